Background: an optimization exercise with open tools, aiming at small area and a short achievable clock period. Do not read the settings as production practice. RTL that was checked went through simulation tests only; none was proved equivalent to the original. The runs stand in the order in which they began. Some may have run side by side, so a run need not build on the results above it, and the first need not be the original design. Some runs may be left out. An edit can pass the tests and still lose a function that they never use. Function not checked in runs 1 to 5, 8, 10, 11, 13, 34 to 40, 45, 46, 51 and 52: the RTL went through the layout flow alone. Power and IR drop assume default switching activity.

==> flow/design.v <==
module part2 (
    clear,
    clock,
    digit,
    digit_valid,
    end_of_line,
    total,
    line_result
);
    input clear;
    input clock;
    input [3:0] digit;
    input digit_valid;
    input end_of_line;
    output [63:0] total;
    output [47:0] line_result;
    wire [63:0] _205;
    wire [47:0] _38;
    wire [43:0] _196;
    wire [47:0] _197;
    wire [47:0] _193;
    wire [47:0] _186;
    wire [47:0] _172;
    wire [47:0] _158;
    wire [47:0] _144;
    wire [47:0] _130;
    wire [47:0] _116;
    wire [47:0] _102;
    wire [47:0] _88;
    wire [47:0] _74;
    wire [47:0] _60;
    wire vdd;
    wire _3;
    wire _5;
    wire [47:0] _49;
    wire [3:0] _7;
    wire [47:0] _45;
    wire _46;
    wire _47;
    wire [47:0] _50;
    wire [47:0] _52;
    wire [47:0] _8;
    reg [47:0] _43;
    wire [47:0] _9;
    wire [95:0] _57;
    wire [47:0] _58;
    wire [47:0] _61;
    wire _62;
    wire _63;
    wire [47:0] _64;
    wire [47:0] _66;
    wire [47:0] _10;
    reg [47:0] _55;
    wire [47:0] _11;
    wire [95:0] _71;
    wire [47:0] _72;
    wire [47:0] _75;
    wire _76;
    wire _77;
    wire [47:0] _78;
    wire [47:0] _80;
    wire [47:0] _12;
    reg [47:0] _69;
    wire [47:0] _13;
    wire [95:0] _85;
    wire [47:0] _86;
    wire [47:0] _89;
    wire _90;
    wire _91;
    wire [47:0] _92;
    wire [47:0] _94;
    wire [47:0] _14;
    reg [47:0] _83;
    wire [47:0] _15;
    wire [95:0] _99;
    wire [47:0] _100;
    wire [47:0] _103;
    wire _104;
    wire _105;
    wire [47:0] _106;
    wire [47:0] _108;
    wire [47:0] _16;
    reg [47:0] _97;
    wire [47:0] _17;
    wire [95:0] _113;
    wire [47:0] _114;
    wire [47:0] _117;
    wire _118;
    wire _119;
    wire [47:0] _120;
    wire [47:0] _122;
    wire [47:0] _18;
    reg [47:0] _111;
    wire [47:0] _19;
    wire [95:0] _127;
    wire [47:0] _128;
    wire [47:0] _131;
    wire _132;
    wire _133;
    wire [47:0] _134;
    wire [47:0] _136;
    wire [47:0] _20;
    reg [47:0] _125;
    wire [47:0] _21;
    wire [95:0] _141;
    wire [47:0] _142;
    wire [47:0] _145;
    wire _146;
    wire _147;
    wire [47:0] _148;
    wire [47:0] _150;
    wire [47:0] _22;
    reg [47:0] _139;
    wire [47:0] _23;
    wire [95:0] _155;
    wire [47:0] _156;
    wire [47:0] _159;
    wire _160;
    wire _161;
    wire [47:0] _162;
    wire [47:0] _164;
    wire [47:0] _24;
    reg [47:0] _153;
    wire [47:0] _25;
    wire [95:0] _169;
    wire [47:0] _170;
    wire [47:0] _173;
    wire _174;
    wire _175;
    wire [47:0] _176;
    wire [47:0] _178;
    wire [47:0] _26;
    reg [47:0] _167;
    wire [47:0] _27;
    wire [95:0] _183;
    wire [47:0] _184;
    wire [47:0] _187;
    wire _188;
    wire _189;
    wire [47:0] _190;
    wire [47:0] _192;
    wire [47:0] _28;
    reg [47:0] _181;
    wire [47:0] _29;
    wire [95:0] _194;
    wire [47:0] _195;
    wire [47:0] _198;
    wire _199;
    wire _31;
    wire _200;
    wire [47:0] _201;
    wire _33;
    wire [47:0] _203;
    wire [47:0] _34;
    reg [47:0] _40;
    wire [15:0] _207;
    wire [63:0] _208;
    wire [63:0] _209;
    wire [63:0] _35;
    reg [63:0] _206;
    assign _205 = 64'b0000000000000000000000000000000000000000000000000000000000000000;
    assign _38 = 48'b000000000000000000000000000000000000000000000000;
    assign _196 = 44'b00000000000000000000000000000000000000000000;
    assign _197 = { _196,
                    _7 };
    assign _193 = 48'b000000000000000000000000000000000000000000001010;
    assign _186 = { _196,
                    _7 };
    assign _172 = { _196,
                    _7 };
    assign _158 = { _196,
                    _7 };
    assign _144 = { _196,
                    _7 };
    assign _130 = { _196,
                    _7 };
    assign _116 = { _196,
                    _7 };
    assign _102 = { _196,
                    _7 };
    assign _88 = { _196,
                   _7 };
    assign _74 = { _196,
                   _7 };
    assign _60 = { _196,
                   _7 };
    assign vdd = 1'b1;
    assign _3 = clear;
    assign _5 = clock;
    assign _49 = { _196,
                   _7 };
    assign _7 = digit;
    assign _45 = { _196,
                   _7 };
    assign _46 = _43 < _45;
    assign _47 = _31 & _46;
    assign _50 = _47 ? _49 : _43;
    assign _52 = _33 ? _38 : _50;
    assign _8 = _52;
    always @(posedge _5) begin
        if (_3)
            _43 <= _38;
        else
            _43 <= _8;
    end
    assign _9 = _43;
    assign _57 = _9 * _193;
    assign _58 = _57[47:0];
    assign _61 = _58 + _60;
    assign _62 = _55 < _61;
    assign _63 = _31 & _62;
    assign _64 = _63 ? _61 : _55;
    assign _66 = _33 ? _38 : _64;
    assign _10 = _66;
    always @(posedge _5) begin
        if (_3)
            _55 <= _38;
        else
            _55 <= _10;
    end
    assign _11 = _55;
    assign _71 = _11 * _193;
    assign _72 = _71[47:0];
    assign _75 = _72 + _74;
    assign _76 = _69 < _75;
    assign _77 = _31 & _76;
    assign _78 = _77 ? _75 : _69;
    assign _80 = _33 ? _38 : _78;
    assign _12 = _80;
    always @(posedge _5) begin
        if (_3)
            _69 <= _38;
        else
            _69 <= _12;
    end
    assign _13 = _69;
    assign _85 = _13 * _193;
    assign _86 = _85[47:0];
    assign _89 = _86 + _88;
    assign _90 = _83 < _89;
    assign _91 = _31 & _90;
    assign _92 = _91 ? _89 : _83;
    assign _94 = _33 ? _38 : _92;
    assign _14 = _94;
    always @(posedge _5) begin
        if (_3)
            _83 <= _38;
        else
            _83 <= _14;
    end
    assign _15 = _83;
    assign _99 = _15 * _193;
    assign _100 = _99[47:0];
    assign _103 = _100 + _102;
    assign _104 = _97 < _103;
    assign _105 = _31 & _104;
    assign _106 = _105 ? _103 : _97;
    assign _108 = _33 ? _38 : _106;
    assign _16 = _108;
    always @(posedge _5) begin
        if (_3)
            _97 <= _38;
        else
            _97 <= _16;
    end
    assign _17 = _97;
    assign _113 = _17 * _193;
    assign _114 = _113[47:0];
    assign _117 = _114 + _116;
    assign _118 = _111 < _117;
    assign _119 = _31 & _118;
    assign _120 = _119 ? _117 : _111;
    assign _122 = _33 ? _38 : _120;
    assign _18 = _122;
    always @(posedge _5) begin
        if (_3)
            _111 <= _38;
        else
            _111 <= _18;
    end
    assign _19 = _111;
    assign _127 = _19 * _193;
    assign _128 = _127[47:0];
    assign _131 = _128 + _130;
    assign _132 = _125 < _131;
    assign _133 = _31 & _132;
    assign _134 = _133 ? _131 : _125;
    assign _136 = _33 ? _38 : _134;
    assign _20 = _136;
    always @(posedge _5) begin
        if (_3)
            _125 <= _38;
        else
            _125 <= _20;
    end
    assign _21 = _125;
    assign _141 = _21 * _193;
    assign _142 = _141[47:0];
    assign _145 = _142 + _144;
    assign _146 = _139 < _145;
    assign _147 = _31 & _146;
    assign _148 = _147 ? _145 : _139;
    assign _150 = _33 ? _38 : _148;
    assign _22 = _150;
    always @(posedge _5) begin
        if (_3)
            _139 <= _38;
        else
            _139 <= _22;
    end
    assign _23 = _139;
    assign _155 = _23 * _193;
    assign _156 = _155[47:0];
    assign _159 = _156 + _158;
    assign _160 = _153 < _159;
    assign _161 = _31 & _160;
    assign _162 = _161 ? _159 : _153;
    assign _164 = _33 ? _38 : _162;
    assign _24 = _164;
    always @(posedge _5) begin
        if (_3)
            _153 <= _38;
        else
            _153 <= _24;
    end
    assign _25 = _153;
    assign _169 = _25 * _193;
    assign _170 = _169[47:0];
    assign _173 = _170 + _172;
    assign _174 = _167 < _173;
    assign _175 = _31 & _174;
    assign _176 = _175 ? _173 : _167;
    assign _178 = _33 ? _38 : _176;
    assign _26 = _178;
    always @(posedge _5) begin
        if (_3)
            _167 <= _38;
        else
            _167 <= _26;
    end
    assign _27 = _167;
    assign _183 = _27 * _193;
    assign _184 = _183[47:0];
    assign _187 = _184 + _186;
    assign _188 = _181 < _187;
    assign _189 = _31 & _188;
    assign _190 = _189 ? _187 : _181;
    assign _192 = _33 ? _38 : _190;
    assign _28 = _192;
    always @(posedge _5) begin
        if (_3)
            _181 <= _38;
        else
            _181 <= _28;
    end
    assign _29 = _181;
    assign _194 = _29 * _193;
    assign _195 = _194[47:0];
    assign _198 = _195 + _197;
    assign _199 = _40 < _198;
    assign _31 = digit_valid;
    assign _200 = _31 & _199;
    assign _201 = _200 ? _198 : _40;
    assign _33 = end_of_line;
    assign _203 = _33 ? _38 : _201;
    assign _34 = _203;
    always @(posedge _5) begin
        if (_3)
            _40 <= _38;
        else
            _40 <= _34;
    end
    assign _207 = 16'b0000000000000000;
    assign _208 = { _207,
                    _40 };
    assign _209 = _206 + _208;
    assign _35 = _209;
    always @(posedge _5) begin
        if (_3)
            _206 <= _205;
        else
            if (_33)
                _206 <= _35;
    end
    assign total = _206;
    assign line_result = _40;
endmodule
==> flow/run.sh <==
#!/bin/bash
# synth_recipe.tcl (not shown) runs the flow's synth.tcl, then flattens the netlist and writes it again
# the make line also repeats each setting of config.mk as NAME=value (left out here)
make -C /OpenROAD-flow-scripts/flow DESIGN_CONFIG=/design/flow/config.mk WORK_HOME=/design/flow/orfs CLKGATE_MAP_FILE= SYNTH_SCRIPT=/design/flow/synth_recipe.tcl finish
==> flow/config.mk <==
export PLATFORM = sky130hd
export DESIGN_NAME = part2
export DESIGN_NICKNAME = part2
export VERILOG_FILES = /design/flow/design.v
export SDC_FILE = /design/flow/constraint.sdc
export NUM_CORES = 4
export LEC_CHECK = 0
export CAP_MARGIN = 20
export CORE_MARGIN = 2
export CORE_UTILIZATION = 40
export SLEW_MARGIN = 20
==> flow/constraint.sdc <==
create_clock -name core_clock -period 6.5 [get_ports {clock}]
set_input_delay 1.3000 -clock core_clock [delete_from_list [all_inputs] [get_ports {clock}]]
set_output_delay 1.3000 -clock core_clock [all_outputs]
set_load 0.01 [all_outputs]
==> impl_metrics.csv, run 1 <==
group,metric,value,unit
outcome,status,"complete, no violations",
floorplanning,floorplan.die_area,134000,µm²
timing,final.period_utilization,96.9,%
timing,maxSlewViolCount,0,
grt,grt_pass1_vias,47300,
timing,clock_skew,42.0,ps
synth,yosysWarnings,1,
floorplanning,row_count,132,
synth,netlist_instances,6594,
grt,grt_util_all_layers,20.8,%
power,power.net_switching,7.10,mW
power,clkPwrFrac,20.1,%
clock_tree,clock-sinks,424,
floorplanning,dieHeight,366,µm
route,remaining_drc_errors,0,
power,leakagePower,28.1,nW
worst_setup_path,cpPeakStageDelay,540,ps
power,power.total,16.5,mW
synth,synth-seq-cells,424,
placed_design,dp_hpwl,117000,µm
route,post_drt_wl_per_cell,17.0,µm
synth,synth.avg_cell_area,7.95,µm²
floorplanning,coreArea,130000,µm²
timing,setup_violations,0,
cells_and_area,drive_gt1_share,11.6,%
clock_tree,clockBufferDepth,3,
job,max_cap_viol_count,0,
floorplanning,io_pins,120,
cells_and_area,num_antenna_cells,0,
worst_setup_path,end_kind,"flip-flop",
route,routed_wl,148000,µm
synth,yosys.area.top_type,"ha_1",
synth,yosysSeqAreaShare,16.2,%
placed_design,dp_cells,8585,
power,seqPwrFrac,21.6,%
power,power.internal,9.38,mW
synth,synthFlopType,"dfxtp_1",
synth,synthTopCellsByArea,"ha_1, dfxtp_1, xnor2_1",
synth,yosysMostFrequentCell,"ha_1",
cells_and_area,stdcell_count,8730,
timing,tightest_slew,1000,ps
clock_tree,cts_buffers,56,
synth,yosys-top-cells-count,"ha_1, nor2_1, a21oi_1, nand2_1, dfxtp_1",
synth,synth-edff-count,0,
clock_tree,clkTransAtPathRegs,60,ps
timing,fmax,159,MHz
cells_and_area,fillerInstances,12800,
worst_setup_path,crit_fanout,8,
grt,grt_max_degree,94,
worst_setup_path,cpMostUsedCell,"a21o_1",
synth,ys_types,115,
timing,fin_crit,6300,ps
power,comb_power_share,58.3,%
route,viasPerCell,5.68,
clock_tree,clk_latency,660,ps
cells_and_area,nets,7973,
worst_setup_path,cp-start-kind,"flip-flop",
floorplanning,die_x,366,µm
route,vias,49600,
grt,grt_overflow,0,
min_path,min_path_type,"reg -> reg",
cells_and_area,final_core_util,47.4,%
route,drtIter0Drc,2556,
synth,syn_area,52400,µm²
placed_design,portBuffers,119,
timing,slew_headroom,33.1,%
clock_tree,cts_max_level,2,
worst_setup_path,crit_type,"reg -> reg",
grt,antenna_found_initial,3,
synth,synth-async-reset-ratio,0,%
floorplanning,start_util,40.4,%
grt,grt_pass1_wl,240000,µm
power,switching_share,43.1,%
power,power_density,268,nW/µm²
timing,timing.final.hold_violations,0,
worst_setup_path,cp.required,7030,ps
clock_tree,ctsHoldBuffers,0,
timing,tns,0,ps
placed_design,gp_congestion,0.896,
worst_setup_path,slowest_stage,"or4b_4",
synth,yosysTopAreaCellShare,23.8,%
route,dr.pass1.iters,6,
cells_and_area,syn2layout_area_growth,17.3,%
route,drt.antenna.violating_nets,0,
clock_tree,cts_tree,"yes",
clock_tree,root_buffer,"clkbuf_16",
worst_setup_path,arrival,6830,ps
power,peakVddDrop,0.000377,V
## metal layers
metal | GRT usage, % | up-vias | wire [µm]
li1 | - | 25300 | -
met1 | 26.9 | 23300 | 68500
met2 | 37.5 | 819 | 72300
met3 | 1.81 | 183 | 4410
met4 | 4.47 | 4 | 2830
met5 | 0 | - | 28
## power groups by stage
stage                     sequential [mW]  clock, mW  combinational, mW
after global routing                 3.62       3.49               10.7
after detailed placement             3.62          0               8.69
after global placement               3.62          0               8.57
after CTS                            3.57       3.40               8.77
after floorplan                      3.44          0               5.74
final                                3.56       3.31               9.61
## path summary, 6_finish.rpt
kind	from	end	slack, ps	cells after the start
setup / recovery	_181[3]	_40[15]	200	29
hold / removal	_181[47]	_181[47]	470	2
setup reg to reg	_181[3]	_40[15]	200	29
hold reg to reg	_181[47]	_181[47]	470	2
## cells in the final DEF, fill, tap and decap left out, types with 192 or more instances in the layout
cell / count
inv_1: 192
nand2_1: 448
xor2_1: 232
ha_1: 981
dfxtp_1: 411
buf_4: 388
o21ai_0: 314
a21o_1: 259
a21oi_1: 496
a211oi_1: 234
nor2_1: 596
xnor2_1: 296
## final cells by class
type | count | area, µm² | area share [%]
clock buffer | 74 | 1580 | 2.57
clock inverter | 29 | 359 | 0.584
inverter | 194 | 728 | 1.18
multi-input combinational | 5724 | 43300 | 70.5
sequential | 424 | 8510 | 13.8
tap | 1742 | 2180 | 3.55
timing repair buffer | 543 | 4780 | 7.78
## through the flow
step                cell area (µm²)  setup WS, ps  hold slack (ps)
floorplan                     52500          8.92              433
global placement              58000          -570              450
finish                        61500           200              465
global route                  61500         -57.3              499
CTS                           60100         -9.78              464
detailed placement            58000          -692              456
## flip-flops by register name, summed over array words and instances, names as in the netlist, 29 cells and up
name  count
_206     64
_167     48
_181     48
_40      48
_153     44
_139     39
_125     34
_111     29
## what timing repair did
item | CTS | global route
pin swaps | 8 | 42
cloned | 0 | 8
buffers inserted | 5 | 29
gates resized for setup | 23 | 208
endpoints found under the setup margin | 86 | 257
## cell families (layout without fill, tap and decap cells)
group,after synthesis,in the layout,synth area share (%)
buffers and inverters,452,840,3.32
adder cells (fa/ha/maj),1022,1022,24.7
AO/OA/AOI/OAI,1927,1927,24.3
XOR/XNOR,542,542,9.05
flip-flops,424,424,16.2
AND/OR/NAND/NOR,2126,2126,20.5
other,1,7,0.00715
multiplexers,100,100,1.92
## worst max-delay path: cells and delay by family, from the launching register on
kind	cells	cell delay (ps)
XOR/XNOR	2	420
AO/OA/AOI/OAI	12	2400
AND/OR/NAND/NOR	4	1030
buffers and inverters	7	860
adder cells (fa/ha/maj)	4	1070
flip-flops	1	360
==> run 2, diff against run 1 <==
==> flow/design.v (replaced) <==
module part2 (
    clear,
    clock,
    digit,
    digit_valid,
    end_of_line,
    total,
    line_result
);
    input clear;
    input clock;
    input [3:0] digit;
    input digit_valid;
    input end_of_line;
    output [63:0] total;
    output [47:0] line_result;
    reg [47:0] x;        
    reg [39:0] lr;       
    reg [63:0] tot;
    function [3:0] dig;
        input [47:0] v;
        input integer i;
        dig = v[48 - 4 * i +: 4];
    endfunction
    wire [51:0] ext = {x, digit};    
    reg  [12:1] asc;
    reg  [12:1] sh;
    reg  [47:0] y;
    integer i;
    always @(*) begin
        for (i = 1; i <= 12; i = i + 1)
            asc[i] = ext[52 - 4 * i +: 4] < ext[48 - 4 * i +: 4];
        sh[1] = asc[1];
        for (i = 2; i <= 12; i = i + 1)
            sh[i] = sh[i - 1] | asc[i];
        for (i = 1; i <= 12; i = i + 1)
            y[48 - 4 * i +: 4] = sh[i] ? ext[48 - 4 * i +: 4] : ext[52 - 4 * i +: 4];
    end
    wire [39:0] yv =
          y[47:44] * 40'd100000000000 + y[43:40] * 40'd10000000000
        + y[39:36] * 40'd1000000000   + y[35:32] * 40'd100000000
        + y[31:28] * 40'd10000000     + y[27:24] * 40'd1000000
        + y[23:20] * 40'd100000       + y[19:16] * 40'd10000
        + y[15:12] * 40'd1000         + y[11:8]  * 40'd100
        + y[7:4]   * 40'd10           + y[3:0];
    always @(posedge clock) begin
        if (clear | end_of_line) begin
            x  <= 48'd0;
            lr <= 40'd0;
        end else if (digit_valid) begin
            x  <= y;
            lr <= yv;
        end
        if (clear)
            tot <= 64'd0;
        else if (end_of_line)
            tot <= tot + {24'd0, lr};
    end
    assign total = tot;
    assign line_result = {8'd0, lr};
endmodule
==> impl_metrics.csv, run 2 <==
group,metric,value,unit
cells_and_area,clockBufferCount,18,
power,leakagePower,15.4,nW
worst_setup_path,crit_type,"reg -> reg",
clock_tree,postCtsSetupRepairBufs,35,
worst_setup_path,cp-start-kind,"flip-flop",
route,routed_wl,65900,µm
outcome,violations,"negative setup slack",
route,viasPerCell,5.16,
timing,final.period_utilization,133,%
worst_setup_path,crit_fanout,6,
cells_and_area,multi_input_area_share,61.1,%
cells_and_area,stdcell_count,3849,
placed_design,pre_cts_ws,-2400,ps
grt,grt_util_all_layers,23.5,%
cells_and_area,final_core_util,56.6,%
route,drt.antenna.violating_nets,0,
power,power_density,247,nW/µm²
timing,fmax,116,MHz
timing,slew_headroom,29.9,%
floorplanning,die_x,235,µm
clock_tree,cts-resized-gates,107,
clock_tree,root_buffer,"clkbuf_16",
timing,clock_skew,20.6,ps
route,post_drt_wl_per_cell,17.1,µm
timing,whs,487,ps
route,dr.pass1.iters,6,
worst_setup_path,crit_family,"adder cells",
route,drtIter0Drc,1081,
synth,synth-seq-cells,151,
placed_design,placed_area,27800,µm²
job,max_cap_viol_count,0,
timing,fin_crit,8640,ps
grt,grt_overflow,0,
cells_and_area,largest_register,"tot",
route,vias,19900,
synth,yosys.area.top_type,"ha_1",
cells_and_area,seq_area_share,10.2,%
grt,grt_pass1_wl,105000,µm
cells_and_area,nFlopsAndLatches,151,
timing,rsz0062_at_grt,"true",
synth,yosys-top-cells-count,"ha_1, inv_1, nor2_1, fa_1, a21oi_1",
cells_and_area,syn2layout_area_growth,39.6,%
cells_and_area,inverters,338,
outcome,status,"failed layout checks",
clock_tree,ctsHoldBuffers,0,
synth,synth.avg_cell_area,8.69,µm²
cells_and_area,comb.multi_input.count,1912,
timing,maxSlewViolCount,0,
cells_and_area,largest_reg_flops,64,
floorplanning,nWellTaps,688,
grt,grt_max_degree,72,
synth,synthTopCellsByArea,"ha_1, fa_1, dfxtp_1",
synth,synthFlopType,"dfxtp_1",
floorplanning,row_count,84,
worst_setup_path,cp.required,6830,ps
floorplanning,start_util,40.5,%
cells_and_area,largestRegisters,"tot x64, x x48, lr x39",
placed_design,dp_cells,3763,
synth,syn_area,21400,µm²
timing,tns,-53390,ps
clock_tree,clkTransAtPathRegs,80,ps
clock_tree,clk_latency,470,ps
worst_setup_path,cp_num_buf_inv,9,
power,power.total,7.35,mW
cells_and_area,nets,3716,
min_path,min_path_type,"reg -> reg",
worst_setup_path,cpMostUsedCell,"inv_2",
cells_and_area,drive_gt1_share,29.0,%
cells_and_area,clkCellAreaFrac,1.86,%
placed_design,portBuffers,111,
clock_tree,cts_tree,"yes",
placed_design,dp_hpwl,54400,µm
cells_and_area,num_antenna_cells,0,
synth,synth-edff-count,0,
floorplanning,io_pins,120,
grt,grt_pass1_vias,20300,
synth,ys_types,80,
floorplanning,dieHeight,235,µm
synth,yosysWarnings,1,
timing,setup_violations,32,
cells_and_area,bufAreaShareNonClock,19.7,%
route,remaining_drc_errors,0,
cells_and_area,biggestCellCategory,"multi-input combinational cells",
synth,synth-async-reset-ratio,0,%
timing,timing.final.hold_violations,0,
synth,netlist_instances,2457,
cells_and_area,regArea,3040,µm²
timing,timing.final.ws_setup,-2140,ps
worst_setup_path,cpPeakStageDelay,570,ps
cells_and_area,n_all_buffers,728,
clock_tree,cts_buffers,17,
cells_and_area,final_common_cell,"buf_4",
clock_tree,clockBufferDepth,2,
timing,tightest_slew,1050,ps
floorplanning,floorplan.die_area,55200,µm²
worst_setup_path,end_kind,"flip-flop",
cells_and_area,multi_input_area,18200,µm²
worst_setup_path,arrival,8960,ps
power,peakVddDrop,0.000345,V
floorplanning,coreArea,52700,µm²
synth,yosysTopAreaCellShare,22.5,%
synth,yosysSeqAreaShare,14.2,%
run 2: cell count changes after synthesis, sizes merged, moves of 144 or more:
cell / before / now
clkbuf: 225 / 43
xnor2: 305 / 134
ha: 999 / 384
nor2: 605 / 227
inv: 193 / 337
a21oi: 517 / 167
a21o: 260 / 97
o21ai: 348 / 98
xor2: 237 / 62
a211oi: 260 / 45
fa: 23 / 176
nand2: 448 / 106
dfxtp: 424 / 151
run 2: logic make-up after synthesis:
group | count (synthesis) | share of synthesized area (%)
AOI/OAI and AO/OA | 546 | 16.7
xor gates and xnor gates | 196 | 8.04
adders and majority gates | 560 | 39.0
buffers and inverters | 401 | 7.26
DFF | 151 | 14.2
muxes | 67 | 3.15
other | 1 | 0.0176
and+or+nand+nor | 535 | 11.7
run 2: worst paths after layout:
path | start | endpoint | slack [ps] | cells after the start
worst max-delay path | x[37] | lr[39] | -2140 | 42
worst min-delay path | tot[24] | tot[24] | 490 | 2
worst max register to register | x[37] | lr[39] | -2140 | 42
worst min register to register | tot[24] | tot[24] | 490 | 2
run 2: power by group:
part | internal, mW | switching (mW) | total [mW]
combinational | 2.69 | 2.59 | 5.27
clock | 0.507 | 0.478 | 0.985
sequential | 1.01 | 0.0847 | 1.09
total | 4.20 | 3.15 | 7.35
run 2: routing by layer:
layer  vias to the layer above  part of all wire, %  wire length (µm)  track usage [%]
met5                         -                    0                 0                0
met4                         0                  2.4              1560             6.23
met3                        95                  3.4              2250             2.51
met2                       376                   49             32000             39.8
met1                      9642                   46             30100             31.9
li1                       9763                    -                 -                -
run 2: worst register-to-register path, delay by kind of cell (launching register included):
kind | cells | cell delay [ps]
DFF | 1 | 390
AOI/OAI and AO/OA | 15 | 2300
buffers and inverters | 9 | 670
adders and majority gates | 9 | 3810
xor gates and xnor gates | 2 | 260
and+or+nand+nor | 7 | 1040
--- run 3: outline of the changes from run 2 ---
flow/design.v: 61 -> 1046 lines; modules unchanged: 0
  part2: edited, 61 -> 1046 lines, shown in part
==> module part2, changes in run 3, first 39 of 1050 lines <==
@@ -17,32 +17,1017 @@
     reg [47:0] x;        
     reg [39:0] lr;       
     reg [63:0] tot;
-    function [3:0] dig;
-        input [47:0] v;
-        input integer i;
-        dig = v[48 - 4 * i +: 4];
-    endfunction
     wire [51:0] ext = {x, digit};    
-    reg  [12:1] asc;
-    reg  [12:1] sh;
-    reg  [47:0] y;
-    integer i;
+    reg  [11:0] asc;     
+    reg  [11:0] sh;      
+    reg  [47:0] y;       
+    integer k;
     always @(*) begin
-        for (i = 1; i <= 12; i = i + 1)
-            asc[i] = ext[52 - 4 * i +: 4] < ext[48 - 4 * i +: 4];
-        sh[1] = asc[1];
-        for (i = 2; i <= 12; i = i + 1)
-            sh[i] = sh[i - 1] | asc[i];
-        for (i = 1; i <= 12; i = i + 1)
-            y[48 - 4 * i +: 4] = sh[i] ? ext[48 - 4 * i +: 4] : ext[52 - 4 * i +: 4];
+        for (k = 0; k < 12; k = k + 1)
+            asc[k] = ext[4 * k + 4 +: 4] < ext[4 * k +: 4];
+        sh[11] = asc[11];
+        for (k = 10; k >= 0; k = k - 1)
+            sh[k] = sh[k + 1] | asc[k];
+        for (k = 0; k < 12; k = k + 1)
+            y[4 * k +: 4] = sh[k] ? ext[4 * k +: 4] : ext[4 * k + 4 +: 4];
     end
-    wire [39:0] yv =
-          y[47:44] * 40'd100000000000 + y[43:40] * 40'd10000000000
-        + y[39:36] * 40'd1000000000   + y[35:32] * 40'd100000000
-        + y[31:28] * 40'd10000000     + y[27:24] * 40'd1000000
-        + y[23:20] * 40'd100000       + y[19:16] * 40'd10000
==> impl_metrics.csv, run 3 <==
group,metric,value,unit
synth,synth.avg_cell_area,8.55,µm²
timing,timing.final.hold_violations,0,
worst_setup_path,cp.required,6870,ps
cells_and_area,n_all_buffers,464,
route,remaining_drc_errors,0,
floorplanning,start_util,40.4,%
cells_and_area,biggestCellCategory,"multi-input combinational cells",
worst_setup_path,rr_worst_depth,32,
worst_setup_path,cp-start-kind,"flip-flop",
route,post_drt_wl_per_cell,16.0,µm
cells_and_area,regArea,3050,µm²
synth,yosys-top-cells-count,"inv_1, ha_1, nor2_1, dfxtp_1, fa_1",
cells_and_area,largestRegisters,"tot x64, x x47, lr x40",
timing,clock_skew,11.5,ps
floorplanning,floorplan.die_area,40500,µm²
power,power_density,274,nW/µm²
timing,timing.final.ws_setup,-370,ps
timing,setup_violations,22,
worst_setup_path,arrival,7240,ps
synth,ys_types,76,
timing,final.period_utilization,106,%
power,leakagePower,10.2,nW
cells_and_area,largest_reg_flops,64,
floorplanning,io_pins,120,
synth,synth-seq-cells,151,
synth,yosysSeqAreaShare,19.4,%
clock_tree,clk_latency,450,ps
cells_and_area,seq_area_share,14.2,%
grt,grt_max_degree,67,
cells_and_area,clkCellAreaFrac,2.74,%
route,routed_wl,44500,µm
placed_design,gp_congestion,0.944,
cells_and_area,inverters,267,
floorplanning,coreArea,38600,µm²
route,viasPerCell,5.03,
clock_tree,clockBufferDepth,2,
route,drt.antenna.violating_nets,0,
clock_tree,root_buffer,"clkbuf_16",
cells_and_area,num_antenna_cells,0,
cells_and_area,final_common_cell,"buf_4",
timing,maxSlewViolCount,0,
clock_tree,clkTransAtPathRegs,70,ps
cells_and_area,final_cell_mix,"buf_4, inv_1, nor2_1, ha_1, dfxtp_1",
min_path,hold_path_depth,2,
placed_design,dp_cells,2704,
cells_and_area,design_area,21500,µm²
grt,grt_overflow,0,
clock_tree,cts_tree,"yes",
worst_setup_path,end_kind,"flip-flop",
synth,synth-edff-count,0,
cells_and_area,nFlopsAndLatches,151,
route,drtIter0Drc,698,
min_path,min_path_type,"reg -> reg",
power,power.total,5.89,mW
cells_and_area,largest_register,"tot",
synth,synth-async-reset-ratio,0,%
cells_and_area,clockBufferCount,21,
cells_and_area,drive_gt1_share,26.2,%
synth,netlist_instances,1821,
grt,grt_pass1_vias,13900,
clock_tree,cts_buffers,17,
synth,yosysMostFrequentCell,"inv_1",
clock_tree,cts_max_level,4,
outcome,violations,"negative setup slack",
timing,rsz0062_at_grt,"true",
cells_and_area,final_core_util,55.7,%
grt,grt_pass1_wl,71700,µm
cells_and_area,stdcell_count,2781,
placed_design,portBuffers,111,
job,max_cap_viol_count,0,
synth,yosys.area.top_type,"dfxtp_1",
synth,synthTopCellsByArea,"dfxtp_1, fa_1, ha_1",
timing,fin_crit,6870,ps
cells_and_area,multi_input_area,12300,µm²
worst_setup_path,crit_fanout,7,
worst_setup_path,cpPeakStageDelay,540,ps
synth,yosysWarnings,1,
cells_and_area,comb.multi_input.count,1349,
grt,antenna_found_initial,0,
floorplanning,row_count,72,
placed_design,pre_cts_ws,-554,ps
floorplanning,dieHeight,201,µm
power,peakVddDrop,0.000249,V
timing,fmax,146,MHz
synth,yosysTopAreaCellShare,19.4,%
floorplanning,nWellTaps,518,
worst_setup_path,crit_type,"reg -> reg",
synth,syn_area,15600,µm²
cells_and_area,syn2layout_area_growth,37.9,%
timing,tns,-4990,ps
route,dr.pass1.iters,5,
cells_and_area,multi_input_area_share,57.5,%
cells_and_area,nets,2571,
route,vias,14000,
synth,synthFlopType,"dfxtp_1",
clock_tree,ctsHoldBuffers,0,
grt,grt_util_all_layers,21.8,%
placed_design,dp_hpwl,35700,µm
clock_tree,clock-sinks,151,
timing,whs,482,ps
worst_setup_path,cpMostUsedCell,"inv_2",
outcome,status,"failed layout checks",
cells_and_area,bufAreaShareNonClock,17.9,%
floorplanning,die_x,201,µm
placed_design,placed_area,19900,µm²
worst_setup_path,slowest_stage,"fa_1",
timing,slew_headroom,32.9,%
cells_and_area,fillerInstances,3511,
timing,tightest_slew,1000,ps
run 3: cell types whose count changed after synthesis, sizes merged, moves of 16 or more:
cell and change:
a21oi -64, inv -71, xor2 -16, nor2 -43, mux2i +22, ha -197, xnor2 -104, a21o -51
o21ai -19, o21bai -17, fa -50
run 3: layer usage:
metal / vias up / share of wire [%] / track usage (%)
met4: 0 / 1.9 / 5.96
met3: 42 / 3.4 / 2.98
li1: 7018 / - / -
met1: 6658 / 48 / 29.5
met5: - / 0 / 0
met2: 284 / 47 / 36.6
run 3: repair_timing:
| action | 4_1_cts | 5_1_grt |
|---|---|---|
| pin swaps | 55 | 58 |
| resized for setup | 67 | 79 |
| setup buffers | 24 | 21 |
| setup endpoints to repair | 27 | 30 |
run 3: logic make-up (layout without fill, tap and decap cells):
| family | Yosys count | after routing | share of synthesized area (%) |
|---|---|---|---|
| and+or+nand+nor | 468 | 468 | 14.1 |
| AOI/OAI and AO/OA | 394 | 394 | 16.8 |
| buffers and inverters | 328 | 763 | 8.19 |
| adders and majority gates | 313 | 313 | 31.2 |
| DFF | 151 | 151 | 19.4 |
| muxes | 90 | 90 | 6.00 |
| xor gates and xnor gates | 76 | 76 | 4.27 |
| other | 1 | 8 | 0.0241 |
run 3: critical path, delay by kind of cell (launching register included):
family          cells  cell delay [ps]
flops               1              330
buf+inv             9              710
compound gates      7             1310
mux                 1              320
simple gates        7              940
fa+ha+maj           8             3150
run 3: final timing paths:
check                               end  slack, ps    start
worst max-delay path             lr[33]       -370    x[43]
worst min-delay path            tot[25]        480  tot[25]
worst max register to register   lr[33]       -370    x[43]
worst min register to register  tot[25]        480  tot[25]
run 3: power by group:
part	leakage, nW	total, mW	internal (mW)	switching, mW
registers	1.23	1.12	1.02	0.101
clock network	0.283	1.03	0.575	0.451
logic	8.68	3.74	1.92	1.82
total	10.2	5.89	3.51	2.38
==> run 4, diff against run 3 <==
--- a/flow/design.v
+++ b/flow/design.v
@@ -15,22 +15,23 @@
     output [63:0] total;
     output [47:0] line_result;
     reg [47:0] x;        
-    reg [39:0] lr;       
+    reg [39:0] la;       
+    reg [37:1] lb;
     reg [63:0] tot;
-    wire [51:0] ext = {x, digit};    
-    reg  [11:0] asc;     
-    reg  [11:0] sh;      
-    reg  [47:0] y;       
     integer k;
+    wire [51:0] ext = {x, digit};    
+    reg  [11:1] shr;     
+    wire [11:0] sh = {shr, shr[1] | (x[3:0] < digit)};
+    reg  [11:1] ysh;
     always @(*) begin
-        for (k = 0; k < 12; k = k + 1)
-            asc[k] = ext[4 * k + 4 +: 4] < ext[4 * k +: 4];
-        sh[11] = asc[11];
-        for (k = 10; k >= 0; k = k - 1)
-            sh[k] = sh[k + 1] | asc[k];
+        ysh[11] = y[47:44] < y[43:40];
+        for (k = 10; k >= 1; k = k - 1)
+            ysh[k] = ysh[k + 1] | (y[4 * k +: 4] < y[4 * k - 4 +: 4]);
+    end
+    reg  [47:0] y;       
+    always @(*)
         for (k = 0; k < 12; k = k + 1)
             y[4 * k +: 4] = sh[k] ? ext[4 * k +: 4] : ext[4 * k + 4 +: 4];
-    end
     reg [3:0] r0;    
     always @(*) case (y[3:0]) 4'd0: r0 = 4'd0; 4'd1: r0 = 4'd1; 4'd2: r0 = 4'd2; 4'd3: r0 = 4'd3; 4'd4: r0 = 4'd4; 4'd5: r0 = 4'd5; 4'd6: r0 = 4'd6; 4'd7: r0 = 4'd7; 4'd8: r0 = 4'd8; 4'd9: r0 = 4'd9; 4'd10: r0 = 4'd8; 4'd11: r0 = 4'd9; 4'd12: r0 = 4'd8; 4'd13: r0 = 4'd9; 4'd14: r0 = 4'd8; 4'd15: r0 = 4'd9; endcase
     reg [5:0] r1;    
@@ -213,8 +214,8 @@
     wire c156 = r8[20] & r9[19];
     wire s157 = r8[21] ^ r9[20];
     wire c158 = r8[21] & r9[20];
-    wire s159 = r0[3] ^ r1[2];
-    wire c160 = r0[3] & r1[2];
+    wire s159 = r1[2] ^ r2[1];
+    wire c160 = r1[2] & r2[1];
     wire s161 = r1[3] ^ r2[2] ^ r3[1];
     wire c162 = (r1[3] & r2[2]) | (r1[3] & r3[1]) | (r2[2] & r3[1]);
     wire s163 = s67 ^ r3[2] ^ r4[1];
@@ -275,10 +276,10 @@
     wire c218 = r9[23] & r10[22];
     wire s219 = r9[24] ^ r10[23];
     wire c220 = r9[24] & r10[23];
-    wire s221 = r0[2] ^ r1[1];
-    wire c222 = r0[2] & r1[1];
-    wire s223 = s159 ^ r2[1] ^ r3[0];
-    wire c224 = (s159 & r2[1]) | (s159 & r3[0]) | (r2[1] & r3[0]);
+    wire s221 = r1[1] ^ r2[0];
+    wire c222 = r1[1] & r2[0];
+    wire s223 = s159 ^ r3[0] ^ r0[3];
+    wire c224 = (s159 & r3[0]) | (s159 & r0[3]) | (r3[0] & r0[3]);
     wire s225 = c160 ^ s161 ^ r4[0];
     wire c226 = (c160 & s161) | (c160 & r4[0]) | (s161 & r4[0]);
     wire s227 = c162 ^ s163 ^ r5[0];
@@ -345,84 +346,86 @@
     wire c288 = r10[25] & r11[24];
     wire s289 = r10[26] ^ r11[25];
     wire c290 = r10[26] & r11[25];
-    wire ag291 = r0[1] & r1[0];
-    wire ap292 = r0[1] ^ r1[0];
-    wire ag293 = s221 & r2[0];
-    wire ap294 = s221 ^ r2[0];
-    wire ag295 = c222 & s223;
-    wire ap296 = c222 ^ s223;
-    wire ag297 = c224 & s225;
-    wire ap298 = c224 ^ s225;
-    wire ag299 = c226 & s227;
-    wire ap300 = c226 ^ s227;
-    wire ag301 = c228 & s229;
-    wire ap302 = c228 ^ s229;
-    wire ag303 = c230 & s231;
-    wire ap304 = c230 ^ s231;
-    wire ag305 = c232 & s233;
-    wire ap306 = c232 ^ s233;
-    wire ag307 = c234 & s235;
-    wire ap308 = c234 ^ s235;
-    wire ag309 = c236 & s237;
-    wire ap310 = c236 ^ s237;
-    wire ag311 = c238 & s239;
-    wire ap312 = c238 ^ s239;
-    wire ag313 = c240 & s241;
-    wire ap314 = c240 ^ s241;
-    wire ag315 = c242 & s243;
-    wire ap316 = c242 ^ s243;
-    wire ag317 = c244 & s245;
-    wire ap318 = c244 ^ s245;
-    wire ag319 = c246 & s247;
-    wire ap320 = c246 ^ s247;
-    wire ag321 = c248 & s249;
-    wire ap322 = c248 ^ s249;
-    wire ag323 = c250 & s251;
-    wire ap324 = c250 ^ s251;
-    wire ag325 = c252 & s253;
-    wire ap326 = c252 ^ s253;
-    wire ag327 = c254 & s255;
-    wire ap328 = c254 ^ s255;
-    wire ag329 = c256 & s257;
-    wire ap330 = c256 ^ s257;
-    wire ag331 = c258 & s259;
-    wire ap332 = c258 ^ s259;
-    wire ag333 = c260 & s261;
-    wire ap334 = c260 ^ s261;
-    wire ag335 = c262 & s263;
-    wire ap336 = c262 ^ s263;
-    wire ag337 = c264 & s265;
-    wire ap338 = c264 ^ s265;
-    wire ag339 = c266 & s267;
-    wire ap340 = c266 ^ s267;
-    wire ag341 = c268 & s269;
-    wire ap342 = c268 ^ s269;
-    wire ag343 = c270 & s271;
-    wire ap344 = c270 ^ s271;
-    wire ag345 = c272 & s273;
-    wire ap346 = c272 ^ s273;
-    wire ag347 = c274 & s275;
-    wire ap348 = c274 ^ s275;
-    wire ag349 = c276 & s277;
-    wire ap350 = c276 ^ s277;
-    wire ag351 = c278 & s279;
-    wire ap352 = c278 ^ s279;
-    wire ag353 = c280 & s281;
-    wire ap354 = c280 ^ s281;
-    wire ag355 = c282 & s283;
-    wire ap356 = c282 ^ s283;
-    wire ag357 = c284 & s285;
-    wire ap358 = c284 ^ s285;
-    wire ag359 = c286 & s287;
-    wire ap360 = c286 ^ s287;
-    wire ag361 = c288 & s289;
-    wire ap362 = c288 ^ s289;
-    wire ag363 = c290 & r11[26];
-    wire ap364 = c290 ^ r11[26];
-    wire ag365 = r11[27] & 1'b0;
-    wire ap366 = r11[27] ^ 1'b0;
-    wire ag367 = r11[28] & 1'b0;
-    wire ap368 = r11[28] ^ 1'b0;
+    wire [39:0] ya = {r11[28], r11[27], c290, c288, c286, c284, c282, c280, c278, c276, c274, c272, c270, c268, c266, c264, c262, c260, c258, c256, c254, c252, c250, c248, c246, c244, c242, c240, c238, c236, c234, c232, c230, c228, c226, c224, c222, s221, r1[0], r0[0]};
+    wire [39:0] yb = {1'b0, 1'b0, r11[26], s289, s287, s285, s283, s281, s279, s277, s275, s273, s271, s269, s267, s265, s263, s261, s259, s257, s255, s253, s251, s249, s247, s245, s243, s241, s239, s237, s235, s233, s231, s229, s227, s225, s223, r0[2], r0[1], 1'b0};
+    wire ag291 = la[1] & lb[1];
+    wire ap292 = la[1] ^ lb[1];
+    wire ag293 = la[2] & lb[2];
+    wire ap294 = la[2] ^ lb[2];
+    wire ag295 = la[3] & lb[3];
+    wire ap296 = la[3] ^ lb[3];
+    wire ag297 = la[4] & lb[4];
+    wire ap298 = la[4] ^ lb[4];
+    wire ag299 = la[5] & lb[5];
+    wire ap300 = la[5] ^ lb[5];
+    wire ag301 = la[6] & lb[6];
+    wire ap302 = la[6] ^ lb[6];
+    wire ag303 = la[7] & lb[7];
+    wire ap304 = la[7] ^ lb[7];
+    wire ag305 = la[8] & lb[8];
+    wire ap306 = la[8] ^ lb[8];
+    wire ag307 = la[9] & lb[9];
+    wire ap308 = la[9] ^ lb[9];
+    wire ag309 = la[10] & lb[10];
+    wire ap310 = la[10] ^ lb[10];
+    wire ag311 = la[11] & lb[11];
+    wire ap312 = la[11] ^ lb[11];
+    wire ag313 = la[12] & lb[12];
+    wire ap314 = la[12] ^ lb[12];
+    wire ag315 = la[13] & lb[13];
+    wire ap316 = la[13] ^ lb[13];
+    wire ag317 = la[14] & lb[14];
+    wire ap318 = la[14] ^ lb[14];
+    wire ag319 = la[15] & lb[15];
+    wire ap320 = la[15] ^ lb[15];
+    wire ag321 = la[16] & lb[16];
+    wire ap322 = la[16] ^ lb[16];
+    wire ag323 = la[17] & lb[17];
+    wire ap324 = la[17] ^ lb[17];
+    wire ag325 = la[18] & lb[18];
+    wire ap326 = la[18] ^ lb[18];
+    wire ag327 = la[19] & lb[19];
+    wire ap328 = la[19] ^ lb[19];
+    wire ag329 = la[20] & lb[20];
+    wire ap330 = la[20] ^ lb[20];
+    wire ag331 = la[21] & lb[21];
+    wire ap332 = la[21] ^ lb[21];
+    wire ag333 = la[22] & lb[22];
+    wire ap334 = la[22] ^ lb[22];
+    wire ag335 = la[23] & lb[23];
+    wire ap336 = la[23] ^ lb[23];
+    wire ag337 = la[24] & lb[24];
+    wire ap338 = la[24] ^ lb[24];
+    wire ag339 = la[25] & lb[25];
+    wire ap340 = la[25] ^ lb[25];
+    wire ag341 = la[26] & lb[26];
+    wire ap342 = la[26] ^ lb[26];
+    wire ag343 = la[27] & lb[27];
+    wire ap344 = la[27] ^ lb[27];
+    wire ag345 = la[28] & lb[28];
+    wire ap346 = la[28] ^ lb[28];
+    wire ag347 = la[29] & lb[29];
+    wire ap348 = la[29] ^ lb[29];
+    wire ag349 = la[30] & lb[30];
+    wire ap350 = la[30] ^ lb[30];
+    wire ag351 = la[31] & lb[31];
+    wire ap352 = la[31] ^ lb[31];
+    wire ag353 = la[32] & lb[32];
+    wire ap354 = la[32] ^ lb[32];
+    wire ag355 = la[33] & lb[33];
+    wire ap356 = la[33] ^ lb[33];
+    wire ag357 = la[34] & lb[34];
+    wire ap358 = la[34] ^ lb[34];
+    wire ag359 = la[35] & lb[35];
+    wire ap360 = la[35] ^ lb[35];
+    wire ag361 = la[36] & lb[36];
+    wire ap362 = la[36] ^ lb[36];
+    wire ag363 = la[37] & lb[37];
+    wire ap364 = la[37] ^ lb[37];
+    wire ag365 = la[38] & 1'b0;
+    wire ap366 = la[38] ^ 1'b0;
+    wire ag367 = la[39] & 1'b0;
+    wire ap368 = la[39] ^ 1'b0;
     wire aG369 = ag293 | (ap294 & ag291);
     wire aP370 = ap294 & ap292;
     wire aG371 = ag297 | (ap298 & ag295);
@@ -615,426 +618,428 @@
     wire aP558 = aP480 & aP546;
     wire aG559 = aG481 | (aP482 & aG545);
     wire aP560 = aP482 & aP546;
-    wire as561 = ap292 ^ 1'b0;
-    wire as562 = ap294 ^ ag291;
-    wire as563 = ap296 ^ aG369;
-    wire as564 = ap298 ^ aG407;
-    wire as565 = ap300 ^ aG409;
-    wire as566 = ap302 ^ aG445;
-    wire as567 = ap304 ^ aG447;
-    wire as568 = ap306 ^ aG449;
-    wire as569 = ap308 ^ aG451;
-    wire as570 = ap310 ^ aG483;
-    wire as571 = ap312 ^ aG485;
-    wire as572 = ap314 ^ aG487;
-    wire as573 = ap316 ^ aG489;
-    wire as574 = ap318 ^ aG491;
-    wire as575 = ap320 ^ aG493;
-    wire as576 = ap322 ^ aG495;
-    wire as577 = ap324 ^ aG497;
-    wire as578 = ap326 ^ aG515;
-    wire as579 = ap328 ^ aG517;
-    wire as580 = ap330 ^ aG519;
-    wire as581 = ap332 ^ aG521;
-    wire as582 = ap334 ^ aG523;
-    wire as583 = ap336 ^ aG525;
-    wire as584 = ap338 ^ aG527;
-    wire as585 = ap340 ^ aG529;
-    wire as586 = ap342 ^ aG531;
-    wire as587 = ap344 ^ aG533;
-    wire as588 = ap346 ^ aG535;
-    wire as589 = ap348 ^ aG537;
-    wire as590 = ap350 ^ aG539;
-    wire as591 = ap352 ^ aG541;
-    wire as592 = ap354 ^ aG543;
-    wire as593 = ap356 ^ aG545;
-    wire as594 = ap358 ^ aG547;
-    wire as595 = ap360 ^ aG549;
-    wire as596 = ap362 ^ aG551;
-    wire as597 = ap364 ^ aG553;
-    wire as598 = ap366 ^ aG555;
-    wire as599 = ap368 ^ aG557;
-    wire [39:0] yv = {as599, as598, as597, as596, as595, as594, as593, as592, as591, as590, as589, as588, as587, as586, as585, as584, as583, as582, as581, as580, as579, as578, as577, as576, as575, as574, as573, as572, as571, as570, as569, as568, as567, as566, as565, as564, as563, as562, as561, r0[0]};
-    wire tg600 = tot[0] & lr[0];
-    wire tp601 = tot[0] ^ lr[0];
-    wire tg602 = tot[1] & lr[1];
-    wire tp603 = tot[1] ^ lr[1];
-    wire tg604 = tot[2] & lr[2];
-    wire tp605 = tot[2] ^ lr[2];
-    wire tg606 = tot[3] & lr[3];
-    wire tp607 = tot[3] ^ lr[3];
-    wire tg608 = tot[4] & lr[4];
-    wire tp609 = tot[4] ^ lr[4];
-    wire tg610 = tot[5] & lr[5];
-    wire tp611 = tot[5] ^ lr[5];
-    wire tg612 = tot[6] & lr[6];
-    wire tp613 = tot[6] ^ lr[6];
-    wire tg614 = tot[7] & lr[7];
-    wire tp615 = tot[7] ^ lr[7];
-    wire tg616 = tot[8] & lr[8];
-    wire tp617 = tot[8] ^ lr[8];
-    wire tg618 = tot[9] & lr[9];
-    wire tp619 = tot[9] ^ lr[9];
-    wire tg620 = tot[10] & lr[10];
-    wire tp621 = tot[10] ^ lr[10];
-    wire tg622 = tot[11] & lr[11];
-    wire tp623 = tot[11] ^ lr[11];
-    wire tg624 = tot[12] & lr[12];
-    wire tp625 = tot[12] ^ lr[12];
-    wire tg626 = tot[13] & lr[13];
-    wire tp627 = tot[13] ^ lr[13];
-    wire tg628 = tot[14] & lr[14];
-    wire tp629 = tot[14] ^ lr[14];
-    wire tg630 = tot[15] & lr[15];
-    wire tp631 = tot[15] ^ lr[15];
-    wire tg632 = tot[16] & lr[16];
-    wire tp633 = tot[16] ^ lr[16];
-    wire tg634 = tot[17] & lr[17];
-    wire tp635 = tot[17] ^ lr[17];
-    wire tg636 = tot[18] & lr[18];
-    wire tp637 = tot[18] ^ lr[18];
-    wire tg638 = tot[19] & lr[19];
-    wire tp639 = tot[19] ^ lr[19];
-    wire tg640 = tot[20] & lr[20];
-    wire tp641 = tot[20] ^ lr[20];
-    wire tg642 = tot[21] & lr[21];
-    wire tp643 = tot[21] ^ lr[21];
-    wire tg644 = tot[22] & lr[22];
-    wire tp645 = tot[22] ^ lr[22];
-    wire tg646 = tot[23] & lr[23];
-    wire tp647 = tot[23] ^ lr[23];
-    wire tg648 = tot[24] & lr[24];
-    wire tp649 = tot[24] ^ lr[24];
-    wire tg650 = tot[25] & lr[25];
-    wire tp651 = tot[25] ^ lr[25];
-    wire tg652 = tot[26] & lr[26];
-    wire tp653 = tot[26] ^ lr[26];
-    wire tg654 = tot[27] & lr[27];
-    wire tp655 = tot[27] ^ lr[27];
-    wire tg656 = tot[28] & lr[28];
-    wire tp657 = tot[28] ^ lr[28];
-    wire tg658 = tot[29] & lr[29];
-    wire tp659 = tot[29] ^ lr[29];
-    wire tg660 = tot[30] & lr[30];
-    wire tp661 = tot[30] ^ lr[30];
-    wire tg662 = tot[31] & lr[31];
-    wire tp663 = tot[31] ^ lr[31];
-    wire tg664 = tot[32] & lr[32];
-    wire tp665 = tot[32] ^ lr[32];
-    wire tg666 = tot[33] & lr[33];
-    wire tp667 = tot[33] ^ lr[33];
-    wire tg668 = tot[34] & lr[34];
-    wire tp669 = tot[34] ^ lr[34];
-    wire tg670 = tot[35] & lr[35];
-    wire tp671 = tot[35] ^ lr[35];
-    wire tg672 = tot[36] & lr[36];
-    wire tp673 = tot[36] ^ lr[36];
-    wire tg674 = tot[37] & lr[37];
-    wire tp675 = tot[37] ^ lr[37];
-    wire tg676 = tot[38] & lr[38];
-    wire tp677 = tot[38] ^ lr[38];
-    wire tg678 = tot[39] & lr[39];
-    wire tp679 = tot[39] ^ lr[39];
-    wire tG680 = tg602 | (tp603 & tg600);
-    wire tP681 = tp603 & tp601;
-    wire tG682 = tg606 | (tp607 & tg604);
-    wire tP683 = tp607 & tp605;
-    wire tG684 = tg610 | (tp611 & tg608);
-    wire tP685 = tp611 & tp609;
-    wire tG686 = tg614 | (tp615 & tg612);
-    wire tP687 = tp615 & tp613;
-    wire tG688 = tg618 | (tp619 & tg616);
-    wire tP689 = tp619 & tp617;
-    wire tG690 = tg622 | (tp623 & tg620);
-    wire tP691 = tp623 & tp621;
-    wire tG692 = tg626 | (tp627 & tg624);
-    wire tP693 = tp627 & tp625;
-    wire tG694 = tg630 | (tp631 & tg628);
-    wire tP695 = tp631 & tp629;
-    wire tG696 = tg634 | (tp635 & tg632);
-    wire tP697 = tp635 & tp633;
-    wire tG698 = tg638 | (tp639 & tg636);
-    wire tP699 = tp639 & tp637;
-    wire tG700 = tg642 | (tp643 & tg640);
-    wire tP701 = tp643 & tp641;
-    wire tG702 = tg646 | (tp647 & tg644);
-    wire tP703 = tp647 & tp645;
-    wire tG704 = tg650 | (tp651 & tg648);
-    wire tP705 = tp651 & tp649;
-    wire tG706 = tg654 | (tp655 & tg652);
-    wire tP707 = tp655 & tp653;
-    wire tG708 = tg658 | (tp659 & tg656);
-    wire tP709 = tp659 & tp657;
-    wire tG710 = tg662 | (tp663 & tg660);
-    wire tP711 = tp663 & tp661;
-    wire tG712 = tg666 | (tp667 & tg664);
-    wire tP713 = tp667 & tp665;
-    wire tG714 = tg670 | (tp671 & tg668);
-    wire tP715 = tp671 & tp669;
-    wire tG716 = tg674 | (tp675 & tg672);
-    wire tP717 = tp675 & tp673;
-    wire tG718 = tg678 | (tp679 & tg676);
-    wire tP719 = tp679 & tp677;
-    wire tG720 = tg604 | (tp605 & tG680);
-    wire tP721 = tp605 & tP681;
-    wire tG722 = tG682 | (tP683 & tG680);
-    wire tP723 = tP683 & tP681;
-    wire tG724 = tg612 | (tp613 & tG684);
-    wire tP725 = tp613 & tP685;
-    wire tG726 = tG686 | (tP687 & tG684);
-    wire tP727 = tP687 & tP685;
-    wire tG728 = tg620 | (tp621 & tG688);
-    wire tP729 = tp621 & tP689;
-    wire tG730 = tG690 | (tP691 & tG688);
-    wire tP731 = tP691 & tP689;
-    wire tG732 = tg628 | (tp629 & tG692);
-    wire tP733 = tp629 & tP693;
-    wire tG734 = tG694 | (tP695 & tG692);
-    wire tP735 = tP695 & tP693;
-    wire tG736 = tg636 | (tp637 & tG696);
-    wire tP737 = tp637 & tP697;
-    wire tG738 = tG698 | (tP699 & tG696);
-    wire tP739 = tP699 & tP697;
-    wire tG740 = tg644 | (tp645 & tG700);
-    wire tP741 = tp645 & tP701;
-    wire tG742 = tG702 | (tP703 & tG700);
-    wire tP743 = tP703 & tP701;
-    wire tG744 = tg652 | (tp653 & tG704);
-    wire tP745 = tp653 & tP705;
-    wire tG746 = tG706 | (tP707 & tG704);
-    wire tP747 = tP707 & tP705;
-    wire tG748 = tg660 | (tp661 & tG708);
-    wire tP749 = tp661 & tP709;
-    wire tG750 = tG710 | (tP711 & tG708);
-    wire tP751 = tP711 & tP709;
-    wire tG752 = tg668 | (tp669 & tG712);
-    wire tP753 = tp669 & tP713;
-    wire tG754 = tG714 | (tP715 & tG712);
-    wire tP755 = tP715 & tP713;
-    wire tG756 = tg676 | (tp677 & tG716);
-    wire tP757 = tp677 & tP717;
-    wire tG758 = tG718 | (tP719 & tG716);
-    wire tP759 = tP719 & tP717;
-    wire tG760 = tg608 | (tp609 & tG722);
-    wire tP761 = tp609 & tP723;
-    wire tG762 = tG684 | (tP685 & tG722);
-    wire tP763 = tP685 & tP723;
-    wire tG764 = tG724 | (tP725 & tG722);
-    wire tP765 = tP725 & tP723;
-    wire tG766 = tG726 | (tP727 & tG722);
-    wire tP767 = tP727 & tP723;
-    wire tG768 = tg624 | (tp625 & tG730);
-    wire tP769 = tp625 & tP731;
-    wire tG770 = tG692 | (tP693 & tG730);
-    wire tP771 = tP693 & tP731;
-    wire tG772 = tG732 | (tP733 & tG730);
-    wire tP773 = tP733 & tP731;
-    wire tG774 = tG734 | (tP735 & tG730);
-    wire tP775 = tP735 & tP731;
-    wire tG776 = tg640 | (tp641 & tG738);
-    wire tP777 = tp641 & tP739;
-    wire tG778 = tG700 | (tP701 & tG738);
-    wire tP779 = tP701 & tP739;
-    wire tG780 = tG740 | (tP741 & tG738);
-    wire tP781 = tP741 & tP739;
-    wire tG782 = tG742 | (tP743 & tG738);
-    wire tP783 = tP743 & tP739;
-    wire tG784 = tg656 | (tp657 & tG746);
-    wire tP785 = tp657 & tP747;
-    wire tG786 = tG708 | (tP709 & tG746);
-    wire tP787 = tP709 & tP747;
-    wire tG788 = tG748 | (tP749 & tG746);
-    wire tP789 = tP749 & tP747;
-    wire tG790 = tG750 | (tP751 & tG746);
-    wire tP791 = tP751 & tP747;
-    wire tG792 = tg672 | (tp673 & tG754);
-    wire tP793 = tp673 & tP755;
-    wire tG794 = tG716 | (tP717 & tG754);
-    wire tP795 = tP717 & tP755;
-    wire tG796 = tG756 | (tP757 & tG754);
-    wire tP797 = tP757 & tP755;
-    wire tG798 = tG758 | (tP759 & tG754);
-    wire tP799 = tP759 & tP755;
-    wire tG800 = tg616 | (tp617 & tG766);
-    wire tP801 = tp617 & tP767;
-    wire tG802 = tG688 | (tP689 & tG766);
-    wire tP803 = tP689 & tP767;
-    wire tG804 = tG728 | (tP729 & tG766);
-    wire tP805 = tP729 & tP767;
-    wire tG806 = tG730 | (tP731 & tG766);
-    wire tP807 = tP731 & tP767;
-    wire tG808 = tG768 | (tP769 & tG766);
-    wire tP809 = tP769 & tP767;
-    wire tG810 = tG770 | (tP771 & tG766);
-    wire tP811 = tP771 & tP767;
-    wire tG812 = tG772 | (tP773 & tG766);
-    wire tP813 = tP773 & tP767;
-    wire tG814 = tG774 | (tP775 & tG766);
-    wire tP815 = tP775 & tP767;
-    wire tG816 = tg648 | (tp649 & tG782);
-    wire tP817 = tp649 & tP783;
-    wire tG818 = tG704 | (tP705 & tG782);
-    wire tP819 = tP705 & tP783;
-    wire tG820 = tG744 | (tP745 & tG782);
-    wire tP821 = tP745 & tP783;
-    wire tG822 = tG746 | (tP747 & tG782);
-    wire tP823 = tP747 & tP783;
-    wire tG824 = tG784 | (tP785 & tG782);
-    wire tP825 = tP785 & tP783;
-    wire tG826 = tG786 | (tP787 & tG782);
-    wire tP827 = tP787 & tP783;
-    wire tG828 = tG788 | (tP789 & tG782);
-    wire tP829 = tP789 & tP783;
-    wire tG830 = tG790 | (tP791 & tG782);
-    wire tP831 = tP791 & tP783;
-    wire tG832 = tg632 | (tp633 & tG814);
-    wire tP833 = tp633 & tP815;
-    wire tG834 = tG696 | (tP697 & tG814);
-    wire tP835 = tP697 & tP815;
-    wire tG836 = tG736 | (tP737 & tG814);
-    wire tP837 = tP737 & tP815;
-    wire tG838 = tG738 | (tP739 & tG814);
-    wire tP839 = tP739 & tP815;
-    wire tG840 = tG776 | (tP777 & tG814);
-    wire tP841 = tP777 & tP815;
-    wire tG842 = tG778 | (tP779 & tG814);
-    wire tP843 = tP779 & tP815;
-    wire tG844 = tG780 | (tP781 & tG814);
-    wire tP845 = tP781 & tP815;
-    wire tG846 = tG782 | (tP783 & tG814);
-    wire tP847 = tP783 & tP815;
-    wire tG848 = tG816 | (tP817 & tG814);
-    wire tP849 = tP817 & tP815;
-    wire tG850 = tG818 | (tP819 & tG814);
-    wire tP851 = tP819 & tP815;
-    wire tG852 = tG820 | (tP821 & tG814);
-    wire tP853 = tP821 & tP815;
-    wire tG854 = tG822 | (tP823 & tG814);
-    wire tP855 = tP823 & tP815;
-    wire tG856 = tG824 | (tP825 & tG814);
-    wire tP857 = tP825 & tP815;
-    wire tG858 = tG826 | (tP827 & tG814);
-    wire tP859 = tP827 & tP815;
-    wire tG860 = tG828 | (tP829 & tG814);
-    wire tP861 = tP829 & tP815;
-    wire tG862 = tG830 | (tP831 & tG814);
-    wire tP863 = tP831 & tP815;
-    wire tG864 = tg664 | (tp665 & tG862);
-    wire tP865 = tp665 & tP863;
-    wire tG866 = tG712 | (tP713 & tG862);
-    wire tP867 = tP713 & tP863;
-    wire tG868 = tG752 | (tP753 & tG862);
-    wire tP869 = tP753 & tP863;
-    wire tG870 = tG754 | (tP755 & tG862);
-    wire tP871 = tP755 & tP863;
-    wire tG872 = tG792 | (tP793 & tG862);
-    wire tP873 = tP793 & tP863;
-    wire tG874 = tG794 | (tP795 & tG862);
-    wire tP875 = tP795 & tP863;
-    wire tG876 = tG796 | (tP797 & tG862);
-    wire tP877 = tP797 & tP863;
-    wire tG878 = tG798 | (tP799 & tG862);
-    wire tP879 = tP799 & tP863;
-    wire ts880 = tp601 ^ 1'b0;
-    wire ts881 = tp603 ^ tg600;
-    wire ts882 = tp605 ^ tG680;
-    wire ts883 = tp607 ^ tG720;
-    wire ts884 = tp609 ^ tG722;
-    wire ts885 = tp611 ^ tG760;
-    wire ts886 = tp613 ^ tG762;
-    wire ts887 = tp615 ^ tG764;
-    wire ts888 = tp617 ^ tG766;
-    wire ts889 = tp619 ^ tG800;
-    wire ts890 = tp621 ^ tG802;
-    wire ts891 = tp623 ^ tG804;
-    wire ts892 = tp625 ^ tG806;
-    wire ts893 = tp627 ^ tG808;
-    wire ts894 = tp629 ^ tG810;
-    wire ts895 = tp631 ^ tG812;
-    wire ts896 = tp633 ^ tG814;
-    wire ts897 = tp635 ^ tG832;
-    wire ts898 = tp637 ^ tG834;
-    wire ts899 = tp639 ^ tG836;
-    wire ts900 = tp641 ^ tG838;
-    wire ts901 = tp643 ^ tG840;
-    wire ts902 = tp645 ^ tG842;
-    wire ts903 = tp647 ^ tG844;
-    wire ts904 = tp649 ^ tG846;
-    wire ts905 = tp651 ^ tG848;
-    wire ts906 = tp653 ^ tG850;
-    wire ts907 = tp655 ^ tG852;
-    wire ts908 = tp657 ^ tG854;
-    wire ts909 = tp659 ^ tG856;
-    wire ts910 = tp661 ^ tG858;
-    wire ts911 = tp663 ^ tG860;
-    wire ts912 = tp665 ^ tG862;
-    wire ts913 = tp667 ^ tG864;
-    wire ts914 = tp669 ^ tG866;
-    wire ts915 = tp671 ^ tG868;
-    wire ts916 = tp673 ^ tG870;
-    wire ts917 = tp675 ^ tG872;
-    wire ts918 = tp677 ^ tG874;
-    wire ts919 = tp679 ^ tG876;
-    wire tP920 = tot[41] & tot[40];
-    wire tP921 = tot[43] & tot[42];
-    wire tP922 = tot[45] & tot[44];
-    wire tP923 = tot[47] & tot[46];
-    wire tP924 = tot[49] & tot[48];
-    wire tP925 = tot[51] & tot[50];
-    wire tP926 = tot[53] & tot[52];
-    wire tP927 = tot[55] & tot[54];
-    wire tP928 = tot[57] & tot[56];
-    wire tP929 = tot[59] & tot[58];
-    wire tP930 = tot[61] & tot[60];
-    wire tP931 = tot[63] & tot[62];
-    wire tP932 = tot[42] & tP920;
+    wire as561 = ap294 ^ ag291;
+    wire as562 = ap296 ^ aG369;
+    wire as563 = ap298 ^ aG407;
+    wire as564 = ap300 ^ aG409;
+    wire as565 = ap302 ^ aG445;
+    wire as566 = ap304 ^ aG447;
+    wire as567 = ap306 ^ aG449;
+    wire as568 = ap308 ^ aG451;
+    wire as569 = ap310 ^ aG483;
+    wire as570 = ap312 ^ aG485;
+    wire as571 = ap314 ^ aG487;
+    wire as572 = ap316 ^ aG489;
+    wire as573 = ap318 ^ aG491;
+    wire as574 = ap320 ^ aG493;
+    wire as575 = ap322 ^ aG495;
+    wire as576 = ap324 ^ aG497;
+    wire as577 = ap326 ^ aG515;
+    wire as578 = ap328 ^ aG517;
+    wire as579 = ap330 ^ aG519;
+    wire as580 = ap332 ^ aG521;
+    wire as581 = ap334 ^ aG523;
+    wire as582 = ap336 ^ aG525;
+    wire as583 = ap338 ^ aG527;
+    wire as584 = ap340 ^ aG529;
+    wire as585 = ap342 ^ aG531;
+    wire as586 = ap344 ^ aG533;
+    wire as587 = ap346 ^ aG535;
+    wire as588 = ap348 ^ aG537;
+    wire as589 = ap350 ^ aG539;
+    wire as590 = ap352 ^ aG541;
+    wire as591 = ap354 ^ aG543;
+    wire as592 = ap356 ^ aG545;
+    wire as593 = ap358 ^ aG547;
+    wire as594 = ap360 ^ aG549;
+    wire as595 = ap362 ^ aG551;
+    wire as596 = ap364 ^ aG553;
+    wire as597 = ap366 ^ aG555;
+    wire as598 = ap368 ^ aG557;
+    wire [39:0] lr = {as598, as597, as596, as595, as594, as593, as592, as591, as590, as589, as588, as587, as586, as585, as584, as583, as582, as581, as580, as579, as578, as577, as576, as575, as574, as573, as572, as571, as570, as569, as568, as567, as566, as565, as564, as563, as562, as561, ap292, la[0]};
+    wire tg599 = tot[0] & lr[0];
+    wire tp600 = tot[0] ^ lr[0];
+    wire tg601 = tot[1] & lr[1];
+    wire tp602 = tot[1] ^ lr[1];
+    wire tg603 = tot[2] & lr[2];
+    wire tp604 = tot[2] ^ lr[2];
+    wire tg605 = tot[3] & lr[3];
+    wire tp606 = tot[3] ^ lr[3];
+    wire tg607 = tot[4] & lr[4];
+    wire tp608 = tot[4] ^ lr[4];
+    wire tg609 = tot[5] & lr[5];
+    wire tp610 = tot[5] ^ lr[5];
+    wire tg611 = tot[6] & lr[6];
+    wire tp612 = tot[6] ^ lr[6];
+    wire tg613 = tot[7] & lr[7];
+    wire tp614 = tot[7] ^ lr[7];
+    wire tg615 = tot[8] & lr[8];
+    wire tp616 = tot[8] ^ lr[8];
+    wire tg617 = tot[9] & lr[9];
+    wire tp618 = tot[9] ^ lr[9];
+    wire tg619 = tot[10] & lr[10];
+    wire tp620 = tot[10] ^ lr[10];
+    wire tg621 = tot[11] & lr[11];
+    wire tp622 = tot[11] ^ lr[11];
+    wire tg623 = tot[12] & lr[12];
+    wire tp624 = tot[12] ^ lr[12];
+    wire tg625 = tot[13] & lr[13];
+    wire tp626 = tot[13] ^ lr[13];
+    wire tg627 = tot[14] & lr[14];
+    wire tp628 = tot[14] ^ lr[14];
+    wire tg629 = tot[15] & lr[15];
+    wire tp630 = tot[15] ^ lr[15];
+    wire tg631 = tot[16] & lr[16];
+    wire tp632 = tot[16] ^ lr[16];
+    wire tg633 = tot[17] & lr[17];
+    wire tp634 = tot[17] ^ lr[17];
+    wire tg635 = tot[18] & lr[18];
+    wire tp636 = tot[18] ^ lr[18];
+    wire tg637 = tot[19] & lr[19];
+    wire tp638 = tot[19] ^ lr[19];
+    wire tg639 = tot[20] & lr[20];
+    wire tp640 = tot[20] ^ lr[20];
+    wire tg641 = tot[21] & lr[21];
+    wire tp642 = tot[21] ^ lr[21];
+    wire tg643 = tot[22] & lr[22];
+    wire tp644 = tot[22] ^ lr[22];
+    wire tg645 = tot[23] & lr[23];
+    wire tp646 = tot[23] ^ lr[23];
+    wire tg647 = tot[24] & lr[24];
+    wire tp648 = tot[24] ^ lr[24];
+    wire tg649 = tot[25] & lr[25];
+    wire tp650 = tot[25] ^ lr[25];
+    wire tg651 = tot[26] & lr[26];
+    wire tp652 = tot[26] ^ lr[26];
+    wire tg653 = tot[27] & lr[27];
+    wire tp654 = tot[27] ^ lr[27];
+    wire tg655 = tot[28] & lr[28];
+    wire tp656 = tot[28] ^ lr[28];
+    wire tg657 = tot[29] & lr[29];
+    wire tp658 = tot[29] ^ lr[29];
+    wire tg659 = tot[30] & lr[30];
+    wire tp660 = tot[30] ^ lr[30];
+    wire tg661 = tot[31] & lr[31];
+    wire tp662 = tot[31] ^ lr[31];
+    wire tg663 = tot[32] & lr[32];
+    wire tp664 = tot[32] ^ lr[32];
+    wire tg665 = tot[33] & lr[33];
+    wire tp666 = tot[33] ^ lr[33];
+    wire tg667 = tot[34] & lr[34];
+    wire tp668 = tot[34] ^ lr[34];
+    wire tg669 = tot[35] & lr[35];
+    wire tp670 = tot[35] ^ lr[35];
+    wire tg671 = tot[36] & lr[36];
+    wire tp672 = tot[36] ^ lr[36];
+    wire tg673 = tot[37] & lr[37];
+    wire tp674 = tot[37] ^ lr[37];
+    wire tg675 = tot[38] & lr[38];
+    wire tp676 = tot[38] ^ lr[38];
+    wire tg677 = tot[39] & lr[39];
+    wire tp678 = tot[39] ^ lr[39];
+    wire tG679 = tg601 | (tp602 & tg599);
+    wire tP680 = tp602 & tp600;
+    wire tG681 = tg605 | (tp606 & tg603);
+    wire tP682 = tp606 & tp604;
+    wire tG683 = tg609 | (tp610 & tg607);
+    wire tP684 = tp610 & tp608;
+    wire tG685 = tg613 | (tp614 & tg611);
+    wire tP686 = tp614 & tp612;
+    wire tG687 = tg617 | (tp618 & tg615);
+    wire tP688 = tp618 & tp616;
+    wire tG689 = tg621 | (tp622 & tg619);
+    wire tP690 = tp622 & tp620;
+    wire tG691 = tg625 | (tp626 & tg623);
+    wire tP692 = tp626 & tp624;
+    wire tG693 = tg629 | (tp630 & tg627);
+    wire tP694 = tp630 & tp628;
+    wire tG695 = tg633 | (tp634 & tg631);
+    wire tP696 = tp634 & tp632;
+    wire tG697 = tg637 | (tp638 & tg635);
+    wire tP698 = tp638 & tp636;
+    wire tG699 = tg641 | (tp642 & tg639);
+    wire tP700 = tp642 & tp640;
+    wire tG701 = tg645 | (tp646 & tg643);
+    wire tP702 = tp646 & tp644;
+    wire tG703 = tg649 | (tp650 & tg647);
+    wire tP704 = tp650 & tp648;
+    wire tG705 = tg653 | (tp654 & tg651);
+    wire tP706 = tp654 & tp652;
+    wire tG707 = tg657 | (tp658 & tg655);
+    wire tP708 = tp658 & tp656;
+    wire tG709 = tg661 | (tp662 & tg659);
+    wire tP710 = tp662 & tp660;
+    wire tG711 = tg665 | (tp666 & tg663);
+    wire tP712 = tp666 & tp664;
+    wire tG713 = tg669 | (tp670 & tg667);
+    wire tP714 = tp670 & tp668;
+    wire tG715 = tg673 | (tp674 & tg671);
+    wire tP716 = tp674 & tp672;
+    wire tG717 = tg677 | (tp678 & tg675);
+    wire tP718 = tp678 & tp676;
+    wire tG719 = tg603 | (tp604 & tG679);
+    wire tP720 = tp604 & tP680;
+    wire tG721 = tG681 | (tP682 & tG679);
+    wire tP722 = tP682 & tP680;
+    wire tG723 = tg611 | (tp612 & tG683);
+    wire tP724 = tp612 & tP684;
+    wire tG725 = tG685 | (tP686 & tG683);
+    wire tP726 = tP686 & tP684;
+    wire tG727 = tg619 | (tp620 & tG687);
+    wire tP728 = tp620 & tP688;
+    wire tG729 = tG689 | (tP690 & tG687);
+    wire tP730 = tP690 & tP688;
+    wire tG731 = tg627 | (tp628 & tG691);
+    wire tP732 = tp628 & tP692;
+    wire tG733 = tG693 | (tP694 & tG691);
+    wire tP734 = tP694 & tP692;
+    wire tG735 = tg635 | (tp636 & tG695);
+    wire tP736 = tp636 & tP696;
+    wire tG737 = tG697 | (tP698 & tG695);
+    wire tP738 = tP698 & tP696;
+    wire tG739 = tg643 | (tp644 & tG699);
+    wire tP740 = tp644 & tP700;
+    wire tG741 = tG701 | (tP702 & tG699);
+    wire tP742 = tP702 & tP700;
+    wire tG743 = tg651 | (tp652 & tG703);
+    wire tP744 = tp652 & tP704;
+    wire tG745 = tG705 | (tP706 & tG703);
+    wire tP746 = tP706 & tP704;
+    wire tG747 = tg659 | (tp660 & tG707);
+    wire tP748 = tp660 & tP708;
+    wire tG749 = tG709 | (tP710 & tG707);
+    wire tP750 = tP710 & tP708;
+    wire tG751 = tg667 | (tp668 & tG711);
+    wire tP752 = tp668 & tP712;
+    wire tG753 = tG713 | (tP714 & tG711);
+    wire tP754 = tP714 & tP712;
+    wire tG755 = tg675 | (tp676 & tG715);
+    wire tP756 = tp676 & tP716;
+    wire tG757 = tG717 | (tP718 & tG715);
+    wire tP758 = tP718 & tP716;
+    wire tG759 = tg607 | (tp608 & tG721);
+    wire tP760 = tp608 & tP722;
+    wire tG761 = tG683 | (tP684 & tG721);
+    wire tP762 = tP684 & tP722;
+    wire tG763 = tG723 | (tP724 & tG721);
+    wire tP764 = tP724 & tP722;
+    wire tG765 = tG725 | (tP726 & tG721);
+    wire tP766 = tP726 & tP722;
+    wire tG767 = tg623 | (tp624 & tG729);
+    wire tP768 = tp624 & tP730;
+    wire tG769 = tG691 | (tP692 & tG729);
+    wire tP770 = tP692 & tP730;
+    wire tG771 = tG731 | (tP732 & tG729);
+    wire tP772 = tP732 & tP730;
+    wire tG773 = tG733 | (tP734 & tG729);
+    wire tP774 = tP734 & tP730;
+    wire tG775 = tg639 | (tp640 & tG737);
+    wire tP776 = tp640 & tP738;
+    wire tG777 = tG699 | (tP700 & tG737);
+    wire tP778 = tP700 & tP738;
+    wire tG779 = tG739 | (tP740 & tG737);
+    wire tP780 = tP740 & tP738;
+    wire tG781 = tG741 | (tP742 & tG737);
+    wire tP782 = tP742 & tP738;
+    wire tG783 = tg655 | (tp656 & tG745);
+    wire tP784 = tp656 & tP746;
+    wire tG785 = tG707 | (tP708 & tG745);
+    wire tP786 = tP708 & tP746;
+    wire tG787 = tG747 | (tP748 & tG745);
+    wire tP788 = tP748 & tP746;
+    wire tG789 = tG749 | (tP750 & tG745);
+    wire tP790 = tP750 & tP746;
+    wire tG791 = tg671 | (tp672 & tG753);
+    wire tP792 = tp672 & tP754;
+    wire tG793 = tG715 | (tP716 & tG753);
+    wire tP794 = tP716 & tP754;
+    wire tG795 = tG755 | (tP756 & tG753);
+    wire tP796 = tP756 & tP754;
+    wire tG797 = tG757 | (tP758 & tG753);
+    wire tP798 = tP758 & tP754;
+    wire tG799 = tg615 | (tp616 & tG765);
+    wire tP800 = tp616 & tP766;
+    wire tG801 = tG687 | (tP688 & tG765);
+    wire tP802 = tP688 & tP766;
+    wire tG803 = tG727 | (tP728 & tG765);
+    wire tP804 = tP728 & tP766;
+    wire tG805 = tG729 | (tP730 & tG765);
+    wire tP806 = tP730 & tP766;
+    wire tG807 = tG767 | (tP768 & tG765);
+    wire tP808 = tP768 & tP766;
+    wire tG809 = tG769 | (tP770 & tG765);
+    wire tP810 = tP770 & tP766;
+    wire tG811 = tG771 | (tP772 & tG765);
+    wire tP812 = tP772 & tP766;
+    wire tG813 = tG773 | (tP774 & tG765);
+    wire tP814 = tP774 & tP766;
+    wire tG815 = tg647 | (tp648 & tG781);
+    wire tP816 = tp648 & tP782;
+    wire tG817 = tG703 | (tP704 & tG781);
+    wire tP818 = tP704 & tP782;
+    wire tG819 = tG743 | (tP744 & tG781);
+    wire tP820 = tP744 & tP782;
+    wire tG821 = tG745 | (tP746 & tG781);
+    wire tP822 = tP746 & tP782;
+    wire tG823 = tG783 | (tP784 & tG781);
+    wire tP824 = tP784 & tP782;
+    wire tG825 = tG785 | (tP786 & tG781);
+    wire tP826 = tP786 & tP782;
+    wire tG827 = tG787 | (tP788 & tG781);
+    wire tP828 = tP788 & tP782;
+    wire tG829 = tG789 | (tP790 & tG781);
+    wire tP830 = tP790 & tP782;
+    wire tG831 = tg631 | (tp632 & tG813);
+    wire tP832 = tp632 & tP814;
+    wire tG833 = tG695 | (tP696 & tG813);
+    wire tP834 = tP696 & tP814;
+    wire tG835 = tG735 | (tP736 & tG813);
+    wire tP836 = tP736 & tP814;
+    wire tG837 = tG737 | (tP738 & tG813);
+    wire tP838 = tP738 & tP814;
+    wire tG839 = tG775 | (tP776 & tG813);
+    wire tP840 = tP776 & tP814;
+    wire tG841 = tG777 | (tP778 & tG813);
+    wire tP842 = tP778 & tP814;
+    wire tG843 = tG779 | (tP780 & tG813);
+    wire tP844 = tP780 & tP814;
+    wire tG845 = tG781 | (tP782 & tG813);
+    wire tP846 = tP782 & tP814;
+    wire tG847 = tG815 | (tP816 & tG813);
+    wire tP848 = tP816 & tP814;
+    wire tG849 = tG817 | (tP818 & tG813);
+    wire tP850 = tP818 & tP814;
+    wire tG851 = tG819 | (tP820 & tG813);
+    wire tP852 = tP820 & tP814;
+    wire tG853 = tG821 | (tP822 & tG813);
+    wire tP854 = tP822 & tP814;
+    wire tG855 = tG823 | (tP824 & tG813);
+    wire tP856 = tP824 & tP814;
+    wire tG857 = tG825 | (tP826 & tG813);
+    wire tP858 = tP826 & tP814;
+    wire tG859 = tG827 | (tP828 & tG813);
+    wire tP860 = tP828 & tP814;
+    wire tG861 = tG829 | (tP830 & tG813);
+    wire tP862 = tP830 & tP814;
+    wire tG863 = tg663 | (tp664 & tG861);
+    wire tP864 = tp664 & tP862;
+    wire tG865 = tG711 | (tP712 & tG861);
+    wire tP866 = tP712 & tP862;
+    wire tG867 = tG751 | (tP752 & tG861);
+    wire tP868 = tP752 & tP862;
+    wire tG869 = tG753 | (tP754 & tG861);
+    wire tP870 = tP754 & tP862;
+    wire tG871 = tG791 | (tP792 & tG861);
+    wire tP872 = tP792 & tP862;
+    wire tG873 = tG793 | (tP794 & tG861);
+    wire tP874 = tP794 & tP862;
+    wire tG875 = tG795 | (tP796 & tG861);
+    wire tP876 = tP796 & tP862;
+    wire tG877 = tG797 | (tP798 & tG861);
+    wire tP878 = tP798 & tP862;
+    wire ts879 = tp602 ^ tg599;
+    wire ts880 = tp604 ^ tG679;
+    wire ts881 = tp606 ^ tG719;
+    wire ts882 = tp608 ^ tG721;
+    wire ts883 = tp610 ^ tG759;
+    wire ts884 = tp612 ^ tG761;
+    wire ts885 = tp614 ^ tG763;
+    wire ts886 = tp616 ^ tG765;
+    wire ts887 = tp618 ^ tG799;
+    wire ts888 = tp620 ^ tG801;
+    wire ts889 = tp622 ^ tG803;
+    wire ts890 = tp624 ^ tG805;
+    wire ts891 = tp626 ^ tG807;
+    wire ts892 = tp628 ^ tG809;
+    wire ts893 = tp630 ^ tG811;
+    wire ts894 = tp632 ^ tG813;
+    wire ts895 = tp634 ^ tG831;
+    wire ts896 = tp636 ^ tG833;
+    wire ts897 = tp638 ^ tG835;
+    wire ts898 = tp640 ^ tG837;
+    wire ts899 = tp642 ^ tG839;
+    wire ts900 = tp644 ^ tG841;
+    wire ts901 = tp646 ^ tG843;
+    wire ts902 = tp648 ^ tG845;
+    wire ts903 = tp650 ^ tG847;
+    wire ts904 = tp652 ^ tG849;
+    wire ts905 = tp654 ^ tG851;
+    wire ts906 = tp656 ^ tG853;
+    wire ts907 = tp658 ^ tG855;
+    wire ts908 = tp660 ^ tG857;
+    wire ts909 = tp662 ^ tG859;
+    wire ts910 = tp664 ^ tG861;
+    wire ts911 = tp666 ^ tG863;
+    wire ts912 = tp668 ^ tG865;
+    wire ts913 = tp670 ^ tG867;
+    wire ts914 = tp672 ^ tG869;
+    wire ts915 = tp674 ^ tG871;
+    wire ts916 = tp676 ^ tG873;
+    wire ts917 = tp678 ^ tG875;
+    wire tP918 = tot[41] & tot[40];
+    wire tP919 = tot[43] & tot[42];
+    wire tP920 = tot[45] & tot[44];
+    wire tP921 = tot[47] & tot[46];
+    wire tP922 = tot[49] & tot[48];
+    wire tP923 = tot[51] & tot[50];
+    wire tP924 = tot[53] & tot[52];
+    wire tP925 = tot[55] & tot[54];
+    wire tP926 = tot[57] & tot[56];
+    wire tP927 = tot[59] & tot[58];
+    wire tP928 = tot[61] & tot[60];
+    wire tP929 = tot[63] & tot[62];
+    wire tP930 = tot[42] & tP918;
+    wire tP931 = tP919 & tP918;
+    wire tP932 = tot[46] & tP920;
     wire tP933 = tP921 & tP920;
-    wire tP934 = tot[46] & tP922;
+    wire tP934 = tot[50] & tP922;
     wire tP935 = tP923 & tP922;
-    wire tP936 = tot[50] & tP924;
+    wire tP936 = tot[54] & tP924;
     wire tP937 = tP925 & tP924;
-    wire tP938 = tot[54] & tP926;
+    wire tP938 = tot[58] & tP926;
     wire tP939 = tP927 & tP926;
-    wire tP940 = tot[58] & tP928;
+    wire tP940 = tot[62] & tP928;
     wire tP941 = tP929 & tP928;
-    wire tP942 = tot[62] & tP930;
-    wire tP943 = tP931 & tP930;
-    wire tP944 = tot[44] & tP933;
-    wire tP945 = tP922 & tP933;
-    wire tP946 = tP934 & tP933;
-    wire tP947 = tP935 & tP933;
-    wire tP948 = tot[52] & tP937;
-    wire tP949 = tP926 & tP937;
-    wire tP950 = tP938 & tP937;
-    wire tP951 = tP939 & tP937;
-    wire tP952 = tot[60] & tP941;
-    wire tP953 = tP930 & tP941;
-    wire tP954 = tP942 & tP941;
-    wire tP955 = tP943 & tP941;
-    wire tP956 = tot[48] & tP947;
-    wire tP957 = tP924 & tP947;
-    wire tP958 = tP936 & tP947;
-    wire tP959 = tP937 & tP947;
-    wire tP960 = tP948 & tP947;
-    wire tP961 = tP949 & tP947;
-    wire tP962 = tP950 & tP947;
-    wire tP963 = tP951 & tP947;
-    wire tP964 = tot[56] & tP963;
-    wire tP965 = tP928 & tP963;
-    wire tP966 = tP940 & tP963;
-    wire tP967 = tP941 & tP963;
-    wire tP968 = tP952 & tP963;
-    wire tP969 = tP953 & tP963;
-    wire tP970 = tP954 & tP963;
-    wire tP971 = tP955 & tP963;
-    wire [63:0] tsum = {(tot[63] ^ (tG878 & tP970)), (tot[62] ^ (tG878 & tP969)), (tot[61] ^ (tG878 & tP968)), (tot[60] ^ (tG878 & tP967)), (tot[59] ^ (tG878 & tP966)), (tot[58] ^ (tG878 & tP965)), (tot[57] ^ (tG878 & tP964)), (tot[56] ^ (tG878 & tP963)), (tot[55] ^ (tG878 & tP962)), (tot[54] ^ (tG878 & tP961)), (tot[53] ^ (tG878 & tP960)), (tot[52] ^ (tG878 & tP959)), (tot[51] ^ (tG878 & tP958)), (tot[50] ^ (tG878 & tP957)), (tot[49] ^ (tG878 & tP956)), (tot[48] ^ (tG878 & tP947)), (tot[47] ^ (tG878 & tP946)), (tot[46] ^ (tG878 & tP945)), (tot[45] ^ (tG878 & tP944)), (tot[44] ^ (tG878 & tP933)), (tot[43] ^ (tG878 & tP932)), (tot[42] ^ (tG878 & tP920)), (tot[41] ^ (tG878 & tot[40])), (tot[40] ^ tG878), ts919, ts918, ts917, ts916, ts915, ts914, ts913, ts912, ts911, ts910, ts909, ts908, ts907, ts906, ts905, ts904, ts903, ts902, ts901, ts900, ts899, ts898, ts897, ts896, ts895, ts894, ts893, ts892, ts891, ts890, ts889, ts888, ts887, ts886, ts885, ts884, ts883, ts882, ts881, ts880};
+    wire tP942 = tot[44] & tP931;
+    wire tP943 = tP920 & tP931;
+    wire tP944 = tP932 & tP931;
+    wire tP945 = tP933 & tP931;
+    wire tP946 = tot[52] & tP935;
+    wire tP947 = tP924 & tP935;
+    wire tP948 = tP936 & tP935;
+    wire tP949 = tP937 & tP935;
+    wire tP950 = tot[60] & tP939;
+    wire tP951 = tP928 & tP939;
+    wire tP952 = tP940 & tP939;
+    wire tP953 = tP941 & tP939;
+    wire tP954 = tot[48] & tP945;
+    wire tP955 = tP922 & tP945;
+    wire tP956 = tP934 & tP945;
+    wire tP957 = tP935 & tP945;
+    wire tP958 = tP946 & tP945;
+    wire tP959 = tP947 & tP945;
+    wire tP960 = tP948 & tP945;
+    wire tP961 = tP949 & tP945;
+    wire tP962 = tot[56] & tP961;
+    wire tP963 = tP926 & tP961;
+    wire tP964 = tP938 & tP961;
+    wire tP965 = tP939 & tP961;
+    wire tP966 = tP950 & tP961;
+    wire tP967 = tP951 & tP961;
+    wire tP968 = tP952 & tP961;
+    wire tP969 = tP953 & tP961;
+    wire [63:0] tsum = {(tot[63] ^ (tG877 & tP968)), (tot[62] ^ (tG877 & tP967)), (tot[61] ^ (tG877 & tP966)), (tot[60] ^ (tG877 & tP965)), (tot[59] ^ (tG877 & tP964)), (tot[58] ^ (tG877 & tP963)), (tot[57] ^ (tG877 & tP962)), (tot[56] ^ (tG877 & tP961)), (tot[55] ^ (tG877 & tP960)), (tot[54] ^ (tG877 & tP959)), (tot[53] ^ (tG877 & tP958)), (tot[52] ^ (tG877 & tP957)), (tot[51] ^ (tG877 & tP956)), (tot[50] ^ (tG877 & tP955)), (tot[49] ^ (tG877 & tP954)), (tot[48] ^ (tG877 & tP945)), (tot[47] ^ (tG877 & tP944)), (tot[46] ^ (tG877 & tP943)), (tot[45] ^ (tG877 & tP942)), (tot[44] ^ (tG877 & tP931)), (tot[43] ^ (tG877 & tP930)), (tot[42] ^ (tG877 & tP918)), (tot[41] ^ (tG877 & tot[40])), (tot[40] ^ tG877), ts917, ts916, ts915, ts914, ts913, ts912, ts911, ts910, ts909, ts908, ts907, ts906, ts905, ts904, ts903, ts902, ts901, ts900, ts899, ts898, ts897, ts896, ts895, ts894, ts893, ts892, ts891, ts890, ts889, ts888, ts887, ts886, ts885, ts884, ts883, ts882, ts881, ts880, ts879, tp600};
     always @(posedge clock) begin
         if (clear | end_of_line) begin
             x  <= 48'd0;
-            lr <= 40'd0;
+            shr <= 11'd0;
+            la <= 40'd0;
+            lb <= 0;
         end else if (digit_valid) begin
             x  <= y;
-            lr <= yv;
+            shr <= ysh;
+            la <= ya;
+            lb <= yb[37:1];
         end
         if (clear)
             tot <= 64'd0;
==> impl_metrics.csv, run 4 <==
group,metric,value,unit
worst_setup_path,cp-start-kind,"flip-flop",
cells_and_area,stdcell_count,2520,
timing,timing.final.hold_violations,0,
job,max_cap_viol_count,0,
synth,yosysMostFrequentCell,"nor2_1",
synth,synth-seq-cells,198,
worst_setup_path,slowest_stage,"a2111oi_4",
clock_tree,cts_buffers,17,
placed_design,placed_area,18200,µm²
floorplanning,floorplan.die_area,43800,µm²
worst_setup_path,cpPeakStageDelay,590,ps
cells_and_area,design_area,18700,µm²
placed_design,dp_hpwl,33800,µm
synth,yosys.area.top_type,"dfxtp_1",
clock_tree,clkTransAtPathRegs,70,ps
power,seqPwrFrac,36.6,%
power,power.internal,2.37,mW
grt,grt_pass1_vias,12600,
timing,maxSlewViolCount,0,
route,routed_wl,42000,µm
route,remaining_drc_errors,0,
route,post_drt_wl_per_cell,16.7,µm
timing,setup_violations,0,
synth,netlist_instances,1931,
synth,yosysWarnings,1,
cells_and_area,num_antenna_cells,0,
timing,slew_headroom,30.8,%
route,drt.antenna.violating_nets,0,
route,drtIter0Drc,1016,
timing,tns,0,ps
power,clkPwrFrac,28.6,%
synth,synthTopCellsByArea,"dfxtp_1, fa_1, ha_1",
grt,antenna_found_initial,0,
route,dr.pass1.iters,7,
placed_design,pre_cts_ws,640,ps
cells_and_area,syn2layout_area_growth,11.1,%
power,switching_share,35.8,%
cells_and_area,final_common_cell,"nor2_1",
synth,yosysSeqAreaShare,23.5,%
cells_and_area,largest_register,"tot",
timing,fmax,169,MHz
placed_design,dp_cells,2488,
route,viasPerCell,5.16,
power,comb_power_share,34.8,%
floorplanning,die_x,209,µm
synth,synth-async-reset-ratio,0,%
power,peakVddDrop,0.000227,V
synth,yosys-top-cells-count,"nor2_1, inv_1, dfxtp_1, ha_1, fa_1",
cells_and_area,nets,2286,
clock_tree,root_buffer,"clkbuf_16",
clock_tree,clock-sinks,198,
cells_and_area,fillerInstances,4032,
synth,synthFlopType,"dfxtp_1",
grt,grt_util_all_layers,19.3,%
cells_and_area,multi_input_area,11400,µm²
cells_and_area,drive_gt1_share,3.28,%
synth,yosysTopAreaCellShare,23.5,%
floorplanning,row_count,75,
power,power_leader,"sequential cells",
cells_and_area,regArea,3960,µm²
timing,whs,472,ps
clock_tree,cts-resized-gates,0,
worst_setup_path,cp.required,6900,ps
clock_tree,postCtsSetupRepairBufs,0,
power,p_comb,1.28,mW
timing,rsz0062_at_grt,"false",
power,power.total,3.69,mW
grt,grt_max_degree,95,
placed_design,portBuffers,111,
cells_and_area,final_core_util,44.9,%
clock_tree,clk_latency,470,ps
cells_and_area,largestRegisters,"tot x64, x x46, la x40",
grt,grt_pass1_wl,67600,µm
power,power.net_switching,1.32,mW
synth,ys_types,64,
worst_setup_path,crit_family,"compound AO/OA/AOI/OAI gates",
timing,fin_crit,5910,ps
power,leakagePower,8.90,nW
timing,final.period_utilization,90.9,%
worst_setup_path,path_cells,"ha_1 > inv_1 > fa_1 > nor2b_1 > o31a_1 > o31ai_1 > a211oi_1 > buf_4 > o2111ai_1 > o21ai_0 > a21o_1 > fa_1 > xor2_1 > ha_1 > nand4_1 > nor3_1 > nand2_1 > nor2_1 > a221oi_2 > a2111oi_4 > nand3_4 > or4_1 > a21oi_1",
timing,clock_skew,14.1,ps
route,vias,13000,
floorplanning,dieHeight,209,µm
clock_tree,cts_max_level,4,
worst_setup_path,crit_type,"reg -> reg",
power,power_density,197,nW/µm²
worst_setup_path,cp_num_buf_inv,2,
grt,grt_overflow,0,
placed_design,gp_congestion,0.934,
outcome,status,"complete, no violations",
cells_and_area,largest_reg_flops,64,
cells_and_area,final_cell_mix,"nor2_1, inv_1, dfxtp_1, ha_1, fa_1",
power,pg_seq,1.35,mW
clock_tree,ctsHoldBuffers,0,
min_path,min_path_type,"reg -> reg",
timing,tightest_slew,1010,ps
worst_setup_path,crit_fanout,9,
floorplanning,coreArea,41800,µm²
clock_tree,cts_tree,"yes",
power,clk-power,1.05,mW
worst_setup_path,end_kind,"flip-flop",
worst_setup_path,arrival,6310,ps
==> run 4: cell count changes after synthesis, sizes merged, moves of 24 or more <==
| cell | before | now |
|---|---|---|
| buf | 24 | 59 |
| o21ai | 79 | 103 |
| nor2 | 184 | 249 |
| mux2i | 87 | 123 |
| inv | 266 | 222 |
| dfxtp | 151 | 198 |
==> run 4: final cells by class <==
| class | instances | area share, % |
|---|---|---|
| sequential | 198 | 21.1 |
| tap | 539 | 3.60 |
| clock inverter | 13 | 0.661 |
| timing repair buffer | 129 | 6.65 |
| inverter | 228 | 4.57 |
| clock buffer | 19 | 2.31 |
| multi-input combinational | 1394 | 61.1 |
==> run 4: cells by family (layout without fill, tap and decap cells) <==
logic type | after synthesis | in the layout | share of synthesized area [%]
adder cells (fa/ha/maj) | 310 | 310 | 28.6
XOR/XNOR | 87 | 87 | 4.52
AO/OA/AOI/OAI | 381 | 381 | 14.4
buffers and inverters | 346 | 389 | 8.81
other | 1 | 8 | 0.0222
multiplexers | 127 | 127 | 7.57
AND/OR/NAND/NOR | 481 | 481 | 12.5
flip-flops | 198 | 198 | 23.5
==> run 4: worst min-delay path: cells and delay by family (launching register included) <==
kind,cells,cell delay (ps)
simple gates,1,60
flops,1,320
compound gates,1,50
==> run 4: final timing paths <==
check / slack, ps / to / from / depth (start not counted)
worst min register to register: 470 / lb[2] / lb[2] / 2
worst min-delay path: 470 / lb[2] / lb[2] / 2
worst max register to register: 590 / tot[61] / la[1] / 23
worst max-delay path: 590 / tot[61] / la[1] / 23
==> run 4: routing by layer <==
layer | share of wire, % | routed length, µm | track usage, % | up-vias
met2 | 45 | 18800 | 30.8 | 216
met1 | 50 | 21100 | 27.2 | 6206
li1 | - | - | - | 6525
met5 | 0 | 0 | 0 | -
met4 | 2.0 | 825 | 5.79 | 0
met3 | 3.0 | 1260 | 2.71 | 49
==> run 5, diff against run 4 <==
--- a/flow/config.mk
+++ b/flow/config.mk
@@ -5,6 +5,7 @@
 export SDC_FILE = /design/flow/constraint.sdc
 export NUM_CORES = 4
 export LEC_CHECK = 0
+export ABC_AREA = 1
 export CAP_MARGIN = 20
 export CORE_MARGIN = 2
 export CORE_UTILIZATION = 40
==> impl_metrics.csv, run 5 <==
group,metric,value,unit
synth,synth-seq-cells,198,
synth,yosysWarnings,1,
worst_setup_path,cpMostUsedCell,"nand2_1",
timing,tightest_slew,929,ps
min_path,hold_path_startpoint,"tot[45]",
clock_tree,postCtsSetupRepairBufs,0,
synth,synthTopCellsByArea,"dfxtp_1, fa_1, ha_1",
grt,grt_overflow,0,
placed_design,dp_hpwl,37200,µm
cells_and_area,final_core_util,44.6,%
floorplanning,coreArea,43900,µm²
worst_setup_path,ff2ff_setup_slack,1690,ps
clock_tree,clockBufferDepth,2,
floorplanning,start_util,40.2,%
clock_tree,cts-resized-gates,0,
clock_tree,cts_tree,"yes",
worst_setup_path,slowest_stage,"clkdlybuf4s50_1",
cells_and_area,largestRegisters,"tot x64, x x46, la x40",
outcome,status,"complete, no violations",
synth,yosysSeqAreaShare,22.4,%
timing,rsz0062_at_grt,"false",
worst_setup_path,rr_worst_depth,21,
floorplanning,row_count,77,
route,post_drt_wl_per_cell,15.2,µm
power,power.total,4.00,mW
clock_tree,cts_max_level,4,
timing,tns,0,ps
timing,final.period_utilization,79.7,%
worst_setup_path,crit_type,"reg -> out",
cells_and_area,syn2layout_area_growth,10.9,%
min_path,hold_path_depth,2,
clock_tree,cts_buffers,17,
min_path,hold_path_end,"tot[45]",
floorplanning,floorplan.die_area,45900,µm²
cells_and_area,design_area,19600,µm²
placed_design,portBuffers,111,
route,routed_wl,47000,µm
min_path,min_path_type,"reg -> reg",
synth,yosysMostFrequentCell,"nand2_1",
job,max_cap_viol_count,0,
grt,grt_util_met1,29.4,%
timing,maxSlewViolCount,0,
timing,clock_skew,15.3,ps
worst_setup_path,cp-start-kind,"flip-flop",
worst_setup_path,end_kind,"output port",
synth,synthFlopType,"dfxtp_1",
cells_and_area,num_antenna_cells,0,
synth,yosys-top-cells-count,"nand2_1, inv_1, a21oi_1, dfxtp_1, ha_1",
synth,synth-edff-count,0,
grt,grt_pass1_wl,76500,µm
cells_and_area,largest_reg_flops,64,
cells_and_area,final_cell_mix,"nand2_1, inv_1, a21oi_1, dfxtp_1, ha_1",
route,viasPerCell,4.94,
timing,slew_headroom,37.4,%
clock_tree,clk_latency,480,ps
timing,fmax,193,MHz
floorplanning,io_pins,120,
worst_setup_path,cp.required,5200,ps
clock_tree,ctsHoldBuffers,0,
floorplanning,dieHeight,214,µm
cells_and_area,nets,2811,
synth,netlist_instances,2460,
synth,yosysTopAreaCellShare,22.4,%
clock_tree,root_buffer,"clkbuf_16",
synth,synth-async-reset-ratio,0,%
timing,whs,462,ps
worst_setup_path,crit_start,"la[1]",
grt,grt_max_degree,98,
timing,setup_violations,0,
worst_setup_path,regToRegEndpoint,"tot[40]",
worst_setup_path,timing.rr.start,"la[1]",
route,drt.antenna.violating_nets,0,
cells_and_area,largest_register,"tot",
grt,antenna_found_initial,0,
placed_design,placed_area,19000,µm²
worst_setup_path,path_cells,"ha_1 > inv_1 > fa_1 > o21ai_1 > nand2_1 > nand2_1 > nand3_1 > nand2_2 > nand2_1 > nand2_2 > nand2_1 > nand2_1 > fa_1 > xor2_1 > clkdlybuf4s50_1",
grt,grt_util_all_layers,20.8,%
power,power_density,204,nW/µm²
synth,syn_area,17700,µm²
timing,fin_crit,5180,ps
power,leakagePower,9.86,nW
placed_design,gp_congestion,0.937,
grt,met3_usage,2.72,%
clock_tree,clkTransAtPathRegs,80,ps
power,peakVddDrop,0.000216,V
cells_and_area,final_common_cell,"nand2_1",
floorplanning,die_x,214,µm
cells_and_area,drive_gt1_share,3.83,%
worst_setup_path,crit_fanout,12,
synth,synth.avg_cell_area,7.19,µm²
grt,grtUsageMet2,32.8,%
grt,grt_pass1_vias,14600,
worst_setup_path,arrival,3880,ps
timing,timing.final.hold_violations,0,
route,remaining_drc_errors,0,
grt,grt_busiest_layer,"met2",
worst_setup_path,cpPeakStageDelay,600,ps
route,dr.pass1.iters,8,
synth,ys_types,54,
clock_tree,clock-sinks,198,
synth,yosys.area.top_type,"dfxtp_1",
route,drtIter0Drc,1134,
route,vias,15300,
-- run 5: power by group --
part | switching, mW | leakage [nW] | internal [mW]
logic | 0.920 | 7.96 | 0.599
clock network | 0.559 | 0.289 | 0.565
registers | 0.0660 | 1.61 | 1.29
total | 1.55 | 9.86 | 2.45
-- run 5: layout make-up --
| cell class | instances | area, µm² |
|---|---|---|
| fillers | 4518 | 24300 |
| well taps | 592 | 741 |
| inverters | 474 | 1790 |
| clock inverters | 12 | 134 |
| flip-flops and latches | 198 | 3960 |
| repair buffers | 124 | 1210 |
| clock buffers | 20 | 457 |
| multi-input cells | 1678 | 11300 |
-- run 5: per-stage QoR --
stage,std cells,setup slack [ps]
after detailed placement,3065,1740
final,3098,1320
after global routing,3098,1050
after global placement,3065,1880
after floorplan,2467,2260
after CTS,3097,1300
-- run 5: cells by family after synthesis --
family	Yosys count	synth area share, %
buf+inv	591	13.8
simple gates	836	19.5
flops	198	22.4
fa+ha+maj	310	27.3
other cells	1	0.0212
xor+xnor	30	1.49
compound gates	494	15.5
-- run 5: layer usage --
layer | vias to the layer above | share of wire [%]
met1 | 7117 | 49
met3 | 53 | 4.3
met5 | - | 0
met2 | 351 | 44
li1 | 7778 | -
met4 | 0 | 2.1
-- run 5: worst max path at each step --
stage,endpoint,slack [ps],cells past startpoint
detailed placement,tot[40],1740,21
CTS,line_result[34],1300,15
finish,line_result[34],1320,15
global placement,tot[40],1880,21
global route,line_result[34],1050,15
floorplan,tot[33],2260,23
-- run 5: critical path: cells and delay by family (launching register included) --
| kind | cells | cell delay, ps |
|---|---|---|
| compound gates | 1 | 230 |
| buf+inv | 2 | 650 |
| simple gates | 8 | 1080 |
| xor+xnor | 1 | 270 |
| flops | 1 | 370 |
| fa+ha+maj | 3 | 810 |
## Run 6: large edit since run 5, in outline
flow/design.v: 1051 -> 995 lines; modules unchanged: 0
  part2: edited, 1051 -> 995 lines, shown in part
==> module part2 as of run 6, first 38 of 995 lines <==
module part2 (
    clear,
    clock,
    digit,
    digit_valid,
    end_of_line,
    total,
    line_result
);
    input clear;
    input clock;
    input [3:0] digit;
    input digit_valid;
    input end_of_line;
    output [63:0] total;
    output [47:0] line_result;
    reg [47:0] x;        
    reg [39:0] ls;       
    reg [3:0] lg;        
    reg [4:1] lp;        
    reg [63:0] tot;
    integer k;
    wire [51:0] ext = {x, digit};    
    reg  [11:1] shr;     
    wire [11:0] sh = {shr, shr[1] | (x[3:0] < digit)};
    reg  [11:1] ysh;
    always @(*) begin
        ysh[11] = y[47:44] < y[43:40];
        for (k = 10; k >= 1; k = k - 1)
            ysh[k] = ysh[k + 1] | (y[4 * k +: 4] < y[4 * k - 4 +: 4]);
    end
    reg  [47:0] y;       
    always @(*)
        for (k = 0; k < 12; k = k + 1)
            y[4 * k +: 4] = sh[k] ? ext[4 * k +: 4] : ext[4 * k + 4 +: 4];
    reg [3:0] r0;    
    always @(*) case (y[3:0]) 4'd0: r0 = 4'd0; 4'd1: r0 = 4'd1; 4'd2: r0 = 4'd2; 4'd3: r0 = 4'd3; 4'd4: r0 = 4'd4; 4'd5: r0 = 4'd5; 4'd6: r0 = 4'd6; 4'd7: r0 = 4'd7; 4'd8: r0 = 4'd8; 4'd9: r0 = 4'd9; 4'd10: r0 = 4'd8; 4'd11: r0 = 4'd9; 4'd12: r0 = 4'd8; 4'd13: r0 = 4'd9; 4'd14: r0 = 4'd8; 4'd15: r0 = 4'd9; endcase
    reg [5:0] r1;    
--- a/flow/config.mk
+++ b/flow/config.mk
@@ -9,4 +9,5 @@
 export CAP_MARGIN = 20
 export CORE_MARGIN = 2
 export CORE_UTILIZATION = 40
+export SETUP_SLACK_MARGIN = 3.0
 export SLEW_MARGIN = 20
==> impl_metrics.csv, run 6 <==
group,metric,value,unit
outcome,status,"complete, no violations",
floorplanning,die_x,209,µm
floorplanning,row_count,75,
floorplanning,io_pins,120,
placed_design,pre_cts_ws,1460,ps
clock_tree,ctsHoldBuffers,0,
worst_setup_path,path_cells,"inv_2 > o21ai_4 > inv_4 > ha_4 > o21ai_4 > a21oi_4 > fa_2 > inv_2 > fa_1 > inv_1 > fa_1 > inv_2 > fa_1 > inv_2 > ha_4 > fa_2 > nand2_2 > nand2_2 > fa_2 > nand2_1 > a21oi_2",
route,wl_met2,23300,µm
route,top_layer,"met4",
synth,synthTopCellsByArea,"dfxtp_1, fa_1, ha_1",
grt,met3_usage,2.95,%
cells_and_area,design_area,23000,µm²
placed_design,gp_congestion,0.957,
synth,yosys.area.top_type,"dfxtp_1",
timing,tightest_slew,1180,ps
route,drt.antenna.violating_nets,0,
route,routed_wl,48500,µm
floorplanning,dieHeight,209,µm
grt,grt_overflow,0,
timing,timing.final.hold_violations,0,
cells_and_area,final_cell_mix,"inv_1, nand2_1, nor2_1, dfxtp_1, ha_1",
synth,yosysMostFrequentCell,"inv_1",
timing,whs,468,ps
floorplanning,start_util,40.3,%
grt,grt_util_all_layers,22.3,%
power,leakagePower,11.2,nW
worst_setup_path,rr_worst_depth,21,
route,vias,15200,
placed_design,dp_hpwl,35000,µm
timing,slew_headroom,21.0,%
cells_and_area,nets,2879,
timing,clock_skew,17.6,ps
worst_setup_path,end_kind,"flip-flop",
job,max_cap_viol_count,0,
cells_and_area,largest_reg_flops,64,
cells_and_area,num_antenna_cells,0,
placed_design,placed_area,19400,µm²
grt,grt_pass1_wl,78600,µm
route,wl_met3,1620,µm
route,remaining_drc_errors,0,
power,peakVddDrop,0.000258,V
min_path,hold_path_startpoint,"lp[0]",
synth,netlist_instances,2279,
timing,fin_crit,4630,ps
timing,timing.final.ws_setup,1870,ps
route,wl_met1,22600,µm
synth,ys_types,56,
grt,grtUsageMet2,38.0,%
synth,synth.avg_cell_area,7.37,µm²
synth,yosysTopAreaCellShare,20.1,%
worst_setup_path,crit_fanout,5,
clock_tree,clk_latency,480,ps
floorplanning,floorplan.die_area,43600,µm²
placed_design,portBuffers,111,
cells_and_area,final_common_cell,"inv_1",
clock_tree,clock-sinks,169,
worst_setup_path,cpPeakStageDelay,520,ps
grt,grt_busiest_layer,"met2",
clock_tree,cts_tree,"yes",
clock_tree,root_buffer,"clkbuf_16",
synth,syn_area,16800,µm²
min_path,hold_path_end,"lp[0]",
clock_tree,clockBufferDepth,2,
timing,rsz0062_at_grt,"true",
timing,tns,0,ps
clock_tree,cts_max_level,4,
synth,yosysSeqAreaShare,20.1,%
min_path,min_path_type,"reg -> reg",
timing,setup_violations,0,
timing,maxSlewViolCount,0,
cells_and_area,largestRegisters,"tot x64, x x47, ls x40",
==> run 6: changes by cell type in the layout (fill, tap and decap cells not counted), moves of 53 or more <==
cell / before / now
a21oi_1: 228 / 133
buf_4: 13 / 137
buf_6: 0 / 55
ha_4: 0 / 65
inv_1: 461 / 408
inv_2: 7 / 61
nand2_1: 541 / 317
o21ai_0: 155 / 97
==> run 6: cell type report <==
cell class	instances	area, µm²
Fill cell	3799	18700
Multi-Input combinational cell	1546	13600
Sequential cell	169	3440
Timing Repair Buffer	290	2670
Inverter	497	1960
Tap cell	539	674
Clock buffer	18	439
Clock inverter	14	169
==> run 6: how the worst max path moves through the flow <==
| stage | start | slack (ps) | depth (start not counted) | endpoint |
|---|---|---|---|---|
| 2_1_floorplan | shr[5] | 1980 | 21 | ls[12] |
| 3_3_place_gp | shr[5] | 1510 | 19 | ls[21] |
| 3_5_place_dp | shr[8] | 1460 | 22 | ls[21] |
| 4_1_cts | shr[7] | 1860 | 17 | ls[12] |
| 5_1_grt | shr[9] | 1640 | 21 | ls[20] |
| 6_report | x[37] | 1870 | 21 | ls[20] |
==> run 6: report_power, final <==
part	internal (mW)	switching [mW]	leakage, nW
sequential	1.12	0.0934	1.39
clock	0.562	0.513	0.300
combinational	1.35	1.63	9.55
total	3.03	2.23	11.2
==> run 6: what timing repair did <==
action                                 CTS  global route
pin swaps                              107           102
setup endpoints to repair              105           111
buffers inserted                       120            50
endpoints found under the hold margin    0             0
cloned                                   3             0
resized for setup                      346           256
==> run 6: cell families after synthesis <==
group / Yosys count / share of synthesized area [%]
compound gates: 459 / 15.4
xor+xnor: 30 / 1.56
fa+ha+maj: 350 / 32.1
buf+inv: 574 / 13.5
flops: 169 / 20.1
other cells: 1 / 0.0223
simple gates: 696 / 17.3
==> run 6: through the flow <==
step	power, mW	instances
global placement	3.64	2868
global route	5.71	3073
detailed placement	3.70	2868
CTS	5.05	3023
floorplan	3.06	2286
finish	5.26	3073
==> run 7, diff against run 6 <==
--- a/flow/config.mk
+++ b/flow/config.mk
@@ -9,5 +9,5 @@
 export CAP_MARGIN = 20
 export CORE_MARGIN = 2
 export CORE_UTILIZATION = 40
-export SETUP_SLACK_MARGIN = 3.0
+export SETUP_SLACK_MARGIN = 2.0
 export SLEW_MARGIN = 20
==> impl_metrics.csv, run 7 <==
group,metric,value,unit
placed_design,dp_cells,2868,
synth,synthTopCellsByArea,"dfxtp_1, fa_1, ha_1",
power,comb_power_share,56.7,%
power,power_leader,"combinational logic",
power,clk-power,1.03,mW
placed_design,portBuffers,111,
power,power_density,241,nW/µm²
synth,yosysWarnings,1,
synth,synth-seq-cells,169,
power,p_comb,2.91,mW
clock_tree,clkTransAtPathRegs,80,ps
clock_tree,clk_latency,470,ps
timing,final.period_utilization,72.1,%
worst_setup_path,cp-start-kind,"flip-flop",
power,power.internal,2.93,mW
power,pg_seq,1.19,mW
min_path,min_path_type,"reg -> reg",
route,drtIter0Drc,962,
worst_setup_path,cpPeakStageDelay,490,ps
cells_and_area,largestRegisters,"tot x64, x x47, ls x40",
grt,grt_max_degree,62,
floorplanning,dieHeight,209,µm
timing,tightest_slew,959,ps
cells_and_area,syn2layout_area_growth,26.8,%
cells_and_area,fillerInstances,3970,
placed_design,dp_hpwl,35100,µm
timing,fmax,213,MHz
synth,synthFlopType,"dfxtp_1",
grt,grt_util_all_layers,21.4,%
floorplanning,row_count,75,
worst_setup_path,cp.required,6830,ps
clock_tree,root_buffer,"clkbuf_16",
synth,yosysSeqAreaShare,20.1,%
outcome,status,"complete, no violations",
timing,tns,0,ps
worst_setup_path,end_kind,"flip-flop",
worst_setup_path,crit_fanout,8,
cells_and_area,design_area,21300,µm²
floorplanning,floorplan.die_area,43600,µm²
cells_and_area,nets,2842,
job,max_cap_viol_count,0,
synth,yosysTopAreaCellShare,20.1,%
cells_and_area,stdcell_count,3036,
clock_tree,clockBufferDepth,2,
synth,yosys.area.top_type,"dfxtp_1",
synth,ys_types,56,
worst_setup_path,cpMostUsedCell,"fa_1",
route,vias,15100,
power,power.total,5.13,mW
power,peakVddDrop,0.000251,V
cells_and_area,drive_gt1_share,20.2,%
timing,rsz0062_at_grt,"true",
clock_tree,cts-resized-gates,168,
cells_and_area,largest_reg_flops,64,
synth,yosysMostFrequentCell,"inv_1",
floorplanning,start_util,40.3,%
route,dr.pass1.iters,5,
placed_design,gp_congestion,0.943,
worst_setup_path,path_cells,"buf_6 > o21ai_4 > clkinv_4 > ha_4 > nand2_2 > nand2_2 > nor2_2 > nor2_1 > fa_1 > fa_1 > inv_1 > fa_1 > inv_1 > fa_1 > inv_2 > ha_4 > nand2_4 > o21ai_4 > fa_2 > nand2_1 > a21oi_1",
clock_tree,cts_max_level,4,
timing,timing.final.hold_violations,0,
clock_tree,clock-sinks,169,
synth,synth-compound-area-share,15.4,%
timing,slew_headroom,36.0,%
synth,netlist_instances,2279,
synth,yosys-top-cells-count,"inv_1, nand2_1, ha_1, nor2_1, a21oi_1",
route,drt.antenna.violating_nets,0,
cells_and_area,num_antenna_cells,0,
synth,synth.avg_cell_area,7.37,µm²
cells_and_area,final_common_cell,"inv_1",
synth,synthAdderAreaFrac,32.1,%
placed_design,placed_area,18600,µm²
synth,synthMuxAreaShare,0,%
timing,timing.final.ws_setup,1810,ps
grt,grt_pass1_vias,14600,
timing,setup_violations,0,
power,power.net_switching,2.20,mW
worst_setup_path,crit_type,"reg -> reg",
route,remaining_drc_errors,0,
route,post_drt_wl_per_cell,15.5,µm
route,routed_wl,46900,µm
floorplanning,die_x,209,µm
power,leakagePower,10.8,nW
clock_tree,cts_buffers,17,
timing,maxSlewViolCount,0,
power,switching_share,42.9,%
floorplanning,coreArea,41700,µm²
grt,antenna_found_initial,0,
clock_tree,ctsHoldBuffers,0,
cells_and_area,final_cell_mix,"inv_1, nand2_1, ha_1, nor2_1, a21oi_1",
synth,synthXorXnorAreaFrac,1.56,%
clock_tree,cts_tree,"yes",
grt,grt_overflow,0,
power,seqPwrFrac,23.3,%
worst_setup_path,slowest_stage,"fa_1",
grt,grt_pass1_wl,74500,µm
synth,synth-edff-count,0,
cells_and_area,final_core_util,51.1,%
synth,synth-async-reset-ratio,0,%
synth,synth_top_family_by_area,"adder cells",
synth,syn_area,16800,µm²
route,viasPerCell,4.96,
==> run 7: changes by cell type in the layout (fill, tap and decap cells not counted), moves of 19 or more <==
cell / previous run / this run
nand2_2: 60 / 34
a21oi_2: 42 / 23
buf_6: 55 / 30
ha_4: 65 / 22
inv_1: 408 / 428
a21oi_1: 133 / 154
clkdlybuf4s50_1: 77 / 105
buf_4: 137 / 111
nand2_1: 317 / 353
ha_1: 142 / 186
o21ai_0: 97 / 117
==> run 7: critical path: cells and delay by family (launching register included) <==
kind	cells	cell delay, ps
flip-flops	1	370
adder cells (fa/ha/maj)	7	2930
AND/OR/NAND/NOR	6	420
AO/OA/AOI/OAI	3	450
buffers and inverters	5	380
==> run 7: layout make-up <==
| type | instances | area [µm²] | area share (%) |
|---|---|---|---|
| clock buffers | 18 | 439 | 2.06 |
| clock inverters | 14 | 131 | 0.617 |
| inverters | 497 | 1920 | 9.00 |
| multi-input cells | 1544 | 12400 | 58.1 |
| flip-flops and latches | 169 | 3430 | 16.1 |
| well taps | 539 | 674 | 3.17 |
| repair buffers | 255 | 2320 | 10.9 |
==> run 7: final timing paths <==
check	from	to	slack (ps)	cells past startpoint
setup / recovery	shr[5]	ls[12]	1810	21
hold / removal	tot[60]	tot[60]	470	2
setup reg to reg	shr[5]	ls[12]	1810	21
hold reg to reg	tot[60]	tot[60]	470	2
==> run 7: metal layers <==
metal,wire length [µm],share of wire [%],up-vias,GRT usage (%)
li1,-,-,7571,-
met1,22100,47,7118,28.8
met2,21900,47,303,35.3
met3,1930,4.1,60,3.68
met4,1030,2.2,0,6.03
met5,0,0,-,0
==> run 7: cells by family after synthesis <==
kind of cell	count (synthesis)
AO/OA/AOI/OAI	459
XOR/XNOR	30
adder cells (fa/ha/maj)	350
buffers and inverters	574
flip-flops	169
other	1
AND/OR/NAND/NOR	696
==> run 8, diff against run 7 <==
==> flow/design.v: back to that of run 4 <==
==> flow/flow/run.sh (new file) <==
#!/bin/bash
# The standard layout, except that synthesis maps adders to plain gates
# (no full/half adder cells), so ABC can restructure the arithmetic.
set -euo pipefail
bash standard.sh ADDER_MAP_FILE= finish > standard_flow.log 2>&1
==> flow/standard.sh (new file) <==
#!/bin/bash
# synth_recipe.tcl (not shown) runs the flow's synth.tcl, then flattens the netlist and writes it again
# the make line also repeats each setting of config.mk as NAME=value (left out here)
make -C /OpenROAD-flow-scripts/flow DESIGN_CONFIG=/design/flow/config.mk WORK_HOME=/design/flow/orfs CLKGATE_MAP_FILE= SYNTH_SCRIPT=/design/flow/synth_recipe.tcl "${@:-finish}"
--- a/flow/config.mk
+++ b/flow/config.mk
@@ -9,5 +9,4 @@
 export CAP_MARGIN = 20
 export CORE_MARGIN = 2
 export CORE_UTILIZATION = 40
-export SETUP_SLACK_MARGIN = 2.0
 export SLEW_MARGIN = 20
removed: flow/run.sh
==> impl_metrics.csv, run 8 <==
group,metric,value,unit
outcome,status,"complete, no violations",
route,remaining_drc_errors,0,
cells_and_area,largest_reg_flops,64,
grt,met3_usage,3.44,%
synth,synthXorXnorAreaFrac,5.71,%
clock_tree,cts_buffers,17,
cells_and_area,largest_register,"tot",
synth,netlist_instances,3433,
synth,synthTopCellsByArea,"nand2_1, dfxtp_1, inv_1",
clock_tree,cts_max_level,4,
timing,tightest_slew,986,ps
clock_tree,clockBufferDepth,2,
min_path,hold_path_startpoint,"tot[44]",
grt,grt_pass1_vias,17100,
power,leakagePower,11.0,nW
synth,yosysTopAreaCellShare,21.7,%
synth,synth_simple_gate_area_share,40.1,%
route,vias,19300,
worst_setup_path,arrival,3050,ps
route,drt.antenna.violating_nets,0,
worst_setup_path,cp.required,5200,ps
grt,grtUsageMet2,32.3,%
timing,tns,0,ps
grt,grt_util_met1,31.0,%
cells_and_area,final_cell_mix,"nand2_1, inv_1, nor2_1, a21oi_1, nand3_1",
route,wl_met1,27200,µm
floorplanning,row_count,79,
placed_design,portBuffers,111,
timing,rsz0062_at_grt,"false",
cells_and_area,num_antenna_cells,0,
cells_and_area,final_core_util,44.5,%
timing,timing.final.hold_violations,0,
route,viasPerCell,4.74,
timing,final.period_utilization,66.9,%
worst_setup_path,ff2ff_setup_slack,2820,ps
synth,yosysMostFrequentCell,"nand2_1",
floorplanning,coreArea,46500,µm²
power,power_density,178,nW/µm²
grt,grt_pass1_wl,86100,µm
synth,yosysSeqAreaShare,21.1,%
clock_tree,clk_latency,500,ps
route,wl_met3,2070,µm
synth,synthMuxAreaShare,0,%
cells_and_area,final_common_cell,"nand2_1",
synth,synth-async-reset-ratio,0,%
floorplanning,start_util,40.5,%
timing,fmax,230,MHz
clock_tree,clock-sinks,198,
grt,grt_max_degree,86,
grt,grt_overflow,0,
synth,synth-compound-area-share,17.0,%
synth,synthFlopType,"dfxtp_1",
worst_setup_path,crit_fanout,6,
min_path,hold_path_depth,2,
clock_tree,clkTransAtPathRegs,80,ps
min_path,min_path_type,"reg -> reg",
route,wl_met2,21400,µm
route,post_drt_wl_per_cell,12.6,µm
worst_setup_path,timing.rr.start,"la[1]",
synth,synth-seq-cells,198,
worst_setup_path,crit_type,"reg -> out",
floorplanning,dieHeight,221,µm
floorplanning,die_x,221,µm
worst_setup_path,regToRegEndpoint,"tot[54]",
grt,grt_util_all_layers,21.2,%
clock_tree,cts-resized-gates,0,
synth,yosys.area.top_type,"nand2_1",
grt,antenna_found_initial,0,
timing,maxSlewViolCount,0,
synth,yosysWarnings,1,
synth,syn_area,18800,µm²
route,routed_wl,51500,µm
timing,slew_headroom,34.2,%
cells_and_area,drive_gt1_share,4.87,%
clock_tree,cts_tree,"yes",
power,peakVddDrop,0.000219,V
cells_and_area,regArea,3960,µm²
clock_tree,postCtsSetupRepairBufs,0,
cells_and_area,nets,3462,
synth,synth.avg_cell_area,5.48,µm²
synth,ys_types,59,
placed_design,dp_hpwl,40700,µm
route,dr.pass1.iters,6,
clock_tree,root_buffer,"clkbuf_16",
grt,grt_busiest_layer,"met2",
min_path,hold_path_end,"tot[44]",
route,drtIter0Drc,1344,
job,max_cap_viol_count,0,
cells_and_area,largestRegisters,"tot x64, x x46, la x40",
worst_setup_path,end_kind,"output port",
floorplanning,floorplan.die_area,48800,µm²
synth,synthAdderAreaFrac,0.266,%
cells_and_area,syn2layout_area_growth,9.77,%
route,top_layer,"met4",
cells_and_area,fillerInstances,5128,
timing,fin_crit,4350,ps
worst_setup_path,rr_worst_depth,23,
synth,yosys-top-cells-count,"nand2_1, inv_1, nor2_1, a21oi_1, nand3_1",
worst_setup_path,cp-start-kind,"flip-flop",
placed_design,gp_congestion,0.922,
clock_tree,ctsHoldBuffers,0,
synth,synth_top_family_by_area,"simple AND/OR/NAND/NOR gates",
## run 8: cell count changes after synthesis, sizes merged, moves of 46 or more
cell / before / now
fa: 135 / 0
a21oi: 180 / 226
inv: 492 / 597
xor2: 25 / 93
ha: 215 / 0
nand3: 53 / 226
nor2: 199 / 363
nand2: 405 / 1113
## run 8: area by class of cell
type | instances | area share (%)
Clock buffer | 18 | 2.08
Multi-Input combinational cell | 2510 | 57.6
Clock inverter | 14 | 0.630
Timing Repair Buffer | 126 | 5.89
Tap cell | 607 | 3.68
Sequential cell | 198 | 19.2
Inverter | 601 | 10.9
## run 8: kinds of logic after synthesis
group | after synthesis
adder cells (fa/ha/maj) | 5
XOR/XNOR | 121
other | 1
buffers and inverters | 732
AND/OR/NAND/NOR | 1804
flip-flops | 198
AO/OA/AOI/OAI | 572
## run 8: worst max path at each step
stage,depth (start not counted),startpoint,end
4_1_cts,15,la[1],line_result[39]
2_1_floorplan,14,digit[0],shr[1]
3_5_place_dp,9,clear,la[39]
3_3_place_gp,9,clear,la[39]
5_1_grt,15,la[27],line_result[36]
6_report,16,la[26],line_result[38]
## run 8: where the power goes
group,switching [mW],total (mW),leakage (nW),internal (mW)
sequential,0.0511,1.32,1.61,1.27
clock,0.561,1.07,0.282,0.509
combinational,0.827,1.29,9.14,0.465
total,1.44,3.68,11.0,2.24
## run 8: through the flow
stage,std cells,worst slack [ps],hold slack [ps],power (mW),cell area [µm²]
floorplan,3440,3310,450,2.33,18900
global placement,4042,2460,451,2.62,20100
detailed placement,4042,2450,461,2.63,20100
CTS,4074,2120,473,3.72,20700
global route,4074,1830,499,3.96,20700
finish,4074,2150,466,3.68,20700
## run 8: critical path, cell delays in order (launching register included)
cell	delay [ps]
dfxtp_1	330
nand2_1	90
inv_1	40
nor2_1	130
inv_1	80
nor2_2	140
nand2_1	140
nor2_1	150
inv_1	70
nor2_1	200
a21oi_1	190
nand2_4	140
nand3_2	90
nand2_1	120
nand2_1	70
inv_1	50
clkdlybuf4s50_1	520
==> run 9, diff against run 8 <==
==> flow/design.v: back to that of run 6 <==
==> impl_metrics.csv, run 9 <==
group,metric,value,unit
outcome,status,"complete, no violations",
worst_setup_path,rr_worst_depth,25,
timing,rsz0062_at_grt,"false",
clock_tree,clk_latency,480,ps
synth,ys_types,64,
route,drt.antenna.violating_nets,0,
clock_tree,ctsHoldBuffers,0,
worst_setup_path,cp-start-kind,"flip-flop",
floorplanning,coreArea,47500,µm²
worst_setup_path,cp.required,5200,ps
synth,synthFlopType,"dfxtp_1",
cells_and_area,final_cell_mix,"nand2_1, inv_1, nand3_1, nor2_1, a21oi_1",
cells_and_area,fillerInstances,5167,
clock_tree,cts_max_level,4,
cells_and_area,drive_gt1_share,9.98,%
placed_design,pre_cts_ws,2310,ps
synth,yosysTopAreaCellShare,24.2,%
min_path,min_path_type,"reg -> reg",
floorplanning,start_util,40.3,%
min_path,hold_path_depth,2,
clock_tree,postCtsSetupRepairBufs,0,
timing,fmax,231,MHz
synth,netlist_instances,3477,
route,drtIter0Drc,1343,
worst_setup_path,slowest_stage,"clkdlybuf4s50_1",
floorplanning,floorplan.die_area,49600,µm²
cells_and_area,multi_input_area,13000,µm²
synth,synth-seq-cells,169,
route,routed_wl,54700,µm
grt,grt_overflow,0,
route,viasPerCell,4.87,
cells_and_area,regArea,3380,µm²
placed_design,portBuffers,111,
route,post_drt_wl_per_cell,13.1,µm
clock_tree,clkTransAtPathRegs,70,ps
synth,synth.avg_cell_area,5.51,µm²
clock_tree,root_buffer,"clkbuf_16",
grt,grt_max_degree,89,
cells_and_area,nets,3542,
worst_setup_path,path_cells,"a21o_2 > nand2_2 > nand2_2 > nand2_1 > nand2_1 > nand4_2 > nor2_1 > nand2_1 > inv_2 > nand3_1 > xor2_1 > clkdlybuf4s50_1",
synth,synth-edff-count,0,
synth,yosys.area.top_type,"nand2_1",
synth,synth-async-reset-ratio,0,%
floorplanning,row_count,80,
power,peakVddDrop,0.000208,V
route,vias,20300,
cells_and_area,syn2layout_area_growth,10.7,%
floorplanning,io_pins,120,
placed_design,gp_congestion,0.967,
timing,timing.final.hold_violations,0,
clock_tree,clock-sinks,169,
synth,yosysMostFrequentCell,"nand2_1",
route,remaining_drc_errors,0,
worst_setup_path,arrival,3030,ps
placed_design,dp_hpwl,43900,µm
timing,tightest_slew,918,ps
cells_and_area,num_antenna_cells,0,
cells_and_area,largestRegisters,"tot x64, x x47, ls x40",
synth,yosys-top-cells-count,"nand2_1, inv_1, nand3_1, nor2_1, a21oi_1",
floorplanning,dieHeight,223,µm
timing,tns,0,ps
job,max_cap_viol_count,0,
grt,grt_util_all_layers,22.2,%
clock_tree,cts_tree,"yes",
cells_and_area,largest_reg_flops,64,
timing,slew_headroom,38.8,%
route,dr.pass1.iters,5,
timing,timing.final.ws_setup,2170,ps
worst_setup_path,cpPeakStageDelay,650,ps
floorplanning,die_x,223,µm
timing,clock_skew,21.8,ps
synth,synthTopCellsByArea,"nand2_1, dfxtp_1, inv_1",
worst_setup_path,crit_type,"reg -> out",
cells_and_area,largest_register,"tot",
timing,fin_crit,4330,ps
grt,grt_pass1_wl,90400,µm
timing,setup_violations,0,
synth,syn_area,19100,µm²
clock_tree,cts-resized-gates,0,
power,power_density,229,nW/µm²
cells_and_area,final_common_cell,"nand2_1",
worst_setup_path,cpMostUsedCell,"nand2_1",
grt,antenna_found_initial,0,
timing,maxSlewViolCount,0,
clock_tree,clockBufferDepth,2,
timing,final.period_utilization,66.6,%
worst_setup_path,end_kind,"output port",
clock_tree,cts_buffers,17,
synth,yosysWarnings,1,
worst_setup_path,crit_fanout,5,
power,leakagePower,11.6,nW
grt,grt_pass1_vias,18000,
synth,yosysSeqAreaShare,17.7,%
run 9: cell count changes in the layout (fill, tap and decap cells not counted), moves of 31 or more:
cell / change
nand2_2: +56
a21oi_1: -49
nand2_1: +147
nor2_1: -131
inv_2: +55
nand3_1: +113
inv_1: -72
o21ai_0: -31
run 9: cell type report:
class	count	area share (%)
clock inverter	14	0.785
timing repair buffer	119	5.57
tap	615	3.63
sequential	169	16.0
clock buffer	18	2.07
inverter	587	10.5
multi-input combinational	2640	61.5
run 9: metrics by stage:
step	hold WS, ps	cell area (µm²)	power, mW	instances	utilization (%)
after global routing	485	21200	5.29	4162	44.6
after global placement	457	20600	3.75	4129	43.3
after detailed placement	458	20600	3.76	4129	43.3
after CTS	470	21200	4.88	4161	44.5
after floorplan	445	19200	3.21	3484	-
final	465	21200	4.85	4162	44.6
run 9: cell families after synthesis:
group / share of synthesized area, %
simple gates: 46.5
buf+inv: 14.4
compound gates: 15.8
flops: 17.7
xor+xnor: 5.47
fa+ha+maj: 0.157
other cells: 0.0196
run 9: final timing paths:
check,start,end,slack [ps]
worst max-delay path,lg[0],line_result[39],2170
worst min-delay path,tot[46],tot[46],470
worst max register to register,shr[8],ls[21],2560
worst min register to register,tot[46],tot[46],470
run 9: per-layer routing:
metal / vias up / wire length [µm] / track usage (%)
met5: - / 0 / 0
met4: 0 / 1420 / 6.75
met3: 59 / 2170 / 2.35
met2: 408 / 23200 / 35.6
met1: 8761 / 27900 / 31.3
li1: 11000 / - / -
run 9: critical path: cells and delay by family (launching register included):
| family | cells | cell delay [ps] |
|---|---|---|
| xor gates and xnor gates | 1 | 310 |
| buffers and inverters | 2 | 730 |
| and+or+nand+nor | 8 | 900 |
| AOI/OAI and AO/OA | 1 | 240 |
| DFF | 1 | 390 |
run 9: power breakdown:
part	internal [mW]	switching, mW	total, mW
Clock	0.587	0.513	1.10
Combinational	0.894	1.70	2.59
Sequential	1.10	0.0611	1.16
Total	2.58	2.28	4.85
==> run 10, diff against run 9 <==
==> flow/design.v: back to that of run 4 <==
--- a/flow/config.mk
+++ b/flow/config.mk
@@ -9,4 +9,5 @@
 export CAP_MARGIN = 20
 export CORE_MARGIN = 2
 export CORE_UTILIZATION = 40
+export SETUP_SLACK_MARGIN = 2.5
 export SLEW_MARGIN = 20
==> impl_metrics.csv, run 10 <==
group,metric,value,unit
worst_setup_path,path_cells,"nand2_2 > inv_1 > nor2_2 > inv_1 > nor2_4 > nand2_4 > nor2_4 > inv_1 > nor2_4 > nand3_4 > nand2_4 > buf_4 > nand2_1 > nand2_1 > nand3_2 > inv_1 > clkdlybuf4s15_1",
timing,fmax,256,MHz
worst_setup_path,endpoint,"line_result[37]",
route,remaining_drc_errors,0,
floorplanning,start_util,40.5,%
cells_and_area,final_common_cell,"nand2_1",
job,max_cap_viol_count,0,
timing,clock_skew,15.6,ps
timing,maxSlewViolCount,0,
route,drt.antenna.violating_nets,0,
timing,tightest_slew,987,ps
power,leakagePower,11.4,nW
worst_setup_path,cp-start-kind,"flip-flop",
timing,slew_headroom,34.1,%
synth,yosysMostFrequentCell,"nand2_1",
clock_tree,ctsHoldBuffers,0,
clock_tree,clkTransAtPathRegs,80,ps
grt,grt_overflow,0,
floorplanning,floorplan.die_area,48800,µm²
floorplanning,die_x,221,µm
placed_design,gp_congestion,0.922,
synth,syn_area,18800,µm²
synth,yosysWarnings,1,
worst_setup_path,crit_family,"simple AND/OR/NAND/NOR gates",
clock_tree,clk_latency,500,ps
power,peakVddDrop,0.000219,V
worst_setup_path,slowest_stage,"dfxtp_2",
clock_tree,cts_tree,"yes",
worst_setup_path,end_kind,"output port",
worst_setup_path,cp.depth,17,
floorplanning,io_pins,120,
placed_design,placed_area,20100,µm²
synth,synth-seq-cells,198,
timing,final.period_utilization,60.0,%
synth,synthFlopType,"dfxtp_1",
cells_and_area,final_cell_mix,"nand2_1, inv_1, nor2_1, a21oi_1, nand3_1",
cells_and_area,largest_register,"tot",
clock_tree,cts_buffers,17,
min_path,hold_path_startpoint,"tot[44]",
worst_setup_path,cp.required,5200,ps
route,post_drt_wl_per_cell,12.8,µm
grt,grt_pass1_wl,86400,µm
power,power_density,175,nW/µm²
worst_setup_path,crit_type,"reg -> out",
route,routed_wl,52200,µm
cells_and_area,drive_gt1_share,8.05,%
outcome,status,"complete, no violations",
synth,yosysTopAreaCellShare,21.7,%
grt,grt_pass1_vias,17200,
cells_and_area,nets,3484,
worst_setup_path,crit_start,"la[26]",
route,vias,19600,
cells_and_area,largestRegisters,"tot x64, x x46, la x40",
synth,yosysSeqAreaShare,21.1,%
cells_and_area,design_area,21200,µm²
cells_and_area,num_antenna_cells,0,
timing,timing.final.hold_violations,0,
timing,setup_violations,0,
synth,synthTopCellsByArea,"nand2_1, dfxtp_1, inv_1",
min_path,hold_path_depth,2,
route,dr.pass1.iters,8,
timing,fin_crit,3900,ps
route,viasPerCell,4.79,
worst_setup_path,ff2ff_setup_slack,2870,ps
synth,synth-edff-count,0,
clock_tree,cts_max_level,4,
clock_tree,clock-sinks,198,
floorplanning,row_count,79,
synth,yosys.area.top_type,"nand2_1",
cells_and_area,largest_reg_flops,64,
cells_and_area,syn2layout_area_growth,12.6,%
worst_setup_path,crit_fanout,5,
min_path,min_path_type,"reg -> reg",
clock_tree,root_buffer,"clkbuf_16",
floorplanning,dieHeight,221,µm
synth,synth.avg_cell_area,5.48,µm²
synth,yosys-top-cells-count,"nand2_1, inv_1, nor2_1, a21oi_1, nand3_1",
worst_setup_path,cpMostUsedCell,"inv_1",
placed_design,dp_hpwl,40700,µm
clock_tree,clockBufferDepth,2,
worst_setup_path,arrival,2600,ps
route,drtIter0Drc,1270,
synth,ys_types,59,
floorplanning,coreArea,46500,µm²
min_path,hold_path_end,"tot[44]",
timing,rsz0062_at_grt,"true",
worst_setup_path,timing.rr.start,"shr[11]",
grt,grt_util_all_layers,21.3,%
worst_setup_path,cpPeakStageDelay,340,ps
timing,tns,0,ps
synth,netlist_instances,3433,
synth,synth-async-reset-ratio,0,%
placed_design,portBuffers,111,
worst_setup_path,cp_num_buf_inv,6,
grt,grt_max_degree,86,
grt,antenna_found_initial,0,
worst_setup_path,rr_worst_depth,17,
worst_setup_path,regToRegEndpoint,"lb[14]",
==> run 10: cell types whose count changed after synthesis, sizes merged, moves of 14 or more <==
cell    before   now
xor2        75    93
clkbuf      40    62
inv        583   597
dfxtp      169   198
or2         19    47
a21oi      179   226
nor2       255   363
nand4       42    18
nand3      354   226
nand2     1323  1113
buf         48    69
==> run 10: timing repair <==
action	4_1_cts	5_1_grt
gates cloned	0	1
buffers inserted	5	16
pin swaps	5	16
endpoints found under the hold margin	0	0
endpoints found under the setup margin	22	36
resized for setup	50	102
==> run 10: kinds of logic (layout without fill, tap and decap cells) <==
family                     Yosys count  count (layout)  synth area share [%]
xor gates and xnor gates           121             121                  5.71
other                                1               8                0.0199
adders and majority gates            5               5                 0.266
buffers and inverters              732             780                  15.9
DFF                                198             198                  21.1
and+or+nand+nor                   1804            1805                  40.1
AOI/OAI and AO/OA                  572             572                  17.0
==> run 10: through the flow <==
stage	hold slack [ps]	util [%]	setup slack (ps)	instances	power [mW]
6_report	466	45.6	2600	4096	3.70
2_1_floorplan	450	-	3310	3440	2.33
5_1_grt	493	45.6	2450	4096	3.97
3_3_place_gp	451	43.3	2460	4042	2.62
4_1_cts	473	44.8	2330	4079	3.72
3_5_place_dp	461	43.3	2450	4042	2.63
==> run 10: layer usage <==
metal  global-route usage, %  part of all wire [%]
met1                    31.0                    52
met2                    32.6                    42
met3                    3.44                   3.8
met4                    5.50                   1.6
met5                       0                     0
==> run 10: final cells by class <==
class	instances	area, µm²
Fill cell	5112	25300
Multi-Input combinational cell	2511	12300
Sequential cell	198	3990
Inverter	601	2260
Timing Repair Buffer	147	1380
Tap cell	607	759
Clock buffer	18	429
Clock inverter	14	130
==> run 10: where the power goes <==
group	internal [mW]	switching, mW
Sequential	1.27	0.0540
Clock	0.509	0.562
Combinational	0.468	0.838
==> run 11, diff against run 10 <==
--- a/flow/design.v
+++ b/flow/design.v
@@ -15,8 +15,7 @@
     output [63:0] total;
     output [47:0] line_result;
     reg [47:0] x;        
-    reg [39:0] la;       
-    reg [37:1] lb;
+    reg [39:0] lr;       
     reg [63:0] tot;
     integer k;
     wire [51:0] ext = {x, digit};    
@@ -348,84 +347,84 @@
     wire c290 = r10[26] & r11[25];
     wire [39:0] ya = {r11[28], r11[27], c290, c288, c286, c284, c282, c280, c278, c276, c274, c272, c270, c268, c266, c264, c262, c260, c258, c256, c254, c252, c250, c248, c246, c244, c242, c240, c238, c236, c234, c232, c230, c228, c226, c224, c222, s221, r1[0], r0[0]};
     wire [39:0] yb = {1'b0, 1'b0, r11[26], s289, s287, s285, s283, s281, s279, s277, s275, s273, s271, s269, s267, s265, s263, s261, s259, s257, s255, s253, s251, s249, s247, s245, s243, s241, s239, s237, s235, s233, s231, s229, s227, s225, s223, r0[2], r0[1], 1'b0};
-    wire ag291 = la[1] & lb[1];
-    wire ap292 = la[1] ^ lb[1];
-    wire ag293 = la[2] & lb[2];
-    wire ap294 = la[2] ^ lb[2];
-    wire ag295 = la[3] & lb[3];
-    wire ap296 = la[3] ^ lb[3];
-    wire ag297 = la[4] & lb[4];
-    wire ap298 = la[4] ^ lb[4];
-    wire ag299 = la[5] & lb[5];
-    wire ap300 = la[5] ^ lb[5];
-    wire ag301 = la[6] & lb[6];
-    wire ap302 = la[6] ^ lb[6];
-    wire ag303 = la[7] & lb[7];
-    wire ap304 = la[7] ^ lb[7];
-    wire ag305 = la[8] & lb[8];
-    wire ap306 = la[8] ^ lb[8];
-    wire ag307 = la[9] & lb[9];
-    wire ap308 = la[9] ^ lb[9];
-    wire ag309 = la[10] & lb[10];
-    wire ap310 = la[10] ^ lb[10];
-    wire ag311 = la[11] & lb[11];
-    wire ap312 = la[11] ^ lb[11];
-    wire ag313 = la[12] & lb[12];
-    wire ap314 = la[12] ^ lb[12];
-    wire ag315 = la[13] & lb[13];
-    wire ap316 = la[13] ^ lb[13];
-    wire ag317 = la[14] & lb[14];
-    wire ap318 = la[14] ^ lb[14];
-    wire ag319 = la[15] & lb[15];
-    wire ap320 = la[15] ^ lb[15];
-    wire ag321 = la[16] & lb[16];
-    wire ap322 = la[16] ^ lb[16];
-    wire ag323 = la[17] & lb[17];
-    wire ap324 = la[17] ^ lb[17];
-    wire ag325 = la[18] & lb[18];
-    wire ap326 = la[18] ^ lb[18];
-    wire ag327 = la[19] & lb[19];
-    wire ap328 = la[19] ^ lb[19];
-    wire ag329 = la[20] & lb[20];
-    wire ap330 = la[20] ^ lb[20];
-    wire ag331 = la[21] & lb[21];
-    wire ap332 = la[21] ^ lb[21];
-    wire ag333 = la[22] & lb[22];
-    wire ap334 = la[22] ^ lb[22];
-    wire ag335 = la[23] & lb[23];
-    wire ap336 = la[23] ^ lb[23];
-    wire ag337 = la[24] & lb[24];
-    wire ap338 = la[24] ^ lb[24];
-    wire ag339 = la[25] & lb[25];
-    wire ap340 = la[25] ^ lb[25];
-    wire ag341 = la[26] & lb[26];
-    wire ap342 = la[26] ^ lb[26];
-    wire ag343 = la[27] & lb[27];
-    wire ap344 = la[27] ^ lb[27];
-    wire ag345 = la[28] & lb[28];
-    wire ap346 = la[28] ^ lb[28];
-    wire ag347 = la[29] & lb[29];
-    wire ap348 = la[29] ^ lb[29];
-    wire ag349 = la[30] & lb[30];
-    wire ap350 = la[30] ^ lb[30];
-    wire ag351 = la[31] & lb[31];
-    wire ap352 = la[31] ^ lb[31];
-    wire ag353 = la[32] & lb[32];
-    wire ap354 = la[32] ^ lb[32];
-    wire ag355 = la[33] & lb[33];
-    wire ap356 = la[33] ^ lb[33];
-    wire ag357 = la[34] & lb[34];
-    wire ap358 = la[34] ^ lb[34];
-    wire ag359 = la[35] & lb[35];
-    wire ap360 = la[35] ^ lb[35];
-    wire ag361 = la[36] & lb[36];
-    wire ap362 = la[36] ^ lb[36];
-    wire ag363 = la[37] & lb[37];
-    wire ap364 = la[37] ^ lb[37];
-    wire ag365 = la[38] & 1'b0;
-    wire ap366 = la[38] ^ 1'b0;
-    wire ag367 = la[39] & 1'b0;
-    wire ap368 = la[39] ^ 1'b0;
+    wire ag291 = r1[0] & r0[1];
+    wire ap292 = r1[0] ^ r0[1];
+    wire ag293 = s221 & r0[2];
+    wire ap294 = s221 ^ r0[2];
+    wire ag295 = c222 & s223;
+    wire ap296 = c222 ^ s223;
+    wire ag297 = c224 & s225;
+    wire ap298 = c224 ^ s225;
+    wire ag299 = c226 & s227;
+    wire ap300 = c226 ^ s227;
+    wire ag301 = c228 & s229;
+    wire ap302 = c228 ^ s229;
+    wire ag303 = c230 & s231;
+    wire ap304 = c230 ^ s231;
+    wire ag305 = c232 & s233;
+    wire ap306 = c232 ^ s233;
+    wire ag307 = c234 & s235;
+    wire ap308 = c234 ^ s235;
+    wire ag309 = c236 & s237;
+    wire ap310 = c236 ^ s237;
+    wire ag311 = c238 & s239;
+    wire ap312 = c238 ^ s239;
+    wire ag313 = c240 & s241;
+    wire ap314 = c240 ^ s241;
+    wire ag315 = c242 & s243;
+    wire ap316 = c242 ^ s243;
+    wire ag317 = c244 & s245;
+    wire ap318 = c244 ^ s245;
+    wire ag319 = c246 & s247;
+    wire ap320 = c246 ^ s247;
+    wire ag321 = c248 & s249;
+    wire ap322 = c248 ^ s249;
+    wire ag323 = c250 & s251;
+    wire ap324 = c250 ^ s251;
+    wire ag325 = c252 & s253;
+    wire ap326 = c252 ^ s253;
+    wire ag327 = c254 & s255;
+    wire ap328 = c254 ^ s255;
+    wire ag329 = c256 & s257;
+    wire ap330 = c256 ^ s257;
+    wire ag331 = c258 & s259;
+    wire ap332 = c258 ^ s259;
+    wire ag333 = c260 & s261;
+    wire ap334 = c260 ^ s261;
+    wire ag335 = c262 & s263;
+    wire ap336 = c262 ^ s263;
+    wire ag337 = c264 & s265;
+    wire ap338 = c264 ^ s265;
+    wire ag339 = c266 & s267;
+    wire ap340 = c266 ^ s267;
+    wire ag341 = c268 & s269;
+    wire ap342 = c268 ^ s269;
+    wire ag343 = c270 & s271;
+    wire ap344 = c270 ^ s271;
+    wire ag345 = c272 & s273;
+    wire ap346 = c272 ^ s273;
+    wire ag347 = c274 & s275;
+    wire ap348 = c274 ^ s275;
+    wire ag349 = c276 & s277;
+    wire ap350 = c276 ^ s277;
+    wire ag351 = c278 & s279;
+    wire ap352 = c278 ^ s279;
+    wire ag353 = c280 & s281;
+    wire ap354 = c280 ^ s281;
+    wire ag355 = c282 & s283;
+    wire ap356 = c282 ^ s283;
+    wire ag357 = c284 & s285;
+    wire ap358 = c284 ^ s285;
+    wire ag359 = c286 & s287;
+    wire ap360 = c286 ^ s287;
+    wire ag361 = c288 & s289;
+    wire ap362 = c288 ^ s289;
+    wire ag363 = c290 & r11[26];
+    wire ap364 = c290 ^ r11[26];
+    wire ag365 = r11[27] & 1'b0;
+    wire ap366 = r11[27] ^ 1'b0;
+    wire ag367 = r11[28] & 1'b0;
+    wire ap368 = r11[28] ^ 1'b0;
     wire aG369 = ag293 | (ap294 & ag291);
     wire aP370 = ap294 & ap292;
     wire aG371 = ag297 | (ap298 & ag295);
@@ -656,7 +655,7 @@
     wire as596 = ap364 ^ aG553;
     wire as597 = ap366 ^ aG555;
     wire as598 = ap368 ^ aG557;
-    wire [39:0] lr = {as598, as597, as596, as595, as594, as593, as592, as591, as590, as589, as588, as587, as586, as585, as584, as583, as582, as581, as580, as579, as578, as577, as576, as575, as574, as573, as572, as571, as570, as569, as568, as567, as566, as565, as564, as563, as562, as561, ap292, la[0]};
+    wire [39:0] yv = {as598, as597, as596, as595, as594, as593, as592, as591, as590, as589, as588, as587, as586, as585, as584, as583, as582, as581, as580, as579, as578, as577, as576, as575, as574, as573, as572, as571, as570, as569, as568, as567, as566, as565, as564, as563, as562, as561, ap292, r0[0]};
     wire tg599 = tot[0] & lr[0];
     wire tp600 = tot[0] ^ lr[0];
     wire tg601 = tot[1] & lr[1];
@@ -1033,13 +1032,11 @@
         if (clear | end_of_line) begin
             x  <= 48'd0;
             shr <= 11'd0;
-            la <= 40'd0;
-            lb <= 0;
+            lr <= 40'd0;
         end else if (digit_valid) begin
             x  <= y;
             shr <= ysh;
-            la <= ya;
-            lb <= yb[37:1];
+            lr <= yv;
         end
         if (clear)
             tot <= 64'd0;
==> impl_metrics.csv, run 11 <==
group,metric,value,unit
grt,grt_util_all_layers,23.6,%
cells_and_area,num_antenna_cells,0,
timing,clock_skew,13.0,ps
min_path,min_path_type,"reg -> reg",
worst_setup_path,cp.required,6890,ps
clock_tree,postCtsSetupRepairBufs,9,
min_path,hold_path_startpoint,"tot[41]",
synth,syn_area,18600,µm²
worst_setup_path,crit_start,"digit[3]",
synth,synthFlopType,"dfxtp_1",
cells_and_area,largestRegisters,"tot x64, x x47, lr x40",
worst_setup_path,slowest_stage,"clkdlybuf4s50_1",
route,remaining_drc_errors,0,
worst_setup_path,path_cells,"clkdlybuf4s50_1 > o21ai_1 > o21ai_2 > nand2_1 > o21ai_2 > nand2_2 > xor2_2 > nand2_2 > o21ai_2 > nand3_1 > nand2_1 > nand3_2 > nand2_2 > nand3_2 > nand3_4 > nand3_4 > nand3_4 > nand2_4 > nand2_4 > buf_4 > xor2_1 > o21ai_1 > inv_1",
route,viasPerCell,5.04,
floorplanning,floorplan.die_area,48300,µm²
worst_setup_path,arrival,4180,ps
synth,synth-seq-cells,162,
timing,tns,0,ps
power,seqPwrFrac,21.4,%
clock_tree,cts_tree,"yes",
clock_tree,cts-resized-gates,48,
worst_setup_path,end_kind,"flip-flop",
timing,maxSlewViolCount,0,
timing,fin_crit,3790,ps
timing,whs,484,ps
synth,yosysMostFrequentCell,"nand2_1",
cells_and_area,final_common_cell,"nand2_1",
grt,grt_max_degree,89,
synth,yosysTopAreaCellShare,27.8,%
clock_tree,root_buffer,"clkbuf_16",
floorplanning,coreArea,46300,µm²
synth,ys_types,60,
clock_tree,clock-sinks,162,
placed_design,dp_hpwl,44100,µm
clock_tree,cts_buffers,17,
route,routed_wl,59400,µm
clock_tree,clockBufferDepth,2,
grt,antenna_found_initial,0,
power,power_density,224,nW/µm²
job,max_cap_viol_count,0,
power,power.net_switching,2.53,mW
placed_design,dp_cells,4217,
route,drt.antenna.violating_nets,0,
worst_setup_path,crit_type,"in -> reg",
worst_setup_path,cpPeakStageDelay,510,ps
clock_tree,clk_latency,500,ps
cells_and_area,final_core_util,50.8,%
timing,timing.final.ws_setup,2710,ps
worst_setup_path,crit_family,"simple AND/OR/NAND/NOR gates",
timing,final.period_utilization,58.4,%
placed_design,pre_cts_ws,1640,ps
cells_and_area,design_area,23500,µm²
timing,fmax,264,MHz
route,dr.pass1.iters,8,
timing,setup_violations,0,
floorplanning,row_count,79,
cells_and_area,final_cell_mix,"nand2_1, inv_1, nand3_1, nor2_1, a21oi_1",
synth,netlist_instances,3572,
placed_design,gp_congestion,0.929,
synth,yosysSeqAreaShare,17.4,%
placed_design,placed_area,20100,µm²
worst_setup_path,crit_fanout,7,
grt,grt_pass1_wl,91600,µm
worst_setup_path,timing.rr.start,"shr[8]",
power,clkPwrFrac,20.2,%
grt,grt_overflow,0,
synth,yosys.area.top_type,"nand2_1",
cells_and_area,drive_gt1_share,17.3,%
route,post_drt_wl_per_cell,13.5,µm
timing,tightest_slew,1020,ps
timing,rsz0062_at_grt,"true",
floorplanning,die_x,220,µm
clock_tree,cts_max_level,4,
route,drtIter0Drc,1720,
power,power.internal,2.74,mW
worst_setup_path,cp_num_buf_inv,3,
power,leakagePower,12.8,nW
cells_and_area,nets,3786,
timing,slew_headroom,31.4,%
clock_tree,clkTransAtPathRegs,70,ps
route,vias,22100,
synth,synth.avg_cell_area,5.22,µm²
grt,grt_pass1_vias,18300,
synth,synth-edff-count,0,
cells_and_area,syn2layout_area_growth,26.2,%
floorplanning,io_pins,120,
synth,synth-async-reset-ratio,0,%
clock_tree,ctsHoldBuffers,0,
power,peakVddDrop,0.000240,V
cells_and_area,fillerInstances,4892,
synth,yosysWarnings,1,
power,comb_power_share,58.4,%
outcome,status,"complete, no violations",
power,power.total,5.27,mW
floorplanning,start_util,40.3,%
placed_design,portBuffers,111,
synth,synthTopCellsByArea,"nand2_1, dfxtp_1, inv_1",
timing,timing.final.hold_violations,0,
cells_and_area,largest_register,"tot",
cells_and_area,largest_reg_flops,64,
cells_and_area,stdcell_count,4398,
[run 11: cell type report]
| class | instances | area (µm²) | share of cell area [%] |
|---|---|---|---|
| Timing Repair Buffer | 266 | 2340 | 9.95 |
| Clock buffer | 19 | 443 | 1.88 |
| Clock inverter | 13 | 149 | 0.633 |
| Tap cell | 607 | 759 | 3.23 |
| Multi-Input combinational cell | 2798 | 14500 | 61.7 |
| Inverter | 533 | 2030 | 8.62 |
| Sequential cell | 162 | 3300 | 14.0 |
[run 11: metal layers]
layer	vias to the layer above	GRT usage, %	part of all wire, %
met1	9828	32.3	48
met2	517	37.3	43
met3	102	3.92	4.9
li1	11700	-	-
met4	0	8.03	3.2
met5	-	0	0
[run 11: worst paths after layout]
path / slack [ps] / cells after the start / to
setup reg to reg: 2720 / 32 / lr[37]
setup / recovery: 2710 / 23 / lr[25]
hold reg to reg: 480 / 2 / tot[41]
hold / removal: 480 / 2 / tot[41]
[run 11: cells by family (layout without fill, tap and decap cells)]
logic type / Yosys count / after routing / synth area share [%]
AOI/OAI and AO/OA: 502 / 504 / 15.7
xor gates and xnor gates: 78 / 78 / 3.83
adders and majority gates: 4 / 4 / 0.215
buffers and inverters: 623 / 831 / 13.3
DFF: 162 / 162 / 17.4
other: 1 / 8 / 0.0201
and+or+nand+nor: 2202 / 2204 / 49.5
[run 11: power by group through the flow]
stage | clock network (mW) | registers [mW] | logic (mW)
2_1_floorplan | 0 | 1.15 | 2.07
4_1_cts | 1.10 | 1.13 | 2.67
5_1_grt | 1.13 | 1.14 | 3.50
6_report | 1.07 | 1.13 | 3.08
3_3_place_gp | 0 | 1.15 | 2.62
3_5_place_dp | 0 | 1.16 | 2.64
[run 11: tightest hold or removal path: stages, from the launching register on]
cell and delay (ps):
dfxtp_1 340, inv_1 60, a21oi_1 50
==> run 12, diff against run 11 <==
==> flow/design.v: back to that of run 6 <==
==> impl_metrics.csv, run 12 <==
group,metric,value,unit
grt,grt_pass1_vias,18000,
synth,yosysTopAreaCellShare,24.2,%
synth,synthFlopType,"dfxtp_1",
clock_tree,root_buffer,"clkbuf_16",
synth,synthTopCellsByArea,"nand2_1, dfxtp_1, inv_1",
min_path,hold_path_depth,2,
cells_and_area,stdcell_count,4166,
cells_and_area,final_cell_mix,"nand2_1, inv_1, nand3_1, nor2_1, a21oi_1",
cells_and_area,largest_reg_flops,64,
route,drtIter0Drc,1225,
floorplanning,dieHeight,223,µm
grt,grt_overflow,0,
placed_design,pre_cts_ws,2310,ps
route,drt.antenna.violating_nets,0,
floorplanning,start_util,40.3,%
cells_and_area,largestRegisters,"tot x64, x x47, ls x40",
floorplanning,floorplan.die_area,49600,µm²
synth,netlist_instances,3477,
clock_tree,cts_max_level,4,
worst_setup_path,cp-start-kind,"flip-flop",
outcome,status,"complete, no violations",
worst_setup_path,arrival,2530,ps
synth,yosys-top-cells-count,"nand2_1, inv_1, nand3_1, nor2_1, a21oi_1",
min_path,min_path_type,"reg -> reg",
timing,maxSlewViolCount,0,
floorplanning,coreArea,47500,µm²
cells_and_area,drive_gt1_share,10.6,%
worst_setup_path,rr_worst_depth,22,
worst_setup_path,end_kind,"output port",
timing,final.period_utilization,58.9,%
clock_tree,clockBufferDepth,2,
worst_setup_path,slowest_stage,"clkdlybuf4s50_1",
timing,fmax,261,MHz
min_path,hold_path_end,"tot[46]",
route,routed_wl,55100,µm
clock_tree,clock-sinks,169,
floorplanning,row_count,80,
worst_setup_path,cpMostUsedCell,"nand2_2",
route,viasPerCell,4.88,
timing,tns,0,ps
clock_tree,cts_tree,"yes",
cells_and_area,syn2layout_area_growth,11.4,%
cells_and_area,fillerInstances,5149,
route,dr.pass1.iters,5,
clock_tree,clkTransAtPathRegs,70,ps
route,remaining_drc_errors,0,
cells_and_area,largest_register,"tot",
worst_setup_path,ff2ff_setup_slack,2870,ps
cells_and_area,design_area,21300,µm²
placed_design,placed_area,20600,µm²
worst_setup_path,cp.required,5200,ps
power,peakVddDrop,0.000208,V
synth,ys_types,64,
power,power.total,4.86,mW
timing,rsz0062_at_grt,"true",
placed_design,dp_cells,4129,
timing,timing.final.ws_setup,2670,ps
synth,syn_area,19100,µm²
placed_design,gp_congestion,0.967,
cells_and_area,final_common_cell,"nand2_1",
worst_setup_path,crit_fanout,5,
timing,whs,466,ps
job,max_cap_viol_count,0,
grt,grt_pass1_wl,90500,µm
timing,slew_headroom,38.5,%
clock_tree,clk_latency,480,ps
synth,yosysSeqAreaShare,17.7,%
floorplanning,die_x,223,µm
worst_setup_path,crit_type,"reg -> out",
timing,clock_skew,21.7,ps
grt,antenna_found_initial,0,
## run 12: cell types whose count changed after synthesis, moves of 13 or more
cell,delta
xnor2_1,+14
nor2_2,+15
nand3_2,+17
inv_1,+19
inv_2,+30
nand3_1,-26
nand2_2,+37
nand2_1,-148
xor2_1,+13
nand3b_1,-14
nor2_1,-82
## run 12: area by class of cell
type / instances / share of cell area, %
Tap cell: 615 / 3.61
Clock inverter: 14 / 0.780
Sequential cell: 169 / 15.9
Inverter: 587 / 10.4
Multi-Input combinational cell: 2641 / 61.5
Timing Repair Buffer: 122 / 5.71
Clock buffer: 18 / 2.06
## run 12: where the power goes
part	internal, mW	switching, mW	leakage, nW
sequential	1.10	0.0617	1.38
combinational	0.897	1.70	10.0
clock	0.587	0.515	0.292
total	2.58	2.28	11.7
## run 12: layer usage
| layer | part of all wire (%) | track usage [%] | wire, µm |
|---|---|---|---|
| met3 | 4.0 | 2.35 | 2180 |
| met2 | 43 | 35.7 | 23500 |
| met4 | 2.4 | 6.75 | 1330 |
| met5 | 0 | 0 | 0 |
| met1 | 51 | 31.3 | 28000 |
## run 12: logic make-up after synthesis
group / Yosys count / share of synthesized area (%)
fa+ha+maj: 3 / 0.157
flops: 169 / 17.7
simple gates: 2023 / 46.5
other cells: 1 / 0.0196
compound gates: 495 / 15.8
xor+xnor: 111 / 5.47
buf+inv: 675 / 14.4
## run 12: what timing repair did
action,CTS,global route
cloned,0,1
setup buffers,0,3
resized for setup,6,23
pin swaps,0,3
setup endpoints to repair,5,48
hold buffers,0,0
## run 12: critical path: cells and delay by family (launching register included)
kind	cells	cell delay, ps
XOR/XNOR	1	190
buffers and inverters	3	690
AO/OA/AOI/OAI	1	160
flip-flops	1	370
AND/OR/NAND/NOR	6	640
## run 12: worst max path at each step
stage,from,to,cells after the start
after floorplan,digit[1],lg[0],20
after global placement,digit[1],ls[7],22
after detailed placement,digit[1],ls[7],22
after CTS,lg[0],line_result[38],14
after global routing,shr[6],ls[21],29
final,lg[0],line_result[31],11
## Run 13: large edit since run 12, in outline
flow/design.v: 995 -> 1201 lines; modules unchanged: 0
  part2: edited, 995 -> 1201 lines, shown in part
==> module part2 as of run 13, first 35 of 1201 lines <==
module part2 (
    clear,
    clock,
    digit,
    digit_valid,
    end_of_line,
    total,
    line_result
);
    input clear;
    input clock;
    input [3:0] digit;
    input digit_valid;
    input end_of_line;
    output [63:0] total;
    output [47:0] line_result;
    reg [47:0] x;        
    reg [39:0] la;       
    reg [37:1] lb;
    reg [63:0] tot;
    integer k;
    wire [51:0] ext = {x, digit};    
    reg  [11:1] shr;     
    wire [11:0] sh = {shr, shr[1] | (x[3:0] < digit)};
    reg  [11:1] ysh;
    always @(*) begin
        ysh[11] = y[47:44] < y[43:40];
        for (k = 10; k >= 1; k = k - 1)
            ysh[k] = ysh[k + 1] | (y[4 * k +: 4] < y[4 * k - 4 +: 4]);
    end
    reg  [47:0] y;       
    always @(*)
        for (k = 0; k < 12; k = k + 1)
            y[4 * k +: 4] = sh[k] ? ext[4 * k +: 4] : ext[4 * k + 4 +: 4];
    reg [3:0] r0;    
removed: flow/flow/run.sh
removed: flow/standard.sh
==> flow/run.sh (new file) <==
#!/bin/bash
# synth_recipe.tcl (not shown) runs the flow's synth.tcl, then flattens the netlist and writes it again
# the make line also repeats each setting of config.mk as NAME=value (left out here)
make -C /OpenROAD-flow-scripts/flow DESIGN_CONFIG=/design/flow/config.mk WORK_HOME=/design/flow/orfs CLKGATE_MAP_FILE= SYNTH_SCRIPT=/design/flow/synth_recipe.tcl finish
==> impl_metrics.csv, run 13 <==
group,metric,value,unit
synth,ys_types,52,
timing,rsz0062_at_grt,"true",
synth,netlist_instances,2595,
placed_design,dp_hpwl,40400,µm
synth,synth-async-reset-ratio,0,%
placed_design,dp_cells,3202,
floorplanning,row_count,78,
clock_tree,clock-sinks,198,
worst_setup_path,crit_type,"reg -> out",
synth,synthFlopType,"dfxtp_1",
power,leakagePower,10.5,nW
synth,synth-edff-count,0,
min_path,min_path_type,"reg -> reg",
worst_setup_path,cpPeakStageDelay,340,ps
clock_tree,clk_latency,500,ps
cells_and_area,regArea,4020,µm²
cells_and_area,stdcell_count,3304,
synth,yosys-top-cells-count,"nand2_1, inv_1, a21oi_1, nor2_1, dfxtp_1",
timing,whs,463,ps
route,post_drt_wl_per_cell,16.1,µm
worst_setup_path,cp.required,5200,ps
timing,tns,0,ps
synth,synth.avg_cell_area,7.01,µm²
clock_tree,cts_max_level,4,
clock_tree,ctsHoldBuffers,0,
grt,grt_pass1_vias,16100,
power,clkPwrFrac,26.3,%
power,seqPwrFrac,33.5,%
timing,fin_crit,4000,ps
power,switching_share,38.8,%
worst_setup_path,crit_fanout,5,
synth,syn_area,18200,µm²
synth,synth-seq-cells,198,
route,vias,16800,
route,dr.pass1.iters,5,
worst_setup_path,cp-start-kind,"flip-flop",
synth,yosysWarnings,1,
cells_and_area,drive_gt1_share,16.5,%
floorplanning,start_util,40.4,%
worst_setup_path,cp_num_buf_inv,1,
route,viasPerCell,5.08,
route,drtIter0Drc,1082,
cells_and_area,num_antenna_cells,0,
cells_and_area,largest_register,"tot",
floorplanning,io_pins,120,
clock_tree,cts_tree,"yes",
clock_tree,cts_buffers,17,
timing,fmax,250,MHz
clock_tree,clockBufferDepth,2,
worst_setup_path,path_cells,"ha_4 > nand2_1 > nor2_1 > nand4_1 > nor3_2 > a21oi_2 > o21ai_1 > xor2_1 > clkdlybuf4s15_2",
worst_setup_path,slowest_stage,"dfxtp_2",
timing,slew_headroom,30.7,%
placed_design,portBuffers,111,
power,comb_power_share,40.2,%
cells_and_area,final_core_util,49.3,%
route,drt.antenna.violating_nets,0,
cells_and_area,multi_input_area,13500,µm²
power,power.internal,2.52,mW
power,peakVddDrop,0.000237,V
clock_tree,root_buffer,"clkbuf_16",
synth,yosysTopAreaCellShare,21.8,%
job,max_cap_viol_count,0,
grt,grt_util_all_layers,22.3,%
timing,timing.final.ws_setup,2500,ps
cells_and_area,largest_reg_flops,64,
placed_design,pre_cts_ws,1790,ps
floorplanning,die_x,217,µm
grt,grt_max_degree,82,
worst_setup_path,end_kind,"output port",
grt,antenna_found_initial,1,
outcome,status,"complete, no violations",
timing,clock_skew,11.5,ps
timing,tightest_slew,1040,ps
grt,grt_overflow,0,
floorplanning,coreArea,45100,µm²
timing,final.period_utilization,61.5,%
timing,setup_violations,0,
clock_tree,clkTransAtPathRegs,80,ps
route,remaining_drc_errors,0,
worst_setup_path,arrival,2700,ps
cells_and_area,final_cell_mix,"nand2_1, inv_1, a21oi_1, nor2_1, dfxtp_1",
worst_setup_path,crit_family,"simple AND/OR/NAND/NOR gates",
grt,grt_pass1_wl,83200,µm
cells_and_area,final_common_cell,"nand2_1",
floorplanning,floorplan.die_area,47200,µm²
synth,yosysSeqAreaShare,21.8,%
cells_and_area,largestRegisters,"tot x64, x x46, la x40",
timing,timing.final.hold_violations,0,
synth,yosysMostFrequentCell,"nand2_1",
synth,synthTopCellsByArea,"dfxtp_1, fa_1, ha_1",
cells_and_area,syn2layout_area_growth,22.3,%
placed_design,gp_congestion,0.927,
cells_and_area,fillerInstances,4425,
cells_and_area,nets,3005,
timing,maxSlewViolCount,0,
route,routed_wl,53100,µm
synth,yosys.area.top_type,"dfxtp_1",
power,power_density,185,nW/µm²
floorplanning,dieHeight,217,µm
power,power.net_switching,1.60,mW
-- run 13: cell count changes in the layout (fill, tap and decap cells not counted), sizes merged, moves of 72 or more --
cell   before  now
buf        13   88
fa          0  122
inv       587  468
ha          0  184
nand2    1323  578
a21oi     179  251
nand3     354   82
-- run 13: metrics by stage --
step / instance area, µm² / power [mW]
finish: 22200 / 4.12
global route: 22200 / 4.44
CTS: 21200 / 4.07
detailed placement: 19500 / 2.89
global placement: 19500 / 2.86
floorplan: 18200 / 2.46
-- run 13: worst paths after layout --
kind                            slack, ps               to  cells past startpoint     from
worst max-delay path                 2500  line_result[23]                      9    lb[7]
worst min register to register        460          tot[49]                      2  tot[49]
worst min-delay path                  460          tot[49]                      2  tot[49]
worst max register to register       2530          tot[33]                     18    lb[7]
-- run 13: power by group through the flow --
stage,logic [mW],clock network [mW],registers (mW)
after floorplan,1.08,0,1.37
after global placement,1.48,0,1.38
after detailed placement,1.51,0,1.38
after CTS,1.58,1.12,1.37
after global routing,1.89,1.16,1.39
final,1.66,1.08,1.38
-- run 13: repair_timing --
item,CTS,global route
pin swaps,44,72
buffers inserted,29,40
cloned,1,0
setup endpoints to repair,97,91
gates resized for setup,281,197
-- run 13: kinds of logic after synthesis --
group	share of synthesized area [%]
simple gates	20.4
xor+xnor	1.97
flops	21.8
compound gates	16.4
mux	0.0619
buf+inv	13.3
other cells	0.0206
fa+ha+maj	26.1
-- run 13: layout make-up --
cell class                 count  area share [%]
clock inverter                12           0.517
inverter                     469            8.02
timing repair buffer         189            7.49
multi-input combinational   1816            60.5
tap                          600            3.37
sequential                   198            18.1
clock buffer                  20            2.01
-- run 13: metal layers --
metal | track usage, % | wire (µm)
met2 | 37.6 | 25200
met5 | 0 | 13
met1 | 28.7 | 24200
met3 | 3.91 | 2180
met4 | 8.01 | 1520
==> run 14, diff against run 13 <==
==> flow/design.v: back to that of run 6 <==
==> flow/flow/run.sh (new file) <==
#!/bin/bash
# The standard layout, except that synthesis maps adders to plain gates
# (no full/half adder cells), so ABC can restructure the arithmetic.
set -euo pipefail
bash standard.sh ADDER_MAP_FILE= finish > standard_flow.log 2>&1
==> flow/standard.sh (new file) <==
#!/bin/bash
# synth_recipe.tcl (not shown) runs the flow's synth.tcl, then flattens the netlist and writes it again
# the make line also repeats each setting of config.mk as NAME=value (left out here)
make -C /OpenROAD-flow-scripts/flow DESIGN_CONFIG=/design/flow/config.mk WORK_HOME=/design/flow/orfs CLKGATE_MAP_FILE= SYNTH_SCRIPT=/design/flow/synth_recipe.tcl "${@:-finish}"
--- a/flow/config.mk
+++ b/flow/config.mk
@@ -9,5 +9,5 @@
 export CAP_MARGIN = 20
 export CORE_MARGIN = 2
 export CORE_UTILIZATION = 40
-export SETUP_SLACK_MARGIN = 2.5
+export SETUP_SLACK_MARGIN = 3.5
 export SLEW_MARGIN = 20
removed: flow/run.sh
==> impl_metrics.csv, run 14 <==
group,metric,value,unit
outcome,status,"complete, no violations",
route,dr.pass1.iters,6,
timing,maxSlewViolCount,0,
grt,grt_util_all_layers,25.3,%
synth,yosysWarnings,1,
timing,timing.final.ws_setup,3020,ps
worst_setup_path,cp.required,6850,ps
worst_setup_path,slowest_stage,"dfxtp_4",
placed_design,dp_cells,4130,
synth,netlist_instances,3477,
worst_setup_path,arrival,3840,ps
min_path,hold_path_depth,2,
cells_and_area,design_area,30600,µm²
synth,yosysMostFrequentCell,"nand2_1",
power,leakagePower,15.5,nW
floorplanning,coreArea,47500,µm²
cells_and_area,final_cell_mix,"nand2_1, inv_1, nand2_2, buf_4, nand2_4",
timing,fin_crit,3480,ps
worst_setup_path,cpMostUsedCell,"nand2_2",
grt,grt_overflow,0,
route,routed_wl,75700,µm
cells_and_area,largestRegisters,"tot x64, x x47, ls x40",
worst_setup_path,crit_type,"reg -> reg",
route,drt.antenna.violating_nets,0,
clock_tree,clkTransAtPathRegs,80,ps
timing,slew_headroom,57.2,%
placed_design,gp_congestion,0.937,
worst_setup_path,cp_num_buf_inv,4,
synth,synth.avg_cell_area,5.51,µm²
clock_tree,cts_tree,"yes",
grt,antenna_found_initial,0,
route,vias,24500,
grt,grt_pass1_vias,20900,
min_path,min_path_type,"reg -> reg",
cells_and_area,nets,3969,
placed_design,portBuffers,111,
synth,yosys-top-cells-count,"nand2_1, inv_1, nand3_1, nor2_1, a21oi_1",
floorplanning,io_pins,120,
clock_tree,cts_buffers,17,
route,post_drt_wl_per_cell,16.5,µm
placed_design,dp_hpwl,44300,µm
cells_and_area,drive_gt1_share,44.4,%
cells_and_area,stdcell_count,4589,
clock_tree,root_buffer,"clkbuf_16",
worst_setup_path,cp-start-kind,"flip-flop",
synth,synth-async-reset-ratio,0,%
worst_setup_path,crit_fanout,8,
cells_and_area,largest_register,"tot",
worst_setup_path,end_kind,"flip-flop",
worst_setup_path,rr_worst_depth,26,
synth,synthTopCellsByArea,"nand2_1, dfxtp_1, inv_1",
floorplanning,floorplan.die_area,49600,µm²
cells_and_area,num_antenna_cells,0,
timing,fmax,287,MHz
clock_tree,cts_max_level,4,
timing,whs,463,ps
timing,clock_skew,16.5,ps
timing,rsz0062_at_grt,"true",
floorplanning,die_x,223,µm
cells_and_area,syn2layout_area_growth,59.9,%
power,power.total,6.84,mW
route,remaining_drc_errors,0,
placed_design,placed_area,20600,µm²
worst_setup_path,crit_family,"simple AND/OR/NAND/NOR gates",
grt,grt_max_degree,66,
synth,ys_types,64,
synth,yosys.area.top_type,"nand2_1",
synth,yosysSeqAreaShare,17.7,%
synth,synth-seq-cells,169,
synth,yosysTopAreaCellShare,24.2,%
synth,synthFlopType,"dfxtp_1",
placed_design,pre_cts_ws,2400,ps
job,max_cap_viol_count,0,
floorplanning,dieHeight,223,µm
cells_and_area,largest_reg_flops,64,
cells_and_area,final_core_util,64.4,%
floorplanning,start_util,40.3,%
timing,final.period_utilization,53.6,%
clock_tree,clockBufferDepth,2,
clock_tree,ctsHoldBuffers,0,
clock_tree,clock-sinks,169,
synth,synth-edff-count,0,
power,peakVddDrop,0.000231,V
route,drtIter0Drc,2394,
route,viasPerCell,5.35,
clock_tree,clk_latency,470,ps
floorplanning,row_count,80,
grt,grt_pass1_wl,103000,µm
synth,syn_area,19100,µm²
timing,setup_violations,0,
power,power_density,223,nW/µm²
timing,tightest_slew,642,ps
cells_and_area,final_common_cell,"nand2_1",
timing,timing.final.hold_violations,0,
worst_setup_path,cpPeakStageDelay,400,ps
worst_setup_path,cp.depth,26,
timing,tns,0,ps
[run 14: cell count changes after synthesis, moves of 39 or more]
| cell | delta |
|---|---|
| nand2_1 | +664 |
| inv_2 | +61 |
| xor2_1 | +39 |
| nand2_2 | +72 |
| a21oi_1 | -79 |
| ha_1 | -184 |
| fa_1 | -122 |
| nand3_1 | +246 |
| inv_1 | +51 |
[run 14: power breakdown]
group	total (mW)	switching, mW	internal (mW)
Sequential	1.17	0.0730	1.10
Clock	1.19	0.494	0.691
Combinational	4.49	2.71	1.78
[run 14: layer usage]
layer  part of all wire [%]  GRT usage, %
met5                      0             0
met4                    5.0          9.57
met3                    7.1          3.25
met2                     47          42.6
met1                     41          32.9
[run 14: logic make-up (layout without fill, tap and decap cells)]
group,after synthesis,in the layout,share of synthesized area [%]
and+or+nand+nor,2023,2025,46.5
buffers and inverters,675,1160,14.4
AOI/OAI and AO/OA,495,498,15.8
DFF,169,169,17.7
xor gates and xnor gates,111,111,5.47
adders and majority gates,3,3,0.157
other,1,8,0.0196
[run 14: final cells by class]
cell class | instances | area (µm²)
clock buffers | 21 | 480
inverters | 587 | 2310
fillers | 3872 | 16900
flip-flops and latches | 169 | 3440
clock inverters | 11 | 181
repair inverters | 1 | 5.00
repair buffers | 540 | 4910
well taps | 615 | 769
multi-input cells | 2645 | 18500
[run 14: worst register-to-register path: cells and delay by family (launching register included)]
family                 cells  cell delay, ps
buffers and inverters      4             610
AO/OA/AOI/OAI              2             460
AND/OR/NAND/NOR           20            1880
flip-flops                 1             400
[run 14: worst paths after layout]
kind                  end  slack, ps  startpoint
setup reg to reg   ls[23]       3020      shr[9]
hold reg to reg   tot[43]        460     tot[43]
hold / removal    tot[43]        460     tot[43]
setup / recovery   ls[23]       3020      shr[9]
[run 14: repair_timing]
action | CTS | global route
setup buffers | 248 | 172
cloned | 4 | 3
endpoints found under the setup margin | 152 | 120
pin swaps | 248 | 443
resized for setup | 825 | 894
==> run 15, diff against run 14 <==
==> flow/flow/run.sh (replaced) <==
#!/bin/bash
set -euo pipefail
here=$(pwd)
rm -rf "$here/synth_scripts"
cp -r "$FLOW_HOME/scripts" "$here/synth_scripts"
cp "$here/flow/abc_area.script" "$here/synth_scripts/abc_area.script"
bash standard.sh ADDER_MAP_FILE= SCRIPTS_DIR="$here/synth_scripts" synth > synth.log 2>&1
bash standard.sh ADDER_MAP_FILE= finish > layout.log 2>&1
==> flow/flow/abc_area.script (new file) <==
strash
dch
map -D 3000
topo
stime -c
buffer -c
upsize -c -D 3000
dnsize -c -D 3000
--- a/flow/config.mk
+++ b/flow/config.mk
@@ -9,5 +9,5 @@
 export CAP_MARGIN = 20
 export CORE_MARGIN = 2
 export CORE_UTILIZATION = 40
-export SETUP_SLACK_MARGIN = 3.5
+export SETUP_SLACK_MARGIN = 3.0
 export SLEW_MARGIN = 20
==> impl_metrics.csv, run 15 <==
group,metric,value,unit
route,vias,18400,
cells_and_area,fillerInstances,3597,
floorplanning,floorplan.die_area,42300,µm²
worst_setup_path,crit_type,"reg -> reg",
power,leakagePower,10.7,nW
clock_tree,clk_latency,470,ps
synth,synth-seq-cells,169,
grt,grtUsageMet2,40.6,%
placed_design,placed_area,17700,µm²
route,drt.antenna.violating_nets,0,
synth,synth.avg_cell_area,5.88,µm²
cells_and_area,design_area,23500,µm²
timing,fin_crit,3880,ps
clock_tree,cts_tree,"yes",
timing,setup_violations,0,
floorplanning,start_util,40.8,%
clock_tree,root_buffer,"clkbuf_16",
cells_and_area,stdcell_count,3660,
cells_and_area,final_common_cell,"nand2_1",
timing,timing.final.ws_setup,2620,ps
timing,rsz0062_at_grt,"true",
placed_design,dp_hpwl,36800,µm
cells_and_area,drive_gt1_share,31.9,%
synth,synth-async-reset-ratio,0,%
cells_and_area,final_cell_mix,"nand2_1, nor2_1, inv_1, buf_4, a21oi_1",
outcome,status,"complete, no violations",
power,power.total,6.65,mW
timing,whs,468,ps
cells_and_area,largest_reg_flops,64,
synth,yosys.area.top_type,"dfxtp_1",
cells_and_area,multi_input_area,13700,µm²
timing,final.period_utilization,59.7,%
route,remaining_drc_errors,0,
floorplanning,io_pins,120,
timing,slew_headroom,25.7,%
clock_tree,cts_max_level,4,
synth,yosysWarnings,1,
cells_and_area,regArea,3440,µm²
worst_setup_path,cp.required,6860,ps
synth,syn_area,16300,µm²
cells_and_area,largest_register,"tot",
clock_tree,clock-sinks,169,
synth,yosysMostFrequentCell,"nand2_1",
grt,grt_max_degree,104,
synth,ys_types,78,
placed_design,pre_cts_ws,1940,ps
floorplanning,coreArea,39900,µm²
grt,grt_pass1_wl,83600,µm
cells_and_area,final_core_util,58.9,%
grt,grt_util_all_layers,24.3,%
worst_setup_path,slowest_stage,"dfxtp_4",
route,dr.pass1.iters,5,
synth,yosysSeqAreaShare,20.8,%
floorplanning,die_x,206,µm
floorplanning,row_count,73,
route,drtIter0Drc,1089,
clock_tree,clockBufferDepth,2,
grt,grt_busiest_layer,"met2",
timing,tightest_slew,1110,ps
synth,yosysTopAreaCellShare,20.8,%
timing,timing.final.hold_violations,0,
timing,tns,0,ps
cells_and_area,num_antenna_cells,0,
worst_setup_path,end_kind,"flip-flop",
power,peakVddDrop,0.000255,V
synth,synthFlopType,"dfxtp_1",
grt,met3_usage,3.63,%
grt,grt_util_met1,32.0,%
worst_setup_path,cpPeakStageDelay,370,ps
placed_design,gp_congestion,0.962,
clock_tree,clkTransAtPathRegs,70,ps
synth,yosys-top-cells-count,"nand2_1, nor2_1, inv_1, a21oi_1, o21ai_0",
worst_setup_path,crit_fanout,5,
route,post_drt_wl_per_cell,14.7,µm
timing,clock_skew,9.77,ps
worst_setup_path,cp-start-kind,"flip-flop",
job,max_cap_viol_count,0,
worst_setup_path,ff2ff_setup_slack,2620,ps
timing,fmax,258,MHz
synth,synth-edff-count,0,
route,viasPerCell,5.04,
cells_and_area,largestRegisters,"tot x64, x x47, ls x40",
power,power_density,283,nW/µm²
timing,maxSlewViolCount,0,
grt,antenna_found_initial,0,
min_path,min_path_type,"reg -> reg",
clock_tree,cts_buffers,17,
worst_setup_path,arrival,4240,ps
clock_tree,ctsHoldBuffers,0,
grt,grt_pass1_vias,17100,
floorplanning,dieHeight,206,µm
cells_and_area,nets,3130,
cells_and_area,syn2layout_area_growth,44.3,%
placed_design,portBuffers,111,
synth,synthTopCellsByArea,"dfxtp_1, nand2_1, nor2_1",
route,routed_wl,53700,µm
placed_design,dp_cells,3342,
synth,netlist_instances,2770,
grt,grt_overflow,0,
run 15: cell count changes after synthesis, moves of 39 or more:
cell	delta
a21oi_1	+62
inv_1	-150
nand2_1	-629
nand2_2	-62
nand3_1	-271
nor2_1	+242
o21ai_0	+39
xor2_1	+68
run 15: per-layer routing:
| layer | up-vias | part of all wire [%] |
|---|---|---|
| li1 | 9499 | - |
| met1 | 8417 | 46 |
| met2 | 433 | 47 |
| met3 | 81 | 4.3 |
| met4 | 0 | 2.1 |
| met5 | - | 0 |
run 15: cells by family (layout without fill, tap and decap cells):
group           count (synthesis)  after routing  share of synthesized area [%]
fa+ha+maj                       5              5                          0.307
flops                         169            169                           20.8
simple gates                 1275           1275                           32.4
xor+xnor                      192            192                           10.7
buf+inv                       479            836                           11.9
compound gates                649            650                           23.9
other cells                     1              8                         0.0230
run 15: power breakdown:
| part | switching [mW] | leakage [nW] | internal [mW] | total [mW] |
|---|---|---|---|---|
| logic | 2.49 | 8.98 | 1.88 | 4.37 |
| clock network | 0.466 | 0.286 | 0.608 | 1.07 |
| registers | 0.0918 | 1.39 | 1.12 | 1.21 |
run 15: final timing paths:
kind | to | start | depth (start not counted)
hold reg to reg | tot[62] | tot[62] | 2
hold / removal | tot[62] | tot[62] | 2
setup reg to reg | ls[15] | shr[7] | 25
setup / recovery | ls[15] | shr[7] | 25
run 15: cell type report:
type | count | share of cell area (%)
tap | 525 | 2.80
sequential | 169 | 14.6
timing repair buffer | 403 | 15.0
multi-input combinational | 2130 | 58.2
clock buffer | 23 | 2.08
inverter | 401 | 6.72
clock inverter | 9 | 0.485
run 15: critical path, delay by kind of cell (launching register included):
family                    cells  cell delay, ps
AOI/OAI and AO/OA             8            1260
xor gates and xnor gates      3             500
and+or+nand+nor              10            1100
DFF                           1             370
buffers and inverters         4             510
run 15: repair_timing:
action / in CTS / in global routing
buffers inserted: 200 / 85
pin swaps: 168 / 166
gates cloned: 1 / 0
setup endpoints to repair: 101 / 102
resized for setup: 559 / 317
==> run 16, diff against run 15 <==
==> flow/flow/abc_area.script (replaced) <==
strash
dch
map -D 2500
topo
stime -c
buffer -c
upsize -c -D 2500
dnsize -c -D 2500
--- a/flow/config.mk
+++ b/flow/config.mk
@@ -9,5 +9,5 @@
 export CAP_MARGIN = 20
 export CORE_MARGIN = 2
 export CORE_UTILIZATION = 40
-export SETUP_SLACK_MARGIN = 3.0
+export SETUP_SLACK_MARGIN = 2.5
 export SLEW_MARGIN = 20
==> impl_metrics.csv, run 16 <==
group,metric,value,unit
cells_and_area,num_antenna_cells,0,
power,power.total,5.37,mW
worst_setup_path,rr_worst_depth,19,
clock_tree,cts_buffers,17,
clock_tree,root_buffer,"clkbuf_16",
synth,synth.avg_cell_area,6.06,µm²
cells_and_area,largest_register,"tot",
synth,synthXorXnorAreaFrac,10.2,%
worst_setup_path,cp-start-kind,"flip-flop",
timing,tightest_slew,849,ps
min_path,hold_path_depth,2,
outcome,status,"complete, no violations",
synth,synthMuxAreaShare,0,%
floorplanning,dieHeight,210,µm
worst_setup_path,cp.required,5200,ps
worst_setup_path,end_kind,"output port",
clock_tree,clock-sinks,169,
power,comb_power_share,59.6,%
placed_design,gp_congestion,0.961,
clock_tree,clkTransAtPathRegs,70,ps
job,max_cap_viol_count,0,
worst_setup_path,path_cells,"a21o_1 > a21o_1 > buf_4 > a21oi_2 > nor2_2 > nand2_1 > nor2_2 > nor2_1 > clkdlybuf4s50_1",
worst_setup_path,regToRegEndpoint,"ls[29]",
worst_setup_path,timing.rr.start,"shr[7]",
cells_and_area,drive_gt1_share,15.1,%
cells_and_area,nets,2952,
route,vias,17800,
power,power.net_switching,2.55,mW
clock_tree,cts_tree,"yes",
timing,rsz0062_at_grt,"true",
placed_design,placed_area,18300,µm²
synth,yosysTopAreaCellShare,20.0,%
floorplanning,coreArea,41900,µm²
timing,timing.final.ws_setup,2650,ps
clock_tree,cts-resized-gates,37,
worst_setup_path,crit_start,"lg[0]",
worst_setup_path,ff2ff_setup_slack,2730,ps
synth,synth-seq-cells,169,
synth,netlist_instances,2795,
cells_and_area,fillerInstances,4310,
worst_setup_path,crit_type,"reg -> out",
grt,grt_pass1_wl,81300,µm
route,drtIter0Drc,1371,
synth,synth-async-reset-ratio,0,%
worst_setup_path,slowest_stage,"clkdlybuf4s50_1",
synth,yosysWarnings,1,
synth,yosys-top-cells-count,"nand2_1, nor2_1, inv_1, o21ai_0, a21oi_1",
placed_design,portBuffers,111,
clock_tree,clockBufferDepth,2,
synth,yosys.area.top_type,"dfxtp_1",
timing,whs,475,ps
cells_and_area,stdcell_count,3496,
synth,synth-edff-count,0,
route,post_drt_wl_per_cell,14.6,µm
cells_and_area,largestRegisters,"tot x64, x x47, ls x40",
grt,grt_overflow,0,
worst_setup_path,crit_family,"buffers and inverters",
clock_tree,cts_max_level,4,
placed_design,pre_cts_ws,1820,ps
timing,clock_skew,10.0,ps
route,routed_wl,51100,µm
floorplanning,start_util,40.5,%
synth,syn_area,16900,µm²
timing,setup_violations,0,
worst_setup_path,crit_fanout,4,
route,remaining_drc_errors,0,
cells_and_area,final_common_cell,"nand2_1",
timing,final.period_utilization,59.3,%
grt,grt_util_all_layers,22.7,%
worst_setup_path,endpoint,"line_result[34]",
placed_design,dp_cells,3377,
synth,yosysSeqAreaShare,20.0,%
grt,grt_pass1_vias,16000,
worst_setup_path,cp.depth,9,
synth,synthFlopType,"dfxtp_1",
timing,fmax,260,MHz
synth,yosysMostFrequentCell,"nand2_1",
timing,slew_headroom,43.3,%
power,clkPwrFrac,18.2,%
timing,fin_crit,3850,ps
route,drt.antenna.violating_nets,0,
cells_and_area,design_area,20400,µm²
timing,maxSlewViolCount,0,
synth,synthTopCellsByArea,"dfxtp_1, nand2_1, nor2_1",
synth,synth_top_family_by_area,"simple AND/OR/NAND/NOR gates",
cells_and_area,largest_reg_flops,64,
clock_tree,ctsHoldBuffers,0,
floorplanning,row_count,75,
power,power_density,264,nW/µm²
power,leakagePower,9.21,nW
grt,grt_max_degree,88,
worst_setup_path,cpPeakStageDelay,590,ps
synth,ys_types,86,
floorplanning,floorplan.die_area,44000,µm²
floorplanning,io_pins,120,
synth,synthAdderAreaFrac,0.185,%
power,peakVddDrop,0.000258,V
synth,synth_simple_gate_area_share,34.2,%
route,viasPerCell,5.09,
placed_design,dp_hpwl,39800,µm
worst_setup_path,cp_num_buf_inv,2,
timing,timing.final.hold_violations,0,
run 16: changes by cell type in the layout (fill, tap and decap cells not counted), moves of 49 or more:
cell,previous run,this run
nand2_1,520,704
buf_4,239,91
buf_6,62,0
nand2_2,88,32
nor2_4,72,18
nand3_1,43,92
run 16: layout make-up:
class                      instances  area (µm²)  share of cell area [%]
timing repair buffer             202        1790                    8.78
multi-input combinational       2243       12700                    62.6
clock inverter                    11        90.1                   0.443
clock buffer                      21         450                    2.21
inverter                         311        1190                    5.84
tap                              539         674                    3.31
sequential                       169        3420                    16.8
run 16: power by group through the flow:
| stage | clock network, mW | logic (mW) | registers, mW |
|---|---|---|---|
| floorplan | 0 | 2.39 | 1.19 |
| global placement | 0 | 2.96 | 1.21 |
| detailed placement | 0 | 3.01 | 1.21 |
| CTS | 1.01 | 3.03 | 1.19 |
| global route | 1.05 | 3.61 | 1.21 |
| finish | 0.978 | 3.20 | 1.19 |
run 16: worst min path at each step:
stage                  from       to  slack, ps
floorplan             lp[2]    lp[2]        440
global placement    tot[63]  tot[63]        450
detailed placement    lp[0]    lp[0]        460
CTS                   lp[2]    lp[2]        470
global route          lp[1]    lp[1]        500
finish                lp[0]    lp[0]        470
run 16: routing by layer:
layer	GRT usage [%]	part of all wire [%]	vias to the layer above
li1	-	-	9434
met1	31.6	50	7932
met2	36.5	44	360
met3	3.59	4.1	53
met4	6.16	1.7	0
met5	0	0	-
run 16: cells by family after synthesis:
group	after synthesis
AOI/OAI and AO/OA	693
xor gates and xnor gates	188
adders and majority gates	3
buffers and inverters	393
DFF	169
other	1
and+or+nand+nor	1348
run 16: worst min-delay path: cells and delay by family (launching register included):
kind / cells / cell delay [ps]
flip-flops: 1 / 320
AND/OR/NAND/NOR: 1 / 60
AO/OA/AOI/OAI: 1 / 50
==> run 17, diff against run 16 <==
==> flow/flow/abc_area.script (replaced) <==
strash
dch
map -D 3000
topo
stime -c
buffer -c
upsize -c -D 3000
dnsize -c -D 3000
--- a/flow/config.mk
+++ b/flow/config.mk
@@ -8,6 +8,6 @@
 export ABC_AREA = 1
 export CAP_MARGIN = 20
 export CORE_MARGIN = 2
-export CORE_UTILIZATION = 40
-export SETUP_SLACK_MARGIN = 2.5
+export CORE_UTILIZATION = 65
+export SETUP_SLACK_MARGIN = 2.2
 export SLEW_MARGIN = 20
==> impl_metrics.csv, run 17 <==
group,metric,value,unit
worst_setup_path,cpPeakStageDelay,500,ps
clock_tree,clk_latency,450,ps
cells_and_area,final_common_cell,"nand2_1",
timing,fin_crit,4150,ps
cells_and_area,largest_reg_flops,64,
route,remaining_drc_errors,0,
placed_design,gp_congestion,0.985,
grt,grt_pass1_wl,73700,µm
worst_setup_path,timing.rr.start,"lg[0]",
placed_design,portBuffers,111,
clock_tree,cts_tree,"yes",
floorplanning,row_count,57,
cells_and_area,syn2layout_area_growth,14.9,%
cells_and_area,regArea,3410,µm²
cells_and_area,largestRegisters,"tot x64, x x47, ls x40",
placed_design,placed_area,17500,µm²
synth,yosysWarnings,1,
grt,grt_max_degree,104,
placed_design,dp_hpwl,34700,µm
clock_tree,root_buffer,"clkbuf_16",
synth,ys_types,78,
clock_tree,cts_buffers,17,
worst_setup_path,regToRegEndpoint,"tot[59]",
clock_tree,cts_max_level,4,
power,power_density,294,nW/µm²
floorplanning,io_pins,120,
timing,setup_violations,0,
cells_and_area,fillerInstances,1987,
synth,synth-async-reset-ratio,0,%
worst_setup_path,crit_fanout,6,
cells_and_area,num_antenna_cells,0,
cells_and_area,largest_register,"tot",
timing,final.period_utilization,63.9,%
power,peakVddDrop,0.000167,V
synth,netlist_instances,2770,
worst_setup_path,cp-start-kind,"input port",
grt,grt_pass1_vias,15900,
power,power.total,5.50,mW
min_path,hold_path_end,"tot[62]",
synth,yosys.area.top_type,"dfxtp_1",
floorplanning,floorplan.die_area,26300,µm²
outcome,status,"complete, no violations",
worst_setup_path,crit_type,"in -> reg",
min_path,hold_path_depth,2,
grt,grt_util_all_layers,33.7,%
synth,synthTopCellsByArea,"dfxtp_1, nand2_1, nor2_1",
cells_and_area,final_cell_mix,"nand2_1, nor2_1, inv_1, a21oi_1, o21ai_0",
timing,slew_headroom,41.3,%
timing,clock_skew,20.2,ps
route,vias,17900,
route,drtIter0Drc,1728,
cells_and_area,stdcell_count,3201,
route,dr.pass1.iters,6,
timing,timing.final.hold_violations,0,
route,viasPerCell,5.59,
worst_setup_path,slowest_stage,"clkdlybuf4s50_1",
worst_setup_path,end_kind,"flip-flop",
cells_and_area,nets,2872,
synth,synth-seq-cells,169,
floorplanning,dieHeight,162,µm
cells_and_area,design_area,18700,µm²
synth,yosysMostFrequentCell,"nand2_1",
synth,yosysTopAreaCellShare,20.8,%
timing,tns,0,ps
grt,grt_overflow,0,
synth,synthFlopType,"dfxtp_1",
floorplanning,start_util,66.6,%
synth,synth.avg_cell_area,5.88,µm²
grt,grtUsageMet2,58.7,%
route,routed_wl,46300,µm
grt,grt_util_met1,44.4,%
[run 17: worst max-delay path by stage]
stage / slack, ps / start / cells after the start / end
global placement: 1970 / digit[3] / 21 / ls[7]
floorplan: 2690 / digit[2] / 20 / ls[7]
finish: 2350 / digit[3] / 23 / ls[7]
detailed placement: 1830 / digit[3] / 21 / ls[7]
CTS: 2220 / shr[9] / 23 / ls[22]
global route: 2120 / ls[8] / 27 / tot[55]
[run 17: cell families after synthesis]
kind of cell    Yosys count  synth area share (%)
compound gates          649                  23.9
flops                   169                  20.8
xor+xnor                192                  10.7
buf+inv                 479                  11.9
simple gates           1275                  32.4
fa+ha+maj                 5                 0.307
other cells               1                0.0230
[run 17: layer usage]
layer,part of all wire (%),wire (µm)
met1,44,20300
met2,46,21500
met3,7.3,3380
met4,2.4,1110
met5,0,0
[run 17: power by group]
part	switching, mW	leakage, nW	internal, mW
logic	2.00	7.03	1.21
clock network	0.526	0.294	0.565
registers	0.0829	1.39	1.12
total	2.61	8.71	2.89
[run 17: cell type report]
class / count / share of cell area (%)
clock inverters: 14 / 0.903
multi-input cells: 2129 / 60.7
flip-flops and latches: 169 / 18.2
well taps: 324 / 2.17
clock buffers: 18 / 2.35
repair buffers: 146 / 7.54
inverters: 401 / 8.14
[run 17: through the flow]
step | setup WS (ps) | hold slack, ps
floorplan | 2690 | 444
global placement | 1970 | 447
detailed placement | 1830 | 458
CTS | 2220 | 468
global route | 2120 | 493
finish | 2350 | 468
[run 17: critical path, delay by kind of cell]
kind	cells	cell delay [ps]
fa+ha+maj	1	380
simple gates	6	410
compound gates	11	1510
buf+inv	5	900
[run 17: repair_timing]
| item | in CTS | in global routing |
|---|---|---|
| resized for setup | 4 | 101 |
| setup buffers | 0 | 27 |
| setup endpoints to repair | 5 | 59 |
| pin swaps | 1 | 14 |
| cloned | 0 | 0 |
==> run 18, diff against run 17 <==
==> flow/flow/abc_area.script (replaced) <==
strash
dch
map -D 2500
topo
stime -c
buffer -c
upsize -c -D 2500
dnsize -c -D 2500
--- a/flow/config.mk
+++ b/flow/config.mk
@@ -9,5 +9,5 @@
 export CAP_MARGIN = 20
 export CORE_MARGIN = 2
 export CORE_UTILIZATION = 65
-export SETUP_SLACK_MARGIN = 2.2
+export SETUP_SLACK_MARGIN = 2.5
 export SLEW_MARGIN = 20
==> impl_metrics.csv, run 18 <==
group,metric,value,unit
synth,synth-seq-cells,169,
synth,syn_area,16900,µm²
floorplanning,die_x,165,µm
clock_tree,clk_latency,460,ps
timing,clock_skew,21.1,ps
worst_setup_path,cp.depth,22,
min_path,hold_path_depth,2,
route,drtIter0Drc,1848,
floorplanning,row_count,59,
placed_design,gp_congestion,1.00,
grt,grt_pass1_wl,78800,µm
synth,netlist_instances,2795,
grt,grt_busiest_layer,"met2",
timing,slew_headroom,34.4,%
power,peakVddDrop,0.000210,V
route,wl_met1,22200,µm
worst_setup_path,crit_type,"reg -> reg",
clock_tree,cts_max_level,4,
synth,yosysMostFrequentCell,"nand2_1",
timing,final.period_utilization,63.0,%
clock_tree,cts_tree,"yes",
timing,timing.final.hold_violations,0,
route,top_layer,"met4",
cells_and_area,syn2layout_area_growth,18.9,%
route,vias,19300,
synth,synth-edff-count,0,
route,wl_met3,4100,µm
cells_and_area,nets,2942,
grt,antenna_found_initial,0,
synth,yosys-top-cells-count,"nand2_1, nor2_1, inv_1, o21ai_0, a21oi_1",
timing,maxSlewViolCount,0,
cells_and_area,drive_gt1_share,15.1,%
worst_setup_path,rr_worst_depth,22,
worst_setup_path,cp-start-kind,"flip-flop",
grt,grt_pass1_vias,16500,
placed_design,portBuffers,111,
clock_tree,root_buffer,"clkbuf_16",
cells_and_area,final_cell_mix,"nand2_1, nor2_1, inv_1, o21ai_0, a21oi_1",
clock_tree,clkTransAtPathRegs,90,ps
clock_tree,clockBufferDepth,2,
grt,grt_util_all_layers,35.4,%
cells_and_area,largest_register,"tot",
grt,grtUsageMet2,59.4,%
worst_setup_path,arrival,4460,ps
floorplanning,floorplan.die_area,27400,µm²
timing,rsz0062_at_grt,"true",
floorplanning,io_pins,120,
cells_and_area,largest_reg_flops,64,
placed_design,pre_cts_ws,1760,ps
synth,yosys.area.top_type,"dfxtp_1",
route,remaining_drc_errors,0,
route,drt.antenna.violating_nets,0,
worst_setup_path,crit_fanout,5,
grt,grt_util_met1,47.0,%
synth,yosysTopAreaCellShare,20.0,%
min_path,min_path_type,"reg -> reg",
clock_tree,ctsHoldBuffers,0,
timing,timing.final.ws_setup,2410,ps
cells_and_area,fillerInstances,1944,
grt,grt_overflow,0,
cells_and_area,design_area,20100,µm²
clock_tree,clock-sinks,169,
timing,tightest_slew,984,ps
cells_and_area,num_antenna_cells,0,
outcome,status,"complete, no violations",
timing,fmax,244,MHz
grt,grt_max_degree,107,
worst_setup_path,end_kind,"flip-flop",
worst_setup_path,crit_family,"simple AND/OR/NAND/NOR gates",
placed_design,placed_area,18100,µm²
grt,met3_usage,4.10,%
==> run 18: cell count changes after synthesis, sizes merged, moves of 18 or more <==
| cell | previous run | this run |
|---|---|---|
| nor2 | 482 | 358 |
| nand2 | 621 | 739 |
| inv | 399 | 307 |
| nand3 | 56 | 101 |
| a21oi | 242 | 221 |
| xor2 | 142 | 124 |
==> run 18: path summary, 6_finish.rpt <==
kind,slack (ps),from,endpoint
hold / removal,470,lp[0],lp[0]
hold reg to reg,470,lp[0],lp[0]
setup / recovery,2410,lg[0],tot[52]
setup reg to reg,2410,lg[0],tot[52]
==> run 18: power breakdown <==
part           internal, mW  leakage, nW  switching (mW)
clock                 0.566        0.309           0.567
combinational          1.23         7.50            2.11
sequential             1.11         1.39          0.0849
total                  2.91         9.20            2.76
==> run 18: layout make-up <==
class,count,area [µm²],share of cell area [%]
clock buffers,17,425,2.11
clock inverters,15,215,1.07
multi-input cells,2241,12700,63.2
repair buffers,194,1760,8.71
well taps,335,419,2.08
flip-flops and latches,169,3420,17.0
inverters,311,1170,5.83
==> run 18: cell families (layout without fill, tap and decap cells) <==
logic type               count (synthesis)  in the layout  share of synthesized area [%]
buffers and inverters                  393            537                           9.76
other                                    1              8                         0.0221
flip-flops                             169            169                           20.0
AND/OR/NAND/NOR                       1348           1349                           34.2
AO/OA/AOI/OAI                          693            693                           25.7
adder cells (fa/ha/maj)                  3              3                          0.185
XOR/XNOR                               188            188                           10.2
==> run 18: what timing repair did <==
action	4_1_cts	5_1_grt
pin swaps	8	47
gates resized for setup	24	198
hold endpoints to repair	0	0
buffers inserted	13	64
setup endpoints to repair	27	72
cloned	1	0
==> run 18: stage by stage <==
step / power [mW] / utilization (%) / hold slack [ps] / instances
after floorplan: 3.58 / - / 445 / 2802
after global placement: 4.09 / 69.9 / 448 / 3172
after detailed placement: 4.21 / 69.9 / 459 / 3172
after CTS: 5.35 / 73.0 / 470 / 3218
after global routing: 6.07 / 78.0 / 503 / 3282
final: 5.67 / 78.0 / 472 / 3282
==> run 19, diff against run 18 <==
==> flow/flow/abc_area.script (replaced) <==
strash
dch
amap
topo
stime -c
buffer -c
upsize -c
dnsize -c
--- a/flow/config.mk
+++ b/flow/config.mk
@@ -8,6 +8,6 @@
 export ABC_AREA = 1
 export CAP_MARGIN = 20
 export CORE_MARGIN = 2
-export CORE_UTILIZATION = 65
-export SETUP_SLACK_MARGIN = 2.5
+export CORE_UTILIZATION = 40
+export SETUP_SLACK_MARGIN = 2.0
 export SLEW_MARGIN = 20
==> impl_metrics.csv, run 19 <==
group,metric,value,unit
clock_tree,cts_max_level,4,
route,drtIter0Drc,1292,
placed_design,dp_cells,2878,
timing,clock_skew,13.3,ps
worst_setup_path,ff2ff_setup_slack,1740,ps
clock_tree,cts_buffers,17,
worst_setup_path,cp-start-kind,"flip-flop",
outcome,status,"complete, no violations",
cells_and_area,largestRegisters,"tot x64, x x47, ls x40",
route,wl_met1,23900,µm
cells_and_area,clkCellAreaFrac,2.84,%
clock_tree,clkTransAtPathRegs,70,ps
floorplanning,io_pins,120,
route,remaining_drc_errors,0,
synth,synthTopCellsByArea,"dfxtp_1, nor2_1, o21ai_0",
worst_setup_path,arrival,5120,ps
floorplanning,row_count,70,
synth,syn_area,14600,µm²
floorplanning,die_x,195,µm
floorplanning,coreArea,36300,µm²
cells_and_area,num_antenna_cells,0,
worst_setup_path,endpoint,"tot[33]",
worst_setup_path,cpMostUsedCell,"buf_4",
route,vias,17500,
grt,grt_max_degree,74,
floorplanning,start_util,40.2,%
cells_and_area,n_all_buffers,322,
cells_and_area,drive_gt1_share,30.7,%
cells_and_area,design_area,20500,µm²
power,peakVddDrop,0.000243,V
cells_and_area,bufAreaShareNonClock,13.6,%
worst_setup_path,regToRegEndpoint,"tot[33]",
grt,grt_util_all_layers,24.6,%
placed_design,dp_hpwl,35200,µm
clock_tree,clock-sinks,169,
timing,timing.final.hold_violations,0,
synth,yosysSeqAreaShare,23.1,%
worst_setup_path,end_kind,"flip-flop",
cells_and_area,multi_input_area_share,59.6,%
cells_and_area,multi_input_area,12200,µm²
worst_setup_path,cp.required,6860,ps
timing,tightest_slew,1130,ps
cells_and_area,largest_register,"tot",
cells_and_area,nets,2631,
clock_tree,cts_tree,"yes",
timing,setup_violations,0,
route,wl_met2,23500,µm
clock_tree,root_buffer,"clkbuf_16",
power,leakagePower,7.83,nW
cells_and_area,largest_reg_flops,64,
cells_and_area,final_common_cell,"nor2_1",
min_path,min_path_type,"reg -> reg",
timing,slew_headroom,24.8,%
synth,yosys-top-cells-count,"nor2_1, nand2_1, o21ai_0, a21oi_1, dfxtp_1",
cells_and_area,nFlopsAndLatches,169,
cells_and_area,comb.multi_input.count,1895,
worst_setup_path,crit_start,"lp[0]",
job,max_cap_viol_count,0,
timing,tns,0,ps
worst_setup_path,rr_worst_depth,31,
cells_and_area,fillerInstances,3432,
cells_and_area,regArea,3430,µm²
timing,whs,465,ps
synth,synth-async-reset-ratio,0,%
worst_setup_path,crit_fanout,4,
synth,yosys.area.top_type,"dfxtp_1",
cells_and_area,clockBufferCount,19,
worst_setup_path,slowest_stage,"nor4_4",
floorplanning,dieHeight,195,µm
cells_and_area,syn2layout_area_growth,39.9,%
timing,rsz0062_at_grt,"true",
synth,yosysTopAreaCellShare,23.1,%
placed_design,gp_congestion,0.925,
grt,grt_overflow,0,
placed_design,placed_area,16100,µm²
timing,final.period_utilization,73.2,%
min_path,hold_path_startpoint,"tot[63]",
route,post_drt_wl_per_cell,16.3,µm
grt,grt_pass1_vias,15000,
grt,grt_pass1_wl,76700,µm
route,routed_wl,50700,µm
cells_and_area,biggestCellCategory,"multi-input combinational cells",
synth,synthFlopType,"dfxtp_1",
synth,synth-seq-cells,169,
synth,yosysMostFrequentCell,"nor2_1",
timing,maxSlewViolCount,0,
synth,synth-edff-count,0,
timing,timing.final.ws_setup,1740,ps
clock_tree,clk_latency,470,ps
clock_tree,clockBufferDepth,2,
floorplanning,floorplan.die_area,38100,µm²
placed_design,pre_cts_ws,1350,ps
worst_setup_path,cpPeakStageDelay,340,ps
cells_and_area,final_cell_mix,"nor2_1, nand2_1, buf_4, o21ai_0, a21oi_1",
synth,ys_types,68,
route,wl_met3,2100,µm
route,viasPerCell,5.63,
power,power.total,4.99,mW
synth,yosysWarnings,1,
floorplanning,nWellTaps,468,
synth,netlist_instances,2351,
route,dr.pass1.iters,9,
## run 19: cell types whose count changed after synthesis, sizes merged, moves of 36 or more
| cell | change |
|---|---|
| xnor2 | -62 |
| xor2 | -119 |
| o22ai | +85 |
| nand3 | -94 |
| o221a | +59 |
| nor2 | +171 |
| nand2 | -475 |
| inv | -93 |
| a21oi | +36 |
| or2 | -53 |
| o21ai | +53 |
## run 19: per-layer routing
| metal | vias to the layer above | global-route usage, % |
|---|---|---|
| li1 | 8920 | - |
| met1 | 8049 | 33.4 |
| met2 | 439 | 40.4 |
| met3 | 83 | 2.75 |
| met4 | 0 | 8.59 |
| met5 | - | 0 |
## run 19: power breakdown
| part | total, mW | internal [mW] | switching (mW) |
|---|---|---|---|
| combinational | 2.78 | 1.10 | 1.69 |
| sequential | 1.17 | 1.10 | 0.0700 |
| clock | 1.04 | 0.549 | 0.492 |
| total | 4.99 | 2.75 | 2.25 |
## run 19: what timing repair did
item | CTS | global route
pin swaps | 51 | 118
setup endpoints to repair | 51 | 62
resized for setup | 199 | 421
setup buffers | 57 | 136
cloned | 1 | 0
## run 19: worst min-delay path by stage
stage	end	slack, ps	depth (start not counted)
6_report	tot[63]	470	1
4_1_cts	tot[63]	470	1
3_3_place_gp	tot[63]	450	1
5_1_grt	tot[63]	490	1
3_5_place_dp	tot[63]	460	1
2_1_floorplan	lp[1]	440	2
## run 19: cells by family (layout without fill, tap and decap cells)
kind of cell / Yosys count / after routing / share of synthesized area, %
buffers and inverters: 294 / 572 / 8.12
XOR/XNOR: 7 / 7 / 0.419
other: 1 / 8 / 0.0256
AND/OR/NAND/NOR: 955 / 955 / 27.7
AO/OA/AOI/OAI: 925 / 925 / 40.6
flip-flops: 169 / 169 / 23.1
## run 19: critical path, delay by kind of cell (launching register included)
kind	cells	cell delay, ps
and+or+nand+nor	12	1700
DFF	1	320
AOI/OAI and AO/OA	5	900
buffers and inverters	14	1720
==> run 20, diff against run 19 <==
==> flow/flow/abc_area.script (replaced) <==
strash
dch
map -D 3000
topo
stime -c
buffer -c
upsize -c -D 3000
dnsize -c -D 3000
--- a/flow/config.mk
+++ b/flow/config.mk
@@ -9,5 +9,5 @@
 export CAP_MARGIN = 20
 export CORE_MARGIN = 2
 export CORE_UTILIZATION = 40
-export SETUP_SLACK_MARGIN = 2.0
+export SETUP_SLACK_MARGIN = 2.2
 export SLEW_MARGIN = 20
==> impl_metrics.csv, run 20 <==
group,metric,value,unit
timing,maxSlewViolCount,0,
job,max_cap_viol_count,0,
clock_tree,cts_tree,"yes",
timing,tns,0,ps
floorplanning,start_util,40.8,%
route,remaining_drc_errors,0,
cells_and_area,syn2layout_area_growth,16.5,%
cells_and_area,nets,2870,
power,comb_power_share,58.7,%
min_path,hold_path_startpoint,"tot[62]",
cells_and_area,largest_register,"tot",
synth,synth.avg_cell_area,5.88,µm²
power,p_comb,3.15,mW
clock_tree,clkTransAtPathRegs,70,ps
placed_design,portBuffers,111,
synth,netlist_instances,2770,
grt,grt_pass1_vias,15100,
grt,grt_overflow,0,
placed_design,gp_congestion,0.926,
synth,synth-compound-area-share,23.9,%
route,routed_wl,46100,µm
cells_and_area,largestRegisters,"tot x64, x x47, ls x40",
worst_setup_path,cpPeakStageDelay,480,ps
synth,yosysSeqAreaShare,20.8,%
power,switching_share,46.5,%
worst_setup_path,crit_start,"digit[2]",
clock_tree,cts_max_level,4,
synth,synthXorXnorAreaFrac,10.7,%
power,seqPwrFrac,22.3,%
floorplanning,dieHeight,206,µm
worst_setup_path,cp_num_buf_inv,4,
worst_setup_path,timing.rr.start,"shr[6]",
grt,grt_pass1_wl,74500,µm
clock_tree,root_buffer,"clkbuf_16",
placed_design,dp_cells,3342,
floorplanning,floorplan.die_area,42300,µm²
grt,grt_max_degree,98,
worst_setup_path,cp.required,6880,ps
clock_tree,clk_latency,470,ps
grt,grt_util_all_layers,21.7,%
timing,timing.final.hold_violations,0,
route,vias,16800,
cells_and_area,drive_gt1_share,10.6,%
power,power_density,283,nW/µm²
route,dr.pass1.iters,5,
synth,yosys-top-cells-count,"nand2_1, nor2_1, inv_1, a21oi_1, o21ai_0",
clock_tree,clockBufferDepth,2,
synth,synth-seq-cells,169,
min_path,min_path_type,"reg -> reg",
synth,synthAdderAreaFrac,0.307,%
timing,fmax,246,MHz
timing,rsz0062_at_grt,"false",
worst_setup_path,ff2ff_setup_slack,2560,ps
timing,fin_crit,4060,ps
worst_setup_path,arrival,4450,ps
route,viasPerCell,4.95,
power,leakagePower,8.72,nW
cells_and_area,final_common_cell,"nand2_1",
power,peakVddDrop,0.000227,V
floorplanning,die_x,206,µm
clock_tree,clock-sinks,169,
outcome,status,"complete, no violations",
floorplanning,row_count,73,
route,post_drt_wl_per_cell,13.6,µm
synth,synth_top_family_by_area,"simple AND/OR/NAND/NOR gates",
route,drt.antenna.violating_nets,0,
synth,synth_simple_gate_area_share,32.4,%
cells_and_area,largest_reg_flops,64,
power,clkPwrFrac,19.0,%
cells_and_area,final_cell_mix,"nand2_1, nor2_1, inv_1, a21oi_1, o21ai_0",
synth,ys_types,78,
worst_setup_path,cpMostUsedCell,"nand2_1",
timing,final.period_utilization,62.5,%
cells_and_area,num_antenna_cells,0,
synth,synthTopCellsByArea,"dfxtp_1, nand2_1, nor2_1",
synth,yosysTopAreaCellShare,20.8,%
worst_setup_path,crit_family,"compound AO/OA/AOI/OAI gates",
worst_setup_path,end_kind,"flip-flop",
timing,setup_violations,0,
power,pg_seq,1.20,mW
timing,tightest_slew,867,ps
power,power_leader,"combinational logic",
worst_setup_path,cp-start-kind,"input port",
floorplanning,io_pins,120,
grt,antenna_found_initial,0,
power,power.internal,2.87,mW
worst_setup_path,slowest_stage,"clkdlybuf4s50_1",
synth,synthFlopType,"dfxtp_1",
worst_setup_path,crit_type,"in -> reg",
timing,clock_skew,11.9,ps
power,clk-power,1.02,mW
synth,synth-async-reset-ratio,0,%
route,drtIter0Drc,1087,
synth,yosys.area.top_type,"dfxtp_1",
placed_design,dp_hpwl,36600,µm
power,power.net_switching,2.49,mW
floorplanning,coreArea,39900,µm²
synth,synth-edff-count,0,
synth,syn_area,16300,µm²
synth,yosysMostFrequentCell,"nand2_1",
synth,yosysWarnings,1,
worst_setup_path,crit_fanout,5,
-- run 20: cell types whose count changed in the layout (fill, tap and decap cells not counted), moves of 34 or more --
cell / before / now
nor2_4: 51 / 9
or2_1: 1 / 35
nand2_1: 240 / 602
o221a_2: 54 / 0
inv_1: 145 / 362
xor2_1: 5 / 131
buf_4: 194 / 31
o22ai_4: 37 / 1
nand3_1: 6 / 54
a21oi_2: 73 / 15
xnor2_1: 2 / 46
a21oi_1: 177 / 224
-- run 20: final timing paths --
check,end,cells after the start
min,tot[62],2
max reg2reg,ls[31],28
max,ls[7],22
min reg2reg,tot[62],2
-- run 20: layout make-up --
| type | count | area, µm² |
|---|---|---|
| sequential | 169 | 3410 |
| clock buffer | 20 | 457 |
| multi-input combinational | 2130 | 11500 |
| tap | 525 | 657 |
| fill | 4170 | 20900 |
| inverter | 401 | 1520 |
| clock inverter | 11 | 113 |
| timing repair buffer | 143 | 1370 |
-- run 20: timing repair --
action | in CTS | in global routing
setup buffers | 0 | 25
pin swaps | 0 | 13
cloned | 0 | 1
gates resized for setup | 11 | 114
endpoints found under the setup margin | 12 | 68
hold buffers | 0 | 0
-- run 20: through the flow --
stage	utilization (%)	hold WS [ps]	worst slack (ps)	area (µm²)	total power, mW
6_report	47.5	475	2440	19000	5.36
5_1_grt	47.5	496	2170	19000	5.87
4_1_cts	45.9	469	2210	18300	5.33
3_5_place_dp	44.4	457	1870	17700	4.30
3_3_place_gp	44.4	450	1960	17700	4.25
2_1_floorplan	-	444	2690	16300	3.67
-- run 20: kinds of logic after synthesis --
logic type	count (synthesis)
AOI/OAI and AO/OA	649
buffers and inverters	479
adders and majority gates	5
and+or+nand+nor	1275
xor gates and xnor gates	192
other	1
DFF	169
-- run 20: layer usage --
layer	track usage [%]	wire (µm)	share of wire, %
met3	3.31	1970	4.3
met2	35.1	20300	44
met5	0	0	0
met4	5.66	827	1.8
met1	29.9	23000	50
==> run 21, diff against run 20 <==
==> flow/flow/run.sh (replaced) <==
#!/bin/bash
# The standard layout (standard.sh), with these changes:
#  - synthesis leaves adders to ABC as plain gates (ADDER_MAP_FILE empty: no
#    full or half adder cells), so ABC can restructure the arithmetic;
#  - ABC's area script maps for a delay target (flow/abc_area.script) instead
#    of the unreachable default, so it can recover area off the critical paths;
set -euo pipefail
here=$(pwd)
rm -rf "$here/synth_scripts"
cp -r "$FLOW_HOME/scripts" "$here/synth_scripts"
cp "$here/flow/abc_area.script" "$here/synth_scripts/abc_area.script"
bash standard.sh ADDER_MAP_FILE= SCRIPTS_DIR="$here/synth_scripts" synth > synth.log 2>&1
export BUFFER_PORTS_ARGS="-buffer_cell sky130_fd_sc_hd__buf_2"
bash standard.sh ADDER_MAP_FILE= "BUFFER_PORTS_ARGS=$BUFFER_PORTS_ARGS" finish > layout.log 2>&1
==> impl_metrics.csv, run 21 <==
group,metric,value,unit
timing,maxSlewViolCount,0,
timing,final.period_utilization,61.0,%
clock_tree,clkTransAtPathRegs,70,ps
min_path,min_path_type,"reg -> reg",
synth,ys_types,78,
grt,grt_overflow,0,
cells_and_area,final_common_cell,"nand2_1",
synth,yosysTopAreaCellShare,20.8,%
grt,grt_max_degree,104,
timing,rsz0062_at_grt,"true",
timing,slew_headroom,34.8,%
synth,synth-async-reset-ratio,0,%
grt,antenna_found_initial,0,
cells_and_area,syn2layout_area_growth,11.6,%
worst_setup_path,crit_fanout,4,
floorplanning,die_x,206,µm
timing,timing.final.hold_violations,0,
route,remaining_drc_errors,0,
synth,netlist_instances,2770,
grt,grt_pass1_vias,14800,
synth,yosysWarnings,1,
worst_setup_path,crit_start,"lg[0]",
route,drt.antenna.violating_nets,0,
worst_setup_path,timing.rr.start,"shr[7]",
floorplanning,start_util,40.8,%
placed_design,portBuffers,111,
worst_setup_path,end_kind,"output port",
synth,synthFlopType,"dfxtp_1",
timing,tns,0,ps
min_path,hold_path_startpoint,"tot[63]",
clock_tree,cts_max_level,4,
cells_and_area,largestRegisters,"tot x64, x x47, ls x40",
synth,syn_area,16300,µm²
cells_and_area,largest_register,"tot",
clock_tree,cts_tree,"yes",
placed_design,dp_hpwl,36100,µm
synth,yosys.area.top_type,"dfxtp_1",
floorplanning,row_count,73,
timing,fin_crit,3960,ps
route,vias,16600,
floorplanning,coreArea,39900,µm²
route,drtIter0Drc,1191,
cells_and_area,largest_reg_flops,64,
cells_and_area,fillerInstances,4198,
timing,clock_skew,10.6,ps
cells_and_area,nets,2855,
job,max_cap_viol_count,0,
floorplanning,io_pins,120,
grt,grt_util_all_layers,21.6,%
synth,synth-seq-cells,169,
power,power_density,292,nW/µm²
synth,yosysMostFrequentCell,"nand2_1",
cells_and_area,drive_gt1_share,13.3,%
clock_tree,root_buffer,"clkbuf_16",
worst_setup_path,crit_type,"reg -> out",
route,dr.pass1.iters,5,
route,post_drt_wl_per_cell,13.5,µm
worst_setup_path,cp-start-kind,"flip-flop",
cells_and_area,regArea,3400,µm²
clock_tree,clock-sinks,169,
clock_tree,clockBufferDepth,2,
placed_design,pre_cts_ws,1910,ps
worst_setup_path,arrival,2660,ps
synth,synth.avg_cell_area,5.88,µm²
synth,synthTopCellsByArea,"dfxtp_1, nand2_1, nor2_1",
synth,yosys-top-cells-count,"nand2_1, nor2_1, inv_1, a21oi_1, o21ai_0",
floorplanning,dieHeight,206,µm
clock_tree,cts_buffers,17,
timing,whs,468,ps
synth,yosysSeqAreaShare,20.8,%
cells_and_area,design_area,18200,µm²
timing,timing.final.ws_setup,2540,ps
timing,tightest_slew,977,ps
power,peakVddDrop,0.000224,V
cells_and_area,final_core_util,45.5,%
route,viasPerCell,4.91,
worst_setup_path,cp.required,5200,ps
synth,synth-edff-count,0,
floorplanning,floorplan.die_area,42300,µm²
placed_design,placed_area,17100,µm²
clock_tree,clk_latency,470,ps
cells_and_area,num_antenna_cells,0,
cells_and_area,final_cell_mix,"nand2_1, nor2_1, inv_1, a21oi_1, o21ai_0",
power,leakagePower,8.78,nW
grt,grt_pass1_wl,74000,µm
cells_and_area,multi_input_area,11300,µm²
placed_design,gp_congestion,0.960,
timing,setup_violations,0,
outcome,status,"complete, no violations",
timing,fmax,252,MHz
route,routed_wl,45900,µm
==> run 21: path summary, 6_finish.rpt <==
kind | cells after the start | end | slack [ps]
worst max-delay path | 14 | line_result[39] | 2540
worst min-delay path | 2 | tot[63] | 470
worst max register to register | 23 | ls[15] | 2540
worst min register to register | 2 | tot[63] | 470
==> run 21: through the flow <==
stage | std cells | power (mW)
floorplan | 2777 | 3.67
global placement | 3339 | 4.18
detailed placement | 3339 | 4.22
CTS | 3371 | 5.30
global route | 3385 | 5.82
finish | 3385 | 5.32
==> run 21: repair_timing <==
item / in CTS / in global routing
hold endpoints to repair: 0 / 0
endpoints found under the setup margin: 11 / 54
cloned: 0 / 1
resized for setup: 4 / 80
hold buffers: 0 / 0
pin swaps: 0 / 7
buffers inserted: 0 / 13
==> run 21: logic make-up after synthesis <==
logic type / share of synthesized area, %
AOI/OAI and AO/OA: 23.9
DFF: 20.8
adders and majority gates: 0.307
buffers and inverters: 11.9
xor gates and xnor gates: 10.7
and+or+nand+nor: 32.4
other: 0.0230
==> run 21: where the power goes <==
group	total, mW	switching (mW)	internal (mW)
Combinational	3.07	1.94	1.13
Sequential	1.19	0.0769	1.12
Clock	1.06	0.497	0.559
Total	5.32	2.51	2.81
==> run 21: layout make-up <==
type	count	share of cell area, %
multi-input combinational	2130	62.2
clock buffer	19	2.49
sequential	169	18.7
tap	525	3.61
timing repair buffer	128	3.91
inverter	401	8.38
clock inverter	13	0.730
==> run 21: per-layer routing <==
metal	GRT usage, %	wire length, µm
met3	3.71	2260
met4	5.64	927
met2	34.3	19700
met1	30.2	23000
met5	0	0
==> run 21: worst max-delay path, stage by stage (launching register included) <==
cell and delay (ps):
dfxtp_2 360, a21oi_1 100, inv_1 110, a21oi_1 100
inv_1 100, a21oi_1 90, nor2_1 130, inv_1 90
nor3_2 170, nand2_1 100, nor2_1 170, nand2_1 110
nor2_2 160, xor2_2 220, buf_2 170
==> run 22, diff against run 21 <==
==> flow/flow/abc_area.script (replaced) <==
strash
dch
map -D 3500
topo
stime -c
buffer -c
upsize -c -D 3500
dnsize -c -D 3500
==> impl_metrics.csv, run 22 <==
group,metric,value,unit
outcome,status,"complete, no violations",
timing,rsz0062_at_grt,"true",
min_path,hold_path_startpoint,"tot[63]",
cells_and_area,final_cell_mix,"nor2_1, nand2_1, inv_1, a21oi_1, o21ai_0",
min_path,min_path_type,"reg -> reg",
worst_setup_path,end_kind,"flip-flop",
timing,clock_skew,20.9,ps
cells_and_area,largestRegisters,"tot x64, x x47, ls x40",
synth,syn_area,16000,µm²
floorplanning,row_count,73,
placed_design,dp_hpwl,36100,µm
power,power.internal,3.14,mW
synth,yosysWarnings,1,
grt,grt_pass1_vias,15100,
placed_design,portBuffers,111,
timing,timing.final.hold_violations,0,
power,p_comb,3.63,mW
grt,grt_max_degree,103,
synth,netlist_instances,2770,
worst_setup_path,endpoint,"ls[31]",
clock_tree,clk_latency,470,ps
timing,final.period_utilization,63.7,%
worst_setup_path,ff2ff_setup_slack,2360,ps
clock_tree,cts_buffers,17,
synth,synth.avg_cell_area,5.79,µm²
worst_setup_path,timing.rr.start,"shr[7]",
cells_and_area,final_common_cell,"nor2_1",
floorplanning,io_pins,120,
worst_setup_path,slowest_stage,"dfxtp_4",
worst_setup_path,cpPeakStageDelay,420,ps
synth,ys_types,66,
synth,yosys.area.top_type,"dfxtp_1",
timing,fin_crit,4140,ps
route,drtIter0Drc,1254,
cells_and_area,largest_reg_flops,64,
cells_and_area,syn2layout_area_growth,23.3,%
min_path,hold_path_end,"tot[63]",
grt,antenna_found_initial,0,
synth,yosysTopAreaCellShare,21.1,%
worst_setup_path,rr_worst_depth,28,
cells_and_area,drive_gt1_share,21.3,%
timing,tightest_slew,992,ps
worst_setup_path,crit_start,"shr[7]",
synth,synth-async-reset-ratio,0,%
synth,synthTopCellsByArea,"dfxtp_1, nor2_1, nand2_1",
power,leakagePower,9.40,nW
timing,maxSlewViolCount,0,
cells_and_area,fillerInstances,4039,
grt,grt_overflow,0,
cells_and_area,final_core_util,49.9,%
clock_tree,clockBufferDepth,2,
synth,synth-edff-count,0,
power,power_density,297,nW/µm²
clock_tree,clock-sinks,169,
job,max_cap_viol_count,0,
power,clk-power,1.05,mW
synth,yosysSeqAreaShare,21.1,%
worst_setup_path,crit_fanout,8,
route,post_drt_wl_per_cell,13.7,µm
route,vias,17400,
timing,fmax,241,MHz
synth,yosysMostFrequentCell,"nor2_1",
synth,yosys-top-cells-count,"nor2_1, nand2_1, inv_1, a21oi_1, o21ai_0",
synth,synthFlopType,"dfxtp_1",
worst_setup_path,cp.required,6830,ps
worst_setup_path,cpMostUsedCell,"nand2_2",
clock_tree,root_buffer,"clkbuf_16",
power,power.net_switching,2.74,mW
grt,grt_pass1_wl,74500,µm
synth,synth-seq-cells,169,
timing,slew_headroom,33.8,%
power,peakVddDrop,0.000218,V
clock_tree,cts_tree,"yes",
worst_setup_path,cp-start-kind,"flip-flop",
floorplanning,start_util,40.5,%
clock_tree,clkTransAtPathRegs,70,ps
cells_and_area,stdcell_count,3503,
floorplanning,coreArea,39600,µm²
min_path,hold_path_depth,2,
route,remaining_drc_errors,0,
power,switching_share,46.6,%
worst_setup_path,regToRegEndpoint,"ls[31]",
power,clkPwrFrac,17.9,%
route,routed_wl,47800,µm
placed_design,dp_cells,3342,
worst_setup_path,arrival,4470,ps
cells_and_area,largest_register,"tot",
placed_design,gp_congestion,0.947,
power,seqPwrFrac,20.4,%
route,drt.antenna.violating_nets,0,
floorplanning,die_x,204,µm
grt,grt_util_all_layers,21.9,%
worst_setup_path,crit_type,"reg -> reg",
cells_and_area,num_antenna_cells,0,
cells_and_area,nets,2973,
power,comb_power_share,61.7,%
floorplanning,floorplan.die_area,41700,µm²
clock_tree,cts_max_level,4,
power,power_leader,"combinational logic",
route,dr.pass1.iters,8,
timing,tns,0,ps
route,viasPerCell,4.96,
power,pg_seq,1.20,mW
floorplanning,dieHeight,204,µm
timing,setup_violations,0,
-- run 22: changes by cell type after synthesis, sizes merged, moves of 5 or more --
cell    delta
nor2      +79
inv       +45
and2      +10
o211ai     -6
nand2    -115
xor2       -7
nand3b     -5
o21a       -7
a21oi     +28
or2        +5
nand3     -18
a21boi     -8
nor3       +7
-- run 22: layout make-up --
class                      instances  area (µm²)  area share (%)
clock buffer                      17         425            2.15
clock inverter                    15         173           0.873
inverter                         449        1710            8.65
multi-input combinational       2081       11700            59.4
sequential                       169        3420            17.3
tap                              525         657            3.32
timing repair buffer             247        1640            8.29
-- run 22: per-stage QoR --
stage	total power, mW	hold slack, ps	worst slack [ps]	cell area, µm²
6_report	5.88	468	2360	19800
5_1_grt	6.40	481	2060	19800
4_1_cts	5.43	464	2160	17800
3_5_place_dp	4.34	453	1720	17000
3_3_place_gp	4.29	448	1830	17000
2_1_floorplan	3.74	445	2700	16100
-- run 22: worst max-delay path: cells and delay by family (launching register included) --
kind | cells | cell delay (ps)
DFF | 1 | 420
xor gates and xnor gates | 5 | 1030
AOI/OAI and AO/OA | 6 | 780
and+or+nand+nor | 15 | 1620
buffers and inverters | 2 | 120
-- run 22: per-layer routing --
metal	share of wire (%)	vias up	global-route usage, %
met1	48	7768	30.4
met2	45	410	35.3
met4	2.0	0	5.95
met5	0	-	0
met3	4.9	50	3.22
li1	-	9138	-
-- run 22: logic make-up after synthesis --
kind of cell / after synthesis / synth area share (%)
XOR/XNOR: 187 / 10.7
flip-flops: 169 / 21.1
buffers and inverters: 528 / 13.0
AND/OR/NAND/NOR: 1233 / 31.5
adder cells (fa/ha/maj): 5 / 0.320
AO/OA/AOI/OAI: 647 / 23.4
other: 1 / 0.0234
-- run 22: repair_timing --
action	CTS	global route
setup buffers	6	122
resized for setup	43	269
hold buffers	0	0
endpoints found under the setup margin	38	65
cloned	0	1
endpoints found under the hold margin	0	0
pin swaps	4	80
==> run 23, diff against run 22 <==
==> flow/flow/abc_area.script (replaced) <==
strash
dch
map -D 3000
topo
stime -c
buffer -c
upsize -c -D 3000
dnsize -c -D 3000
--- a/flow/config.mk
+++ b/flow/config.mk
@@ -9,5 +9,6 @@
 export CAP_MARGIN = 20
 export CORE_MARGIN = 2
 export CORE_UTILIZATION = 40
+export CTS_BUF_LIST = sky130_fd_sc_hd__clkbuf_4 sky130_fd_sc_hd__clkbuf_8
 export SETUP_SLACK_MARGIN = 2.2
 export SLEW_MARGIN = 20
==> impl_metrics.csv, run 23 <==
group,metric,value,unit
timing,setup_violations,0,
worst_setup_path,crit_fanout,4,
synth,syn_area,16300,µm²
timing,final.period_utilization,61.6,%
cells_and_area,fillerInstances,4223,
clock_tree,ctsHoldBuffers,0,
grt,grt_pass1_vias,14800,
worst_setup_path,cp.required,5200,ps
clock_tree,cts_tree,"yes",
cells_and_area,drive_gt1_share,13.5,%
worst_setup_path,end_kind,"output port",
synth,synth-edff-count,0,
worst_setup_path,timing.rr.start,"shr[7]",
worst_setup_path,rr_worst_depth,23,
placed_design,portBuffers,111,
worst_setup_path,cp-start-kind,"flip-flop",
worst_setup_path,crit_type,"reg -> out",
outcome,status,"complete, no violations",
timing,whs,472,ps
worst_setup_path,ff2ff_setup_slack,2510,ps
grt,grt_util_met1,30.0,%
timing,fmax,250,MHz
clock_tree,clock-sinks,169,
route,routed_wl,45900,µm
timing,rsz0062_at_grt,"true",
timing,fin_crit,4010,ps
synth,ys_types,78,
timing,slew_headroom,35.0,%
clock_tree,root_buffer,"clkbuf_8",
cells_and_area,final_cell_mix,"nand2_1, nor2_1, inv_1, a21oi_1, o21ai_0",
grt,grt_overflow,0,
synth,synthTopCellsByArea,"dfxtp_1, nand2_1, nor2_1",
grt,grt_busiest_layer,"met2",
cells_and_area,regArea,3400,µm²
route,dr.pass1.iters,5,
route,post_drt_wl_per_cell,13.5,µm
grt,grt_pass1_wl,73600,µm
timing,maxSlewViolCount,0,
route,wl_met1,22900,µm
worst_setup_path,regToRegEndpoint,"ls[15]",
floorplanning,coreArea,39900,µm²
floorplanning,dieHeight,206,µm
synth,yosys.area.top_type,"dfxtp_1",
cells_and_area,largest_reg_flops,64,
power,power.total,5.06,mW
floorplanning,die_x,206,µm
cells_and_area,syn2layout_area_growth,10.8,%
floorplanning,floorplan.die_area,42300,µm²
timing,tns,0,ps
worst_setup_path,arrival,2710,ps
floorplanning,start_util,40.8,%
cells_and_area,stdcell_count,3390,
floorplanning,row_count,73,
grt,grtUsageMet2,34.0,%
clock_tree,clkTransAtPathRegs,100,ps
cells_and_area,multi_input_area,11300,µm²
cells_and_area,nets,2860,
cells_and_area,final_core_util,45.2,%
grt,antenna_found_initial,0,
power,peakVddDrop,0.000124,V
cells_and_area,final_common_cell,"nand2_1",
timing,timing.final.ws_setup,2490,ps
clock_tree,cts_max_level,4,
placed_design,gp_congestion,0.960,
placed_design,placed_area,17100,µm²
clock_tree,clockBufferDepth,2,
placed_design,dp_cells,3339,
cells_and_area,num_antenna_cells,0,
power,leakagePower,8.74,nW
clock_tree,clk_latency,540,ps
timing,timing.final.hold_violations,0,
job,max_cap_viol_count,0,
grt,grt_max_degree,104,
synth,yosysMostFrequentCell,"nand2_1",
grt,grt_util_all_layers,21.5,%
route,vias,16600,
synth,synthFlopType,"dfxtp_1",
synth,synth-seq-cells,169,
synth,synth.avg_cell_area,5.88,µm²
timing,tightest_slew,975,ps
floorplanning,io_pins,120,
grt,met3_usage,3.58,%
route,wl_met2,19700,µm
placed_design,dp_hpwl,36100,µm
synth,yosysTopAreaCellShare,20.8,%
route,viasPerCell,4.90,
route,wl_met3,2220,µm
worst_setup_path,endpoint,"line_result[39]",
cells_and_area,design_area,18000,µm²
synth,netlist_instances,2770,
min_path,min_path_type,"reg -> reg",
placed_design,pre_cts_ws,1910,ps
cells_and_area,largest_register,"tot",
route,drtIter0Drc,1225,
route,drt.antenna.violating_nets,0,
synth,synth-async-reset-ratio,0,%
worst_setup_path,crit_start,"lg[0]",
power,power_density,281,nW/µm²
route,top_layer,"met4",
synth,yosys-top-cells-count,"nand2_1, nor2_1, inv_1, a21oi_1, o21ai_0",
synth,yosysWarnings,1,
synth,yosysSeqAreaShare,20.8,%
timing,clock_skew,17.4,ps
clock_tree,cts_buffers,17,
route,remaining_drc_errors,0,
cells_and_area,largestRegisters,"tot x64, x x47, ls x40",
-- run 23: cells by family (layout without fill, tap and decap cells) --
family,Yosys count,after routing,share of synthesized area [%]
and+or+nand+nor,1275,1276,32.4
AOI/OAI and AO/OA,649,649,23.9
buffers and inverters,479,566,11.9
xor gates and xnor gates,192,192,10.7
DFF,169,169,20.8
adders and majority gates,5,5,0.307
other,1,8,0.0230
-- run 23: how the worst min path moves through the flow --
stage	start	end	slack, ps	depth (start not counted)
after global routing	tot[63]	tot[63]	480	2
final	tot[63]	tot[63]	470	2
after floorplan	lp[0]	lp[0]	440	2
after detailed placement	tot[63]	tot[63]	450	2
after CTS	tot[63]	tot[63]	470	2
after global placement	tot[63]	tot[63]	450	2
-- run 23: final cells by class --
cell class | count | area share [%]
Sequential cell | 169 | 18.9
Inverter | 401 | 8.42
Clock inverter | 13 | 0.735
Tap cell | 525 | 3.64
Clock buffer | 19 | 1.45
Timing Repair Buffer | 133 | 4.15
Multi-Input combinational cell | 2130 | 62.8
-- run 23: critical path: stages (launching register included) --
cell,delay [ps]
dfxtp_2,370
a21oi_1,100
inv_1,110
a21oi_1,100
inv_1,100
a21oi_1,90
nor2_1,130
inv_1,110
nor3_4,150
nand2_1,100
nor2_2,120
nand2_1,80
nor2_1,170
xor2_1,260
buf_2,180
-- run 23: what timing repair did --
| action | in CTS | in global routing |
|---|---|---|
| gates resized for setup | 4 | 85 |
| endpoints found under the setup margin | 12 | 54 |
| hold endpoints to repair | 0 | 0 |
| gates cloned | 0 | 1 |
| buffers inserted | 1 | 17 |
| pin swaps | 1 | 10 |
-- run 23: where the power goes --
| group | internal, mW | leakage, nW | switching, mW |
|---|---|---|---|
| registers | 1.12 | 1.39 | 0.0767 |
| clock network | 0.334 | 0.206 | 0.460 |
| logic | 1.13 | 7.15 | 1.94 |
| total | 2.58 | 8.74 | 2.48 |
==> run 24, diff against run 23 <==
==> flow/flow/abc_area.script (replaced) <==
strash
dch -f
map -D 3000
topo
stime -c
buffer -c
upsize -c -D 3000
dnsize -c -D 3000
--- a/flow/config.mk
+++ b/flow/config.mk
@@ -9,6 +9,5 @@
 export CAP_MARGIN = 20
 export CORE_MARGIN = 2
 export CORE_UTILIZATION = 40
-export CTS_BUF_LIST = sky130_fd_sc_hd__clkbuf_4 sky130_fd_sc_hd__clkbuf_8
 export SETUP_SLACK_MARGIN = 2.2
 export SLEW_MARGIN = 20
==> impl_metrics.csv, run 24 <==
group,metric,value,unit
clock_tree,root_buffer,"clkbuf_16",
route,wl_met3,1940,µm
route,post_drt_wl_per_cell,13.5,µm
timing,slew_headroom,42.8,%
floorplanning,die_x,204,µm
min_path,min_path_type,"reg -> reg",
power,power.net_switching,1.72,mW
route,dr.pass1.iters,8,
grt,grt_util_all_layers,21.6,%
power,seqPwrFrac,28.9,%
power,clkPwrFrac,23.7,%
power,pg_seq,1.16,mW
grt,antenna_found_initial,0,
power,leakagePower,8.49,nW
worst_setup_path,ff2ff_setup_slack,2500,ps
synth,synth-async-reset-ratio,0,%
route,remaining_drc_errors,0,
worst_setup_path,crit_type,"reg -> out",
route,drt.antenna.violating_nets,0,
placed_design,dp_hpwl,36100,µm
cells_and_area,largestRegisters,"tot x64, x x47, ls x40",
cells_and_area,syn2layout_area_growth,11.1,%
power,clk-power,951,µW
clock_tree,clk_latency,470,ps
outcome,status,"complete, no violations",
worst_setup_path,arrival,2740,ps
floorplanning,coreArea,39700,µm²
synth,yosysTopAreaCellShare,21.1,%
route,top_layer,"met4",
timing,fmax,247,MHz
timing,final.period_utilization,62.2,%
timing,tightest_slew,853,ps
synth,yosys-top-cells-count,"nand2_1, nor2_1, inv_1, a21oi_1, o21ai_0",
floorplanning,dieHeight,204,µm
grt,grt_pass1_wl,73700,µm
route,wl_met2,19900,µm
cells_and_area,final_cell_mix,"nand2_1, nor2_1, inv_1, a21oi_1, o21ai_0",
timing,timing.final.hold_violations,0,
timing,rsz0062_at_grt,"true",
power,power.total,4.02,mW
synth,netlist_instances,2755,
cells_and_area,final_core_util,44.9,%
worst_setup_path,cp.required,5200,ps
power,p_comb,1.91,mW
synth,yosys.area.top_type,"dfxtp_1",
placed_design,dp_cells,3332,
floorplanning,floorplan.die_area,41800,µm²
synth,synth-seq-cells,169,
synth,yosysWarnings,1,
floorplanning,io_pins,120,
cells_and_area,stdcell_count,3378,
power,power_density,225,nW/µm²
timing,tns,0,ps
job,max_cap_viol_count,0,
route,vias,16700,
placed_design,portBuffers,111,
synth,yosysMostFrequentCell,"nand2_1",
clock_tree,clockBufferDepth,2,
power,peakVddDrop,0.000126,V
synth,synthTopCellsByArea,"dfxtp_1, nand2_1, nor2_1",
cells_and_area,drive_gt1_share,12.4,%
route,viasPerCell,4.96,
clock_tree,cts_tree,"yes",
cells_and_area,num_antenna_cells,0,
floorplanning,start_util,40.4,%
route,routed_wl,45500,µm
floorplanning,row_count,73,
worst_setup_path,slowest_stage,"dfxtp_2",
worst_setup_path,path_cells,"a21oi_2 > inv_2 > a21oi_2 > inv_1 > a21oi_1 > nor2_1 > inv_1 > nor2_2 > and2_1 > nand2_1 > nor2_1 > nand2_1 > nor2_1 > xnor2_1 > inv_1 > buf_2",
clock_tree,clock-sinks,169,
synth,synth.avg_cell_area,5.83,µm²
cells_and_area,final_common_cell,"nand2_1",
synth,synthFlopType,"dfxtp_1",
synth,syn_area,16100,µm²
synth,ys_types,79,
worst_setup_path,cp-start-kind,"flip-flop",
timing,clock_skew,11.6,ps
cells_and_area,nets,2850,
power,switching_share,42.9,%
power,comb_power_share,47.5,%
clock_tree,cts_max_level,4,
cells_and_area,largest_reg_flops,64,
grt,grt_max_degree,79,
grt,grt_overflow,0,
power,power_leader,"combinational logic",
timing,maxSlewViolCount,0,
cells_and_area,largest_register,"tot",
timing,setup_violations,0,
worst_setup_path,cpPeakStageDelay,350,ps
worst_setup_path,crit_fanout,4,
clock_tree,clkTransAtPathRegs,70,ps
power,power.internal,2.29,mW
worst_setup_path,end_kind,"output port",
route,drtIter0Drc,1080,
grt,grt_pass1_vias,15000,
synth,synth-edff-count,0,
synth,yosysSeqAreaShare,21.1,%
route,wl_met1,22800,µm
clock_tree,cts_buffers,17,
cells_and_area,fillerInstances,4182,
placed_design,gp_congestion,0.972,
timing,fin_crit,4040,ps
timing,whs,471,ps
clock_tree,ctsHoldBuffers,0,
-- run 24: cell type report --
class / instances / area [µm²] / area share, %
Clock buffer: 20 / 447 / 2.50
Tap cell: 525 / 657 / 3.68
Timing Repair Buffer: 135 / 738 / 4.14
Inverter: 363 / 1390 / 7.77
Sequential cell: 169 / 3400 / 19.0
Multi-Input combinational cell: 2156 / 11200 / 62.5
Clock inverter: 10 / 72.6 / 0.407
-- run 24: per-stage QoR --
stage          setup WS (ps)  instance area [µm²]
6_report                2460                17800
5_1_grt                 2130                17800
4_1_cts                 2240                17500
3_5_place_dp            1960                17000
3_3_place_gp            2080                17000
2_1_floorplan           2430                16100
-- run 24: cells by family after synthesis --
kind of cell               synth area share [%]
other                                    0.0233
and+or+nand+nor                            34.5
DFF                                        21.1
xor gates and xnor gates                   11.3
buffers and inverters                      11.1
AOI/OAI and AO/OA                          21.7
adders and majority gates                 0.311
-- run 24: routing by layer --
layer | track usage [%] | vias to the layer above
li1 | - | 8941
met4 | 7.22 | 0
met3 | 2.77 | 39
met2 | 34.3 | 326
met1 | 30.1 | 7442
met5 | 0 | -
-- run 24: worst max-delay path, delay by kind of cell (launching register included) --
| family | cells | cell delay, ps |
|---|---|---|
| AOI/OAI and AO/OA | 3 | 640 |
| xor gates and xnor gates | 1 | 220 |
| buffers and inverters | 5 | 490 |
| DFF | 1 | 350 |
| and+or+nand+nor | 7 | 560 |
-- run 24: worst paths after layout --
kind,endpoint,cells after the start,start
worst max-delay path,line_result[39],16,lg[0]
worst min-delay path,lp[2],2,lp[2]
worst max register to register,ls[31],23,shr[7]
worst min register to register,lp[2],2,lp[2]
-- run 24: timing repair --
action / CTS / global route
endpoints found under the setup margin: 6 / 55
resized for setup: 2 / 66
setup buffers: 0 / 16
pin swaps: 0 / 7
==> run 25, diff against run 24 <==
==> flow/flow/abc_area.script (replaced) <==
strash
dch -f
map -D 3000 -A 0.9
topo
stime -c
buffer -c
upsize -c -D 3000
dnsize -c -D 3000
==> impl_metrics.csv, run 25 <==
group,metric,value,unit
outcome,status,"complete, no violations",
clock_tree,ctsHoldBuffers,0,
clock_tree,clkTransAtPathRegs,70,ps
worst_setup_path,cpMostUsedCell,"inv_1",
floorplanning,coreArea,40600,µm²
timing,timing.final.hold_violations,0,
placed_design,dp_cells,3574,
timing,clock_skew,11.2,ps
cells_and_area,largest_register,"tot",
grt,grt_pass1_wl,75100,µm
placed_design,placed_area,17400,µm²
power,power.total,4.20,mW
timing,tightest_slew,973,ps
clock_tree,cts_max_level,4,
clock_tree,clockBufferDepth,2,
floorplanning,floorplan.die_area,42700,µm²
route,viasPerCell,4.73,
floorplanning,die_x,207,µm
route,drt.antenna.violating_nets,0,
route,remaining_drc_errors,0,
route,dr.pass1.iters,7,
route,vias,17100,
cells_and_area,final_common_cell,"nand2_1",
cells_and_area,nets,3070,
cells_and_area,drive_gt1_share,10.9,%
placed_design,pre_cts_ws,2210,ps
worst_setup_path,rr_worst_depth,25,
synth,yosysSeqAreaShare,20.6,%
timing,slew_headroom,35.1,%
min_path,hold_path_startpoint,"tot[58]",
worst_setup_path,cp.required,5200,ps
synth,yosysMostFrequentCell,"nand2_1",
route,routed_wl,45800,µm
grt,grt_overflow,0,
cells_and_area,stdcell_count,3607,
floorplanning,io_pins,120,
min_path,hold_path_depth,2,
min_path,hold_path_end,"tot[58]",
timing,whs,464,ps
worst_setup_path,end_kind,"output port",
cells_and_area,final_core_util,44.8,%
timing,tns,0,ps
floorplanning,row_count,74,
worst_setup_path,slowest_stage,"dfxtp_1",
synth,synthFlopType,"dfxtp_1",
synth,synthTopCellsByArea,"nand2_1, dfxtp_1, nor2_1",
synth,yosys.area.top_type,"nand2_1",
worst_setup_path,arrival,2670,ps
timing,timing.final.ws_setup,2530,ps
worst_setup_path,cp-start-kind,"flip-flop",
power,peakVddDrop,0.000148,V
worst_setup_path,regToRegEndpoint,"ls[23]",
synth,ys_types,52,
clock_tree,cts_tree,"yes",
synth,synth.avg_cell_area,5.49,µm²
cells_and_area,largest_reg_flops,64,
cells_and_area,design_area,18200,µm²
worst_setup_path,crit_family,"simple AND/OR/NAND/NOR gates",
timing,final.period_utilization,61.1,%
placed_design,portBuffers,111,
worst_setup_path,timing.rr.start,"shr[10]",
synth,syn_area,16400,µm²
timing,maxSlewViolCount,0,
placed_design,dp_hpwl,36600,µm
synth,yosys-top-cells-count,"nand2_1, nor2_1, inv_1, a21oi_1, o21ai_0",
clock_tree,clock-sinks,169,
synth,netlist_instances,2988,
worst_setup_path,crit_fanout,4,
route,drtIter0Drc,948,
synth,synth-seq-cells,169,
timing,rsz0062_at_grt,"false",
==> run 25: cell types whose count changed in the layout (fill, tap and decap cells not counted), moves of 15 or more <==
cell,delta
o22ai_1,-15
xnor2_1,+25
nand3_1,-20
nor3_1,-17
buf_4,-19
nor2_1,+79
nand2_1,+239
a31oi_1,-17
nor2_2,+18
inv_1,+51
==> run 25: cells by family after synthesis <==
| family | count (synthesis) | share of synthesized area, % |
|---|---|---|
| compound gates | 480 | 15.5 |
| buf+inv | 489 | 11.8 |
| flops | 169 | 20.6 |
| other cells | 1 | 0.0228 |
| simple gates | 1629 | 40.0 |
| xor+xnor | 220 | 12.1 |
==> run 25: area by class of cell <==
cell class	instances	area, µm²
Inverter	420	1600
Timing Repair Buffer	117	616
Tap cell	532	666
Clock inverter	14	185
Multi-Input combinational cell	2337	11300
Fill cell	4407	22400
Sequential cell	169	3390
Clock buffer	18	439
==> run 25: report_power, final <==
part	switching [mW]	leakage (nW)	total [mW]	internal (mW)
sequential	0.0562	1.38	1.15	1.10
combinational	1.22	7.75	1.92	0.700
clock	0.496	0.307	1.12	0.626
==> run 25: how the worst max path moves through the flow <==
stage                        start               to  slack (ps)  depth (start not counted)
after floorplan           digit[1]            ls[7]        3010                         23
after global placement       lg[0]          tot[43]        2290                         27
after detailed placement     lg[0]          tot[44]        2210                         27
after CTS                    ls[1]          tot[42]        2310                         29
after global routing       shr[10]            lp[0]        2200                         24
final                        lg[0]  line_result[39]        2530                         18
==> run 25: layer usage <==
metal / wire (µm) / up-vias / track usage, %
met3: 1790 / 33 / 2.81
met5: 0 / - / 0
met2: 20200 / 289 / 35.2
met1: 23100 / 7493 / 30.4
met4: 674 / 0 / 5.46
li1: - / 9257 / -
==> run 25: repair_timing <==
item                                   4_1_cts  5_1_grt
endpoints found under the hold margin        0        0
setup buffers                                0        1
pin swaps                                    0        5
setup endpoints to repair                    2       42
gates resized for setup                      2       59
==> run 26, diff against run 25 <==
--- a/flow/config.mk
+++ b/flow/config.mk
@@ -9,5 +9,5 @@
 export CAP_MARGIN = 20
 export CORE_MARGIN = 2
 export CORE_UTILIZATION = 40
-export SETUP_SLACK_MARGIN = 2.2
+export SETUP_SLACK_MARGIN = 2.4
 export SLEW_MARGIN = 20
==> impl_metrics.csv, run 26 <==
group,metric,value,unit
clock_tree,cts_max_level,4,
route,dr.pass1.iters,5,
route,vias,17300,
worst_setup_path,cpPeakStageDelay,340,ps
grt,met3_usage,2.81,%
cells_and_area,final_cell_mix,"nand2_1, nor2_1, inv_1, a21oi_1, o21ai_0",
timing,clock_skew,13.0,ps
timing,slew_headroom,34.5,%
route,remaining_drc_errors,0,
worst_setup_path,cpMostUsedCell,"inv_1",
synth,yosysSeqAreaShare,20.6,%
synth,synth.avg_cell_area,5.49,µm²
route,drtIter0Drc,938,
cells_and_area,drive_gt1_share,14.0,%
synth,synthFlopType,"dfxtp_1",
synth,synth-async-reset-ratio,0,%
worst_setup_path,timing.rr.start,"shr[4]",
worst_setup_path,slowest_stage,"dfxtp_2",
outcome,status,"complete, no violations",
cells_and_area,largest_reg_flops,64,
grt,antenna_found_initial,0,
placed_design,placed_area,17400,µm²
grt,grt_max_degree,107,
route,post_drt_wl_per_cell,12.7,µm
clock_tree,clkTransAtPathRegs,70,ps
synth,yosys-top-cells-count,"nand2_1, nor2_1, inv_1, a21oi_1, o21ai_0",
clock_tree,clk_latency,470,ps
synth,netlist_instances,2988,
floorplanning,coreArea,40600,µm²
timing,rsz0062_at_grt,"true",
synth,yosysWarnings,1,
worst_setup_path,path_cells,"a21oi_2 > inv_1 > nand2_1 > inv_1 > nor2_2 > inv_1 > a21oi_1 > inv_1 > nand2_1 > nor2_2 > and2_1 > nand2_1 > nor2_2 > nand2_1 > nor2_4 > xnor2_2 > inv_1 > buf_2",
min_path,min_path_type,"reg -> reg",
synth,yosys.area.top_type,"nand2_1",
placed_design,dp_hpwl,36600,µm
timing,setup_violations,0,
synth,yosysTopAreaCellShare,20.8,%
placed_design,portBuffers,111,
route,routed_wl,46500,µm
timing,maxSlewViolCount,0,
grt,grt_overflow,0,
synth,synth-edff-count,0,
synth,synth-seq-cells,169,
worst_setup_path,arrival,2540,ps
grt,grt_pass1_wl,75100,µm
cells_and_area,design_area,18800,µm²
timing,fin_crit,3840,ps
timing,tns,0,ps
worst_setup_path,end_kind,"output port",
worst_setup_path,crit_type,"reg -> out",
floorplanning,die_x,207,µm
worst_setup_path,crit_start,"lg[0]",
job,max_cap_viol_count,0,
grt,grtUsageMet2,35.3,%
floorplanning,row_count,74,
clock_tree,root_buffer,"clkbuf_16",
synth,yosysMostFrequentCell,"nand2_1",
worst_setup_path,cp-start-kind,"flip-flop",
timing,whs,465,ps
grt,grt_pass1_vias,15200,
floorplanning,start_util,40.4,%
grt,grt_busiest_layer,"met2",
cells_and_area,syn2layout_area_growth,14.6,%
grt,grt_util_all_layers,21.7,%
timing,final.period_utilization,59.0,%
floorplanning,io_pins,120,
min_path,hold_path_startpoint,"lp[1]",
power,peakVddDrop,0.000150,V
timing,fmax,261,MHz
synth,synthTopCellsByArea,"nand2_1, dfxtp_1, nor2_1",
timing,tightest_slew,983,ps
route,drt.antenna.violating_nets,0,
synth,syn_area,16400,µm²
power,leakagePower,9.69,nW
clock_tree,ctsHoldBuffers,0,
synth,ys_types,52,
cells_and_area,nets,3107,
clock_tree,clock-sinks,169,
floorplanning,dieHeight,207,µm
cells_and_area,num_antenna_cells,0,
power,power_density,228,nW/µm²
cells_and_area,final_common_cell,"nand2_1",
cells_and_area,largestRegisters,"tot x64, x x47, ls x40",
floorplanning,floorplan.die_area,42700,µm²
grt,grt_util_met1,30.4,%
cells_and_area,largest_register,"tot",
clock_tree,cts_tree,"yes",
timing,timing.final.hold_violations,0,
clock_tree,clockBufferDepth,2,
clock_tree,cts_buffers,17,
route,viasPerCell,4.74,
worst_setup_path,cp.required,5200,ps
placed_design,gp_congestion,0.927,
worst_setup_path,crit_fanout,4,
run 26: area by class of cell:
| type | instances | area, µm² |
|---|---|---|
| multi-input cells | 2338 | 11600 |
| well taps | 532 | 666 |
| clock buffers | 18 | 439 |
| clock inverters | 14 | 185 |
| flip-flops and latches | 169 | 3400 |
| repair buffers | 153 | 886 |
| inverters | 420 | 1620 |
| fillers | 4350 | 21800 |
run 26: cell families after synthesis:
| logic type | synth area share, % |
|---|---|
| AOI/OAI and AO/OA | 15.5 |
| xor gates and xnor gates | 12.1 |
| buffers and inverters | 11.8 |
| DFF | 20.6 |
| other | 0.0228 |
| and+or+nand+nor | 40.0 |
run 26: critical path: cells and delay by family (launching register included):
kind	cells	cell delay, ps
and+or+nand+nor	9	820
DFF	1	340
xor gates and xnor gates	1	160
buffers and inverters	6	460
AOI/OAI and AO/OA	2	280
run 26: power by group:
group	leakage, nW	switching (mW)	internal, mW
Clock	0.307	0.498	0.626
Combinational	7.99	1.25	0.749
Sequential	1.38	0.0571	1.10
Total	9.69	1.81	2.47
run 26: through the flow:
stage	total power, mW	std cells	worst slack [ps]	utilization (%)
3_5_place_dp	3.08	3574	2210	42.7
6_report	4.28	3644	2660	46.3
3_3_place_gp	3.05	3574	2290	42.7
4_1_cts	4.21	3606	2410	44.3
2_1_floorplan	2.71	2995	3010	-
5_1_grt	4.65	3644	2370	46.3
run 26: worst paths after layout:
kind | to | cells past startpoint | slack (ps)
worst min-delay path | lp[1] | 2 | 470
worst max register to register | ls[23] | 24 | 2710
worst max-delay path | line_result[39] | 18 | 2660
worst min register to register | lp[1] | 2 | 470
run 26: routing by layer:
layer	share of wire, %	up-vias	routed length [µm]
met5	0	-	0
met4	1.9	0	860
met3	4.0	45	1870
met2	44	316	20600
met1	50	7571	23100
li1	-	9333	-
run 26: repair_timing:
action                                  in CTS  in global routing
buffers inserted                             0                 37
endpoints found under the setup margin      24                 61
gates cloned                                 0                  1
gates resized for setup                      5                151
pin swaps                                    0                 21
==> run 27, diff against run 26 <==
--- a/flow/config.mk
+++ b/flow/config.mk
@@ -9,5 +9,6 @@
 export CAP_MARGIN = 20
 export CORE_MARGIN = 2
 export CORE_UTILIZATION = 40
-export SETUP_SLACK_MARGIN = 2.4
+export GPL_TIMING_DRIVEN = 1
+export SETUP_SLACK_MARGIN = 2.2
 export SLEW_MARGIN = 20
==> impl_metrics.csv, run 27 <==
group,metric,value,unit
floorplanning,dieHeight,207,µm
worst_setup_path,cp-start-kind,"flip-flop",
cells_and_area,final_common_cell,"nand2_1",
cells_and_area,final_cell_mix,"nand2_1, nor2_1, inv_1, a21oi_1, o21ai_0",
route,routed_wl,45800,µm
power,seqPwrFrac,27.5,%
worst_setup_path,cpPeakStageDelay,370,ps
floorplanning,io_pins,120,
power,clk-power,1.12,mW
outcome,status,"complete, no violations",
clock_tree,cts_max_level,4,
grt,grt_pass1_wl,75100,µm
worst_setup_path,arrival,2670,ps
floorplanning,coreArea,40600,µm²
synth,yosys.area.top_type,"nand2_1",
worst_setup_path,crit_fanout,4,
clock_tree,clkTransAtPathRegs,70,ps
cells_and_area,nets,3070,
clock_tree,clk_latency,470,ps
worst_setup_path,endpoint,"line_result[39]",
power,power_leader,"combinational logic",
synth,yosysSeqAreaShare,20.6,%
route,post_drt_wl_per_cell,12.7,µm
cells_and_area,stdcell_count,3607,
cells_and_area,largest_reg_flops,64,
cells_and_area,fillerInstances,4407,
clock_tree,cts_buffers,17,
synth,syn_area,16400,µm²
power,power.net_switching,1.77,mW
timing,clock_skew,11.2,ps
synth,synth.avg_cell_area,5.49,µm²
worst_setup_path,cp_num_buf_inv,6,
grt,grt_util_all_layers,21.7,%
power,clkPwrFrac,26.7,%
cells_and_area,num_antenna_cells,0,
power,switching_share,42.3,%
grt,grt_pass1_vias,15300,
worst_setup_path,cp.required,5200,ps
timing,maxSlewViolCount,0,
power,p_comb,1.92,mW
floorplanning,die_x,207,µm
clock_tree,root_buffer,"clkbuf_16",
worst_setup_path,path_cells,"a21oi_1 > inv_1 > nand2_1 > inv_1 > nor2_1 > inv_1 > a21oi_1 > inv_1 > nand2_1 > nor2_1 > and2_1 > nand2_1 > nor2_1 > nand2_1 > nor2_2 > xnor2_2 > inv_1 > buf_2",
placed_design,dp_hpwl,36600,µm
cells_and_area,syn2layout_area_growth,11.0,%
placed_design,dp_cells,3574,
worst_setup_path,ff2ff_setup_slack,2610,ps
power,power.internal,2.42,mW
synth,yosysMostFrequentCell,"nand2_1",
power,peakVddDrop,0.000148,V
clock_tree,clock-sinks,169,
route,vias,17100,
worst_setup_path,crit_family,"simple AND/OR/NAND/NOR gates",
synth,synth-edff-count,0,
synth,synth-async-reset-ratio,0,%
synth,yosysTopAreaCellShare,20.8,%
synth,yosysWarnings,1,
power,comb_power_share,45.8,%
grt,grt_max_degree,107,
timing,fin_crit,3970,ps
cells_and_area,largest_register,"tot",
grt,grt_overflow,0,
timing,slew_headroom,35.1,%
cells_and_area,regArea,3390,µm²
cells_and_area,drive_gt1_share,10.9,%
min_path,min_path_type,"reg -> reg",
synth,synthFlopType,"dfxtp_1",
timing,final.period_utilization,61.1,%
route,drt.antenna.violating_nets,0,
cells_and_area,largestRegisters,"tot x64, x x47, ls x40",
worst_setup_path,cpMostUsedCell,"inv_1",
timing,tns,0,ps
grt,antenna_found_initial,0,
worst_setup_path,crit_type,"reg -> out",
worst_setup_path,timing.rr.start,"shr[10]",
floorplanning,row_count,74,
route,viasPerCell,4.73,
worst_setup_path,crit_start,"lg[0]",
timing,fmax,252,MHz
floorplanning,start_util,40.4,%
route,dr.pass1.iters,7,
placed_design,gp_congestion,0.927,
worst_setup_path,end_kind,"output port",
job,max_cap_viol_count,0,
route,remaining_drc_errors,0,
clock_tree,clockBufferDepth,2,
synth,netlist_instances,2988,
placed_design,portBuffers,111,
timing,tightest_slew,973,ps
power,leakagePower,9.43,nW
worst_setup_path,regToRegEndpoint,"ls[23]",
timing,rsz0062_at_grt,"false",
timing,setup_violations,0,
route,drtIter0Drc,948,
timing,timing.final.hold_violations,0,
power,power_density,230,nW/µm²
synth,yosys-top-cells-count,"nand2_1, nor2_1, inv_1, a21oi_1, o21ai_0",
cells_and_area,multi_input_area,11300,µm²
worst_setup_path,slowest_stage,"dfxtp_1",
worst_setup_path,rr_worst_depth,25,
synth,ys_types,52,
floorplanning,floorplan.die_area,42700,µm²
run 27: what timing repair did:
| action | 4_1_cts | 5_1_grt |
|---|---|---|
| gates resized for setup | 2 | 59 |
| buffers inserted | 0 | 1 |
| pin swaps | 0 | 5 |
| endpoints found under the setup margin | 2 | 42 |
| hold buffers | 0 | 0 |
run 27: kinds of logic (layout without fill, tap and decap cells):
kind of cell	after synthesis	count (layout)	synth area share, %
xor gates and xnor gates	220	220	12.1
DFF	169	169	20.6
AOI/OAI and AO/OA	480	480	15.5
buffers and inverters	489	569	11.8
and+or+nand+nor	1629	1629	40.0
other	1	8	0.0228
run 27: per-stage QoR:
step / util [%] / worst slack (ps) / cell area [µm²] / power (mW) / hold slack [ps]
final: 44.8 / 2530 / 18200 / 4.20 / 464
after detailed placement: 42.7 / 2210 / 17400 / 3.08 / 454
after global routing: 44.8 / 2200 / 18200 / 4.57 / 488
after floorplan: - / 3010 / 16400 / 2.71 / 445
after global placement: 42.7 / 2290 / 17400 / 3.05 / 448
after CTS: 44.3 / 2310 / 18000 / 4.21 / 466
run 27: final cells by class:
cell class	count	area share [%]
Multi-Input combinational cell	2337	62.2
Timing Repair Buffer	117	3.38
Inverter	420	8.76
Sequential cell	169	18.6
Tap cell	532	3.66
Clock buffer	18	2.41
Clock inverter	14	1.02
run 27: routing by layer:
metal  track usage [%]  wire length (µm)
met1              30.4             23100
met2              35.2             20200
met3              2.81              1790
met4              5.46               674
met5                 0                 0
run 27: how the worst min path moves through the flow:
stage                 start      end  cells past startpoint
finish              tot[58]  tot[58]                      2
global route          lp[1]    lp[1]                      2
global placement    tot[56]  tot[56]                      2
CTS                 tot[58]  tot[58]                      2
floorplan             lp[0]    lp[0]                      2
detailed placement  tot[58]  tot[58]                      2
run 27: tightest hold or removal path, cell delays in order (launching register included):
cell and delay, ps:
dfxtp_1 330, inv_1 50, a21oi_1 50
## Run 28: large edit since run 27, in outline
flow/design.v: 995 -> 1184 lines; modules unchanged: 0
  part2: edited, 995 -> 1184 lines, shown in part
==> module part2, changes in run 28, first 29 of 285 lines <==
@@ -14,49 +14,236 @@
     input end_of_line;
     output [63:0] total;
     output [47:0] line_result;
-    reg [47:0] x;        
+    reg [47:4] z;        
+    reg [3:0] x0;        
     reg [39:0] ls;       
     reg [3:0] lg;        
     reg [4:1] lp;        
     reg [63:0] tot;
     integer k;
-    wire [51:0] ext = {x, digit};    
     reg  [11:1] shr;     
-    wire [11:0] sh = {shr, shr[1] | (x[3:0] < digit)};
+    wire [3:0]  y0 = (shr[1] | (x0 < digit)) ? digit : x0;
+    wire [47:0] y = {z, y0};
     reg  [11:1] ysh;
     always @(*) begin
         ysh[11] = y[47:44] < y[43:40];
         for (k = 10; k >= 1; k = k - 1)
             ysh[k] = ysh[k + 1] | (y[4 * k +: 4] < y[4 * k - 4 +: 4]);
     end
-    reg  [47:0] y;       
+    reg  [47:4] zn;
     always @(*)
-        for (k = 0; k < 12; k = k + 1)
-            y[4 * k +: 4] = sh[k] ? ext[4 * k +: 4] : ext[4 * k + 4 +: 4];
-    reg [3:0] r0;    
--- a/flow/config.mk
+++ b/flow/config.mk
@@ -9,6 +9,5 @@
 export CAP_MARGIN = 20
 export CORE_MARGIN = 2
 export CORE_UTILIZATION = 40
-export GPL_TIMING_DRIVEN = 1
-export SETUP_SLACK_MARGIN = 2.2
+export SETUP_SLACK_MARGIN = 2.6
 export SLEW_MARGIN = 20
==> impl_metrics.csv, run 28 <==
group,metric,value,unit
cells_and_area,final_core_util,47.9,%
worst_setup_path,end_kind,"flip-flop",
route,drt.antenna.violating_nets,0,
clock_tree,root_buffer,"clkbuf_16",
synth,yosys-top-cells-count,"nand2_1, nor2_1, inv_1, a21oi_1, o21ai_0",
floorplanning,coreArea,37800,µm²
cells_and_area,biggestCellCategory,"multi-input combinational cells",
cells_and_area,clkCellAreaFrac,3.07,%
synth,synthTopCellsByArea,"dfxtp_1, nand2_1, nor2_1",
cells_and_area,multi_input_area_share,60.8,%
synth,ys_types,48,
grt,grt_max_degree,98,
timing,slew_headroom,29.0,%
clock_tree,clkTransAtPathRegs,70,ps
cells_and_area,largest_reg_flops,64,
placed_design,portBuffers,111,
floorplanning,start_util,40.8,%
worst_setup_path,crit_family,"simple AND/OR/NAND/NOR gates",
cells_and_area,final_common_cell,"nand2_1",
synth,synth.avg_cell_area,5.51,µm²
min_path,hold_path_depth,2,
grt,grt_util_all_layers,20.9,%
cells_and_area,final_cell_mix,"nand2_1, nor2_1, inv_1, a21oi_1, o21ai_0",
timing,timing.final.ws_setup,2790,ps
worst_setup_path,slowest_stage,"dfxtp_4",
cells_and_area,drive_gt1_share,16.2,%
worst_setup_path,cp.depth,23,
timing,tightest_slew,1060,ps
clock_tree,clk_latency,450,ps
min_path,min_path_type,"reg -> reg",
worst_setup_path,ff2ff_setup_slack,2790,ps
cells_and_area,clockBufferCount,21,
cells_and_area,fillerInstances,4017,
cells_and_area,regArea,3300,µm²
route,dr.pass1.iters,6,
clock_tree,ctsHoldBuffers,0,
worst_setup_path,crit_type,"reg -> reg",
cells_and_area,seq_area_share,18.2,%
timing,rsz0062_at_grt,"true",
worst_setup_path,cp.required,6880,ps
min_path,hold_path_end,"tot[57]",
worst_setup_path,timing.rr.start,"lg[0]",
cells_and_area,n_all_buffers,168,
outcome,status,"complete, no violations",
synth,netlist_instances,2800,
route,remaining_drc_errors,0,
floorplanning,dieHeight,200,µm
route,post_drt_wl_per_cell,12.6,µm
timing,setup_violations,0,
timing,clock_skew,11.2,ps
worst_setup_path,cpPeakStageDelay,370,ps
cells_and_area,syn2layout_area_growth,17.4,%
worst_setup_path,crit_fanout,5,
route,vias,16000,
grt,grt_pass1_vias,14000,
clock_tree,clock-sinks,160,
timing,timing.final.hold_violations,0,
cells_and_area,multi_input_area,11000,µm²
synth,synth-seq-cells,160,
synth,syn_area,15400,µm²
cells_and_area,comb.multi_input.count,2159,
timing,final.period_utilization,57.1,%
grt,grt_overflow,0,
route,routed_wl,43500,µm
synth,yosysWarnings,1,
floorplanning,nWellTaps,511,
worst_setup_path,arrival,4090,ps
worst_setup_path,cp-start-kind,"flip-flop",
floorplanning,floorplan.die_area,40200,µm²
min_path,hold_path_startpoint,"tot[57]",
synth,synth-edff-count,0,
-- run 28: cell count changes after synthesis, moves of 13 or more --
cell,delta
inv_2,-21
xor2_1,+18
nand2_1,-148
nand2_2,-14
nor2_1,+13
inv_1,+16
a21oi_1,-16
-- run 28: metrics by stage --
stage / cell area, µm² / hold slack [ps] / instances
final: 18100 / 472 / 3444
after detailed placement: 16300 / 458 / 3360
after floorplan: 15500 / 445 / 2807
after global placement: 16300 / 449 / 3360
after CTS: 17000 / 469 / 3397
after global routing: 18100 / 487 / 3444
-- run 28: logic make-up (layout without fill, tap and decap cells) --
kind of cell | after synthesis | in the layout | synth area share (%)
flip-flops | 160 | 160 | 20.7
XOR/XNOR | 229 | 229 | 13.3
AND/OR/NAND/NOR | 1483 | 1483 | 38.7
adder cells (fa/ha/maj) | 3 | 3 | 0.195
other | 1 | 8 | 0.0243
AO/OA/AOI/OAI | 436 | 436 | 14.5
buffers and inverters | 488 | 614 | 12.6
-- run 28: worst max path at each step --
stage | startpoint | to
after floorplan | digit[0] | ls[7]
final | lg[0] | tot[59]
after CTS | z[39] | ls[31]
after global routing | z[31] | ls[31]
after detailed placement | digit[0] | ls[7]
after global placement | digit[0] | ls[7]
-- run 28: what timing repair did --
item | in CTS | in global routing
setup buffers | 5 | 46
pin swaps | 3 | 52
gates resized for setup | 27 | 229
endpoints found under the setup margin | 46 | 66
endpoints found under the hold margin | 0 | 0
cloned | 0 | 1
-- run 28: tightest hold or removal path, stage by stage, from the launching register on --
cell     delay [ps]
dfxtp_1         320
inv_1            50
a21oi_1          50
-- run 28: per-layer routing --
metal / vias to the layer above / routed length [µm] / track usage [%]
met1: 6950 / 21400 / 29.2
met2: 333 / 19300 / 33.9
li1: 8715 / - / -
met4: 0 / 603 / 4.74
met5: - / 0 / 0
met3: 34 / 2080 / 3.28
Power of run 28 is not shown: the default activity estimate is doubtful for this run.
==> run 29, diff against run 28 <==
--- a/flow/config.mk
+++ b/flow/config.mk
@@ -9,5 +9,5 @@
 export CAP_MARGIN = 20
 export CORE_MARGIN = 2
 export CORE_UTILIZATION = 40
-export SETUP_SLACK_MARGIN = 2.6
+export SETUP_SLACK_MARGIN = 2.2
 export SLEW_MARGIN = 20
==> impl_metrics.csv, run 29 <==
group,metric,value,unit
grt,antenna_found_initial,0,
worst_setup_path,arrival,2640,ps
cells_and_area,largest_register,"tot",
placed_design,placed_area,16300,µm²
timing,timing.final.hold_violations,0,
timing,final.period_utilization,60.6,%
floorplanning,row_count,71,
synth,netlist_instances,2800,
worst_setup_path,crit_fanout,4,
clock_tree,cts_max_level,4,
floorplanning,io_pins,120,
route,post_drt_wl_per_cell,12.4,µm
clock_tree,clockBufferDepth,2,
route,routed_wl,42000,µm
worst_setup_path,rr_worst_depth,20,
cells_and_area,nets,2881,
cells_and_area,drive_gt1_share,9.36,%
clock_tree,root_buffer,"clkbuf_16",
timing,setup_violations,0,
timing,slew_headroom,28.8,%
synth,synth-edff-count,0,
min_path,hold_path_startpoint,"lp[1]",
synth,synth-seq-cells,160,
route,remaining_drc_errors,0,
min_path,hold_path_depth,2,
synth,yosys.area.top_type,"dfxtp_1",
timing,rsz0062_at_grt,"true",
floorplanning,coreArea,37800,µm²
worst_setup_path,timing.rr.start,"z[43]",
cells_and_area,largest_reg_flops,64,
outcome,status,"complete, no violations",
synth,synthFlopType,"dfxtp_1",
placed_design,gp_congestion,0.901,
synth,yosysWarnings,1,
clock_tree,cts_tree,"yes",
cells_and_area,final_common_cell,"nand2_1",
synth,syn_area,15400,µm²
grt,grt_overflow,0,
cells_and_area,num_antenna_cells,0,
floorplanning,die_x,200,µm
grt,grt_pass1_wl,69400,µm
floorplanning,dieHeight,200,µm
synth,yosysMostFrequentCell,"nand2_1",
synth,yosysSeqAreaShare,20.7,%
synth,yosys-top-cells-count,"nand2_1, nor2_1, inv_1, a21oi_1, o21ai_0",
synth,synth-async-reset-ratio,0,%
route,vias,15700,
min_path,min_path_type,"reg -> reg",
grt,grt_pass1_vias,14000,
route,viasPerCell,4.62,
placed_design,dp_hpwl,33300,µm
clock_tree,clock-sinks,160,
grt,grt_max_degree,98,
worst_setup_path,cp.required,5200,ps
cells_and_area,final_cell_mix,"nand2_1, nor2_1, inv_1, a21oi_1, o21ai_0",
worst_setup_path,end_kind,"output port",
route,drtIter0Drc,989,
timing,fin_crit,3940,ps
worst_setup_path,crit_start,"lg[0]",
timing,maxSlewViolCount,0,
floorplanning,start_util,40.8,%
clock_tree,clk_latency,450,ps
synth,yosysTopAreaCellShare,20.7,%
worst_setup_path,ff2ff_setup_slack,2560,ps
route,dr.pass1.iters,6,
route,drt.antenna.violating_nets,0,
grt,grt_util_all_layers,20.9,%
min_path,hold_path_end,"lp[1]",
synth,ys_types,48,
cells_and_area,design_area,17000,µm²
synth,synth.avg_cell_area,5.51,µm²
placed_design,portBuffers,111,
clock_tree,clkTransAtPathRegs,70,ps
timing,fmax,254,MHz
timing,tightest_slew,1070,ps
cells_and_area,largestRegisters,"tot x64, z x44, ls x40",
cells_and_area,syn2layout_area_growth,10.2,%
job,max_cap_viol_count,0,
worst_setup_path,crit_type,"reg -> out",
worst_setup_path,regToRegEndpoint,"ls[23]",
timing,clock_skew,11.6,ps
synth,synthTopCellsByArea,"dfxtp_1, nand2_1, nor2_1",
worst_setup_path,cp-start-kind,"flip-flop",
timing,tns,0,ps
clock_tree,cts_buffers,17,
floorplanning,floorplan.die_area,40200,µm²
-- run 29: cell counts after synthesis --
Identical to the previous run, type by type.
-- run 29: kinds of logic after synthesis --
group / synth area share [%]
AO/OA/AOI/OAI: 14.5
XOR/XNOR: 13.3
adder cells (fa/ha/maj): 0.195
buffers and inverters: 12.6
flip-flops: 20.7
other: 0.0243
AND/OR/NAND/NOR: 38.7
-- run 29: layout make-up --
class	count	area, µm²
clock buffer	21	450
clock inverter	11	106
fill	4112	20800
inverter	414	1570
multi-input combinational	2159	10400
sequential	160	3220
tap	511	639
timing repair buffer	121	631
-- run 29: what timing repair did --
item	4_1_cts	5_1_grt
hold buffers	0	0
resized for setup	0	36
setup buffers	0	5
setup endpoints to repair	0	47
-- run 29: critical path, stage by stage (launching register included) --
cell	delay (ps)
dfxtp_2	360
a21oi_2	90
nor2_1	140
nor2_1	70
inv_1	100
a21oi_1	120
nor2_1	140
nand2_1	60
inv_1	80
nand2_1	50
inv_1	80
nand2_1	80
nor2_2	120
nand2_1	80
nor2_1	150
xor2_1	280
buf_2	190
-- run 29: metal layers --
layer / vias up / wire, µm / track usage, %
met1: 6685 / 21200 / 29.1
met2: 344 / 18300 / 33.8
met5: - / 0 / 0
li1: 8643 / - / -
met4: 0 / 479 / 4.74
met3: 27 / 2070 / 3.28
-- run 29: worst max-delay path by stage --
stage	end	slack [ps]	depth (start not counted)
finish	line_result[39]	2560	16
global route	ls[31]	2130	26
CTS	ls[31]	2310	22
detailed placement	ls[7]	2220	23
global placement	ls[7]	2360	23
floorplan	ls[7]	2690	22
-- run 29: per-stage QoR --
stage / setup WS [ps] / util, % / hold WS, ps / std cells
2_1_floorplan: 2690 / - / 445 / 2807
3_3_place_gp: 2360 / 43.1 / 449 / 3360
3_5_place_dp: 2220 / 43.1 / 458 / 3360
4_1_cts: 2310 / 44.6 / 469 / 3392
5_1_grt: 2130 / 45.0 / 488 / 3397
6_report: 2560 / 45.0 / 470 / 3397
Power of run 29 is not shown: the default activity estimate is doubtful for this run.
==> run 30, diff against run 29 <==
==> flow/flow/abc_area.script (replaced) <==
strash
dch -f
map -D 3500 -A 0.9
topo
stime -c
buffer -c
upsize -c -D 3500
dnsize -c -D 3500
==> impl_metrics.csv, run 30 <==
group,metric,value,unit
job,max_cap_viol_count,0,
synth,yosysWarnings,1,
clock_tree,cts_tree,"yes",
worst_setup_path,crit_fanout,5,
clock_tree,cts_buffers,17,
grt,met3_usage,3.71,%
grt,grt_busiest_layer,"met2",
synth,yosys-top-cells-count,"nand2_1, nor2_1, inv_1, a21oi_1, o21ai_0",
worst_setup_path,cp.required,6840,ps
route,routed_wl,42700,µm
floorplanning,die_x,200,µm
timing,tns,0,ps
synth,yosysTopAreaCellShare,20.9,%
floorplanning,row_count,71,
route,wl_met1,21600,µm
cells_and_area,largestRegisters,"tot x64, z x44, ls x40",
synth,synth-async-reset-ratio,0,%
route,post_drt_wl_per_cell,12.3,µm
route,wl_met2,18200,µm
worst_setup_path,slowest_stage,"dfxtp_4",
worst_setup_path,arrival,4490,ps
timing,maxSlewViolCount,0,
grt,grt_overflow,0,
grt,grt_util_all_layers,21.6,%
placed_design,placed_area,16300,µm²
synth,yosys.area.top_type,"dfxtp_1",
floorplanning,dieHeight,200,µm
cells_and_area,largest_register,"tot",
synth,synthTopCellsByArea,"dfxtp_1, nand2_1, nor2_1",
timing,fmax,241,MHz
worst_setup_path,end_kind,"flip-flop",
placed_design,portBuffers,111,
synth,ys_types,32,
placed_design,gp_congestion,0.897,
synth,yosysMostFrequentCell,"nand2_1",
timing,fin_crit,4150,ps
synth,netlist_instances,2871,
timing,final.period_utilization,63.8,%
route,drtIter0Drc,901,
clock_tree,clk_latency,450,ps
grt,grt_pass1_wl,69400,µm
cells_and_area,syn2layout_area_growth,14.1,%
route,wl_met3,2070,µm
synth,synth.avg_cell_area,5.35,µm²
route,drt.antenna.violating_nets,0,
timing,rsz0062_at_grt,"true",
route,top_layer,"met4",
outcome,status,"complete, no violations",
worst_setup_path,cpMostUsedCell,"nor2_2",
cells_and_area,final_cell_mix,"nand2_1, nor2_1, inv_1, a21oi_1, o21ai_0",
floorplanning,coreArea,37800,µm²
synth,yosysSeqAreaShare,20.9,%
synth,synthFlopType,"dfxtp_1",
route,dr.pass1.iters,5,
timing,timing.final.hold_violations,0,
cells_and_area,design_area,17500,µm²
cells_and_area,largest_reg_flops,64,
floorplanning,io_pins,120,
synth,syn_area,15400,µm²
timing,slew_headroom,35.5,%
timing,tightest_slew,967,ps
clock_tree,clock-sinks,160,
grt,grt_pass1_vias,14400,
placed_design,dp_hpwl,33600,µm
grt,grt_util_met1,29.4,%
cells_and_area,nets,2971,
cells_and_area,final_common_cell,"nand2_1",
clock_tree,cts_max_level,4,
synth,synth-seq-cells,160,
cells_and_area,drive_gt1_share,11.8,%
floorplanning,floorplan.die_area,40000,µm²
worst_setup_path,cpPeakStageDelay,370,ps
grt,grt_max_degree,98,
worst_setup_path,crit_type,"reg -> reg",
route,vias,16100,
min_path,min_path_type,"reg -> reg",
synth,synth-edff-count,0,
cells_and_area,fillerInstances,4044,
timing,setup_violations,0,
cells_and_area,num_antenna_cells,0,
grt,antenna_found_initial,0,
floorplanning,start_util,40.7,%
clock_tree,root_buffer,"clkbuf_16",
clock_tree,clkTransAtPathRegs,70,ps
route,remaining_drc_errors,0,
route,viasPerCell,4.63,
timing,clock_skew,13.9,ps
grt,grtUsageMet2,35.1,%
clock_tree,clockBufferDepth,2,
worst_setup_path,cp-start-kind,"flip-flop",
[run 30: cells by family (layout without fill, tap and decap cells)]
group | after synthesis | after routing | share of synthesized area (%)
fa+ha+maj | 3 | 3 | 0.196
buf+inv | 577 | 675 | 14.6
simple gates | 1471 | 1471 | 37.4
other cells | 1 | 8 | 0.0244
xor+xnor | 215 | 215 | 12.3
flops | 160 | 160 | 20.9
compound gates | 444 | 444 | 14.6
[run 30: metrics by stage]
stage / setup slack (ps) / hold WS (ps) / instances / util [%]
final: 2350 / 462 / 3487 / 46.4
after global routing: 2060 / 487 / 3487 / 46.4
after CTS: 2200 / 465 / 3463 / 44.7
after detailed placement: 2000 / 454 / 3429 / 43.1
after global placement: 2090 / 450 / 3429 / 43.1
after floorplan: 2690 / 445 / 2878 / -
[run 30: worst paths after layout]
kind / startpoint / end / slack (ps) / cells past startpoint
min: tot[57] / tot[57] / 460 / 2
min reg2reg: tot[57] / tot[57] / 460 / 2
max: ls[1] / tot[59] / 2350 / 33
max reg2reg: ls[1] / tot[59] / 2350 / 33
[run 30: layout make-up]
type,count,area (µm²),area share (%)
inverter,501,1900,10.9
timing repair buffer,142,788,4.50
sequential,160,3280,18.7
clock inverter,12,121,0.693
multi-input combinational,2141,10300,58.9
clock buffer,20,467,2.66
tap,511,639,3.65
[run 30: timing repair]
action | in CTS | in global routing
buffers inserted | 2 | 24
setup endpoints to repair | 22 | 53
pin swaps | 1 | 34
resized for setup | 8 | 165
endpoints found under the hold margin | 0 | 0
hold buffers | 0 | 0
[run 30: critical path: cells and delay by family, from the launching register on]
family / cells / cell delay, ps
AO/OA/AOI/OAI: 5 / 720
buffers and inverters: 5 / 370
flip-flops: 1 / 370
AND/OR/NAND/NOR: 23 / 2590
Power of run 30 is not shown: the default activity estimate is doubtful for this run.
==> run 31, diff against run 30 <==
==> flow/flow/abc_area.script (replaced) <==
strash
dch -f
map -D 2000 -A 0.9
topo
stime -c
buffer -c
upsize -c -D 2000
dnsize -c -D 2000
--- a/flow/config.mk
+++ b/flow/config.mk
@@ -9,5 +9,5 @@
 export CAP_MARGIN = 20
 export CORE_MARGIN = 2
 export CORE_UTILIZATION = 40
-export SETUP_SLACK_MARGIN = 2.2
+export SETUP_SLACK_MARGIN = 2.9
 export SLEW_MARGIN = 20
==> impl_metrics.csv, run 31 <==
group,metric,value,unit
floorplanning,die_x,211,µm
route,routed_wl,56400,µm
synth,synthFlopType,"dfxtp_1",
grt,grt_pass1_wl,90600,µm
cells_and_area,largest_reg_flops,64,
timing,timing.final.ws_setup,2890,ps
placed_design,pre_cts_ws,2510,ps
worst_setup_path,crit_fanout,3,
clock_tree,clock-sinks,160,
floorplanning,floorplan.die_area,44400,µm²
clock_tree,clk_latency,470,ps
cells_and_area,syn2layout_area_growth,17.0,%
floorplanning,row_count,75,
placed_design,dp_hpwl,43800,µm
synth,yosys-top-cells-count,"nand2_1, nor2_1, inv_1, nand3_1, a21oi_1",
worst_setup_path,regToRegEndpoint,"tot[42]",
clock_tree,clkTransAtPathRegs,80,ps
timing,clock_skew,14.1,ps
worst_setup_path,cp.depth,12,
synth,synth-async-reset-ratio,0,%
route,drt.antenna.violating_nets,0,
floorplanning,coreArea,42000,µm²
floorplanning,io_pins,120,
timing,rsz0062_at_grt,"true",
worst_setup_path,crit_type,"reg -> out",
cells_and_area,design_area,20000,µm²
synth,synth-seq-cells,160,
worst_setup_path,crit_family,"simple AND/OR/NAND/NOR gates",
route,dr.pass1.iters,6,
min_path,hold_path_depth,2,
clock_tree,cts_max_level,4,
synth,ys_types,60,
grt,grt_pass1_vias,17900,
grt,antenna_found_initial,1,
synth,netlist_instances,3136,
worst_setup_path,crit_start,"lg[0]",
route,remaining_drc_errors,0,
cells_and_area,nets,3271,
timing,tns,0,ps
placed_design,gp_congestion,0.962,
timing,setup_violations,0,
synth,yosysSeqAreaShare,18.8,%
worst_setup_path,end_kind,"output port",
grt,grt_util_all_layers,25.2,%
synth,yosysWarnings,1,
worst_setup_path,cpPeakStageDelay,380,ps
cells_and_area,fillerInstances,4461,
floorplanning,start_util,40.6,%
timing,tightest_slew,906,ps
worst_setup_path,cp.required,5200,ps
cells_and_area,largestRegisters,"tot x64, z x44, ls x40",
grt,grt_max_degree,57,
placed_design,portBuffers,111,
synth,yosys.area.top_type,"nand2_1",
synth,syn_area,17100,µm²
worst_setup_path,slowest_stage,"dfxtp_4",
min_path,min_path_type,"reg -> reg",
timing,maxSlewViolCount,0,
worst_setup_path,endpoint,"line_result[30]",
synth,synth.avg_cell_area,5.45,µm²
timing,final.period_utilization,55.5,%
cells_and_area,final_common_cell,"nand2_1",
route,viasPerCell,5.24,
floorplanning,dieHeight,211,µm
cells_and_area,num_antenna_cells,0,
synth,yosysTopAreaCellShare,20.5,%
route,vias,20000,
timing,slew_headroom,39.4,%
grt,grt_overflow,0,
worst_setup_path,ff2ff_setup_slack,3000,ps
worst_setup_path,path_cells,"a21oi_4 > o21ai_2 > buf_4 > buf_6 > nand2_4 > nor2_4 > nand2_2 > nor3_4 > and2_4 > buf_12 > xor2_4 > buf_2",
clock_tree,ctsHoldBuffers,0,
timing,fmax,277,MHz
cells_and_area,final_cell_mix,"nand2_1, nor2_1, inv_1, nand3_1, a21oi_1",
clock_tree,root_buffer,"clkbuf_16",
job,max_cap_viol_count,0,
synth,synth-edff-count,0,
clock_tree,cts_buffers,17,
placed_design,placed_area,18000,µm²
worst_setup_path,cp_num_buf_inv,4,
worst_setup_path,cp-start-kind,"flip-flop",
route,post_drt_wl_per_cell,14.8,µm
worst_setup_path,arrival,2310,ps
cells_and_area,largest_register,"tot",
clock_tree,cts_tree,"yes",
timing,timing.final.hold_violations,0,
clock_tree,clockBufferDepth,2,
worst_setup_path,timing.rr.start,"lg[0]",
worst_setup_path,rr_worst_depth,19,
timing,fin_crit,3610,ps
outcome,status,"complete, no violations",
route,drtIter0Drc,1441,
cells_and_area,drive_gt1_share,14.7,%
synth,yosysMostFrequentCell,"nand2_1",
synth,synthTopCellsByArea,"nand2_1, dfxtp_1, nor2_1",
run 31: cell types whose count changed in the layout (fill, tap and decap cells not counted), moves of 21 or more:
cell and delta:
nand3_1 +224, a31oi_1 +28, xor2_1 -48, nand4_1 +29, nor2_1 -222, inv_1 -151
nand3b_1 +21, nand2_1 +247, buf_4 +33
run 31: worst min path at each step:
stage | startpoint | endpoint | slack (ps)
5_1_grt | x0[0] | x0[0] | 490
4_1_cts | x0[0] | x0[0] | 470
2_1_floorplan | lp[1] | lp[1] | 450
6_report | x0[0] | x0[0] | 470
3_5_place_dp | lp[2] | lp[2] | 460
3_3_place_gp | lp[2] | lp[2] | 460
run 31: repair_timing:
item,CTS,global route
gates cloned,2,0
gates resized for setup,65,202
pin swaps,14,51
buffers inserted,30,32
setup endpoints to repair,65,91
run 31: through the flow:
| step | hold WS (ps) | utilization [%] | std cells |
|---|---|---|---|
| after global placement | 455 | 42.8 | 3719 |
| after global routing | 486 | 47.5 | 3815 |
| after floorplan | 445 | - | 3143 |
| final | 474 | 47.5 | 3815 |
| after detailed placement | 460 | 42.8 | 3719 |
| after CTS | 474 | 45.3 | 3783 |
run 31: layout make-up:
class | instances | area [µm²] | share of cell area, %
clock buffer | 18 | 429 | 2.15
multi-input combinational | 2554 | 13000 | 64.9
timing repair buffer | 181 | 1130 | 5.67
clock inverter | 14 | 156 | 0.783
sequential | 160 | 3280 | 16.4
inverter | 349 | 1340 | 6.72
tap | 539 | 674 | 3.38
run 31: kinds of logic after synthesis:
kind of cell | synth area share, %
AO/OA/AOI/OAI | 17.9
XOR/XNOR | 8.01
buffers and inverters | 10.1
flip-flops | 18.8
other | 0.0220
AND/OR/NAND/NOR | 45.2
run 31: layer usage:
layer / GRT usage, % / wire (µm) / up-vias
li1: - / - / 10400
met1: 33.5 / 26300 / 9008
met2: 42.0 / 25100 / 550
met3: 3.18 / 3150 / 94
met4: 9.06 / 1880 / 2
met5: 0 / 13 / -
Power of run 31 is not shown: the default activity estimate is doubtful for this run.
==> run 32, diff against run 31 <==
==> flow/flow/abc_area.script (replaced) <==
strash
dch -f
map -D 2500 -A 0.9
topo
stime -c
buffer -c
upsize -c -D 2500
dnsize -c -D 2500
==> impl_metrics.csv, run 32 <==
group,metric,value,unit
outcome,status,"complete, no violations",
route,top_layer,"met4",
floorplanning,floorplan.die_area,41900,µm²
worst_setup_path,rr_worst_depth,24,
worst_setup_path,cp.depth,12,
grt,grt_pass1_wl,73200,µm
cells_and_area,largestRegisters,"tot x64, z x44, ls x40",
worst_setup_path,crit_type,"reg -> out",
timing,rsz0062_at_grt,"true",
route,remaining_drc_errors,0,
floorplanning,row_count,73,
grt,grt_util_all_layers,21.4,%
route,drtIter0Drc,971,
cells_and_area,num_antenna_cells,0,
worst_setup_path,endpoint,"line_result[31]",
placed_design,dp_hpwl,35600,µm
cells_and_area,final_common_cell,"nand2_1",
floorplanning,dieHeight,205,µm
synth,yosys-top-cells-count,"nand2_1, nor2_1, inv_1, a21oi_1, o21ai_0",
clock_tree,cts_tree,"yes",
placed_design,gp_congestion,0.910,
timing,clock_skew,11.2,ps
synth,synthFlopType,"dfxtp_1",
worst_setup_path,path_cells,"a21oi_4 > o21ai_2 > buf_4 > nand2_4 > nor2_4 > nand2_2 > nor2_4 > nand2_4 > nor2_8 > nand2_4 > xnor2_4 > buf_6",
cells_and_area,largest_reg_flops,64,
worst_setup_path,ff2ff_setup_slack,2980,ps
synth,yosysMostFrequentCell,"nand2_1",
worst_setup_path,regToRegEndpoint,"tot[58]",
worst_setup_path,cpPeakStageDelay,370,ps
worst_setup_path,crit_family,"simple AND/OR/NAND/NOR gates",
floorplanning,coreArea,39700,µm²
clock_tree,clk_latency,460,ps
cells_and_area,stdcell_count,3487,
synth,yosysWarnings,1,
synth,synth.avg_cell_area,5.68,µm²
route,wl_met3,1900,µm
timing,timing.final.hold_violations,0,
timing,whs,469,ps
cells_and_area,drive_gt1_share,17.0,%
timing,maxSlewViolCount,0,
synth,synthTopCellsByArea,"dfxtp_1, nand2_1, nor2_1",
route,drt.antenna.violating_nets,0,
floorplanning,start_util,40.5,%
placed_design,portBuffers,111,
timing,slew_headroom,37.4,%
synth,synth-edff-count,0,
cells_and_area,nets,2957,
cells_and_area,final_core_util,47.2,%
worst_setup_path,crit_start,"lg[0]",
synth,yosysTopAreaCellShare,19.9,%
job,max_cap_viol_count,0,
cells_and_area,syn2layout_area_growth,16.3,%
placed_design,dp_cells,3408,
floorplanning,io_pins,120,
worst_setup_path,end_kind,"output port",
worst_setup_path,crit_fanout,3,
route,wl_met2,20800,µm
timing,tightest_slew,939,ps
clock_tree,ctsHoldBuffers,0,
synth,ys_types,59,
timing,fin_crit,3550,ps
synth,syn_area,16100,µm²
clock_tree,root_buffer,"clkbuf_16",
route,viasPerCell,4.81,
timing,fmax,282,MHz
cells_and_area,fillerInstances,4184,
worst_setup_path,arrival,2250,ps
route,vias,16800,
synth,synth-seq-cells,160,
clock_tree,clockBufferDepth,2,
route,routed_wl,45800,µm
synth,netlist_instances,2834,
route,post_drt_wl_per_cell,13.1,µm
clock_tree,cts_buffers,17,
clock_tree,cts_max_level,4,
timing,final.period_utilization,54.6,%
timing,tns,0,ps
worst_setup_path,cp_num_buf_inv,2,
synth,yosysSeqAreaShare,19.9,%
synth,synth-async-reset-ratio,0,%
synth,yosys.area.top_type,"dfxtp_1",
route,wl_met1,22300,µm
route,dr.pass1.iters,5,
min_path,min_path_type,"reg -> reg",
floorplanning,die_x,205,µm
worst_setup_path,cpMostUsedCell,"nand2_4",
clock_tree,clkTransAtPathRegs,80,ps
clock_tree,clock-sinks,160,
worst_setup_path,cp-start-kind,"flip-flop",
worst_setup_path,timing.rr.start,"lg[0]",
grt,grt_max_degree,96,
cells_and_area,largest_register,"tot",
timing,setup_violations,0,
worst_setup_path,cp.required,5200,ps
grt,antenna_found_initial,0,
worst_setup_path,slowest_stage,"dfxtp_4",
grt,grt_pass1_vias,14900,
grt,grt_overflow,0,
cells_and_area,final_cell_mix,"nand2_1, nor2_1, inv_1, o21ai_0, a21oi_1",
==> run 32: per-stage QoR <==
| stage | setup WS [ps] | instance area, µm² |
|---|---|---|
| finish | 2950 | 18700 |
| global placement | 2270 | 17000 |
| global route | 2750 | 18700 |
| detailed placement | 2190 | 17000 |
| CTS | 2740 | 17700 |
| floorplan | 2910 | 16100 |
==> run 32: how the worst min path moves through the flow <==
stage,to,depth (start not counted),from,slack (ps)
floorplan,lp[1],2,lp[1],450
CTS,tot[57],2,tot[57],470
global placement,tot[57],2,tot[57],450
finish,tot[57],2,tot[57],470
global route,tot[57],2,tot[57],490
detailed placement,tot[57],2,tot[57],460
==> run 32: area by class of cell <==
cell class              instances  area (µm²)  share of cell area (%)
multi-input cells            2229       11800                    62.9
flip-flops and latches        160        3290                    17.6
inverters                     380        1460                    7.77
repair buffers                161         957                    5.11
well taps                     525         657                    3.51
clock buffers                  17         425                    2.27
clock inverters                15         173                   0.922
==> run 32: timing repair <==
item | CTS | global route
pin swaps | 11 | 59
setup endpoints to repair | 50 | 80
resized for setup | 24 | 203
buffers inserted | 8 | 39
==> run 32: routing by layer <==
layer / global-route usage (%) / up-vias
li1: - / 8940
met1: 28.9 / 7461
met2: 35.3 / 330
met3: 3.53 / 45
met4: 5.72 / 0
met5: 0 / -
==> run 32: tightest hold or removal path: stages (launching register included) <==
cell and delay [ps]:
dfxtp_1 330, inv_1 50, a21oi_1 50
==> run 32: cells by family (layout without fill, tap and decap cells) <==
kind of cell / count (synthesis) / after routing / share of synthesized area [%]
and+or+nand+nor: 1527 / 1527 / 40.3
AOI/OAI and AO/OA: 463 / 463 / 15.4
buffers and inverters: 452 / 573 / 11.2
xor gates and xnor gates: 227 / 227 / 12.9
DFF: 160 / 160 / 19.9
adders and majority gates: 4 / 4 / 0.264
other: 1 / 8 / 0.0233
Power of run 32 is not shown: the default activity estimate is doubtful for this run.
==> run 33, diff against run 32 <==
--- a/flow/config.mk
+++ b/flow/config.mk
@@ -9,5 +9,5 @@
 export CAP_MARGIN = 20
 export CORE_MARGIN = 2
 export CORE_UTILIZATION = 40
-export SETUP_SLACK_MARGIN = 2.9
+export SETUP_SLACK_MARGIN = 2.6
 export SLEW_MARGIN = 20
==> impl_metrics.csv, run 33 <==
group,metric,value,unit
placed_design,placed_area,17000,µm²
worst_setup_path,end_kind,"output port",
worst_setup_path,rr_worst_depth,21,
route,post_drt_wl_per_cell,13.0,µm
worst_setup_path,regToRegEndpoint,"ls[31]",
cells_and_area,stdcell_count,3450,
timing,slew_headroom,33.8,%
clock_tree,clkTransAtPathRegs,70,ps
placed_design,dp_cells,3409,
synth,yosysSeqAreaShare,19.9,%
worst_setup_path,endpoint,"line_result[31]",
route,drt.antenna.violating_nets,0,
worst_setup_path,arrival,2390,ps
cells_and_area,num_antenna_cells,0,
clock_tree,clock-sinks,160,
synth,yosys-top-cells-count,"nand2_1, nor2_1, inv_1, a21oi_1, o21ai_0",
cells_and_area,final_common_cell,"nand2_1",
floorplanning,die_x,205,µm
worst_setup_path,ff2ff_setup_slack,2920,ps
cells_and_area,drive_gt1_share,12.1,%
timing,fmax,271,MHz
placed_design,gp_congestion,0.905,
worst_setup_path,crit_start,"lg[0]",
timing,maxSlewViolCount,0,
grt,antenna_found_initial,0,
floorplanning,io_pins,120,
synth,synth-seq-cells,160,
cells_and_area,largest_reg_flops,64,
worst_setup_path,crit_type,"reg -> out",
synth,synth-edff-count,0,
synth,yosysMostFrequentCell,"nand2_1",
synth,synthFlopType,"dfxtp_1",
grt,grt_util_all_layers,21.6,%
cells_and_area,largestRegisters,"tot x64, z x44, ls x40",
synth,synthTopCellsByArea,"dfxtp_1, nand2_1, nor2_1",
route,dr.pass1.iters,5,
cells_and_area,fillerInstances,4236,
grt,grt_pass1_vias,14800,
floorplanning,dieHeight,205,µm
timing,final.period_utilization,56.8,%
synth,ys_types,59,
timing,rsz0062_at_grt,"true",
clock_tree,root_buffer,"clkbuf_16",
cells_and_area,syn2layout_area_growth,10.3,%
synth,yosysWarnings,1,
timing,clock_skew,10.5,ps
worst_setup_path,cp.required,5200,ps
timing,fin_crit,3690,ps
synth,netlist_instances,2834,
cells_and_area,largest_register,"tot",
grt,grt_overflow,0,
timing,setup_violations,0,
job,max_cap_viol_count,0,
floorplanning,coreArea,39700,µm²
synth,syn_area,16100,µm²
cells_and_area,design_area,17800,µm²
floorplanning,row_count,73,
clock_tree,clk_latency,460,ps
timing,tightest_slew,987,ps
synth,synth-async-reset-ratio,0,%
timing,whs,459,ps
timing,timing.final.hold_violations,0,
clock_tree,cts_max_level,4,
synth,synth.avg_cell_area,5.68,µm²
cells_and_area,final_cell_mix,"nand2_1, nor2_1, inv_1, a21oi_1, o21ai_0",
worst_setup_path,cp-start-kind,"flip-flop",
route,drtIter0Drc,1116,
clock_tree,clockBufferDepth,2,
route,routed_wl,44700,µm
outcome,status,"complete, no violations",
floorplanning,floorplan.die_area,41900,µm²
cells_and_area,nets,2920,
timing,tns,0,ps
synth,yosysTopAreaCellShare,19.9,%
clock_tree,cts_tree,"yes",
min_path,min_path_type,"reg -> reg",
worst_setup_path,crit_fanout,4,
route,remaining_drc_errors,0,
floorplanning,start_util,40.5,%
clock_tree,cts_buffers,17,
grt,grt_max_degree,97,
route,viasPerCell,4.74,
grt,grt_pass1_wl,73400,µm
worst_setup_path,timing.rr.start,"z[31]",
placed_design,dp_hpwl,35600,µm
route,vias,16400,
placed_design,portBuffers,111,
synth,yosys.area.top_type,"dfxtp_1",
## run 33: area by class of cell
class	count	area [µm²]	area share, %
clock buffer	22	464	2.61
clock inverter	10	78.8	0.444
inverter	380	1430	8.04
multi-input combinational	2229	11300	63.4
sequential	160	3230	18.2
tap	525	657	3.70
timing repair buffer	124	653	3.68
## run 33: worst max-delay path: stages, from the launching register on
cell     delay (ps)
dfxtp_2         370
a21oi_2         100
o21ai_2         170
buf_4           140
nand2_2          60
nor2_4          110
nand2_2          90
nor2_4          180
nand2_4          90
nor2_8          110
nand2_1          90
xnor2_2         230
buf_2           170
## run 33: kinds of logic (layout without fill, tap and decap cells)
logic type,count (synthesis),in the layout,synth area share (%)
other,1,8,0.0233
AND/OR/NAND/NOR,1527,1527,40.3
AO/OA/AOI/OAI,463,463,15.4
XOR/XNOR,227,227,12.9
adder cells (fa/ha/maj),4,4,0.264
buffers and inverters,452,536,11.2
flip-flops,160,160,19.9
## run 33: repair_timing
item                                   CTS  global route
setup buffers                            1             8
hold buffers                             0             0
pin swaps                                2            11
endpoints found under the hold margin    0             0
setup endpoints to repair                3            42
gates resized for setup                  3            50
## run 33: worst min-delay path by stage
stage / startpoint / to / cells after the start
after floorplan: lp[1] / lp[1] / 2
after global placement: tot[57] / tot[57] / 2
after detailed placement: tot[57] / tot[57] / 2
after CTS: tot[57] / tot[57] / 2
after global routing: tot[57] / tot[57] / 2
final: tot[57] / tot[57] / 2
## run 33: per-stage QoR
stage          utilization (%)  setup slack [ps]
3_5_place_dp              42.8              2270
6_report                  44.7              2810
5_1_grt                   44.7              2600
3_3_place_gp              42.8              2320
2_1_floorplan                -              2760
4_1_cts                   44.2              2620
## run 33: routing by layer
metal	GRT usage, %	part of all wire [%]	vias up
met5	0	0	-
met4	5.64	1.8	0
met3	3.72	4.3	46
met2	35.1	44	308
met1	29.5	50	7124
li1	-	-	8875
Power of run 33 is not shown: the default activity estimate is doubtful for this run.
==> run 34: too many edits to list; what changed since run 33 <==
flow/design.v: 1184 -> 1158 lines; modules unchanged: 0
  part2: edited, 1184 -> 1158 lines, shown in part
==> module part2, changes in run 34, first 39 of 1193 lines <==
@@ -17,8 +17,8 @@
     reg [47:4] z;        
     reg [3:0] x0;        
     reg [39:0] ls;       
-    reg [3:0] lg;        
-    reg [4:1] lp;        
+    reg [5:0] lg;        
+    reg [6:1] lp;        
     reg [63:0] tot;
     integer k;
     reg  [11:1] shr;     
@@ -548,616 +548,590 @@
     wire b0_p300 = c224 ^ s225;
     wire b0_g301 = c226 & s227;
     wire b0_p302 = c226 ^ s227;
-    wire b0_g303 = c228 & s229;
-    wire b0_p304 = c228 ^ s229;
-    wire b0_g305 = c230 & s231;
-    wire b0_p306 = c230 ^ s231;
-    wire b0_G307 = b0_g293 | (b0_p294 & b0_g291);
-    wire b0_P308 = b0_p294 & b0_p292;
-    wire b0_G309 = b0_g297 | (b0_p298 & b0_g295);
-    wire b0_P310 = b0_p298 & b0_p296;
-    wire b0_G311 = b0_g301 | (b0_p302 & b0_g299);
-    wire b0_P312 = b0_p302 & b0_p300;
-    wire b0_G313 = b0_g305 | (b0_p306 & b0_g303);
-    wire b0_P314 = b0_p306 & b0_p304;
-    wire b0_G315 = b0_g295 | (b0_p296 & b0_G307);
-    wire b0_P316 = b0_p296 & b0_P308;
-    wire b0_G317 = b0_G309 | (b0_P310 & b0_G307);
-    wire b0_P318 = b0_P310 & b0_P308;
-    wire b0_G319 = b0_g303 | (b0_p304 & b0_G311);
-    wire b0_P320 = b0_p304 & b0_P312;
-    wire b0_G321 = b0_G313 | (b0_P314 & b0_G311);
-    wire b0_P322 = b0_P314 & b0_P312;
-    wire b0_G323 = b0_g299 | (b0_p300 & b0_G317);
-    wire b0_P324 = b0_p300 & b0_P318;
-    wire b0_G325 = b0_G311 | (b0_P312 & b0_G317);
-    wire b0_P326 = b0_P312 & b0_P318;
==> impl_metrics.csv, run 34 <==
group,metric,value,unit
outcome,status,"complete, no violations",
synth,yosysMostFrequentCell,"nand2_1",
grt,grt_pass1_vias,15000,
route,routed_wl,45700,µm
clock_tree,clkTransAtPathRegs,70,ps
floorplanning,dieHeight,205,µm
min_path,hold_path_startpoint,"lp[3]",
min_path,hold_path_end,"lp[3]",
worst_setup_path,cp.required,5200,ps
synth,synth.avg_cell_area,5.57,µm²
synth,yosysWarnings,1,
synth,yosys.area.top_type,"dfxtp_1",
worst_setup_path,arrival,2410,ps
synth,netlist_instances,2889,
clock_tree,clock-sinks,164,
clock_tree,cts_max_level,4,
synth,ys_types,51,
worst_setup_path,crit_fanout,4,
cells_and_area,final_cell_mix,"nand2_1, nor2_1, inv_1, a21oi_1, o21ai_0",
synth,syn_area,16100,µm²
route,dr.pass1.iters,5,
timing,tightest_slew,956,ps
floorplanning,die_x,205,µm
timing,tns,0,ps
timing,slew_headroom,36.3,%
min_path,min_path_type,"reg -> reg",
cells_and_area,largest_register,"tot",
placed_design,dp_hpwl,36500,µm
floorplanning,floorplan.die_area,41800,µm²
worst_setup_path,rr_worst_depth,22,
route,post_drt_wl_per_cell,13.1,µm
floorplanning,io_pins,120,
clock_tree,clk_latency,460,ps
cells_and_area,drive_gt1_share,10.4,%
grt,antenna_found_initial,0,
cells_and_area,final_core_util,44.6,%
timing,clock_skew,9.37,ps
route,drtIter0Drc,1024,
worst_setup_path,crit_type,"reg -> out",
synth,yosys-top-cells-count,"nand2_1, nor2_1, inv_1, a21oi_1, o21ai_0",
synth,yosysSeqAreaShare,20.4,%
route,viasPerCell,4.76,
clock_tree,root_buffer,"clkbuf_16",
placed_design,placed_area,17000,µm²
synth,synth-async-reset-ratio,0,%
timing,setup_violations,0,
grt,grt_overflow,0,
job,max_cap_viol_count,0,
cells_and_area,num_antenna_cells,0,
clock_tree,cts_tree,"yes",
cells_and_area,largestRegisters,"tot x64, z x44, ls x40",
synth,yosysTopAreaCellShare,20.4,%
timing,whs,468,ps
route,remaining_drc_errors,0,
synth,synthTopCellsByArea,"dfxtp_1, nand2_1, nor2_1",
route,vias,16600,
worst_setup_path,timing.rr.start,"z[45]",
min_path,hold_path_depth,2,
synth,synth-edff-count,0,
floorplanning,row_count,73,
placed_design,portBuffers,111,
timing,final.period_utilization,57.0,%
worst_setup_path,regToRegEndpoint,"ls[29]",
grt,grt_util_all_layers,22.1,%
timing,maxSlewViolCount,0,
cells_and_area,design_area,17700,µm²
worst_setup_path,ff2ff_setup_slack,2930,ps
timing,rsz0062_at_grt,"true",
clock_tree,cts_buffers,17,
route,drt.antenna.violating_nets,0,
worst_setup_path,cp-start-kind,"flip-flop",
timing,fin_crit,3710,ps
clock_tree,clockBufferDepth,2,
cells_and_area,final_common_cell,"nand2_1",
synth,synth-seq-cells,164,
grt,grt_max_degree,96,
floorplanning,start_util,40.5,%
cells_and_area,largest_reg_flops,64,
timing,fmax,270,MHz
placed_design,gp_congestion,0.985,
worst_setup_path,end_kind,"output port",
grt,grt_pass1_wl,74500,µm
cells_and_area,syn2layout_area_growth,10.1,%
synth,synthFlopType,"dfxtp_1",
cells_and_area,nets,2964,
floorplanning,coreArea,39700,µm²
timing,timing.final.hold_violations,0,
run 34: changes by cell type after synthesis, sizes merged, moves of 5 or more:
cell    change
nand3       +6
or2         -6
nor2       +16
or3         -5
clkbuf      +5
a31oi       -7
inv         +5
xnor2      +18
and2        -6
nand2      +39
run 34: per-stage QoR:
stage                     setup WS [ps]  cells
after floorplan                    3040   2896
after global placement             2720   3461
after detailed placement           2620   3461
final                              2790   3494
after CTS                          2650   3494
after global routing               2570   3494
run 34: critical path: stages (launching register included):
cell and delay [ps]:
dfxtp_2 360, a21oi_2 90, o21ai_4 200, nand2_1 90, nand2_2 90, nand2_1 80
nand2_2 90, nand2_1 80, nor2_2 150, nand2_2 90, nor2_4 110, nand2_2 80
xor2_2 190, inv_1 80, buf_2 140
run 34: final cells by class:
cell class / count / area (µm²)
clock buffer: 19 / 443
clock inverter: 13 / 148
fill: 4249 / 22000
inverter: 387 / 1460
multi-input combinational: 2268 / 11100
sequential: 164 / 3310
tap: 525 / 657
timing repair buffer: 118 / 608
run 34: kinds of logic after synthesis:
family          share of synthesized area, %
flops                                   20.4
compound gates                          14.7
xor+xnor                                13.6
fa+ha+maj                              0.187
other cells                           0.0233
buf+inv                                 11.5
simple gates                            39.7
run 34: how the worst max path moves through the flow:
stage / from / end / slack (ps) / cells past startpoint
3_5_place_dp: digit[0] / z[5] / 2620 / 20
4_1_cts: lg[0] / line_result[35] / 2650 / 14
2_1_floorplan: digit[0] / ls[5] / 3040 / 20
5_1_grt: lg[0] / line_result[35] / 2570 / 14
3_3_place_gp: digit[0] / z[5] / 2720 / 20
6_report: lg[0] / line_result[35] / 2790 / 14
run 34: layer usage:
layer	GRT usage, %	routed length [µm]	share of wire, %
met4	7.17	1110	2.4
met5	0	0	0
met1	30.2	22700	50
met2	35.5	19800	43
met3	3.47	2030	4.4
run 34: timing repair:
item	in CTS	in global routing
endpoints found under the setup margin	2	25
buffers inserted	1	0
hold buffers	0	0
endpoints found under the hold margin	0	0
pin swaps	1	2
gates resized for setup	2	43
Power of run 34 is left out: the tool's default activity adds up to more than one toggle a clock period on the data nets, which glitch-free logic cannot reach.
--- run 35: outline of the changes from run 34 ---
flow/design.v: 1158 -> 1184 lines; modules unchanged: 0
  part2: edited, 1158 -> 1184 lines, shown in part
==> module part2, changes in run 35, first 39 of 1202 lines <==
@@ -17,8 +17,8 @@
     reg [47:4] z;        
     reg [3:0] x0;        
     reg [39:0] ls;       
-    reg [5:0] lg;        
-    reg [6:1] lp;        
+    reg [3:0] lg;        
+    reg [4:1] lp;        
     reg [63:0] tot;
     integer k;
     reg  [11:1] shr;     
@@ -548,590 +548,616 @@
     wire b0_p300 = c224 ^ s225;
     wire b0_g301 = c226 & s227;
     wire b0_p302 = c226 ^ s227;
-    wire b0_G303 = b0_g293 | (b0_p294 & b0_g291);
-    wire b0_P304 = b0_p294 & b0_p292;
-    wire b0_G305 = b0_g297 | (b0_p298 & b0_g295);
-    wire b0_P306 = b0_p298 & b0_p296;
-    wire b0_G307 = b0_g301 | (b0_p302 & b0_g299);
-    wire b0_P308 = b0_p302 & b0_p300;
-    wire b0_G309 = b0_g295 | (b0_p296 & b0_G303);
-    wire b0_P310 = b0_p296 & b0_P304;
-    wire b0_G311 = b0_G305 | (b0_P306 & b0_G303);
-    wire b0_P312 = b0_P306 & b0_P304;
-    wire b0_G313 = b0_g299 | (b0_p300 & b0_G311);
-    wire b0_P314 = b0_p300 & b0_P312;
-    wire b0_G315 = b0_G307 | (b0_P308 & b0_G311);
-    wire b0_P316 = b0_P308 & b0_P312;
-    wire b0_s317 = b0_p294 ^ b0_g291;
-    wire b0_s318 = b0_p296 ^ b0_G303;
-    wire b0_s319 = b0_p298 ^ b0_G309;
-    wire b0_s320 = b0_p300 ^ b0_G311;
-    wire b0_s321 = b0_p302 ^ b0_G313;
-    wire bp322 = (r0[0] ^ 1'b0) & (r1[0] ^ r0[1]) & (s221 ^ r0[2]) & (c222 ^ s223) & (c224 ^ s225) & (c226 ^ s227);
-    wire b1_g323 = c228 & s229;
-    wire b1_p324 = c228 ^ s229;
-    wire b1_g325 = c230 & s231;
-    wire b1_p326 = c230 ^ s231;
==> impl_metrics.csv, run 35 <==
group,metric,value,unit
floorplanning,die_x,204,µm
synth,yosysTopAreaCellShare,19.9,%
cells_and_area,regArea,3230,µm²
synth,yosys-top-cells-count,"nand2_1, nor2_1, inv_1, a21oi_1, o21ai_0",
cells_and_area,final_cell_mix,"nand2_1, nor2_1, inv_1, a21oi_1, o21ai_0",
floorplanning,floorplan.die_area,41800,µm²
timing,clock_skew,9.60,ps
grt,grt_max_degree,89,
cells_and_area,fillerInstances,4218,
synth,ys_types,60,
timing,slew_headroom,39.2,%
worst_setup_path,cp.required,5200,ps
cells_and_area,drive_gt1_share,12.7,%
synth,yosys.area.top_type,"dfxtp_1",
route,drt.antenna.violating_nets,0,
clock_tree,clk_latency,470,ps
timing,whs,466,ps
synth,synthFlopType,"dfxtp_1",
synth,syn_area,16100,µm²
timing,fmax,270,MHz
grt,grt_overflow,0,
synth,synth-async-reset-ratio,0,%
worst_setup_path,timing.rr.start,"z[25]",
synth,netlist_instances,2844,
floorplanning,dieHeight,204,µm
worst_setup_path,rr_worst_depth,21,
clock_tree,ctsHoldBuffers,0,
synth,yosysSeqAreaShare,19.9,%
worst_setup_path,end_kind,"output port",
worst_setup_path,slowest_stage,"dfxtp_4",
worst_setup_path,crit_family,"simple AND/OR/NAND/NOR gates",
synth,synth-edff-count,0,
clock_tree,cts_max_level,4,
grt,grt_util_all_layers,20.6,%
cells_and_area,final_common_cell,"nand2_1",
route,viasPerCell,4.66,
cells_and_area,largest_reg_flops,64,
cells_and_area,multi_input_area,11100,µm²
timing,tns,0,ps
worst_setup_path,ff2ff_setup_slack,2950,ps
worst_setup_path,cpPeakStageDelay,370,ps
cells_and_area,nets,2928,
synth,synth-seq-cells,160,
worst_setup_path,arrival,2410,ps
route,drtIter0Drc,1049,
cells_and_area,num_antenna_cells,0,
floorplanning,io_pins,120,
floorplanning,row_count,73,
synth,synth.avg_cell_area,5.65,µm²
timing,maxSlewViolCount,0,
worst_setup_path,cp-start-kind,"flip-flop",
route,dr.pass1.iters,7,
timing,timing.final.hold_violations,0,
min_path,hold_path_depth,2,
outcome,status,"complete, no violations",
synth,yosysWarnings,1,
route,vias,16100,
worst_setup_path,regToRegEndpoint,"lg[2]",
worst_setup_path,crit_type,"reg -> out",
route,wl_met3,1940,µm
timing,final.period_utilization,57.0,%
placed_design,dp_hpwl,34200,µm
worst_setup_path,path_cells,"a21oi_2 > nor2_2 > or2_1 > nand2_2 > nand2_1 > nand2_1 > nor2_2 > nand2_2 > nor2_4 > nand2_4 > nor2_4 > nand2_2 > xnor2_2 > buf_2",
placed_design,portBuffers,111,
cells_and_area,largestRegisters,"tot x64, z x44, ls x40",
clock_tree,root_buffer,"clkbuf_16",
min_path,hold_path_end,"lp[1]",
timing,tightest_slew,912,ps
route,wl_met2,18500,µm
worst_setup_path,cpMostUsedCell,"nand2_2",
job,max_cap_viol_count,0,
route,post_drt_wl_per_cell,12.4,µm
clock_tree,clockBufferDepth,2,
min_path,hold_path_startpoint,"lp[1]",
clock_tree,clkTransAtPathRegs,70,ps
floorplanning,start_util,40.4,%
route,routed_wl,42900,µm
clock_tree,cts_buffers,17,
grt,antenna_found_initial,0,
grt,grt_pass1_vias,14400,
synth,yosysMostFrequentCell,"nand2_1",
clock_tree,cts_tree,"yes",
floorplanning,coreArea,39700,µm²
route,wl_met1,21200,µm
cells_and_area,syn2layout_area_growth,11.0,%
timing,rsz0062_at_grt,"true",
synth,synthTopCellsByArea,"dfxtp_1, nand2_1, nor2_1",
clock_tree,clock-sinks,160,
worst_setup_path,crit_fanout,4,
route,remaining_drc_errors,0,
route,top_layer,"met4",
timing,fin_crit,3710,ps
timing,setup_violations,0,
worst_setup_path,cp_num_buf_inv,1,
min_path,min_path_type,"reg -> reg",
grt,grt_pass1_wl,69700,µm
cells_and_area,largest_register,"tot",
placed_design,gp_congestion,0.949,
-- run 35: worst max-delay path by stage --
stage           startpoint         endpoint  cells past startpoint  slack, ps
2_1_floorplan     digit[0]            ls[7]                     23       2670
3_3_place_gp   end_of_line          tot[45]                     26       2120
3_5_place_dp   end_of_line          tot[51]                     26       2080
4_1_cts              lg[0]  line_result[39]                     14       2600
5_1_grt        end_of_line          tot[63]                     26       2490
6_report             lg[0]  line_result[39]                     14       2790
-- run 35: cell families after synthesis --
family,Yosys count,synth area share [%]
other,1,0.0233
flip-flops,160,19.9
buffers and inverters,488,12.2
AND/OR/NAND/NOR,1562,41.2
AO/OA/AOI/OAI,404,13.3
XOR/XNOR,226,13.2
adder cells (fa/ha/maj),3,0.187
-- run 35: metal layers --
layer | track usage, % | vias to the layer above
met1 | 27.9 | 6923
met2 | 32.6 | 308
li1 | - | 8812
met3 | 3.59 | 66
met5 | 0 | -
met4 | 7.69 | 0
-- run 35: layout make-up --
| type | instances | share of cell area (%) |
|---|---|---|
| sequential | 160 | 18.1 |
| clock inverter | 13 | 0.786 |
| inverter | 413 | 8.76 |
| clock buffer | 19 | 2.48 |
| tap | 525 | 3.68 |
| timing repair buffer | 125 | 3.93 |
| multi-input combinational | 2203 | 62.2 |
-- run 35: per-stage QoR --
| step | util (%) | std cells | setup WS (ps) | cell area, µm² |
|---|---|---|---|---|
| after floorplan | - | 2851 | 2670 | 16100 |
| after global placement | 42.7 | 3417 | 2120 | 17000 |
| after detailed placement | 42.7 | 3417 | 2080 | 17000 |
| after CTS | 44.3 | 3452 | 2600 | 17600 |
| after global routing | 44.9 | 3458 | 2490 | 17800 |
| final | 44.9 | 3458 | 2790 | 17800 |
-- run 35: repair_timing --
| item | in CTS | in global routing |
|---|---|---|
| gates resized for setup | 9 | 65 |
| endpoints found under the setup margin | 9 | 65 |
| pin swaps | 4 | 19 |
| setup buffers | 3 | 5 |
| gates cloned | 0 | 1 |
Power of run 35 is not shown: the default activity estimate is doubtful for this run.
## Run 36: large edit since run 35, in outline
flow/design.v: 1184 -> 1165 lines; modules unchanged: 0
  part2: edited, 1184 -> 1165 lines, shown in part
==> module part2 as of run 36, first 41 of 1165 lines <==
module part2 (
    clear,
    clock,
    digit,
    digit_valid,
    end_of_line,
    total,
    line_result
);
    input clear;
    input clock;
    input [3:0] digit;
    input digit_valid;
    input end_of_line;
    output [63:0] total;
    output [47:0] line_result;
    reg [47:4] z;        
    reg [3:0] x0;        
    reg [39:0] ls;       
    reg [4:0] lg;        
    reg [5:1] lp;        
    reg [63:0] tot;
    integer k;
    reg  [11:1] shr;     
    wire [3:0]  y0 = (shr[1] | (x0 < digit)) ? digit : x0;
    wire [47:0] y = {z, y0};
    reg  [11:1] ysh;
    always @(*) begin
        ysh[11] = y[47:44] < y[43:40];
        for (k = 10; k >= 1; k = k - 1)
            ysh[k] = ysh[k + 1] | (y[4 * k +: 4] < y[4 * k - 4 +: 4]);
    end
    reg  [47:4] zn;
    always @(*)
        for (k = 1; k < 12; k = k + 1)
            zn[4 * k +: 4] = ysh[k] ? y[4 * k - 4 +: 4] : y[4 * k +: 4];
    wire [3:0] r0;    
    assign r0[0] = (y[3:0] == 4'd1) | (y[3:0] == 4'd3) | (y[3:0] == 4'd5) | (y[3:0] == 4'd7) | (y[3:0] == 4'd9) | (y[3:0] == 4'd11) | (y[3:0] == 4'd13) | (y[3:0] == 4'd15);
    assign r0[1] = (y[3:0] == 4'd2) | (y[3:0] == 4'd3) | (y[3:0] == 4'd6) | (y[3:0] == 4'd7);
    assign r0[2] = (y[3:0] == 4'd4) | (y[3:0] == 4'd5) | (y[3:0] == 4'd6) | (y[3:0] == 4'd7);
    assign r0[3] = (y[3:0] == 4'd8) | (y[3:0] == 4'd9) | (y[3:0] == 4'd10) | (y[3:0] == 4'd11) | (y[3:0] == 4'd12) | (y[3:0] == 4'd13) | (y[3:0] == 4'd14) | (y[3:0] == 4'd15);
==> impl_metrics.csv, run 36 <==
group,metric,value,unit
worst_setup_path,arrival,2380,ps
cells_and_area,design_area,17600,µm²
cells_and_area,nets,2903,
clock_tree,clock-sinks,162,
cells_and_area,drive_gt1_share,11.3,%
clock_tree,cts_buffers,17,
synth,yosysSeqAreaShare,20.1,%
clock_tree,clk_latency,470,ps
cells_and_area,multi_input_area,11200,µm²
synth,synth-async-reset-ratio,0,%
worst_setup_path,ff2ff_setup_slack,2950,ps
outcome,status,"complete, no violations",
worst_setup_path,timing.rr.start,"z[47]",
grt,grt_overflow,0,
synth,synth-edff-count,0,
worst_setup_path,endpoint,"line_result[39]",
worst_setup_path,cpPeakStageDelay,350,ps
route,remaining_drc_errors,0,
route,viasPerCell,4.78,
route,drtIter0Drc,1173,
placed_design,portBuffers,111,
route,drt.antenna.violating_nets,0,
synth,synthFlopType,"dfxtp_1",
synth,synth.avg_cell_area,5.71,µm²
worst_setup_path,end_kind,"output port",
floorplanning,floorplan.die_area,42000,µm²
synth,yosysMostFrequentCell,"nand2_1",
timing,timing.final.ws_setup,2820,ps
grt,grtUsageMet2,35.5,%
synth,syn_area,16100,µm²
worst_setup_path,cp.required,5200,ps
grt,antenna_found_initial,0,
synth,synth-seq-cells,162,
placed_design,dp_hpwl,35600,µm
grt,grt_max_degree,93,
synth,yosysTopAreaCellShare,20.1,%
synth,yosys.area.top_type,"dfxtp_1",
worst_setup_path,crit_type,"reg -> out",
synth,ys_types,52,
route,routed_wl,44500,µm
timing,whs,475,ps
clock_tree,cts_max_level,4,
worst_setup_path,crit_fanout,5,
worst_setup_path,path_cells,"nand2_1 > nand2_2 > a21oi_4 > inv_2 > a21oi_4 > inv_1 > a21oi_2 > nor2_1 > nand2_1 > nor2_2 > nand2_2 > xor2_2 > inv_1 > buf_2",
clock_tree,ctsHoldBuffers,0,
cells_and_area,final_cell_mix,"nand2_1, nor2_1, inv_1, a21oi_1, o21ai_0",
grt,grt_util_all_layers,21.5,%
floorplanning,io_pins,120,
worst_setup_path,crit_family,"compound AO/OA/AOI/OAI gates",
timing,rsz0062_at_grt,"false",
grt,grt_pass1_vias,14800,
timing,final.period_utilization,56.6,%
timing,fin_crit,3680,ps
grt,grt_pass1_wl,73000,µm
route,dr.pass1.iters,5,
worst_setup_path,slowest_stage,"dfxtp_2",
clock_tree,clkTransAtPathRegs,70,ps
worst_setup_path,cp.depth,14,
worst_setup_path,crit_start,"lg[0]",
timing,clock_skew,13.3,ps
route,vias,16400,
placed_design,pre_cts_ws,2420,ps
route,wl_met1,22200,µm
cells_and_area,num_antenna_cells,0,
cells_and_area,largest_register,"tot",
placed_design,gp_congestion,0.945,
cells_and_area,largestRegisters,"tot x64, z x44, ls x40",
cells_and_area,final_common_cell,"nand2_1",
worst_setup_path,regToRegEndpoint,"ls[26]",
timing,fmax,272,MHz
floorplanning,coreArea,39700,µm²
clock_tree,cts_tree,"yes",
cells_and_area,syn2layout_area_growth,9.38,%
grt,grt_busiest_layer,"met2",
worst_setup_path,cp_num_buf_inv,4,
synth,yosysWarnings,1,
cells_and_area,largest_reg_flops,64,
synth,synthTopCellsByArea,"dfxtp_1, nand2_1, nor2_1",
worst_setup_path,cp-start-kind,"flip-flop",
grt,met3_usage,2.94,%
floorplanning,die_x,205,µm
clock_tree,root_buffer,"clkbuf_16",
job,max_cap_viol_count,0,
synth,yosys-top-cells-count,"nand2_1, nor2_1, inv_1, a21oi_1, o21ai_0",
route,top_layer,"met4",
timing,setup_violations,0,
route,post_drt_wl_per_cell,13.0,µm
grt,grt_util_met1,29.2,%
timing,timing.final.hold_violations,0,
synth,netlist_instances,2828,
floorplanning,start_util,40.6,%
timing,maxSlewViolCount,0,
floorplanning,row_count,73,
route,wl_met2,19500,µm
worst_setup_path,rr_worst_depth,17,
cells_and_area,fillerInstances,4249,
timing,slew_headroom,31.1,%
floorplanning,dieHeight,205,µm
clock_tree,clockBufferDepth,2,
timing,tightest_slew,1030,ps
route,wl_met3,2050,µm
placed_design,placed_area,17000,µm²
## run 36: cell types whose count changed after synthesis, sizes merged, moves of 10 or more
cell	previous run	this run
a21oi	187	224
and2	16	27
inv	413	352
nand2	861	828
nor2	499	489
nor3	37	26
o21ai	193	233
or2	77	67
xor2	143	159
## run 36: worst reg2reg max path: cells and delay by family (launching register included)
kind / cells / cell delay (ps)
compound gates: 5 / 1190
simple gates: 10 / 1550
buf+inv: 1 / 140
xor+xnor: 1 / 170
flops: 1 / 380
## run 36: final cells by class
class | instances | share of cell area, %
Clock buffer | 21 | 2.61
Tap cell | 525 | 3.72
Sequential cell | 162 | 18.5
Clock inverter | 11 | 0.553
Inverter | 352 | 7.50
Timing Repair Buffer | 119 | 3.49
Multi-Input combinational cell | 2243 | 63.6
## run 36: worst min-delay path by stage
stage / from / endpoint / depth (start not counted)
2_1_floorplan: lp[3] / lp[3] / 2
3_3_place_gp: tot[57] / tot[57] / 2
3_5_place_dp: tot[57] / tot[57] / 2
4_1_cts: tot[57] / tot[57] / 2
5_1_grt: tot[63] / tot[63] / 2
6_report: tot[57] / tot[57] / 2
## run 36: metrics by stage
stage,cells,utilization (%)
2_1_floorplan,2835,-
3_3_place_gp,3399,42.8
3_5_place_dp,3399,42.8
4_1_cts,3432,44.2
5_1_grt,3433,44.4
6_report,3433,44.4
## run 36: what timing repair did
action / 4_1_cts / 5_1_grt
resized for setup: 3 / 31
pin swaps: 2 / 4
setup endpoints to repair: 3 / 31
buffers inserted: 1 / 1
## run 36: logic make-up (layout without fill, tap and decap cells)
group	after synthesis	in the layout	synth area share (%)
DFF	162	162	20.1
AOI/OAI and AO/OA	480	480	15.7
buffers and inverters	430	503	10.9
xor gates and xnor gates	251	251	14.3
adders and majority gates	2	2	0.124
other	1	8	0.0232
and+or+nand+nor	1502	1502	38.9
Power of run 36 is left out: the tool's default activity adds up to more than one toggle a clock period on the data nets, which glitch-free logic cannot reach.
==> run 37, diff against run 36 <==
--- a/flow/config.mk
+++ b/flow/config.mk
@@ -8,6 +8,6 @@
 export ABC_AREA = 1
 export CAP_MARGIN = 20
 export CORE_MARGIN = 2
-export CORE_UTILIZATION = 40
+export CORE_UTILIZATION = 50
 export SETUP_SLACK_MARGIN = 2.6
 export SLEW_MARGIN = 20
==> impl_metrics.csv, run 37 <==
group,metric,value,unit
timing,setup_violations,0,
synth,yosysSeqAreaShare,20.1,%
synth,synthTopCellsByArea,"dfxtp_1, nand2_1, nor2_1",
placed_design,gp_congestion,0.941,
synth,yosys-top-cells-count,"nand2_1, nor2_1, inv_1, a21oi_1, o21ai_0",
clock_tree,cts_max_level,4,
synth,synth.avg_cell_area,5.71,µm²
synth,synthFlopType,"dfxtp_1",
job,max_cap_viol_count,0,
placed_design,placed_area,16800,µm²
synth,synth-seq-cells,162,
worst_setup_path,rr_worst_depth,20,
timing,fmax,270,MHz
grt,grtUsageMet2,43.7,%
grt,antenna_found_initial,0,
cells_and_area,final_core_util,55.5,%
timing,tightest_slew,1060,ps
grt,grt_util_met1,38.1,%
route,remaining_drc_errors,0,
worst_setup_path,crit_type,"reg -> out",
timing,maxSlewViolCount,0,
worst_setup_path,ff2ff_setup_slack,2900,ps
cells_and_area,syn2layout_area_growth,8.86,%
worst_setup_path,cp-start-kind,"flip-flop",
cells_and_area,design_area,17600,µm²
synth,yosysTopAreaCellShare,20.1,%
grt,met3_usage,3.33,%
floorplanning,io_pins,120,
min_path,hold_path_end,"tot[57]",
timing,timing.final.hold_violations,0,
cells_and_area,nets,2908,
floorplanning,floorplan.die_area,33700,µm²
grt,grt_max_degree,91,
min_path,hold_path_startpoint,"tot[57]",
worst_setup_path,cp.required,5200,ps
clock_tree,cts_tree,"yes",
outcome,status,"complete, no violations",
worst_setup_path,cp_num_buf_inv,4,
synth,yosysMostFrequentCell,"nand2_1",
timing,final.period_utilization,57.0,%
grt,grt_overflow,0,
worst_setup_path,arrival,2410,ps
floorplanning,dieHeight,184,µm
placed_design,portBuffers,111,
route,dr.pass1.iters,5,
worst_setup_path,cpMostUsedCell,"nand2_1",
synth,syn_area,16100,µm²
timing,rsz0062_at_grt,"false",
synth,ys_types,52,
route,viasPerCell,4.97,
route,wl_met1,22700,µm
synth,netlist_instances,2828,
worst_setup_path,end_kind,"output port",
route,wl_met2,19200,µm
clock_tree,clk_latency,460,ps
grt,grt_util_all_layers,27.0,%
clock_tree,clock-sinks,162,
floorplanning,coreArea,31600,µm²
clock_tree,cts_buffers,17,
cells_and_area,largest_register,"tot",
route,drtIter0Drc,1170,
clock_tree,ctsHoldBuffers,0,
grt,grt_pass1_wl,73400,µm
route,vias,16500,
cells_and_area,largestRegisters,"tot x64, z x44, ls x40",
route,wl_met3,2220,µm
clock_tree,clkTransAtPathRegs,80,ps
cells_and_area,final_common_cell,"nand2_1",
worst_setup_path,cpPeakStageDelay,350,ps
worst_setup_path,crit_fanout,5,
worst_setup_path,timing.rr.start,"z[40]",
min_path,hold_path_depth,2,
clock_tree,root_buffer,"clkbuf_16",
route,routed_wl,44800,µm
synth,synth-edff-count,0,
synth,yosysWarnings,1,
cells_and_area,largest_reg_flops,64,
cells_and_area,num_antenna_cells,0,
clock_tree,clockBufferDepth,2,
synth,synth-async-reset-ratio,0,%
timing,fin_crit,3710,ps
worst_setup_path,regToRegEndpoint,"z[5]",
min_path,min_path_type,"reg -> reg",
floorplanning,die_x,184,µm
grt,grt_busiest_layer,"met2",
route,drt.antenna.violating_nets,0,
timing,slew_headroom,29.1,%
synth,yosys.area.top_type,"dfxtp_1",
cells_and_area,final_cell_mix,"nand2_1, nor2_1, inv_1, a21oi_1, o21ai_0",
timing,tns,0,ps
timing,clock_skew,17.7,ps
cells_and_area,drive_gt1_share,11.5,%
worst_setup_path,path_cells,"nand2_1 > nand2_2 > a21oi_4 > inv_2 > a21oi_4 > inv_1 > a21oi_2 > nor2_1 > nand2_1 > nor2_1 > nand2_1 > xor2_2 > inv_1 > buf_2",
floorplanning,start_util,51.0,%
placed_design,dp_hpwl,35500,µm
route,post_drt_wl_per_cell,13.5,µm
grt,grt_pass1_vias,14900,
worst_setup_path,slowest_stage,"dfxtp_2",
floorplanning,row_count,65,
worst_setup_path,crit_family,"compound AO/OA/AOI/OAI gates",
route,top_layer,"met4",
-- run 37: cell count changes in the layout (fill, tap and decap cells not counted), sizes merged --
cell / before / now
buf: 119 / 124
clkbuf: 21 / 18
clkinv: 4 / 7
clkinvlp: 3 / 2
inv: 356 / 357
-- run 37: logic make-up (layout without fill, tap and decap cells) --
family                     Yosys count  count (layout)  share of synthesized area (%)
AOI/OAI and AO/OA                  480             480                           15.7
xor gates and xnor gates           251             251                           14.3
adders and majority gates            2               2                          0.124
buffers and inverters              430             508                           10.9
DFF                                162             162                           20.1
other                                1               8                         0.0232
and+or+nand+nor                   1502            1502                           38.9
-- run 37: cell type report --
| class | count | area, µm² |
|---|---|---|
| fillers | 3372 | 14100 |
| inverters | 352 | 1330 |
| clock inverters | 14 | 159 |
| repair buffers | 124 | 653 |
| well taps | 402 | 503 |
| multi-input cells | 2243 | 11200 |
| clock buffers | 18 | 439 |
| flip-flops and latches | 162 | 3270 |
-- run 37: how the worst max path moves through the flow --
stage	cells after the start	slack (ps)	start	end
6_report	14	2790	lg[0]	line_result[39]
4_1_cts	14	2650	lg[0]	line_result[39]
5_1_grt	22	2600	z[25]	ls[24]
2_1_floorplan	22	2820	digit[0]	ls[6]
3_3_place_gp	23	2440	digit[0]	ls[6]
3_5_place_dp	23	2410	digit[0]	ls[6]
-- run 37: through the flow --
step / instances / hold WS, ps / setup slack (ps)
3_5_place_dp: 3276 / 460 / 2410
3_3_place_gp: 3276 / 444 / 2440
4_1_cts: 3308 / 470 / 2650
6_report: 3315 / 471 / 2790
5_1_grt: 3315 / 504 / 2600
2_1_floorplan: 2835 / 445 / 2820
-- run 37: timing repair --
item	4_1_cts	5_1_grt
cloned	0	0
resized for setup	1	35
buffers inserted	0	7
endpoints found under the setup margin	1	42
pin swaps	0	4
-- run 37: worst min-delay path, cell delays in order (launching register included) --
cell and delay (ps):
dfxtp_1 330, inv_1 60, a21oi_1 50
Power of run 37 is left out for the same reason.
==> run 38, diff against run 37 <==
==> flow/flow/abc_area.script (replaced) <==
strash
dch -f
map -D 2500 -A 2
topo
stime -c
buffer -c
upsize -c -D 2500
dnsize -c -D 2500
--- a/flow/config.mk
+++ b/flow/config.mk
@@ -8,6 +8,6 @@
 export ABC_AREA = 1
 export CAP_MARGIN = 20
 export CORE_MARGIN = 2
-export CORE_UTILIZATION = 50
+export CORE_UTILIZATION = 40
 export SETUP_SLACK_MARGIN = 2.6
 export SLEW_MARGIN = 20
==> impl_metrics.csv, run 38 <==
group,metric,value,unit
synth,synth-edff-count,0,
synth,ys_types,43,
synth,yosysMostFrequentCell,"nand2_1",
synth,yosys.area.top_type,"nand2_1",
clock_tree,clkTransAtPathRegs,70,ps
route,remaining_drc_errors,0,
clock_tree,cts_buffers,17,
grt,grt_pass1_vias,15800,
route,drtIter0Drc,966,
placed_design,portBuffers,111,
timing,tightest_slew,781,ps
floorplanning,floorplan.die_area,45700,µm²
timing,setup_violations,0,
route,vias,17900,
cells_and_area,final_cell_mix,"nand2_1, nor2_1, inv_1, dfxtp_1, xor2_1",
floorplanning,die_x,214,µm
cells_and_area,largest_register,"tot",
clock_tree,root_buffer,"clkbuf_16",
route,drt.antenna.violating_nets,0,
cells_and_area,final_common_cell,"nand2_1",
cells_and_area,drive_gt1_share,9.17,%
cells_and_area,largestRegisters,"tot x64, z x44, ls x40",
synth,yosys-top-cells-count,"nand2_1, nor2_1, inv_1, dfxtp_1, xor2_1",
worst_setup_path,cpPeakStageDelay,350,ps
worst_setup_path,slowest_stage,"dfxtp_2",
synth,synth.avg_cell_area,5.11,µm²
route,dr.pass1.iters,8,
worst_setup_path,crit_fanout,3,
grt,antenna_found_initial,0,
synth,yosysWarnings,1,
synth,yosysTopAreaCellShare,28.1,%
route,wl_met2,19900,µm
grt,grt_util_met1,28.8,%
timing,final.period_utilization,57.1,%
floorplanning,dieHeight,214,µm
route,viasPerCell,4.35,
clock_tree,clock-sinks,162,
grt,grt_overflow,0,
clock_tree,cts_max_level,4,
outcome,status,"complete, no violations",
grt,grt_busiest_layer,"met2",
timing,clock_skew,16.6,ps
cells_and_area,largest_reg_flops,64,
route,wl_met3,1680,µm
job,max_cap_viol_count,0,
grt,met3_usage,2.62,%
clock_tree,clk_latency,490,ps
timing,timing.final.hold_violations,0,
min_path,min_path_type,"reg -> reg",
worst_setup_path,path_cells,"nand2_2 > nand2_2 > and2_4 > nor2_2 > inv_2 > nand2_2 > nand2_2 > and2_4 > nor2_2 > nor2_2 > nand2_2 > nor2_4 > inv_2 > nor2_4 > xor2_2 > buf_2",
route,routed_wl,46400,µm
synth,netlist_instances,3446,
clock_tree,cts_tree,"yes",
floorplanning,io_pins,120,
synth,syn_area,17600,µm²
synth,synth-async-reset-ratio,0,%
grt,grt_pass1_wl,76800,µm
timing,slew_headroom,47.9,%
synth,synthFlopType,"dfxtp_1",
worst_setup_path,end_kind,"output port",
grt,grt_util_all_layers,20.9,%
timing,rsz0062_at_grt,"false",
grt,grt_max_degree,65,
cells_and_area,syn2layout_area_growth,9.64,%
worst_setup_path,crit_type,"reg -> out",
floorplanning,row_count,76,
route,top_layer,"met4",
worst_setup_path,cp-start-kind,"flip-flop",
floorplanning,coreArea,43300,µm²
worst_setup_path,cpMostUsedCell,"nand2_2",
synth,synthTopCellsByArea,"nand2_1, nor2_1, dfxtp_1",
cells_and_area,nets,3527,
placed_design,dp_hpwl,37400,µm
route,wl_met1,24100,µm
placed_design,gp_congestion,0.912,
clock_tree,clockBufferDepth,2,
route,post_drt_wl_per_cell,11.3,µm
floorplanning,start_util,40.7,%
timing,tns,0,ps
timing,maxSlewViolCount,0,
worst_setup_path,arrival,2410,ps
synth,yosysSeqAreaShare,18.4,%
worst_setup_path,cp.required,5200,ps
synth,synth-seq-cells,162,
timing,fmax,269,MHz
grt,grtUsageMet2,34.3,%
cells_and_area,num_antenna_cells,0,
timing,fin_crit,3710,ps
## run 38: path summary, 6_finish.rpt
| path | start | end | cells after the start | slack [ps] |
|---|---|---|---|---|
| max | lg[0] | line_result[39] | 16 | 2790 |
| min | lp[1] | lp[1] | 2 | 470 |
| max reg2reg | z[34] | ls[20] | 22 | 2950 |
| min reg2reg | lp[1] | lp[1] | 2 | 470 |
## run 38: worst max-delay path, delay by kind of cell (launching register included)
family	cells	cell delay (ps)
buffers and inverters	3	290
xor gates and xnor gates	1	180
and+or+nand+nor	12	1110
DFF	1	350
## run 38: cell families (layout without fill, tap and decap cells)
family / after synthesis / count (layout) / synth area share (%)
AO/OA/AOI/OAI: 79 / 79 / 2.57
XOR/XNOR: 225 / 225 / 11.6
buffers and inverters: 568 / 647 / 12.8
flip-flops: 162 / 162 / 18.4
other: 1 / 8 / 0.0213
AND/OR/NAND/NOR: 2411 / 2411 / 54.7
## run 38: through the flow
| stage | worst slack (ps) | hold slack [ps] | utilization [%] | area, µm² | cells |
|---|---|---|---|---|---|
| detailed placement | 2490 | 455 | 42.9 | 18600 | 4079 |
| global route | 2600 | 483 | 44.6 | 19300 | 4117 |
| finish | 2790 | 468 | 44.6 | 19300 | 4117 |
| floorplan | 2870 | 441 | - | 17600 | 3453 |
| global placement | 2500 | 454 | 42.9 | 18600 | 4079 |
| CTS | 2620 | 468 | 44.4 | 19200 | 4114 |
## run 38: layout make-up
type	count	area, µm²
clock buffers	20	467
clock inverters	12	97.6
fillers	4870	24000
inverters	491	1860
multi-input cells	2723	12200
flip-flops and latches	162	3260
well taps	585	732
repair buffers	124	653
## run 38: what timing repair did
action,CTS,global route
setup buffers,3,3
setup endpoints to repair,6,39
pin swaps,3,9
hold buffers,0,0
gates resized for setup,9,30
endpoints found under the hold margin,0,0
Power of run 38 is not shown: the default activity estimate is doubtful for this run.
==> run 39, diff against run 38 <==
--- a/flow/design.v
+++ b/flow/design.v
@@ -17,12 +17,12 @@
     reg [47:4] z;        
     reg [3:0] x0;        
     reg [39:0] ls;       
-    reg [4:0] lg;        
-    reg [5:1] lp;        
+    reg [5:1] lcr;       
     reg [63:0] tot;
     integer k;
     reg  [11:1] shr;     
-    wire [3:0]  y0 = (shr[1] | (x0 < digit)) ? digit : x0;
+    wire        sh0 = shr[1] | (x0 < digit);    
+    wire [3:0]  y0 = sh0 ? digit : x0;
     wire [47:0] y = {z, y0};
     reg  [11:1] ysh;
     always @(*) begin
@@ -759,13 +759,13 @@
     wire [39:0] ys = {b5_s509, b5_s508, b5_s507, b5_s506, b5_p487, b4_s484, b4_s483, b4_s482, b4_s481, b4_s480, b4_s479, b4_p448, b3_s445, b3_s444, b3_s443, b3_s442, b3_s441, b3_s440, b3_p409, b2_s406, b2_s405, b2_s404, b2_s403, b2_s402, b2_s401, b2_p370, b1_s367, b1_s366, b1_s365, b1_s364, b1_s363, b1_s362, b1_p331, b0_s328, b0_s327, b0_s326, b0_s325, b0_s324, b0_s323, b0_p292};
     wire [4:0] yg = {b4_G477, b3_G438, b2_G399, b1_G360, b0_G321};
     wire [5:1] yp = {bp510, bp485, bp446, bp407, bp368};
-    wire [5:0] lc;
-    assign lc[0] = 1'b0;
-    assign lc[1] = lg[0];
-    assign lc[2] = lg[1] | (lp[1] & lc[1]);
-    assign lc[3] = lg[2] | (lp[2] & lc[2]);
-    assign lc[4] = lg[3] | (lp[3] & lc[3]);
-    assign lc[5] = lg[4] | (lp[4] & lc[4]);
+    wire [5:1] yc;    
+    assign yc[1] = b0_G321;
+    assign yc[2] = b1_G360 | (bp368 & yc[1]);
+    assign yc[3] = b2_G399 | (bp407 & yc[2]);
+    assign yc[4] = b3_G438 | (bp446 & yc[3]);
+    assign yc[5] = b4_G477 | (bp485 & yc[4]);
+    wire [5:0] lc = {lcr, 1'b0};
     wire [39:0] lr = {(ls[39] ^ (lc[5] & ls[35] & ls[36] & ls[37] & ls[38])), (ls[38] ^ (lc[5] & ls[35] & ls[36] & ls[37])), (ls[37] ^ (lc[5] & ls[35] & ls[36])), (ls[36] ^ (lc[5] & ls[35])), (ls[35] ^ (lc[5])), (ls[34] ^ (lc[4] & ls[28] & ls[29] & ls[30] & ls[31] & ls[32] & ls[33])), (ls[33] ^ (lc[4] & ls[28] & ls[29] & ls[30] & ls[31] & ls[32])), (ls[32] ^ (lc[4] & ls[28] & ls[29] & ls[30] & ls[31])), (ls[31] ^ (lc[4] & ls[28] & ls[29] & ls[30])), (ls[30] ^ (lc[4] & ls[28] & ls[29])), (ls[29] ^ (lc[4] & ls[28])), (ls[28] ^ (lc[4])), (ls[27] ^ (lc[3] & ls[21] & ls[22] & ls[23] & ls[24] & ls[25] & ls[26])), (ls[26] ^ (lc[3] & ls[21] & ls[22] & ls[23] & ls[24] & ls[25])), (ls[25] ^ (lc[3] & ls[21] & ls[22] & ls[23] & ls[24])), (ls[24] ^ (lc[3] & ls[21] & ls[22] & ls[23])), (ls[23] ^ (lc[3] & ls[21] & ls[22])), (ls[22] ^ (lc[3] & ls[21])), (ls[21] ^ (lc[3])), (ls[20] ^ (lc[2] & ls[14] & ls[15] & ls[16] & ls[17] & ls[18] & ls[19])), (ls[19] ^ (lc[2] & ls[14] & ls[15] & ls[16] & ls[17] & ls[18])), (ls[18] ^ (lc[2] & ls[14] & ls[15] & ls[16] & ls[17])), (ls[17] ^ (lc[2] & ls[14] & ls[15] & ls[16])), (ls[16] ^ (lc[2] & ls[14] & ls[15])), (ls[15] ^ (lc[2] & ls[14])), (ls[14] ^ (lc[2])), (ls[13] ^ (lc[1] & ls[7] & ls[8] & ls[9] & ls[10] & ls[11] & ls[12])), (ls[12] ^ (lc[1] & ls[7] & ls[8] & ls[9] & ls[10] & ls[11])), (ls[11] ^ (lc[1] & ls[7] & ls[8] & ls[9] & ls[10])), (ls[10] ^ (lc[1] & ls[7] & ls[8] & ls[9])), (ls[9] ^ (lc[1] & ls[7] & ls[8])), (ls[8] ^ (lc[1] & ls[7])), (ls[7] ^ (lc[1])), ls[6], ls[5], ls[4], ls[3], ls[2], ls[1], ls[0]};
     wire tg511 = tot[0] & lr[0];
     wire tp512 = tot[0] ^ lr[0];
@@ -1145,15 +1145,13 @@
             x0 <= 4'd0;
             shr <= 11'd0;
             ls <= 40'd0;
-            lg <= 0;
-            lp <= 0;
+            lcr <= 0;
         end else if (digit_valid) begin
             z  <= zn;
             x0 <= y0;
             shr <= ysh;
             ls <= ys;
-            lg <= yg;
-            lp <= yp;
+            lcr <= yc;
         end
         if (clear)
             tot <= 64'd0;
==> flow/flow/abc_area.script (replaced) <==
strash
dch -f
map -D 2500 -A 0.9
topo
stime -c
buffer -c
upsize -c -D 2500
dnsize -c -D 2500
==> impl_metrics.csv, run 39 <==
group,metric,value,unit
synth,netlist_instances,2899,
worst_setup_path,crit_family,"simple AND/OR/NAND/NOR gates",
synth,synth.avg_cell_area,5.56,µm²
timing,fin_crit,3640,ps
floorplanning,dieHeight,205,µm
timing,rsz0062_at_grt,"true",
cells_and_area,drive_gt1_share,10.8,%
grt,grt_overflow,0,
worst_setup_path,path_cells,"inv_1 > nor2_2 > nand2_1 > o21ai_2 > nor2_1 > or2_4 > and2_1 > or2_1 > nand2_1 > nand2_1 > nand2_2 > xor2_1 > a21oi_1 > a21oi_1 > nand3_1 > nand2_1 > nand4_1 > nand3_1 > nand3_1 > a21oi_2 > o21bai_1 > a21oi_1",
route,dr.pass1.iters,6,
synth,yosys.area.top_type,"dfxtp_1",
timing,maxSlewViolCount,0,
clock_tree,cts_tree,"yes",
clock_tree,ctsHoldBuffers,0,
synth,yosysSeqAreaShare,19.6,%
clock_tree,clockBufferDepth,2,
floorplanning,die_x,205,µm
synth,synth-async-reset-ratio,0,%
timing,final.period_utilization,56.1,%
floorplanning,floorplan.die_area,41900,µm²
synth,ys_types,55,
cells_and_area,regArea,3200,µm²
grt,grt_util_all_layers,22.6,%
route,drt.antenna.violating_nets,0,
route,post_drt_wl_per_cell,13.4,µm
worst_setup_path,cp_num_buf_inv,1,
grt,grt_pass1_wl,77100,µm
synth,synthFlopType,"dfxtp_1",
synth,syn_area,16100,µm²
worst_setup_path,end_kind,"flip-flop",
worst_setup_path,cp-start-kind,"flip-flop",
route,remaining_drc_errors,0,
worst_setup_path,crit_type,"reg -> reg",
cells_and_area,num_antenna_cells,0,
cells_and_area,fillerInstances,4355,
outcome,status,"complete, no violations",
worst_setup_path,cpPeakStageDelay,470,ps
timing,tns,0,ps
grt,antenna_found_initial,1,
placed_design,gp_congestion,0.927,
synth,yosys-top-cells-count,"nand2_1, nor2_1, inv_1, a21oi_1, o21ai_0",
placed_design,portBuffers,111,
route,viasPerCell,4.89,
worst_setup_path,cpMostUsedCell,"nand2_1",
route,drtIter0Drc,1114,
clock_tree,cts_max_level,4,
worst_setup_path,arrival,4030,ps
cells_and_area,final_common_cell,"nand2_1",
timing,setup_violations,0,
synth,yosysWarnings,1,
grt,grt_pass1_vias,15800,
cells_and_area,largest_register,"tot",
clock_tree,clkTransAtPathRegs,70,ps
cells_and_area,nets,2978,
floorplanning,coreArea,39700,µm²
cells_and_area,final_core_util,44.8,%
cells_and_area,final_cell_mix,"nand2_1, nor2_1, inv_1, a21oi_1, o21ai_0",
clock_tree,root_buffer,"clkbuf_16",
clock_tree,clock-sinks,158,
synth,synthTopCellsByArea,"dfxtp_1, nand2_1, nor2_1",
timing,tightest_slew,917,ps
cells_and_area,syn2layout_area_growth,10.3,%
synth,yosysTopAreaCellShare,19.6,%
synth,synth-edff-count,0,
worst_setup_path,slowest_stage,"dfxtp_2",
synth,synth-seq-cells,158,
cells_and_area,largest_reg_flops,64,
cells_and_area,largestRegisters,"tot x64, z x44, ls x40",
timing,fmax,274,MHz
grt,grt_max_degree,95,
route,vias,17200,
clock_tree,clk_latency,450,ps
timing,slew_headroom,38.9,%
floorplanning,io_pins,120,
placed_design,dp_hpwl,37400,µm
timing,clock_skew,13.4,ps
timing,timing.final.hold_violations,0,
route,routed_wl,47100,µm
worst_setup_path,crit_fanout,12,
synth,yosysMostFrequentCell,"nand2_1",
timing,whs,469,ps
job,max_cap_viol_count,0,
floorplanning,row_count,73,
floorplanning,start_util,40.6,%
worst_setup_path,cp.required,6880,ps
clock_tree,cts_buffers,17,
min_path,min_path_type,"reg -> reg",
cells_and_area,multi_input_area,11300,µm²
## run 39: worst paths after layout
kind / startpoint / cells after the start / slack, ps / end
worst max-delay path: z[37] / 22 / 2860 / lcr[5]
worst min-delay path: tot[57] / 2 / 470 / tot[57]
worst max register to register: z[37] / 22 / 2860 / lcr[5]
worst min register to register: tot[57] / 2 / 470 / tot[57]
## run 39: logic make-up after synthesis
| family | share of synthesized area, % |
|---|---|
| DFF | 19.6 |
| adders and majority gates | 0.256 |
| and+or+nand+nor | 41.5 |
| other | 0.0233 |
| AOI/OAI and AO/OA | 15.7 |
| buffers and inverters | 11.2 |
| xor gates and xnor gates | 11.7 |
## run 39: stage by stage
stage                     worst slack (ps)  instances  instance area, µm²
after floorplan                       2910       2906               16100
after CTS                             2650       3502               17600
after detailed placement              2320       3470               17000
final                                 2860       3508               17800
after global routing                  2510       3508               17800
after global placement                2320       3470               17000
## run 39: worst reg2reg max path, stage by stage (launching register included)
cell      delay [ps]
dfxtp_2          470
inv_1            160
nor2_2           220
nand2_1          110
o21ai_2           80
nor2_1           100
or2_4            250
and2_1           150
or2_1            260
nand2_1           70
nand2_1           70
nand2_2           80
xor2_1           180
a21oi_1          110
a21oi_1          220
nand3_1          110
nand2_1          140
nand4_1          120
nand3_1          170
nand3_1          150
a21oi_2          170
o21bai_1          80
a21oi_1          110
## run 39: area by class of cell
cell class | count | share of cell area, %
well taps | 525 | 3.69
multi-input cells | 2306 | 63.5
clock buffers | 18 | 2.41
inverters | 364 | 7.79
repair buffers | 123 | 3.69
flip-flops and latches | 158 | 18.0
clock inverters | 14 | 0.964
## run 39: what timing repair did
action                     4_1_cts  5_1_grt
setup endpoints to repair        4       45
gates resized for setup          1       62
buffers inserted                 0        5
pin swaps                        0        1
gates cloned                     0        0
## run 39: per-layer routing
layer / part of all wire, % / track usage, %
met4: 2.5 / 7.40
met2: 46 / 38.1
met3: 4.4 / 3.05
met5: 0 / 0
met1: 47 / 29.6
Power of run 39 is not shown: default switching activity piles up to over one toggle a cycle in this logic, so the estimate is an artifact.
==> run 40: too many edits to list; what changed since run 39 <==
flow/design.v: 1163 -> 1182 lines; modules unchanged: 0
  part2: edited, 1163 -> 1182 lines, shown in part
==> module part2, changes in run 40, first 37 of 1199 lines <==
@@ -17,7 +17,7 @@
     reg [47:4] z;        
     reg [3:0] x0;        
     reg [39:0] ls;       
-    reg [5:1] lcr;       
+    reg [4:1] lcr;       
     reg [63:0] tot;
     integer k;
     reg  [11:1] shr;     
@@ -550,595 +550,614 @@
     wire b0_p302 = c226 ^ s227;
     wire b0_g303 = c228 & s229;
     wire b0_p304 = c228 ^ s229;
-    wire b0_G305 = b0_g293 | (b0_p294 & b0_g291);
-    wire b0_P306 = b0_p294 & b0_p292;
-    wire b0_G307 = b0_g297 | (b0_p298 & b0_g295);
-    wire b0_P308 = b0_p298 & b0_p296;
-    wire b0_G309 = b0_g301 | (b0_p302 & b0_g299);
-    wire b0_P310 = b0_p302 & b0_p300;
-    wire b0_G311 = b0_g295 | (b0_p296 & b0_G305);
-    wire b0_P312 = b0_p296 & b0_P306;
-    wire b0_G313 = b0_G307 | (b0_P308 & b0_G305);
-    wire b0_P314 = b0_P308 & b0_P306;
-    wire b0_G315 = b0_g303 | (b0_p304 & b0_G309);
-    wire b0_P316 = b0_p304 & b0_P310;
-    wire b0_G317 = b0_g299 | (b0_p300 & b0_G313);
-    wire b0_P318 = b0_p300 & b0_P314;
-    wire b0_G319 = b0_G309 | (b0_P310 & b0_G313);
-    wire b0_P320 = b0_P310 & b0_P314;
-    wire b0_G321 = b0_G315 | (b0_P316 & b0_G313);
-    wire b0_P322 = b0_P316 & b0_P314;
-    wire b0_s323 = b0_p294 ^ b0_g291;
-    wire b0_s324 = b0_p296 ^ b0_G305;
-    wire b0_s325 = b0_p298 ^ b0_G311;
-    wire b0_s326 = b0_p300 ^ b0_G313;
-    wire b0_s327 = b0_p302 ^ b0_G317;
-    wire b0_s328 = b0_p304 ^ b0_G319;
==> impl_metrics.csv, run 40 <==
group,metric,value,unit
cells_and_area,largest_reg_flops,64,
synth,yosysWarnings,1,
route,vias,16700,
route,routed_wl,45100,µm
min_path,hold_path_startpoint,"x0[0]",
placed_design,portBuffers,111,
clock_tree,clkTransAtPathRegs,60,ps
worst_setup_path,cp-start-kind,"input port",
floorplanning,row_count,73,
cells_and_area,stdcell_count,3466,
route,viasPerCell,4.81,
synth,synth-async-reset-ratio,0,%
cells_and_area,largestRegisters,"tot x64, z x44, ls x40",
route,post_drt_wl_per_cell,13.0,µm
grt,grt_util_met1,28.7,%
floorplanning,io_pins,120,
min_path,min_path_type,"reg -> reg",
route,dr.pass1.iters,5,
clock_tree,clock-sinks,157,
timing,fmax,273,MHz
clock_tree,cts_tree,"yes",
route,top_layer,"met4",
timing,tns,0,ps
synth,synthMuxAreaShare,0,%
synth,ys_types,63,
synth,synthTopCellsByArea,"dfxtp_1, nand2_1, nor2_1",
clock_tree,cts_max_level,4,
worst_setup_path,crit_fanout,6,
grt,grt_util_all_layers,21.6,%
timing,timing.final.hold_violations,0,
placed_design,gp_congestion,0.982,
grt,grt_overflow,0,
synth,synthXorXnorAreaFrac,12.9,%
grt,antenna_found_initial,0,
timing,rsz0062_at_grt,"true",
timing,final.period_utilization,56.3,%
timing,slew_headroom,35.8,%
grt,grt_max_degree,95,
synth,yosysTopAreaCellShare,19.5,%
grt,grt_pass1_vias,14900,
cells_and_area,syn2layout_area_growth,10.2,%
synth,syn_area,16100,µm²
grt,grt_pass1_wl,73200,µm
route,wl_met2,20200,µm
worst_setup_path,crit_start,"digit[1]",
cells_and_area,num_antenna_cells,0,
placed_design,dp_cells,3427,
clock_tree,cts_buffers,17,
floorplanning,die_x,205,µm
clock_tree,clk_latency,470,ps
job,max_cap_viol_count,0,
grt,grtUsageMet2,35.9,%
floorplanning,floorplan.die_area,42000,µm²
synth,netlist_instances,2856,
route,wl_met3,1980,µm
timing,tightest_slew,962,ps
floorplanning,dieHeight,205,µm
synth,yosys.area.top_type,"dfxtp_1",
synth,yosysSeqAreaShare,19.5,%
clock_tree,root_buffer,"clkbuf_16",
synth,synth_simple_gate_area_share,40.7,%
synth,synthFlopType,"dfxtp_1",
synth,synthAdderAreaFrac,0.194,%
worst_setup_path,end_kind,"flip-flop",
synth,synth-compound-area-share,15.6,%
grt,grt_busiest_layer,"met2",
route,wl_met1,21800,µm
synth,synth_top_family_by_area,"simple AND/OR/NAND/NOR gates",
worst_setup_path,cp.required,6840,ps
cells_and_area,final_cell_mix,"nand2_1, nor2_1, inv_1, o21ai_0, a21oi_1",
cells_and_area,final_common_cell,"nand2_1",
timing,setup_violations,0,
synth,synth-seq-cells,157,
synth,synth.avg_cell_area,5.65,µm²
synth,yosysMostFrequentCell,"nand2_1",
route,remaining_drc_errors,0,
worst_setup_path,timing.rr.start,"z[44]",
timing,clock_skew,17.8,ps
floorplanning,start_util,40.5,%
worst_setup_path,arrival,4000,ps
synth,yosys-top-cells-count,"nand2_1, nor2_1, inv_1, o21ai_0, a21oi_1",
cells_and_area,nets,2936,
route,drt.antenna.violating_nets,0,
cells_and_area,largest_register,"tot",
outcome,status,"complete, no violations",
worst_setup_path,crit_type,"in -> reg",
clock_tree,clockBufferDepth,2,
route,drtIter0Drc,1129,
timing,maxSlewViolCount,0,
synth,synth-edff-count,0,
placed_design,dp_hpwl,35700,µm
cells_and_area,drive_gt1_share,11.9,%
floorplanning,coreArea,39800,µm²
timing,fin_crit,3660,ps
grt,met3_usage,2.77,%
==> run 40: cell count changes after synthesis, sizes merged, moves of 3 or more <==
cell   previous run  this run
xor2            124       142
and2             34        23
nor3             27        42
o21ai           236       241
nor3b             6         0
a21oi           222       215
nand3           101        74
o21a              4         1
nand2           821       816
or2              60        73
nor2            527       497
inv             361       356
==> run 40: layout make-up <==
type	instances	area (µm²)
multi-input cells	2270	11300
clock buffers	21	470
inverters	359	1370
well taps	525	657
repair buffers	123	646
fillers	4201	22000
flip-flops and latches	157	3190
clock inverters	11	108
==> run 40: cells by family after synthesis <==
group / after synthesis
and+or+nand+nor: 1556
AOI/OAI and AO/OA: 476
buffers and inverters: 436
xor gates and xnor gates: 227
DFF: 157
adders and majority gates: 3
other: 1
==> run 40: final timing paths <==
check                               to  slack [ps]  cells after the start
worst max-delay path            lcr[4]        2840                     24
worst min-delay path             x0[0]         480                      2
worst max register to register    z[4]        2900                     21
worst min register to register   x0[0]         480                      2
==> run 40: stage by stage <==
step / worst slack (ps) / util [%] / hold WS (ps) / instance area [µm²]
floorplan: 2870 / - / 445 / 16200
global placement: 2300 / 42.7 / 457 / 17000
detailed placement: 2220 / 42.7 / 460 / 17000
CTS: 2670 / 44.2 / 470 / 17600
global route: 2520 / 44.6 / 506 / 17800
finish: 2840 / 44.6 / 483 / 17800
==> run 40: repair_timing <==
item                       CTS  global route
resized for setup            0            53
hold buffers                 0             0
setup endpoints to repair    0            36
buffers inserted             0             7
==> run 40: critical path: stages <==
cell	delay (ps)
buf_2	110
nor2_1	120
a21oi_1	70
o21ai_0	190
nand2_1	150
a21oi_4	200
inv_1	80
nand2_1	70
nand2_1	100
nand2_1	110
xor2_1	220
nor2_1	60
nor2_1	140
nor2_1	80
nor2_2	170
o21ai_2	90
nand2_1	60
nand2_1	70
nand2_1	70
nand2_1	90
nand4_1	140
a21oi_2	90
o21ai_1	130
a21oi_1	70
Power of run 40 is not shown: the default activity estimate is doubtful for this run.
## Run 41: large edit since run 40, in outline
flow/design.v: 1182 -> 1166 lines; modules unchanged: 0
  part2: edited, 1182 -> 1166 lines, shown in part
==> module part2, changes in run 41, first 39 of 1217 lines <==
@@ -17,7 +17,8 @@
     reg [47:4] z;        
     reg [3:0] x0;        
     reg [39:0] ls;       
-    reg [4:1] lcr;       
+    reg [4:0] lg;        
+    reg [5:1] lp;        
     reg [63:0] tot;
     integer k;
     reg  [11:1] shr;     
@@ -550,627 +551,610 @@
     wire b0_p302 = c226 ^ s227;
     wire b0_g303 = c228 & s229;
     wire b0_p304 = c228 ^ s229;
-    wire b0_g305 = c230 & s231;
-    wire b0_p306 = c230 ^ s231;
-    wire b0_G307 = b0_g293 | (b0_p294 & b0_g291);
-    wire b0_P308 = b0_p294 & b0_p292;
-    wire b0_G309 = b0_g297 | (b0_p298 & b0_g295);
-    wire b0_P310 = b0_p298 & b0_p296;
-    wire b0_G311 = b0_g301 | (b0_p302 & b0_g299);
-    wire b0_P312 = b0_p302 & b0_p300;
-    wire b0_G313 = b0_g305 | (b0_p306 & b0_g303);
-    wire b0_P314 = b0_p306 & b0_p304;
-    wire b0_G315 = b0_g295 | (b0_p296 & b0_G307);
-    wire b0_P316 = b0_p296 & b0_P308;
-    wire b0_G317 = b0_G309 | (b0_P310 & b0_G307);
-    wire b0_P318 = b0_P310 & b0_P308;
-    wire b0_G319 = b0_g303 | (b0_p304 & b0_G311);
-    wire b0_P320 = b0_p304 & b0_P312;
-    wire b0_G321 = b0_G313 | (b0_P314 & b0_G311);
-    wire b0_P322 = b0_P314 & b0_P312;
-    wire b0_G323 = b0_g299 | (b0_p300 & b0_G317);
-    wire b0_P324 = b0_p300 & b0_P318;
-    wire b0_G325 = b0_G311 | (b0_P312 & b0_G317);
-    wire b0_P326 = b0_P312 & b0_P318;
-    wire b0_G327 = b0_G319 | (b0_P320 & b0_G317);
-    wire b0_P328 = b0_P320 & b0_P318;
-    wire b0_G329 = b0_G321 | (b0_P322 & b0_G317);
==> impl_metrics.csv, run 41 <==
group,metric,value,unit
grt,grt_util_met1,29.2,%
synth,yosysTopAreaCellShare,20.1,%
route,remaining_drc_errors,0,
cells_and_area,nets,2903,
timing,timing.final.ws_setup,2820,ps
floorplanning,dieHeight,205,µm
grt,grt_pass1_wl,73000,µm
floorplanning,coreArea,39700,µm²
grt,grt_max_degree,93,
synth,synth-edff-count,0,
worst_setup_path,timing.rr.start,"z[47]",
cells_and_area,num_antenna_cells,0,
outcome,status,"complete, no violations",
cells_and_area,final_core_util,44.4,%
route,drt.antenna.violating_nets,0,
timing,maxSlewViolCount,0,
grt,grtUsageMet2,35.5,%
clock_tree,clk_latency,470,ps
grt,grt_util_all_layers,21.5,%
min_path,min_path_type,"reg -> reg",
synth,netlist_instances,2828,
synth,synth.avg_cell_area,5.71,µm²
placed_design,pre_cts_ws,2420,ps
synth,yosys.area.top_type,"dfxtp_1",
timing,tns,0,ps
cells_and_area,multi_input_area,11200,µm²
worst_setup_path,crit_family,"compound AO/OA/AOI/OAI gates",
synth,yosysSeqAreaShare,20.1,%
grt,antenna_found_initial,0,
cells_and_area,regArea,3270,µm²
synth,ys_types,52,
timing,slew_headroom,31.1,%
worst_setup_path,cp.required,5200,ps
worst_setup_path,ff2ff_setup_slack,2950,ps
worst_setup_path,cpPeakStageDelay,350,ps
floorplanning,floorplan.die_area,42000,µm²
route,dr.pass1.iters,5,
route,routed_wl,44500,µm
worst_setup_path,arrival,2380,ps
clock_tree,clockBufferDepth,2,
synth,synthFlopType,"dfxtp_1",
worst_setup_path,cp-start-kind,"flip-flop",
grt,met3_usage,2.94,%
clock_tree,clkTransAtPathRegs,70,ps
worst_setup_path,slowest_stage,"dfxtp_2",
grt,grt_busiest_layer,"met2",
floorplanning,row_count,73,
clock_tree,cts_max_level,4,
min_path,hold_path_depth,2,
synth,syn_area,16100,µm²
worst_setup_path,end_kind,"output port",
timing,rsz0062_at_grt,"false",
cells_and_area,final_cell_mix,"nand2_1, nor2_1, inv_1, a21oi_1, o21ai_0",
cells_and_area,syn2layout_area_growth,9.38,%
synth,synth-async-reset-ratio,0,%
clock_tree,cts_buffers,17,
synth,yosys-top-cells-count,"nand2_1, nor2_1, inv_1, a21oi_1, o21ai_0",
cells_and_area,stdcell_count,3433,
timing,setup_violations,0,
timing,tightest_slew,1030,ps
grt,grt_overflow,0,
cells_and_area,largest_reg_flops,64,
synth,synth-seq-cells,162,
job,max_cap_viol_count,0,
worst_setup_path,regToRegEndpoint,"ls[26]",
synth,yosysMostFrequentCell,"nand2_1",
timing,clock_skew,13.3,ps
cells_and_area,fillerInstances,4249,
floorplanning,die_x,205,µm
worst_setup_path,cp.depth,14,
worst_setup_path,crit_start,"lg[0]",
grt,grt_pass1_vias,14800,
cells_and_area,drive_gt1_share,11.3,%
clock_tree,clock-sinks,162,
worst_setup_path,crit_fanout,5,
cells_and_area,final_common_cell,"nand2_1",
worst_setup_path,rr_worst_depth,17,
route,viasPerCell,4.78,
route,vias,16400,
clock_tree,root_buffer,"clkbuf_16",
placed_design,dp_hpwl,35600,µm
clock_tree,ctsHoldBuffers,0,
route,drtIter0Drc,1173,
worst_setup_path,path_cells,"nand2_1 > nand2_2 > a21oi_4 > inv_2 > a21oi_4 > inv_1 > a21oi_2 > nor2_1 > nand2_1 > nor2_2 > nand2_2 > xor2_2 > inv_1 > buf_2",
floorplanning,start_util,40.6,%
worst_setup_path,crit_type,"reg -> out",
placed_design,gp_congestion,0.945,
timing,fin_crit,3680,ps
clock_tree,cts_tree,"yes",
cells_and_area,largestRegisters,"tot x64, z x44, ls x40",
timing,timing.final.hold_violations,0,
worst_setup_path,endpoint,"line_result[39]",
placed_design,portBuffers,111,
cells_and_area,largest_register,"tot",
synth,synthTopCellsByArea,"dfxtp_1, nand2_1, nor2_1",
floorplanning,io_pins,120,
timing,fmax,272,MHz
worst_setup_path,cp_num_buf_inv,4,
placed_design,dp_cells,3399,
route,post_drt_wl_per_cell,13.0,µm
synth,yosysWarnings,1,
timing,final.period_utilization,56.6,%
## run 41: logic make-up (layout without fill, tap and decap cells)
kind of cell	after synthesis	after routing	share of synthesized area (%)
and+or+nand+nor	1502	1502	38.9
AOI/OAI and AO/OA	480	480	15.7
buffers and inverters	430	503	10.9
xor gates and xnor gates	251	251	14.3
DFF	162	162	20.1
adders and majority gates	2	2	0.124
other	1	8	0.0232
## run 41: final cells by class
| class | count | area share [%] |
|---|---|---|
| multi-input combinational | 2243 | 63.6 |
| sequential | 162 | 18.5 |
| clock inverter | 11 | 0.553 |
| tap | 525 | 3.72 |
| timing repair buffer | 119 | 3.49 |
| clock buffer | 21 | 2.61 |
| inverter | 352 | 7.50 |
## run 41: per-stage QoR
stage               cell area, µm²  hold WS (ps)
finish                       17600           475
CTS                          17600           480
detailed placement           17000           469
global placement             17000           447
floorplan                    16200           445
global route                 17600           495
## run 41: worst min path at each step
stage	startpoint	end
after floorplan	lp[3]	lp[3]
after global placement	tot[57]	tot[57]
after detailed placement	tot[57]	tot[57]
after CTS	tot[57]	tot[57]
after global routing	tot[63]	tot[63]
final	tot[57]	tot[57]
## run 41: timing repair
item / CTS / global route
setup endpoints to repair: 3 / 31
resized for setup: 3 / 31
pin swaps: 2 / 4
cloned: 0 / 0
buffers inserted: 1 / 1
## run 41: metal layers
layer,routed length [µm],up-vias,share of wire [%]
met5,0,-,0
met4,736,0,1.7
met3,2050,42,4.6
met2,19500,323,44
met1,22200,7189,50
li1,-,8850,-
## run 41: worst reg2reg max path, stage by stage (launching register included)
cell and delay, ps:
dfxtp_1 380, nor2_1 280, inv_1 140, o21ai_1 470, or2_1 200, a21boi_1 230, nand2_1 90, a21boi_1 150
or2_1 260, nand2_1 120, xor2_1 170, nor2_1 90, nor2_1 180, nand2_1 110, o21ai_2 260, nand2_1 120
nand3b_1 100, a31oi_1 80
Power of run 41 is left out: the tool's default activity adds up to more than one toggle a clock period on the data nets, which glitch-free logic cannot reach.
==> run 42, diff against run 41 <==
--- a/flow/flow/run.sh
+++ b/flow/flow/run.sh
@@ -10,5 +10,5 @@
 cp -r "$FLOW_HOME/scripts" "$here/synth_scripts"
 cp "$here/flow/abc_area.script" "$here/synth_scripts/abc_area.script"
 bash standard.sh ADDER_MAP_FILE= SCRIPTS_DIR="$here/synth_scripts" synth > synth.log 2>&1
-export BUFFER_PORTS_ARGS="-buffer_cell sky130_fd_sc_hd__buf_2"
+export BUFFER_PORTS_ARGS="-buffer_cell sky130_fd_sc_hd__buf_1"
 bash standard.sh ADDER_MAP_FILE= "BUFFER_PORTS_ARGS=$BUFFER_PORTS_ARGS" finish > layout.log 2>&1
==> impl_metrics.csv, run 42 <==
group,metric,value,unit
cells_and_area,stdcell_count,3434,
floorplanning,die_x,205,µm
timing,rsz0062_at_grt,"false",
cells_and_area,final_core_util,44.2,%
synth,yosys-top-cells-count,"nand2_1, nor2_1, inv_1, a21oi_1, o21ai_0",
synth,synth-async-reset-ratio,0,%
timing,fin_crit,3710,ps
placed_design,gp_congestion,0.917,
timing,slew_headroom,32.3,%
route,routed_wl,45300,µm
floorplanning,coreArea,39700,µm²
worst_setup_path,cpPeakStageDelay,330,ps
worst_setup_path,arrival,2410,ps
clock_tree,clock-sinks,162,
placed_design,placed_area,16900,µm²
route,drtIter0Drc,1135,
grt,grt_pass1_vias,14700,
grt,grt_max_degree,91,
floorplanning,dieHeight,205,µm
clock_tree,cts_buffers,17,
placed_design,pre_cts_ws,2440,ps
cells_and_area,design_area,17500,µm²
clock_tree,clk_latency,470,ps
worst_setup_path,cp-start-kind,"flip-flop",
synth,synth-edff-count,0,
placed_design,dp_cells,3400,
synth,netlist_instances,2828,
synth,synthTopCellsByArea,"dfxtp_1, nand2_1, nor2_1",
route,dr.pass1.iters,6,
synth,ys_types,52,
timing,setup_violations,0,
cells_and_area,final_cell_mix,"nand2_1, nor2_1, inv_1, a21oi_1, o21ai_0",
outcome,status,"complete, no violations",
grt,grt_overflow,0,
cells_and_area,final_common_cell,"nand2_1",
synth,yosysMostFrequentCell,"nand2_1",
grt,antenna_found_initial,0,
timing,whs,477,ps
synth,syn_area,16100,µm²
clock_tree,ctsHoldBuffers,0,
timing,tns,0,ps
cells_and_area,nets,2904,
cells_and_area,largestRegisters,"tot x64, z x44, ls x40",
cells_and_area,largest_reg_flops,64,
cells_and_area,syn2layout_area_growth,8.72,%
clock_tree,clkTransAtPathRegs,70,ps
timing,maxSlewViolCount,0,
worst_setup_path,end_kind,"output port",
worst_setup_path,path_cells,"nand2_1 > nand2_2 > a21oi_4 > inv_2 > a21oi_4 > inv_1 > a21oi_2 > nor2_1 > nand2_1 > nor2_2 > nand2_2 > xor2_2 > inv_1 > buf_1",
synth,synth-seq-cells,162,
route,drt.antenna.violating_nets,0,
clock_tree,cts_max_level,4,
worst_setup_path,crit_fanout,3,
worst_setup_path,cp.required,5200,ps
synth,yosysSeqAreaShare,20.1,%
synth,yosysTopAreaCellShare,20.1,%
route,post_drt_wl_per_cell,13.2,µm
timing,tightest_slew,1010,ps
placed_design,portBuffers,111,
synth,synthFlopType,"dfxtp_1",
timing,fmax,269,MHz
route,remaining_drc_errors,0,
job,max_cap_viol_count,0,
route,viasPerCell,4.82,
worst_setup_path,crit_type,"reg -> out",
cells_and_area,drive_gt1_share,7.70,%
timing,final.period_utilization,57.1,%
cells_and_area,num_antenna_cells,0,
cells_and_area,largest_register,"tot",
worst_setup_path,slowest_stage,"dfxtp_1",
timing,timing.final.ws_setup,2790,ps
clock_tree,root_buffer,"clkbuf_16",
floorplanning,io_pins,120,
clock_tree,cts_tree,"yes",
floorplanning,row_count,73,
grt,grt_pass1_wl,73800,µm
route,vias,16600,
placed_design,dp_hpwl,36100,µm
synth,synth.avg_cell_area,5.71,µm²
floorplanning,start_util,40.6,%
floorplanning,floorplan.die_area,42000,µm²
synth,yosysWarnings,1,
min_path,min_path_type,"reg -> reg",
timing,clock_skew,14.5,ps
synth,yosys.area.top_type,"dfxtp_1",
clock_tree,clockBufferDepth,2,
timing,timing.final.hold_violations,0,
grt,grt_util_all_layers,21.9,%
[run 42: cell count changes in the layout (fill, tap and decap cells not counted), sizes merged]
| cell | delta |
|---|---|
| bufinv | +1 |
| clkinv | +2 |
| clkinvlp | -1 |
| inv | -1 |
[run 42: layout make-up]
| cell class | instances | area, µm² |
|---|---|---|
| fill | 4312 | 22200 |
| timing repair buffer | 120 | 487 |
| inverter | 352 | 1320 |
| clock buffer | 20 | 447 |
| tap | 525 | 657 |
| clock inverter | 12 | 124 |
| sequential | 162 | 3270 |
| multi-input combinational | 2243 | 11200 |
[run 42: repair_timing]
item | in CTS | in global routing
setup endpoints to repair | 2 | 57
resized for setup | 2 | 36
cloned | 0 | 0
pin swaps | 1 | 5
setup buffers | 1 | 1
[run 42: logic make-up after synthesis]
| kind of cell | after synthesis | share of synthesized area (%) |
|---|---|---|
| XOR/XNOR | 251 | 14.3 |
| AO/OA/AOI/OAI | 480 | 15.7 |
| AND/OR/NAND/NOR | 1502 | 38.9 |
| adder cells (fa/ha/maj) | 2 | 0.124 |
| other | 1 | 0.0232 |
| buffers and inverters | 430 | 10.9 |
| flip-flops | 162 | 20.1 |
[run 42: metal layers]
layer  part of all wire, %  GRT usage (%)  wire length, µm  vias to the layer above
met5                     0              0                0                        -
li1                      -              -                -                     8852
met2                    44           35.9            20100                      345
met1                    50           30.0            22500                     7305
met3                   4.3           2.31             1950                       48
met4                   1.7           6.78              771                        0
[run 42: path summary, 6_finish.rpt]
kind	cells after the start	slack, ps	to	from
setup / recovery	14	2790	line_result[39]	lp[0]
hold / removal	2	480	tot[57]	tot[57]
setup reg to reg	20	2900	z[5]	z[40]
hold reg to reg	2	480	tot[57]	tot[57]
[run 42: worst max-delay path, delay by kind of cell (launching register included)]
kind            cells  cell delay, ps
compound gates      3             530
xor+xnor            1             200
buf+inv             4             410
flops               1             330
simple gates        6             480
Power of run 42 is left out for the same reason.
==> run 43, diff against run 42 <==
--- a/flow/flow/run.sh
+++ b/flow/flow/run.sh
@@ -10,5 +10,5 @@
 cp -r "$FLOW_HOME/scripts" "$here/synth_scripts"
 cp "$here/flow/abc_area.script" "$here/synth_scripts/abc_area.script"
 bash standard.sh ADDER_MAP_FILE= SCRIPTS_DIR="$here/synth_scripts" synth > synth.log 2>&1
-export BUFFER_PORTS_ARGS="-buffer_cell sky130_fd_sc_hd__buf_1"
+export BUFFER_PORTS_ARGS="-buffer_cell sky130_fd_sc_hd__buf_2"
 bash standard.sh ADDER_MAP_FILE= "BUFFER_PORTS_ARGS=$BUFFER_PORTS_ARGS" finish > layout.log 2>&1
--- a/flow/config.mk
+++ b/flow/config.mk
@@ -9,5 +9,5 @@
 export CAP_MARGIN = 20
 export CORE_MARGIN = 2
 export CORE_UTILIZATION = 40
-export SETUP_SLACK_MARGIN = 2.6
+export SETUP_SLACK_MARGIN = 2.45
 export SLEW_MARGIN = 20
==> impl_metrics.csv, run 43 <==
group,metric,value,unit
cells_and_area,largest_register,"tot",
min_path,min_path_type,"reg -> reg",
worst_setup_path,end_kind,"output port",
synth,synth-async-reset-ratio,0,%
worst_setup_path,cp.depth,14,
clock_tree,clock-sinks,162,
grt,grt_overflow,0,
cells_and_area,num_antenna_cells,0,
grt,grt_util_all_layers,21.5,%
route,drt.antenna.violating_nets,0,
cells_and_area,final_cell_mix,"nand2_1, nor2_1, inv_1, a21oi_1, o21ai_0",
synth,netlist_instances,2828,
route,viasPerCell,4.77,
cells_and_area,final_common_cell,"nand2_1",
synth,synthTopCellsByArea,"dfxtp_1, nand2_1, nor2_1",
placed_design,gp_congestion,0.945,
worst_setup_path,cpPeakStageDelay,350,ps
synth,syn_area,16100,µm²
route,routed_wl,44600,µm
timing,timing.final.ws_setup,2720,ps
worst_setup_path,cpMostUsedCell,"nand2_1",
floorplanning,row_count,73,
cells_and_area,largestRegisters,"tot x64, z x44, ls x40",
clock_tree,clk_latency,470,ps
worst_setup_path,regToRegEndpoint,"ls[26]",
worst_setup_path,cp.required,5200,ps
route,dr.pass1.iters,5,
timing,clock_skew,12.7,ps
cells_and_area,syn2layout_area_growth,8.93,%
synth,yosysWarnings,1,
cells_and_area,largest_reg_flops,64,
grt,grt_max_degree,93,
floorplanning,die_x,205,µm
worst_setup_path,cp-start-kind,"flip-flop",
route,drtIter0Drc,1159,
synth,yosys-top-cells-count,"nand2_1, nor2_1, inv_1, a21oi_1, o21ai_0",
job,max_cap_viol_count,0,
grt,grt_pass1_wl,73000,µm
min_path,hold_path_startpoint,"tot[57]",
grt,grt_pass1_vias,14800,
timing,tns,0,ps
outcome,status,"complete, no violations",
timing,tightest_slew,1060,ps
placed_design,dp_cells,3399,
placed_design,dp_hpwl,35600,µm
timing,timing.final.hold_violations,0,
synth,synth.avg_cell_area,5.71,µm²
min_path,hold_path_end,"tot[57]",
worst_setup_path,ff2ff_setup_slack,2780,ps
clock_tree,ctsHoldBuffers,0,
timing,fin_crit,3780,ps
timing,setup_violations,0,
floorplanning,io_pins,120,
worst_setup_path,crit_family,"compound AO/OA/AOI/OAI gates",
grt,antenna_found_initial,0,
cells_and_area,drive_gt1_share,10.4,%
route,remaining_drc_errors,0,
floorplanning,dieHeight,205,µm
floorplanning,start_util,40.6,%
synth,yosysSeqAreaShare,20.1,%
timing,slew_headroom,28.7,%
synth,synthFlopType,"dfxtp_1",
worst_setup_path,crit_type,"reg -> out",
synth,yosysTopAreaCellShare,20.1,%
clock_tree,cts_tree,"yes",
synth,synth-edff-count,0,
worst_setup_path,path_cells,"nand2_1 > nand2_2 > a21oi_4 > inv_2 > a21oi_4 > inv_1 > a21oi_1 > nor2_1 > nand2_1 > nor2_1 > nand2_1 > xor2_2 > inv_1 > buf_2",
placed_design,pre_cts_ws,2420,ps
worst_setup_path,arrival,2480,ps
cells_and_area,nets,2902,
timing,maxSlewViolCount,0,
clock_tree,clkTransAtPathRegs,70,ps
timing,rsz0062_at_grt,"true",
route,post_drt_wl_per_cell,13.0,µm
synth,synth-seq-cells,162,
timing,fmax,264,MHz
floorplanning,coreArea,39700,µm²
timing,final.period_utilization,58.2,%
worst_setup_path,slowest_stage,"dfxtp_1",
clock_tree,cts_buffers,17,
synth,ys_types,52,
clock_tree,cts_max_level,4,
min_path,hold_path_depth,2,
route,vias,16400,
floorplanning,floorplan.die_area,42000,µm²
clock_tree,clockBufferDepth,2,
worst_setup_path,timing.rr.start,"z[43]",
worst_setup_path,cp_num_buf_inv,4,
placed_design,portBuffers,111,
cells_and_area,final_core_util,44.2,%
synth,yosys.area.top_type,"dfxtp_1",
worst_setup_path,rr_worst_depth,18,
worst_setup_path,crit_fanout,5,
clock_tree,root_buffer,"clkbuf_16",
cells_and_area,stdcell_count,3432,
synth,yosysMostFrequentCell,"nand2_1",
## run 43: changes by cell type in the layout (fill, tap and decap cells not counted), sizes merged
cell      before  now
clkinv         6    4
buf          119  118
bufinv         1    0
clkinvlp       2    3
inv          355  356
## run 43: worst max path at each step
| stage | from | end |
|---|---|---|
| floorplan | digit[0] | ls[6] |
| global placement | digit[0] | ls[6] |
| detailed placement | digit[0] | ls[6] |
| CTS | lg[0] | line_result[39] |
| global route | z[43] | ls[27] |
| finish | lg[0] | line_result[39] |
## run 43: area by class of cell
cell class	count	area (µm²)
Fill cell	4253	22200
Multi-Input combinational cell	2243	11200
Sequential cell	162	3250
Inverter	352	1320
Tap cell	525	657
Timing Repair Buffer	118	608
Clock buffer	21	460
Clock inverter	11	97.6
## run 43: logic make-up after synthesis
logic type               count (synthesis)  synth area share [%]
AO/OA/AOI/OAI                          480                  15.7
XOR/XNOR                               251                  14.3
adder cells (fa/ha/maj)                  2                 0.124
buffers and inverters                  430                  10.9
flip-flops                             162                  20.1
other                                    1                0.0232
AND/OR/NAND/NOR                       1502                  38.9
## run 43: per-layer routing
metal,GRT usage (%),share of wire (%),up-vias,wire [µm]
li1,-,-,8843,-
met1,29.2,50,7198,22300
met2,35.6,44,307,19600
met3,2.94,4.3,37,1920
met4,5.95,1.6,0,725
met5,0,0,-,0
## run 43: worst reg2reg max path, delay by kind of cell, from the launching register on
| family | cells | cell delay [ps] |
|---|---|---|
| buffers and inverters | 1 | 280 |
| flip-flops | 1 | 630 |
| XOR/XNOR | 1 | 170 |
| AND/OR/NAND/NOR | 10 | 1430 |
| AO/OA/AOI/OAI | 6 | 1070 |
## run 43: what timing repair did
action,in CTS,in global routing
resized for setup,1,4
setup buffers,0,1
pin swaps,1,1
gates cloned,0,0
setup endpoints to repair,1,12
## run 43: stage by stage
step,instance area (µm²),hold WS (ps)
3_3_place_gp,17000,447
3_5_place_dp,17000,469
5_1_grt,17600,495
4_1_cts,17600,480
6_report,17600,475
2_1_floorplan,16200,445
Power of run 43 is left out for the same reason.
==> run 44, diff against run 43 <==
--- a/flow/config.mk
+++ b/flow/config.mk
@@ -9,5 +9,5 @@
 export CAP_MARGIN = 20
 export CORE_MARGIN = 2
 export CORE_UTILIZATION = 40
-export SETUP_SLACK_MARGIN = 2.45
+export SETUP_SLACK_MARGIN = 2.75
 export SLEW_MARGIN = 20
==> impl_metrics.csv, run 44 <==
group,metric,value,unit
route,drtIter0Drc,1218,
cells_and_area,drive_gt1_share,12.8,%
synth,synth-async-reset-ratio,0,%
cells_and_area,largest_reg_flops,64,
synth,yosysWarnings,1,
timing,tns,0,ps
worst_setup_path,arrival,2340,ps
clock_tree,cts-resized-gates,10,
min_path,min_path_type,"reg -> reg",
clock_tree,postCtsSetupRepairBufs,3,
placed_design,gp_congestion,0.945,
clock_tree,root_buffer,"clkbuf_16",
route,routed_wl,44600,µm
cells_and_area,largest_register,"tot",
synth,yosys-top-cells-count,"nand2_1, nor2_1, inv_1, a21oi_1, o21ai_0",
clock_tree,clk_latency,470,ps
clock_tree,clock-sinks,162,
timing,timing.final.hold_violations,0,
grt,grt_util_met1,29.2,%
placed_design,dp_hpwl,35600,µm
floorplanning,dieHeight,205,µm
route,viasPerCell,4.78,
timing,tightest_slew,1050,ps
worst_setup_path,crit_fanout,5,
cells_and_area,num_antenna_cells,0,
synth,synth-edff-count,0,
worst_setup_path,cp.required,5200,ps
min_path,hold_path_end,"tot[57]",
route,dr.pass1.iters,5,
grt,grtUsageMet2,35.6,%
cells_and_area,syn2layout_area_growth,10.6,%
worst_setup_path,end_kind,"output port",
synth,synthFlopType,"dfxtp_1",
timing,setup_violations,0,
cells_and_area,design_area,17800,µm²
timing,clock_skew,15.9,ps
outcome,status,"complete, no violations",
route,remaining_drc_errors,0,
worst_setup_path,timing.rr.start,"z[40]",
min_path,hold_path_startpoint,"tot[57]",
timing,maxSlewViolCount,0,
synth,synthMuxAreaShare,0,%
min_path,hold_path_depth,2,
worst_setup_path,cp-start-kind,"flip-flop",
placed_design,portBuffers,111,
grt,grt_util_all_layers,21.5,%
cells_and_area,final_common_cell,"nand2_1",
grt,grt_max_degree,93,
grt,grt_pass1_wl,73000,µm
cells_and_area,final_cell_mix,"nand2_1, nor2_1, inv_1, a21oi_1, o21ai_0",
timing,rsz0062_at_grt,"true",
synth,yosysTopAreaCellShare,20.1,%
worst_setup_path,crit_type,"reg -> out",
clock_tree,cts_tree,"yes",
worst_setup_path,ff2ff_setup_slack,3010,ps
floorplanning,start_util,40.6,%
route,vias,16400,
cells_and_area,largestRegisters,"tot x64, z x44, ls x40",
clock_tree,clockBufferDepth,2,
clock_tree,clkTransAtPathRegs,70,ps
synth,syn_area,16100,µm²
cells_and_area,final_core_util,44.9,%
synth,synthXorXnorAreaFrac,14.3,%
floorplanning,io_pins,120,
synth,ys_types,52,
timing,slew_headroom,29.6,%
synth,synth-compound-area-share,15.7,%
synth,synthAdderAreaFrac,0.124,%
grt,grt_busiest_layer,"met2",
floorplanning,die_x,205,µm
clock_tree,cts_buffers,17,
timing,fmax,275,MHz
floorplanning,row_count,73,
route,drt.antenna.violating_nets,0,
grt,grt_overflow,0,
worst_setup_path,rr_worst_depth,20,
synth,synth_simple_gate_area_share,38.9,%
clock_tree,ctsHoldBuffers,0,
synth,yosysSeqAreaShare,20.1,%
placed_design,placed_area,17000,µm²
timing,fin_crit,3640,ps
grt,grt_pass1_vias,14900,
cells_and_area,nets,2908,
synth,synthTopCellsByArea,"dfxtp_1, nand2_1, nor2_1",
job,max_cap_viol_count,0,
floorplanning,floorplan.die_area,42000,µm²
clock_tree,cts_max_level,4,
synth,synth.avg_cell_area,5.71,µm²
floorplanning,coreArea,39700,µm²
route,post_drt_wl_per_cell,13.0,µm
grt,antenna_found_initial,0,
synth,yosys.area.top_type,"dfxtp_1",
synth,synth_top_family_by_area,"simple AND/OR/NAND/NOR gates",
timing,whs,475,ps
timing,final.period_utilization,55.9,%
synth,yosysMostFrequentCell,"nand2_1",
grt,met3_usage,2.94,%
synth,synth-seq-cells,162,
worst_setup_path,regToRegEndpoint,"z[7]",
synth,netlist_instances,2828,
[run 44: worst max path at each step]
stage          startpoint              end  slack (ps)  depth (start not counted)
4_1_cts             lg[0]  line_result[39]        2700                         14
3_3_place_gp     digit[0]            ls[6]        2430                         23
5_1_grt             lg[0]  line_result[39]        2710                         14
3_5_place_dp     digit[0]            ls[6]        2420                         23
2_1_floorplan    digit[0]            ls[6]        2820                         22
6_report            lg[0]  line_result[39]        2860                         14
[run 44: metal layers]
layer  part of all wire [%]  vias to the layer above
li1                       -                     8849
met1                     50                     7222
met2                     44                      326
met3                    4.6                       41
met4                    1.6                        0
met5                      0                        -
[run 44: cell families (layout without fill, tap and decap cells)]
| family | Yosys count | after routing |
|---|---|---|
| XOR/XNOR | 251 | 251 |
| AND/OR/NAND/NOR | 1502 | 1502 |
| buffers and inverters | 430 | 508 |
| adder cells (fa/ha/maj) | 2 | 2 |
| AO/OA/AOI/OAI | 480 | 480 |
| other | 1 | 8 |
| flip-flops | 162 | 162 |
[run 44: worst max-delay path, stage by stage, from the launching register on]
cell	delay, ps
dfxtp_4	370
nand2_4	60
nand2_4	60
a21oi_4	180
inv_2	80
a21oi_4	200
inv_2	70
a21oi_2	170
nor2_2	80
nand2_2	80
nor2_2	50
nand2_2	70
xor2_2	200
inv_2	80
buf_6	120
[run 44: per-stage QoR]
| stage | std cells | worst slack [ps] |
|---|---|---|
| 2_1_floorplan | 2835 | 2820 |
| 4_1_cts | 3434 | 2700 |
| 3_5_place_dp | 3399 | 2420 |
| 5_1_grt | 3438 | 2710 |
| 6_report | 3438 | 2860 |
| 3_3_place_gp | 3399 | 2430 |
[run 44: final cells by class]
type                       instances  area [µm²]
clock buffer                      21         460
clock inverter                    11        97.6
fill                            4249       21900
inverter                         352        1340
multi-input combinational       2243       11300
sequential                       162        3290
tap                              525         657
timing repair buffer             124         659
Power of run 44 is left out for the same reason.
==> run 45: too many edits to list; what changed since run 44 <==
flow/design.v: 1166 -> 1156 lines; modules unchanged: 0
  part2: edited, 1166 -> 1156 lines, shown in part
==> module part2, changes in run 45, first 28 of 1147 lines <==
@@ -557,209 +557,199 @@
     wire b0_P308 = b0_p298 & b0_p296;
     wire b0_G309 = b0_g301 | (b0_p302 & b0_g299);
     wire b0_P310 = b0_p302 & b0_p300;
-    wire b0_G311 = b0_g295 | (b0_p296 & b0_G305);
-    wire b0_P312 = b0_p296 & b0_P306;
-    wire b0_G313 = b0_G307 | (b0_P308 & b0_G305);
-    wire b0_P314 = b0_P308 & b0_P306;
-    wire b0_G315 = b0_g303 | (b0_p304 & b0_G309);
-    wire b0_P316 = b0_p304 & b0_P310;
-    wire b0_G317 = b0_g299 | (b0_p300 & b0_G313);
-    wire b0_P318 = b0_p300 & b0_P314;
-    wire b0_G319 = b0_G309 | (b0_P310 & b0_G313);
-    wire b0_P320 = b0_P310 & b0_P314;
-    wire b0_G321 = b0_G315 | (b0_P316 & b0_G313);
-    wire b0_P322 = b0_P316 & b0_P314;
-    wire b0_s323 = b0_p294 ^ b0_g291;
-    wire b0_s324 = b0_p296 ^ b0_G305;
-    wire b0_s325 = b0_p298 ^ b0_G311;
-    wire b0_s326 = b0_p300 ^ b0_G313;
-    wire b0_s327 = b0_p302 ^ b0_G317;
-    wire b0_s328 = b0_p304 ^ b0_G319;
-    wire bp329 = (r0[0] ^ 1'b0) & (r1[0] ^ r0[1]) & (s221 ^ r0[2]) & (c222 ^ s223) & (c224 ^ s225) & (c226 ^ s227) & (c228 ^ s229);
-    wire b1_g330 = c230 & s231;
-    wire b1_p331 = c230 ^ s231;
-    wire b1_g332 = c232 & s233;
-    wire b1_p333 = c232 ^ s233;
-    wire b1_g334 = c234 & s235;
--- a/flow/config.mk
+++ b/flow/config.mk
@@ -9,5 +9,5 @@
 export CAP_MARGIN = 20
 export CORE_MARGIN = 2
 export CORE_UTILIZATION = 40
-export SETUP_SLACK_MARGIN = 2.75
+export SETUP_SLACK_MARGIN = 2.6
 export SLEW_MARGIN = 20
==> impl_metrics.csv, run 45 <==
group,metric,value,unit
clock_tree,clk_latency,470,ps
placed_design,dp_hpwl,35400,µm
grt,grt_pass1_vias,15100,
timing,clock_skew,14.9,ps
worst_setup_path,crit_family,"simple AND/OR/NAND/NOR gates",
synth,ys_types,52,
synth,synth.avg_cell_area,5.59,µm²
timing,timing.final.hold_violations,0,
floorplanning,row_count,73,
grt,grt_overflow,0,
route,dr.pass1.iters,6,
worst_setup_path,arrival,3990,ps
worst_setup_path,cpMostUsedCell,"nand2_1",
grt,grt_pass1_wl,73500,µm
cells_and_area,syn2layout_area_growth,10.9,%
synth,synthFlopType,"dfxtp_1",
job,max_cap_viol_count,0,
route,wl_met1,21900,µm
worst_setup_path,crit_fanout,13,
clock_tree,clkTransAtPathRegs,70,ps
synth,yosys-top-cells-count,"nand2_1, nor2_1, inv_1, a21oi_1, o21ai_0",
synth,synth-async-reset-ratio,0,%
synth,synth-seq-cells,162,
route,drt.antenna.violating_nets,0,
worst_setup_path,crit_type,"reg -> reg",
route,post_drt_wl_per_cell,12.9,µm
cells_and_area,final_cell_mix,"nand2_1, nor2_1, inv_1, a21oi_1, o21ai_0",
timing,slew_headroom,41.2,%
floorplanning,dieHeight,203,µm
worst_setup_path,slowest_stage,"dfxtp_2",
timing,tns,0,ps
cells_and_area,fillerInstances,4279,
synth,syn_area,15900,µm²
placed_design,pre_cts_ws,2240,ps
cells_and_area,drive_gt1_share,10.5,%
clock_tree,root_buffer,"clkbuf_16",
grt,grt_max_degree,84,
placed_design,placed_area,16800,µm²
min_path,min_path_type,"reg -> reg",
timing,maxSlewViolCount,0,
synth,yosysTopAreaCellShare,20.4,%
route,wl_met2,19900,µm
timing,whs,465,ps
timing,tightest_slew,876,ps
route,vias,16700,
route,wl_met3,2080,µm
synth,yosysWarnings,1,
grt,antenna_found_initial,0,
synth,synth-edff-count,0,
cells_and_area,largest_register,"tot",
timing,fmax,273,MHz
worst_setup_path,cp-start-kind,"flip-flop",
synth,yosysSeqAreaShare,20.4,%
synth,yosys.area.top_type,"dfxtp_1",
worst_setup_path,end_kind,"flip-flop",
floorplanning,io_pins,120,
timing,fin_crit,3670,ps
outcome,status,"complete, no violations",
grt,grt_busiest_layer,"met2",
floorplanning,floorplan.die_area,41300,µm²
worst_setup_path,path_cells,"inv_1 > nor2_1 > a21oi_1 > o21ai_0 > nand2_1 > xor2_1 > nand2_1 > nand2_1 > nand2_1 > nand2_1 > nand3_1 > and2_1 > nand2_1 > nand2_1 > xor2_1 > nand2_1 > nand4_2 > o21ai_2 > nand3_1 > a21o_1 > nand3_1 > a21oi_1",
route,top_layer,"met4",
cells_and_area,design_area,17600,µm²
cells_and_area,nets,2926,
grt,grtUsageMet2,36.1,%
cells_and_area,num_antenna_cells,0,
clock_tree,ctsHoldBuffers,0,
floorplanning,die_x,203,µm
clock_tree,cts_buffers,17,
floorplanning,coreArea,39500,µm²
grt,grt_util_all_layers,21.8,%
route,drtIter0Drc,1263,
clock_tree,cts_max_level,4,
worst_setup_path,cp_num_buf_inv,1,
cells_and_area,largestRegisters,"tot x64, z x44, ls x40",
clock_tree,clock-sinks,162,
route,viasPerCell,4.82,
clock_tree,clockBufferDepth,2,
route,routed_wl,44700,µm
placed_design,gp_congestion,0.898,
cells_and_area,final_common_cell,"nand2_1",
cells_and_area,largest_reg_flops,64,
floorplanning,start_util,40.3,%
worst_setup_path,cp.required,6830,ps
synth,yosysMostFrequentCell,"nand2_1",
timing,rsz0062_at_grt,"true",
grt,grt_util_met1,29.7,%
synth,netlist_instances,2845,
placed_design,portBuffers,111,
timing,setup_violations,0,
worst_setup_path,cpPeakStageDelay,410,ps
grt,met3_usage,2.91,%
clock_tree,cts_tree,"yes",
timing,final.period_utilization,56.4,%
timing,timing.final.ws_setup,2830,ps
synth,synthTopCellsByArea,"dfxtp_1, nand2_1, nor2_1",
route,remaining_drc_errors,0,
==> run 45: cell types whose count changed after synthesis, moves of 8 or more <==
cell,change
and2_1,+9
inv_1,+23
nand2_1,+18
nand2_2,-15
nor2_1,+26
nor3_1,+9
o21ai_0,-8
or2_1,-10
==> run 45: final cells by class <==
type                    count  area [µm²]  share of cell area [%]
flip-flops and latches    162        3280                    18.6
inverters                 376        1410                    8.02
repair buffers            122         638                    3.62
well taps                 525         657                    3.73
clock inverters            14         216                    1.23
multi-input cells        2239       11000                    62.4
clock buffers              18         429                    2.44
==> run 45: worst paths after layout <==
check,endpoint,depth (start not counted),slack (ps),start
min,lp[3],2,460,lp[3]
max reg2reg,ls[20],22,2830,z[28]
max,ls[20],22,2830,z[28]
min reg2reg,lp[3],2,460,lp[3]
==> run 45: stage by stage <==
step / utilization, % / cells
finish: 44.7 / 3456
global route: 44.7 / 3456
CTS: 44.3 / 3451
detailed placement: 42.6 / 3418
global placement: 42.6 / 3418
floorplan: - / 2852
==> run 45: cell families (layout without fill, tap and decap cells) <==
kind of cell | count (synthesis) | in the layout | synth area share (%)
compound gates | 458 | 458 | 15.2
xor+xnor | 236 | 236 | 13.3
fa+ha+maj | 2 | 2 | 0.126
buf+inv | 451 | 530 | 11.3
flops | 162 | 162 | 20.4
other cells | 1 | 8 | 0.0236
simple gates | 1535 | 1535 | 39.7
==> run 45: worst register-to-register path: stages, from the launching register on <==
cell and delay (ps):
dfxtp_2 410, inv_1 240, nor2_1 120, a21oi_1 300
o21ai_0 190, nand2_1 110, xor2_1 320, nand2_1 140
nand2_1 80, nand2_1 50, nand2_1 100, nand3_1 100
and2_1 170, nand2_1 60, nand2_1 80, xor2_1 150
nand2_1 120, nand4_2 130, o21ai_2 210, nand3_1 120
a21o_1 180, nand3_1 80, a21oi_1 70
==> run 45: what timing repair did <==
item,4_1_cts,5_1_grt
buffers inserted,1,5
endpoints found under the hold margin,0,0
setup endpoints to repair,5,51
resized for setup,5,53
pin swaps,1,13
gates cloned,0,0
Power of run 45 is not shown: the default activity estimate is doubtful for this run.
==> run 46, diff against run 45 <==
--- a/flow/config.mk
+++ b/flow/config.mk
@@ -9,5 +9,5 @@
 export CAP_MARGIN = 20
 export CORE_MARGIN = 2
 export CORE_UTILIZATION = 40
-export SETUP_SLACK_MARGIN = 2.6
+export SETUP_SLACK_MARGIN = 2.75
 export SLEW_MARGIN = 20
==> impl_metrics.csv, run 46 <==
group,metric,value,unit
timing,fmax,278,MHz
clock_tree,clock-sinks,162,
grt,grt_pass1_wl,73500,µm
placed_design,dp_cells,3418,
cells_and_area,final_cell_mix,"nand2_1, nor2_1, inv_1, a21oi_1, o21ai_0",
route,viasPerCell,4.79,
worst_setup_path,end_kind,"output port",
cells_and_area,largest_register,"tot",
grt,antenna_found_initial,0,
synth,synth.avg_cell_area,5.59,µm²
worst_setup_path,slowest_stage,"dfxtp_4",
route,routed_wl,45100,µm
timing,timing.final.ws_setup,2900,ps
route,vias,16600,
cells_and_area,num_antenna_cells,0,
route,top_layer,"met4",
route,wl_met2,19800,µm
worst_setup_path,crit_fanout,4,
cells_and_area,design_area,18000,µm²
placed_design,placed_area,16800,µm²
job,max_cap_viol_count,0,
placed_design,pre_cts_ws,2340,ps
cells_and_area,final_core_util,45.6,%
grt,grt_overflow,0,
synth,yosys-top-cells-count,"nand2_1, nor2_1, inv_1, a21oi_1, o21ai_0",
route,drt.antenna.violating_nets,0,
route,drtIter0Drc,1090,
synth,ys_types,52,
synth,synthFlopType,"dfxtp_1",
worst_setup_path,crit_type,"reg -> out",
worst_setup_path,cpPeakStageDelay,370,ps
timing,maxSlewViolCount,0,
clock_tree,ctsHoldBuffers,0,
floorplanning,start_util,40.3,%
timing,fin_crit,3600,ps
floorplanning,row_count,73,
synth,synth-seq-cells,162,
clock_tree,clk_latency,460,ps
clock_tree,root_buffer,"clkbuf_16",
worst_setup_path,path_cells,"a21oi_4 > o21ai_4 > a21oi_4 > inv_2 > a21oi_2 > nor2_2 > inv_2 > nor2_4 > buf_4 > nor2_1 > buf_2",
clock_tree,clkTransAtPathRegs,70,ps
synth,synth-async-reset-ratio,0,%
synth,synthTopCellsByArea,"dfxtp_1, nand2_1, nor2_1",
grt,grt_max_degree,58,
timing,tightest_slew,700,ps
timing,whs,471,ps
route,remaining_drc_errors,0,
cells_and_area,final_common_cell,"nand2_1",
worst_setup_path,cp_num_buf_inv,4,
synth,yosys.area.top_type,"dfxtp_1",
min_path,min_path_type,"reg -> reg",
grt,grt_util_all_layers,22.0,%
placed_design,gp_congestion,0.940,
floorplanning,floorplan.die_area,41300,µm²
synth,yosysWarnings,1,
timing,timing.final.hold_violations,0,
synth,syn_area,15900,µm²
clock_tree,cts_max_level,4,
outcome,status,"complete, no violations",
synth,netlist_instances,2845,
clock_tree,clockBufferDepth,2,
cells_and_area,nets,2940,
timing,final.period_utilization,55.3,%
placed_design,dp_hpwl,35400,µm
placed_design,portBuffers,111,
synth,yosysTopAreaCellShare,20.4,%
worst_setup_path,cp-start-kind,"flip-flop",
floorplanning,die_x,203,µm
worst_setup_path,cp.required,5200,ps
clock_tree,cts_tree,"yes",
route,post_drt_wl_per_cell,13.0,µm
route,dr.pass1.iters,5,
timing,slew_headroom,53.1,%
timing,rsz0062_at_grt,"true",
timing,setup_violations,0,
cells_and_area,drive_gt1_share,12.9,%
route,wl_met3,2130,µm
timing,tns,0,ps
cells_and_area,syn2layout_area_growth,13.1,%
grt,grt_pass1_vias,15000,
worst_setup_path,arrival,2300,ps
timing,clock_skew,10.3,ps
route,wl_met1,22000,µm
cells_and_area,largestRegisters,"tot x64, z x44, ls x40",
floorplanning,io_pins,120,
floorplanning,coreArea,39500,µm²
cells_and_area,largest_reg_flops,64,
synth,yosysMostFrequentCell,"nand2_1",
synth,synth-edff-count,0,
clock_tree,cts_buffers,17,
worst_setup_path,crit_family,"compound AO/OA/AOI/OAI gates",
cells_and_area,stdcell_count,3470,
floorplanning,dieHeight,203,µm
synth,yosysSeqAreaShare,20.4,%
-- run 46: metal layers --
| layer | vias to the layer above | GRT usage [%] |
|---|---|---|
| li1 | 8915 | - |
| met1 | 7308 | 29.5 |
| met2 | 346 | 35.5 |
| met3 | 63 | 3.60 |
| met4 | 0 | 7.79 |
| met5 | - | 0 |
-- run 46: timing repair --
action                                  CTS  global route
pin swaps                                 1            24
buffers inserted                          1            18
resized for setup                        10           131
endpoints found under the setup margin   15            59
-- run 46: cells by family after synthesis --
kind of cell             share of synthesized area (%)
flip-flops                                        20.4
other                                           0.0236
AO/OA/AOI/OAI                                     15.2
adder cells (fa/ha/maj)                          0.126
XOR/XNOR                                          13.3
buffers and inverters                             11.3
AND/OR/NAND/NOR                                   39.7
-- run 46: path summary, 6_finish.rpt --
path | from | to | slack, ps | depth (start not counted)
hold reg to reg | lp[1] | lp[1] | 470 | 2
setup / recovery | lg[0] | line_result[36] | 2900 | 11
setup reg to reg | ls[1] | tot[62] | 3010 | 23
hold / removal | lp[1] | lp[1] | 470 | 2
-- run 46: worst reg2reg max path, stage by stage (launching register included) --
cell and delay (ps):
dfxtp_2 350, xor2_1 170, nand2_1 90, nand2_1 80
nand2_1 80, nand2_1 90, a21oi_2 210, nor2_1 60
or2_4 250, a21oi_4 180, nor2_1 80, o21ai_2 130
nand2_2 100, nand2_1 90, nand2_2 110, a21oi_4 240
nor2_1 80, nor2_2 210, o21bai_4 110, a21o_4 250
nand2_4 120, inv_2 60, a21oi_1 150, nor3_2 60
-- run 46: final cells by class --
type	count	area (µm²)
multi-input cells	2239	11200
clock inverters	14	140
well taps	525	657
fillers	4246	21500
flip-flops and latches	162	3320
clock buffers	18	439
repair buffers	136	776
inverters	376	1430
Power of run 46 is not shown: the default activity estimate is doubtful for this run.
## Run 47: large edit since run 46, in outline
flow/design.v: 1156 -> 1166 lines; modules unchanged: 0
  part2: edited, 1156 -> 1166 lines, shown in part
==> module part2, changes in run 47, first 15 of 1555 lines <==
@@ -36,215 +36,215 @@
         for (k = 1; k < 12; k = k + 1)
             zn[4 * k +: 4] = ysh[k] ? y[4 * k - 4 +: 4] : y[4 * k +: 4];
     wire [3:0] r0;    
-    assign r0[0] = (y[3:0] == 4'd1) | (y[3:0] == 4'd3) | (y[3:0] == 4'd5) | (y[3:0] == 4'd7) | (y[3:0] == 4'd9) | (y[3:0] == 4'd11) | (y[3:0] == 4'd13) | (y[3:0] == 4'd15);
-    assign r0[1] = (y[3:0] == 4'd2) | (y[3:0] == 4'd3) | (y[3:0] == 4'd6) | (y[3:0] == 4'd7);
-    assign r0[2] = (y[3:0] == 4'd4) | (y[3:0] == 4'd5) | (y[3:0] == 4'd6) | (y[3:0] == 4'd7);
-    assign r0[3] = (y[3:0] == 4'd8) | (y[3:0] == 4'd9) | (y[3:0] == 4'd10) | (y[3:0] == 4'd11) | (y[3:0] == 4'd12) | (y[3:0] == 4'd13) | (y[3:0] == 4'd14) | (y[3:0] == 4'd15);
+    assign r0[0] = (y[0]);
+    assign r0[1] = (y[1]);
+    assign r0[2] = (y[2]);
+    assign r0[3] = (y[3]);
     wire [5:0] r1;    
-    assign r1[0] = (y[7:4] == 4'd1) | (y[7:4] == 4'd3) | (y[7:4] == 4'd5) | (y[7:4] == 4'd7) | (y[7:4] == 4'd9) | (y[7:4] == 4'd11) | (y[7:4] == 4'd13) | (y[7:4] == 4'd15);
-    assign r1[1] = (y[7:4] == 4'd2) | (y[7:4] == 4'd3) | (y[7:4] == 4'd6) | (y[7:4] == 4'd7);
--- a/flow/config.mk
+++ b/flow/config.mk
@@ -9,5 +9,5 @@
 export CAP_MARGIN = 20
 export CORE_MARGIN = 2
 export CORE_UTILIZATION = 40
-export SETUP_SLACK_MARGIN = 2.75
+export SETUP_SLACK_MARGIN = 2.6
 export SLEW_MARGIN = 20
==> impl_metrics.csv, run 47 <==
group,metric,value,unit
floorplanning,floorplan.die_area,40900,µm²
timing,tightest_slew,1030,ps
clock_tree,cts_max_level,4,
worst_setup_path,end_kind,"output port",
grt,antenna_found_initial,0,
synth,yosysTopAreaCellShare,20.5,%
cells_and_area,syn2layout_area_growth,9.91,%
synth,yosysMostFrequentCell,"nand2_1",
floorplanning,row_count,72,
min_path,min_path_type,"reg -> reg",
timing,tns,0,ps
clock_tree,clock-sinks,161,
synth,synthTopCellsByArea,"dfxtp_1, nand2_1, nor2_1",
floorplanning,coreArea,38700,µm²
route,drtIter0Drc,1055,
synth,synthXorXnorAreaFrac,13.3,%
cells_and_area,largest_register,"tot",
timing,setup_violations,0,
worst_setup_path,path_cells,"nand2_1 > nand2_2 > a21oi_4 > inv_2 > nand2_1 > nand2_2 > a21oi_2 > nor2_1 > nand2_1 > nor2_2 > nand2_1 > xor2_2 > inv_1 > buf_2",
grt,grt_max_degree,97,
cells_and_area,drive_gt1_share,11.0,%
clock_tree,cts_tree,"yes",
grt,grt_pass1_vias,14700,
synth,syn_area,15700,µm²
cells_and_area,nets,2866,
placed_design,gp_congestion,0.912,
grt,grt_pass1_wl,72400,µm
worst_setup_path,cp.depth,14,
clock_tree,clkTransAtPathRegs,70,ps
cells_and_area,final_cell_mix,"nand2_1, nor2_1, inv_1, a21oi_1, o21ai_0",
cells_and_area,final_common_cell,"nand2_1",
synth,synth_top_family_by_area,"simple AND/OR/NAND/NOR gates",
timing,rsz0062_at_grt,"true",
synth,synth_simple_gate_area_share,40.0,%
synth,ys_types,54,
floorplanning,start_util,40.6,%
worst_setup_path,cp.required,5200,ps
synth,yosys-top-cells-count,"nand2_1, nor2_1, inv_1, a21oi_1, o21ai_0",
timing,whs,477,ps
synth,synthFlopType,"dfxtp_1",
worst_setup_path,arrival,2410,ps
placed_design,portBuffers,111,
timing,fin_crit,3710,ps
route,post_drt_wl_per_cell,13.2,µm
worst_setup_path,slowest_stage,"dfxtp_2",
worst_setup_path,cpMostUsedCell,"nand2_1",
clock_tree,clockBufferDepth,2,
synth,synth-seq-cells,161,
synth,yosysSeqAreaShare,20.5,%
clock_tree,ctsHoldBuffers,0,
placed_design,pre_cts_ws,2510,ps
timing,timing.final.hold_violations,0,
timing,final.period_utilization,57.1,%
worst_setup_path,rr_worst_depth,23,
cells_and_area,design_area,17300,µm²
worst_setup_path,cp-start-kind,"flip-flop",
timing,timing.final.ws_setup,2790,ps
clock_tree,root_buffer,"clkbuf_16",
timing,fmax,269,MHz
grt,grt_overflow,0,
worst_setup_path,crit_fanout,4,
route,vias,16200,
synth,synth-compound-area-share,15.1,%
worst_setup_path,cp_num_buf_inv,3,
timing,maxSlewViolCount,0,
route,viasPerCell,4.78,
floorplanning,die_x,202,µm
cells_and_area,num_antenna_cells,0,
timing,slew_headroom,31.0,%
worst_setup_path,crit_family,"simple AND/OR/NAND/NOR gates",
synth,yosys.area.top_type,"dfxtp_1",
worst_setup_path,crit_type,"reg -> out",
timing,clock_skew,14.3,ps
clock_tree,clk_latency,470,ps
synth,yosysWarnings,1,
route,dr.pass1.iters,5,
synth,netlist_instances,2790,
grt,grt_util_all_layers,21.8,%
min_path,hold_path_depth,2,
clock_tree,cts_buffers,17,
synth,synthMuxAreaShare,0,%
placed_design,dp_hpwl,35500,µm
synth,synth.avg_cell_area,5.64,µm²
cells_and_area,largestRegisters,"tot x64, z x44, ls x40",
placed_design,placed_area,16600,µm²
job,max_cap_viol_count,0,
floorplanning,io_pins,120,
synth,synthAdderAreaFrac,0.127,%
synth,synth-async-reset-ratio,0,%
route,drt.antenna.violating_nets,0,
cells_and_area,fillerInstances,4208,
outcome,status,"complete, no violations",
worst_setup_path,cpPeakStageDelay,340,ps
synth,synth-edff-count,0,
floorplanning,dieHeight,202,µm
cells_and_area,largest_reg_flops,64,
route,routed_wl,44600,µm
route,remaining_drc_errors,0,
## run 47: cell count changes after synthesis, moves of 5 or more
| cell | before | now |
|---|---|---|
| or2_1 | 33 | 28 |
| o21ai_1 | 14 | 19 |
| inv_1 | 351 | 319 |
| and2_1 | 30 | 24 |
| nand2_1 | 821 | 766 |
| o21ai_0 | 200 | 193 |
| nor3_1 | 27 | 39 |
| or2_2 | 23 | 28 |
| nor2_1 | 490 | 514 |
| nand2_2 | 8 | 16 |
| xor2_1 | 148 | 140 |
## run 47: logic make-up after synthesis
family,Yosys count
AO/OA/AOI/OAI,454
XOR/XNOR,231
adder cells (fa/ha/maj),2
buffers and inverters,423
flip-flops,161
other,1
AND/OR/NAND/NOR,1518
## run 47: worst paths after layout
path,start,end,slack (ps)
setup / recovery,lg[0],line_result[39],2790
hold reg to reg,tot[63],tot[63],480
setup reg to reg,z[28],ls[19],2900
hold / removal,tot[63],tot[63],480
## run 47: layout make-up
type                       instances  area (µm²)  share of cell area, %
clock inverter                    12         121                  0.702
tap                              518         648                   3.75
inverter                         345        1300                   7.54
multi-input combinational       2213       10900                   63.0
clock buffer                      19         453                   2.62
sequential                       161        3250                   18.8
timing repair buffer             120         623                   3.61
## run 47: repair_timing
item	CTS	global route
buffers inserted	1	3
setup endpoints to repair	5	34
pin swaps	1	4
resized for setup	4	38
## run 47: per-stage QoR
step | cells | util (%)
global route | 3388 | 44.6
detailed placement | 3353 | 42.8
finish | 3388 | 44.6
global placement | 3353 | 42.8
floorplan | 2797 | -
CTS | 3385 | 44.3
## run 47: metal layers
| layer | up-vias | wire [µm] | track usage (%) |
|---|---|---|---|
| li1 | 8737 | - | - |
| met1 | 7077 | 22300 | 29.7 |
| met2 | 312 | 19200 | 34.8 |
| met3 | 68 | 1920 | 3.66 |
| met4 | 0 | 1130 | 7.46 |
| met5 | - | 0 | 0 |
Power of run 47 is not shown: default switching activity piles up to over one toggle a cycle in this logic, so the estimate is an artifact.
==> run 48, diff against run 47 <==
--- a/flow/config.mk
+++ b/flow/config.mk
@@ -9,5 +9,5 @@
 export CAP_MARGIN = 20
 export CORE_MARGIN = 2
 export CORE_UTILIZATION = 40
-export SETUP_SLACK_MARGIN = 2.6
+export SETUP_SLACK_MARGIN = 2.9
 export SLEW_MARGIN = 20
==> impl_metrics.csv, run 48 <==
group,metric,value,unit
outcome,status,"complete, no violations",
cells_and_area,nets,2898,
timing,timing.final.hold_violations,0,
cells_and_area,syn2layout_area_growth,14.4,%
synth,synth.avg_cell_area,5.64,µm²
cells_and_area,largest_reg_flops,64,
synth,synth-edff-count,0,
synth,synthFlopType,"dfxtp_1",
timing,slew_headroom,35.4,%
grt,grt_util_all_layers,21.7,%
timing,clock_skew,11.8,ps
grt,grt_pass1_wl,72600,µm
worst_setup_path,ff2ff_setup_slack,3090,ps
timing,rsz0062_at_grt,"true",
timing,setup_violations,0,
synth,netlist_instances,2790,
cells_and_area,largestRegisters,"tot x64, z x44, ls x40",
cells_and_area,final_cell_mix,"nand2_1, nor2_1, inv_1, a21oi_1, o21ai_0",
cells_and_area,stdcell_count,3420,
synth,synthTopCellsByArea,"dfxtp_1, nand2_1, nor2_1",
grt,grt_pass1_vias,14900,
route,remaining_drc_errors,0,
placed_design,placed_area,16600,µm²
min_path,hold_path_startpoint,"ls[14]",
timing,maxSlewViolCount,0,
timing,tns,0,ps
clock_tree,cts_buffers,17,
synth,yosys-top-cells-count,"nand2_1, nor2_1, inv_1, a21oi_1, o21ai_0",
synth,synth-seq-cells,161,
route,post_drt_wl_per_cell,13.2,µm
cells_and_area,drive_gt1_share,14.9,%
synth,yosysTopAreaCellShare,20.5,%
worst_setup_path,cp.required,5200,ps
floorplanning,coreArea,38700,µm²
floorplanning,floorplan.die_area,40900,µm²
placed_design,portBuffers,111,
worst_setup_path,end_kind,"output port",
cells_and_area,final_common_cell,"nand2_1",
worst_setup_path,cp.depth,14,
clock_tree,cts_tree,"yes",
clock_tree,root_buffer,"clkbuf_16",
timing,tightest_slew,968,ps
synth,syn_area,15700,µm²
placed_design,dp_hpwl,34900,µm
grt,grt_overflow,0,
worst_setup_path,crit_type,"reg -> out",
worst_setup_path,cp_num_buf_inv,3,
synth,ys_types,54,
min_path,min_path_type,"reg -> reg",
worst_setup_path,timing.rr.start,"lg[0]",
timing,final.period_utilization,54.3,%
placed_design,gp_congestion,0.935,
min_path,hold_path_depth,2,
placed_design,dp_cells,3352,
worst_setup_path,crit_family,"simple AND/OR/NAND/NOR gates",
cells_and_area,design_area,18000,µm²
clock_tree,clk_latency,470,ps
synth,synth-async-reset-ratio,0,%
route,vias,16700,
worst_setup_path,crit_start,"lg[0]",
synth,yosys.area.top_type,"dfxtp_1",
route,viasPerCell,4.87,
clock_tree,clkTransAtPathRegs,70,ps
clock_tree,cts_max_level,4,
timing,fmax,283,MHz
worst_setup_path,cpMostUsedCell,"nand2_2",
min_path,hold_path_end,"ls[14]",
clock_tree,clock-sinks,161,
route,drtIter0Drc,1201,
job,max_cap_viol_count,0,
floorplanning,dieHeight,202,µm
worst_setup_path,crit_fanout,3,
synth,yosysWarnings,1,
worst_setup_path,cpPeakStageDelay,330,ps
route,routed_wl,45000,µm
placed_design,pre_cts_ws,2550,ps
route,drt.antenna.violating_nets,0,
worst_setup_path,path_cells,"nand2_2 > nand2_4 > a21oi_4 > inv_2 > nand2_2 > nand2_4 > a21oi_4 > nor2_4 > nand2_2 > nor2_4 > nand2_2 > xor2_2 > inv_1 > buf_6",
floorplanning,io_pins,120,
timing,fin_crit,3530,ps
worst_setup_path,regToRegEndpoint,"tot[47]",
synth,yosysMostFrequentCell,"nand2_1",
worst_setup_path,rr_worst_depth,22,
worst_setup_path,slowest_stage,"dfxtp_2",
worst_setup_path,endpoint,"line_result[39]",
cells_and_area,largest_register,"tot",
route,dr.pass1.iters,6,
clock_tree,clockBufferDepth,2,
timing,timing.final.ws_setup,2970,ps
floorplanning,die_x,202,µm
floorplanning,start_util,40.6,%
grt,antenna_found_initial,1,
synth,yosysSeqAreaShare,20.5,%
grt,grt_max_degree,98,
clock_tree,ctsHoldBuffers,0,
worst_setup_path,cp-start-kind,"flip-flop",
floorplanning,row_count,72,
worst_setup_path,arrival,2230,ps
## run 48: cell counts after synthesis
No cell type changed its count.
## run 48: cells by family (layout without fill, tap and decap cells)
kind of cell / Yosys count / count (layout) / share of synthesized area (%)
AND/OR/NAND/NOR: 1518 / 1518 / 40.0
AO/OA/AOI/OAI: 454 / 454 / 15.1
buffers and inverters: 423 / 527 / 11.0
XOR/XNOR: 231 / 231 / 13.3
flip-flops: 161 / 161 / 20.5
adder cells (fa/ha/maj): 2 / 2 / 0.127
other: 1 / 9 / 0.0238
## run 48: worst reg2reg max path, delay by kind of cell, from the launching register on
kind,cells,cell delay [ps]
compound gates,7,1130
flops,1,350
simple gates,12,1190
buf+inv,1,140
xor+xnor,2,470
## run 48: metrics by stage
step	util, %	hold slack (ps)
after CTS	44.6	476
after floorplan	-	445
final	46.5	488
after global routing	46.5	517
after global placement	42.8	456
after detailed placement	42.8	460
## run 48: area by class of cell
| type | count | area [µm²] |
|---|---|---|
| diodes | 1 | 2.50 |
| flip-flops and latches | 161 | 3310 |
| multi-input cells | 2213 | 11300 |
| inverters | 345 | 1330 |
| fillers | 4092 | 20700 |
| repair buffers | 152 | 882 |
| clock buffers | 18 | 429 |
| clock inverters | 12 | 138 |
| well taps | 518 | 648 |
## run 48: per-layer routing
layer / share of wire [%] / up-vias / global-route usage (%)
met1: 49 / 7395 / 29.7
met2: 45 / 379 / 35.2
met4: 2.1 / 0 / 6.57
met3: 4.6 / 68 / 3.35
li1: - / 8814 / -
met5: 0 / - / 0
## run 48: repair_timing
item	in CTS	in global routing
buffers inserted	8	29
pin swaps	12	30
resized for setup	35	141
endpoints found under the setup margin	34	68
Power of run 48 is left out for the same reason.
==> run 49, diff against run 48 <==
--- a/flow/config.mk
+++ b/flow/config.mk
@@ -9,5 +9,5 @@
 export CAP_MARGIN = 20
 export CORE_MARGIN = 2
 export CORE_UTILIZATION = 40
-export SETUP_SLACK_MARGIN = 2.9
+export SETUP_SLACK_MARGIN = 3.05
 export SLEW_MARGIN = 20
==> impl_metrics.csv, run 49 <==
group,metric,value,unit
outcome,status,"complete, no violations",
cells_and_area,final_core_util,49.1,%
timing,fin_crit,3570,ps
timing,tightest_slew,1100,ps
cells_and_area,num_antenna_cells,0,
route,remaining_drc_errors,0,
timing,clock_skew,11.0,ps
clock_tree,cts_max_level,4,
synth,ys_types,54,
clock_tree,cts_buffers,17,
cells_and_area,drive_gt1_share,20.3,%
min_path,min_path_type,"reg -> reg",
synth,yosysSeqAreaShare,20.5,%
cells_and_area,largest_register,"tot",
timing,setup_violations,0,
worst_setup_path,timing.rr.start,"lg[0]",
synth,syn_area,15700,µm²
timing,final.period_utilization,54.9,%
grt,grt_pass1_vias,14800,
synth,yosysTopAreaCellShare,20.5,%
cells_and_area,largestRegisters,"tot x64, z x44, ls x40",
synth,synthMuxAreaShare,0,%
worst_setup_path,crit_start,"lg[0]",
worst_setup_path,crit_fanout,3,
worst_setup_path,cp-start-kind,"flip-flop",
timing,fmax,280,MHz
cells_and_area,stdcell_count,3463,
worst_setup_path,slowest_stage,"dfxtp_2",
synth,synth_top_family_by_area,"simple AND/OR/NAND/NOR gates",
clock_tree,clockBufferDepth,2,
synth,synth-edff-count,0,
synth,synthAdderAreaFrac,0.127,%
worst_setup_path,arrival,2270,ps
route,drtIter0Drc,1007,
timing,rsz0062_at_grt,"true",
job,max_cap_viol_count,0,
worst_setup_path,cpPeakStageDelay,330,ps
timing,slew_headroom,26.4,%
timing,maxSlewViolCount,0,
placed_design,dp_hpwl,35900,µm
route,vias,16700,
cells_and_area,syn2layout_area_growth,20.9,%
synth,netlist_instances,2790,
synth,synth-async-reset-ratio,0,%
floorplanning,start_util,40.6,%
cells_and_area,nets,2940,
placed_design,portBuffers,111,
route,viasPerCell,4.83,
grt,grt_pass1_wl,73900,µm
clock_tree,clk_latency,470,ps
grt,grt_overflow,0,
grt,antenna_found_initial,0,
timing,tns,0,ps
synth,synth.avg_cell_area,5.64,µm²
route,dr.pass1.iters,5,
worst_setup_path,crit_type,"reg -> out",
route,routed_wl,47200,µm
placed_design,gp_congestion,0.880,
floorplanning,die_x,202,µm
worst_setup_path,cp_num_buf_inv,3,
worst_setup_path,cp.required,5200,ps
grt,grt_util_all_layers,22.2,%
clock_tree,clock-sinks,161,
cells_and_area,final_cell_mix,"nand2_1, nor2_1, inv_1, a21oi_1, o21ai_0",
synth,synth-seq-cells,161,
floorplanning,coreArea,38700,µm²
clock_tree,clkTransAtPathRegs,70,ps
worst_setup_path,end_kind,"output port",
grt,grt_max_degree,98,
synth,synthXorXnorAreaFrac,13.3,%
synth,yosys.area.top_type,"dfxtp_1",
min_path,hold_path_startpoint,"lp[0]",
synth,yosysWarnings,1,
route,drt.antenna.violating_nets,0,
cells_and_area,final_common_cell,"nand2_1",
clock_tree,root_buffer,"clkbuf_16",
floorplanning,floorplan.die_area,40900,µm²
synth,synthFlopType,"dfxtp_1",
cells_and_area,fillerInstances,3976,
clock_tree,cts_tree,"yes",
placed_design,dp_cells,3353,
synth,synth-compound-area-share,15.1,%
worst_setup_path,crit_family,"simple AND/OR/NAND/NOR gates",
synth,synth_simple_gate_area_share,40.0,%
floorplanning,row_count,72,
route,post_drt_wl_per_cell,13.6,µm
synth,yosysMostFrequentCell,"nand2_1",
timing,timing.final.hold_violations,0,
floorplanning,dieHeight,202,µm
synth,yosys-top-cells-count,"nand2_1, nor2_1, inv_1, a21oi_1, o21ai_0",
floorplanning,io_pins,120,
cells_and_area,largest_reg_flops,64,
synth,synthTopCellsByArea,"dfxtp_1, nand2_1, nor2_1",
worst_setup_path,path_cells,"nand2_2 > nand2_4 > a21oi_4 > inv_2 > nand2_2 > nand2_4 > a21oi_4 > nor2_4 > nand2_4 > nor2_4 > nand2_2 > xor2_2 > inv_1 > buf_2",
[run 49: logic make-up after synthesis]
family	count (synthesis)
AND/OR/NAND/NOR	1518
other	1
adder cells (fa/ha/maj)	2
AO/OA/AOI/OAI	454
XOR/XNOR	231
buffers and inverters	423
flip-flops	161
[run 49: final timing paths]
check	to	slack (ps)	cells after the start
max reg2reg	tot[63]	3070	28
min	lp[0]	470	2
min reg2reg	lp[0]	470	2
max	line_result[39]	2930	14
[run 49: repair_timing]
action / 4_1_cts / 5_1_grt
cloned: 0 / 1
hold buffers: 0 / 0
pin swaps: 17 / 68
setup endpoints to repair: 64 / 89
resized for setup: 79 / 289
setup buffers: 11 / 66
[run 49: final cells by class]
| cell class | instances | area (µm²) | area share, % |
|---|---|---|---|
| inverters | 345 | 1350 | 7.07 |
| clock inverters | 15 | 195 | 1.03 |
| clock buffers | 17 | 425 | 2.24 |
| flip-flops and latches | 161 | 3340 | 17.6 |
| multi-input cells | 2214 | 11800 | 62.3 |
| well taps | 518 | 648 | 3.41 |
| repair buffers | 193 | 1220 | 6.40 |
[run 49: through the flow]
step	hold WS (ps)	cell area, µm²	setup WS (ps)
2_1_floorplan	445	15800	3070
3_3_place_gp	456	16600	2690
3_5_place_dp	459	16600	2670
4_1_cts	474	17500	2850
5_1_grt	491	19000	2820
6_report	472	19000	2930
[run 49: tightest hold or removal path, cell delays in order, from the launching register on]
cell and delay, ps:
dfxtp_2 320, nand2_1 60, a21oi_1 50
[run 49: metal layers]
layer  part of all wire (%)  routed length [µm]  GRT usage (%)  vias up
li1                       -                   -              -     8891
met3                    4.0                1900           3.39       56
met2                     45               21400           36.4      339
met4                    1.8                 841           5.66        0
met5                      0                   0              0        -
met1                     49               23100           30.4     7427
Power of run 49 is left out for the same reason.
==> run 50, diff against run 49 <==
--- a/flow/config.mk
+++ b/flow/config.mk
@@ -9,5 +9,5 @@
 export CAP_MARGIN = 20
 export CORE_MARGIN = 2
 export CORE_UTILIZATION = 40
-export SETUP_SLACK_MARGIN = 3.05
+export SETUP_SLACK_MARGIN = 2.75
 export SLEW_MARGIN = 20
==> impl_metrics.csv, run 50 <==
group,metric,value,unit
route,drtIter0Drc,1001,
timing,final.period_utilization,56.0,%
worst_setup_path,timing.rr.start,"z[36]",
worst_setup_path,cpMostUsedCell,"nand2_4",
worst_setup_path,cp.required,5200,ps
cells_and_area,largest_reg_flops,64,
cells_and_area,num_antenna_cells,0,
route,remaining_drc_errors,0,
worst_setup_path,rr_worst_depth,24,
grt,grt_overflow,0,
grt,grt_pass1_wl,72500,µm
synth,synthFlopType,"dfxtp_1",
route,viasPerCell,4.78,
cells_and_area,final_common_cell,"nand2_1",
worst_setup_path,regToRegEndpoint,"ls[19]",
worst_setup_path,crit_fanout,4,
timing,rsz0062_at_grt,"true",
worst_setup_path,slowest_stage,"dfxtp_4",
timing,fin_crit,3640,ps
synth,synth-edff-count,0,
synth,synthMuxAreaShare,0,%
floorplanning,dieHeight,202,µm
floorplanning,coreArea,38700,µm²
floorplanning,floorplan.die_area,40900,µm²
timing,clock_skew,12.6,ps
cells_and_area,drive_gt1_share,12.1,%
clock_tree,ctsHoldBuffers,0,
grt,grt_busiest_layer,"met2",
route,vias,16200,
outcome,status,"complete, no violations",
synth,synth-seq-cells,161,
timing,fmax,275,MHz
synth,netlist_instances,2790,
clock_tree,clockBufferDepth,2,
worst_setup_path,crit_type,"reg -> out",
clock_tree,clkTransAtPathRegs,70,ps
synth,yosys.area.top_type,"dfxtp_1",
worst_setup_path,arrival,2340,ps
grt,grtUsageMet2,34.9,%
worst_setup_path,end_kind,"output port",
synth,yosysTopAreaCellShare,20.5,%
synth,ys_types,54,
route,drt.antenna.violating_nets,0,
cells_and_area,nets,2869,
clock_tree,clock-sinks,161,
synth,synthXorXnorAreaFrac,13.3,%
cells_and_area,final_cell_mix,"nand2_1, nor2_1, inv_1, a21oi_1, o21ai_0",
cells_and_area,largest_register,"tot",
grt,met3_usage,3.66,%
min_path,hold_path_end,"tot[63]",
worst_setup_path,cpPeakStageDelay,360,ps
floorplanning,start_util,40.6,%
synth,yosysMostFrequentCell,"nand2_1",
route,post_drt_wl_per_cell,13.2,µm
synth,synth.avg_cell_area,5.64,µm²
placed_design,portBuffers,111,
timing,maxSlewViolCount,0,
route,dr.pass1.iters,5,
floorplanning,die_x,202,µm
synth,syn_area,15700,µm²
grt,grt_util_all_layers,21.8,%
clock_tree,cts_buffers,17,
clock_tree,clk_latency,460,ps
job,max_cap_viol_count,0,
synth,synth-compound-area-share,15.1,%
timing,tns,0,ps
placed_design,gp_congestion,0.912,
synth,yosys-top-cells-count,"nand2_1, nor2_1, inv_1, a21oi_1, o21ai_0",
worst_setup_path,ff2ff_setup_slack,3020,ps
timing,setup_violations,0,
min_path,hold_path_startpoint,"tot[63]",
synth,yosysSeqAreaShare,20.5,%
synth,synth-async-reset-ratio,0,%
floorplanning,io_pins,120,
route,routed_wl,44800,µm
cells_and_area,largestRegisters,"tot x64, z x44, ls x40",
grt,grt_util_met1,29.7,%
timing,slew_headroom,29.0,%
clock_tree,root_buffer,"clkbuf_16",
min_path,hold_path_depth,2,
grt,grt_max_degree,97,
grt,grt_pass1_vias,14700,
placed_design,dp_hpwl,35500,µm
min_path,min_path_type,"reg -> reg",
synth,synth_top_family_by_area,"simple AND/OR/NAND/NOR gates",
synth,yosysWarnings,1,
grt,antenna_found_initial,0,
timing,tightest_slew,1060,ps
clock_tree,cts_tree,"yes",
clock_tree,cts_max_level,4,
worst_setup_path,cp-start-kind,"flip-flop",
synth,synthTopCellsByArea,"dfxtp_1, nand2_1, nor2_1",
cells_and_area,syn2layout_area_growth,11.0,%
floorplanning,row_count,72,
timing,timing.final.hold_violations,0,
synth,synth_simple_gate_area_share,40.0,%
synth,synthAdderAreaFrac,0.127,%
worst_setup_path,path_cells,"nand2_4 > nand2_4 > a21oi_4 > inv_2 > nand2_2 > nand2_4 > a21oi_4 > nor2_4 > nand2_2 > nor2_2 > nand2_1 > xor2_2 > inv_2 > buf_2",
run 50: cell counts after synthesis:
Identical to the previous run, type by type.
run 50: worst max-delay path: cells and delay by family, from the launching register on:
kind / cells / cell delay (ps)
and+or+nand+nor: 8 / 560
AOI/OAI and AO/OA: 2 / 430
xor gates and xnor gates: 1 / 220
DFF: 1 / 360
buffers and inverters: 3 / 290
run 50: how the worst max path moves through the flow:
| stage | start | end | slack, ps | cells after the start |
|---|---|---|---|---|
| detailed placement | digit[0] | ls[6] | 2510 | 21 |
| CTS | lg[0] | line_result[39] | 2730 | 14 |
| floorplan | digit[0] | ls[6] | 2900 | 20 |
| global placement | digit[0] | ls[6] | 2560 | 21 |
| global route | lg[0] | line_result[39] | 2710 | 14 |
| finish | lg[0] | line_result[39] | 2860 | 14 |
run 50: metrics by stage:
step | area [µm²] | util (%) | hold slack [ps] | worst slack, ps | instances
detailed placement | 16600 | 42.8 | 460 | 2510 | 3353
global placement | 16600 | 42.8 | 453 | 2560 | 3353
finish | 17500 | 45.1 | 477 | 2860 | 3391
CTS | 17200 | 44.4 | 479 | 2730 | 3387
global route | 17500 | 45.1 | 508 | 2710 | 3391
floorplan | 15800 | - | 445 | 2900 | 2797
run 50: routing by layer:
layer	vias to the layer above	part of all wire, %
met5	-	0
met2	303	43
met4	0	2.8
met3	68	4.1
li1	8738	-
met1	7101	50
run 50: repair_timing:
item / in CTS / in global routing
pin swaps: 4 / 14
endpoints found under the setup margin: 12 / 50
gates resized for setup: 9 / 81
setup buffers: 3 / 4
run 50: final cells by class:
type | instances | area, µm²
sequential | 161 | 3270
fill | 4220 | 21300
clock inverter | 12 | 121
tap | 518 | 648
timing repair buffer | 123 | 646
multi-input combinational | 2213 | 11000
inverter | 345 | 1300
clock buffer | 19 | 453
Power of run 50 is left out for the same reason.
==> run 51: too many edits to list; what changed since run 50 <==
flow/design.v: 1166 -> 1159 lines; modules unchanged: 0
  part2: edited, 1166 -> 1159 lines, shown in part
==> module part2 as of run 51, first 52 of 1159 lines <==
module part2 (
    clear,
    clock,
    digit,
    digit_valid,
    end_of_line,
    total,
    line_result
);
    input clear;
    input clock;
    input [3:0] digit;
    input digit_valid;
    input end_of_line;
    output [63:0] total;
    output [47:0] line_result;
    reg [47:4] z;        
    reg [3:0] x0;        
    reg [39:0] ls;       
    reg [5:0] lg;        
    reg [6:1] lp;        
    reg [63:0] tot;
    integer k;
    reg  [11:1] shr;     
    wire        sh0 = shr[1] | (x0 < digit);    
    wire [3:0]  y0 = sh0 ? digit : x0;
    wire [47:0] y = {z, y0};
    reg  [11:1] ysh;
    always @(*) begin
        ysh[11] = y[47:44] < y[43:40];
        for (k = 10; k >= 1; k = k - 1)
            ysh[k] = ysh[k + 1] | (y[4 * k +: 4] < y[4 * k - 4 +: 4]);
    end
    reg  [47:4] zn;
    always @(*)
        for (k = 1; k < 12; k = k + 1)
            zn[4 * k +: 4] = ysh[k] ? y[4 * k - 4 +: 4] : y[4 * k +: 4];
    wire [3:0] r0;    
    assign r0[0] = (y[0]);
    assign r0[1] = (y[1]);
    assign r0[2] = (y[2]);
    assign r0[3] = (y[3]);
    wire [5:0] r1;    
    assign r1[0] = (y[4]);
    assign r1[1] = (y[5]);
    assign r1[2] = (y[4] & ~y[6]) | (~y[4] & y[6]);
    assign r1[3] = (~y[4] & y[5]) | (y[5] & ~y[6]) | (y[4] & ~y[5] & y[6]) | (y[7]);
    assign r1[4] = (~y[4] & y[6]) | (~y[5] & y[6]);
    assign r1[5] = (y[4] & y[5] & y[6]) | (y[7]);
    wire [7:0] r2;    
    assign r2[0] = (y[8]);
    assign r2[1] = (y[9]);
==> impl_metrics.csv, run 51 <==
group,metric,value,unit
worst_setup_path,cp_num_buf_inv,1,
synth,yosys.area.top_type,"dfxtp_1",
synth,yosys-top-cells-count,"nand2_1, nor2_1, inv_1, a21oi_1, o21ai_0",
grt,grt_util_all_layers,21.9,%
timing,maxSlewViolCount,0,
cells_and_area,design_area,17800,µm²
worst_setup_path,cpPeakStageDelay,370,ps
cells_and_area,final_core_util,44.9,%
synth,synth-async-reset-ratio,0,%
floorplanning,dieHeight,204,µm
synth,yosysMostFrequentCell,"nand2_1",
synth,yosysTopAreaCellShare,20.4,%
cells_and_area,num_antenna_cells,0,
synth,synth.avg_cell_area,5.66,µm²
outcome,status,"complete, no violations",
worst_setup_path,crit_fanout,3,
cells_and_area,drive_gt1_share,12.8,%
synth,netlist_instances,2832,
cells_and_area,nets,2918,
grt,grt_pass1_wl,74500,µm
timing,setup_violations,0,
clock_tree,clkTransAtPathRegs,80,ps
placed_design,placed_area,16900,µm²
grt,antenna_found_initial,0,
grt,grtUsageMet2,36.1,%
route,viasPerCell,4.83,
timing,fin_crit,3670,ps
floorplanning,start_util,40.4,%
worst_setup_path,slowest_stage,"dfxtp_4",
cells_and_area,final_common_cell,"nand2_1",
timing,final.period_utilization,56.4,%
synth,synthFlopType,"dfxtp_1",
floorplanning,row_count,73,
floorplanning,coreArea,39600,µm²
cells_and_area,largest_register,"tot",
worst_setup_path,arrival,2370,ps
clock_tree,clock-sinks,163,
timing,rsz0062_at_grt,"true",
worst_setup_path,cpMostUsedCell,"nand2_2",
grt,grt_util_met1,29.7,%
synth,yosysWarnings,1,
synth,synthTopCellsByArea,"dfxtp_1, nand2_1, nor2_1",
job,max_cap_viol_count,0,
timing,tns,0,ps
route,vias,16600,
placed_design,pre_cts_ws,2600,ps
worst_setup_path,crit_type,"reg -> out",
grt,grt_overflow,0,
placed_design,portBuffers,111,
synth,synth-seq-cells,163,
floorplanning,die_x,204,µm
floorplanning,floorplan.die_area,41700,µm²
cells_and_area,final_cell_mix,"nand2_1, nor2_1, inv_1, a21oi_1, o21ai_0",
timing,timing.final.hold_violations,0,
timing,slew_headroom,35.2,%
synth,yosysSeqAreaShare,20.4,%
floorplanning,io_pins,120,
min_path,min_path_type,"reg -> reg",
clock_tree,cts_max_level,4,
route,drtIter0Drc,1296,
timing,tightest_slew,971,ps
route,post_drt_wl_per_cell,13.0,µm
timing,timing.final.ws_setup,2830,ps
route,remaining_drc_errors,0,
grt,grt_pass1_vias,15300,
clock_tree,root_buffer,"clkbuf_16",
placed_design,gp_congestion,0.893,
grt,met3_usage,2.93,%
worst_setup_path,end_kind,"output port",
clock_tree,clockBufferDepth,2,
clock_tree,clk_latency,470,ps
worst_setup_path,path_cells,"a21oi_4 > o21ai_4 > a21oi_4 > o21ai_4 > nand2_2 > nor2_4 > nand2_2 > nor2_4 > nand2_2 > xnor2_2 > buf_2",
clock_tree,cts_buffers,17,
grt,grt_busiest_layer,"met2",
grt,grt_max_degree,96,
route,drt.antenna.violating_nets,0,
route,routed_wl,44900,µm
clock_tree,cts_tree,"yes",
synth,syn_area,16000,µm²
cells_and_area,largestRegisters,"tot x64, z x44, ls x40",
worst_setup_path,cp.required,5200,ps
cells_and_area,syn2layout_area_growth,11.2,%
clock_tree,ctsHoldBuffers,0,
route,dr.pass1.iters,5,
placed_design,dp_hpwl,35400,µm
timing,clock_skew,18.8,ps
synth,ys_types,54,
worst_setup_path,crit_family,"compound AO/OA/AOI/OAI gates",
timing,fmax,273,MHz
cells_and_area,largest_reg_flops,64,
synth,synth-edff-count,0,
worst_setup_path,cp-start-kind,"flip-flop",
[run 51: changes by cell type after synthesis, sizes merged, moves of 5 or more]
cell / previous run / this run
a31oi: 4 / 9
nand3: 53 / 47
inv: 342 / 385
nor3: 45 / 37
or2: 59 / 73
o21ai: 217 / 203
nand2: 783 / 803
a21oi: 220 / 207
[run 51: worst reg2reg max path, delay by kind of cell (launching register included)]
family	cells	cell delay [ps]
buffers and inverters	3	270
AND/OR/NAND/NOR	13	1590
flip-flops	1	370
AO/OA/AOI/OAI	6	940
XOR/XNOR	1	160
[run 51: layer usage]
layer / share of wire [%] / vias up
li1: - / 8813
met1: 49 / 7399
met2: 45 / 391
met3: 5.0 / 43
met4: 1.7 / 0
met5: 0 / -
[run 51: per-stage QoR]
step	hold WS, ps	cells
finish	469	3447
global route	487	3447
CTS	470	3433
detailed placement	460	3400
global placement	446	3400
floorplan	445	2839
[run 51: cell families (layout without fill, tap and decap cells)]
logic type / count (synthesis) / count (layout) / synth area share, %
fa+ha+maj: 3 / 3 / 0.187
xor+xnor: 234 / 234 / 13.4
flops: 163 / 163 / 20.4
buf+inv: 467 / 550 / 11.8
other cells: 1 / 8 / 0.0234
simple gates: 1533 / 1533 / 39.8
compound gates: 431 / 431 / 14.4
[run 51: worst paths after layout]
kind / depth (start not counted) / slack (ps) / startpoint / endpoint
min: 2 / 470 / tot[57] / tot[57]
max: 11 / 2830 / lp[0] / line_result[35]
min reg2reg: 2 / 470 / tot[57] / tot[57]
max reg2reg: 23 / 3030 / lp[0] / tot[61]
[run 51: repair_timing]
action / 4_1_cts / 5_1_grt
buffers inserted: 2 / 14
pin swaps: 4 / 10
setup endpoints to repair: 10 / 65
gates resized for setup: 13 / 70
[run 51: cell type report]
class,count,area (µm²)
flip-flops and latches,163,3320
well taps,525,657
clock buffers,18,439
clock inverters,13,125
fillers,4209,21800
inverters,387,1480
multi-input cells,2209,11100
repair buffers,132,721
Power of run 51 is left out for the same reason.
==> run 52: too many edits to list; what changed since run 51 <==
flow/design.v: 1159 -> 1185 lines; modules unchanged: 0
  part2: edited, 1159 -> 1185 lines, shown in part
==> module part2 as of run 52, first 52 of 1185 lines <==
module part2 (
    clear,
    clock,
    digit,
    digit_valid,
    end_of_line,
    total,
    line_result
);
    input clear;
    input clock;
    input [3:0] digit;
    input digit_valid;
    input end_of_line;
    output [63:0] total;
    output [47:0] line_result;
    reg [47:4] z;        
    reg [3:0] x0;        
    reg [39:0] ls;       
    reg [3:0] lg;        
    reg [4:1] lp;        
    reg [63:0] tot;
    integer k;
    reg  [11:1] shr;     
    wire        sh0 = shr[1] | (x0 < digit);    
    wire [3:0]  y0 = sh0 ? digit : x0;
    wire [47:0] y = {z, y0};
    reg  [11:1] ysh;
    always @(*) begin
        ysh[11] = y[47:44] < y[43:40];
        for (k = 10; k >= 1; k = k - 1)
            ysh[k] = ysh[k + 1] | (y[4 * k +: 4] < y[4 * k - 4 +: 4]);
    end
    reg  [47:4] zn;
    always @(*)
        for (k = 1; k < 12; k = k + 1)
            zn[4 * k +: 4] = ysh[k] ? y[4 * k - 4 +: 4] : y[4 * k +: 4];
    wire [3:0] r0;    
    assign r0[0] = (y[0]);
    assign r0[1] = (y[1]);
    assign r0[2] = (y[2]);
    assign r0[3] = (y[3]);
    wire [5:0] r1;    
    assign r1[0] = (y[4]);
    assign r1[1] = (y[5]);
    assign r1[2] = (y[4] & ~y[6]) | (~y[4] & y[6]);
    assign r1[3] = (~y[4] & y[5]) | (y[5] & ~y[6]) | (y[4] & ~y[5] & y[6]) | (y[7]);
    assign r1[4] = (~y[4] & y[6]) | (~y[5] & y[6]);
    assign r1[5] = (y[4] & y[5] & y[6]) | (y[7]);
    wire [7:0] r2;    
    assign r2[0] = (y[8]);
    assign r2[1] = (y[9]);
==> impl_metrics.csv, run 52 <==
group,metric,value,unit
outcome,status,"complete, no violations",
timing,tightest_slew,987,ps
cells_and_area,largest_reg_flops,64,
timing,rsz0062_at_grt,"true",
worst_setup_path,end_kind,"output port",
placed_design,dp_hpwl,34100,µm
grt,grt_pass1_wl,72200,µm
worst_setup_path,arrival,2370,ps
clock_tree,ctsHoldBuffers,0,
grt,grt_pass1_vias,14900,
synth,synthFlopType,"dfxtp_1",
clock_tree,cts_tree,"yes",
worst_setup_path,path_cells,"a21oi_4 > o21ai_4 > a21oi_2 > inv_2 > nand2_2 > nor2_4 > nand2_2 > nor2_4 > nand2_2 > nor2_4 > and2_4 > xnor2_4 > inv_1 > buf_2",
grt,grt_overflow,0,
timing,slew_headroom,34.2,%
cells_and_area,fillerInstances,4117,
synth,yosysSeqAreaShare,20.4,%
timing,fin_crit,3670,ps
route,post_drt_wl_per_cell,12.8,µm
worst_setup_path,cpPeakStageDelay,380,ps
route,remaining_drc_errors,0,
synth,synthMuxAreaShare,0,%
worst_setup_path,cp_num_buf_inv,3,
synth,synth.avg_cell_area,5.57,µm²
synth,yosysMostFrequentCell,"nand2_1",
timing,tns,0,ps
synth,synthXorXnorAreaFrac,13.0,%
cells_and_area,syn2layout_area_growth,14.1,%
synth,synth-seq-cells,159,
worst_setup_path,cp-start-kind,"flip-flop",
cells_and_area,largest_register,"tot",
timing,maxSlewViolCount,0,
synth,synthAdderAreaFrac,0.128,%
worst_setup_path,crit_fanout,4,
placed_design,portBuffers,111,
cells_and_area,final_common_cell,"nand2_1",
grt,grt_util_all_layers,21.5,%
synth,yosysWarnings,1,
clock_tree,clockBufferDepth,2,
grt,antenna_found_initial,0,
worst_setup_path,crit_type,"reg -> out",
route,drtIter0Drc,1345,
synth,syn_area,15600,µm²
timing,final.period_utilization,56.4,%
floorplanning,row_count,72,
min_path,min_path_type,"reg -> reg",
synth,synth-compound-area-share,14.5,%
cells_and_area,final_cell_mix,"nand2_1, nor2_1, inv_1, a21oi_1, o21ai_0",
route,routed_wl,43800,µm
floorplanning,coreArea,38600,µm²
synth,yosys-top-cells-count,"nand2_1, nor2_1, inv_1, o21ai_0, a21oi_1",
floorplanning,floorplan.die_area,40600,µm²
route,viasPerCell,4.79,
clock_tree,root_buffer,"clkbuf_16",
worst_setup_path,slowest_stage,"dfxtp_4",
clock_tree,clock-sinks,159,
cells_and_area,drive_gt1_share,13.6,%
synth,synth_top_family_by_area,"simple AND/OR/NAND/NOR gates",
cells_and_area,num_antenna_cells,0,
synth,yosysTopAreaCellShare,20.4,%
synth,ys_types,51,
job,max_cap_viol_count,0,
cells_and_area,nets,2905,
timing,clock_skew,9.69,ps
synth,synth_simple_gate_area_share,40.7,%
floorplanning,die_x,202,µm
timing,setup_violations,0,
synth,netlist_instances,2803,
worst_setup_path,cp.required,5200,ps
worst_setup_path,ff2ff_setup_slack,2930,ps
clock_tree,clk_latency,450,ps
floorplanning,start_util,40.5,%
timing,fmax,273,MHz
clock_tree,cts_max_level,4,
route,dr.pass1.iters,5,
synth,synth-async-reset-ratio,0,%
clock_tree,clkTransAtPathRegs,70,ps
clock_tree,cts_buffers,17,
placed_design,gp_congestion,0.939,
route,vias,16400,
cells_and_area,largestRegisters,"tot x64, z x44, ls x40",
floorplanning,dieHeight,202,µm
route,drt.antenna.violating_nets,0,
timing,timing.final.hold_violations,0,
synth,yosys.area.top_type,"dfxtp_1",
cells_and_area,regArea,3260,µm²
synth,synthTopCellsByArea,"dfxtp_1, nand2_1, nor2_1",
worst_setup_path,crit_family,"simple AND/OR/NAND/NOR gates",
grt,grt_max_degree,90,
floorplanning,io_pins,120,
cells_and_area,multi_input_area,11000,µm²
synth,synth-edff-count,0,
run 52: changes by cell type in the layout (fill, tap and decap cells not counted), sizes merged, moves of 8 or more:
cell	change
nand2	+15
o21ai	+13
nand3	+9
a21oi	-8
inv	-32
buf	+20
run 52: final cells by class:
cell class	count	area share [%]
Tap cell	518	3.64
Multi-Input combinational cell	2211	62.0
Timing Repair Buffer	152	4.90
Sequential cell	159	18.3
Clock inverter	13	1.12
Clock buffer	18	2.47
Inverter	356	7.59
run 52: stage by stage:
step | utilization (%) | instances | area, µm² | hold WS, ps | worst slack [ps]
2_1_floorplan | - | 2810 | 15600 | 445 | 2810
3_3_place_gp | 42.7 | 3360 | 16500 | 452 | 2440
3_5_place_dp | 42.7 | 3360 | 16500 | 455 | 2320
4_1_cts | 44.5 | 3393 | 17200 | 465 | 2700
5_1_grt | 46.2 | 3427 | 17800 | 493 | 2680
6_report | 46.2 | 3427 | 17800 | 463 | 2830
run 52: final timing paths:
path	startpoint	end	cells past startpoint
worst max register to register	lg[0]	tot[45]	26
worst min register to register	tot[55]	tot[55]	2
worst min-delay path	tot[55]	tot[55]	2
worst max-delay path	lg[0]	line_result[39]	14
run 52: cell families (layout without fill, tap and decap cells):
group / Yosys count / in the layout
xor+xnor: 223 / 223
simple gates: 1543 / 1543
buf+inv: 440 / 539
compound gates: 435 / 435
other cells: 1 / 8
fa+ha+maj: 2 / 2
flops: 159 / 159
run 52: repair_timing:
item	in CTS	in global routing
setup buffers	2	34
resized for setup	20	137
hold endpoints to repair	0	0
pin swaps	2	34
endpoints found under the setup margin	24	67
run 52: layer usage:
metal | part of all wire (%) | GRT usage, % | vias to the layer above
li1 | - | - | 8790
met1 | 49 | 29.5 | 7216
met2 | 44 | 35.1 | 370
met3 | 5.1 | 3.00 | 54
met4 | 2.1 | 6.33 | 0
met5 | 0 | 0 | -
Power of run 52 is left out for the same reason.
==> run 53, diff against run 52 <==
==> flow/design.v: back to that of run 47 <==
--- a/flow/config.mk
+++ b/flow/config.mk
@@ -9,5 +9,7 @@
 export CAP_MARGIN = 20
 export CORE_MARGIN = 2
 export CORE_UTILIZATION = 40
+export CTS_CLUSTER_DIAMETER = 100
+export CTS_CLUSTER_SIZE = 40
 export SETUP_SLACK_MARGIN = 2.75
 export SLEW_MARGIN = 20
==> impl_metrics.csv, run 53 <==
group,metric,value,unit
timing,setup_violations,0,
clock_tree,cts_max_level,4,
worst_setup_path,slowest_stage,"dfxtp_4",
timing,slew_headroom,29.0,%
cells_and_area,largest_reg_flops,64,
synth,netlist_instances,2790,
worst_setup_path,path_cells,"nand2_4 > nand2_4 > a21oi_4 > inv_2 > nand2_2 > nand2_4 > a21oi_4 > nor2_4 > nand2_2 > nor2_2 > nand2_1 > xor2_2 > inv_2 > buf_2",
placed_design,gp_congestion,0.912,
floorplanning,dieHeight,202,µm
worst_setup_path,cpPeakStageDelay,360,ps
placed_design,portBuffers,111,
clock_tree,cts_tree,"yes",
grt,grt_max_degree,97,
synth,yosysTopAreaCellShare,20.5,%
timing,fin_crit,3640,ps
route,viasPerCell,4.78,
route,remaining_drc_errors,0,
cells_and_area,syn2layout_area_growth,11.0,%
timing,timing.final.hold_violations,0,
route,drt.antenna.violating_nets,0,
synth,synthTopCellsByArea,"dfxtp_1, nand2_1, nor2_1",
synth,synth_top_family_by_area,"simple AND/OR/NAND/NOR gates",
timing,clock_skew,12.6,ps
timing,final.period_utilization,56.0,%
job,max_cap_viol_count,0,
floorplanning,die_x,202,µm
synth,synthXorXnorAreaFrac,13.3,%
grt,grt_pass1_vias,14700,
clock_tree,clockBufferDepth,2,
timing,maxSlewViolCount,0,
grt,grt_overflow,0,
clock_tree,cts_buffers,17,
grt,grt_pass1_wl,72500,µm
worst_setup_path,cp.required,5200,ps
route,post_drt_wl_per_cell,13.2,µm
timing,tightest_slew,1060,ps
synth,yosysMostFrequentCell,"nand2_1",
worst_setup_path,arrival,2340,ps
route,vias,16200,
timing,fmax,275,MHz
cells_and_area,largest_register,"tot",
grt,grt_util_all_layers,21.8,%
worst_setup_path,cp-start-kind,"flip-flop",
worst_setup_path,crit_fanout,4,
floorplanning,start_util,40.6,%
min_path,min_path_type,"reg -> reg",
outcome,status,"complete, no violations",
clock_tree,clock-sinks,161,
synth,synth_simple_gate_area_share,40.0,%
synth,synthFlopType,"dfxtp_1",
synth,yosys-top-cells-count,"nand2_1, nor2_1, inv_1, a21oi_1, o21ai_0",
synth,yosysWarnings,1,
synth,synth-async-reset-ratio,0,%
clock_tree,clk_latency,460,ps
grt,antenna_found_initial,0,
synth,synth-seq-cells,161,
cells_and_area,drive_gt1_share,12.1,%
synth,syn_area,15700,µm²
clock_tree,ctsHoldBuffers,0,
clock_tree,clkTransAtPathRegs,70,ps
timing,tns,0,ps
cells_and_area,final_cell_mix,"nand2_1, nor2_1, inv_1, a21oi_1, o21ai_0",
timing,rsz0062_at_grt,"true",
floorplanning,row_count,72,
synth,synthMuxAreaShare,0,%
route,dr.pass1.iters,5,
synth,synth.avg_cell_area,5.64,µm²
worst_setup_path,cpMostUsedCell,"nand2_4",
floorplanning,coreArea,38700,µm²
clock_tree,root_buffer,"clkbuf_16",
cells_and_area,nets,2869,
synth,yosysSeqAreaShare,20.5,%
cells_and_area,largestRegisters,"tot x64, z x44, ls x40",
worst_setup_path,end_kind,"output port",
route,routed_wl,44800,µm
worst_setup_path,crit_type,"reg -> out",
floorplanning,io_pins,120,
cells_and_area,final_common_cell,"nand2_1",
synth,yosys.area.top_type,"dfxtp_1",
synth,ys_types,54,
synth,synth-edff-count,0,
placed_design,dp_hpwl,35500,µm
floorplanning,floorplan.die_area,40900,µm²
route,drtIter0Drc,1001,
synth,synth-compound-area-share,15.1,%
cells_and_area,num_antenna_cells,0,
synth,synthAdderAreaFrac,0.127,%
## run 53: path summary, 6_finish.rpt
path,start,endpoint,slack (ps),cells after the start
max,lg[0],line_result[39],2860,14
max reg2reg,z[36],ls[19],3020,24
min,tot[63],tot[63],480,2
min reg2reg,tot[63],tot[63],480,2
## run 53: cells by family (layout without fill, tap and decap cells)
kind of cell,after synthesis,in the layout
fa+ha+maj,2,2
xor+xnor,231,231
compound gates,454,454
flops,161,161
buf+inv,423,499
other cells,1,8
simple gates,1518,1518
## run 53: repair_timing
action,CTS,global route
pin swaps,4,14
buffers inserted,3,4
endpoints found under the setup margin,12,50
resized for setup,9,81
## run 53: layout make-up
type | count | area, µm²
clock buffer | 19 | 453
fill | 4220 | 21300
timing repair buffer | 123 | 646
inverter | 345 | 1300
sequential | 161 | 3270
tap | 518 | 648
clock inverter | 12 | 121
multi-input combinational | 2213 | 11000
## run 53: worst max-delay path: cells and delay by family (launching register included)
kind / cells / cell delay, ps
AO/OA/AOI/OAI: 2 / 430
XOR/XNOR: 1 / 220
buffers and inverters: 3 / 290
flip-flops: 1 / 360
AND/OR/NAND/NOR: 8 / 560
## run 53: layer usage
metal  GRT usage, %  vias to the layer above  share of wire, %
li1               -                     8738                 -
met3           3.66                       68               4.1
met5              0                        -                 0
met2           34.9                      303                43
met4           7.46                        0               2.8
met1           29.7                     7101                50
## run 53: through the flow
step | std cells | setup WS (ps) | utilization (%) | hold WS, ps | instance area [µm²]
floorplan | 2797 | 2900 | - | 445 | 15800
global placement | 3353 | 2560 | 42.8 | 453 | 16600
detailed placement | 3353 | 2510 | 42.8 | 460 | 16600
CTS | 3387 | 2730 | 44.4 | 479 | 17200
global route | 3391 | 2710 | 45.1 | 508 | 17500
finish | 3391 | 2860 | 45.1 | 477 | 17500
Power of run 53 is left out for the same reason.
==> run 54, diff against run 53 <==
--- a/flow/config.mk
+++ b/flow/config.mk
@@ -9,7 +9,6 @@
 export CAP_MARGIN = 20
 export CORE_MARGIN = 2
 export CORE_UTILIZATION = 40
-export CTS_CLUSTER_DIAMETER = 100
-export CTS_CLUSTER_SIZE = 40
+export CTS_BUF_LIST = sky130_fd_sc_hd__clkbuf_4 sky130_fd_sc_hd__clkbuf_8
 export SETUP_SLACK_MARGIN = 2.75
 export SLEW_MARGIN = 20
==> impl_metrics.csv, run 54 <==
group,metric,value,unit
grt,grt_pass1_vias,14700,
timing,maxSlewViolCount,0,
cells_and_area,syn2layout_area_growth,10.5,%
worst_setup_path,arrival,2300,ps
grt,grt_max_degree,97,
timing,setup_violations,0,
cells_and_area,final_cell_mix,"nand2_1, nor2_1, inv_1, a21oi_1, o21ai_0",
worst_setup_path,end_kind,"output port",
floorplanning,coreArea,38700,µm²
grt,antenna_found_initial,0,
route,dr.pass1.iters,5,
timing,final.period_utilization,55.4,%
floorplanning,io_pins,120,
synth,ys_types,54,
clock_tree,cts_tree,"yes",
clock_tree,ctsHoldBuffers,0,
grt,grt_util_all_layers,21.9,%
cells_and_area,multi_input_area,11100,µm²
worst_setup_path,crit_fanout,3,
clock_tree,clkTransAtPathRegs,90,ps
timing,tightest_slew,1050,ps
synth,yosysTopAreaCellShare,20.5,%
timing,timing.final.hold_violations,0,
placed_design,portBuffers,111,
cells_and_area,regArea,3270,µm²
synth,synth-async-reset-ratio,0,%
synth,netlist_instances,2790,
synth,synth-seq-cells,161,
synth,synth-edff-count,0,
clock_tree,clk_latency,520,ps
clock_tree,cts_max_level,4,
synth,syn_area,15700,µm²
timing,tns,0,ps
clock_tree,postCtsSetupRepairBufs,8,
route,drt.antenna.violating_nets,0,
worst_setup_path,crit_type,"reg -> out",
grt,grt_overflow,0,
synth,yosysWarnings,1,
grt,grt_pass1_wl,73000,µm
cells_and_area,design_area,17400,µm²
cells_and_area,largest_register,"tot",
placed_design,gp_congestion,0.912,
synth,yosysMostFrequentCell,"nand2_1",
synth,synthFlopType,"dfxtp_1",
clock_tree,clockBufferDepth,2,
placed_design,placed_area,16600,µm²
cells_and_area,num_antenna_cells,0,
floorplanning,die_x,202,µm
route,drtIter0Drc,960,
clock_tree,root_buffer,"clkbuf_8",
placed_design,dp_hpwl,35500,µm
synth,yosys.area.top_type,"dfxtp_1",
floorplanning,start_util,40.6,%
synth,yosys-top-cells-count,"nand2_1, nor2_1, inv_1, a21oi_1, o21ai_0",
cells_and_area,drive_gt1_share,13.0,%
worst_setup_path,cp.required,5200,ps
min_path,min_path_type,"reg -> reg",
route,routed_wl,44900,µm
timing,fin_crit,3600,ps
timing,fmax,278,MHz
cells_and_area,largest_reg_flops,64,
timing,clock_skew,14.2,ps
route,viasPerCell,4.80,
synth,synth.avg_cell_area,5.64,µm²
route,vias,16300,
job,max_cap_viol_count,0,
cells_and_area,nets,2879,
cells_and_area,largestRegisters,"tot x64, z x44, ls x40",
floorplanning,floorplan.die_area,40900,µm²
outcome,status,"complete, no violations",
clock_tree,clock-sinks,161,
floorplanning,dieHeight,202,µm
clock_tree,cts_buffers,17,
route,post_drt_wl_per_cell,13.2,µm
timing,slew_headroom,29.8,%
worst_setup_path,cp-start-kind,"flip-flop",
timing,rsz0062_at_grt,"true",
synth,synthTopCellsByArea,"dfxtp_1, nand2_1, nor2_1",
clock_tree,cts-resized-gates,16,
floorplanning,row_count,72,
route,remaining_drc_errors,0,
cells_and_area,final_common_cell,"nand2_1",
cells_and_area,fillerInstances,4228,
synth,yosysSeqAreaShare,20.5,%
-- run 54: cell types whose count changed in the layout (fill, tap and decap cells not counted), sizes merged --
cell	before	now
buf	123	133
-- run 54: cell families after synthesis --
kind of cell | after synthesis | share of synthesized area (%)
AND/OR/NAND/NOR | 1518 | 40.0
XOR/XNOR | 231 | 13.3
other | 1 | 0.0238
adder cells (fa/ha/maj) | 2 | 0.127
buffers and inverters | 423 | 11.0
flip-flops | 161 | 20.5
AO/OA/AOI/OAI | 454 | 15.1
-- run 54: path summary, 6_finish.rpt --
| path | from | endpoint | slack, ps | depth (start not counted) |
|---|---|---|---|---|
| min | tot[63] | tot[63] | 480 | 2 |
| min reg2reg | tot[63] | tot[63] | 480 | 2 |
| max reg2reg | z[36] | ls[19] | 3020 | 24 |
| max | lg[0] | line_result[34] | 2900 | 14 |
-- run 54: area by class of cell --
class,instances,area share (%)
clock buffers,19,1.50
clock inverters,12,0.698
flip-flops and latches,161,18.8
well taps,518,3.73
repair buffers,133,4.15
inverters,345,7.50
multi-input cells,2213,63.6
-- run 54: worst max-delay path, stage by stage, from the launching register on --
cell	delay, ps
dfxtp_2	350
nand2_2	70
nand2_4	80
a21oi_4	70
inv_2	100
nand2_2	70
nand2_4	100
nand2_2	90
nor2_4	100
nand2_2	80
nor2_4	110
nand2_2	90
nor2_4	130
xor2_2	210
buf_2	170
-- run 54: through the flow --
| stage | util, % | std cells | setup slack (ps) | hold WS [ps] |
|---|---|---|---|---|
| finish | 44.9 | 3401 | 2900 | 480 |
| CTS | 44.0 | 3392 | 2740 | 483 |
| global placement | 42.8 | 3353 | 2560 | 453 |
| floorplan | - | 2797 | 2900 | 445 |
| global route | 44.9 | 3401 | 2680 | 513 |
| detailed placement | 42.8 | 3353 | 2510 | 460 |
-- run 54: per-layer routing --
layer / track usage (%) / part of all wire [%]
met4: 4.77 / 1.5
met2: 36.2 / 45
met3: 3.31 / 3.9
met5: 0 / 0
met1: 30.1 / 50
Power of run 54 is left out for the same reason.
==> run 55, diff against run 54 <==
--- a/flow/config.mk
+++ b/flow/config.mk
@@ -9,6 +9,6 @@
 export CAP_MARGIN = 20
 export CORE_MARGIN = 2
 export CORE_UTILIZATION = 40
-export CTS_BUF_LIST = sky130_fd_sc_hd__clkbuf_4 sky130_fd_sc_hd__clkbuf_8
-export SETUP_SLACK_MARGIN = 2.75
+export CTS_BUF_LIST = sky130_fd_sc_hd__clkbuf_8
+export SETUP_SLACK_MARGIN = 2.9
 export SLEW_MARGIN = 20
==> impl_metrics.csv, run 55 <==
group,metric,value,unit
route,vias,16700,
grt,antenna_found_initial,1,
synth,netlist_instances,2790,
synth,synth.avg_cell_area,5.64,µm²
floorplanning,start_util,40.6,%
clock_tree,cts_buffers,17,
cells_and_area,nets,2907,
synth,yosysTopAreaCellShare,20.5,%
worst_setup_path,cp.depth,14,
worst_setup_path,cp_num_buf_inv,3,
timing,tns,0,ps
synth,syn_area,15700,µm²
worst_setup_path,crit_fanout,3,
cells_and_area,fillerInstances,4104,
clock_tree,cts_tree,"yes",
timing,rsz0062_at_grt,"true",
timing,timing.final.hold_violations,0,
clock_tree,clock-sinks,161,
floorplanning,row_count,72,
min_path,min_path_type,"reg -> reg",
clock_tree,clockBufferDepth,2,
grt,grt_pass1_wl,72700,µm
worst_setup_path,path_cells,"nand2_2 > nand2_4 > a21oi_4 > inv_2 > nand2_2 > nand2_4 > a21oi_4 > nor2_4 > nand2_2 > nor2_4 > nand2_2 > xor2_2 > inv_1 > buf_6",
synth,synth-async-reset-ratio,0,%
placed_design,dp_hpwl,34900,µm
worst_setup_path,cp-start-kind,"flip-flop",
worst_setup_path,end_kind,"output port",
min_path,hold_path_depth,2,
route,viasPerCell,4.87,
synth,yosysSeqAreaShare,20.5,%
floorplanning,floorplan.die_area,40900,µm²
cells_and_area,final_core_util,46.2,%
floorplanning,die_x,202,µm
cells_and_area,final_cell_mix,"nand2_1, nor2_1, inv_1, a21oi_1, o21ai_0",
outcome,status,"complete, no violations",
grt,grt_max_degree,98,
cells_and_area,largest_reg_flops,64,
grt,grt_pass1_vias,14800,
synth,ys_types,54,
synth,synthFlopType,"dfxtp_1",
cells_and_area,largestRegisters,"tot x64, z x44, ls x40",
route,dr.pass1.iters,6,
clock_tree,root_buffer,"clkbuf_8",
synth,yosys.area.top_type,"dfxtp_1",
route,drtIter0Drc,1279,
synth,yosysWarnings,1,
clock_tree,clkTransAtPathRegs,90,ps
timing,clock_skew,19.0,ps
timing,fmax,278,MHz
synth,yosys-top-cells-count,"nand2_1, nor2_1, inv_1, a21oi_1, o21ai_0",
cells_and_area,drive_gt1_share,15.2,%
timing,tightest_slew,987,ps
grt,grt_util_all_layers,21.7,%
floorplanning,dieHeight,202,µm
timing,maxSlewViolCount,0,
synth,synth-edff-count,0,
cells_and_area,syn2layout_area_growth,13.8,%
timing,whs,479,ps
timing,final.period_utilization,55.4,%
synth,synth-seq-cells,161,
route,remaining_drc_errors,0,
placed_design,gp_congestion,0.935,
worst_setup_path,cp.required,5200,ps
floorplanning,coreArea,38700,µm²
worst_setup_path,cpPeakStageDelay,340,ps
placed_design,portBuffers,111,
floorplanning,io_pins,120,
clock_tree,clk_latency,520,ps
cells_and_area,final_common_cell,"nand2_1",
timing,setup_violations,0,
synth,yosysMostFrequentCell,"nand2_1",
synth,synthTopCellsByArea,"dfxtp_1, nand2_1, nor2_1",
worst_setup_path,crit_family,"simple AND/OR/NAND/NOR gates",
worst_setup_path,arrival,2300,ps
cells_and_area,largest_register,"tot",
timing,slew_headroom,34.1,%
clock_tree,cts_max_level,4,
route,routed_wl,45300,µm
worst_setup_path,cpMostUsedCell,"nand2_2",
worst_setup_path,crit_type,"reg -> out",
grt,grt_overflow,0,
timing,fin_crit,3600,ps
worst_setup_path,rr_worst_depth,23,
route,post_drt_wl_per_cell,13.2,µm
worst_setup_path,slowest_stage,"dfxtp_2",
clock_tree,ctsHoldBuffers,0,
route,drt.antenna.violating_nets,0,
job,max_cap_viol_count,0,
run 55: area by class of cell:
cell class | count | area (µm²) | share of cell area [%]
multi-input combinational | 2213 | 11300 | 63.1
sequential | 161 | 3310 | 18.5
inverter | 345 | 1330 | 7.41
timing repair buffer | 161 | 946 | 5.29
tap | 518 | 648 | 3.62
clock buffer | 17 | 234 | 1.31
clock inverter | 13 | 141 | 0.790
antenna | 1 | 2.50 | 0.0140
run 55: path summary, 6_finish.rpt:
path,from,to,slack (ps)
max reg2reg,lg[0],tot[47],3100
max,lg[0],line_result[39],2900
min,tot[63],tot[63],480
min reg2reg,tot[63],tot[63],480
run 55: worst reg2reg max path, delay by kind of cell (launching register included):
kind                   cells  cell delay, ps
AO/OA/AOI/OAI              3             630
flip-flops                 1             350
AND/OR/NAND/NOR           17            1790
buffers and inverters      1             110
XOR/XNOR                   2             390
run 55: metal layers:
layer	up-vias	wire length (µm)	share of wire, %	track usage [%]
li1	8812	-	-	-
met1	7440	22100	49	29.7
met2	394	20200	45	35.0
met3	63	1920	4.2	2.69
met4	0	1040	2.3	7.51
met5	-	0	0	0
run 55: repair_timing:
item | 4_1_cts | 5_1_grt
setup buffers | 9 | 37
gates resized for setup | 43 | 143
pin swaps | 11 | 29
setup endpoints to repair | 36 | 70
hold endpoints to repair | 0 | 0
run 55: kinds of logic after synthesis:
family | share of synthesized area [%]
and+or+nand+nor | 40.0
AOI/OAI and AO/OA | 15.1
buffers and inverters | 11.0
xor gates and xnor gates | 13.3
DFF | 20.5
adders and majority gates | 0.127
other | 0.0238
run 55: metrics by stage:
stage | instances | area [µm²] | setup slack [ps]
floorplan | 2797 | 15800 | 2980
global placement | 3352 | 16600 | 2660
detailed placement | 3352 | 16600 | 2550
CTS | 3391 | 17100 | 2750
global route | 3429 | 17900 | 2780
finish | 3429 | 17900 | 2900
Power of run 55 is left out for the same reason.
==> run 56, diff against run 55 <==
--- a/flow/config.mk
+++ b/flow/config.mk
@@ -10,5 +10,5 @@
 export CORE_MARGIN = 2
 export CORE_UTILIZATION = 40
 export CTS_BUF_LIST = sky130_fd_sc_hd__clkbuf_8
-export SETUP_SLACK_MARGIN = 2.9
+export SETUP_SLACK_MARGIN = 2.75
 export SLEW_MARGIN = 20
==> impl_metrics.csv, run 56 <==
group,metric,value,unit
route,vias,16300,
grt,grt_pass1_wl,73000,µm
cells_and_area,drive_gt1_share,13.0,%
grt,grt_overflow,0,
cells_and_area,final_cell_mix,"nand2_1, nor2_1, inv_1, a21oi_1, o21ai_0",
cells_and_area,largestRegisters,"tot x64, z x44, ls x40",
clock_tree,clock-sinks,161,
timing,rsz0062_at_grt,"true",
grt,antenna_found_initial,0,
timing,tns,0,ps
floorplanning,coreArea,38700,µm²
synth,netlist_instances,2790,
clock_tree,root_buffer,"clkbuf_8",
cells_and_area,final_common_cell,"nand2_1",
synth,synth.avg_cell_area,5.64,µm²
grt,grt_pass1_vias,14700,
worst_setup_path,end_kind,"output port",
timing,setup_violations,0,
route,drtIter0Drc,960,
floorplanning,die_x,202,µm
timing,whs,480,ps
placed_design,placed_area,16600,µm²
cells_and_area,num_antenna_cells,0,
cells_and_area,largest_reg_flops,64,
timing,fin_crit,3600,ps
placed_design,pre_cts_ws,2510,ps
cells_and_area,final_core_util,44.9,%
synth,synth-edff-count,0,
timing,final.period_utilization,55.4,%
clock_tree,clk_latency,520,ps
cells_and_area,multi_input_area,11100,µm²
timing,timing.final.ws_setup,2900,ps
cells_and_area,stdcell_count,3401,
synth,yosysWarnings,1,
synth,synth-async-reset-ratio,0,%
synth,synthTopCellsByArea,"dfxtp_1, nand2_1, nor2_1",
route,drt.antenna.violating_nets,0,
synth,syn_area,15700,µm²
clock_tree,clockBufferDepth,2,
synth,yosys.area.top_type,"dfxtp_1",
clock_tree,clkTransAtPathRegs,90,ps
cells_and_area,regArea,3270,µm²
clock_tree,cts_tree,"yes",
clock_tree,cts_buffers,17,
cells_and_area,fillerInstances,4228,
placed_design,gp_congestion,0.912,
job,max_cap_viol_count,0,
route,remaining_drc_errors,0,
timing,tightest_slew,1050,ps
placed_design,portBuffers,111,
floorplanning,row_count,72,
cells_and_area,syn2layout_area_growth,10.5,%
cells_and_area,nets,2879,
synth,synth-seq-cells,161,
timing,fmax,278,MHz
synth,yosys-top-cells-count,"nand2_1, nor2_1, inv_1, a21oi_1, o21ai_0",
synth,ys_types,54,
route,post_drt_wl_per_cell,13.2,µm
synth,yosysTopAreaCellShare,20.5,%
grt,grt_max_degree,97,
cells_and_area,design_area,17400,µm²
grt,grt_util_all_layers,21.9,%
clock_tree,cts_max_level,4,
timing,clock_skew,14.2,ps
timing,maxSlewViolCount,0,
outcome,status,"complete, no violations",
synth,yosysSeqAreaShare,20.5,%
route,dr.pass1.iters,5,
floorplanning,start_util,40.6,%
route,routed_wl,44900,µm
floorplanning,io_pins,120,
timing,slew_headroom,29.8,%
synth,yosysMostFrequentCell,"nand2_1",
placed_design,dp_hpwl,35500,µm
worst_setup_path,cp-start-kind,"flip-flop",
placed_design,dp_cells,3353,
worst_setup_path,arrival,2300,ps
timing,timing.final.hold_violations,0,
route,viasPerCell,4.80,
floorplanning,dieHeight,202,µm
min_path,min_path_type,"reg -> reg",
cells_and_area,largest_register,"tot",
worst_setup_path,crit_fanout,3,
floorplanning,floorplan.die_area,40900,µm²
worst_setup_path,cp.required,5200,ps
worst_setup_path,crit_type,"reg -> out",
synth,synthFlopType,"dfxtp_1",
-- run 56: cell counts after synthesis --
Identical to the previous run, type by type.
-- run 56: kinds of logic (layout without fill, tap and decap cells) --
group	Yosys count	in the layout	share of synthesized area (%)
and+or+nand+nor	1518	1518	40.0
DFF	161	161	20.5
buffers and inverters	423	509	11.0
adders and majority gates	2	2	0.127
AOI/OAI and AO/OA	454	454	15.1
xor gates and xnor gates	231	231	13.3
other	1	8	0.0238
-- run 56: final timing paths --
| check | from | end | slack (ps) | cells past startpoint |
|---|---|---|---|---|
| setup / recovery | lg[0] | line_result[34] | 2900 | 14 |
| hold / removal | tot[63] | tot[63] | 480 | 2 |
| setup reg to reg | z[36] | ls[19] | 3020 | 24 |
| hold reg to reg | tot[63] | tot[63] | 480 | 2 |
-- run 56: area by class of cell --
type	instances	area share, %
multi-input combinational	2213	63.6
clock buffer	19	1.50
inverter	345	7.50
timing repair buffer	133	4.15
sequential	161	18.8
tap	518	3.73
clock inverter	12	0.698
-- run 56: layer usage --
| metal | vias up | global-route usage, % | wire, µm |
|---|---|---|---|
| met1 | 7210 | 30.1 | 22400 |
| met5 | - | 0 | 0 |
| met2 | 292 | 36.2 | 20100 |
| met4 | 0 | 4.77 | 674 |
| met3 | 43 | 3.31 | 1750 |
| li1 | 8770 | - | - |
-- run 56: worst max-delay path, stage by stage, from the launching register on --
cell     delay (ps)
dfxtp_2         350
nand2_2          70
nand2_4          80
a21oi_4          70
inv_2           100
nand2_2          70
nand2_4         100
nand2_2          90
nor2_4          100
nand2_2          80
nor2_4          110
nand2_2          90
nor2_4          130
xor2_2          210
buf_2           170
-- run 56: what timing repair did --
action	4_1_cts	5_1_grt
hold buffers	0	0
pin swaps	10	15
setup endpoints to repair	13	50
buffers inserted	8	9
gates resized for setup	16	88
Power of run 56 is left out for the same reason.
==> run 57, diff against run 56 <==
--- a/flow/config.mk
+++ b/flow/config.mk
@@ -12,3 +12,4 @@
 export CTS_BUF_LIST = sky130_fd_sc_hd__clkbuf_8
 export SETUP_SLACK_MARGIN = 2.75
 export SLEW_MARGIN = 20
+export TNS_END_PERCENT = 20
==> impl_metrics.csv, run 57 <==
group,metric,value,unit
worst_setup_path,crit_type,"reg -> out",
timing,fin_crit,3700,ps
route,dr.pass1.iters,5,
cells_and_area,num_antenna_cells,0,
cells_and_area,largest_register,"tot",
grt,grtUsageMet2,36.1,%
synth,yosysMostFrequentCell,"nand2_1",
cells_and_area,multi_input_area,11000,µm²
cells_and_area,design_area,17200,µm²
min_path,hold_path_depth,2,
clock_tree,root_buffer,"clkbuf_8",
clock_tree,clkTransAtPathRegs,90,ps
clock_tree,ctsHoldBuffers,0,
synth,yosys.area.top_type,"dfxtp_1",
clock_tree,clockBufferDepth,2,
synth,netlist_instances,2790,
grt,grt_busiest_layer,"met2",
route,drt.antenna.violating_nets,0,
synth,synthTopCellsByArea,"dfxtp_1, nand2_1, nor2_1",
synth,yosysWarnings,1,
worst_setup_path,regToRegEndpoint,"ls[19]",
worst_setup_path,slowest_stage,"dfxtp_2",
worst_setup_path,rr_worst_depth,24,
clock_tree,clock-sinks,161,
cells_and_area,final_common_cell,"nand2_1",
placed_design,dp_cells,3353,
synth,ys_types,54,
cells_and_area,stdcell_count,3391,
grt,met3_usage,3.31,%
placed_design,dp_hpwl,35500,µm
synth,syn_area,15700,µm²
worst_setup_path,cp.required,5200,ps
route,vias,16300,
placed_design,placed_area,16600,µm²
grt,grt_util_met1,30.0,%
placed_design,gp_congestion,0.912,
cells_and_area,drive_gt1_share,11.9,%
grt,antenna_found_initial,0,
clock_tree,cts_tree,"yes",
cells_and_area,nets,2869,
timing,slew_headroom,29.8,%
route,routed_wl,44700,µm
grt,grt_pass1_wl,72800,µm
worst_setup_path,cp-start-kind,"flip-flop",
cells_and_area,syn2layout_area_growth,9.50,%
synth,yosysTopAreaCellShare,20.5,%
timing,whs,480,ps
timing,tightest_slew,1050,ps
synth,synth-async-reset-ratio,0,%
synth,synth.avg_cell_area,5.64,µm²
synth,synth-edff-count,0,
route,drtIter0Drc,959,
cells_and_area,final_cell_mix,"nand2_1, nor2_1, inv_1, a21oi_1, o21ai_0",
synth,yosys-top-cells-count,"nand2_1, nor2_1, inv_1, a21oi_1, o21ai_0",
clock_tree,cts_max_level,4,
route,post_drt_wl_per_cell,13.2,µm
worst_setup_path,end_kind,"output port",
floorplanning,die_x,202,µm
worst_setup_path,cpPeakStageDelay,340,ps
worst_setup_path,cpMostUsedCell,"nand2_2",
min_path,hold_path_end,"tot[63]",
floorplanning,dieHeight,202,µm
min_path,min_path_type,"reg -> reg",
worst_setup_path,ff2ff_setup_slack,3020,ps
cells_and_area,regArea,3270,µm²
placed_design,portBuffers,111,
route,viasPerCell,4.80,
floorplanning,row_count,72,
min_path,hold_path_startpoint,"tot[63]",
worst_setup_path,timing.rr.start,"z[36]",
grt,grt_max_degree,97,
worst_setup_path,crit_fanout,4,
synth,synth-seq-cells,161,
outcome,status,"complete, no violations",
clock_tree,cts_buffers,17,
job,max_cap_viol_count,0,
route,remaining_drc_errors,0,
grt,grt_overflow,0,
floorplanning,coreArea,38700,µm²
timing,tns,0,ps
synth,yosysSeqAreaShare,20.5,%
cells_and_area,fillerInstances,4242,
cells_and_area,largest_reg_flops,64,
timing,setup_violations,0,
timing,timing.final.hold_violations,0,
timing,fmax,270,MHz
worst_setup_path,arrival,2400,ps
floorplanning,floorplan.die_area,40900,µm²
cells_and_area,largestRegisters,"tot x64, z x44, ls x40",
timing,final.period_utilization,56.9,%
clock_tree,clk_latency,520,ps
grt,grt_util_all_layers,21.8,%
floorplanning,io_pins,120,
timing,maxSlewViolCount,0,
floorplanning,start_util,40.6,%
timing,clock_skew,13.2,ps
timing,rsz0062_at_grt,"true",
grt,grt_pass1_vias,14700,
synth,synthFlopType,"dfxtp_1",
worst_setup_path,path_cells,"nand2_1 > nand2_2 > a21oi_4 > inv_2 > nand2_1 > nand2_2 > a21oi_4 > nor2_4 > nand2_2 > nor2_4 > nand2_2 > xor2_2 > inv_1 > buf_2",
-- run 57: worst max path at each step --
stage,from,end,slack (ps),cells after the start
floorplan,digit[0],ls[6],2900,20
global route,lg[0],line_result[39],2630,14
finish,lg[0],line_result[39],2800,14
CTS,lg[0],line_result[34],2640,14
detailed placement,digit[0],ls[6],2510,21
global placement,digit[0],ls[6],2560,21
-- run 57: routing by layer --
metal  share of wire (%)  up-vias  wire (µm)
li1                    -     8742          -
met2                  45      311      19900
met5                   0        -          0
met4                 1.5        0        650
met3                 3.8       42       1710
met1                  50     7172      22400
-- run 57: cell families (layout without fill, tap and decap cells) --
family | Yosys count | count (layout) | share of synthesized area (%)
xor gates and xnor gates | 231 | 231 | 13.3
adders and majority gates | 2 | 2 | 0.127
and+or+nand+nor | 1518 | 1518 | 40.0
DFF | 161 | 161 | 20.5
buffers and inverters | 423 | 499 | 11.0
AOI/OAI and AO/OA | 454 | 454 | 15.1
other | 1 | 8 | 0.0238
-- run 57: what timing repair did --
action / CTS / global route
hold endpoints to repair: 0 / 0
resized for setup: 9 / 67
pin swaps: 4 / 11
buffers inserted: 2 / 5
endpoints found under the setup margin: 13 / 51
-- run 57: worst max-delay path: cells and delay by family (launching register included) --
| kind | cells | cell delay [ps] |
|---|---|---|
| xor gates and xnor gates | 1 | 180 |
| AOI/OAI and AO/OA | 2 | 430 |
| and+or+nand+nor | 8 | 610 |
| DFF | 1 | 340 |
| buffers and inverters | 3 | 320 |
-- run 57: per-stage QoR --
step | worst slack [ps] | utilization [%]
detailed placement | 2510 | 42.8
CTS | 2640 | 43.9
global route | 2630 | 44.4
global placement | 2560 | 42.8
floorplan | 2900 | -
finish | 2800 | 44.4
-- run 57: area by class of cell --
class	count	area share, %
multi-input combinational	2213	63.7
clock inverter	12	0.705
sequential	161	19.0
tap	518	3.76
inverter	345	7.57
clock buffer	19	1.52
timing repair buffer	123	3.75
Power of run 57 is left out for the same reason.
==> run 58, diff against run 57 <==
--- a/flow/config.mk
+++ b/flow/config.mk
@@ -6,10 +6,9 @@
 export NUM_CORES = 4
 export LEC_CHECK = 0
 export ABC_AREA = 1
-export CAP_MARGIN = 20
+export CAP_MARGIN = 10
 export CORE_MARGIN = 2
 export CORE_UTILIZATION = 40
 export CTS_BUF_LIST = sky130_fd_sc_hd__clkbuf_8
 export SETUP_SLACK_MARGIN = 2.75
-export SLEW_MARGIN = 20
-export TNS_END_PERCENT = 20
+export SLEW_MARGIN = 10
==> impl_metrics.csv, run 58 <==
group,metric,value,unit
outcome,status,"complete, no violations",
route,vias,16300,
cells_and_area,final_common_cell,"nand2_1",
floorplanning,start_util,40.6,%
floorplanning,io_pins,120,
timing,tns,0,ps
worst_setup_path,arrival,2300,ps
grt,grt_pass1_wl,73000,µm
route,routed_wl,44900,µm
synth,yosys-top-cells-count,"nand2_1, nor2_1, inv_1, a21oi_1, o21ai_0",
synth,yosysTopAreaCellShare,20.5,%
cells_and_area,stdcell_count,3401,
placed_design,placed_area,16600,µm²
clock_tree,clock-sinks,161,
min_path,min_path_type,"reg -> reg",
timing,rsz0062_at_grt,"true",
grt,grt_overflow,0,
synth,yosys.area.top_type,"dfxtp_1",
synth,synthTopCellsByArea,"dfxtp_1, nand2_1, nor2_1",
cells_and_area,drive_gt1_share,13.0,%
worst_setup_path,cp-start-kind,"flip-flop",
cells_and_area,syn2layout_area_growth,10.5,%
clock_tree,clockBufferDepth,2,
cells_and_area,largestRegisters,"tot x64, z x44, ls x40",
worst_setup_path,rr_worst_depth,24,
cells_and_area,largest_reg_flops,64,
synth,netlist_instances,2790,
timing,maxSlewViolCount,0,
grt,grt_max_degree,97,
floorplanning,row_count,72,
placed_design,dp_cells,3353,
worst_setup_path,end_kind,"output port",
timing,fin_crit,3600,ps
route,dr.pass1.iters,5,
floorplanning,floorplan.die_area,40900,µm²
synth,ys_types,54,
route,viasPerCell,4.80,
timing,timing.final.ws_setup,2900,ps
timing,slew_headroom,29.8,%
min_path,hold_path_depth,2,
timing,setup_violations,0,
cells_and_area,final_cell_mix,"nand2_1, nor2_1, inv_1, a21oi_1, o21ai_0",
cells_and_area,num_antenna_cells,0,
clock_tree,root_buffer,"clkbuf_8",
clock_tree,cts_tree,"yes",
grt,antenna_found_initial,0,
worst_setup_path,cp.required,5200,ps
synth,synth-async-reset-ratio,0,%
timing,final.period_utilization,55.4,%
synth,syn_area,15700,µm²
job,max_cap_viol_count,0,
clock_tree,cts_max_level,4,
cells_and_area,largest_register,"tot",
worst_setup_path,crit_type,"reg -> out",
route,drtIter0Drc,960,
route,drt.antenna.violating_nets,0,
grt,grt_util_all_layers,21.9,%
placed_design,dp_hpwl,35500,µm
placed_design,portBuffers,111,
timing,tightest_slew,1050,ps
synth,synth-seq-cells,161,
synth,synth.avg_cell_area,5.64,µm²
route,remaining_drc_errors,0,
placed_design,gp_congestion,0.912,
synth,synthFlopType,"dfxtp_1",
clock_tree,cts_buffers,17,
synth,synth-edff-count,0,
placed_design,pre_cts_ws,2510,ps
timing,timing.final.hold_violations,0,
cells_and_area,design_area,17400,µm²
floorplanning,dieHeight,202,µm
clock_tree,clk_latency,520,ps
timing,clock_skew,14.2,ps
floorplanning,coreArea,38700,µm²
route,post_drt_wl_per_cell,13.2,µm
cells_and_area,nets,2879,
grt,grt_pass1_vias,14700,
synth,yosysWarnings,1,
timing,fmax,278,MHz
synth,yosysMostFrequentCell,"nand2_1",
clock_tree,clkTransAtPathRegs,90,ps
synth,yosysSeqAreaShare,20.5,%
worst_setup_path,crit_fanout,3,
floorplanning,die_x,202,µm
## run 58: cell counts after synthesis
No cell type changed its count.
## run 58: final cells by class
| class | count | area (µm²) |
|---|---|---|
| tap | 518 | 648 |
| clock buffer | 19 | 262 |
| sequential | 161 | 3270 |
| multi-input combinational | 2213 | 11100 |
| timing repair buffer | 133 | 721 |
| inverter | 345 | 1300 |
| clock inverter | 12 | 121 |
| fill | 4228 | 21400 |
## run 58: kinds of logic after synthesis
logic type               after synthesis  synth area share [%]
adder cells (fa/ha/maj)                2                 0.127
other                                  1                0.0238
buffers and inverters                423                  11.0
flip-flops                           161                  20.5
AND/OR/NAND/NOR                     1518                  40.0
AO/OA/AOI/OAI                        454                  15.1
XOR/XNOR                             231                  13.3
## run 58: critical path: stages, from the launching register on
cell and delay [ps]:
dfxtp_2 350, nand2_2 70, nand2_4 80, a21oi_4 70
inv_2 100, nand2_2 70, nand2_4 100, nand2_2 90
nor2_4 100, nand2_2 80, nor2_4 110, nand2_2 90
nor2_4 130, xor2_2 210, buf_2 170
## run 58: through the flow
step	util, %	hold slack (ps)
after floorplan	-	445
after global placement	42.8	453
after detailed placement	42.8	460
after CTS	44.0	483
after global routing	44.9	513
final	44.9	480
## run 58: what timing repair did
action	CTS	global route
setup buffers	8	9
resized for setup	16	88
pin swaps	10	15
hold buffers	0	0
setup endpoints to repair	13	50
## run 58: metal layers
metal | global-route usage [%] | part of all wire (%) | vias up
li1 | - | - | 8770
met1 | 30.1 | 50 | 7210
met2 | 36.2 | 45 | 292
met3 | 3.31 | 3.9 | 43
met4 | 4.77 | 1.5 | 0
met5 | 0 | 0 | -
## run 58: worst paths after layout
kind	startpoint	endpoint	slack, ps
max	lg[0]	line_result[34]	2900
min	tot[63]	tot[63]	480
max reg2reg	z[36]	ls[19]	3020
min reg2reg	tot[63]	tot[63]	480
Power of run 58 is left out for the same reason.
==> run 59, diff against run 58 <==
==> flow/flow/abc_area.script (replaced) <==
strash
dch -f
map -D 2300 -A 0.9
topo
stime -c
buffer -c
upsize -c -D 2300
dnsize -c -D 2300
--- a/flow/config.mk
+++ b/flow/config.mk
@@ -6,9 +6,9 @@
 export NUM_CORES = 4
 export LEC_CHECK = 0
 export ABC_AREA = 1
-export CAP_MARGIN = 10
+export CAP_MARGIN = 20
 export CORE_MARGIN = 2
 export CORE_UTILIZATION = 40
 export CTS_BUF_LIST = sky130_fd_sc_hd__clkbuf_8
 export SETUP_SLACK_MARGIN = 2.75
-export SLEW_MARGIN = 10
+export SLEW_MARGIN = 20
==> impl_metrics.csv, run 59 <==
group,metric,value,unit
synth,yosysWarnings,1,
grt,grt_pass1_wl,77300,µm
cells_and_area,drive_gt1_share,12.2,%
job,max_cap_viol_count,0,
timing,tightest_slew,1060,ps
synth,yosysMostFrequentCell,"nand2_1",
synth,yosys.area.top_type,"dfxtp_1",
synth,synth_top_family_by_area,"simple AND/OR/NAND/NOR gates",
clock_tree,clockBufferDepth,2,
min_path,min_path_type,"reg -> reg",
min_path,hold_path_startpoint,"tot[63]",
timing,slew_headroom,29.4,%
clock_tree,cts_tree,"yes",
floorplanning,coreArea,39700,µm²
synth,synth_simple_gate_area_share,40.6,%
route,vias,17100,
cells_and_area,largest_reg_flops,64,
synth,synthTopCellsByArea,"dfxtp_1, nand2_1, nor2_1",
synth,synthXorXnorAreaFrac,11.5,%
timing,fmax,274,MHz
cells_and_area,final_core_util,44.9,%
route,remaining_drc_errors,0,
route,viasPerCell,4.88,
floorplanning,row_count,73,
cells_and_area,largest_register,"tot",
worst_setup_path,timing.rr.start,"z[16]",
clock_tree,clock-sinks,161,
timing,maxSlewViolCount,0,
synth,yosysSeqAreaShare,20.0,%
floorplanning,dieHeight,205,µm
clock_tree,cts_buffers,17,
timing,clock_skew,22.3,ps
placed_design,placed_area,17000,µm²
timing,timing.final.hold_violations,0,
timing,final.period_utilization,56.1,%
synth,synth-compound-area-share,16.6,%
synth,synthAdderAreaFrac,0.186,%
cells_and_area,num_antenna_cells,0,
synth,yosysTopAreaCellShare,20.0,%
cells_and_area,fillerInstances,4260,
grt,grt_max_degree,70,
floorplanning,start_util,40.6,%
route,dr.pass1.iters,5,
floorplanning,floorplan.die_area,41900,µm²
cells_and_area,final_common_cell,"nand2_1",
synth,synthFlopType,"dfxtp_1",
clock_tree,root_buffer,"clkbuf_8",
worst_setup_path,cp-start-kind,"flip-flop",
synth,ys_types,59,
grt,grt_pass1_vias,15600,
grt,grt_util_all_layers,22.8,%
synth,synth.avg_cell_area,5.60,µm²
timing,rsz0062_at_grt,"true",
synth,synthMuxAreaShare,0,%
timing,fin_crit,3650,ps
placed_design,dp_hpwl,37500,µm
timing,tns,0,ps
timing,setup_violations,0,
placed_design,portBuffers,111,
cells_and_area,final_cell_mix,"nand2_1, nor2_1, inv_1, a21oi_1, o21ai_0",
route,drtIter0Drc,1049,
worst_setup_path,crit_fanout,4,
worst_setup_path,cp.required,5200,ps
synth,synth-seq-cells,161,
worst_setup_path,crit_start,"lg[0]",
synth,synth-async-reset-ratio,0,%
synth,yosys-top-cells-count,"nand2_1, nor2_1, inv_1, a21oi_1, o21ai_0",
clock_tree,cts_max_level,4,
route,post_drt_wl_per_cell,13.5,µm
clock_tree,clkTransAtPathRegs,100,ps
clock_tree,clk_latency,530,ps
cells_and_area,design_area,17800,µm²
placed_design,gp_congestion,0.893,
grt,grt_overflow,0,
worst_setup_path,end_kind,"output port",
route,routed_wl,47100,µm
grt,antenna_found_initial,0,
cells_and_area,syn2layout_area_growth,10.7,%
worst_setup_path,crit_type,"reg -> out",
synth,netlist_instances,2879,
route,drt.antenna.violating_nets,0,
floorplanning,die_x,205,µm
synth,synth-edff-count,0,
outcome,status,"complete, no violations",
cells_and_area,nets,2970,
synth,syn_area,16100,µm²
worst_setup_path,arrival,2350,ps
cells_and_area,largestRegisters,"tot x64, z x44, ls x40",
floorplanning,io_pins,120,
## run 59: changes by cell type in the layout (fill, tap and decap cells not counted), sizes merged, moves of 13 or more
cell,delta
nand2,+28
nor3,-13
o21ai,+17
nand3,+27
inv,+23
nor2,-15
xnor2,-13
## run 59: per-stage QoR
| stage | setup slack (ps) | hold slack [ps] | std cells |
|---|---|---|---|
| final | 2850 | 475 | 3500 |
| after global routing | 2730 | 502 | 3500 |
| after CTS | 2710 | 480 | 3492 |
| after detailed placement | 2410 | 462 | 3449 |
| after global placement | 2440 | 456 | 3449 |
| after floorplan | 2920 | 445 | 2886 |
## run 59: final cells by class
| cell class | count | area (µm²) | area share [%] |
|---|---|---|---|
| clock buffers | 19 | 262 | 1.47 |
| inverters | 367 | 1400 | 7.84 |
| multi-input cells | 2280 | 11300 | 63.4 |
| well taps | 525 | 657 | 3.68 |
| repair buffers | 135 | 761 | 4.27 |
| clock inverters | 13 | 163 | 0.912 |
| flip-flops and latches | 161 | 3290 | 18.4 |
## run 59: path summary, 6_finish.rpt
kind / end / slack, ps / cells after the start
setup / recovery: line_result[34] / 2850 / 12
setup reg to reg: ls[18] / 3020 / 18
hold / removal: tot[63] / 480 / 2
hold reg to reg: tot[63] / 480 / 2
## run 59: repair_timing
item	CTS	global route
hold buffers	0	0
pin swaps	6	8
setup buffers	11	8
endpoints found under the setup margin	22	44
gates resized for setup	15	79
## run 59: critical path, cell delays in order, from the launching register on
cell and delay [ps]:
dfxtp_4 380, a21oi_2 90, o21ai_2 190, nand2_1 120, nand2_4 110, nand2_2 60, nor2_2 120, nand2_2 90
nor2_4 120, nand2_2 80, nor2_4 140, xor2_2 190, buf_2 170
## run 59: layer usage
metal	routed length [µm]	GRT usage, %	vias up
met5	0	0	-
met4	944	7.30	0
met3	2160	3.36	52
met2	21100	37.9	345
met1	22900	30.3	7555
li1	-	-	9143
Power of run 59 is not shown: the default activity estimate is doubtful for this run.
==> run 60, diff against run 59 <==
==> flow/flow/abc_area.script (replaced) <==
strash
dch -f
map -D 2700 -A 0.9
topo
stime -c
buffer -c
upsize -c -D 2700
dnsize -c -D 2700
==> impl_metrics.csv, run 60 <==
group,metric,value,unit
clock_tree,cts_max_level,4,
worst_setup_path,cpMostUsedCell,"a21oi_4",
synth,yosysTopAreaCellShare,20.5,%
worst_setup_path,crit_type,"reg -> out",
outcome,status,"complete, no violations",
cells_and_area,syn2layout_area_growth,12.4,%
synth,yosysMostFrequentCell,"nand2_1",
timing,slew_headroom,26.7,%
worst_setup_path,path_cells,"a21oi_4 > inv_2 > a21oi_4 > inv_2 > nand2_4 > nand2_4 > a21oi_4 > nor2_2 > nand2_2 > nor2_4 > nand2_2 > xor2_2 > inv_1 > buf_2",
route,routed_wl,44100,µm
floorplanning,io_pins,120,
route,drtIter0Drc,1004,
placed_design,gp_congestion,0.971,
placed_design,portBuffers,111,
floorplanning,floorplan.die_area,41000,µm²
cells_and_area,nets,2888,
synth,synth-compound-area-share,14.5,%
synth,yosys-top-cells-count,"nand2_1, nor2_1, inv_1, a21oi_1, o21ai_0",
synth,yosysSeqAreaShare,20.5,%
cells_and_area,drive_gt1_share,14.6,%
synth,synth-async-reset-ratio,0,%
floorplanning,row_count,72,
cells_and_area,largest_reg_flops,64,
route,drt.antenna.violating_nets,0,
worst_setup_path,rr_worst_depth,27,
route,viasPerCell,4.75,
timing,tns,0,ps
synth,syn_area,15800,µm²
worst_setup_path,cp-start-kind,"flip-flop",
grt,grt_max_degree,82,
synth,ys_types,52,
cells_and_area,largest_register,"tot",
floorplanning,start_util,40.7,%
min_path,hold_path_depth,2,
timing,fmax,278,MHz
timing,setup_violations,0,
grt,grt_pass1_vias,14500,
floorplanning,coreArea,38700,µm²
route,post_drt_wl_per_cell,12.9,µm
synth,synth_simple_gate_area_share,39.7,%
clock_tree,clkTransAtPathRegs,90,ps
cells_and_area,final_common_cell,"nand2_1",
synth,synth.avg_cell_area,5.65,µm²
synth,synth-edff-count,0,
synth,synth_top_family_by_area,"simple AND/OR/NAND/NOR gates",
worst_setup_path,end_kind,"output port",
worst_setup_path,crit_fanout,4,
worst_setup_path,cp.required,5200,ps
synth,yosysWarnings,1,
synth,yosys.area.top_type,"dfxtp_1",
timing,whs,492,ps
synth,synthXorXnorAreaFrac,13.5,%
synth,synthMuxAreaShare,0,%
clock_tree,clockBufferDepth,2,
clock_tree,clock-sinks,161,
clock_tree,cts_tree,"yes",
grt,antenna_found_initial,0,
placed_design,dp_hpwl,34900,µm
floorplanning,dieHeight,202,µm
synth,synth-seq-cells,161,
timing,final.period_utilization,55.3,%
synth,synthAdderAreaFrac,0.0635,%
grt,grt_util_all_layers,21.5,%
clock_tree,cts_buffers,17,
job,max_cap_viol_count,0,
clock_tree,clk_latency,510,ps
route,remaining_drc_errors,0,
timing,timing.final.hold_violations,0,
worst_setup_path,cpPeakStageDelay,370,ps
clock_tree,root_buffer,"clkbuf_8",
worst_setup_path,arrival,2300,ps
synth,synthFlopType,"dfxtp_1",
route,vias,16200,
cells_and_area,largestRegisters,"tot x64, z x44, ls x40",
synth,synthTopCellsByArea,"dfxtp_1, nand2_1, nor2_1",
route,dr.pass1.iters,5,
timing,maxSlewViolCount,0,
worst_setup_path,slowest_stage,"dfxtp_4",
timing,clock_skew,19.9,ps
grt,grt_pass1_wl,72100,µm
grt,grt_overflow,0,
min_path,min_path_type,"reg -> reg",
cells_and_area,final_cell_mix,"nand2_1, nor2_1, inv_1, a21oi_1, o21ai_0",
floorplanning,die_x,202,µm
timing,tightest_slew,1100,ps
timing,rsz0062_at_grt,"true",
clock_tree,ctsHoldBuffers,0,
cells_and_area,num_antenna_cells,0,
synth,netlist_instances,2789,
timing,fin_crit,3600,ps
## run 60: cell types whose count changed in the layout (fill, tap and decap cells not counted), sizes merged, moves of 10 or more
cell    delta
a21oi     -22
buf       +10
nand2     -74
nand3     -42
nand3b    -11
nor2      +60
o21ai     -19
or2       +16
xor2      +18
## run 60: worst max-delay path: cells and delay by family, from the launching register on
family | cells | cell delay, ps
xor+xnor | 1 | 180
simple gates | 6 | 410
compound gates | 3 | 470
flops | 1 | 370
buf+inv | 4 | 360
## run 60: layout make-up
| type | count | area [µm²] |
|---|---|---|
| Fill cell | 4143 | 21000 |
| Multi-Input combinational cell | 2181 | 11100 |
| Sequential cell | 161 | 3300 |
| Inverter | 374 | 1430 |
| Timing Repair Buffer | 145 | 815 |
| Tap cell | 518 | 648 |
| Clock buffer | 19 | 262 |
| Clock inverter | 13 | 160 |
## run 60: worst paths after layout
kind	end	slack (ps)	startpoint
worst min register to register	lp[0]	490	lp[0]
worst max register to register	tot[59]	2980	lg[0]
worst max-delay path	line_result[39]	2900	lg[0]
worst min-delay path	lp[0]	490	lp[0]
## run 60: layer usage
layer | vias up | part of all wire (%) | GRT usage, %
met2 | 393 | 44 | 35.0
met3 | 36 | 5.1 | 3.51
li1 | 8705 | - | -
met5 | - | 0 | 0
met1 | 7080 | 49 | 29.7
met4 | 0 | 1.7 | 5.37
## run 60: through the flow
stage	area, µm²	utilization (%)	setup WS, ps	instances
2_1_floorplan	15800	-	2930	2796
3_3_place_gp	16600	42.9	2560	3351
3_5_place_dp	16600	42.9	2510	3351
4_1_cts	17100	44.1	2750	3387
5_1_grt	17700	45.7	2710	3411
6_report	17700	45.7	2900	3411
## run 60: timing repair
item / 4_1_cts / 5_1_grt
hold endpoints to repair: 0 / 0
pin swaps: 2 / 34
setup buffers: 4 / 24
gates resized for setup: 8 / 136
endpoints found under the setup margin: 7 / 59
Power of run 60 is not shown: default switching activity piles up to over one toggle a cycle in this logic, so the estimate is an artifact.
==> run 61, diff against run 60 <==
==> flow/flow/abc_area.script (replaced) <==
strash
dch -f
map -D 2500 -A 0.9
topo
stime -c
buffer -c
upsize -c -D 2500
dnsize -c -D 2500
--- a/flow/config.mk
+++ b/flow/config.mk
@@ -8,7 +8,7 @@
 export ABC_AREA = 1
 export CAP_MARGIN = 20
 export CORE_MARGIN = 2
-export CORE_UTILIZATION = 40
+export CORE_UTILIZATION = 45
 export CTS_BUF_LIST = sky130_fd_sc_hd__clkbuf_8
 export SETUP_SLACK_MARGIN = 2.75
 export SLEW_MARGIN = 20
==> impl_metrics.csv, run 61 <==
group,metric,value,unit
cells_and_area,final_cell_mix,"nand2_1, nor2_1, inv_1, a21oi_1, o21ai_0",
cells_and_area,nets,2881,
cells_and_area,drive_gt1_share,13.2,%
synth,yosysTopAreaCellShare,20.5,%
synth,synth.avg_cell_area,5.64,µm²
grt,grt_overflow,0,
timing,maxSlewViolCount,0,
synth,synth-edff-count,0,
timing,setup_violations,0,
synth,yosysWarnings,1,
worst_setup_path,cp-start-kind,"flip-flop",
cells_and_area,final_core_util,50.4,%
synth,synthXorXnorAreaFrac,13.3,%
worst_setup_path,ff2ff_setup_slack,2950,ps
placed_design,portBuffers,111,
worst_setup_path,regToRegEndpoint,"tot[44]",
cells_and_area,fillerInstances,3652,
grt,grt_util_all_layers,24.4,%
worst_setup_path,timing.rr.start,"lg[0]",
clock_tree,clkTransAtPathRegs,90,ps
job,max_cap_viol_count,0,
route,remaining_drc_errors,0,
worst_setup_path,crit_type,"reg -> out",
placed_design,dp_hpwl,35100,µm
cells_and_area,largestRegisters,"tot x64, z x44, ls x40",
route,dr.pass1.iters,5,
worst_setup_path,slowest_stage,"dfxtp_2",
synth,syn_area,15700,µm²
worst_setup_path,crit_fanout,3,
floorplanning,start_util,45.6,%
route,drtIter0Drc,1028,
worst_setup_path,end_kind,"output port",
route,viasPerCell,4.89,
synth,yosys.area.top_type,"dfxtp_1",
worst_setup_path,cpMostUsedCell,"nand2_2",
timing,tightest_slew,975,ps
synth,synthTopCellsByArea,"dfxtp_1, nand2_1, nor2_1",
floorplanning,floorplan.die_area,36500,µm²
cells_and_area,final_common_cell,"nand2_1",
route,routed_wl,44500,µm
timing,rsz0062_at_grt,"true",
worst_setup_path,path_cells,"nand2_1 > nand2_2 > a21oi_4 > inv_2 > nand2_2 > nand2_4 > nand2_4 > nor2_4 > nand2_2 > nor2_4 > nand2_2 > nor2_4 > xor2_2 > buf_2",
timing,final.period_utilization,55.2,%
floorplanning,die_x,191,µm
timing,whs,475,ps
worst_setup_path,rr_worst_depth,23,
floorplanning,coreArea,34500,µm²
route,drt.antenna.violating_nets,0,
clock_tree,clock-sinks,161,
route,vias,16300,
grt,grt_max_degree,72,
timing,slew_headroom,34.9,%
synth,synthAdderAreaFrac,0.127,%
cells_and_area,num_antenna_cells,0,
clock_tree,root_buffer,"clkbuf_8",
worst_setup_path,cp.required,5200,ps
cells_and_area,largest_register,"tot",
timing,fmax,278,MHz
grt,grt_pass1_vias,14400,
synth,synth_simple_gate_area_share,40.0,%
timing,tns,0,ps
synth,yosysSeqAreaShare,20.5,%
worst_setup_path,cp_num_buf_inv,2,
floorplanning,io_pins,120,
timing,timing.final.hold_violations,0,
route,post_drt_wl_per_cell,13.3,µm
grt,grt_pass1_wl,71500,µm
synth,netlist_instances,2790,
floorplanning,dieHeight,191,µm
clock_tree,cts_buffers,17,
grt,antenna_found_initial,0,
worst_setup_path,endpoint,"line_result[34]",
synth,synth-compound-area-share,15.1,%
worst_setup_path,cpPeakStageDelay,350,ps
floorplanning,row_count,68,
synth,synthFlopType,"dfxtp_1",
worst_setup_path,crit_start,"lg[0]",
cells_and_area,largest_reg_flops,64,
worst_setup_path,crit_family,"simple AND/OR/NAND/NOR gates",
clock_tree,clockBufferDepth,2,
synth,synth-seq-cells,161,
clock_tree,cts_tree,"yes",
timing,clock_skew,14.6,ps
synth,synth-async-reset-ratio,0,%
clock_tree,ctsHoldBuffers,0,
cells_and_area,syn2layout_area_growth,10.5,%
clock_tree,clk_latency,490,ps
timing,fin_crit,3590,ps
synth,yosys-top-cells-count,"nand2_1, nor2_1, inv_1, a21oi_1, o21ai_0",
synth,synthMuxAreaShare,0,%
outcome,status,"complete, no violations",
worst_setup_path,cp.depth,14,
synth,ys_types,54,
placed_design,gp_congestion,0.908,
clock_tree,cts_max_level,4,
synth,synth_top_family_by_area,"simple AND/OR/NAND/NOR gates",
synth,yosysMostFrequentCell,"nand2_1",
min_path,min_path_type,"reg -> reg",
worst_setup_path,arrival,2290,ps
## run 61: changes by cell type after synthesis, sizes merged, moves of 3 or more
cell / change
and2: +5
nand3b: +5
a21oi: +10
nor3: +4
a21o: +3
nand2b: -3
or2: -10
inv: -26
xnor2: +4
nand3: +15
clkinv: -3
nand2: +46
xor2: -6
nor2: -45
## run 61: area by class of cell
cell class              instances  area, µm²  share of cell area (%)
clock inverters                13        131                   0.756
clock buffers                  18        248                    1.43
well taps                     455        569                    3.28
inverters                     345       1310                    7.53
flip-flops and latches        161       3280                    18.9
repair buffers                135        742                    4.27
multi-input cells            2213      11100                    63.9
## run 61: metrics by stage
step	setup WS, ps	area (µm²)	std cells
3_5_place_dp	2450	16500	3291
4_1_cts	2760	17000	3328
5_1_grt	2700	17400	3340
3_3_place_gp	2540	16500	3291
2_1_floorplan	2900	15800	2797
6_report	2910	17400	3340
## run 61: tightest hold or removal path, stage by stage (launching register included)
cell	delay, ps
dfxtp_1	320
inv_1	60
a21oi_1	50
## run 61: how the worst min path moves through the flow
stage            start       to  slack [ps]  depth (start not counted)
6_report       tot[63]  tot[63]         470                          2
2_1_floorplan    lp[3]    lp[3]         440                          2
3_5_place_dp     lp[0]    lp[0]         460                          2
4_1_cts          lp[0]    lp[0]         470                          2
5_1_grt        tot[63]  tot[63]         520                          2
3_3_place_gp     lp[0]    lp[0]         460                          2
## run 61: per-layer routing
layer | routed length, µm | vias to the layer above | track usage (%) | share of wire (%)
met4 | 656 | 0 | 5.43 | 1.5
met2 | 19200 | 348 | 39.0 | 43
met1 | 22400 | 7159 | 34.5 | 50
li1 | - | 8783 | - | -
met3 | 2230 | 36 | 3.38 | 5.0
met5 | 0 | - | 0 | 0
## run 61: timing repair
item / 4_1_cts / 5_1_grt
setup buffers: 6 / 12
pin swaps: 7 / 19
gates resized for setup: 13 / 100
setup endpoints to repair: 11 / 59
Power of run 61 is left out for the same reason.
==> run 62, diff against run 61 <==
--- a/flow/config.mk
+++ b/flow/config.mk
@@ -8,7 +8,8 @@
 export ABC_AREA = 1
 export CAP_MARGIN = 20
 export CORE_MARGIN = 2
-export CORE_UTILIZATION = 45
+export CORE_UTILIZATION = 40
 export CTS_BUF_LIST = sky130_fd_sc_hd__clkbuf_8
+export GPL_ROUTABILITY_DRIVEN = 0
 export SETUP_SLACK_MARGIN = 2.75
 export SLEW_MARGIN = 20
==> impl_metrics.csv, run 62 <==
group,metric,value,unit
outcome,status,"complete, no violations",
cells_and_area,num_antenna_cells,0,
route,remaining_drc_errors,0,
cells_and_area,multi_input_area,11100,µm²
min_path,hold_path_end,"lp[0]",
worst_setup_path,cp.required,5200,ps
route,dr.pass1.iters,5,
floorplanning,dieHeight,202,µm
synth,yosysMostFrequentCell,"nand2_1",
cells_and_area,drive_gt1_share,13.1,%
grt,grt_pass1_wl,71900,µm
clock_tree,cts_buffers,17,
floorplanning,row_count,72,
worst_setup_path,timing.rr.start,"lg[0]",
timing,clock_skew,15.9,ps
worst_setup_path,ff2ff_setup_slack,3020,ps
worst_setup_path,cp-start-kind,"flip-flop",
min_path,hold_path_depth,2,
clock_tree,ctsHoldBuffers,0,
synth,synth-seq-cells,161,
timing,rsz0062_at_grt,"true",
floorplanning,io_pins,120,
clock_tree,root_buffer,"clkbuf_8",
placed_design,placed_area,16600,µm²
synth,synth.avg_cell_area,5.64,µm²
timing,maxSlewViolCount,0,
timing,slew_headroom,26.5,%
worst_setup_path,regToRegEndpoint,"tot[42]",
job,max_cap_viol_count,0,
synth,synthTopCellsByArea,"dfxtp_1, nand2_1, nor2_1",
worst_setup_path,arrival,2290,ps
floorplanning,start_util,40.6,%
cells_and_area,nets,2880,
grt,grt_max_degree,98,
placed_design,portBuffers,111,
clock_tree,cts_tree,"yes",
worst_setup_path,cpPeakStageDelay,350,ps
cells_and_area,syn2layout_area_growth,10.6,%
worst_setup_path,cpMostUsedCell,"nand2_2",
min_path,hold_path_startpoint,"lp[0]",
clock_tree,cts_max_level,4,
cells_and_area,regArea,3280,µm²
synth,yosysSeqAreaShare,20.5,%
cells_and_area,final_core_util,44.9,%
synth,synth-edff-count,0,
timing,timing.final.hold_violations,0,
timing,tightest_slew,1100,ps
synth,synth-async-reset-ratio,0,%
floorplanning,floorplan.die_area,40900,µm²
grt,grt_pass1_vias,14700,
synth,yosysWarnings,1,
worst_setup_path,rr_worst_depth,24,
clock_tree,clockBufferDepth,2,
cells_and_area,largest_register,"tot",
min_path,min_path_type,"reg -> reg",
route,post_drt_wl_per_cell,12.9,µm
worst_setup_path,slowest_stage,"dfxtp_2",
timing,fmax,278,MHz
route,drt.antenna.violating_nets,0,
synth,yosysTopAreaCellShare,20.5,%
clock_tree,clk_latency,530,ps
synth,ys_types,54,
timing,tns,0,ps
cells_and_area,fillerInstances,4153,
cells_and_area,final_cell_mix,"nand2_1, nor2_1, inv_1, a21oi_1, o21ai_0",
cells_and_area,largest_reg_flops,64,
worst_setup_path,crit_family,"simple AND/OR/NAND/NOR gates",
synth,yosys-top-cells-count,"nand2_1, nor2_1, inv_1, a21oi_1, o21ai_0",
timing,final.period_utilization,55.3,%
cells_and_area,design_area,17400,µm²
worst_setup_path,path_cells,"nand2_2 > nand2_4 > a21oi_4 > inv_2 > nand2_2 > nand2_4 > a21oi_4 > nor2_4 > nand2_2 > nor2_2 > nand2_2 > xor2_2 > inv_2 > buf_2",
synth,synthFlopType,"dfxtp_1",
worst_setup_path,cp_num_buf_inv,3,
synth,netlist_instances,2790,
route,routed_wl,44000,µm
route,vias,16400,
cells_and_area,final_common_cell,"nand2_1",
grt,grt_overflow,0,
synth,syn_area,15700,µm²
floorplanning,coreArea,38700,µm²
worst_setup_path,crit_fanout,3,
clock_tree,clock-sinks,161,
route,viasPerCell,4.83,
route,drtIter0Drc,1242,
grt,grt_util_all_layers,21.4,%
timing,fin_crit,3590,ps
grt,antenna_found_initial,0,
cells_and_area,largestRegisters,"tot x64, z x44, ls x40",
synth,yosys.area.top_type,"dfxtp_1",
worst_setup_path,end_kind,"output port",
floorplanning,die_x,202,µm
worst_setup_path,crit_type,"reg -> out",
clock_tree,clkTransAtPathRegs,100,ps
timing,setup_violations,0,
placed_design,dp_hpwl,34500,µm
run 62: cell counts after synthesis:
No cell type changed its count.
run 62: worst register-to-register path: cells and delay by family (launching register included):
kind                      cells  cell delay, ps
AOI/OAI and AO/OA             3             410
xor gates and xnor gates      1             170
buffers and inverters         2             270
DFF                           1             350
and+or+nand+nor              18            2190
run 62: metrics by stage:
stage	std cells	setup slack [ps]	hold WS [ps]
after global placement	3353	2550	455
final	3403	2910	477
after global routing	3403	2690	501
after detailed placement	3353	2490	459
after floorplan	2797	2900	445
after CTS	3393	2730	477
run 62: what timing repair did:
action                                  CTS  global route
endpoints found under the setup margin   10            56
buffers inserted                          8            10
pin swaps                                11            11
gates resized for setup                  18            93
run 62: routing by layer:
layer,track usage [%],vias to the layer above,wire [µm]
li1,-,8780,-
met1,28.7,7182,21400
met2,34.5,403,19200
met3,3.95,58,2340
met4,7.51,0,1100
met5,0,-,0
run 62: area by class of cell:
type | instances | area share, %
well taps | 518 | 3.73
flip-flops and latches | 161 | 18.9
multi-input cells | 2213 | 63.6
inverters | 345 | 7.51
repair buffers | 134 | 4.19
clock buffers | 17 | 1.34
clock inverters | 15 | 0.712
run 62: logic make-up after synthesis:
kind of cell    synth area share (%)
fa+ha+maj                      0.127
flops                           20.5
compound gates                  15.1
xor+xnor                        13.3
buf+inv                         11.0
simple gates                    40.0
other cells                   0.0238
run 62: worst max path at each step:
stage / from / end / cells after the start
after global routing: lg[0] / line_result[39] / 14
after global placement: digit[0] / ls[6] / 21
after floorplan: digit[0] / ls[6] / 20
final: lg[0] / line_result[39] / 14
after detailed placement: digit[0] / ls[6] / 21
after CTS: lg[0] / line_result[39] / 14
Power of run 62 is left out for the same reason.

## separate check: timing with driven ports
Ports are ideal in the flow. The routed layouts listed here were re-timed in OpenROAD.
Step 1, drivers: a clkbuf_16 drives clock and a buf_2 each remaining input, both assumed.
Step 2 moves the port delays by t, midway between the first and last clock arrival at a register: inputs arrive t later, outputs are due t later. That takes back most of the time a late clock gives input paths.
Three values: ideal ports, drivers, drivers and shift; two values: the first two.
run	t, ns	slack for setup (ns)	pins driven straight from the clock port
run 1	0.719	0.200 / 0.200 / -0.383	1
run 2	0.508	-2.137 / -2.137 / -2.137	1
run 3	0.502	-0.370 / -0.370 / -0.370	1
run 4	0.520	0.589 / 0.589 / 0.589	1
run 5	0.526	1.322 / 1.264 / 1.685	1
run 6	0.520	1.866 / 1.866 / 1.866	1
run 7	0.517	1.813 / 1.813 / 1.787	1
run 8	0.549	2.154 / 2.097 / 2.462	1
run 9	0.521	2.171 / 2.119 / 2.269	1
run 10	0.551	2.597 / 2.540 / 2.454	1
run 11	0.550	2.707 / 2.723 / 2.190	1
run 12	0.522	2.671 / 2.618 / 2.319	1
run 13	0.556	2.502 / 2.443 / 2.532	1
run 14	0.527	3.017 / 3.017 / 2.985	1
run 15	0.522	2.620 / 2.620 / 2.499	1
run 16	0.523	2.647 / 2.597 / 2.253	1
run 17	0.493	2.346 / 2.305 / 1.883	1
run 18	0.506	2.406 / 2.406 / 2.106	1
run 19	0.508	1.740 / 1.740 / 1.740	1
run 20	0.511	2.436 / 2.419 / 1.953	1
run 21	0.522	2.536 / 2.483 / 2.267	1
run 22	0.518	2.358 / 2.358 / 2.232	1
run 23	0.579	2.494 / 2.446 / 2.251	1
run 24	0.517	2.456 / 2.402 / 2.077	1
run 25	0.517	2.526 / 2.470 / 2.533	1
run 26	0.521	2.664 / 2.608 / 2.503	1
run 27	0.517	2.526 / 2.470 / 2.533	1
run 28	0.496	2.785 / 2.744 / 2.472	1
run 29	0.494	2.560 / 2.505 / 2.216	1
run 30	0.501	2.351 / 2.351 / 2.252	1
run 31	0.514	2.891 / 2.838 / 2.708	1
run 32	0.512	2.952 / 2.896 / 2.625	1
run 33	0.508	2.806 / 2.751 / 2.444	1
run 34	0.514	2.793 / 2.739 / 2.513	1
run 35	0.520	2.793 / 2.736 / 2.291	1
run 36	0.513	2.820 / 2.769 / 2.471	1
run 37	0.504	2.793 / 2.738 / 2.468	1
run 38	0.534	2.786 / 2.729 / 2.537	1
run 39	0.502	2.856 / 2.856 / 2.434	1
run 40	0.512	2.842 / 2.873 / 2.361	1
run 41	0.513	2.820 / 2.769 / 2.471	1
run 42	0.512	2.789 / 2.735 / 2.531	1
run 43	0.512	2.717 / 2.666 / 2.433	1
run 44	0.512	2.864 / 2.814 / 2.576	1
run 45	0.519	2.835 / 2.781 / 2.375	1
run 46	0.513	2.903 / 2.850 / 2.520	1
run 47	0.516	2.789 / 2.733 / 2.480	1
run 48	0.520	2.971 / 2.912 / 2.662	1
run 49	0.520	2.929 / 2.872 / 2.751	1
run 50	0.514	2.861 / 2.805 / 2.688	1
run 51	0.516	2.831 / 2.776 / 2.676	1
run 52	0.506	2.834 / 2.776 / 2.567	1
run 53	0.514	2.861 / 2.805 / 2.688	1
run 54	0.565	2.899 / 2.848 / 2.621	1
run 55	0.561	2.898 / 2.846 / 2.625	1
run 56	0.565	2.899 / 2.848 / 2.621	1
run 57	0.565	2.801 / 2.749 / 2.484	1
run 58	0.565	2.899 / 2.848 / 2.621	1
run 59	0.566	2.852 / 2.801 / 2.522	1
run 60	0.557	2.903 / 2.851 / 2.556	1
run 61	0.536	2.909 / 2.858 / 2.535	1
run 62	0.575	2.908 / 2.852 / 2.650	1
Met with ideal ports but missed after step 2: setup timing in run 1. The setup slack of run 1, which loses most, moves by 0.000 ns with the drivers and by -0.583 ns with both steps.
